Source: an optimization exercise on an open RTL-to-GDS flow (aim: small area and a short achievable clock period). Production flows keep margins and buffers that such runs may drop. RTL that was checked went through simulation tests only; none was proved equivalent to the original. Order is by start time. A run may have started before the one above it ended, and the first run may already hold edits. Some runs may be left out. An edit can pass the tests and still lose a function that they never use. Function not checked in runs 2 to 11, 14, 17, 18, 21, 31, 42 and 43: the RTL went through the layout flow alone. The flow treats the clock pin as an ideal source, which a real chip does not have. Power figures rest on the tool's default switching activity, not on a simulated workload.

[flow/config.mk]
export PLATFORM = sky130hd
export DESIGN_NAME = alu_stage
export DESIGN_NICKNAME = alu_stage
export VERILOG_FILES = /design/flow/design.v
export SDC_FILE = /design/flow/constraint.sdc
export NUM_CORES = 4
export LEC_CHECK = 0
export CAP_MARGIN = 20
export CORE_MARGIN = 2
export CORE_UTILIZATION = 40
export SLEW_MARGIN = 20
[flow/constraint.sdc]
create_clock -name core_clock -period 5.0 [get_ports {clk}]
set_input_delay 1.0000 -clock core_clock [delete_from_list [all_inputs] [get_ports {clk}]]
set_output_delay 1.0000 -clock core_clock [all_outputs]
set_load 0.01 [all_outputs]
[flow/design.v]
package core_package;
typedef enum logic [3:0] {
    fetch, 
    decode,  
    execute,
    memory,
    WB,
    stall,
    flush
} state;
typedef enum logic [6:0] {
        OPCODE_LOAD     = 7'b00000_11,
        OPCODE_MISC_MEM = 7'b00011_11, 
        OPCODE_OP_IMM   = 7'b00100_11,  
        OPCODE_AUIPC    = 7'b00101_11, 
        OPCODE_STORE    = 7'b01000_11, 
        OPCODE_OP       = 7'b01100_11, 
        OPCODE_LUI      = 7'b01101_11, 
        OPCODE_BRANCH   = 7'b11000_11, 
        OPCODE_JALR     = 7'b11001_11, 
        OPCODE_JAL      = 7'b11011_11, 
        OPCODE_SYSTEM   = 7'b11100_11
    } opcode_e;
typedef enum {
        INSTR_TYPE_R,
        INSTR_TYPE_I,
        INSTR_TYPE_S,
        INSTR_TYPE_B,
        INSTR_TYPE_U,
        INSTR_TYPE_J,
        INSTR_TYPE_SYSTEM,
        INSTR_TYPE_UNKNOWN
} instr_type_e;
typedef enum {
        ALU_ADD,
        ALU_SUB,
        ALU_XOR,
        ALU_OR,
        ALU_AND,
        ALU_SLL,
        ALU_SLT,
        ALU_SLTU,
        ALU_SRA,
        ALU_SRL,
        ALU_JALR,
        ALU_EQ,
        ALU_NE,
        ALU_LT,
        ALU_LTU,
        ALU_GE,
        ALU_GEU
    } alu_op_e;
typedef enum logic[2:0] {
    LB  = 3'b000,
    LH  = 3'b001,
    LW  = 3'b010,
    LBU = 3'b100,
    LHU = 3'b101
} load_funct3_e;
typedef enum logic[2:0] {
    FENCE = 3'b000,
    FENCE_I = 3'b001
} misc_mem_funct3_e;
typedef enum logic[2:0] {
    ADDI = 3'b000,
    SLTI = 3'b010,
    SLTIU = 3'b011,
    XORI = 3'b100,
    ORI = 3'b110,
    ANDI = 3'b111,
    SLLI = 3'b001,
    SR_LA_I = 3'b101
} op_imm_funct3_e;
typedef enum logic[2:0] {
    SB = 3'b000,
    SH = 3'b001,
    SW = 3'b010
} store_funct3_e;
typedef enum logic[2:0] {
    ADD_SUB = 3'b000,
    SLL = 3'b001,
    SLT = 3'b010,
    SLTU = 3'b011,
    XOR = 3'b100,
    SR_LA = 3'b101,
    OR = 3'b110,
    AND = 3'b111
} op_funct3_e;
typedef enum logic[2:0] {
    BEQ = 3'b000,
    BNE = 3'b001,
    BLT = 3'b100,
    BGE = 3'b101,
    BLTU = 3'b110,
    BGEU = 3'b111
} branch_funct3_e;
typedef enum logic[2:0] {
    ECALL_EBREAK = 3'b000,
    CSRRW = 3'b001,
    CSRRS = 3'b010,
    CSRRC = 3'b011,
    CSRRWI = 3'b101,
    CSRRSI = 3'b110,
    CSRRCI = 3'b111
} system_funct3_e;
typedef enum logic [2:0] {
    MUL = 3'b000,
    MULH = 3'b001,
    MULHSU = 3'b010,
    MULHU = 3'b011,
    DIV = 3'b100,
    DIVU = 3'b101,
    REM = 3'b110,
    REMU = 3'b111
} md_funct3_e;
typedef enum logic [1:0]{
    u_mode = 2'b00,
    s_mode = 2'b01,
    h_mode = 2'b10,
    m_mode = 2'b11
} machine_mode_e;
typedef enum logic [11:0] {
    cycle = 12'hC00,
    utime = 12'hC01,
    instret = 12'hC02,
    cycleh = 12'hC80,
    timeh = 12'hC81,
    instreth = 12'hC82,
    sstatus = 12'h100,
    sie = 12'h104,
    stvec = 12'h105,
    scounteren = 12'h106,
    senvcfg = 12'h10A,
    sscratch = 12'h140,
    sepc = 12'h141,
    scause = 12'h142,
    stval = 12'h143,
    sip = 12'h144,
    satp = 12'h180,
    scontext = 12'h5A8,
    mvenderid = 12'hF11,
    marchid = 12'hF12,
    mimpid = 12'hF13,
    mhartid = 12'hF14,
    mconfigptr = 12'hF15,
    mstatus = 12'h300,
    misa = 12'h301,
    medeleg = 12'h302,
    mideleg = 12'h303,
    mie = 12'h304,
    mtvec = 12'h305,
    mcounteren = 12'h306,
    mstatush = 12'h310,
    mscratch = 12'h340,
    mepc = 12'h341,
    mcause = 12'h342,
    mtval = 12'h343,
    mip = 12'h344,
    mtinst = 12'h34A,
    mtval2 = 12'h34B,
    menvcfg = 12'h30A,
    menvcfgh = 12'h31A,
    mseccfg = 12'h747,
    mseccfgh = 12'h757,
    pmpcfg_start = 12'h3A0,
    pmpaddr_start = 12'h3B0,
    mcycle = 12'hB00,
    minstret = 12'hB02,
    mcycleh = 12'hB80,
    minstreth = 12'hB81,
    mcountinhibit = 12'h120,
    tselect = 12'h7A0,
    tdata1 = 12'h7A1,
    tdata2 = 12'h7A2,
    tdata3 = 12'h7A3,
    mcontext = 12'h7A8,
    dcsr = 12'h7B0,
    dpc = 12'h7B1,
    dscratch = 12'h7B2,
    dscratch1 = 12'h7B3,
    SM_RET = 12'b000_00010,
    WFI  = 12'b000_00101
} csr_e;
typedef enum logic [1:0] { 
    off = 2'b00,
    nondirty_claen_someOn = 2'b01,
    nonDirty_someClean = 2'b10,
    come_dirty = 2'b11
} csr_mstatus_XS_e;
typedef enum { 
    SD=31,
    TSR=22,
    TW=21,
    TVM=20,
    MXR=19,      
    SUM=18,
    MPRV=17,     
    MPP1=12,     
    MPP0=11,
    SPP=8,       
    MPIE=7,      
    UBE=6,
    SPIE=5,      
    MIE=3,       
    SIE=1        
} mstatus_field_e;
typedef enum { 
    MBE=5,       
    SBE=4        
 } mstatush_field_e;
typedef enum { 
    MEIP = 11,   
    SEIP = 9,    
    MTIP = 7,    
    STIP = 5,    
    MSIP = 3,    
    SSIP = 1     
} mip_field_e;
typedef enum { 
    MEIE = 11,   
    SEIE = 9,    
    MTIE = 7,    
    STIE = 5,    
    MSIE = 3,    
    SSIE = 1     
} mie_field_e;
typedef enum logic [7:0]{
    s_s_interrupt = 1,
    m_s_interrupt = 3,
    s_t_interrupt = 5,
    m_t_interrupt = 7,
    s_e_interrupt = 9,
    m_e_interrupt = 11
} mcause_interrupt_e;
typedef enum logic [7:0] {
    instruction_address_missaligmened = 0,
    instruction_access_fault = 1,
    illegal_instruction = 2,
    breakpoint = 3,
    load_address_misaligned = 4,
    load_access_fault = 5,
    store_address_misaligned = 6,
    store_access_fault = 7,
    environment_call_from_u_mode = 8,
    environment_call_from_s_mode = 9,
    environment_call_from_m_mode = 11,
    instruction_page_fault = 12,
    load_page_fault = 13,
    store_page_fault = 15
} mcause_nonInterrupt_e;
typedef enum logic [1:0] {
    Direct = 0,
    Vectored = 1
} mtvec_mode_e;
typedef enum {
    CY=0,
    TM=1,
    IR=2,
    HPM3=3
} mcounteren_field_e;
typedef enum {
    A=0,
    I=8,
    S=18,
    U=20
} misa_e;
endpackage
import core_package::*;
module ALU (
    input   core_package::alu_op_e      opcode_i,
    input   logic [31:0]                operand_A_i,
    input   logic [31:0]                operand_B_i,
    output  logic [31:0]                result_o
);
    always_comb begin : calculation
        case (opcode_i)
            ALU_ADD:    result_o = operand_A_i + operand_B_i;
            ALU_SUB:    result_o = operand_A_i - operand_B_i;
            ALU_AND:    result_o = operand_A_i & operand_B_i;
            ALU_OR:     result_o = operand_A_i | operand_B_i;
            ALU_XOR:    result_o = operand_A_i ^ operand_B_i;
            ALU_SLT:    result_o = {31'b0, $signed(operand_A_i) < $signed(operand_B_i)};
            ALU_SLTU:   result_o = {31'b0, operand_A_i < operand_B_i};
            ALU_SLL:    result_o = operand_A_i << operand_B_i;
            ALU_SRL:    result_o = operand_A_i >> operand_B_i;
            ALU_SRA:    result_o = $signed(operand_A_i) >>> operand_B_i;
            ALU_JALR:   begin
                            result_o = operand_A_i + operand_B_i;
                            result_o = {{result_o[31:1]}, 1'b0};
                        end
            ALU_EQ:     result_o = {31'b0, operand_A_i == operand_B_i};
            ALU_NE:     result_o = {31'b0, operand_A_i != operand_B_i};
            ALU_LT:     result_o = {31'b0, $signed(operand_A_i) < $signed(operand_B_i)};
            ALU_GE:     result_o = {31'b0, $signed(operand_A_i) >= $signed(operand_B_i)};
            ALU_LTU:    result_o = {31'b0, operand_A_i < operand_B_i};
            ALU_GEU:    result_o = {31'b0, operand_A_i >= operand_B_i};
            default: result_o = 32'h0;
        endcase
    end
endmodule
module alu_stage (
    input   logic           clk,
    input   logic [4:0]     op,
    input   logic [31:0]    a,
    input   logic [31:0]    b,
    output  logic [31:0]    y
);
    logic [4:0]  op_q;
    logic [31:0] a_q, b_q;
    logic [31:0] result;
    always_ff @(posedge clk) begin
        op_q <= op;
        a_q  <= a;
        b_q  <= b;
        y    <= result;
    end
    ALU u_alu (
        .opcode_i    ({27'b0, op_q}),
        .operand_A_i (a_q),
        .operand_B_i (b_q),
        .result_o    (result)
    );
endmodule
[flow/run.sh]
#!/bin/bash
# synth_recipe.tcl (not shown) runs the flow's synth.tcl, then flattens the netlist and writes it again
# the make line also repeats each setting of config.mk as NAME=value (left out here)
make -C /OpenROAD-flow-scripts/flow DESIGN_CONFIG=/design/flow/config.mk WORK_HOME=/design/flow/orfs CLKGATE_MAP_FILE= SYNTH_SCRIPT=/design/flow/synth_recipe.tcl finish
==> key figures, run 1 <==
Routing
  – Antenna-violating nets left: 0
  – Drt first pass iters: 6
  – Final WL: 57,300 µm
  – Detail-routed via count per cell: between 6 and 7
  – DRC errors left: 0
  – Detailed Route Iter0 Violations: 2,007
  – Average routed wire per standard cell: 28.5 µm
  – Via count: between 10,000 and 15,000

Critical path
  – Worst Path Class, Setup: flop to flop
  – Logic depth of the worst register-to-register path: 10
  – Arrival time of data at the critical path endpoint: slightly below 5000 ps
  – Register-to-register setup slack: 420 ps
  – Crit end category: flop
  – Largest fanout of any net on the critical path: 17
  – Reg-to-Reg End: y[0]
  – Critical Path Start Type: flop
  – Worst EP required: 5240 ps
  – R2R Path Start: a_q[31]

Placed design
  – Placement-stage worst setup slack: 586 ps
  – IO Port Bufs: 101
  – DPL Wire Length: roughly 44,000 µm
  – Routability congestion estimate: 1.06

Synthesis
  – Area share of the largest cell type after synthesis: 0.169
  – Most frequent cell after synthesis: nor2_1
  – Ys Warns: 2
  – Netlist cell types: 98
  – Mapped Area: 0.0120 mm²
  – Biggest area contributors in the synthesized netlist: dfxtp_1 (17%), ha_1 (10%), mux4_2 (7.9%)
  – Post-Syn Instances: ~1,600
  – Top cell types by occurrence after synthesis: nor2_1 (165), nand2_1 (139), a21oi_1 (128)
  – Async set or reset register ratio after synthesis: 0
  – Synthesized area per cell: 7.63 µm²
  – Cell taking the most area after synthesis: dfxtp_1
  – Post-synthesis sequential area ratio: 0.169
  – #FFs+latches synth: 101
  – Number of enable-type register cells in the synthesized netlist: 0
  – Net count after synthesis: around 1,700
  – Dominant register cell in the synthesized netlist: dfxtp_1

Layout
  – Fraction of layout instances using a drive strength above 1: 0.100
  – Total Nets Final: 1,783
  – Layout-stage area growth over the synthesis result: 13.9%
  – Number of antenna repair diodes: 0

Status
  – Run status: complete, no violations

Timing
  – Final number of max-transition violations: 0
  – Min setup slack post-route: 423 ps
  – Transition time of the tightest slew-check pin: 1140 ps
  – Fin crit period: ~4600 ps
  – Achievable clock frequency: 219 MHz
  – Fin. Hold Viols: 0
  – Hold_ws: 713 ps
  – Setup Skew: 13.6 ps
  – Setup repair after global routing missed its margin: false
  – Final Setup Violations: 0
  – Setup TNS: 0 ps
  – Fraction of the cycle the final worst path needs: 0.915
  – Worst slew slack as a fraction of its limit: 0.238

Clock network
  – Gates resized, CTS repair: 0
  – Clock sink total: 101
  – Post-CTS setup buffer count: 0
  – Inserted Clock Buffers: 9
  – Clock Latency Late Sink: 390 ps
  – CTS max path bufs: 2
  – H-tree depth: 3
  – Clock Tree Root: clkbuf_16
  – CTS tree: done
  – Count of hold-fix buffers inserted at cts: 0
  – Clock transition at the registers of the reported paths: roughly 70 ps

Worst hold path
  – Min-delay worst type: flop to flop
  – Min-delay src: b_q[3]
  – Hold Path End: y[3]
  – Worst Hold Depth: 3

Global routing
  – Vias in the first global route: 12,500
  – Antenna violations before repair: 1
  – First-pass GRT wire length: 84,200 µm
  – Total overflow reported by the global router: 0
  – All-Layer GR Usage: 0.367
  – Pin count of the biggest net entering global routing: between 70 and 80

Power
  – PwrDens: 207 mW/mm²
  – Power consumption: 2.82 mW
  – Leakage power figure: 5.46 nW
  – Worst voltage drop across the vdd grid: 179 µV

Floorplanning
  – Site Rows: 63
  – Top-Level Pins: 102
  – Starting density of the core: 0.405
  – Die Area: 0.0313 mm²
  – Die Width: about 180 µm
  – Die Ht: 177 µm
  – Area of the placeable core: 0.0296 mm²

Job
  – Max capacitance violation total: 0
through the flow:
stage / instances / instance area (µm²) / util
2_1_floorplan: 1568 / 12000 / -
3_3_place_gp: 1994 / 13300 / 0.451
3_5_place_dp: 1994 / 13300 / 0.451
4_1_cts: 2010 / 13600 / 0.461
5_1_grt: 2010 / 13600 / 0.461
6_report: 2010 / 13600 / 0.461
layout by cell type (no fill, tap or decap), types with 5 or more instances in the layout:
cell type / count
a21oi_1: 128
or3_1: 5
ha_1: 96
o31ai_1: 13
nor4_1: 16
a211oi_1: 33
o21ai_1: 27
nor2_1: 165
o21ai_0: 83
a221o_1: 13
o21a_1: 8
o21bai_1: 18
a211o_1: 7
dfxtp_1: 96
o221ai_1: 10
buf_4: 61
xnor2_1: 5
clkbuf_16: 10
a311oi_1: 5
nor3_1: 43
clkdlybuf4s50_1: 101
o2111ai_1: 9
a221oi_1: 39
o22ai_1: 21
o31a_1: 7
a31oi_1: 23
nand3_1: 37
or4_1: 8
nand2_1: 139
inv_1: 93
nand4_1: 12
mux2i_1: 64
o211ai_1: 14
mux4_2: 42
a21o_1: 14
and3_1: 11
a22oi_1: 6
nand2b_1: 16
nor2b_1: 8
report_power, final:
part	internal, mW	total, mW	switching, mW
sequential	0.868	0.941	0.0730
clock	0.419	0.769	0.350
combinational	0.448	1.12	0.667
final cells by class:
class                   count  area [µm²]
multi-input cells        1244        8950
well taps                 390         488
inverters                  96         360
flip-flops and latches    101        2040
clock buffers              13         262
repair buffers            163        1490
fillers                  2995       15900
clock inverters             3        41.3
logic make-up after synthesis:
kind of cell,synth area share
xor+xnor,0.00586
mux,0.138
compound gates,0.317
fa+ha+maj,0.104
flops,0.169
simple gates,0.183
buf+inv,0.0837
worst max-delay path by stage:
stage	from	endpoint	slack, ps	cells past startpoint
after CTS	a_q[31]	y[0]	560	10
final	a_q[31]	y[0]	420	10
after global routing	a_q[31]	y[0]	330	10
after floorplan	b_q[2]	y[21]	1210	16
after global placement	a_q[31]	y[0]	260	10
after detailed placement	a_q[31]	y[0]	590	10
worst max-delay path, cell delays in order, from the launching register on:
cell       delay (ps)
dfxtp_1           790
inv_1             440
ha_1              530
or4_1             610
or4_1             520
nor4_1            380
nand2_1           320
nand3_1           170
o31ai_1            80
a311oi_1          400
o2111ai_1         180
registers in the layout, indices dropped and copies added (netlist names):
signal  count
op_q        5
y          32
b_q        32
a_q        32
per-layer routing:
layer,GRT usage,part of all wire
met3,0.0722,0.090
met2,0.560,0.43
met5,0,0.00019
met4,0.212,0.069
met1,0.481,0.41
==> inputs of run 2 (changes only) <==
--- a/flow/design.v
+++ b/flow/design.v
@@ -267,35 +267,99 @@
 endpackage
 import core_package::*;
+module ALU_pre (
+    input   logic [4:0]     op_i,
+    input   logic [31:0]    a_i,
+    input   logic [31:0]    b_i,
+    output  logic [31:0]    p_o,
+    output  logic [31:0]    g_o,
+    output  logic           cmp_o
+);
+    logic is_add, is_jalr, is_sub, is_cmp, is_scmp, is_lt;
+    logic is_xor, is_or, is_and, is_sll, is_srl, is_sra, is_eq, is_ne;
+    logic arith, inv;
+    logic [31:0] x, yv, pp, gg;
+    logic s0, c1;
+    always_comb begin
+        is_add  = op_i == 5'd0;
+        is_sub  = op_i == 5'd1;
+        is_xor  = op_i == 5'd2;
+        is_or   = op_i == 5'd3;
+        is_and  = op_i == 5'd4;
+        is_sll  = op_i == 5'd5;
+        is_sra  = op_i == 5'd8;
+        is_srl  = op_i == 5'd9;
+        is_jalr = op_i == 5'd10;
+        is_eq   = op_i == 5'd11;
+        is_ne   = op_i == 5'd12;
+        is_cmp  = (op_i == 5'd6) | (op_i == 5'd7) | (op_i == 5'd13) |
+                  (op_i == 5'd14) | (op_i == 5'd15) | (op_i == 5'd16);
+        is_scmp = (op_i == 5'd6) | (op_i == 5'd13) | (op_i == 5'd15);
+        is_lt   = (op_i == 5'd6) | (op_i == 5'd7) | (op_i == 5'd13) | (op_i == 5'd14);
+        inv     = is_sub | is_cmp;
+        arith   = is_add | is_jalr | inv;
+    end
+    assign x  = a_i ^ {is_scmp, 31'b0};
+    assign yv = b_i ^ {32{inv}} ^ {is_scmp, 31'b0};
+    assign pp = x ^ yv;
+    assign gg = x & yv;
+    assign s0 = pp[0] ^ inv;
+    assign c1 = gg[0] | (pp[0] & inv);
+    logic [31:0] sh_in, sh_t, sh_r, rev_r;
+    logic        fill, big;
+    always_comb begin
+        for (int i = 0; i < 32; i++) sh_in[i] = is_sll ? a_i[31-i] : a_i[i];
+        fill = is_sra & a_i[31];
+        big  = |b_i[31:5];
+        sh_t = 32'($signed({fill, sh_in}) >>> b_i[4:0]);
+        sh_r = big ? {32{fill}} : sh_t;
+        for (int i = 0; i < 32; i++) rev_r[i] = sh_r[31-i];
+    end
+    logic eq;
+    assign eq = a_i == b_i;
+    always_comb begin
+        if (arith) begin
+            p_o = {pp[31:1], (is_cmp ? is_lt : (s0 & ~is_jalr))};
+            g_o = {gg[31:1], c1};
+        end else begin
+            g_o = 32'b0;
+            p_o = ({32{is_xor}} & (a_i ^ b_i)) |
+                  ({32{is_or}}  & (a_i | b_i)) |
+                  ({32{is_and}} & (a_i & b_i)) |
+                  ({32{is_srl | is_sra}} & sh_r) |
+                  ({32{is_sll}} & rev_r) |
+                  {31'b0, (is_eq & eq) | (is_ne & ~eq)};
+        end
+        cmp_o = is_cmp;
+    end
+endmodule
 module ALU (
-    input   core_package::alu_op_e      opcode_i,
-    input   logic [31:0]                operand_A_i,
-    input   logic [31:0]                operand_B_i,
-    output  logic [31:0]                result_o
+    input   logic [31:0]    p_i,
+    input   logic [31:0]    g_i,
+    input   logic           cmp_i,
+    output  logic [31:0]    result_o
 );
-    always_comb begin : calculation
-        case (opcode_i)
-            ALU_ADD:    result_o = operand_A_i + operand_B_i;
-            ALU_SUB:    result_o = operand_A_i - operand_B_i;
-            ALU_AND:    result_o = operand_A_i & operand_B_i;
-            ALU_OR:     result_o = operand_A_i | operand_B_i;
-            ALU_XOR:    result_o = operand_A_i ^ operand_B_i;
-            ALU_SLT:    result_o = {31'b0, $signed(operand_A_i) < $signed(operand_B_i)};
-            ALU_SLTU:   result_o = {31'b0, operand_A_i < operand_B_i};
-            ALU_SLL:    result_o = operand_A_i << operand_B_i;
-            ALU_SRL:    result_o = operand_A_i >> operand_B_i;
-            ALU_SRA:    result_o = $signed(operand_A_i) >>> operand_B_i;
-            ALU_JALR:   begin
-                            result_o = operand_A_i + operand_B_i;
-                            result_o = {{result_o[31:1]}, 1'b0};
-                        end
-            ALU_EQ:     result_o = {31'b0, operand_A_i == operand_B_i};
-            ALU_NE:     result_o = {31'b0, operand_A_i != operand_B_i};
-            ALU_LT:     result_o = {31'b0, $signed(operand_A_i) < $signed(operand_B_i)};
-            ALU_GE:     result_o = {31'b0, $signed(operand_A_i) >= $signed(operand_B_i)};
-            ALU_LTU:    result_o = {31'b0, operand_A_i < operand_B_i};
-            ALU_GEU:    result_o = {31'b0, operand_A_i >= operand_B_i};
-            default: result_o = 32'h0;
-        endcase
+    logic [31:0] gl [0:5];
+    logic [31:0] pl [0:5];
+    always_comb begin
+        gl[0] = g_i;
+        pl[0] = {p_i[31:1], 1'b0};
+        for (int l = 0; l < 5; l++) begin
+            for (int i = 0; i < 32; i++) begin
+                if (i >= (1 << l)) begin
+                    gl[l+1][i] = gl[l][i] | (pl[l][i] & gl[l][i - (1 << l)]);
+                    pl[l+1][i] = pl[l][i] & pl[l][i - (1 << l)];
+                end else begin
+                    gl[l+1][i] = gl[l][i];
+                    pl[l+1][i] = pl[l][i];
+                end
+            end
+        end
     end
+    logic [31:0] c;   
+    logic        cout;
+    assign c    = {gl[5][30:0], 1'b0};
+    assign cout = gl[5][31];
+    assign result_o[31:1] = (p_i[31:1] ^ c[31:1]) & {31{~cmp_i}};
+    assign result_o[0]    = p_i[0] ^ (cmp_i & cout);
 endmodule
 module alu_stage (
@@ -306,18 +370,26 @@
     output  logic [31:0]    y
 );
-    logic [4:0]  op_q;
-    logic [31:0] a_q, b_q;
+    logic [31:0] p_d, g_d, p_q, g_q;
+    logic        cmp_d, cmp_q;
     logic [31:0] result;
+    ALU_pre u_pre (
+        .op_i  (op),
+        .a_i   (a),
+        .b_i   (b),
+        .p_o   (p_d),
+        .g_o   (g_d),
+        .cmp_o (cmp_d)
+    );
     always_ff @(posedge clk) begin
-        op_q <= op;
-        a_q  <= a;
-        b_q  <= b;
-        y    <= result;
+        p_q   <= p_d;
+        g_q   <= g_d;
+        cmp_q <= cmp_d;
+        y     <= result;
     end
     ALU u_alu (
-        .opcode_i    ({27'b0, op_q}),
-        .operand_A_i (a_q),
-        .operand_B_i (b_q),
-        .result_o    (result)
+        .p_i      (p_q),
+        .g_i      (g_q),
+        .cmp_i    (cmp_q),
+        .result_o (result)
     );
 endmodule
--- a/flow/config.mk
+++ b/flow/config.mk
@@ -9,3 +9,5 @@
 export CORE_MARGIN = 2
 export CORE_UTILIZATION = 40
+export SETUP_SLACK_MARGIN = 2.5
 export SLEW_MARGIN = 20
+export TNS_END_PERCENT = 100
==> run 2 against run 1 <==
Design area is 12% lower. Utilization is 8.4 points higher. Still clean. Fmax increased by 36%. Combinational power shrank 13%. Largest power group unchanged. Non-clock buffer count is 45 higher. Area after synthesis is 25% lower. Sequential share of layout area is 1.3 points higher. Die area decreased by 24%. Register-to-register slack better by 2100 ps. Setup slack gained 1200 ps. Cell count decreased by 26%.
==> key figures, run 2 <==
Power
  – Leakage power figure: 5.15 nW
  – PwrDens: 215 mW/mm²
  – Power consumption: 2.58 mW
  – Worst voltage drop across the vdd grid: 155 µV

Critical path
  – Crit end category: flop
  – Crit path cell chain: buf_6 > or3b_4 > nor2_4 > buf_6 > mux4_2 > buf_6 > mux2i_4 > mux2_4 > o32ai_1 > or3_1 > a221o_1
  – Worst EP required: 5230 ps
  – Arrival time of data at the critical path endpoint: 3590 ps
  – Register-to-register setup slack: 2530 ps
  – Critical Path Start Type: input port
  – Reg-to-Reg End: y[26]
  – Delay of the slowest cell on the worst path: 520 ps
  – Worst path most repeated cell: buf_6
  – Worst Path Class, Setup: input port to flop
  – Cell at the slowest stage of the critical path: mux4_2
  – R2R Path Start: p_q[1]
  – Logic depth of the worst register-to-register path: 9
  – Largest fanout of any net on the critical path: 4

Synthesis
  – Ys Warns: 5
  – Biggest area contributors in the synthesized netlist: dfxtp_1 (22%), ha_1 (13%), mux4_2 (9.5%)
  – Dominant register cell in the synthesized netlist: dfxtp_1
  – Post-synthesis sequential area ratio: 0.215
  – Top cell types by occurrence after synthesis: dfxtp_1 (97), ha_1 (96), nor2_1 (89)
  – Cell taking the most area after synthesis: dfxtp_1
  – Area share of the largest cell type after synthesis: 0.215
  – Netlist cell types: 67
  – Most frequent cell after synthesis: dfxtp_1
  – Async set or reset register ratio after synthesis: 0
  – Mapped Area: 0.00901 mm²
  – Number of enable-type register cells in the synthesized netlist: 0
  – Synthesized area per cell: 8.56 µm²
  – Post-Syn Instances: 1,053
  – #FFs+latches synth: 97
  – Net count after synthesis: 1,219

Timing
  – Fraction of the cycle the final worst path needs: 0.673
  – Setup TNS: 0 ps
  – Fin crit period: 3360 ps
  – Min setup slack post-route: between 1500 and 2000 ps
  – Worst slew slack as a fraction of its limit: 0.527
  – Fin. Hold Viols: 0
  – Setup repair after global routing missed its margin: true
  – Achievable clock frequency: 297 MHz
  – Final number of max-transition violations: 0
  – Setup Skew: 8.28 ps
  – Final Setup Violations: 0
  – Transition time of the tightest slew-check pin: about 700 ps

Clock network
  – Clock Tree Root: clkbuf_16
  – Clock sink total: 97
  – Inserted Clock Buffers: 9
  – CTS max path bufs: 2
  – CTS tree: done
  – Clock transition at the registers of the reported paths: 70 ps
  – H-tree depth: 3
  – Clock Latency Late Sink: between 300 and 400 ps

Routing
  – Via count: between 8,000 and 9,000
  – Final WL: 32,300 µm
  – Average routed wire per standard cell: roughly 22 µm
  – Antenna-violating nets left: 0
  – Detailed Route Iter0 Violations: 831
  – Drt first pass iters: 7
  – Detail-routed via count per cell: 5.98
  – DRC errors left: 0

Layout
  – Multi-input gate area: 0.00706 mm²
  – Layout-stage area growth over the synthesis result: 32.9%
  – Cell area after layout: approximately 0.012 mm²
  – Most common library cell in the layout ignoring fill and taps: dfxtp_1
  – Fraction of layout instances using a drive strength above 1: 0.222
  – Total Nets Final: 1,376
  – Commonest non-fill, non-tap cells in the layout: dfxtp_1 (95), ha_1 (93), clkdlybuf4s50_1 (87)
  – Number of inserted filler cells in the final layout: 2,020
  – Fraction of the core area covered by cells at the end of the flow: 0.545
  – Sequential cell area in the final layout: 0.00194 mm²
  – Number of antenna repair diodes: 0
  – Biggest regs: g_q: 32 flops, p_q: 32 flops, y: 32 flops

Global routing
  – First-pass GRT wire length: 48,800 µm
  – GRT Max-Usage Layer: met2
  – Pin count of the biggest net entering global routing: 39
  – Vias in the first global route: 8,362
  – Antenna violations before repair: 0
  – GR Layer Usage met2: 0.424
  – Total overflow reported by the global router: 0
  – All-Layer GR Usage: 0.264
  – Met3 Usage GRT: 0.0409
  – Global routing usage on met1: 0.367

Placed design
  – DPL Wire Length: about 25,000 µm
  – Routability congestion estimate: 1.03
  – Placement Cell Area: 0.0104 mm²
  – Placement-stage worst setup slack: 798 ps
  – IO Port Bufs: ~100

Floorplanning
  – Starting density of the core: 0.410
  – Site Rows: 54
  – Die Width: 154 µm
  – Area of the placeable core: 0.0220 mm²
  – Top-Level Pins: roughly 100
  – Die Area: 0.0238 mm²
  – Die Ht: 154 µm

Worst hold path
  – Hold Path End: y[0]
  – Min-delay src: p_q[0]
  – Min-delay worst type: flop to flop
  – Worst Hold Depth: 1

Job
  – Max capacitance violation total: 0

Status
  – Run status: complete, no violations
==> run 2: cell count changes after synthesis, moves of 21 or more <==
cell / before / now
xnor2_1: 5 / 47
a221oi_1: 39 / 3
nor3_1: 43 / 11
mux2i_1: 64 / 43
and2_1: 1 / 37
o21ai_1: 26 / 3
o21ai_0: 84 / 43
nand2_1: 139 / 61
buf_2: 34 / 6
nor2_1: 165 / 89
a21oi_1: 128 / 56
==> run 2: cell families (layout without fill, tap and decap cells) <==
| kind of cell | count (synthesis) | in the layout | share of synthesized area |
|---|---|---|---|
| AND/OR/NAND/NOR | 291 | 292 | 0.160 |
| AO/OA/AOI/OAI | 277 | 277 | 0.221 |
| buffers and inverters | 146 | 307 | 0.0616 |
| flip-flops | 97 | 97 | 0.215 |
| adder cells (fa/ha/maj) | 96 | 96 | 0.133 |
| multiplexers | 89 | 89 | 0.153 |
| XOR/XNOR | 57 | 57 | 0.0554 |
==> run 2: how the worst max path moves through the flow <==
| stage | endpoint | startpoint | slack, ps |
|---|---|---|---|
| after global placement | p_q[13] | op[2] | 830 |
| after floorplan | p_q[25] | op[1] | 1470 |
| after global routing | p_q[8] | op[1] | 1600 |
| final | p_q[13] | op[1] | 1640 |
| after detailed placement | p_q[25] | op[2] | 800 |
| after CTS | p_q[25] | op[4] | 1630 |
==> run 2: metrics by stage <==
step | hold WS [ps] | cells
after global routing | 457 | 1495
after global placement | 445 | 1407
final | 447 | 1495
after floorplan | 409 | 1053
after detailed placement | 443 | 1407
after CTS | 453 | 1458
==> run 2: layout make-up <==
type | count | area share
clock inverters | 6 | 0.00460
repair buffers | 208 | 0.168
multi-input cells | 811 | 0.589
inverters | 83 | 0.0264
well taps | 280 | 0.0292
flip-flops and latches | 97 | 0.162
clock buffers | 10 | 0.0200
==> run 2: report_power, final <==
part           internal, mW  switching (mW)  total, mW
registers             0.859          0.0728      0.932
logic                 0.484           0.492      0.976
clock network         0.362           0.310      0.671
==> run 2: timing repair <==
| action | CTS | global route |
|---|---|---|
| pin swaps | 34 | 37 |
| hold buffers | 0 | 0 |
| gates cloned | 1 | 2 |
| buffers inserted | 34 | 35 |
| endpoints found under the setup margin | 65 | 62 |
| resized for setup | 102 | 74 |
==> run 2: worst max-delay path: cells and delay by family <==
family | cells | cell delay [ps]
buf+inv | 3 | 370
compound gates | 2 | 380
simple gates | 3 | 990
mux | 3 | 850
==> run 2: per-layer routing <==
| metal | up-vias | routed length, µm |
|---|---|---|
| li1 | 4231 | - |
| met1 | 4218 | 13900 |
| met4 | 0 | 992 |
| met2 | 431 | 14700 |
| met5 | - | 0 |
| met3 | 62 | 2740 |
==> inputs of run 3 (changes only) <==
--- a/flow/config.mk
+++ b/flow/config.mk
@@ -9,5 +9,3 @@
 export CORE_MARGIN = 2
 export CORE_UTILIZATION = 40
-export SETUP_SLACK_MARGIN = 2.5
 export SLEW_MARGIN = 20
-export TNS_END_PERCENT = 100
==> run 3 against run 2 <==
Routed wire length fell by 3.5%. First-iteration DRC count is 3.2% higher. Non-clock buffer count down 75. Critical endpoint is now p_q[25]. Highest routed layer unchanged.
==> key figures, run 3 <==
Synthesis
  – Area share of the largest cell type after synthesis: 0.215
  – Number of enable-type register cells in the synthesized netlist: 0
  – Post-synthesis sequential area ratio: 0.215
  – Ys Warns: 5
  – Cell taking the most area after synthesis: dfxtp_1
  – Async set or reset register ratio after synthesis: 0
  – Biggest area contributors in the synthesized netlist: dfxtp_1 (22%), ha_1 (13%), mux4_2 (9.5%)
  – Most frequent cell after synthesis: dfxtp_1
  – Post-Syn Instances: between 1,000 and 1,500
  – Netlist cell types: 67
  – Dominant register cell in the synthesized netlist: dfxtp_1
  – #FFs+latches synth: 97
  – Net count after synthesis: 1,219
  – Synthesized area per cell: between 8 and 9 µm²
  – Mapped Area: 0.00901 mm²
  – Top cell types by occurrence after synthesis: dfxtp_1 (97), ha_1 (96), nor2_1 (89)

Critical path
  – Logic depth of the worst setup path including buffers: 9
  – Crit path cell chain: clkdlybuf4s50_1 > or3b_4 > or2_1 > mux4_2 > mux4_2 > and2_1 > a311oi_1 > o21ai_1 > a221o_1
  – Crit end category: flop
  – Crit path to: p_q[25]
  – Critical path origin: op[2]
  – Worst Path Class, Setup: input port to flop
  – R2R Path Start: p_q[2]
  – Worst path most repeated cell: mux4_2
  – Arrival time of data at the critical path endpoint: 4340 ps
  – Reg-to-Reg End: y[31]
  – Worst path top cell family by delay: multiplexers
  – Register-to-register setup slack: 2320 ps
  – Critical Path Start Type: input port
  – Delay of the slowest cell on the worst path: just under 600 ps
  – Logic depth of the worst register-to-register path: 8
  – Cell at the slowest stage of the critical path: mux4_2
  – Worst path buffer plus inverter count: 1
  – Worst EP required: ~5200 ps
  – Largest fanout of any net on the critical path: 12

Layout
  – Fraction of layout instances using a drive strength above 1: 0.101
  – Commonest non-fill, non-tap cells in the layout: clkdlybuf4s50_1 (100), dfxtp_1 (97), ha_1 (96)
  – Post-route non-filler standard cell count: 1,419
  – Total Nets Final: approximately 1,300
  – Most common library cell in the layout ignoring fill and taps: clkdlybuf4s50_1
  – Number of antenna repair diodes: 0
  – Layout-stage area growth over the synthesis result: 18.5%
  – Number of inserted filler cells in the final layout: between 2,000 and 2,500
  – Biggest regs: g_q: 32 flops, p_q: 32 flops, y: 32 flops

Clock network
  – Clock transition at the registers of the reported paths: 70 ps
  – CTS tree: done
  – Clock Tree Root: clkbuf_16
  – Clock Latency Late Sink: approximately 350 ps
  – Clock sink total: 97
  – Gates resized, CTS repair: 0
  – Post-CTS setup buffer count: 0
  – Inserted Clock Buffers: 9
  – Count of hold-fix buffers inserted at cts: 0
  – H-tree depth: 3
  – CTS max path bufs: 2

Routing
  – Final WL: 31,200 µm
  – Antenna-violating nets left: 0
  – DRC errors left: 0
  – Average routed wire per standard cell: 22.0 µm
  – Detail-routed via count per cell: 6.05
  – Detailed Route Iter0 Violations: 858
  – Via count: 8,582
  – Drt first pass iters: 8

Global routing
  – Antenna violations before repair: 0
  – Pin count of the biggest net entering global routing: 57
  – All-Layer GR Usage: 0.263
  – First-pass GRT wire length: about 49,000 µm
  – Total overflow reported by the global router: 0
  – Vias in the first global route: around 8,000

Power
  – Leakage power figure: 4.59 nW
  – Worst voltage drop across the vdd grid: 125 µV
  – PwrDens: 229 mW/mm²
  – Power consumption: 2.44 mW

Timing
  – Transition time of the tightest slew-check pin: 973 ps
  – Setup TNS: 0 ps
  – Fraction of the cycle the final worst path needs: 0.821
  – Final number of max-transition violations: 0
  – Setup repair after global routing missed its margin: false
  – Setup Skew: roughly 8.4 ps
  – Fin. Hold Viols: 0
  – Fin crit period: 4110 ps
  – Final Setup Violations: 0
  – Achievable clock frequency: 244 MHz
  – Worst slew slack as a fraction of its limit: 0.343

Placed design
  – DPL Wire Length: 24,900 µm
  – Placed Cells incl. Taps: 1,403
  – IO Port Bufs: 101
  – Routability congestion estimate: 1.04

Job
  – Max capacitance violation total: 0

Worst hold path
  – Min-delay worst type: flop to flop
  – Worst Hold Depth: 1

Floorplanning
  – Die Width: 154 µm
  – Die Area: 0.0238 mm²
  – Area of the placeable core: 0.0220 mm²
  – Site Rows: 54
  – Die Ht: ~150 µm
  – Starting density of the core: 0.410
  – Top-Level Pins: 102

Status
  – Run status: complete, no violations
-- run 3: logic make-up after synthesis --
kind of cell    share of synthesized area
compound gates                      0.221
xor+xnor                           0.0554
fa+ha+maj                           0.133
buf+inv                            0.0616
flops                               0.215
mux                                 0.153
simple gates                        0.160
-- run 3: how the worst min path moves through the flow --
stage	start	endpoint	slack (ps)
floorplan	p_q[0]	y[0]	410
finish	p_q[0]	y[0]	450
global placement	p_q[0]	y[0]	440
detailed placement	p_q[0]	y[0]	440
CTS	p_q[0]	y[0]	450
global route	p_q[0]	y[0]	470
-- run 3: stage by stage --
| step | area, µm² | util | hold WS, ps | worst slack (ps) |
|---|---|---|---|---|
| after floorplan | 9010 | - | 409 | 1290 |
| after global placement | 10400 | 0.473 | 445 | 587 |
| after detailed placement | 10400 | 0.473 | 443 | 540 |
| after CTS | 10700 | 0.487 | 454 | 907 |
| after global routing | 10700 | 0.487 | 466 | 681 |
| final | 10700 | 0.487 | 448 | 894 |
-- run 3: layer usage --
layer  track usage  vias to the layer above  share of wire
met5             0                        -              0
met4        0.0837                        0          0.028
met3        0.0383                       52          0.075
met2         0.413                      384           0.45
met1         0.373                     4076           0.45
li1              -                     4070              -
-- run 3: layout make-up --
cell class / instances / area [µm²] / area share
Tap cell: 280 / 350 / 0.0328
Timing Repair Buffer: 133 / 1250 / 0.117
Clock inverter: 6 / 55.1 / 0.00515
Inverter: 83 / 312 / 0.0292
Multi-Input combinational cell: 810 / 6540 / 0.612
Clock buffer: 10 / 239 / 0.0224
Sequential cell: 97 / 1940 / 0.182
-- run 3: report_power, final --
group / internal [mW] / total [mW] / leakage (nW) / switching, mW
Combinational: 0.395 / 0.834 / 3.65 / 0.439
Sequential: 0.859 / 0.932 / 0.800 / 0.0729
Clock: 0.362 / 0.678 / 0.146 / 0.317
Total: 1.62 / 2.44 / 4.59 / 0.829
==> inputs of run 4 (changes only) <==
--- a/flow/design.v
+++ b/flow/design.v
@@ -273,11 +273,8 @@
     output  logic [31:0]    p_o,
     output  logic [31:0]    g_o,
-    output  logic           cmp_o
+    output  logic [3:0]     sel_o
 );
-    logic is_add, is_jalr, is_sub, is_cmp, is_scmp, is_lt;
-    logic is_xor, is_or, is_and, is_sll, is_srl, is_sra, is_eq, is_ne;
-    logic arith, inv;
-    logic [31:0] x, yv, pp, gg;
-    logic s0, c1;
+    logic is_add, is_sub, is_xor, is_or, is_and, is_sll, is_sra, is_srl;
+    logic is_jalr, is_eq, is_ne, is_cmp, is_scmp, is_lt, is_shr;
     always_comb begin
         is_add  = op_i == 5'd0;
@@ -296,39 +293,41 @@
         is_scmp = (op_i == 5'd6) | (op_i == 5'd13) | (op_i == 5'd15);
         is_lt   = (op_i == 5'd6) | (op_i == 5'd7) | (op_i == 5'd13) | (op_i == 5'd14);
-        inv     = is_sub | is_cmp;
-        arith   = is_add | is_jalr | inv;
+        is_shr  = is_sra | is_srl;
     end
-    assign x  = a_i ^ {is_scmp, 31'b0};
-    assign yv = b_i ^ {32{inv}} ^ {is_scmp, 31'b0};
-    assign pp = x ^ yv;
-    assign gg = x & yv;
-    assign s0 = pp[0] ^ inv;
-    assign c1 = gg[0] | (pp[0] & inv);
-    logic [31:0] sh_in, sh_t, sh_r, rev_r;
-    logic        fill, big;
-    always_comb begin
-        for (int i = 0; i < 32; i++) sh_in[i] = is_sll ? a_i[31-i] : a_i[i];
-        fill = is_sra & a_i[31];
-        big  = |b_i[31:5];
-        sh_t = 32'($signed({fill, sh_in}) >>> b_i[4:0]);
-        sh_r = big ? {32{fill}} : sh_t;
-        for (int i = 0; i < 32; i++) rev_r[i] = sh_r[31-i];
+    logic pos, neg;             
+    assign pos = is_add | is_jalr;
+    assign neg = is_sub | is_cmp;
+    logic [31:0] axb, anb, aob, anbn;
+    assign axb  = a_i ^ b_i;
+    assign anb  = a_i & b_i;
+    assign aob  = a_i | b_i;
+    assign anbn = a_i & ~b_i;
+    logic        big, fill;
+    logic [31:0] a_rev, sh_op;
+    always_comb begin
+        for (int i = 0; i < 32; i++) a_rev[i] = a_i[31-i];
+        big   = |b_i[31:5];
+        fill  = is_sra & a_i[31];
+        sh_op = big ? {32{fill}} : (is_sll ? a_rev : a_i);
     end
     logic eq;
     assign eq = a_i == b_i;
     always_comb begin
-        if (arith) begin
-            p_o = {pp[31:1], (is_cmp ? is_lt : (s0 & ~is_jalr))};
-            g_o = {gg[31:1], c1};
-        end else begin
-            g_o = 32'b0;
-            p_o = ({32{is_xor}} & (a_i ^ b_i)) |
-                  ({32{is_or}}  & (a_i | b_i)) |
-                  ({32{is_and}} & (a_i & b_i)) |
-                  ({32{is_srl | is_sra}} & sh_r) |
-                  ({32{is_sll}} & rev_r) |
-                  {31'b0, (is_eq & eq) | (is_ne & ~eq)};
-        end
-        cmp_o = is_cmp;
+        p_o = ({32{pos | is_xor}} & axb) |
+              ({32{neg}}          & ~axb) |
+              ({32{is_or}}        & aob) |
+              ({32{is_and}}       & anb) |
+              ({32{is_sll | is_shr}} & sh_op);
+        g_o = ({32{pos}} & anb) |
+              ({32{neg}} & anbn);
+        if (is_scmp) g_o[31] = ~a_i[31] & b_i[31];
+        if (is_jalr) p_o[0] = 1'b0;
+        if (is_sub)  p_o[0] = axb[0];
+        if (is_cmp)  p_o[0] = is_lt;
+        if (is_eq)   p_o[0] = eq;
+        if (is_ne)   p_o[0] = ~eq;
+        if (neg)     g_o[0] = a_i[0] | ~b_i[0];
+        if (is_sll | is_shr) g_o = {26'b0, is_sra, big ? 5'b0 : b_i[4:0]};
+        sel_o = {is_sll, is_shr, is_cmp, ~(is_sll | is_shr | is_cmp)};
     end
 endmodule
@@ -336,5 +335,5 @@
     input   logic [31:0]    p_i,
     input   logic [31:0]    g_i,
-    input   logic           cmp_i,
+    input   logic [3:0]     sel_i,
     output  logic [31:0]    result_o
 );
@@ -356,10 +355,23 @@
         end
     end
-    logic [31:0] c;   
+    logic [31:0] sum;
     logic        cout;
-    assign c    = {gl[5][30:0], 1'b0};
+    assign sum  = p_i ^ {gl[5][30:0], 1'b0};
     assign cout = gl[5][31];
-    assign result_o[31:1] = (p_i[31:1] ^ c[31:1]) & {31{~cmp_i}};
-    assign result_o[0]    = p_i[0] ^ (cmp_i & cout);
+    logic [31:0] sr, sr_rev;
+    logic        fill;
+    always_comb begin
+        fill = g_i[5] & p_i[31];
+        sr   = 32'($signed({fill, p_i}) >>> g_i[4:0]);
+        for (int i = 0; i < 32; i++) sr_rev[i] = sr[31-i];
+    end
+    logic sel_sll, sel_shr, sel_cmp, sel_add;
+    assign {sel_sll, sel_shr, sel_cmp, sel_add} = sel_i;
+    always_comb begin
+        result_o = ({32{sel_add}} & sum) |
+                   ({32{sel_shr}} & sr) |
+                   ({32{sel_sll}} & sr_rev);
+        result_o[0] = result_o[0] | (sel_cmp & (p_i[0] ^ cout));
+    end
 endmodule
 module alu_stage (
@@ -371,5 +383,5 @@
 );
     logic [31:0] p_d, g_d, p_q, g_q;
-    logic        cmp_d, cmp_q;
+    logic [3:0]  sel_d, sel_q;
     logic [31:0] result;
     ALU_pre u_pre (
@@ -379,10 +391,10 @@
         .p_o   (p_d),
         .g_o   (g_d),
-        .cmp_o (cmp_d)
+        .sel_o (sel_d)
     );
     always_ff @(posedge clk) begin
         p_q   <= p_d;
         g_q   <= g_d;
-        cmp_q <= cmp_d;
+        sel_q <= sel_d;
         y     <= result;
     end
@@ -390,5 +402,5 @@
         .p_i      (p_q),
         .g_i      (g_q),
-        .cmp_i    (cmp_q),
+        .sel_i    (sel_q),
         .result_o (result)
     );
--- a/flow/config.mk
+++ b/flow/config.mk
@@ -9,3 +9,5 @@
 export CORE_MARGIN = 2
 export CORE_UTILIZATION = 40
+export SETUP_SLACK_MARGIN = 2.5
 export SLEW_MARGIN = 20
+export TNS_END_PERCENT = 100
==> run 4 against run 3 <==
Still clean on timing, DRC and antenna. Worst hold slack improved by 96 ps. Sequential share of layout area shrank 0.55 points. First-iteration DRC count is 2.4% higher.
==> key figures, run 4 <==
Clock network
  – CTS max path bufs: 2
  – H-tree depth: 3
  – CTS tree: done
  – Clock transition at the registers of the reported paths: 80 ps
  – Inserted Clock Buffers: 9
  – Clock sink total: 100
  – Clock Tree Root: clkbuf_16
  – Clock Latency Late Sink: ~360 ps

Routing
  – Detailed Route Iter0 Violations: 879
  – Final WL: 30,700 µm
  – Antenna-violating nets left: 0
  – Via count: 9,143
  – Detail-routed via count per cell: 5.87
  – Average routed wire per standard cell: approximately 20 µm
  – DRC errors left: 0
  – Drt first pass iters: 7

Synthesis
  – Post-Syn Instances: 1,197
  – Most frequent cell after synthesis: nand2_1
  – #FFs+latches synth: 100
  – Number of enable-type register cells in the synthesized netlist: 0
  – Net count after synthesis: 1,365
  – Synthesized area per cell: 7.64 µm²
  – Netlist cell types: 62
  – Mapped Area: 0.00914 mm²
  – Cell taking the most area after synthesis: dfxtp_1
  – Top cell types by occurrence after synthesis: nand2_1 (186), dfxtp_1 (100), ha_1 (98)
  – Dominant register cell in the synthesized netlist: dfxtp_1
  – Area share of the largest cell type after synthesis: 0.219
  – Ys Warns: 5
  – Post-synthesis sequential area ratio: 0.219
  – Async set or reset register ratio after synthesis: 0
  – Biggest area contributors in the synthesized netlist: dfxtp_1 (22%), ha_1 (13%), nand2_1 (7.6%)

Critical path
  – Worst EP required: 5300 ps
  – Worst Path Class, Setup: input port to flop
  – R2R Path Start: g_q[0]
  – Register-to-register setup slack: about 2500 ps
  – Crit path cell chain: buf_2 > nor4_4 > nand4_1 > nor2_4 > o21a_1 > o21ai_4 > buf_12 > buf_16 > a31oi_2 > o32ai_2 > a21oi_1
  – Reg-to-Reg End: y[29]
  – Critical Path Start Type: input port
  – Logic depth of the worst register-to-register path: 10
  – Arrival time of data at the critical path endpoint: 2830 ps
  – Delay of the slowest cell on the worst path: 340 ps
  – Cell at the slowest stage of the critical path: nor4_4
  – Critical path origin: b[11]
  – Crit end category: flop
  – Largest fanout of any net on the critical path: 4

Timing
  – Fin crit period: approximately 2500 ps
  – Setup repair after global routing missed its margin: true
  – Setup TNS: 0 ps
  – Setup Skew: 6.20 ps
  – Fraction of the cycle the final worst path needs: 0.507
  – Final number of max-transition violations: 0
  – Final Setup Violations: 0
  – Worst slew slack as a fraction of its limit: 0.391
  – Achievable clock frequency: around 400 MHz
  – Fin. Hold Viols: 0
  – Transition time of the tightest slew-check pin: 912 ps

Floorplanning
  – Die Width: 155 µm
  – Area of the placeable core: 0.0226 mm²
  – Die Area: between 0.02 and 0.025 mm²
  – Site Rows: 55
  – Die Ht: 155 µm
  – Starting density of the core: 0.405
  – Top-Level Pins: between 100 and 150

Power
  – Switching share of power: 0.380
  – PwrDens: 248 mW/mm²
  – Sw Pwr: 1.08 mW
  – Share of total power in sequential cells: 0.373
  – Worst voltage drop across the vdd grid: 138 µV
  – Cell internal power dissipation: 1.76 mW
  – Clock network fraction of total power: 0.249
  – Leakage power figure: 5.12 nW
  – Combinational power share: 0.378

Global routing
  – All-Layer GR Usage: 0.247
  – Antenna violations before repair: 0
  – Met3 Usage GRT: 0.0334
  – Total overflow reported by the global router: 0
  – Pin count of the biggest net entering global routing: 36
  – GR Layer Usage met2: 0.376
  – Vias in the first global route: 8,310
  – Global routing usage on met1: 0.356
  – GRT Max-Usage Layer: met2
  – First-pass GRT wire length: roughly 47,000 µm

Placed design
  – Routability congestion estimate: 0.894
  – DPL Wire Length: 21,700 µm
  – IO Port Bufs: between 100 and 150
  – Placed Cells incl. Taps: 1,506

Layout
  – Biggest regs: g_q: 32 flops, p_q: 32 flops, y: 32 flops
  – Total Nets Final: ~1,400
  – Most common library cell in the layout ignoring fill and taps: nand2_1
  – Layout-stage area growth over the synthesis result: 25.6%
  – Commonest non-fill, non-tap cells in the layout: nand2_1 (182), dfxtp_1 (89), inv_1 (88)
  – Number of antenna repair diodes: 0
  – Fraction of layout instances using a drive strength above 1: 0.174
  – Post-route non-filler standard cell count: around 1,600
  – Number of inserted filler cells in the final layout: approximately 2,200

Status
  – Run status: complete, no violations

Worst hold path
  – Worst Hold Depth: 1
  – Hold Path End: y[0]
  – Min-delay worst type: flop to flop
  – Min-delay src: sel_q[1]

Job
  – Max capacitance violation total: 0
run 4: cell types whose count changed after synthesis, moves of 23 or more:
cell / change
xnor2_1: -34
or3_1: +28
a31oi_1: +30
o21ai_0: +45
and2_1: -34
nand2_1: +125
a22o_1: +23
a21oi_1: +27
run 4: kinds of logic (layout without fill, tap and decap cells):
group / after synthesis / in the layout / synth area share
and+or+nand+nor: 374 / 375 / 0.184
adders and majority gates: 98 / 98 / 0.134
buffers and inverters: 185 / 260 / 0.0835
muxes: 66 / 66 / 0.109
xor gates and xnor gates: 27 / 27 / 0.0259
DFF: 100 / 100 / 0.219
AOI/OAI and AO/OA: 347 / 347 / 0.245
run 4: power groups by stage:
stage	Sequential (mW)	Clock [mW]	Combinational (mW)
2_1_floorplan	0.996	0	0.632
3_3_place_gp	1.07	0	0.954
3_5_place_dp	1.07	0	0.959
4_1_cts	1.05	0.719	1.00
5_1_grt	1.08	0.745	1.16
6_report	1.06	0.707	1.08
run 4: timing repair:
item	CTS	global route
hold buffers	0	0
resized for setup	181	105
pin swaps	28	33
setup endpoints to repair	92	64
cloned	5	5
buffers inserted	5	21
run 4: metrics by stage:
stage	power [mW]	hold WS, ps	utilization	instance area [µm²]	setup WS (ps)
CTS	2.77	528	0.491	11100	2450
detailed placement	2.03	508	0.453	10200	1360
global placement	2.02	513	0.453	10200	1340
finish	2.85	544	0.509	11500	2470
floorplan	1.63	468	-	9150	2450
global route	2.98	549	0.509	11500	2400
run 4: layout make-up:
| type | count | area (µm²) | area share |
|---|---|---|---|
| clock buffers | 10 | 229 | 0.0199 |
| clock inverters | 6 | 53.8 | 0.00469 |
| inverters | 93 | 355 | 0.0310 |
| multi-input cells | 913 | 6970 | 0.608 |
| flip-flops and latches | 100 | 2020 | 0.176 |
| well taps | 285 | 357 | 0.0311 |
| repair buffers | 150 | 1480 | 0.129 |
| repair inverters | 1 | 5.00 | 0.000436 |
run 4: worst max-delay path: cells and delay by family:
| family | cells | cell delay, ps |
|---|---|---|
| AO/OA/AOI/OAI | 5 | 640 |
| buffers and inverters | 3 | 420 |
| AND/OR/NAND/NOR | 3 | 750 |
run 4: routing by layer:
metal	vias up	wire, µm
met5	-	0
li1	4403	-
met1	4322	14000
met3	62	2020
met2	356	13700
met4	0	1030
run 4: worst max-delay path by stage:
stage	to	depth (start not counted)
4_1_cts	p_q[10]	9
2_1_floorplan	p_q[10]	7
5_1_grt	p_q[0]	11
6_report	p_q[0]	11
3_3_place_gp	p_q[24]	8
3_5_place_dp	p_q[19]	8
==> inputs of run 5 (changes only) <==
--- a/flow/config.mk
+++ b/flow/config.mk
@@ -9,5 +9,5 @@
 export CORE_MARGIN = 2
 export CORE_UTILIZATION = 40
-export SETUP_SLACK_MARGIN = 2.5
+export SETUP_SLACK_MARGIN = 3.0
 export SLEW_MARGIN = 20
 export TNS_END_PERCENT = 100
==> run 5 against run 4 <==
Utilization increased by 5.3 points. Sequential share of layout area decreased by 1.6 points. Fmax decreased by 1.2%. Design area increased by 10%. Cell count increased by 3.3%. Count of clock-buffer cells in the layout unchanged. Highest routed layer unchanged. Sequential power about the same.
==> key figures, run 5 <==
Clock network
  – CTS tree: done
  – H-tree depth: 3
  – CTS max path bufs: 2
  – Clock transition at the registers of the reported paths: 80 ps
  – Clock Tree Root: clkbuf_16
  – Clock Latency Late Sink: 370 ps
  – Inserted Clock Buffers: 9
  – Clock sink total: 100

Power
  – Leakage power figure: roughly 5.6 nW
  – Sw Pwr: approximately 1.2 mW
  – Power consumption: 3.04 mW
  – Cell internal power dissipation: around 1.9 mW
  – PwrDens: 240 mW/mm²
  – Clock network fraction of total power: 0.252
  – Share of total power in sequential cells: 0.350
  – Switching share of power: 0.382
  – Worst voltage drop across the vdd grid: 166 µV
  – Combinational power share: 0.399

Floorplanning
  – Site Rows: 55
  – Die Ht: 155 µm
  – Starting density of the core: 0.405
  – Die Area: 0.0241 mm²
  – Die Width: 155 µm
  – Area of the placeable core: between 0.02 and 0.025 mm²
  – Top-Level Pins: 102

Layout
  – Post-route non-filler standard cell count: 1,609
  – Fraction of the core area covered by cells at the end of the flow: 0.562
  – Number of antenna repair diodes: 0
  – Layout-stage area growth over the synthesis result: 38.7%
  – Multi-input gate area: roughly 0.0076 mm²
  – Most common library cell in the layout ignoring fill and taps: nand2_1
  – Fraction of layout instances using a drive strength above 1: 0.274
  – Number of inserted filler cells in the final layout: slightly above 2,000
  – Biggest regs: g_q: 32 flops, p_q: 32 flops, y: 32 flops
  – Total Nets Final: 1,487
  – Sequential cell area in the final layout: 0.00204 mm²
  – Commonest non-fill, non-tap cells in the layout: nand2_1 (177), inv_1 (85), ha_1 (84)

Placed design
  – DPL Wire Length: 21,800 µm
  – Routability congestion estimate: 0.895
  – Placement-stage worst setup slack: 1340 ps
  – IO Port Bufs: 101
  – Placed Cells incl. Taps: 1,510

Timing
  – Final Setup Violations: 0
  – Fin crit period: around 2600 ps
  – Achievable clock frequency: 390 MHz
  – Setup repair after global routing missed its margin: true
  – Final number of max-transition violations: 0
  – Fin. Hold Viols: 0
  – Fraction of the cycle the final worst path needs: 0.513
  – Setup TNS: 0 ps
  – Setup Skew: between 10 and 15 ps
  – Worst slew slack as a fraction of its limit: 0.358
  – Min setup slack post-route: 2440 ps
  – Transition time of the tightest slew-check pin: 962 ps

Synthesis
  – Mapped Area: between 0.009 and 0.01 mm²
  – Biggest area contributors in the synthesized netlist: dfxtp_1 (22%), ha_1 (13%), nand2_1 (7.6%)
  – Number of enable-type register cells in the synthesized netlist: 0
  – Ys Warns: 5
  – Most frequent cell after synthesis: nand2_1
  – Cell taking the most area after synthesis: dfxtp_1
  – Top cell types by occurrence after synthesis: nand2_1 (186), dfxtp_1 (100), ha_1 (98)
  – Post-synthesis sequential area ratio: 0.219
  – Synthesized area per cell: 7.64 µm²
  – Dominant register cell in the synthesized netlist: dfxtp_1
  – Netlist cell types: 62
  – #FFs+latches synth: 100
  – Async set or reset register ratio after synthesis: 0
  – Post-Syn Instances: ~1,200
  – Net count after synthesis: 1,365
  – Area share of the largest cell type after synthesis: 0.219

Global routing
  – Antenna violations before repair: 0
  – Total overflow reported by the global router: 0
  – First-pass GRT wire length: 48,800 µm
  – All-Layer GR Usage: 0.258
  – Vias in the first global route: just under 9,000
  – Pin count of the biggest net entering global routing: 33

Critical path
  – Arrival time of data at the critical path endpoint: between 2000 and 3000 ps
  – Worst Path Class, Setup: flop to flop
  – Critical Path Start Type: flop
  – Largest fanout of any net on the critical path: 8
  – Worst EP required: 5240 ps
  – Crit end category: flop

Worst hold path
  – Min-delay worst type: flop to flop

Routing
  – Via count: 9,532
  – Antenna-violating nets left: 0
  – Average routed wire per standard cell: 20.5 µm
  – Detailed Route Iter0 Violations: just over 1,000
  – Final WL: around 33,000 µm
  – DRC errors left: 0
  – Drt first pass iters: 6
  – Detail-routed via count per cell: between 5 and 6

Status
  – Run status: complete, no violations

Job
  – Max capacitance violation total: 0
## run 5: final timing paths
path / depth (start not counted) / to / slack [ps] / start
worst min register to register: 1 / y[0] / 540 / sel_q[1]
worst max register to register: 10 / y[29] / 2440 / g_q[0]
worst min-delay path: 1 / y[0] / 540 / sel_q[1]
worst max-delay path: 10 / y[29] / 2440 / g_q[0]
## run 5: cells by family (layout without fill, tap and decap cells)
kind of cell | Yosys count | count (layout) | synth area share
AOI/OAI and AO/OA | 347 | 347 | 0.245
xor gates and xnor gates | 27 | 27 | 0.0259
adders and majority gates | 98 | 98 | 0.134
buffers and inverters | 185 | 309 | 0.0835
DFF | 100 | 100 | 0.219
muxes | 66 | 66 | 0.109
and+or+nand+nor | 374 | 377 | 0.184
## run 5: cell type report
class | count | area share
clock inverter | 6 | 0.00621
clock buffer | 10 | 0.0181
multi-input combinational | 915 | 0.597
timing repair buffer | 200 | 0.162
tap | 285 | 0.0281
inverter | 93 | 0.0287
sequential | 100 | 0.161
## run 5: timing repair
action,CTS,global route
pin swaps,64,88
setup buffers,43,24
endpoints found under the setup margin,132,90
cloned,9,7
gates resized for setup,333,152
hold buffers,0,0
## run 5: per-stage QoR
step	hold slack (ps)	cell area, µm²
finish	540	12700
global route	557	12700
CTS	537	11900
detailed placement	520	10400
global placement	526	10400
floorplan	468	9450
## run 5: power by group through the flow
stage | sequential [mW] | clock (mW) | combinational [mW]
after floorplan | 0.996 | 0 | 0.656
after global placement | 1.07 | 0 | 0.971
after detailed placement | 1.07 | 0 | 0.974
after CTS | 1.05 | 0.768 | 1.09
after global routing | 1.08 | 0.796 | 1.30
final | 1.06 | 0.766 | 1.21
## run 5: worst max-delay path, cell delays in order (launching register included)
cell      delay, ps
dfxtp_4         440
buf_12          160
buf_12          140
mux4_2          540
mux2_4          300
nor2_2          100
a31oi_1          70
nor2_1          140
a21oi_1          90
a222oi_1        310
o21ai_1         120
## run 5: layer usage
| layer | up-vias | part of all wire | track usage | wire length, µm |
|---|---|---|---|---|
| li1 | 4508 | - | - | - |
| met2 | 421 | 0.47 | 0.412 | 15300 |
| met3 | 67 | 0.059 | 0.0306 | 1950 |
| met4 | 0 | 0.028 | 0.0874 | 937 |
| met5 | - | 0 | 0 | 0 |
| met1 | 4536 | 0.45 | 0.362 | 14700 |
==> inputs of run 6 (changes only) <==
--- a/flow/design.v
+++ b/flow/design.v
@@ -273,8 +273,8 @@
     output  logic [31:0]    p_o,
     output  logic [31:0]    g_o,
-    output  logic [3:0]     sel_o
+    output  logic [4:0]     sel_o
 );
     logic is_add, is_sub, is_xor, is_or, is_and, is_sll, is_sra, is_srl;
-    logic is_jalr, is_eq, is_ne, is_cmp, is_scmp, is_lt, is_shr;
+    logic is_jalr, is_eq, is_ne, is_cmp, is_scmp, is_lt, is_shr, is_sh;
     always_comb begin
         is_add  = op_i == 5'd0;
@@ -294,23 +294,18 @@
         is_lt   = (op_i == 5'd6) | (op_i == 5'd7) | (op_i == 5'd13) | (op_i == 5'd14);
         is_shr  = is_sra | is_srl;
+        is_sh   = is_shr | is_sll;
     end
     logic pos, neg;             
     assign pos = is_add | is_jalr;
     assign neg = is_sub | is_cmp;
-    logic [31:0] axb, anb, aob, anbn;
+    logic [31:0] axb, anb, aob, anbn, a_rev;
     assign axb  = a_i ^ b_i;
     assign anb  = a_i & b_i;
     assign aob  = a_i | b_i;
     assign anbn = a_i & ~b_i;
-    logic        big, fill;
-    logic [31:0] a_rev, sh_op;
-    always_comb begin
-        for (int i = 0; i < 32; i++) a_rev[i] = a_i[31-i];
-        big   = |b_i[31:5];
-        fill  = is_sra & a_i[31];
-        sh_op = big ? {32{fill}} : (is_sll ? a_rev : a_i);
-    end
-    logic eq;
-    assign eq = a_i == b_i;
+    always_comb for (int i = 0; i < 32; i++) a_rev[i] = a_i[31-i];
+    logic big, eq;
+    assign big = |b_i[31:5];
+    assign eq  = a_i == b_i;
     always_comb begin
         p_o = ({32{pos | is_xor}} & axb) |
@@ -318,5 +313,6 @@
               ({32{is_or}}        & aob) |
               ({32{is_and}}       & anb) |
-              ({32{is_sll | is_shr}} & sh_op);
+              ({32{is_shr}}       & a_i) |
+              ({32{is_sll}}       & a_rev);
         g_o = ({32{pos}} & anb) |
               ({32{neg}} & anbn);
@@ -328,6 +324,7 @@
         if (is_ne)   p_o[0] = ~eq;
         if (neg)     g_o[0] = a_i[0] | ~b_i[0];
-        if (is_sll | is_shr) g_o = {26'b0, is_sra, big ? 5'b0 : b_i[4:0]};
-        sel_o = {is_sll, is_shr, is_cmp, ~(is_sll | is_shr | is_cmp)};
+        if (is_sh)   g_o = {26'b0, is_sra, b_i[4:0]};
+        sel_o = {is_sra & big & a_i[31], is_sll & ~big, is_shr & ~big, is_cmp,
+                 ~(is_sh | is_cmp)};
     end
 endmodule
@@ -335,5 +332,5 @@
     input   logic [31:0]    p_i,
     input   logic [31:0]    g_i,
-    input   logic [3:0]     sel_i,
+    input   logic [4:0]     sel_i,
     output  logic [31:0]    result_o
 );
@@ -355,7 +352,7 @@
         end
     end
-    logic [31:0] sum;
+    logic [31:0] c;             
     logic        cout;
-    assign sum  = p_i ^ {gl[5][30:0], 1'b0};
+    assign c    = {gl[5][30:0], 1'b0};
     assign cout = gl[5][31];
     logic [31:0] sr, sr_rev;
@@ -366,11 +363,14 @@
         for (int i = 0; i < 32; i++) sr_rev[i] = sr[31-i];
     end
-    logic sel_sll, sel_shr, sel_cmp, sel_add;
-    assign {sel_sll, sel_shr, sel_cmp, sel_add} = sel_i;
-    always_comb begin
-        result_o = ({32{sel_add}} & sum) |
-                   ({32{sel_shr}} & sr) |
-                   ({32{sel_sll}} & sr_rev);
-        result_o[0] = result_o[0] | (sel_cmp & (p_i[0] ^ cout));
+    logic sel_ones, sel_sll, sel_shr, sel_cmp, sel_add;
+    assign {sel_ones, sel_sll, sel_shr, sel_cmp, sel_add} = sel_i;
+    logic [31:0] other, r0, r1;
+    always_comb begin
+        other = ({32{sel_shr}} & sr) | ({32{sel_sll}} & sr_rev) | {32{sel_ones}};
+        r0 = other | ({32{sel_add}} & p_i);
+        r1 = other | ({32{sel_add}} & ~p_i);
+        r0[0] = other[0] | ((sel_add | sel_cmp) & p_i[0]);
+        r1[0] = other[0] | (sel_add & p_i[0]) | (sel_cmp & ~p_i[0]);
+        for (int i = 0; i < 32; i++) result_o[i] = ((i == 0) ? cout : c[i]) ? r1[i] : r0[i];
     end
 endmodule
@@ -383,5 +383,5 @@
 );
     logic [31:0] p_d, g_d, p_q, g_q;
-    logic [3:0]  sel_d, sel_q;
+    logic [4:0]  sel_d, sel_q;
     logic [31:0] result;
     ALU_pre u_pre (
--- a/flow/config.mk
+++ b/flow/config.mk
@@ -9,5 +9,5 @@
 export CORE_MARGIN = 2
 export CORE_UTILIZATION = 40
-export SETUP_SLACK_MARGIN = 3.0
+export SETUP_SLACK_MARGIN = 2.5
 export SLEW_MARGIN = 20
 export TNS_END_PERCENT = 100
==> run 6 against run 5 <==
Worst hold slack better by 13 ps. Still clean. Flip-flop and latch count up 1. Combinational power down 3%. Design area is 13% lower. First-iteration DRC count shrank 14%. Critical endpoint is now y[0]. Synthesized cell count decreased by 9.9%. Count of clock-buffer cells in the layout decreased by 1. Highest routed layer unchanged.
==> key figures, run 6 <==
Power
  – Leakage power figure: 4.49 nW
  – PwrDens: 267 mW/mm²
  – Power consumption: 2.95 mW
  – Worst voltage drop across the vdd grid: about 190 µV

Routing
  – Average routed wire per standard cell: 20.8 µm
  – DRC errors left: 0
  – Antenna-violating nets left: 0
  – Detailed Route Iter0 Violations: roughly 870
  – Detail-routed via count per cell: 6.09
  – Final WL: 29,400 µm
  – Drt first pass iters: 17
  – Via count: 8,635

Layout
  – Total Nets Final: 1,299
  – Number of antenna repair diodes: 0
  – Most common library cell in the layout ignoring fill and taps: nand2_1
  – Commonest non-fill, non-tap cells in the layout: nand2_1 (125), dfxtp_1 (91), ha_1 (72)
  – Biggest regs: g_q: 32 flops, p_q: 32 flops, y: 32 flops
  – Cell area after layout: 0.0111 mm²
  – Fraction of layout instances using a drive strength above 1: 0.227
  – Layout-stage area growth over the synthesis result: 23.1%

Placed design
  – Placement-stage worst setup slack: 1310 ps
  – Placement Cell Area: 0.0102 mm²
  – DPL Wire Length: between 20,000 and 25,000 µm
  – Routability congestion estimate: approximately 0.9
  – IO Port Bufs: 101

Timing
  – Setup TNS: 0 ps
  – Transition time of the tightest slew-check pin: 839 ps
  – Achievable clock frequency: roughly 400 MHz
  – Fin. Hold Viols: 0
  – Final number of max-transition violations: 0
  – Setup repair after global routing missed its margin: true
  – Setup Skew: 10.5 ps
  – Fin crit period: about 2500 ps
  – Worst slew slack as a fraction of its limit: 0.438
  – Min setup slack post-route: around 2500 ps
  – Fraction of the cycle the final worst path needs: 0.504
  – Final Setup Violations: 0

Synthesis
  – Top cell types by occurrence after synthesis: nand2_1 (125), dfxtp_1 (101), ha_1 (97)
  – Synthesized area per cell: 8.33 µm²
  – Biggest area contributors in the synthesized netlist: dfxtp_1 (23%), ha_1 (14%), mux4_2 (7.3%)
  – Most frequent cell after synthesis: nand2_1
  – Mapped Area: 0.00898 mm²
  – Cell taking the most area after synthesis: dfxtp_1
  – Dominant register cell in the synthesized netlist: dfxtp_1
  – Async set or reset register ratio after synthesis: 0
  – Netlist cell types: 73
  – #FFs+latches synth: just over 100
  – Net count after synthesis: 1,245
  – Ys Warns: 5
  – Area share of the largest cell type after synthesis: 0.225
  – Number of enable-type register cells in the synthesized netlist: 0
  – Post-synthesis sequential area ratio: 0.225
  – Post-Syn Instances: ~1,100

Critical path
  – Worst Path Class, Setup: flop to flop
  – Arrival time of data at the critical path endpoint: 2780 ps
  – Crit end category: flop
  – Delay of the slowest cell on the worst path: 400 ps
  – Worst EP required: ~5300 ps
  – Cell at the slowest stage of the critical path: dfxtp_4
  – Largest fanout of any net on the critical path: 6
  – Critical Path Start Type: flop
  – Crit path cell chain: buf_6 > a21o_4 > a22o_4 > a221o_1 > a211o_4 > a31oi_4 > buf_4 > or4_1 > nand3_1

Clock network
  – Clock Tree Root: clkbuf_16
  – Clock transition at the registers of the reported paths: 80 ps
  – Count of hold-fix buffers inserted at cts: 0
  – Clock Latency Late Sink: approximately 360 ps
  – H-tree depth: 3
  – CTS tree: done
  – Clock sink total: 101
  – CTS max path bufs: 2
  – Inserted Clock Buffers: 9

Global routing
  – Pin count of the biggest net entering global routing: 45
  – First-pass GRT wire length: 45,200 µm
  – All-Layer GR Usage: 0.241
  – Total overflow reported by the global router: 0
  – Vias in the first global route: 8,023
  – Antenna violations before repair: 0

Floorplanning
  – Die Ht: 154 µm
  – Site Rows: 54
  – Starting density of the core: 0.409
  – Area of the placeable core: roughly 0.022 mm²
  – Die Area: 0.0237 mm²
  – Top-Level Pins: slightly above 100
  – Die Width: between 150 and 200 µm

Job
  – Max capacitance violation total: 0

Worst hold path
  – Min-delay worst type: flop to flop

Status
  – Run status: complete, no violations
[run 6: changes by cell type after synthesis, sizes merged, moves of 9 or more]
| cell | change |
|---|---|
| nor2 | -41 |
| a21oi | -27 |
| a222oi | -9 |
| o221ai | -9 |
| a221oi | +19 |
| a21o | -9 |
| o2111ai | +33 |
| a31oi | -33 |
| a22oi | +24 |
| or3 | -30 |
| nand2 | -61 |
| o21ai | -11 |
[run 6: stage by stage]
stage | instances | utilization | hold slack, ps
floorplan | 1078 | - | 484
global placement | 1379 | 0.464 | 552
detailed placement | 1379 | 0.464 | 551
CTS | 1407 | 0.497 | 557
global route | 1417 | 0.503 | 595
finish | 1417 | 0.503 | 553
[run 6: metal layers]
layer / GRT usage / part of all wire / vias up
met4: 0.0863 / 0.029 / 0
li1: - / - / 4087
met2: 0.363 / 0.44 / 379
met1: 0.350 / 0.47 / 4112
met5: 0 / 0 / -
met3: 0.0327 / 0.066 / 57
[run 6: critical path: cells and delay by family (launching register included)]
| family | cells | cell delay [ps] |
|---|---|---|
| AOI/OAI and AO/OA | 5 | 1530 |
| and+or+nand+nor | 2 | 160 |
| buffers and inverters | 2 | 330 |
| DFF | 1 | 400 |
[run 6: repair_timing]
action	4_1_cts	5_1_grt
gates resized for setup	163	146
setup endpoints to repair	99	47
hold endpoints to repair	0	0
setup buffers	11	9
cloned	1	1
pin swaps	12	24
[run 6: worst paths after layout]
kind,depth (start not counted),endpoint,slack (ps),from
max,9,y[0],2480,g_q[0]
min reg2reg,3,y[0],550,sel_q[1]
max reg2reg,9,y[0],2480,g_q[0]
min,3,y[0],550,sel_q[1]
[run 6: cell type report]
cell class,instances,area [µm²]
clock inverters,7,68.8
clock buffers,9,225
fillers,2059,10900
inverters,83,312
flip-flops and latches,101,2040
multi-input cells,799,6880
repair buffers,138,1170
well taps,280,350
[run 6: power by group]
group | switching (mW) | leakage (nW) | internal, mW
registers | 0.152 | 0.843 | 0.916
logic | 0.618 | 3.51 | 0.556
clock network | 0.359 | 0.143 | 0.351
[run 6: cell families (layout without fill, tap and decap cells)]
| kind of cell | Yosys count | count (layout) | synth area share |
|---|---|---|---|
| AOI/OAI and AO/OA | 355 | 356 | 0.284 |
| xor gates and xnor gates | 22 | 22 | 0.0215 |
| adders and majority gates | 97 | 97 | 0.135 |
| buffers and inverters | 179 | 237 | 0.0805 |
| DFF | 101 | 101 | 0.225 |
| muxes | 69 | 69 | 0.119 |
| and+or+nand+nor | 255 | 255 | 0.135 |
==> inputs of run 7 (changes only) <==
--- a/flow/config.mk
+++ b/flow/config.mk
@@ -9,5 +9,5 @@
 export CORE_MARGIN = 2
 export CORE_UTILIZATION = 40
-export SETUP_SLACK_MARGIN = 2.5
+export SETUP_SLACK_MARGIN = 3.0
 export SLEW_MARGIN = 20
 export TNS_END_PERCENT = 100
==> run 7 against run 6 <==
Still clean. Via count is 8.7% higher. Cell count is 6.8% higher. Utilization is 9.0 points higher. Design area is 18% higher. Critical path type is now input port to flop.
==> key figures, run 7 <==
Status
  – Run status: complete, no violations

Timing
  – Final number of max-transition violations: 0
  – Achievable clock frequency: 405 MHz
  – Hold_ws: 582 ps
  – Transition time of the tightest slew-check pin: 826 ps
  – Fraction of the cycle the final worst path needs: 0.494
  – Setup Skew: 10.3 ps
  – Fin. Hold Viols: 0
  – Setup repair after global routing missed its margin: true
  – Final Setup Violations: 0
  – Min setup slack post-route: 2530 ps
  – Setup TNS: 0 ps
  – Fin crit period: 2470 ps
  – Worst slew slack as a fraction of its limit: 0.449

Synthesis
  – Net count after synthesis: approximately 1,200
  – Synthesized area per cell: 8.33 µm²
  – Area share of the largest cell type after synthesis: 0.225
  – Dominant register cell in the synthesized netlist: dfxtp_1
  – #FFs+latches synth: about 100
  – Area share of and/or/nand/nor cells after synthesis: 0.135
  – Number of enable-type register cells in the synthesized netlist: 0
  – Mapped Area: about 0.009 mm²
  – Cell taking the most area after synthesis: dfxtp_1
  – Async set or reset register ratio after synthesis: 0
  – Biggest area contributors in the synthesized netlist: dfxtp_1 (23%), ha_1 (14%), mux4_2 (7.3%)
  – Post-synthesis sequential area ratio: 0.225
  – Top cell types by occurrence after synthesis: nand2_1 (125), dfxtp_1 (101), ha_1 (97)
  – Largest family of logic cells by synthesized area: compound AO/OA/AOI/OAI gates
  – Share of the synthesized netlist area taken by xor and xnor gates: 0.0215
  – Synth Area in Compound Gates: 0.284
  – Multiplexer share of the synthesized area: 0.119
  – Post-Syn Instances: about 1,100
  – Ys Warns: 5
  – Adder-cell share of the synthesized area: 0.135
  – Most frequent cell after synthesis: nand2_1
  – Netlist cell types: 73

Floorplanning
  – Die Area: 0.0237 mm²
  – Starting density of the core: 0.409
  – Area of the placeable core: 0.0220 mm²
  – Die Ht: 154 µm
  – Site Rows: 54
  – Die Width: 154 µm
  – Top-Level Pins: roughly 100

Placed design
  – Placed Cells incl. Taps: 1,379
  – Routability congestion estimate: 0.894
  – Placement-stage worst setup slack: 1290 ps
  – IO Port Bufs: 101
  – DPL Wire Length: between 20,000 and 25,000 µm
  – Placement Cell Area: ~0.010 mm²

Power
  – Worst voltage drop across the vdd grid: 167 µV
  – Combinational power share: 0.455
  – Clock network fraction of total power: 0.218
  – Sw Pwr: roughly 1.3 mW
  – PwrDens: 253 mW/mm²
  – Cell internal power dissipation: 2.03 mW
  – Leakage power figure: 5.44 nW
  – Switching share of power: 0.383
  – Power consumption: 3.30 mW
  – Share of total power in sequential cells: 0.327

Layout
  – Cell area after layout: 0.0130 mm²
  – Multi-input gate area: 0.00768 mm²
  – Post-route non-filler standard cell count: 1,513
  – Number of antenna repair diodes: 0
  – Most common library cell in the layout ignoring fill and taps: nand2_1
  – Biggest regs: g_q: 32 flops, p_q: 32 flops, y: 32 flops
  – Total Nets Final: between 1,000 and 1,500
  – Sequential cell area in the final layout: 0.00207 mm²
  – Layout-stage area growth over the synthesis result: 45.1%
  – Fraction of layout instances using a drive strength above 1: 0.430
  – Commonest non-fill, non-tap cells in the layout: nand2_1 (121), buf_4 (86), dfxtp_1 (77)
  – Fraction of the core area covered by cells at the end of the flow: 0.594
  – Number of inserted filler cells in the final layout: 1,835

Critical path
  – Worst Path Class, Setup: input port to flop
  – Delay of the slowest cell on the worst path: 350 ps
  – Arrival time of data at the critical path endpoint: 2770 ps
  – Critical Path Start Type: input port
  – Crit path cell chain: buf_2 > inv_1 > ha_4 > nor4_4 > nand4_1 > o41ai_2 > a32oi_1 > or2_4 > a21oi_2
  – Largest fanout of any net on the critical path: 5
  – Cell at the slowest stage of the critical path: o41ai_2
  – Crit end category: flop
  – Worst EP required: 5300 ps

Routing
  – Met2 WL post-DR: 15,600 µm
  – Average routed wire per standard cell: 22.3 µm
  – Via count: 9,388
  – Antenna-violating nets left: 0
  – Max Used Layer: met4
  – Final WL: roughly 34,000 µm
  – Drt first pass iters: 14
  – Routed length on met1: 14,700 µm
  – DRC errors left: 0
  – Detailed Route Iter0 Violations: 925
  – Detailed-routed wire length on met3: 2310 µm
  – Detail-routed via count per cell: 6.20

Global routing
  – All-Layer GR Usage: 0.269
  – Pin count of the biggest net entering global routing: 47
  – Total overflow reported by the global router: 0
  – Vias in the first global route: 8,558
  – First-pass GRT wire length: 50,000 µm
  – Antenna violations before repair: 0

Clock network
  – Count of hold-fix buffers inserted at cts: 0
  – Clock sink total: 101
  – Clock Latency Late Sink: 360 ps
  – Inserted Clock Buffers: 9
  – H-tree depth: 3
  – Clock transition at the registers of the reported paths: 70 ps
  – CTS tree: done
  – Clock Tree Root: clkbuf_16
  – CTS max path bufs: 2

Job
  – Max capacitance violation total: 0

Worst hold path
  – Min-delay worst type: flop to flop
==> run 7: cell counts after synthesis <==
Identical to the previous run, type by type.
==> run 7: kinds of logic (layout without fill, tap and decap cells) <==
kind of cell    Yosys count  count (layout)
flops                   101             101
fa+ha+maj                97              97
mux                      69              69
simple gates            255             256
compound gates          355             356
xor+xnor                 22              22
buf+inv                 179             332
==> run 7: layer usage <==
metal | up-vias | track usage
met5 | - | 0
met4 | 0 | 0.109
met3 | 76 | 0.0324
met2 | 468 | 0.424
met1 | 4536 | 0.374
li1 | 4308 | -
==> run 7: final timing paths <==
path | end | slack, ps | from | cells after the start
setup / recovery | p_q[0] | 2530 | a[2] | 9
hold / removal | y[0] | 580 | sel_q[1] | 3
hold reg to reg | y[0] | 580 | sel_q[1] | 3
setup reg to reg | y[23] | 2540 | g_q[0] | 9
==> run 7: repair_timing <==
action / in CTS / in global routing
pin swaps: 83 / 80
endpoints found under the setup margin: 133 / 90
gates cloned: 8 / 3
buffers inserted: 71 / 36
gates resized for setup: 461 / 228
==> run 7: final cells by class <==
type	instances	share of cell area
multi-input combinational	800	0.590
clock inverter	5	0.00317
timing repair buffer	233	0.174
inverter	83	0.0278
tap	280	0.0269
sequential	101	0.159
clock buffer	11	0.0194
==> run 7: worst max-delay path, delay by kind of cell <==
family	cells	cell delay, ps
buffers and inverters	2	200
and+or+nand+nor	3	760
adders and majority gates	1	240
AOI/OAI and AO/OA	3	560
==> run 7: power groups by stage <==
stage / sequential [mW] / clock [mW] / combinational [mW]
after floorplan: 1.00 / 0 / 0.753
after global placement: 1.10 / 0 / 1.06
after detailed placement: 1.10 / 0 / 1.07
after CTS: 1.07 / 0.723 / 1.32
after global routing: 1.09 / 0.756 / 1.59
final: 1.08 / 0.717 / 1.50
==> inputs of run 8 (changes only) <==
--- a/flow/config.mk
+++ b/flow/config.mk
@@ -6,8 +6,9 @@
 export NUM_CORES = 4
 export LEC_CHECK = 0
+export ABC_AREA = 1
 export CAP_MARGIN = 20
 export CORE_MARGIN = 2
 export CORE_UTILIZATION = 40
-export SETUP_SLACK_MARGIN = 3.0
+export SETUP_SLACK_MARGIN = 3.3
 export SLEW_MARGIN = 20
 export TNS_END_PERCENT = 100
==> run 8 against run 7 <==
Non-clock buffer count increased by 5. Count of clock-buffer cells in the layout decreased by 1. First-iteration DRC count up 50%. Clock power barely moved. Die area rose by 11%. Sequential share of layout area shrank 2.3 points. Synthesized cell count increased by 54%. Cell count is 44% higher. Global-route usage up 8.4 points. Setup slack improved by 530 ps. Combinational power is essentially flat. Clock skew grew 5.4 ps. Critical endpoint is now p_q[15]. Largest cell class unchanged. Largest power group unchanged.
==> key figures, run 8 <==
Status
  – Run status: complete, no violations

Synthesis
  – #FFs+latches synth: 101
  – Area share of the largest cell type after synthesis: 0.202
  – Async set or reset register ratio after synthesis: 0
  – Most frequent cell after synthesis: nand2_1
  – Cell taking the most area after synthesis: dfxtp_1
  – Post-Syn Instances: 1,664
  – Netlist cell types: 41
  – Dominant register cell in the synthesized netlist: dfxtp_1
  – Net count after synthesis: 1,831
  – Top cell types by occurrence after synthesis: nand2_1 (510), nand3_1 (308), inv_1 (223)
  – Biggest area contributors in the synthesized netlist: dfxtp_1 (20%), nand2_1 (19%), nand3_1 (15%)
  – Number of enable-type register cells in the synthesized netlist: 0
  – Mapped Area: between 0.01 and 0.015 mm²
  – Ys Warns: 5
  – Post-synthesis sequential area ratio: 0.202
  – Synthesized area per cell: roughly 6.0 µm²

Layout
  – Total Nets Final: 2,019
  – Most common library cell in the layout ignoring fill and taps: nand2_1
  – Fraction of layout instances using a drive strength above 1: 0.458
  – Number of antenna repair diodes: 0
  – Number of inserted filler cells in the final layout: 2,087
  – Biggest regs: g_q: 32 flops, p_q: 32 flops, y: 32 flops
  – Fraction of the core area covered by cells at the end of the flow: 0.647
  – Cell area after layout: approximately 0.016 mm²
  – Multi-input gate area: 0.00939 mm²
  – Layout-stage area growth over the synthesis result: 58.3%
  – Post-route non-filler standard cell count: 2,181
  – Commonest non-fill, non-tap cells in the layout: nand2_1 (376), nand3_1 (162), inv_1 (147)
  – Sequential cell area in the final layout: ~0.0021 mm²

Timing
  – Hold_ws: 645 ps
  – Setup TNS: 0 ps
  – Final Setup Violations: 0
  – Fin. Hold Viols: 0
  – Setup repair after global routing missed its margin: true
  – Fin crit period: 1940 ps
  – Final number of max-transition violations: 0
  – Fraction of the cycle the final worst path needs: 0.388
  – Achievable clock frequency: 515 MHz
  – Setup Skew: 15.6 ps
  – Transition time of the tightest slew-check pin: 808 ps
  – Min setup slack post-route: 3060 ps
  – Worst slew slack as a fraction of its limit: 0.461

Clock network
  – Clock transition at the registers of the reported paths: 80 ps
  – Clock Tree Root: clkbuf_16
  – Clock sink total: 101
  – H-tree depth: 3
  – CTS max path bufs: 2
  – Inserted Clock Buffers: 9
  – CTS tree: done
  – Clock Latency Late Sink: 370 ps

Placed design
  – DPL Wire Length: 29,900 µm
  – Placed Cells incl. Taps: 2,032
  – Placement-stage worst setup slack: 1670 ps
  – Placement Cell Area: 0.0116 mm²
  – Routability congestion estimate: 0.931
  – IO Port Bufs: 101

Routing
  – Average routed wire per standard cell: roughly 22 µm
  – Detail-routed via count per cell: 5.95
  – Final WL: 49,000 µm
  – DRC errors left: 0
  – Via count: ~13,000
  – Detailed Route Iter0 Violations: 1,384
  – Drt first pass iters: 7
  – Antenna-violating nets left: 0

Global routing
  – Pin count of the biggest net entering global routing: 36
  – All-Layer GR Usage: 0.353
  – Vias in the first global route: 12,100
  – Total overflow reported by the global router: 0
  – First-pass GRT wire length: 70,500 µm
  – Antenna violations before repair: 2

Floorplanning
  – Die Area: 0.0263 mm²
  – Top-Level Pins: 102
  – Die Ht: 162 µm
  – Die Width: 162 µm
  – Starting density of the core: 0.409
  – Site Rows: 57
  – Area of the placeable core: 0.0245 mm²

Worst hold path
  – Min-delay worst type: flop to flop

Critical path
  – Largest fanout of any net on the critical path: 7
  – Crit end category: flop
  – Worst EP required: 5280 ps
  – Worst Path Class, Setup: input port to flop
  – Arrival time of data at the critical path endpoint: 2220 ps
  – Critical Path Start Type: input port
  – Register-to-register setup slack: 3210 ps

Power
  – Worst voltage drop across the vdd grid: 155 µV
  – Leakage power figure: 7.59 nW
  – PwrDens: 204 mW/mm²
  – Power consumption: 3.23 mW

Job
  – Max capacitance violation total: 0
run 8: changes by cell type in the layout (fill, tap and decap cells not counted), sizes merged, moves of 43 or more:
cell   before  now
nand2     125  515
nor2       32  102
o21ai      83   35
inv        85  237
nand3       9  311
buf       174  225
o22ai       5   48
run 8: repair_timing:
item                       CTS  global route
resized for setup          827           378
buffers inserted            84            27
pin swaps                   76            71
setup endpoints to repair  133           132
gates cloned                21             1
hold buffers                 0             0
run 8: layout make-up:
class,instances,area share
inverters,235,0.0676
clock inverters,6,0.00292
repair buffers,238,0.156
repair inverters,6,0.00419
flip-flops and latches,101,0.136
well taps,324,0.0256
clock buffers,10,0.0151
multi-input cells,1261,0.593
run 8: worst paths after layout:
kind	from	to	depth (start not counted)
setup / recovery	op[2]	p_q[15]	9
hold reg to reg	sel_q[1]	y[0]	4
hold / removal	sel_q[1]	y[0]	4
setup reg to reg	g_q[0]	y[30]	13
run 8: cell families after synthesis:
group,synth area share
and+or+nand+nor,0.425
buffers and inverters,0.127
AOI/OAI and AO/OA,0.125
DFF,0.202
adders and majority gates,0.121
run 8: where the power goes:
group	switching (mW)	internal, mW
sequential	0.148	0.897
clock	0.362	0.357
combinational	0.877	0.590
total	1.39	1.84
run 8: worst max-delay path, cell delays in order:
cell,delay [ps]
buf_12,120
nor2_4,200
nand3_2,140
nand3_4,100
nor2_4,60
buf_12,160
buf_12,150
buf_12,120
o211ai_1,160
run 8: layer usage:
layer  part of all wire  routed length [µm]  track usage
met5                  0                   0            0
met1               0.38               18600        0.438
met3              0.097                4760       0.0613
met2               0.45               21800        0.571
met4              0.077                3770        0.218
==> inputs of run 9 (changes only) <==
--- a/flow/config.mk
+++ b/flow/config.mk
@@ -10,5 +10,5 @@
 export CORE_MARGIN = 2
 export CORE_UTILIZATION = 40
-export SETUP_SLACK_MARGIN = 3.3
+export SETUP_SLACK_MARGIN = 3.0
 export SLEW_MARGIN = 20
 export TNS_END_PERCENT = 100
==> run 9 against run 8 <==
Still clean on timing, DRC and antenna. Synthesized cell count stayed put. Register-to-register slack lost 150 ps. First-iteration DRC count is 2.5% lower. Critical path type unchanged.
==> key figures, run 9 <==
Critical path
  – Delay of the slowest cell on the worst path: 190 ps
  – Worst path most repeated cell: buf_4
  – Crit end category: flop
  – Cell at the slowest stage of the critical path: buf_12
  – Largest fanout of any net on the critical path: 7
  – Critical Path Start Type: input port
  – Crit path cell chain: buf_4 > nor2_4 > buf_4 > nand3_4 > buf_12 > buf_4 > o22ai_2 > nor2_1 > o211ai_1
  – Worst Path Class, Setup: input port to flop
  – Arrival time of data at the critical path endpoint: 2260 ps
  – Worst EP required: 5280 ps

Global routing
  – Vias in the first global route: 11,400
  – Antenna violations before repair: 0
  – Global routing usage on met1: 0.426
  – GR Layer Usage met2: 0.526
  – Pin count of the biggest net entering global routing: 35
  – First-pass GRT wire length: between 60,000 and 70,000 µm
  – Met3 Usage GRT: 0.0511
  – All-Layer GR Usage: 0.329
  – GRT Max-Usage Layer: met2
  – Total overflow reported by the global router: 0

Floorplanning
  – Area of the placeable core: 0.0245 mm²
  – Top-Level Pins: 102
  – Die Ht: 162 µm
  – Site Rows: 57
  – Starting density of the core: 0.409
  – Die Area: approximately 0.026 mm²
  – Die Width: ~160 µm

Routing
  – Detailed Route Iter0 Violations: ~1,400
  – Detail-routed via count per cell: slightly below 6
  – Drt first pass iters: 5
  – Average routed wire per standard cell: 20.6 µm
  – DRC errors left: 0
  – Via count: roughly 12,000
  – Antenna-violating nets left: 0
  – Final WL: around 43,000 µm

Synthesis
  – Post-synthesis sequential area ratio: 0.202
  – Cell taking the most area after synthesis: dfxtp_1
  – Area share of the largest cell type after synthesis: 0.202
  – Ys Warns: 5
  – Dominant register cell in the synthesized netlist: dfxtp_1
  – Netlist cell types: just over 40
  – Most frequent cell after synthesis: nand2_1
  – Biggest area contributors in the synthesized netlist: dfxtp_1 (20%), nand2_1 (19%), nand3_1 (15%)
  – #FFs+latches synth: roughly 100
  – Mapped Area: 0.0100 mm²
  – Post-Syn Instances: 1,664
  – Synthesized area per cell: 6.01 µm²
  – Async set or reset register ratio after synthesis: 0
  – Net count after synthesis: between 1,500 and 2,000
  – Top cell types by occurrence after synthesis: nand2_1 (510), nand3_1 (308), inv_1 (223)
  – Number of enable-type register cells in the synthesized netlist: 0

Power
  – Worst voltage drop across the vdd grid: 157 µV
  – Leakage power figure: 6.37 nW
  – Sw Pwr: about 1.2 mW
  – PwrDens: 218 mW/mm²
  – Switching share of power: 0.411
  – Share of total power in sequential cells: 0.365
  – Power consumption: roughly 2.8 mW
  – Clock network fraction of total power: 0.249
  – Cell internal power dissipation: 1.66 mW
  – Combinational power share: 0.386

Layout
  – Biggest regs: g_q: 32 flops, p_q: 32 flops, y: 32 flops
  – Layout-stage area growth over the synthesis result: 29.5%
  – Number of antenna repair diodes: 0
  – Most common library cell in the layout ignoring fill and taps: nand2_1
  – Total Nets Final: 1,951
  – Fraction of layout instances using a drive strength above 1: 0.201
  – Commonest non-fill, non-tap cells in the layout: nand2_1 (501), nand3_1 (293), inv_1 (163)

Placed design
  – DPL Wire Length: 30,000 µm
  – IO Port Bufs: 101
  – Routability congestion estimate: 0.995

Timing
  – Fin crit period: 1980 ps
  – Fraction of the cycle the final worst path needs: 0.396
  – Setup repair after global routing missed its margin: true
  – Transition time of the tightest slew-check pin: 960 ps
  – Final Setup Violations: 0
  – Setup Skew: 9.27 ps
  – Worst slew slack as a fraction of its limit: 0.359
  – Fin. Hold Viols: 0
  – Achievable clock frequency: 505 MHz
  – Setup TNS: 0 ps
  – Final number of max-transition violations: 0

Clock network
  – Clock Latency Late Sink: 370 ps
  – Clock sink total: between 100 and 150
  – CTS max path bufs: 2
  – Clock Tree Root: clkbuf_16
  – Inserted Clock Buffers: 9
  – Count of hold-fix buffers inserted at cts: 0
  – Clock transition at the registers of the reported paths: 80 ps
  – CTS tree: done
  – H-tree depth: 3

Worst hold path
  – Min-delay worst type: flop to flop

Status
  – Run status: complete, no violations

Job
  – Max capacitance violation total: 0
==> run 9: final timing paths <==
check             startpoint  endpoint  slack [ps]  cells past startpoint
hold reg to reg      p_q[25]     y[25]         660                      3
setup / recovery       op[2]    p_q[5]        3020                      9
setup reg to reg      g_q[4]     y[13]        3060                     10
hold / removal       p_q[25]     y[25]         660                      3
==> run 9: layout make-up <==
type,count,area [µm²]
well taps,324,405
flip-flops and latches,101,2070
clock buffers,9,225
multi-input cells,1262,7480
clock inverters,6,52.6
fillers,2421,11500
inverters,235,930
repair inverters,3,23.8
repair buffers,172,1770
==> run 9: power by group through the flow <==
| stage | logic (mW) | clock network [mW] | registers (mW) |
|---|---|---|---|
| 2_1_floorplan | 0.563 | 0 | 0.981 |
| 3_3_place_gp | 0.916 | 0 | 1.03 |
| 3_5_place_dp | 0.920 | 0 | 1.03 |
| 4_1_cts | 1.03 | 0.706 | 1.02 |
| 5_1_grt | 1.18 | 0.744 | 1.04 |
| 6_report | 1.09 | 0.703 | 1.03 |
==> run 9: cells by family after synthesis <==
group	synth area share
and+or+nand+nor	0.425
AOI/OAI and AO/OA	0.125
buffers and inverters	0.127
DFF	0.202
adders and majority gates	0.121
==> run 9: metrics by stage <==
stage | worst slack [ps] | area (µm²) | hold slack [ps] | utilization | instances
2_1_floorplan | 2970 | 10100 | 525 | - | 1664
3_3_place_gp | 1620 | 11200 | 663 | 0.457 | 2031
3_5_place_dp | 1540 | 11200 | 672 | 0.457 | 2031
4_1_cts | 2880 | 12700 | 679 | 0.520 | 2093
5_1_grt | 2960 | 13000 | 686 | 0.530 | 2112
6_report | 3020 | 13000 | 661 | 0.530 | 2112
==> run 9: layer usage <==
layer  share of wire  wire, µm
met1            0.41     17800
met5               0         0
met3           0.089      3860
met4           0.063      2730
met2            0.44     19100
==> run 9: critical path, delay by kind of cell <==
| family | cells | cell delay (ps) |
|---|---|---|
| buffers and inverters | 4 | 630 |
| and+or+nand+nor | 3 | 380 |
| AOI/OAI and AO/OA | 2 | 240 |
==> run 9: repair_timing <==
item	CTS	global route
setup endpoints to repair	132	98
setup buffers	33	15
pin swaps	30	27
resized for setup	349	140
gates cloned	14	4
==> inputs of run 10 (changes only) <==
--- a/flow/design.v
+++ b/flow/design.v
@@ -273,8 +273,9 @@
     output  logic [31:0]    p_o,
     output  logic [31:0]    g_o,
-    output  logic [4:0]     sel_o
+    output  logic [3:0]     sel_o
 );
     logic is_add, is_sub, is_xor, is_or, is_and, is_sll, is_sra, is_srl;
     logic is_jalr, is_eq, is_ne, is_cmp, is_scmp, is_lt, is_shr, is_sh;
+    logic neg, arith, kx, kn;
     always_comb begin
         is_add  = op_i == 5'd0;
@@ -295,35 +296,32 @@
         is_shr  = is_sra | is_srl;
         is_sh   = is_shr | is_sll;
+        neg     = is_sub | is_cmp | is_eq | is_ne;
+        arith   = is_add | is_jalr | is_sub | is_cmp;
+        kx      = arith | is_xor | is_or;
+        kn      = is_or | is_and;
     end
-    logic pos, neg;             
-    assign pos = is_add | is_jalr;
-    assign neg = is_sub | is_cmp;
-    logic [31:0] axb, anb, aob, anbn, a_rev;
-    assign axb  = a_i ^ b_i;
-    assign anb  = a_i & b_i;
-    assign aob  = a_i | b_i;
-    assign anbn = a_i & ~b_i;
+    logic [31:0] bb, x, n, a_rev;
+    assign bb = b_i ^ {32{neg}};
+    assign x  = a_i ^ bb;
+    assign n  = a_i & bb;
     always_comb for (int i = 0; i < 32; i++) a_rev[i] = a_i[31-i];
     logic big, eq;
     assign big = |b_i[31:5];
-    assign eq  = a_i == b_i;
+    assign eq  = &x;            
     always_comb begin
-        p_o = ({32{pos | is_xor}} & axb) |
-              ({32{neg}}          & ~axb) |
-              ({32{is_or}}        & aob) |
-              ({32{is_and}}       & anb) |
-              ({32{is_shr}}       & a_i) |
-              ({32{is_sll}}       & a_rev);
-        g_o = ({32{pos}} & anb) |
-              ({32{neg}} & anbn);
-        if (is_scmp) g_o[31] = ~a_i[31] & b_i[31];
+        p_o = ({32{kx}}     & x) |
+              ({32{kn}}     & n) |
+              ({32{is_shr}} & a_i) |
+              ({32{is_sll}} & a_rev);
+        g_o = {32{arith}} & n;
+        if (is_scmp) g_o[31] = ~(a_i[31] | bb[31]);
         if (is_jalr) p_o[0] = 1'b0;
-        if (is_sub)  p_o[0] = axb[0];
+        if (is_sub)  p_o[0] = ~x[0];
         if (is_cmp)  p_o[0] = is_lt;
         if (is_eq)   p_o[0] = eq;
         if (is_ne)   p_o[0] = ~eq;
-        if (neg)     g_o[0] = a_i[0] | ~b_i[0];
-        if (is_sh)   g_o = {26'b0, is_sra, b_i[4:0]};
-        sel_o = {is_sra & big & a_i[31], is_sll & ~big, is_shr & ~big, is_cmp,
+        if (is_sub | is_cmp) g_o[0] = n[0] | x[0];
+        if (is_sh)   g_o = {26'b0, is_sra, b_i[4:0] | {5{big}}};
+        sel_o = {is_sll & ~big, is_sra | (is_srl & ~big), is_cmp,
                  ~(is_sh | is_cmp)};
     end
@@ -332,7 +330,53 @@
     input   logic [31:0]    p_i,
     input   logic [31:0]    g_i,
-    input   logic [4:0]     sel_i,
+    input   logic [3:0]     sel_i,
     output  logic [31:0]    result_o
 );
+    logic [31:0] c;             
+    ALU_carry u_carry (
+        .p_i (p_i),
+        .g_i (g_i),
+        .c_o (c)
+    );
+    logic [31:0] sr;
+    ALU_shift u_shift (
+        .a_i    (p_i),
+        .amt_i  (g_i[4:0]),
+        .fill_i (g_i[5] & p_i[31]),
+        .r_o    (sr)
+    );
+    ALU_select u_select (
+        .p_i      (p_i),
+        .c_i      (c),
+        .sr_i     (sr),
+        .sel_i    (sel_i),
+        .result_o (result_o)
+    );
+endmodule
+module ALU_select (
+    input   logic [31:0]    p_i,
+    input   logic [31:0]    c_i,
+    input   logic [31:0]    sr_i,
+    input   logic [3:0]     sel_i,
+    output  logic [31:0]    result_o
+);
+    logic sel_sll, sel_shr, sel_cmp, sel_add;
+    assign {sel_sll, sel_shr, sel_cmp, sel_add} = sel_i;
+    logic [31:0] other, r0, r1;
+    always_comb begin
+        for (int i = 0; i < 32; i++)
+            other[i] = (sel_shr & sr_i[i]) | (sel_sll & sr_i[31-i]);
+        r0 = other | ({32{sel_add}} & p_i);
+        r1 = other | ({32{sel_add}} & ~p_i);
+        r0[0] = other[0] | ((sel_add | sel_cmp) & p_i[0]);
+        r1[0] = other[0] | (sel_add & p_i[0]) | (sel_cmp & ~p_i[0]);
+        for (int i = 0; i < 32; i++) result_o[i] = c_i[i] ? r1[i] : r0[i];
+    end
+endmodule
+module ALU_carry (
+    input   logic [31:0]    p_i,
+    input   logic [31:0]    g_i,
+    output  logic [31:0]    c_o
+);
     logic [31:0] gl [0:5];
     logic [31:0] pl [0:5];
@@ -351,27 +395,14 @@
             end
         end
+        c_o = {gl[5][30:0], gl[5][31]};
     end
-    logic [31:0] c;             
-    logic        cout;
-    assign c    = {gl[5][30:0], 1'b0};
-    assign cout = gl[5][31];
-    logic [31:0] sr, sr_rev;
-    logic        fill;
-    always_comb begin
-        fill = g_i[5] & p_i[31];
-        sr   = 32'($signed({fill, p_i}) >>> g_i[4:0]);
-        for (int i = 0; i < 32; i++) sr_rev[i] = sr[31-i];
-    end
-    logic sel_ones, sel_sll, sel_shr, sel_cmp, sel_add;
-    assign {sel_ones, sel_sll, sel_shr, sel_cmp, sel_add} = sel_i;
-    logic [31:0] other, r0, r1;
-    always_comb begin
-        other = ({32{sel_shr}} & sr) | ({32{sel_sll}} & sr_rev) | {32{sel_ones}};
-        r0 = other | ({32{sel_add}} & p_i);
-        r1 = other | ({32{sel_add}} & ~p_i);
-        r0[0] = other[0] | ((sel_add | sel_cmp) & p_i[0]);
-        r1[0] = other[0] | (sel_add & p_i[0]) | (sel_cmp & ~p_i[0]);
-        for (int i = 0; i < 32; i++) result_o[i] = ((i == 0) ? cout : c[i]) ? r1[i] : r0[i];
-    end
+endmodule
+module ALU_shift (
+    input   logic [31:0]    a_i,
+    input   logic [4:0]     amt_i,
+    input   logic           fill_i,
+    output  logic [31:0]    r_o
+);
+    assign r_o = 32'($signed({fill_i, a_i}) >>> amt_i);
 endmodule
 module alu_stage (
@@ -383,5 +414,5 @@
 );
     logic [31:0] p_d, g_d, p_q, g_q;
-    logic [4:0]  sel_d, sel_q;
+    logic [3:0]  sel_d, sel_q;
     logic [31:0] result;
     ALU_pre u_pre (
==> flow/flow/run.sh (new file) <==
#!/bin/bash
# Standard layout, with plain buffers (instead of the delay cells that
# buffer_ports picks by default) on the input and output ports.
set -euo pipefail
bash standard.sh BUFFER_PORTS_ARGS="-buffer_cell sky130_fd_sc_hd__buf_2" finish > standard_make.log 2>&1
==> flow/standard.sh (new file) <==
#!/bin/bash
# synth_recipe.tcl (not shown) runs the flow's synth.tcl, then flattens the netlist and writes it again
# the make line also repeats each setting of config.mk as NAME=value (left out here)
make -C /OpenROAD-flow-scripts/flow DESIGN_CONFIG=/design/flow/config.mk WORK_HOME=/design/flow/orfs CLKGATE_MAP_FILE= SYNTH_SCRIPT=/design/flow/synth_recipe.tcl "${@:-finish}"
--- a/flow/config.mk
+++ b/flow/config.mk
@@ -12,3 +12,4 @@
 export SETUP_SLACK_MARGIN = 3.0
 export SLEW_MARGIN = 20
+export SYNTH_HIERARCHICAL = 1
 export TNS_END_PERCENT = 100
removed: flow/run.sh
==> run 10 against run 9 <==
Still clean. Register-to-register slack improved by 40 ps. Combinational power rose by 17%. Critical path depth rose by 9. Design area shrank 10%. Setup slack lost 1300 ps. Die area shrank 10%. Worst hold slack got worse by 120 ps. Fmax is 40% lower. Sequential power is essentially flat. Critical path type unchanged. Highest routed layer unchanged.
==> key figures, run 10 <==
Timing
  – Hold_ws: 546 ps
  – Achievable clock frequency: 301 MHz
  – Fin crit period: 3320 ps
  – Setup repair after global routing missed its margin: true
  – Setup Skew: 13.6 ps
  – Fin. Hold Viols: 0
  – Transition time of the tightest slew-check pin: 604 ps
  – Setup TNS: 0 ps
  – Fraction of the cycle the final worst path needs: 0.664
  – Final number of max-transition violations: 0
  – Worst slew slack as a fraction of its limit: 0.597
  – Final Setup Violations: 0

Synthesis
  – Biggest area contributors in the synthesized netlist: nand2_1 (26%), dfxtp_1 (22%), nand3_1 (14%)
  – Synthesized area per cell: 5.78 µm²
  – Ys Warns: 12
  – Post-synthesis sequential area ratio: 0.224
  – Dominant register cell in the synthesized netlist: dfxtp_1
  – Area share of the largest cell type after synthesis: 0.255
  – Number of enable-type register cells in the synthesized netlist: 0
  – Post-Syn Instances: 1,547
  – Async set or reset register ratio after synthesis: 0
  – Most frequent cell after synthesis: nand2_1
  – Net count after synthesis: ~1,700
  – Mapped Area: 0.00894 mm²
  – Netlist cell types: 43
  – Top cell types by occurrence after synthesis: nand2_1 (608), nand3_1 (251), inv_1 (187)
  – #FFs+latches synth: 100
  – Cell taking the most area after synthesis: nand2_1

Layout
  – Fraction of the core area covered by cells at the end of the flow: 0.532
  – Biggest regs: g_q: 32 flops, p_q: 32 flops, y: 32 flops
  – Post-route non-filler standard cell count: 1,964
  – Number of inserted filler cells in the final layout: 2,190
  – Total Nets Final: 1,784
  – Layout-stage area growth over the synthesis result: 30.2%
  – Most common library cell in the layout ignoring fill and taps: nand2_1
  – Number of antenna repair diodes: 0
  – Commonest non-fill, non-tap cells in the layout: nand2_1 (583), nand3_1 (240), inv_1 (160)
  – Fraction of layout instances using a drive strength above 1: 0.271

Critical path
  – R2R Path Start: g_q[1]
  – Logic depth of the worst register-to-register path: 13
  – Crit end category: flop
  – Arrival time of data at the critical path endpoint: between 3000 and 4000 ps
  – Worst EP required: 5230 ps
  – Critical Path Start Type: input port
  – Worst Path Class, Setup: input port to flop
  – Largest fanout of any net on the critical path: 6
  – Reg-to-Reg End: y[0]
  – Register-to-register setup slack: 3100 ps

Floorplanning
  – Area of the placeable core: around 0.022 mm²
  – Starting density of the core: 0.409
  – Die Ht: 154 µm
  – Top-Level Pins: 102
  – Site Rows: 54
  – Die Area: ~0.024 mm²
  – Die Width: 154 µm

Routing
  – Via count: ~10,000
  – Average routed wire per standard cell: between 15 and 20 µm
  – Drt first pass iters: 6
  – Detailed Route Iter0 Violations: between 900 and 1,000
  – Detail-routed via count per cell: about 5.3
  – DRC errors left: 0
  – Final WL: 33,600 µm
  – Antenna-violating nets left: 0

Clock network
  – Clock transition at the registers of the reported paths: 80 ps
  – CTS max path bufs: 2
  – CTS tree: done
  – Count of hold-fix buffers inserted at cts: 0
  – Clock sink total: 100
  – Inserted Clock Buffers: 9
  – Clock Tree Root: clkbuf_16
  – H-tree depth: 3
  – Clock Latency Late Sink: 360 ps

Status
  – Run status: complete, no violations

Placed design
  – Routability congestion estimate: ~0.93
  – IO Port Bufs: 101
  – DPL Wire Length: 23,600 µm
  – Placed Cells incl. Taps: 1,878

Worst hold path
  – Min-delay src: p_q[0]
  – Hold Path End: y[0]
  – Worst Hold Depth: 2
  – Min-delay worst type: flop to flop

Job
  – Max capacitance violation total: 0

Global routing
  – First-pass GRT wire length: 51,300 µm
  – GR Layer Usage met2: 0.434
  – Antenna violations before repair: 0
  – Pin count of the biggest net entering global routing: 40
  – Global routing usage on met1: 0.362
  – Vias in the first global route: 9,526
  – Total overflow reported by the global router: 0
  – GRT Max-Usage Layer: met2
  – Met3 Usage GRT: 0.0327
  – All-Layer GR Usage: 0.273

Power
  – PwrDens: around 270 mW/mm²
  – Leakage power figure: ~6 nW
  – Power consumption: 3.14 mW
  – Worst voltage drop across the vdd grid: between 150 and 200 µV
[run 10: changes by cell type after synthesis, moves of 19 or more]
cell / before / now
ha_1: 97 / 34
o22ai_1: 46 / 2
nand2_2: 3 / 30
a21oi_1: 45 / 20
nand3_1: 308 / 251
inv_1: 223 / 187
xor2_1: 0 / 31
nand2_1: 510 / 608
or2_2: 2 / 33
a22oi_1: 1 / 20
[run 10: repair_timing]
action	CTS	global route
buffers inserted	51	11
gates resized for setup	118	138
setup endpoints to repair	99	99
hold endpoints to repair	0	0
cloned	8	1
pin swaps	46	46
[run 10: worst max-delay path by stage]
stage,startpoint,end,cells past startpoint
detailed placement,op[3],p_q[0],15
global route,op[4],p_q[0],18
finish,op[4],p_q[0],18
CTS,op[1],p_q[0],19
floorplan,op[1],p_q[0],17
global placement,op[3],p_q[0],15
[run 10: worst max-delay path, cell delays in order]
cell	delay, ps
buf_12	110
inv_8	40
nand4_1	150
nand2_2	90
nor2_4	100
inv_2	60
a21oi_4	140
nand2_4	100
buf_12	150
buf_4	130
xor2_1	140
ha_2	330
nand2_1	90
nor4_4	350
nor3b_2	280
nand2_1	110
nand2_1	80
nand4_1	100
[run 10: layout make-up]
class	instances	area, µm²	area share
clock buffer	10	229	0.0197
clock inverter	5	108	0.00924
inverter	193	793	0.0681
multi-input combinational	1195	6730	0.578
sequential	100	2020	0.173
tap	280	350	0.0301
timing repair buffer	176	1380	0.119
timing repair inverter	5	37.5	0.00322
[run 10: stage by stage]
stage / setup WS, ps / area, µm²
global route: 1630 / 11600
CTS: 1930 / 10900
finish: 1680 / 11600
detailed placement: 964 / 9570
global placement: 951 / 9570
floorplan: 1960 / 9050
[run 10: power by group]
| group | total [mW] | internal [mW] | switching, mW |
|---|---|---|---|
| Clock | 0.823 | 0.491 | 0.332 |
| Combinational | 1.28 | 0.503 | 0.780 |
| Sequential | 1.03 | 0.902 | 0.133 |
| Total | 3.14 | 1.90 | 1.24 |
[run 10: kinds of logic after synthesis]
| group | count (synthesis) | share of synthesized area |
|---|---|---|
| XOR/XNOR | 32 | 0.0313 |
| adder cells (fa/ha/maj) | 34 | 0.0476 |
| AO/OA/AOI/OAI | 71 | 0.0529 |
| buffers and inverters | 252 | 0.126 |
| flip-flops | 100 | 0.224 |
| AND/OR/NAND/NOR | 1058 | 0.518 |
[run 10: routing by layer]
| metal | share of wire | vias up |
|---|---|---|
| met4 | 0.053 | 0 |
| met5 | 0 | - |
| met3 | 0.077 | 95 |
| met2 | 0.45 | 521 |
| li1 | - | 5141 |
| met1 | 0.42 | 4617 |
[run 10: Yosys stat by module, one instance, submodules excluded]
module / cells / flops+latches / copies in the design
ALU_select: 270 / 0 / 1
ALU: 2 / 0 / 1
ALU_carry: 399 / 0 / 1
ALU_shift: 396 / 0 / 1
alu_stage: 100 / 100 / 1
ALU_pre: 380 / 0 / 1
==> inputs of run 11 (changes only) <==
==> flow/run.sh (new file) <==
#!/bin/bash
# synth_recipe.tcl (not shown) runs the flow's synth.tcl, then flattens the netlist and writes it again
# the make line also repeats each setting of config.mk as NAME=value (left out here)
make -C /OpenROAD-flow-scripts/flow DESIGN_CONFIG=/design/flow/config.mk WORK_HOME=/design/flow/orfs CLKGATE_MAP_FILE= SYNTH_SCRIPT=/design/flow/synth_recipe.tcl finish
removed: flow/flow/run.sh
removed: flow/standard.sh
==> run 11 against run 10 <==
Sequential power is essentially flat. Area after synthesis is the same. Critical path depth shrank 1. Register-to-register slack is essentially flat. Combinational power grew 5%. Routed wire length grew 2.9%. Setup slack gained 65 ps. Count of clock-buffer cells in the layout shrank 1. Largest power group unchanged.
==> key figures, run 11 <==
Status
  – Run status: complete, no violations

Power
  – PwrDens: 252 mW/mm²
  – Worst voltage drop across the vdd grid: ~140 µV
  – Sw Pwr: 1.29 mW
  – Combinational power share: 0.437
  – Cell internal power dissipation: approximately 1.8 mW
  – Switching share of power: 0.418
  – Share of total power in sequential cells: 0.334
  – Leakage power figure: 6.21 nW
  – Clock network fraction of total power: 0.229

Critical path
  – R2R Path Start: p_q[2]
  – Critical Path Start Type: input port
  – Crit path to: p_q[0]
  – Arrival time of data at the critical path endpoint: 3480 ps
  – Largest fanout of any net on the critical path: 6
  – Register-to-register setup slack: around 3100 ps
  – Worst Path Class, Setup: input port to flop
  – Critical path origin: op[4]
  – Worst EP required: 5230 ps
  – Crit end category: flop
  – Reg-to-Reg End: y[23]
  – Logic depth of the worst register-to-register path: 10

Placed design
  – IO Port Bufs: 101
  – Routability congestion estimate: 0.936
  – DPL Wire Length: between 20,000 and 25,000 µm
  – Placement Cell Area: 0.0101 mm²

Layout
  – Cell area after layout: 0.0123 mm²
  – Layout-stage area growth over the synthesis result: 37.1%
  – Commonest non-fill, non-tap cells in the layout: nand2_1 (582), nand3_1 (236), inv_1 (164)
  – Number of inserted filler cells in the final layout: 2,105
  – Fraction of the core area covered by cells at the end of the flow: 0.560
  – Number of antenna repair diodes: 0
  – Biggest regs: g_q: 32 flops, p_q: 32 flops, y: 32 flops
  – Total Nets Final: 1,781
  – Most common library cell in the layout ignoring fill and taps: nand2_1
  – Fraction of layout instances using a drive strength above 1: 0.211

Synthesis
  – Dominant register cell in the synthesized netlist: dfxtp_1
  – Post-Syn Instances: 1,547
  – Area share of the largest cell type after synthesis: 0.255
  – Cell taking the most area after synthesis: nand2_1
  – Async set or reset register ratio after synthesis: 0
  – #FFs+latches synth: 100
  – Net count after synthesis: 1,651
  – Most frequent cell after synthesis: nand2_1
  – Biggest area contributors in the synthesized netlist: nand2_1 (26%), dfxtp_1 (22%), nand3_1 (14%)
  – Ys Warns: 12
  – Number of enable-type register cells in the synthesized netlist: 0
  – Mapped Area: 0.00894 mm²
  – Synthesized area per cell: 5.78 µm²
  – Netlist cell types: 43
  – Post-synthesis sequential area ratio: 0.224
  – Top cell types by occurrence after synthesis: nand2_1 (608), nand3_1 (251), inv_1 (187)

Timing
  – Worst slew slack as a fraction of its limit: 0.308
  – Setup repair after global routing missed its margin: true
  – Final Setup Violations: 0
  – Fin. Hold Viols: 0
  – Final number of max-transition violations: 0
  – Achievable clock frequency: 307 MHz
  – Setup Skew: ~16 ps
  – Fraction of the cycle the final worst path needs: 0.650
  – Transition time of the tightest slew-check pin: 1040 ps
  – Fin crit period: ~3300 ps
  – Setup TNS: 0 ps

Routing
  – Final WL: between 30,000 and 40,000 µm
  – Antenna-violating nets left: 0
  – Detail-routed via count per cell: 5.36
  – Via count: between 10,000 and 15,000
  – DRC errors left: 0
  – Drt first pass iters: 6
  – Detailed Route Iter0 Violations: 900
  – Average routed wire per standard cell: about 18 µm

Job
  – Max capacitance violation total: 0

Clock network
  – Inserted Clock Buffers: 9
  – CTS max path bufs: 2
  – Clock sink total: 100
  – Clock transition at the registers of the reported paths: 80 ps
  – CTS tree: done
  – H-tree depth: 3
  – Clock Latency Late Sink: roughly 370 ps
  – Clock Tree Root: clkbuf_16

Floorplanning
  – Die Area: between 0.02 and 0.025 mm²
  – Site Rows: 54
  – Area of the placeable core: between 0.02 and 0.025 mm²
  – Die Width: 154 µm
  – Starting density of the core: 0.409
  – Top-Level Pins: a little over 100
  – Die Ht: 154 µm

Global routing
  – Antenna violations before repair: 0
  – First-pass GRT wire length: between 50,000 and 60,000 µm
  – Pin count of the biggest net entering global routing: 40
  – Vias in the first global route: 9,477
  – Total overflow reported by the global router: 0
  – All-Layer GR Usage: 0.267

Worst hold path
  – Min-delay worst type: flop to flop
==> run 11: cell counts after synthesis <==
Identical to the previous run, type by type.
==> run 11: how the worst min path moves through the flow <==
stage	endpoint	cells after the start	from	slack, ps
finish	y[0]	2	p_q[0]	550
global route	y[0]	2	p_q[0]	570
CTS	y[0]	2	p_q[0]	560
detailed placement	y[0]	2	p_q[0]	540
global placement	y[0]	2	p_q[0]	530
floorplan	y[0]	2	p_q[0]	440
==> run 11: final cells by class <==
class,count,area (µm²),share of cell area
Multi-Input combinational cell,1198,6940,0.566
Sequential cell,100,2020,0.164
Timing Repair Buffer,171,1830,0.149
Inverter,193,807,0.0658
Tap cell,280,350,0.0286
Clock buffer,9,225,0.0184
Clock inverter,7,72.6,0.00592
Timing Repair inverter,4,30.0,0.00245
==> run 11: metal layers <==
layer | GRT usage | wire length [µm] | share of wire | vias up
met3 | 0.0318 | 2450 | 0.071 | 105
li1 | - | - | - | 5154
met5 | 0 | 0 | 0 | -
met2 | 0.434 | 15600 | 0.45 | 517
met4 | 0.127 | 2160 | 0.062 | 0
met1 | 0.351 | 14300 | 0.41 | 4734
==> run 11: kinds of logic (layout without fill, tap and decap cells) <==
group | count (synthesis) | count (layout) | share of synthesized area
simple gates | 1058 | 1061 | 0.518
buf+inv | 252 | 384 | 0.126
flops | 100 | 100 | 0.224
compound gates | 71 | 71 | 0.0529
fa+ha+maj | 34 | 34 | 0.0476
xor+xnor | 32 | 32 | 0.0313
==> run 11: critical path, cell delays in order <==
cell and delay [ps]:
buf_12 100, inv_6 40, nand4_1 130, nand2_2 90, nor2_4 100, inv_2 70, a21oi_4 140, buf_12 160
nand2_8 90, buf_4 160, xor2_1 150, ha_1 340, nand4_1 170, nor4_2 420, nand2_1 120, nand2_1 90
nand4_1 100
==> run 11: per-stage QoR <==
stage	hold WS [ps]	worst slack [ps]	total power [mW]	instances
after floorplan	442	1960	1.73	1547
after global placement	527	588	2.13	1879
after detailed placement	544	550	2.14	1879
after CTS	556	2020	2.91	1936
after global routing	570	1740	3.27	1962
final	547	1750	3.10	1962
==> run 11: what timing repair did <==
item / in CTS / in global routing
setup endpoints to repair: 132 / 100
resized for setup: 164 / 188
cloned: 6 / 3
buffers inserted: 35 / 23
pin swaps: 55 / 52
hold buffers: 0 / 0
==> run 11: power groups by stage <==
stage | combinational [mW] | clock (mW) | sequential [mW]
after floorplan | 0.712 | 0 | 1.02
after global placement | 1.08 | 0 | 1.04
after detailed placement | 1.09 | 0 | 1.05
after CTS | 1.16 | 0.729 | 1.02
after global routing | 1.47 | 0.753 | 1.05
final | 1.35 | 0.710 | 1.03
==> run 11: modules after synthesis (local to each module, per instance) <==
module      area [µm²]  times used  cells inside
ALU               7.51           1             2
ALU_shift         1890           1           396
ALU_select        1180           1           270
ALU_carry         1680           1           399
ALU_pre           2180           1           380
alu_stage         2000           1           100
==> inputs of run 12 (changes only) <==
--- a/flow/design.v
+++ b/flow/design.v
@@ -298,31 +298,32 @@
         neg     = is_sub | is_cmp | is_eq | is_ne;
         arith   = is_add | is_jalr | is_sub | is_cmp;
-        kx      = arith | is_xor | is_or;
+        kx      = arith | is_xor | is_or | is_eq | is_ne;
         kn      = is_or | is_and;
     end
-    logic [31:0] bb, x, n, a_rev;
-    assign bb = b_i ^ {32{neg}};
-    assign x  = a_i ^ bb;
-    assign n  = a_i & bb;
+    logic [31:0] x, n, m, a_rev;
+    assign x = a_i ^ b_i;
+    assign n = a_i & b_i;
+    assign m = a_i & ~b_i;
     always_comb for (int i = 0; i < 32; i++) a_rev[i] = a_i[31-i];
-    logic big, eq;
+    logic big;
     assign big = |b_i[31:5];
-    assign eq  = &x;            
     always_comb begin
-        p_o = ({32{kx}}     & x) |
+        p_o = ({32{kx}}     & (x ^ {32{neg}})) |
               ({32{kn}}     & n) |
               ({32{is_shr}} & a_i) |
               ({32{is_sll}} & a_rev);
-        g_o = {32{arith}} & n;
-        if (is_scmp) g_o[31] = ~(a_i[31] | bb[31]);
+        g_o = ({32{is_add | is_jalr}} & n) |
+              ({32{is_sub | is_cmp}}  & m);
+        if (is_scmp) g_o[31] = ~a_i[31] & b_i[31];
         if (is_jalr) p_o[0] = 1'b0;
-        if (is_sub)  p_o[0] = ~x[0];
+        if (is_sub)  p_o[0] = x[0];
         if (is_cmp)  p_o[0] = is_lt;
-        if (is_eq)   p_o[0] = eq;
-        if (is_ne)   p_o[0] = ~eq;
-        if (is_sub | is_cmp) g_o[0] = n[0] | x[0];
+        if (is_eq)   p_o[0] = 1'b0;
+        if (is_ne)   p_o[0] = 1'b1;
+        if (is_sub | is_cmp) g_o[0] = a_i[0] | ~b_i[0];
+        if (is_eq | is_ne)   g_o[0] = ~x[0];
         if (is_sh)   g_o = {26'b0, is_sra, b_i[4:0] | {5{big}}};
-        sel_o = {is_sll & ~big, is_sra | (is_srl & ~big), is_cmp,
-                 ~(is_sh | is_cmp)};
+        sel_o = {is_sll & ~big, is_sra | (is_srl & ~big), is_cmp | is_eq | is_ne,
+                 ~(is_sh | is_cmp | is_eq | is_ne)};
     end
 endmodule
==> flow/flow/run.sh (new file) <==
#!/bin/bash
# Standard layout, with plain buffers (instead of the delay cells that
# buffer_ports picks by default) on the input and output ports.
set -euo pipefail
bash standard.sh BUFFER_PORTS_ARGS="-buffer_cell sky130_fd_sc_hd__buf_2" finish > standard_make.log 2>&1
==> flow/standard.sh (new file) <==
#!/bin/bash
# synth_recipe.tcl (not shown) runs the flow's synth.tcl, then flattens the netlist and writes it again
# the make line also repeats each setting of config.mk as NAME=value (left out here)
make -C /OpenROAD-flow-scripts/flow DESIGN_CONFIG=/design/flow/config.mk WORK_HOME=/design/flow/orfs CLKGATE_MAP_FILE= SYNTH_SCRIPT=/design/flow/synth_recipe.tcl "${@:-finish}"
--- a/flow/config.mk
+++ b/flow/config.mk
@@ -6,5 +6,5 @@
 export NUM_CORES = 4
 export LEC_CHECK = 0
-export ABC_AREA = 1
+export ABC_AREA = 0
 export CAP_MARGIN = 20
 export CORE_MARGIN = 2
removed: flow/run.sh
==> run 12 against run 11 <==
Still clean. Count of clock-buffer cells in the layout up 1. Register-to-register slack worse by 520 ps. Setup slack better by 840 ps. Clock power is 0.8% lower. Die area fell by 4.6%. Synthesized cell count down 40%. Sequential power hardly changed. Critical path depth is 10 lower. First-iteration DRC count decreased by 31%. Global-route usage fell by 1.9 points. Via count decreased by 22%. Critical endpoint is now y[26]. Highest routed layer unchanged.
==> key figures, run 12 <==
Floorplanning
  – Die Ht: 150 µm
  – Site Rows: between 50 and 60
  – Die Width: between 100 and 150 µm
  – Top-Level Pins: between 100 and 150
  – Area of the placeable core: roughly 0.021 mm²
  – Starting density of the core: 0.406
  – Die Area: 0.0225 mm²

Layout
  – Number of antenna repair diodes: 0
  – Fraction of layout instances using a drive strength above 1: 0.337
  – Biggest regs: g_q: 32 flops, p_q: 32 flops, y: 32 flops
  – Total Nets Final: between 1,000 and 1,500
  – Layout-stage area growth over the synthesis result: 24.3%
  – Commonest non-fill, non-tap cells in the layout: buf_2 (90), dfxtp_1 (72), ha_1 (65)
  – Most common library cell in the layout ignoring fill and taps: buf_2

Timing
  – Achievable clock frequency: around 410 MHz
  – Setup Skew: 10.5 ps
  – Final number of max-transition violations: 0
  – Hold_ws: between 400 and 500 ps
  – Worst slew slack as a fraction of its limit: 0.427
  – Fin. Hold Viols: 0
  – Fin crit period: about 2400 ps
  – Fraction of the cycle the final worst path needs: 0.482
  – Setup repair after global routing missed its margin: true
  – Final Setup Violations: 0
  – Setup TNS: 0 ps
  – Transition time of the tightest slew-check pin: between 800 and 900 ps

Synthesis
  – Biggest area contributors in the synthesized netlist: dfxtp_1 (24%), ha_1 (9.5%), mux4_2 (8.2%)
  – Async set or reset register ratio after synthesis: 0
  – Cell taking the most area after synthesis: dfxtp_1
  – Net count after synthesis: ~1,100
  – Post-Syn Instances: 924
  – Ys Warns: 12
  – Netlist cell types: 85
  – Most frequent cell after synthesis: dfxtp_1
  – Mapped Area: 0.00852 mm²
  – Number of enable-type register cells in the synthesized netlist: 0
  – Top cell types by occurrence after synthesis: dfxtp_1 (100), ha_1 (65), a22oi_1 (62)
  – Post-synthesis sequential area ratio: 0.235
  – #FFs+latches synth: 100
  – Dominant register cell in the synthesized netlist: dfxtp_1
  – Synthesized area per cell: 9.22 µm²
  – Area share of the largest cell type after synthesis: 0.235

Critical path
  – Crit end category: flop
  – Largest fanout of any net on the critical path: 5
  – Arrival time of data at the critical path endpoint: 2620 ps
  – Worst Path Class, Setup: flop to flop
  – Worst EP required: roughly 5200 ps
  – Critical Path Start Type: flop

Routing
  – Final WL: 28,500 µm
  – Drt first pass iters: 5
  – Detailed Route Iter0 Violations: ~620
  – Antenna-violating nets left: 0
  – DRC errors left: 0
  – Detail-routed via count per cell: around 6.2
  – Average routed wire per standard cell: 21.8 µm
  – Via count: 8,169

Global routing
  – Pin count of the biggest net entering global routing: 33
  – Antenna violations before repair: 0
  – Vias in the first global route: between 7,000 and 8,000
  – Total overflow reported by the global router: 0
  – All-Layer GR Usage: 0.248
  – First-pass GRT wire length: 43,000 µm

Clock network
  – Clock Tree Root: clkbuf_16
  – Clock transition at the registers of the reported paths: 70 ps
  – CTS tree: done
  – Inserted Clock Buffers: 9
  – Clock Latency Late Sink: 360 ps
  – CTS max path bufs: 2
  – Clock sink total: 100
  – Count of hold-fix buffers inserted at cts: 0
  – H-tree depth: 3

Job
  – Max capacitance violation total: 0

Worst hold path
  – Min-delay worst type: flop to flop

Power
  – Leakage power figure: 4.27 nW
  – PwrDens: 267 mW/mm²
  – Worst voltage drop across the vdd grid: 138 µV

Status
  – Run status: complete, no violations

Placed design
  – DPL Wire Length: approximately 20,000 µm
  – IO Port Bufs: approximately 100
  – Routability congestion estimate: 0.958
run 12: metal layers:
metal	part of all wire	track usage	vias to the layer above	wire length, µm
met2	0.45	0.376	354	12700
met1	0.44	0.340	3939	12700
met3	0.080	0.0637	53	2300
met4	0.029	0.0901	0	822
li1	-	-	3823	-
met5	0	0	-	0
run 12: kinds of logic after synthesis:
group | share of synthesized area
flip-flops | 0.235
buffers and inverters | 0.0729
XOR/XNOR | 0.0350
multiplexers | 0.141
adder cells (fa/ha/maj) | 0.0955
AO/OA/AOI/OAI | 0.324
AND/OR/NAND/NOR | 0.0965
run 12: worst paths after layout:
kind | from | to | slack, ps | depth (start not counted)
worst max-delay path | g_q[1] | y[26] | 2590 | 7
worst min-delay path | sel_q[1] | y[0] | 440 | 2
worst max register to register | g_q[1] | y[26] | 2590 | 7
worst min register to register | sel_q[1] | y[0] | 440 | 2
run 12: cell type report:
| class | instances | area (µm²) |
|---|---|---|
| clock inverter | 5 | 60.1 |
| multi-input combinational | 707 | 6470 |
| sequential | 100 | 2050 |
| inverter | 52 | 201 |
| timing repair buffer | 160 | 1230 |
| tap | 275 | 344 |
| clock buffer | 10 | 229 |
| fill | 1991 | 10400 |
run 12: through the flow:
stage          utilization  cell area [µm²]  worst slack (ps)  std cells  total power [mW]
2_1_floorplan            -             8600              2880        924              1.61
3_3_place_gp         0.432             9060              1950       1242              1.92
3_5_place_dp         0.433             9060              1940       1242              1.91
4_1_cts              0.487            10200              2650       1290              2.76
5_1_grt              0.505            10600              2560       1309              2.96
6_report             0.505            10600              2590       1309              2.83
run 12: power by group:
part	internal (mW)	switching [mW]	total (mW)
logic	0.508	0.585	1.09
clock network	0.388	0.315	0.704
registers	0.893	0.140	1.03
run 12: critical path: stages, from the launching register on:
cell and delay, ps:
dfxtp_4 370, buf_12 120, mux4_2 500, mux2_4 290, a222oi_1 370, o211ai_1 270
a22oi_1 250, o21ai_1 100
run 12: what timing repair did:
action                                  CTS  global route
cloned                                    3             2
gates resized for setup                 139            53
setup buffers                            30            17
pin swaps                                22            30
endpoints found under the setup margin   98            70
run 12: Yosys stat by module (local to each module, per instance):
| module | area, µm² | flip-flops and latches | cells inside | times used |
|---|---|---|---|---|
| alu_stage | 2000 | 100 | 100 | 1 |
| ALU_pre | 2730 | 0 | 341 | 1 |
| ALU_shift | 2110 | 0 | 227 | 1 |
| ALU | 6.26 | 0 | 1 | 1 |
| ALU_select | 732 | 0 | 107 | 1 |
| ALU_carry | 936 | 0 | 148 | 1 |
==> inputs of run 13 (changes only) <==
--- a/flow/config.mk
+++ b/flow/config.mk
@@ -6,5 +6,5 @@
 export NUM_CORES = 4
 export LEC_CHECK = 0
-export ABC_AREA = 0
+export ABC_AREA = 1
 export CAP_MARGIN = 20
 export CORE_MARGIN = 2
==> run 13 against run 12 <==
Still clean. Via count increased by 34%. Fmax increased by 22%. Global-route usage increased by 2.1 points. Die area increased by 14%. Register-to-register slack improved by 510 ps. Combinational power decreased by 11%. Synthesized cell count increased by 87%. Cell count increased by 65%. Count of clock-buffer cells in the layout decreased by 1. Critical path type is now input port to flop.
==> key figures, run 13 <==
Critical path
  – Worst path top cell family by delay: buffers and inverters
  – Logic depth of the worst setup path including buffers: 9
  – Crit end category: flop
  – Delay of the slowest cell on the worst path: 220 ps
  – Worst EP required: 5310 ps
  – Worst path buffer plus inverter count: 4
  – Critical Path Start Type: input port
  – Crit path cell chain: buf_4 > nor2_2 > inv_2 > o21ai_4 > bufinv_16 > nand2_8 > clkbuf_16 > nand2_1 > nand3_1
  – Worst Path Class, Setup: input port to flop
  – Cell at the slowest stage of the critical path: bufinv_16
  – Largest fanout of any net on the critical path: 8
  – Logic depth of the worst register-to-register path: 9
  – Arrival time of data at the critical path endpoint: 2280 ps

Clock network
  – CTS max path bufs: 2
  – Clock Latency Late Sink: 360 ps
  – Clock Tree Root: clkbuf_16
  – Inserted Clock Buffers: 9
  – Clock sink total: 100
  – Count of hold-fix buffers inserted at cts: 0
  – Clock transition at the registers of the reported paths: 80 ps
  – CTS tree: done
  – H-tree depth: 3

Routing
  – Detail-routed via count per cell: 5.08
  – Final WL: 35,000 µm
  – Antenna-violating nets left: 0
  – Drt first pass iters: 5
  – DRC errors left: 0
  – Detailed Route Iter0 Violations: around 960
  – Average routed wire per standard cell: 16.2 µm
  – Via count: 11,000

Power
  – Worst voltage drop across the vdd grid: 138 µV
  – Switching share of power: 0.414
  – Cell internal power dissipation: 1.60 mW
  – Leakage power figure: 6.40 nW
  – Clock network fraction of total power: 0.268
  – Combinational power share: 0.357
  – PwrDens: between 200 and 250 mW/mm²
  – Power consumption: 2.72 mW
  – Sw Pwr: 1.13 mW
  – Share of total power in sequential cells: 0.376

Layout
  – Most common library cell in the layout ignoring fill and taps: nand2_1
  – Layout-stage area growth over the synthesis result: 16.9%
  – Multi-input gate area: approximately 0.0065 mm²
  – Number of inserted filler cells in the final layout: 2,655
  – Total Nets Final: 1,965
  – Fraction of layout instances using a drive strength above 1: 0.165
  – Sequential cell area in the final layout: 0.00202 mm²
  – Cell area after layout: around 0.011 mm²
  – Commonest non-fill, non-tap cells in the layout: nand2_1 (614), inv_1 (271), nand3_1 (264)
  – Number of antenna repair diodes: 0
  – Biggest regs: g_q: 32 flops, p_q: 32 flops, y: 32 flops

Synthesis
  – Cell taking the most area after synthesis: nand2_1
  – #FFs+latches synth: 100
  – Net count after synthesis: 1,863
  – Biggest area contributors in the synthesized netlist: nand2_1 (24%), dfxtp_1 (21%), nand3_1 (14%)
  – Area share of the largest cell type after synthesis: 0.242
  – Number of enable-type register cells in the synthesized netlist: 0
  – Top cell types by occurrence after synthesis: nand2_1 (627), inv_1 (279), nand3_1 (269)
  – Ys Warns: 12
  – Synthesized area per cell: 5.63 µm²
  – Netlist cell types: 37
  – Async set or reset register ratio after synthesis: 0
  – Mapped Area: 0.00973 mm²
  – Dominant register cell in the synthesized netlist: dfxtp_1
  – Most frequent cell after synthesis: nand2_1
  – Post-Syn Instances: 1,728
  – Post-synthesis sequential area ratio: 0.206

Timing
  – Worst slew slack as a fraction of its limit: 0.626
  – Setup repair after global routing missed its margin: true
  – Setup TNS: 0 ps
  – Setup Skew: a little over 8 ps
  – Fin. Hold Viols: 0
  – Achievable clock frequency: 507 MHz
  – Fin crit period: 1970 ps
  – Final Setup Violations: 0
  – Final number of max-transition violations: 0
  – Transition time of the tightest slew-check pin: 560 ps
  – Fraction of the cycle the final worst path needs: 0.394
  – Min setup slack post-route: 3030 ps

Worst hold path
  – Min-delay worst type: flop to flop
  – Worst Hold Depth: 4

Placed design
  – Placement-stage worst setup slack: about 1800 ps
  – IO Port Bufs: 101
  – DPL Wire Length: 26,200 µm
  – Placement Cell Area: 0.0103 mm²
  – Routability congestion estimate: 0.963

Global routing
  – Total overflow reported by the global router: 0
  – All-Layer GR Usage: 0.269
  – Pin count of the biggest net entering global routing: 35
  – First-pass GRT wire length: about 54,000 µm
  – Antenna violations before repair: 2
  – Vias in the first global route: roughly 10,000

Floorplanning
  – Starting density of the core: 0.404
  – Area of the placeable core: 0.0241 mm²
  – Site Rows: 57
  – Top-Level Pins: 102
  – Die Ht: roughly 160 µm
  – Die Area: 0.0256 mm²
  – Die Width: ~160 µm

Status
  – Run status: complete, no violations

Job
  – Max capacitance violation total: 0
## run 13: final cells by class
type | count | area share
multi-input cells | 1286 | 0.568
flip-flops and latches | 100 | 0.177
inverters | 284 | 0.0989
repair buffers | 144 | 0.0915
well taps | 324 | 0.0356
clock buffers | 9 | 0.0198
clock inverters | 7 | 0.00572
repair inverters | 5 | 0.00341
## run 13: cell families (layout without fill, tap and decap cells)
logic type,after synthesis,after routing,synth area share
fa+ha+maj,65,65,0.0836
buf+inv,346,449,0.154
compound gates,96,96,0.0553
flops,100,100,0.206
simple gates,1121,1125,0.501
## run 13: worst paths after layout
kind	start	to	slack [ps]
worst max-delay path	op[2]	p_q[2]	3030
worst min-delay path	sel_q[1]	y[0]	560
worst min register to register	sel_q[1]	y[0]	560
worst max register to register	p_q[16]	y[26]	3100
## run 13: modules after synthesis, one instance, submodules excluded
module / cells / flops+latches / area (µm²) / copies in the design
alu_stage: 100 / 100 / 2000 / 1
ALU_select: 270 / 0 / 1180 / 1
ALU_pre: 561 / 0 / 2970 / 1
ALU_carry: 399 / 0 / 1680 / 1
ALU_shift: 396 / 0 / 1890 / 1
ALU: 2 / 0 / 7.51 / 1
## run 13: per-layer routing
layer	track usage	wire length, µm	up-vias	part of all wire
li1	-	-	5564	-
met1	0.347	14700	4850	0.42
met2	0.454	16100	464	0.46
met3	0.0340	2600	78	0.074
met4	0.108	1580	4	0.045
met5	0	31	-	0.00089
## run 13: power groups by stage
stage	Combinational, mW	Clock, mW	Sequential [mW]
finish	0.971	0.729	1.02
global route	1.08	0.768	1.03
CTS	0.921	0.736	1.02
detailed placement	0.876	0	1.04
global placement	0.869	0	1.04
floorplan	0.614	0	0.997
## run 13: per-stage QoR
stage	utilization	instances	hold WS, ps
after floorplan	-	1728	442
after global placement	0.426	2100	531
after detailed placement	0.428	2101	559
after CTS	0.455	2141	571
after global routing	0.472	2159	618
final	0.472	2159	559
## run 13: what timing repair did
action	in CTS	in global routing
cloned	7	6
setup endpoints to repair	97	85
pin swaps	2	10
resized for setup	41	55
setup buffers	17	12
## run 13: worst min-delay path, delay by kind of cell (launching register included)
family	cells	cell delay (ps)
flops	1	320
simple gates	4	200
==> inputs of run 14 (changes only) <==
--- a/flow/design.v
+++ b/flow/design.v
@@ -301,26 +301,31 @@
         kn      = is_or | is_and;
     end
-    logic [31:0] x, n, m, a_rev;
-    assign x = a_i ^ b_i;
-    assign n = a_i & b_i;
-    assign m = a_i & ~b_i;
+    logic t00, t01, t10, t11, g0s, g1s;
+    always_comb begin
+        t00 = neg;                                    
+        t01 = (kx & ~neg);                            
+        t10 = (kx & ~neg) | is_shr;                   
+        t11 = neg | kn | is_shr;                      
+        g1s = is_add | is_jalr;                       
+        g0s = is_sub | is_cmp;                        
+    end
+    logic [31:0] a_rev;
     always_comb for (int i = 0; i < 32; i++) a_rev[i] = a_i[31-i];
     logic big;
     assign big = |b_i[31:5];
     always_comb begin
-        p_o = ({32{kx}}     & (x ^ {32{neg}})) |
-              ({32{kn}}     & n) |
-              ({32{is_shr}} & a_i) |
-              ({32{is_sll}} & a_rev);
-        g_o = ({32{is_add | is_jalr}} & n) |
-              ({32{is_sub | is_cmp}}  & m);
+        for (int i = 0; i < 32; i++) begin
+            p_o[i] = (b_i[i] ? (a_i[i] ? t11 : t01) : (a_i[i] ? t10 : t00)) |
+                     (is_sll & a_rev[i]);
+            g_o[i] = a_i[i] & (b_i[i] ? g1s : g0s);
+        end
         if (is_scmp) g_o[31] = ~a_i[31] & b_i[31];
         if (is_jalr) p_o[0] = 1'b0;
-        if (is_sub)  p_o[0] = x[0];
+        if (is_sub)  p_o[0] = a_i[0] ^ b_i[0];
         if (is_cmp)  p_o[0] = is_lt;
         if (is_eq)   p_o[0] = 1'b0;
         if (is_ne)   p_o[0] = 1'b1;
         if (is_sub | is_cmp) g_o[0] = a_i[0] | ~b_i[0];
-        if (is_eq | is_ne)   g_o[0] = ~x[0];
+        if (is_eq | is_ne)   g_o[0] = a_i[0] ~^ b_i[0];
         if (is_sh)   g_o = {26'b0, is_sra, b_i[4:0] | {5{big}}};
         sel_o = {is_sll & ~big, is_sra | (is_srl & ~big), is_cmp | is_eq | is_ne,
@@ -380,12 +385,21 @@
     output  logic [31:0]    c_o
 );
-    logic [31:0] gl [0:5];
-    logic [31:0] pl [0:5];
+    logic [31:0] gl [0:6];
+    logic [31:0] pl [0:6];
     always_comb begin
         gl[0] = g_i;
         pl[0] = {p_i[31:1], 1'b0};
-        for (int l = 0; l < 5; l++) begin
+        for (int i = 0; i < 32; i++) begin
+            if (i & 1) begin
+                gl[1][i] = gl[0][i] | (pl[0][i] & gl[0][i-1]);
+                pl[1][i] = pl[0][i] & pl[0][i-1];
+            end else begin
+                gl[1][i] = gl[0][i];
+                pl[1][i] = pl[0][i];
+            end
+        end
+        for (int l = 1; l < 5; l++) begin
             for (int i = 0; i < 32; i++) begin
-                if (i >= (1 << l)) begin
+                if ((i & 1) && i >= (1 << l) + 1) begin
                     gl[l+1][i] = gl[l][i] | (pl[l][i] & gl[l][i - (1 << l)]);
                     pl[l+1][i] = pl[l][i] & pl[l][i - (1 << l)];
@@ -396,5 +410,14 @@
             end
         end
-        c_o = {gl[5][30:0], gl[5][31]};
+        for (int i = 0; i < 32; i++) begin
+            if (!(i & 1) && i > 0) begin
+                gl[6][i] = gl[5][i] | (pl[5][i] & gl[5][i-1]);
+                pl[6][i] = pl[5][i] & pl[5][i-1];
+            end else begin
+                gl[6][i] = gl[5][i];
+                pl[6][i] = pl[5][i];
+            end
+        end
+        c_o = {gl[6][30:0], gl[6][31]};
     end
 endmodule
==> run 14 against run 13 <==
Still clean. Die area is 14% lower. Design area is 8.0% lower. Register-to-register slack hardly changed. Worst hold slack worse by 52 ps. Clock skew is 6.8 ps higher. Count of clock-buffer cells in the layout stayed put. Flip-flop and latch count stayed put. Sequential power hardly changed. Combinational power is 18% higher. Routed wire length is 12% lower. Largest power group is now combinational cells.
==> key figures, run 14 <==
Routing
  – Detail-routed via count per cell: 5.36
  – Average routed wire per standard cell: approximately 17 µm
  – Detailed Route Iter0 Violations: between 900 and 1,000
  – Antenna-violating nets left: 0
  – Drt first pass iters: 6
  – Via count: 9,897
  – DRC errors left: 0
  – Final WL: 30,800 µm

Timing
  – Final number of max-transition violations: 0
  – Transition time of the tightest slew-check pin: 602 ps
  – Achievable clock frequency: 461 MHz
  – Final Setup Violations: 0
  – Fraction of the cycle the final worst path needs: 0.434
  – Fin crit period: 2170 ps
  – Worst slew slack as a fraction of its limit: 0.598
  – Setup Skew: 15.0 ps
  – Fin. Hold Viols: 0
  – Setup repair after global routing missed its margin: true
  – Setup TNS: 0 ps

Critical path
  – Worst path top cell family by delay: simple AND/OR/NAND/NOR gates
  – Worst Path Class, Setup: input port to flop
  – Critical Path Start Type: input port
  – Largest fanout of any net on the critical path: 7
  – Worst path most repeated cell: nor2_4
  – Crit end category: flop
  – Worst path buffer plus inverter count: 2
  – Cell at the slowest stage of the critical path: nor3_4
  – Worst EP required: roughly 5200 ps
  – Delay of the slowest cell on the worst path: 290 ps
  – Crit path cell chain: buf_6 > nor2_4 > nand2_4 > nor2_4 > nor3_4 > nand3_4 > inv_4 > a21oi_2 > o21ai_1 > o221ai_1
  – Arrival time of data at the critical path endpoint: 2380 ps

Synthesis
  – Post-synthesis sequential area ratio: 0.240
  – Cell taking the most area after synthesis: dfxtp_1
  – Net count after synthesis: 1,516
  – Area share of the largest cell type after synthesis: 0.240
  – Async set or reset register ratio after synthesis: 0
  – Netlist cell types: 44
  – Top cell types by occurrence after synthesis: nand2_1 (498), nand3_1 (225), inv_1 (188)
  – Most frequent cell after synthesis: nand2_1
  – Ys Warns: 12
  – Synthesized area per cell: 5.76 µm²
  – Dominant register cell in the synthesized netlist: dfxtp_1
  – Post-Syn Instances: 1,445
  – Mapped Area: approximately 0.0083 mm²
  – Biggest area contributors in the synthesized netlist: dfxtp_1 (24%), nand2_1 (22%), nand3_1 (14%)
  – #FFs+latches synth: 100
  – Number of enable-type register cells in the synthesized netlist: 0

Layout
  – Total Nets Final: 1,644
  – Biggest regs: g_q: 32 flops, p_q: 32 flops, y: 32 flops
  – Multi-input gate area: 0.00567 mm²
  – Most common library cell in the layout ignoring fill and taps: nand2_1
  – Layout-stage area growth over the synthesis result: 25.6%
  – Number of inserted filler cells in the final layout: 2,085
  – Commonest non-fill, non-tap cells in the layout: nand2_1 (481), nand3_1 (218), inv_1 (174)
  – Fraction of layout instances using a drive strength above 1: 0.245
  – Number of antenna repair diodes: 0
  – Sequential cell area in the final layout: 0.00202 mm²

Job
  – Max capacitance violation total: 0

Clock network
  – H-tree depth: 3
  – CTS max path bufs: 2
  – Clock sink total: 100
  – Clock Tree Root: clkbuf_16
  – CTS tree: done
  – Count of hold-fix buffers inserted at cts: 0
  – Clock transition at the registers of the reported paths: approximately 60 ps
  – Clock Latency Late Sink: between 300 and 400 ps
  – Inserted Clock Buffers: 9

Global routing
  – Pin count of the biggest net entering global routing: 35
  – Total overflow reported by the global router: 0
  – Antenna violations before repair: 0
  – All-Layer GR Usage: 0.268
  – Vias in the first global route: 8,534
  – First-pass GRT wire length: around 46,000 µm

Floorplanning
  – Die Area: 0.0220 mm²
  – Site Rows: 52
  – Starting density of the core: 0.409
  – Area of the placeable core: 0.0204 mm²
  – Die Ht: approximately 150 µm
  – Top-Level Pins: between 100 and 150
  – Die Width: 148 µm

Worst hold path
  – Min-delay worst type: flop to flop

Placed design
  – DPL Wire Length: 20,800 µm
  – Routability congestion estimate: between 0.9 and 1
  – IO Port Bufs: 101

Status
  – Run status: complete, no violations

Power
  – PwrDens: 279 mW/mm²
  – Worst voltage drop across the vdd grid: 140 µV
  – Leakage power figure: roughly 5.5 nW
  – Power consumption: 2.92 mW
## run 14: cell types whose count changed after synthesis, sizes merged, moves of 7 or more
cell / before / now
ha: 65 / 1
nand2: 658 / 529
a21o: 1 / 8
inv: 284 / 202
o21ai: 32 / 74
o211ai: 0 / 31
o22ai: 31 / 5
nand3: 284 / 243
a21oi: 27 / 72
nor2: 133 / 53
## run 14: routing by layer
layer	track usage	vias up	routed length, µm
met5	0	-	0
met4	0.120	0	1490
met3	0.0337	97	2580
met2	0.422	534	13900
met1	0.368	4338	12800
li1	-	4928	-
## run 14: what timing repair did
action / 4_1_cts / 5_1_grt
gates resized for setup: 84 / 102
pin swaps: 23 / 33
setup endpoints to repair: 92 / 99
cloned: 9 / 7
buffers inserted: 34 / 20
## run 14: cell families after synthesis
family,count (synthesis),synth area share
AND/OR/NAND/NOR,876,0.471
buffers and inverters,263,0.142
AO/OA/AOI/OAI,205,0.145
flip-flops,100,0.240
adder cells (fa/ha/maj),1,0.00150
## run 14: per-stage QoR
stage | cell area, µm² | hold WS, ps | cells | utilization | setup slack (ps)
3_3_place_gp | 8850 | 496 | 1762 | 0.435 | 1310
3_5_place_dp | 8850 | 500 | 1762 | 0.435 | 1240
5_1_grt | 10500 | 515 | 1847 | 0.514 | 2800
4_1_cts | 9820 | 509 | 1820 | 0.482 | 2890
6_report | 10500 | 507 | 1847 | 0.514 | 2830
2_1_floorplan | 8410 | 442 | 1445 | - | 2760
## run 14: layout make-up
type | count | share of cell area
Clock inverter | 6 | 0.00933
Multi-Input combinational cell | 1087 | 0.542
Inverter | 203 | 0.0794
Timing Repair inverter | 8 | 0.00538
Sequential cell | 100 | 0.193
Clock buffer | 9 | 0.0215
Tap cell | 270 | 0.0323
Timing Repair Buffer | 164 | 0.117
## run 14: modules after synthesis (local to each module, per instance)
| module | copies in the design | area (µm²) | flops+latches |
|---|---|---|---|
| ALU_pre | 1 | 2210 | 0 |
| alu_stage | 1 | 2000 | 100 |
| ALU_shift | 1 | 1890 | 0 |
| ALU_select | 1 | 1180 | 0 |
| ALU_carry | 1 | 1040 | 0 |
| ALU | 1 | 7.51 | 0 |
## run 14: path summary, 6_finish.rpt
check	start	to	slack [ps]	depth (start not counted)
setup reg to reg	g_q[1]	y[29]	3110	14
hold / removal	p_q[0]	y[0]	510	2
hold reg to reg	p_q[0]	y[0]	510	2
setup / recovery	op[4]	p_q[23]	2830	10
## run 14: report_power, final
group | total (mW) | internal [mW] | switching [mW]
Clock | 0.775 | 0.443 | 0.332
Combinational | 1.15 | 0.418 | 0.729
Sequential | 0.996 | 0.901 | 0.0951
Total | 2.92 | 1.76 | 1.16
## run 14: worst min-delay path: stages (launching register included)
cell	delay, ps
dfxtp_1	350
nand2_1	70
nand2_1	40
==> inputs of run 15 (changes only) <==
--- a/flow/design.v
+++ b/flow/design.v
@@ -301,31 +301,26 @@
         kn      = is_or | is_and;
     end
-    logic t00, t01, t10, t11, g0s, g1s;
-    always_comb begin
-        t00 = neg;                                    
-        t01 = (kx & ~neg);                            
-        t10 = (kx & ~neg) | is_shr;                   
-        t11 = neg | kn | is_shr;                      
-        g1s = is_add | is_jalr;                       
-        g0s = is_sub | is_cmp;                        
-    end
-    logic [31:0] a_rev;
+    logic [31:0] x, n, m, a_rev;
+    assign x = a_i ^ b_i;
+    assign n = a_i & b_i;
+    assign m = a_i & ~b_i;
     always_comb for (int i = 0; i < 32; i++) a_rev[i] = a_i[31-i];
     logic big;
     assign big = |b_i[31:5];
     always_comb begin
-        for (int i = 0; i < 32; i++) begin
-            p_o[i] = (b_i[i] ? (a_i[i] ? t11 : t01) : (a_i[i] ? t10 : t00)) |
-                     (is_sll & a_rev[i]);
-            g_o[i] = a_i[i] & (b_i[i] ? g1s : g0s);
-        end
+        p_o = ({32{kx}}     & (x ^ {32{neg}})) |
+              ({32{kn}}     & n) |
+              ({32{is_shr}} & a_i) |
+              ({32{is_sll}} & a_rev);
+        g_o = ({32{is_add | is_jalr}} & n) |
+              ({32{is_sub | is_cmp}}  & m);
         if (is_scmp) g_o[31] = ~a_i[31] & b_i[31];
         if (is_jalr) p_o[0] = 1'b0;
-        if (is_sub)  p_o[0] = a_i[0] ^ b_i[0];
+        if (is_sub)  p_o[0] = x[0];
         if (is_cmp)  p_o[0] = is_lt;
         if (is_eq)   p_o[0] = 1'b0;
         if (is_ne)   p_o[0] = 1'b1;
         if (is_sub | is_cmp) g_o[0] = a_i[0] | ~b_i[0];
-        if (is_eq | is_ne)   g_o[0] = a_i[0] ~^ b_i[0];
+        if (is_eq | is_ne)   g_o[0] = ~x[0];
         if (is_sh)   g_o = {26'b0, is_sra, b_i[4:0] | {5{big}}};
         sel_o = {is_sll & ~big, is_sra | (is_srl & ~big), is_cmp | is_eq | is_ne,
--- a/flow/config.mk
+++ b/flow/config.mk
@@ -9,5 +9,5 @@
 export CAP_MARGIN = 20
 export CORE_MARGIN = 2
-export CORE_UTILIZATION = 40
+export CORE_UTILIZATION = 65
 export SETUP_SLACK_MARGIN = 3.0
 export SLEW_MARGIN = 20
==> run 15 against run 14 <==
Cell count is the same. Clock skew shrank 1.9 ps. Critical path depth shrank 1. First-iteration DRC count grew 54%. Utilization grew 26 points. Register-to-register slack lost 30 ps. Highest routed layer unchanged.
==> key figures, run 15 <==
Layout
  – Commonest non-fill, non-tap cells in the layout: nand2_1 (516), nand3_1 (254), inv_1 (226)
  – Post-route non-filler standard cell count: 1,847
  – Number of antenna repair diodes: 0
  – Fraction of the core area covered by cells at the end of the flow: 0.769
  – Most common library cell in the layout ignoring fill and taps: nand2_1
  – Biggest regs: g_q: 32 flops, p_q: 32 flops, y: 32 flops
  – Fraction of layout instances using a drive strength above 1: 0.193
  – Layout-stage area growth over the synthesis result: 16.6%
  – Total Nets Final: 1,797
  – Cell area after layout: 0.0106 mm²

Power
  – PwrDens: 260 mW/mm²
  – Leakage power figure: ~5.9 nW
  – Worst voltage drop across the vdd grid: 178 µV

Synthesis
  – Ys Warns: 12
  – Area share of the largest cell type after synthesis: 0.223
  – #FFs+latches synth: 100
  – Top cell types by occurrence after synthesis: nand2_1 (539), nand3_1 (262), inv_1 (234)
  – Dominant register cell in the synthesized netlist: dfxtp_1
  – Netlist cell types: 33
  – Post-synthesis sequential area ratio: 0.220
  – Net count after synthesis: ~1,700
  – Async set or reset register ratio after synthesis: 0
  – Mapped Area: just over 0.009 mm²
  – Most frequent cell after synthesis: nand2_1
  – Synthesized area per cell: 5.82 µm²
  – Number of enable-type register cells in the synthesized netlist: 0
  – Biggest area contributors in the synthesized netlist: nand2_1 (22%), dfxtp_1 (22%), nand3_1 (14%)
  – Post-Syn Instances: approximately 1,600
  – Cell taking the most area after synthesis: nand2_1

Routing
  – Antenna-violating nets left: 0
  – Final WL: roughly 32,000 µm
  – Detail-routed via count per cell: 5.86
  – Detailed Route Iter0 Violations: 1,390
  – Via count: between 10,000 and 15,000
  – Drt first pass iters: 6
  – DRC errors left: 0
  – Average routed wire per standard cell: 17.4 µm

Critical path
  – Largest fanout of any net on the critical path: 8
  – Delay of the slowest cell on the worst path: 200 ps
  – Worst path most repeated cell: nand3_4
  – Arrival time of data at the critical path endpoint: 2270 ps
  – Worst EP required: 5240 ps
  – Cell at the slowest stage of the critical path: nor2_4
  – Worst Path Class, Setup: input port to flop
  – Crit end category: flop
  – Crit path cell chain: buf_4 > inv_4 > nand4_1 > nand3_4 > nor2_4 > buf_12 > nand3_4 > nand2_1 > nand3_1
  – Worst path buffer plus inverter count: 3
  – Worst path top cell family by delay: simple AND/OR/NAND/NOR gates
  – Critical Path Start Type: input port

Global routing
  – Antenna violations before repair: 0
  – Pin count of the biggest net entering global routing: 35
  – Vias in the first global route: ~9,500
  – All-Layer GR Usage: 0.400
  – Total overflow reported by the global router: 0
  – First-pass GRT wire length: 46,300 µm

Clock network
  – Clock Tree Root: clkbuf_16
  – H-tree depth: 3
  – Clock sink total: 100
  – Clock Latency Late Sink: 370 ps
  – Clock transition at the registers of the reported paths: 80 ps
  – Inserted Clock Buffers: 9
  – CTS max path bufs: 2
  – CTS tree: done

Floorplanning
  – Area of the placeable core: 0.0138 mm²
  – Die Area: roughly 0.015 mm²
  – Die Width: approximately 120 µm
  – Top-Level Pins: 102
  – Site Rows: between 40 and 50
  – Starting density of the core: 0.660
  – Die Ht: 122 µm

Timing
  – Achievable clock frequency: 492 MHz
  – Final number of max-transition violations: 0
  – Transition time of the tightest slew-check pin: 1130 ps
  – Worst slew slack as a fraction of its limit: 0.247
  – Fin. Hold Viols: 0
  – Setup TNS: 0 ps
  – Final Setup Violations: 0
  – Fin crit period: 2030 ps
  – Setup Skew: about 13 ps
  – Setup repair after global routing missed its margin: true
  – Fraction of the cycle the final worst path needs: 0.406

Placed design
  – Routability congestion estimate: around 0.93
  – DPL Wire Length: 21,000 µm
  – Placed Cells incl. Taps: 1,786
  – Placement Cell Area: 0.00943 mm²
  – IO Port Bufs: between 100 and 150

Worst hold path
  – Min-delay worst type: flop to flop

Job
  – Max capacitance violation total: 0

Status
  – Run status: complete, no violations
[run 15: stage by stage]
stage	setup slack, ps	hold WS (ps)	power (mW)
after floorplan	3060	442	1.58
after global placement	1840	481	1.82
after detailed placement	1770	482	1.84
after CTS	2980	489	2.62
after global routing	2920	520	2.87
final	2970	487	2.75
[run 15: cells by family after synthesis]
kind of cell,Yosys count,synth area share
flops,100,0.220
simple gates,1000,0.482
buf+inv,305,0.148
compound gates,91,0.0602
fa+ha+maj,65,0.0895
[run 15: layout make-up]
type	instances	area [µm²]
repair buffers	140	925
flip-flops and latches	100	2020
clock inverters	6	78.8
well taps	180	225
inverters	243	977
repair inverters	5	38.8
clock buffers	10	239
multi-input cells	1163	6080
fillers	1140	3180
[run 15: repair_timing]
item / in CTS / in global routing
endpoints found under the setup margin: 97 / 97
gates resized for setup: 34 / 88
pin swaps: 1 / 18
setup buffers: 10 / 21
endpoints found under the hold margin: 0 / 0
hold buffers: 0 / 0
gates cloned: 6 / 8
[run 15: per-module statistics from Yosys, one instance, submodules excluded]
module	cells inside	flops+latches	area [µm²]	times used
ALU_carry	232	0	1040	1
alu_stage	100	100	2000	1
ALU	2	0	7.51	1
ALU_select	270	0	1180	1
ALU_pre	561	0	2970	1
ALU_shift	396	0	1890	1
[run 15: final timing paths]
check	from	end	slack, ps	depth (start not counted)
min reg2reg	p_q[0]	y[0]	490	2
min	p_q[0]	y[0]	490	2
max reg2reg	g_q[4]	y[31]	3080	14
max	op[4]	p_q[31]	2970	9
[run 15: power breakdown]
part           total [mW]  internal, mW  switching, mW
combinational       0.973         0.344          0.629
sequential           1.00         0.893          0.109
clock               0.775         0.413          0.362
total                2.75          1.65           1.10
[run 15: worst reg2reg max path, cell delays in order (launching register included)]
cell	delay [ps]
dfxtp_1	310
buf_6	170
nand2_1	90
nand2_1	90
inv_1	90
nand3_2	110
nand2_1	110
nand2_2	80
nand2_2	70
nand2_2	90
nand2_1	70
nand2_1	80
or2_2	280
nand3_1	80
nand2_1	80
[run 15: routing by layer]
| layer | vias to the layer above | global-route usage | wire [µm] |
|---|---|---|---|
| li1 | 5087 | - | - |
| met1 | 4784 | 0.498 | 11400 |
| met2 | 764 | 0.652 | 14600 |
| met3 | 195 | 0.0609 | 3660 |
| met4 | 0 | 0.239 | 2460 |
| met5 | - | 0 | 0 |
==> inputs of run 16 (changes only) <==
--- a/flow/config.mk
+++ b/flow/config.mk
@@ -9,5 +9,5 @@
 export CAP_MARGIN = 20
 export CORE_MARGIN = 2
-export CORE_UTILIZATION = 65
+export CORE_UTILIZATION = 40
 export SETUP_SLACK_MARGIN = 3.0
 export SLEW_MARGIN = 20
==> run 16 against run 15 <==
Still clean on timing, DRC and antenna. Clock skew about the same. Area after synthesis unchanged. Die area increased by 60%. Setup slack improved by 78 ps. Clock power decreased by 8.3%. Critical path type is now flop to flop.
==> key figures, run 16 <==
Critical path
  – Crit end category: flop
  – Reg-to-Reg End: y[29]
  – Arrival time of data at the critical path endpoint: roughly 2300 ps
  – Critical path origin: p_q[27]
  – R2R Path Start: p_q[27]
  – Largest fanout of any net on the critical path: 6
  – Critical Path Start Type: flop
  – Worst Path Class, Setup: flop to flop
  – Register-to-register setup slack: 3050 ps
  – Worst EP required: 5290 ps
  – Logic depth of the worst register-to-register path: 11

Synthesis
  – Post-Syn Instances: 1,561
  – Dominant register cell in the synthesized netlist: dfxtp_1
  – Async set or reset register ratio after synthesis: 0
  – Share of the synthesized netlist area taken by xor and xnor gates: 0
  – Area share of the largest cell type after synthesis: 0.223
  – Cell taking the most area after synthesis: nand2_1
  – Netlist cell types: 33
  – Biggest area contributors in the synthesized netlist: nand2_1 (22%), dfxtp_1 (22%), nand3_1 (14%)
  – Synth Area in Compound Gates: 0.0602
  – Synthesized area per cell: 5.82 µm²
  – Most frequent cell after synthesis: nand2_1
  – Adder-cell share of the synthesized area: 0.0895
  – Ys Warns: 12
  – #FFs+latches synth: 100
  – Net count after synthesis: ~1,700
  – Top cell types by occurrence after synthesis: nand2_1 (539), nand3_1 (262), inv_1 (234)
  – Number of enable-type register cells in the synthesized netlist: 0
  – Area share of and/or/nand/nor cells after synthesis: 0.482
  – Multiplexer share of the synthesized area: 0
  – Largest family of logic cells by synthesized area: simple AND/OR/NAND/NOR gates
  – Post-synthesis sequential area ratio: 0.220
  – Mapped Area: slightly above 0.009 mm²

Power
  – Leakage power figure: between 5 and 6 nW
  – Worst voltage drop across the vdd grid: 147 µV
  – PwrDens: 250 mW/mm²
  – Power consumption: 2.66 mW

Job
  – Max capacitance violation total: 0

Placed design
  – Placement Cell Area: roughly 0.0096 mm²
  – IO Port Bufs: slightly above 100
  – DPL Wire Length: 21,900 µm
  – Placement-stage worst setup slack: 2040 ps
  – Routability congestion estimate: 0.919

Floorplanning
  – Starting density of the core: 0.405
  – Die Area: approximately 0.024 mm²
  – Site Rows: 55
  – Die Width: 155 µm
  – Area of the placeable core: 0.0224 mm²
  – Top-Level Pins: slightly above 100
  – Die Ht: 155 µm

Routing
  – Detailed Route Iter0 Violations: 981
  – Final WL: 31,000 µm
  – Detail-routed via count per cell: a little over 5
  – DRC errors left: 0
  – Antenna-violating nets left: 0
  – Average routed wire per standard cell: 15.9 µm
  – Via count: between 9,000 and 10,000
  – Drt first pass iters: 6

Global routing
  – GRT Max-Usage Layer: met2
  – Vias in the first global route: around 9,100
  – All-Layer GR Usage: 0.253
  – Pin count of the biggest net entering global routing: 35
  – GR Layer Usage met2: 0.396
  – Met3 Usage GRT: 0.0235
  – Antenna violations before repair: 0
  – Total overflow reported by the global router: 0
  – First-pass GRT wire length: 47,800 µm
  – Global routing usage on met1: 0.348

Worst hold path
  – Hold Path End: y[0]
  – Min-delay worst type: flop to flop
  – Min-delay src: p_q[0]
  – Worst Hold Depth: 2

Timing
  – Fraction of the cycle the final worst path needs: 0.391
  – Min setup slack post-route: between 3000 and 4000 ps
  – Setup TNS: 0 ps
  – Transition time of the tightest slew-check pin: 1130 ps
  – Final Setup Violations: 0
  – Setup Skew: ~13 ps
  – Setup repair after global routing missed its margin: true
  – Fin crit period: ~2000 ps
  – Achievable clock frequency: 512 MHz
  – Fin. Hold Viols: 0
  – Worst slew slack as a fraction of its limit: 0.244
  – Final number of max-transition violations: 0

Clock network
  – H-tree depth: 3
  – Clock Latency Late Sink: approximately 360 ps
  – CTS tree: done
  – Inserted Clock Buffers: 9
  – Count of hold-fix buffers inserted at cts: 0
  – Clock transition at the registers of the reported paths: 70 ps
  – Clock Tree Root: clkbuf_16
  – CTS max path bufs: 2
  – Clock sink total: 100

Layout
  – Cell area after layout: 0.0106 mm²
  – Number of inserted filler cells in the final layout: 2,436
  – Multi-input gate area: 0.00604 mm²
  – Total Nets Final: 1,787
  – Sequential cell area in the final layout: approximately 0.0020 mm²
  – Most common library cell in the layout ignoring fill and taps: nand2_1
  – Commonest non-fill, non-tap cells in the layout: nand2_1 (522), nand3_1 (254), inv_1 (223)
  – Fraction of layout instances using a drive strength above 1: 0.189
  – Biggest regs: g_q: 32 flops, p_q: 32 flops, y: 32 flops
  – Number of antenna repair diodes: 0
  – Layout-stage area growth over the synthesis result: 17.1%

Status
  – Run status: complete, no violations
[run 16: routing by layer]
layer,up-vias,part of all wire
met5,-,0
met4,0,0.040
met3,66,0.068
met2,428,0.45
met1,4394,0.44
li1,5060,-
[run 16: kinds of logic after synthesis]
family          after synthesis
compound gates               91
fa+ha+maj                    65
buf+inv                     305
flops                       100
simple gates               1000
[run 16: power by group]
part	switching, mW	internal (mW)
Sequential	0.112	0.892
Clock	0.359	0.351
Combinational	0.599	0.342
[run 16: worst max path at each step]
stage,endpoint,slack [ps],cells after the start
4_1_cts,p_q[16],3000,10
5_1_grt,g_q[31],2950,9
3_3_place_gp,g_q[31],2020,8
6_report,y[29],3050,11
3_5_place_dp,g_q[0],2040,8
2_1_floorplan,g_q[1],3060,9
[run 16: worst max-delay path, cell delays in order, from the launching register on]
cell and delay, ps:
dfxtp_1 540, nand2_1 170, nor2_1 180, inv_1 100, nor3_1 210, nand2_1 100, nand2_2 120, nand2_1 70
nand2_1 80, or2_2 100, nand3_1 70, nand2_1 140
[run 16: stage by stage]
step / util / hold slack [ps] / std cells
after floorplan: - / 442 / 1561
after global placement: 0.426 / 504 / 1890
after detailed placement: 0.426 / 500 / 1890
after CTS: 0.454 / 512 / 1924
after global routing: 0.474 / 524 / 1942
final: 0.474 / 497 / 1942
[run 16: repair_timing]
action                                  CTS  global route
pin swaps                                 3            15
endpoints found under the setup margin   98            97
setup buffers                            11            15
gates cloned                              7             3
resized for setup                        41            84
[run 16: cell type report]
type	instances	area share
Clock inverter	7	0.00670
Sequential cell	100	0.191
Timing Repair Buffer	134	0.0865
Inverter	243	0.0908
Tap cell	285	0.0335
Timing Repair inverter	4	0.00271
Clock buffer	9	0.0212
Multi-Input combinational cell	1160	0.568
[run 16: Yosys stat by module (local to each module, per instance)]
module,cells inside,area (µm²),copies in the design
ALU,2,7.51,1
ALU_select,270,1180,1
ALU_shift,396,1890,1
ALU_carry,232,1040,1
ALU_pre,561,2970,1
alu_stage,100,2000,1
==> inputs of run 17 (changes only) <==
--- a/flow/design.v
+++ b/flow/design.v
@@ -301,26 +301,33 @@
         kn      = is_or | is_and;
     end
-    logic [31:0] x, n, m, a_rev;
-    assign x = a_i ^ b_i;
-    assign n = a_i & b_i;
-    assign m = a_i & ~b_i;
+    logic [31:0] a_rev, pb, gb;
     always_comb for (int i = 0; i < 32; i++) a_rev[i] = a_i[31-i];
     logic big;
     assign big = |b_i[31:5];
+    ALU_pre_bit u_bit [31:0] (
+        .a_i   (a_i),
+        .b_i   (b_i),
+        .ar_i  (a_rev),
+        .kxp_i (kx & ~neg),
+        .kxn_i (kx & neg),
+        .kn_i  (kn),
+        .ka_i  (is_shr),
+        .kr_i  (is_sll),
+        .kg1_i (is_add | is_jalr),
+        .kg0_i (is_sub | is_cmp),
+        .p_o   (pb),
+        .g_o   (gb)
+    );
     always_comb begin
-        p_o = ({32{kx}}     & (x ^ {32{neg}})) |
-              ({32{kn}}     & n) |
-              ({32{is_shr}} & a_i) |
-              ({32{is_sll}} & a_rev);
-        g_o = ({32{is_add | is_jalr}} & n) |
-              ({32{is_sub | is_cmp}}  & m);
+        p_o = pb;
+        g_o = gb;
         if (is_scmp) g_o[31] = ~a_i[31] & b_i[31];
         if (is_jalr) p_o[0] = 1'b0;
-        if (is_sub)  p_o[0] = x[0];
+        if (is_sub)  p_o[0] = a_i[0] ^ b_i[0];
         if (is_cmp)  p_o[0] = is_lt;
         if (is_eq)   p_o[0] = 1'b0;
         if (is_ne)   p_o[0] = 1'b1;
         if (is_sub | is_cmp) g_o[0] = a_i[0] | ~b_i[0];
-        if (is_eq | is_ne)   g_o[0] = ~x[0];
+        if (is_eq | is_ne)   g_o[0] = a_i[0] ~^ b_i[0];
         if (is_sh)   g_o = {26'b0, is_sra, b_i[4:0] | {5{big}}};
         sel_o = {is_sll & ~big, is_sra | (is_srl & ~big), is_cmp | is_eq | is_ne,
@@ -328,4 +335,24 @@
     end
 endmodule
+module ALU_pre_bit (
+    input   logic   a_i,
+    input   logic   b_i,
+    input   logic   ar_i,
+    input   logic   kxp_i,
+    input   logic   kxn_i,
+    input   logic   kn_i,
+    input   logic   ka_i,
+    input   logic   kr_i,
+    input   logic   kg1_i,
+    input   logic   kg0_i,
+    output  logic   p_o,
+    output  logic   g_o
+);
+    logic x, n;
+    assign x   = a_i ^ b_i;
+    assign n   = a_i & b_i;
+    assign p_o = (x ? kxp_i : kxn_i) | (kn_i & n) | (ka_i & a_i) | (kr_i & ar_i);
+    assign g_o = a_i & (b_i ? kg1_i : kg0_i);
+endmodule
 module ALU (
     input   logic [31:0]    p_i,
@@ -364,15 +391,37 @@
     logic sel_sll, sel_shr, sel_cmp, sel_add;
     assign {sel_sll, sel_shr, sel_cmp, sel_add} = sel_i;
-    logic [31:0] other, r0, r1;
+    logic [31:0] sr_rev;
+    always_comb for (int i = 0; i < 32; i++) sr_rev[i] = sr_i[31-i];
+    ALU_select_bit u_bit [31:1] (
+        .p_i     (p_i[31:1]),
+        .c_i     (c_i[31:1]),
+        .sr_i    (sr_i[31:1]),
+        .srr_i   (sr_rev[31:1]),
+        .shr_i   (sel_shr),
+        .sll_i   (sel_sll),
+        .add_i   (sel_add),
+        .y_o     (result_o[31:1])
+    );
     always_comb begin
-        for (int i = 0; i < 32; i++)
-            other[i] = (sel_shr & sr_i[i]) | (sel_sll & sr_i[31-i]);
-        r0 = other | ({32{sel_add}} & p_i);
-        r1 = other | ({32{sel_add}} & ~p_i);
-        r0[0] = other[0] | ((sel_add | sel_cmp) & p_i[0]);
-        r1[0] = other[0] | (sel_add & p_i[0]) | (sel_cmp & ~p_i[0]);
-        for (int i = 0; i < 32; i++) result_o[i] = c_i[i] ? r1[i] : r0[i];
+        logic o0;
+        o0 = (sel_shr & sr_i[0]) | (sel_sll & sr_i[31]);
+        result_o[0] = c_i[0] ? (o0 | (sel_add & p_i[0]) | (sel_cmp & ~p_i[0]))
+                             : (o0 | ((sel_add | sel_cmp) & p_i[0]));
     end
 endmodule
+module ALU_select_bit (
+    input   logic   p_i,
+    input   logic   c_i,
+    input   logic   sr_i,
+    input   logic   srr_i,
+    input   logic   shr_i,
+    input   logic   sll_i,
+    input   logic   add_i,
+    output  logic   y_o
+);
+    logic o;
+    assign o   = (shr_i & sr_i) | (sll_i & srr_i);
+    assign y_o = c_i ? (o | (add_i & ~p_i)) : (o | (add_i & p_i));
+endmodule
 module ALU_carry (
     input   logic [31:0]    p_i,
--- a/flow/config.mk
+++ b/flow/config.mk
@@ -6,5 +6,5 @@
 export NUM_CORES = 4
 export LEC_CHECK = 0
-export ABC_AREA = 1
+export ABC_AREA = 0
 export CAP_MARGIN = 20
 export CORE_MARGIN = 2
==> run 17 against run 16 <==
Still clean. Utilization is 7.2 points higher. Non-clock buffer count rose by 66. Worst hold slack worse by 61 ps. Critical path type unchanged. Critical endpoint is now y[23].
==> key figures, run 17 <==
Critical path
  – Critical path origin: g_q[1]
  – Reg-to-Reg End: y[23]
  – Logic depth of the worst register-to-register path: 9
  – Register-to-register setup slack: around 2600 ps
  – Largest fanout of any net on the critical path: 6
  – R2R Path Start: g_q[1]
  – Critical Path Start Type: flop
  – Worst EP required: approximately 5200 ps
  – Crit path to: y[23]
  – Worst Path Class, Setup: flop to flop
  – Crit end category: flop
  – Arrival time of data at the critical path endpoint: 2650 ps

Layout
  – Biggest regs: g_q: 32 flops, p_q: 32 flops, y: 32 flops
  – Layout-stage area growth over the synthesis result: 33.1%
  – Total Nets Final: 1,174
  – Most common library cell in the layout ignoring fill and taps: buf_2
  – Commonest non-fill, non-tap cells in the layout: buf_2 (96), mux2i_1 (91), dfxtp_1 (76)
  – Fraction of the core area covered by cells at the end of the flow: 0.546
  – Sequential cell area in the final layout: 0.00204 mm²
  – Fraction of layout instances using a drive strength above 1: 0.362
  – Number of antenna repair diodes: 0
  – Number of inserted filler cells in the final layout: between 1,500 and 2,000
  – Multi-input gate area: around 0.0064 mm²

Synthesis
  – #FFs+latches synth: 100
  – Post-synthesis sequential area ratio: 0.240
  – Dominant register cell in the synthesized netlist: dfxtp_1
  – Top cell types by occurrence after synthesis: mux2i_1 (103), dfxtp_1 (100), nand2_1 (68)
  – Synthesized area per cell: about 9 µm²
  – Area share of the largest cell type after synthesis: 0.240
  – Ys Warns: 12
  – Most frequent cell after synthesis: mux2i_1
  – Cell taking the most area after synthesis: dfxtp_1
  – Netlist cell types: 78
  – Mapped Area: 0.00833 mm²
  – Post-Syn Instances: ~920
  – Number of enable-type register cells in the synthesized netlist: 0
  – Async set or reset register ratio after synthesis: 0
  – Net count after synthesis: just over 1,000
  – Biggest area contributors in the synthesized netlist: dfxtp_1 (24%), mux2i_1 (12%), mux4_2 (8.4%)

Timing
  – Fin crit period: 2410 ps
  – Final number of max-transition violations: 0
  – Final Setup Violations: 0
  – Fraction of the cycle the final worst path needs: 0.483
  – Setup repair after global routing missed its margin: true
  – Setup TNS: 0 ps
  – Achievable clock frequency: 414 MHz
  – Worst slew slack as a fraction of its limit: 0.521
  – Setup Skew: about 13 ps
  – Transition time of the tightest slew-check pin: between 700 and 800 ps
  – Fin. Hold Viols: 0

Global routing
  – First-pass GRT wire length: 45,200 µm
  – Antenna violations before repair: 0
  – All-Layer GR Usage: 0.267
  – Total overflow reported by the global router: 0
  – Pin count of the biggest net entering global routing: 35
  – Vias in the first global route: 7,465

Clock network
  – Clock sink total: 100
  – CTS tree: done
  – Clock transition at the registers of the reported paths: 60 ps
  – CTS max path bufs: 2
  – Count of hold-fix buffers inserted at cts: 0
  – Clock Latency Late Sink: 370 ps
  – H-tree depth: 3
  – Clock Tree Root: clkbuf_16
  – Inserted Clock Buffers: 9

Floorplanning
  – Starting density of the core: 0.410
  – Area of the placeable core: 0.0203 mm²
  – Die Ht: 148 µm
  – Die Width: 148 µm
  – Die Area: 0.0220 mm²
  – Site Rows: 52
  – Top-Level Pins: about 100

Placed design
  – Routability congestion estimate: 0.959
  – DPL Wire Length: around 20,000 µm
  – IO Port Bufs: 101

Worst hold path
  – Min-delay worst type: flop to flop

Power
  – PwrDens: about 260 mW/mm²
  – Sw Pwr: 1.06 mW
  – Share of total power in sequential cells: 0.358
  – Cell internal power dissipation: 1.78 mW
  – Switching share of power: 0.373
  – Leakage power figure: 4.75 nW
  – Clock network fraction of total power: 0.231
  – Worst voltage drop across the vdd grid: 151 µV
  – Combinational power share: 0.410

Job
  – Max capacitance violation total: 0

Routing
  – Detailed Route Iter0 Violations: between 800 and 900
  – Final WL: 32,000 µm
  – Average routed wire per standard cell: 23.7 µm
  – Via count: 8,358
  – Drt first pass iters: 9
  – DRC errors left: 0
  – Detail-routed via count per cell: roughly 6.2
  – Antenna-violating nets left: 0

Status
  – Run status: complete, no violations
## run 17: cell count changes in the layout (fill, tap and decap cells not counted), moves of 31 or more
cell	delta
nand2_1	-455
nand3_1	-250
inv_1	-174
mux2i_1	+91
nor2_1	-61
nor2b_1	+38
a222oi_1	+35
nand2_2	-35
a22oi_1	+32
ha_1	-32
mux4_2	+31
o21ai_1	+31
## run 17: per-module statistics from Yosys (local to each module, per instance)
module	flip-flops and latches	copies in the design
ALU_pre	0	1
ALU	0	1
ALU_pre_bit	0	32
ALU_shift	0	1
ALU_carry	0	1
alu_stage	100	1
ALU_select	0	1
ALU_select_bit	0	31
## run 17: worst min path at each step
stage | startpoint | to | slack (ps) | cells past startpoint
after floorplan | sel_q[1] | y[0] | 420 | 2
after global placement | sel_q[1] | y[0] | 430 | 2
after detailed placement | sel_q[1] | y[0] | 420 | 2
after CTS | sel_q[1] | y[0] | 430 | 2
after global routing | sel_q[1] | y[0] | 460 | 2
final | sel_q[1] | y[0] | 440 | 2
## run 17: cell families after synthesis
logic type / after synthesis / share of synthesized area
mux: 147 / 0.225
simple gates: 233 / 0.143
fa+ha+maj: 34 / 0.0508
xor+xnor: 35 / 0.0368
buf+inv: 119 / 0.0775
compound gates: 255 / 0.226
flops: 100 / 0.240
## run 17: through the flow
stage	hold slack (ps)	setup slack (ps)	area [µm²]	total power, mW	std cells
2_1_floorplan	416	2120	8470	1.64	923
3_3_place_gp	434	1440	8870	1.91	1236
3_5_place_dp	424	1870	8900	1.91	1238
4_1_cts	433	2590	10400	2.76	1316
5_1_grt	464	2500	11100	2.96	1346
6_report	436	2590	11100	2.85	1346
## run 17: power by group through the flow
stage,logic [mW],clock network (mW),registers (mW)
after global placement,0.860,0,1.05
after detailed placement,0.858,0,1.05
final,1.17,0.658,1.02
after CTS,1.07,0.677,1.01
after floorplan,0.642,0,0.999
after global routing,1.23,0.702,1.03
## run 17: worst max-delay path: stages, from the launching register on
cell and delay (ps):
dfxtp_4 390, buf_6 160, a21o_1 200, o2bb2ai_4 160, a21o_1 210, a31o_4 260, a21o_4 240, a311o_1 350
xnor2_2 210, o21ai_1 110
## run 17: final cells by class
| cell class | instances | share of cell area |
|---|---|---|
| Clock buffer | 9 | 0.0203 |
| Multi-Input combinational cell | 708 | 0.576 |
| Tap cell | 270 | 0.0305 |
| Inverter | 52 | 0.0186 |
| Sequential cell | 100 | 0.184 |
| Timing Repair Buffer | 200 | 0.166 |
| Clock inverter | 7 | 0.00485 |
## run 17: what timing repair did
action / in CTS / in global routing
buffers inserted: 54 / 20
pin swaps: 52 / 61
gates cloned: 8 / 10
endpoints found under the setup margin: 98 / 95
gates resized for setup: 148 / 68
## run 17: per-layer routing
layer	track usage	share of wire	vias up	wire length, µm
li1	-	-	3788	-
met1	0.364	0.42	4030	13400
met2	0.421	0.46	452	14800
met3	0.0423	0.070	88	2240
met4	0.113	0.046	0	1470
met5	0	0	-	0
==> inputs of run 18 (changes only) <==
--- a/flow/design.v
+++ b/flow/design.v
@@ -330,5 +330,5 @@
         if (is_sub | is_cmp) g_o[0] = a_i[0] | ~b_i[0];
         if (is_eq | is_ne)   g_o[0] = a_i[0] ~^ b_i[0];
-        if (is_sh)   g_o = {26'b0, is_sra, b_i[4:0] | {5{big}}};
+        if (is_sh)   g_o[5:0] = {is_sra, b_i[4:0] | {5{big}}};   
         sel_o = {is_sll & ~big, is_sra | (is_srl & ~big), is_cmp | is_eq | is_ne,
                  ~(is_sh | is_cmp | is_eq | is_ne)};
==> run 18 against run 17 <==
Utilization shrank 1.0 points. Cell count shrank 1.6%. Combinational power grew 5%. Count of clock-buffer cells in the layout grew 2. Fmax shrank 0.53%. Sequential power is essentially flat. Clock skew is essentially flat. Total power grew 3.8%. Critical endpoint is now y[4].
==> key figures, run 18 <==
Synthesis
  – Top cell types by occurrence after synthesis: mux2i_1 (102), dfxtp_1 (100), nand2_1 (67)
  – Cell taking the most area after synthesis: dfxtp_1
  – Area share of the largest cell type after synthesis: 0.242
  – Post-synthesis sequential area ratio: 0.242
  – Net count after synthesis: 1,021
  – Synthesized area per cell: 9.02 µm²
  – Most frequent cell after synthesis: mux2i_1
  – Async set or reset register ratio after synthesis: 0
  – Biggest area contributors in the synthesized netlist: dfxtp_1 (24%), mux2i_1 (12%), mux4_2 (8.4%)
  – Dominant register cell in the synthesized netlist: dfxtp_1
  – Ys Warns: 12
  – Number of enable-type register cells in the synthesized netlist: 0
  – #FFs+latches synth: 100
  – Netlist cell types: 76
  – Mapped Area: 0.00828 mm²
  – Post-Syn Instances: ~900

Power
  – Worst voltage drop across the vdd grid: 154 µV
  – Clock network fraction of total power: 0.238
  – Combinational power share: 0.417
  – Switching share of power: 0.372
  – Cell internal power dissipation: between 1.5 and 2 mW
  – Leakage power figure: 4.67 nW
  – Share of total power in sequential cells: 0.345
  – Sw Pwr: 1.10 mW
  – PwrDens: around 270 mW/mm²

Layout
  – Biggest regs: g_q: 32 flops, p_q: 32 flops, y: 32 flops
  – Fraction of layout instances using a drive strength above 1: 0.371
  – Total Nets Final: 1,151
  – Layout-stage area growth over the synthesis result: 31.4%
  – Most common library cell in the layout ignoring fill and taps: buf_2
  – Post-route non-filler standard cell count: roughly 1,300
  – Commonest non-fill, non-tap cells in the layout: buf_2 (96), mux2i_1 (84), dfxtp_1 (84)

Job
  – Max capacitance violation total: 0

Routing
  – Drt first pass iters: 10
  – Via count: 8,160
  – Antenna-violating nets left: 0
  – Average routed wire per standard cell: 22.9 µm
  – Final WL: 30,300 µm
  – DRC errors left: 0
  – Detailed Route Iter0 Violations: approximately 920
  – Detail-routed via count per cell: 6.16

Critical path
  – Crit path cell chain: mux4_2 > mux2_4 > a222oi_1 > o221ai_2 > a22oi_1 > o21ai_1
  – Largest fanout of any net on the critical path: 6
  – Cell at the slowest stage of the critical path: mux4_2
  – Arrival time of data at the critical path endpoint: ~2700 ps
  – Delay of the slowest cell on the worst path: ~550 ps
  – Worst Path Class, Setup: flop to flop
  – Worst EP required: 5240 ps
  – Crit end category: flop
  – Critical Path Start Type: flop

Floorplanning
  – Starting density of the core: 0.408
  – Top-Level Pins: 102
  – Die Width: 148 µm
  – Site Rows: 52
  – Die Area: 0.0219 mm²
  – Die Ht: 148 µm
  – Area of the placeable core: about 0.020 mm²

Clock network
  – Count of hold-fix buffers inserted at cts: 0
  – CTS tree: done
  – Inserted Clock Buffers: 9
  – CTS max path bufs: 2
  – Clock transition at the registers of the reported paths: roughly 70 ps
  – H-tree depth: 3
  – Clock sink total: 100
  – Clock Latency Late Sink: 370 ps
  – Clock Tree Root: clkbuf_16

Timing
  – Setup Skew: around 12 ps
  – Final Setup Violations: 0
  – Setup TNS: 0 ps
  – Final number of max-transition violations: 0
  – Setup repair after global routing missed its margin: true
  – Fraction of the cycle the final worst path needs: 0.485
  – Achievable clock frequency: 412 MHz
  – Fin crit period: ~2400 ps
  – Worst slew slack as a fraction of its limit: 0.256
  – Fin. Hold Viols: 0
  – Transition time of the tightest slew-check pin: 1110 ps

Global routing
  – Pin count of the biggest net entering global routing: 35
  – First-pass GRT wire length: 43,800 µm
  – All-Layer GR Usage: 0.259
  – Vias in the first global route: 7,481
  – Antenna violations before repair: 1
  – Total overflow reported by the global router: 0

Worst hold path
  – Min-delay worst type: flop to flop

Placed design
  – Placed Cells incl. Taps: between 1,000 and 1,500
  – Routability congestion estimate: 0.971
  – IO Port Bufs: 101
  – DPL Wire Length: 19,300 µm

Status
  – Run status: complete, no violations
## run 18: cell count changes in the layout (fill, tap and decap cells not counted), sizes merged, moves of 3 or more
| cell | change |
|---|---|
| and2 | -26 |
| buf | +10 |
| clkinv | -4 |
| inv | +4 |
| clkbuf | -3 |
## run 18: power groups by stage
stage          clock network, mW  registers (mW)  logic, mW
2_1_floorplan                  0            1.00      0.653
5_1_grt                    0.745            1.03       1.29
4_1_cts                    0.714            1.01       1.10
6_report                   0.704            1.02       1.23
3_5_place_dp                   0            1.04      0.865
3_3_place_gp                   0            1.04      0.869
## run 18: per-layer routing
| metal | track usage | vias up | wire length, µm |
|---|---|---|---|
| met4 | 0.107 | 0 | 1080 |
| met1 | 0.344 | 3946 | 12600 |
| met5 | 0 | - | 0 |
| met2 | 0.420 | 432 | 14500 |
| li1 | - | 3711 | - |
| met3 | 0.0435 | 71 | 2030 |
## run 18: kinds of logic after synthesis
kind of cell    Yosys count  synth area share
compound gates          259             0.231
simple gates            205             0.122
mux                     145             0.224
buf+inv                 141            0.0949
flops                   100             0.242
xor+xnor                 35            0.0370
fa+ha+maj                33            0.0499
## run 18: path summary, 6_finish.rpt
check        startpoint   end  slack [ps]  cells after the start
min            sel_q[1]  y[0]         440                      2
max              g_q[1]  y[4]        2570                      6
min reg2reg    sel_q[1]  y[0]         440                      2
max reg2reg      g_q[1]  y[4]        2570                      6
## run 18: modules after synthesis, one instance, submodules excluded
| module | cell area, µm² | flip-flops and latches | copies in the design |
|---|---|---|---|
| ALU | 6.26 | 0 | 1 |
| ALU_pre_bit | 52.6 | 0 | 32 |
| ALU_pre | 968 | 0 | 1 |
| ALU_select_bit | 25.0 | 0 | 31 |
| ALU_select | 27.5 | 0 | 1 |
| alu_stage | 2000 | 100 | 1 |
| ALU_carry | 709 | 0 | 1 |
| ALU_shift | 2110 | 0 | 1 |
## run 18: cell type report
type,instances,area [µm²]
timing repair buffer,204,1710
antenna,1,2.50
tap,270,338
clock inverter,5,41.3
sequential,100,2030
clock buffer,11,253
multi-input combinational,680,6300
inverter,53,208
fill,1803,9420
## run 18: timing repair
item,in CTS,in global routing
pin swaps,56,33
endpoints found under the setup margin,99,82
setup buffers,63,24
resized for setup,159,65
gates cloned,6,4
## run 18: metrics by stage
step / total power [mW] / util / instance area, µm² / setup WS (ps) / hold slack, ps
6_report: 2.95 / 0.536 / 10900 / 2570 / 438
5_1_grt: 3.07 / 0.536 / 10900 / 2490 / 463
4_1_cts: 2.83 / 0.508 / 10300 / 2580 / 438
3_5_place_dp: 1.91 / 0.429 / 8720 / 1740 / 429
3_3_place_gp: 1.91 / 0.429 / 8720 / 1770 / 435
2_1_floorplan: 1.65 / - / 8460 / 2140 / 416
## run 18: critical path, delay by kind of cell (launching register included)
kind	cells	cell delay [ps]
DFF	1	420
AOI/OAI and AO/OA	4	1040
muxes	2	840
==> inputs of run 19 (changes only) <==
==> flow/design.v: back to that of run 15 <==
--- a/flow/config.mk
+++ b/flow/config.mk
@@ -6,9 +6,9 @@
 export NUM_CORES = 4
 export LEC_CHECK = 0
-export ABC_AREA = 0
+export ABC_AREA = 1
 export CAP_MARGIN = 20
 export CORE_MARGIN = 2
 export CORE_UTILIZATION = 40
-export SETUP_SLACK_MARGIN = 3.0
+export SETUP_SLACK_MARGIN = 3.1
 export SLEW_MARGIN = 20
 export SYNTH_HIERARCHICAL = 1
==> run 19 against run 18 <==
Still clean. Utilization fell by 3.2 points. Cell count grew 49%. Area after synthesis increased by 9.7%. Combinational power fell by 17%. Non-clock buffer count fell by 51. Design area grew 3.9%. Setup slack better by 440 ps. Total power is 5.0% lower. Count of clock-buffer cells in the layout shrank 2. Clock power is about 10% higher. Clock skew rose by 5.2 ps. Routed wire length increased by 9.3%. Critical path type is now input port to flop. Largest cell class unchanged.
==> key figures, run 19 <==
Floorplanning
  – Site Rows: between 50 and 60
  – Area of the placeable core: 0.0224 mm²
  – Starting density of the core: 0.405
  – Die Area: ~0.024 mm²
  – Die Width: 155 µm
  – Die Ht: 155 µm
  – Top-Level Pins: 102

Global routing
  – Total overflow reported by the global router: 0
  – All-Layer GR Usage: 0.246
  – Antenna violations before repair: 0
  – Pin count of the biggest net entering global routing: 35
  – Vias in the first global route: 9,006
  – First-pass GRT wire length: 46,600 µm

Clock network
  – H-tree depth: 3
  – Clock sink total: 100
  – Inserted Clock Buffers: 9
  – Clock Latency Late Sink: between 300 and 400 ps
  – Clock transition at the registers of the reported paths: about 80 ps
  – Clock Tree Root: clkbuf_16
  – Count of hold-fix buffers inserted at cts: 0
  – CTS max path bufs: 2
  – CTS tree: done

Layout
  – Layout-stage area growth over the synthesis result: 24.4%
  – Cell area after layout: 0.0113 mm²
  – Commonest non-fill, non-tap cells in the layout: nand2_1 (501), nand3_1 (237), inv_1 (220)
  – Fraction of layout instances using a drive strength above 1: 0.238
  – Number of antenna repair diodes: 0
  – Post-route non-filler standard cell count: 1,967
  – Total Nets Final: 1,812
  – Most common library cell in the layout ignoring fill and taps: nand2_1
  – Number of inserted filler cells in the final layout: 2,330
  – Fraction of the core area covered by cells at the end of the flow: 0.504
  – Biggest regs: g_q: 32 flops, p_q: 32 flops, y: 32 flops

Synthesis
  – Dominant register cell in the synthesized netlist: dfxtp_1
  – Number of enable-type register cells in the synthesized netlist: 0
  – Most frequent cell after synthesis: nand2_1
  – Top cell types by occurrence after synthesis: nand2_1 (539), nand3_1 (262), inv_1 (234)
  – Area share of the largest cell type after synthesis: 0.223
  – Net count after synthesis: between 1,500 and 2,000
  – Post-Syn Instances: 1,561
  – Post-synthesis sequential area ratio: 0.220
  – Ys Warns: 12
  – #FFs+latches synth: 100
  – Mapped Area: 0.00908 mm²
  – Cell taking the most area after synthesis: nand2_1
  – Netlist cell types: 33
  – Synthesized area per cell: 5.82 µm²
  – Async set or reset register ratio after synthesis: 0
  – Biggest area contributors in the synthesized netlist: nand2_1 (22%), dfxtp_1 (22%), nand3_1 (14%)

Routing
  – Average routed wire per standard cell: 16.8 µm
  – Detail-routed via count per cell: 5.22
  – Final WL: around 33,000 µm
  – Via count: approximately 10,000
  – Drt first pass iters: 5
  – Antenna-violating nets left: 0
  – DRC errors left: 0
  – Detailed Route Iter0 Violations: 1,042

Critical path
  – Worst EP required: 5260 ps
  – Critical Path Start Type: input port
  – Crit end category: flop
  – Worst Path Class, Setup: input port to flop
  – Arrival time of data at the critical path endpoint: 2240 ps
  – Logic depth of the worst register-to-register path: 14
  – Largest fanout of any net on the critical path: 9

Timing
  – Setup repair after global routing missed its margin: true
  – Final number of max-transition violations: 0
  – Fraction of the cycle the final worst path needs: 0.397
  – Fin. Hold Viols: 0
  – Fin crit period: 1990 ps
  – Worst slew slack as a fraction of its limit: 0.533
  – Achievable clock frequency: just over 500 MHz
  – Setup Skew: 17.6 ps
  – Final Setup Violations: 0
  – Min setup slack post-route: between 3000 and 4000 ps
  – Transition time of the tightest slew-check pin: 700 ps
  – Setup TNS: 0 ps
  – Hold_ws: between 500 and 600 ps

Placed design
  – Routability congestion estimate: around 0.9
  – Placement Cell Area: 0.00959 mm²
  – IO Port Bufs: 101
  – Placement-stage worst setup slack: 2040 ps
  – Placed Cells incl. Taps: 1,891
  – DPL Wire Length: 22,100 µm

Job
  – Max capacitance violation total: 0

Power
  – PwrDens: 248 mW/mm²
  – Worst voltage drop across the vdd grid: about 130 µV
  – Leakage power figure: 6.17 nW
  – Power consumption: 2.81 mW

Worst hold path
  – Min-delay worst type: flop to flop
  – Worst Hold Depth: 2

Status
  – Run status: complete, no violations
==> run 19: final timing paths <==
path                              from  endpoint  slack, ps
worst min-delay path            p_q[0]      y[0]        510
worst min register to register  p_q[0]      y[0]        510
worst max-delay path             op[2]   g_q[11]       3010
worst max register to register  g_q[2]     y[27]       3120
==> run 19: timing repair <==
| action | 4_1_cts | 5_1_grt |
|---|---|---|
| setup endpoints to repair | 98 | 97 |
| pin swaps | 5 | 34 |
| gates cloned | 4 | 14 |
| gates resized for setup | 43 | 178 |
| buffers inserted | 14 | 28 |
==> run 19: area by class of cell <==
class	instances	area, µm²	share of cell area
clock buffer	9	225	0.0199
inverter	243	1010	0.0890
tap	285	357	0.0316
timing repair inverter	6	48.8	0.00432
timing repair buffer	153	1160	0.103
clock inverter	7	92.6	0.00819
multi-input combinational	1164	6350	0.562
sequential	100	2050	0.182
==> run 19: logic make-up (layout without fill, tap and decap cells) <==
group | count (synthesis) | after routing | share of synthesized area
AND/OR/NAND/NOR | 1000 | 1008 | 0.482
AO/OA/AOI/OAI | 91 | 91 | 0.0602
adder cells (fa/ha/maj) | 65 | 65 | 0.0895
buffers and inverters | 305 | 418 | 0.148
flip-flops | 100 | 100 | 0.220
==> run 19: power breakdown <==
group | switching (mW) | leakage [nW] | internal, mW
Sequential | 0.114 | 0.837 | 0.895
Combinational | 0.639 | 5.17 | 0.382
Clock | 0.372 | 0.156 | 0.403
==> run 19: modules after synthesis (local to each module, per instance) <==
module | cells inside | copies in the design | flops+latches | area (µm²)
ALU | 2 | 1 | 0 | 7.51
ALU_carry | 232 | 1 | 0 | 1040
ALU_pre | 561 | 1 | 0 | 2970
ALU_select | 270 | 1 | 0 | 1180
ALU_shift | 396 | 1 | 0 | 1890
alu_stage | 100 | 1 | 100 | 2000
==> run 19: critical path, cell delays in order <==
cell,delay (ps)
buf_6,110
inv_4,70
nand2_4,60
nor2_4,210
nand2_2,100
o21ai_4,100
buf_4,210
inv_6,80
o21ai_0,280
==> run 19: routing by layer <==
layer | wire length [µm] | up-vias | global-route usage
met3 | 2290 | 95 | 0.0272
met1 | 14300 | 4575 | 0.340
met4 | 1400 | 0 | 0.113
met5 | 0 | - | 0
met2 | 15200 | 470 | 0.385
li1 | - | 5137 | -
==> inputs of run 20 (changes only) <==
--- a/flow/config.mk
+++ b/flow/config.mk
@@ -10,5 +10,5 @@
 export CORE_MARGIN = 2
 export CORE_UTILIZATION = 40
-export SETUP_SLACK_MARGIN = 3.1
+export SETUP_SLACK_MARGIN = 3.2
 export SLEW_MARGIN = 20
 export SYNTH_HIERARCHICAL = 1
==> run 20 against run 19 <==
Fmax rose by 2.8%. Clock power shrank about 10%. Area after synthesis unchanged. Global-route usage up 2.3 points. Cell count is 1.2% higher. Total power grew 1.2%.
==> key figures, run 20 <==
Layout
  – Layout-stage area growth over the synthesis result: 32.7%
  – Total Nets Final: 1,836
  – Biggest regs: g_q: 32 flops, p_q: 32 flops, y: 32 flops
  – Most common library cell in the layout ignoring fill and taps: nand2_1
  – Fraction of layout instances using a drive strength above 1: 0.319
  – Commonest non-fill, non-tap cells in the layout: nand2_1 (453), inv_1 (220), nand3_1 (200)
  – Number of antenna repair diodes: 0

Clock network
  – Clock Latency Late Sink: 360 ps
  – CTS max path bufs: 2
  – Inserted Clock Buffers: 9
  – Clock sink total: 100
  – H-tree depth: 3
  – Clock Tree Root: clkbuf_16
  – CTS tree: done
  – Clock transition at the registers of the reported paths: ~70 ps
  – Count of hold-fix buffers inserted at cts: 0

Timing
  – Final Setup Violations: 0
  – Setup repair after global routing missed its margin: true
  – Fraction of the cycle the final worst path needs: 0.386
  – Setup TNS: 0 ps
  – Worst slew slack as a fraction of its limit: 0.520
  – Setup Skew: 9.49 ps
  – Transition time of the tightest slew-check pin: 719 ps
  – Fin. Hold Viols: 0
  – Final number of max-transition violations: 0
  – Achievable clock frequency: 518 MHz
  – Fin crit period: a little under 2000 ps

Synthesis
  – Dominant register cell in the synthesized netlist: dfxtp_1
  – #FFs+latches synth: 100
  – Synthesized area per cell: 5.82 µm²
  – Netlist cell types: 33
  – Ys Warns: 12
  – Area share of the largest cell type after synthesis: 0.223
  – Top cell types by occurrence after synthesis: nand2_1 (539), nand3_1 (262), inv_1 (234)
  – Async set or reset register ratio after synthesis: 0
  – Post-Syn Instances: 1,561
  – Mapped Area: roughly 0.009 mm²
  – Post-synthesis sequential area ratio: 0.220
  – Most frequent cell after synthesis: nand2_1
  – Net count after synthesis: 1,696
  – Cell taking the most area after synthesis: nand2_1
  – Biggest area contributors in the synthesized netlist: nand2_1 (22%), dfxtp_1 (22%), nand3_1 (14%)
  – Number of enable-type register cells in the synthesized netlist: 0

Critical path
  – Arrival time of data at the critical path endpoint: 2160 ps
  – Crit end category: flop
  – Worst Path Class, Setup: input port to flop
  – Largest fanout of any net on the critical path: 8
  – Critical Path Start Type: input port
  – Worst EP required: 5230 ps

Global routing
  – Total overflow reported by the global router: 0
  – First-pass GRT wire length: 50,300 µm
  – Antenna violations before repair: 0
  – Vias in the first global route: 9,490
  – Pin count of the biggest net entering global routing: 34
  – All-Layer GR Usage: 0.269

Routing
  – DRC errors left: 0
  – Via count: roughly 10,000
  – Detailed Route Iter0 Violations: between 800 and 900
  – Antenna-violating nets left: 0
  – Drt first pass iters: 5
  – Detail-routed via count per cell: 5.23
  – Average routed wire per standard cell: 16.6 µm
  – Final WL: 33,100 µm

Status
  – Run status: complete, no violations

Floorplanning
  – Starting density of the core: 0.405
  – Top-Level Pins: 102
  – Die Width: 155 µm
  – Die Area: 0.0239 mm²
  – Area of the placeable core: 0.0224 mm²
  – Die Ht: 155 µm
  – Site Rows: 55

Power
  – Worst voltage drop across the vdd grid: 143 µV
  – Leakage power figure: 6.56 nW
  – Power consumption: between 2 and 3 mW
  – PwrDens: ~240 mW/mm²

Placed design
  – IO Port Bufs: 101
  – Routability congestion estimate: 0.924
  – DPL Wire Length: 21,700 µm

Job
  – Max capacitance violation total: 0

Worst hold path
  – Min-delay worst type: flop to flop
-- run 20: cell counts after synthesis --
No cell type changed its count.
-- run 20: through the flow --
stage                     hold WS (ps)  cell area [µm²]  setup slack [ps]  instances   util
after global placement             481             9610              1690       1891  0.429
after floorplan                    442             9150              3120       1561      -
after CTS                          503            11100              3120       1969  0.494
final                              498            12100              3070       1991  0.537
after detailed placement           493             9610              1590       1891  0.429
after global routing               539            12100              3020       1991  0.537
-- run 20: worst max-delay path, cell delays in order --
cell,delay (ps)
buf_12,90
clkinv_8,50
nand4_1,180
nand3_4,120
nor2_4,230
buf_6,140
nand3_4,170
nand2_2,100
nand3_1,80
-- run 20: report_power, final --
group | total [mW] | switching (mW) | internal [mW]
registers | 1.01 | 0.109 | 0.898
clock network | 0.697 | 0.337 | 0.360
logic | 1.13 | 0.693 | 0.441
-- run 20: cell type report --
cell class	instances	area, µm²
fill	2253	10400
multi-input combinational	1164	6820
sequential	100	2070
timing repair buffer	175	1440
inverter	243	1010
tap	285	357
clock buffer	10	239
timing repair inverter	8	70.1
clock inverter	6	53.8
-- run 20: path summary, 6_finish.rpt --
| check | endpoint | cells after the start | startpoint | slack [ps] |
|---|---|---|---|---|
| setup reg to reg | y[29] | 13 | p_q[8] | 3210 |
| setup / recovery | p_q[26] | 9 | op[4] | 3070 |
| hold reg to reg | y[0] | 2 | p_q[0] | 500 |
| hold / removal | y[0] | 2 | p_q[0] | 500 |
-- run 20: repair_timing --
action	CTS	global route
pin swaps	29	35
resized for setup	151	215
setup buffers	45	18
cloned	17	4
endpoints found under the setup margin	111	126
-- run 20: modules after synthesis (local to each module, per instance) --
module | cells inside | flip-flops and latches | area [µm²] | times used
ALU_pre | 561 | 0 | 2970 | 1
alu_stage | 100 | 100 | 2000 | 1
ALU_shift | 396 | 0 | 1890 | 1
ALU_select | 270 | 0 | 1180 | 1
ALU_carry | 232 | 0 | 1040 | 1
ALU | 2 | 0 | 7.51 | 1
-- run 20: routing by layer --
| metal | GRT usage | share of wire |
|---|---|---|
| met2 | 0.444 | 0.46 |
| met5 | 0 | 0 |
| met4 | 0.145 | 0.051 |
| met1 | 0.346 | 0.42 |
| met3 | 0.0269 | 0.069 |
-- run 20: logic make-up after synthesis --
group                    count (synthesis)  synth area share
AO/OA/AOI/OAI                           91            0.0602
adder cells (fa/ha/maj)                 65            0.0895
flip-flops                             100             0.220
AND/OR/NAND/NOR                       1000             0.482
buffers and inverters                  305             0.148
==> inputs of run 21 (changes only) <==
--- a/flow/design.v
+++ b/flow/design.v
@@ -301,27 +301,32 @@
         kn      = is_or | is_and;
     end
-    logic [31:0] x, n, m, a_rev;
-    assign x = a_i ^ b_i;
-    assign n = a_i & b_i;
-    assign m = a_i & ~b_i;
+    logic t00, t01, t10, t11, g0s, g1s;
+    always_comb begin
+        t00 = neg;                                    
+        t01 = (kx & ~neg);                            
+        t10 = (kx & ~neg) | is_shr;                   
+        t11 = neg | kn | is_shr;                      
+        g1s = is_add | is_jalr;                       
+        g0s = is_sub | is_cmp;                        
+    end
+    logic [31:0] a_rev;
     always_comb for (int i = 0; i < 32; i++) a_rev[i] = a_i[31-i];
     logic big;
     assign big = |b_i[31:5];
     always_comb begin
-        p_o = ({32{kx}}     & (x ^ {32{neg}})) |
-              ({32{kn}}     & n) |
-              ({32{is_shr}} & a_i) |
-              ({32{is_sll}} & a_rev);
-        g_o = ({32{is_add | is_jalr}} & n) |
-              ({32{is_sub | is_cmp}}  & m);
+        for (int i = 0; i < 32; i++) begin
+            p_o[i] = (b_i[i] ? (a_i[i] ? t11 : t01) : (a_i[i] ? t10 : t00)) |
+                     (is_sll & a_rev[i]);
+            g_o[i] = a_i[i] & (b_i[i] ? g1s : g0s);
+        end
         if (is_scmp) g_o[31] = ~a_i[31] & b_i[31];
         if (is_jalr) p_o[0] = 1'b0;
-        if (is_sub)  p_o[0] = x[0];
+        if (is_sub)  p_o[0] = a_i[0] ^ b_i[0];
         if (is_cmp)  p_o[0] = is_lt;
         if (is_eq)   p_o[0] = 1'b0;
         if (is_ne)   p_o[0] = 1'b1;
         if (is_sub | is_cmp) g_o[0] = a_i[0] | ~b_i[0];
-        if (is_eq | is_ne)   g_o[0] = ~x[0];
-        if (is_sh)   g_o = {26'b0, is_sra, b_i[4:0] | {5{big}}};
+        if (is_eq | is_ne)   g_o[0] = a_i[0] ~^ b_i[0];
+        if (is_sh)   g_o[5:0] = {is_sra, b_i[4:0] | {5{big}}};   
         sel_o = {is_sll & ~big, is_sra | (is_srl & ~big), is_cmp | is_eq | is_ne,
                  ~(is_sh | is_cmp | is_eq | is_ne)};
--- a/flow/config.mk
+++ b/flow/config.mk
@@ -10,5 +10,5 @@
 export CORE_MARGIN = 2
 export CORE_UTILIZATION = 40
-export SETUP_SLACK_MARGIN = 3.2
+export SETUP_SLACK_MARGIN = 3.0
 export SLEW_MARGIN = 20
 export SYNTH_HIERARCHICAL = 1
==> run 21 against run 20 <==
Flip-flop and latch count stayed put. Highest routed layer unchanged. Fmax decreased by 15%. Design area is 10% lower. Register-to-register slack worse by 150 ps. Count of clock-buffer cells in the layout is 1 lower. Largest power group unchanged. Area after synthesis shrank 9.3%. Clock skew grew 1.6 ps. Critical path depth rose by 4. Critical endpoint is now p_q[29]. Sequential share of layout area is 1.6 points higher.
==> key figures, run 21 <==
Status
  – Run status: complete, no violations

Global routing
  – Vias in the first global route: about 8,900
  – Antenna violations before repair: 0
  – All-Layer GR Usage: 0.275
  – First-pass GRT wire length: roughly 47,000 µm
  – Total overflow reported by the global router: 0
  – Pin count of the biggest net entering global routing: 35

Timing
  – Achievable clock frequency: 440 MHz
  – Setup TNS: 0 ps
  – Setup repair after global routing missed its margin: true
  – Worst slew slack as a fraction of its limit: 0.570
  – Hold_ws: roughly 500 ps
  – Fin crit period: approximately 2300 ps
  – Fraction of the cycle the final worst path needs: 0.454
  – Final number of max-transition violations: 0
  – Final Setup Violations: 0
  – Transition time of the tightest slew-check pin: approximately 640 ps
  – Setup Skew: 11.1 ps
  – Fin. Hold Viols: 0

Critical path
  – Critical Path Start Type: input port
  – Worst path most repeated cell: buf_12
  – Logic depth of the worst setup path including buffers: 13
  – Worst EP required: 5240 ps
  – Cell at the slowest stage of the critical path: nor2_4
  – Worst Path Class, Setup: input port to flop
  – Crit path cell chain: buf_12 > nor2_4 > nand4_1 > nand2_2 > buf_12 > nor2_4 > buf_12 > nand2_8 > clkbuf_16 > nand2_2 > o21ai_1 > o21ai_1 > nand2_1
  – Delay of the slowest cell on the worst path: 200 ps
  – Crit end category: flop
  – Arrival time of data at the critical path endpoint: 2510 ps
  – Logic depth of the worst register-to-register path: 13
  – Worst path buffer plus inverter count: 4
  – Worst path top cell family by delay: simple AND/OR/NAND/NOR gates
  – Largest fanout of any net on the critical path: 7

Clock network
  – Clock Latency Late Sink: 350 ps
  – Clock sink total: 100
  – Clock Tree Root: clkbuf_16
  – Inserted Clock Buffers: 9
  – CTS max path bufs: 2
  – Clock transition at the registers of the reported paths: about 70 ps
  – H-tree depth: 3
  – Count of hold-fix buffers inserted at cts: 0
  – CTS tree: done

Synthesis
  – Number of enable-type register cells in the synthesized netlist: 0
  – Post-Syn Instances: 1,456
  – #FFs+latches synth: 100
  – Synthesized area per cell: roughly 5.7 µm²
  – Most frequent cell after synthesis: nand2_1
  – Net count after synthesis: approximately 1,500
  – Mapped Area: 0.00824 mm²
  – Async set or reset register ratio after synthesis: 0
  – Biggest area contributors in the synthesized netlist: dfxtp_1 (24%), nand2_1 (24%), nand3_1 (14%)
  – Ys Warns: 12
  – Area share of the largest cell type after synthesis: 0.243
  – Post-synthesis sequential area ratio: 0.243
  – Netlist cell types: 37
  – Cell taking the most area after synthesis: dfxtp_1
  – Top cell types by occurrence after synthesis: nand2_1 (524), nand3_1 (226), inv_1 (179)
  – Dominant register cell in the synthesized netlist: dfxtp_1

Power
  – Switching share of power: 0.407
  – Clock network fraction of total power: 0.250
  – Sw Pwr: 1.19 mW
  – Combinational power share: 0.403
  – PwrDens: about 270 mW/mm²
  – Leakage power figure: 5.61 nW
  – Cell internal power dissipation: 1.73 mW
  – Worst voltage drop across the vdd grid: 164 µV
  – Share of total power in sequential cells: 0.347

Placed design
  – IO Port Bufs: 101
  – Routability congestion estimate: 0.948
  – DPL Wire Length: 20,600 µm

Layout
  – Biggest regs: g_q: 32 flops, p_q: 32 flops, y: 32 flops
  – Commonest non-fill, non-tap cells in the layout: nand2_1 (464), nand3_1 (219), inv_1 (165)
  – Total Nets Final: 1,662
  – Layout-stage area growth over the synthesis result: 31.5%
  – Multi-input gate area: 0.00579 mm²
  – Most common library cell in the layout ignoring fill and taps: nand2_1
  – Sequential cell area in the final layout: 0.00203 mm²
  – Fraction of layout instances using a drive strength above 1: 0.284
  – Number of antenna repair diodes: 0
  – Number of inserted filler cells in the final layout: 2,007

Floorplanning
  – Die Ht: 147 µm
  – Starting density of the core: 0.407
  – Site Rows: 52
  – Area of the placeable core: 0.0202 mm²
  – Die Area: 0.0218 mm²
  – Top-Level Pins: around 100
  – Die Width: 147 µm

Routing
  – Final WL: 32,900 µm
  – Detailed Route Iter0 Violations: 1,008
  – Average routed wire per standard cell: 17.6 µm
  – Drt first pass iters: 6
  – Detail-routed via count per cell: around 5.5
  – Antenna-violating nets left: 0
  – Via count: slightly above 10,000
  – DRC errors left: 0

Worst hold path
  – Worst Hold Depth: 2
  – Min-delay worst type: flop to flop

Job
  – Max capacitance violation total: 0
run 21: changes by cell type in the layout (fill, tap and decap cells not counted), sizes merged, moves of 25 or more:
cell    change
inv        -53
nand3      -40
a21oi      +49
o22ai      -28
o211ai     +25
ha         -64
nor2       -52
o21ai      +61
run 21: logic make-up after synthesis:
logic type | after synthesis | share of synthesized area
AOI/OAI and AO/OA | 201 | 0.138
and+or+nand+nor | 903 | 0.483
adders and majority gates | 1 | 0.00152
DFF | 100 | 0.243
buffers and inverters | 251 | 0.134
run 21: per-module statistics from Yosys (local to each module, per instance):
module      times used  cells inside  flops+latches  cell area [µm²]
ALU_pre              1           456              0             2120
alu_stage            1           100            100             2000
ALU                  1             2              0             7.51
ALU_shift            1           396              0             1890
ALU_select           1           270              0             1180
ALU_carry            1           232              0             1040
run 21: repair_timing:
action,CTS,global route
endpoints found under the setup margin,99,97
pin swaps,27,60
cloned,12,5
resized for setup,116,165
buffers inserted,38,22
run 21: area by class of cell:
cell class / instances / area share
Tap cell: 270 / 0.0312
Timing Repair Buffer: 177 / 0.144
Sequential cell: 100 / 0.188
Timing Repair inverter: 5 / 0.00381
Multi-Input combinational cell: 1108 / 0.534
Clock buffer: 9 / 0.0208
Inverter: 190 / 0.0717
Clock inverter: 6 / 0.00658
run 21: per-stage QoR:
step	utilization	total power, mW	std cells	setup WS [ps]	cell area, µm²
after global placement	0.437	1.96	1773	1680	8840
after CTS	0.496	2.79	1838	2920	10000
after global routing	0.535	3.07	1865	2690	10800
after floorplan	-	1.66	1456	2900	8350
after detailed placement	0.437	1.97	1773	1620	8840
final	0.535	2.92	1865	2730	10800
run 21: tightest hold or removal path: cells and delay by family (launching register included):
kind	cells	cell delay, ps
simple gates	2	110
flops	1	350
run 21: final timing paths:
| kind | startpoint | endpoint | slack (ps) |
|---|---|---|---|
| min | p_q[0] | y[0] | 500 |
| max | op[2] | p_q[29] | 2730 |
| max reg2reg | g_q[1] | y[24] | 3060 |
| min reg2reg | p_q[0] | y[0] | 500 |
run 21: power groups by stage:
stage	clock network (mW)	registers, mW	logic [mW]
after floorplan	0	1.00	0.659
after global placement	0	1.03	0.935
after detailed placement	0	1.03	0.939
after CTS	0.745	1.01	1.03
after global routing	0.769	1.02	1.28
final	0.729	1.01	1.18
run 21: metal layers:
| layer | global-route usage | share of wire |
|---|---|---|
| met5 | 0 | 0 |
| met4 | 0.120 | 0.055 |
| met3 | 0.0321 | 0.079 |
| met2 | 0.464 | 0.47 |
| met1 | 0.355 | 0.40 |
==> inputs of run 22 (changes only) <==
--- a/flow/design.v
+++ b/flow/design.v
@@ -301,32 +301,27 @@
         kn      = is_or | is_and;
     end
-    logic t00, t01, t10, t11, g0s, g1s;
-    always_comb begin
-        t00 = neg;                                    
-        t01 = (kx & ~neg);                            
-        t10 = (kx & ~neg) | is_shr;                   
-        t11 = neg | kn | is_shr;                      
-        g1s = is_add | is_jalr;                       
-        g0s = is_sub | is_cmp;                        
-    end
-    logic [31:0] a_rev;
+    logic [31:0] x, n, m, a_rev;
+    assign x = a_i ^ b_i;
+    assign n = a_i & b_i;
+    assign m = a_i & ~b_i;
     always_comb for (int i = 0; i < 32; i++) a_rev[i] = a_i[31-i];
     logic big;
     assign big = |b_i[31:5];
     always_comb begin
-        for (int i = 0; i < 32; i++) begin
-            p_o[i] = (b_i[i] ? (a_i[i] ? t11 : t01) : (a_i[i] ? t10 : t00)) |
-                     (is_sll & a_rev[i]);
-            g_o[i] = a_i[i] & (b_i[i] ? g1s : g0s);
-        end
+        p_o = ({32{kx}}     & (x ^ {32{neg}})) |
+              ({32{kn}}     & n) |
+              ({32{is_shr}} & a_i) |
+              ({32{is_sll}} & a_rev);
+        g_o = ({32{is_add | is_jalr}} & n) |
+              ({32{is_sub | is_cmp}}  & m);
         if (is_scmp) g_o[31] = ~a_i[31] & b_i[31];
         if (is_jalr) p_o[0] = 1'b0;
-        if (is_sub)  p_o[0] = a_i[0] ^ b_i[0];
+        if (is_sub)  p_o[0] = x[0];
         if (is_cmp)  p_o[0] = is_lt;
         if (is_eq)   p_o[0] = 1'b0;
         if (is_ne)   p_o[0] = 1'b1;
         if (is_sub | is_cmp) g_o[0] = a_i[0] | ~b_i[0];
-        if (is_eq | is_ne)   g_o[0] = a_i[0] ~^ b_i[0];
-        if (is_sh)   g_o[5:0] = {is_sra, b_i[4:0] | {5{big}}};   
+        if (is_eq | is_ne)   g_o[0] = ~x[0];
+        if (is_sh)   g_o = {26'b0, is_sra, b_i[4:0] | {5{big}}};
         sel_o = {is_sll & ~big, is_sra | (is_srl & ~big), is_cmp | is_eq | is_ne,
                  ~(is_sh | is_cmp | is_eq | is_ne)};
--- a/flow/config.mk
+++ b/flow/config.mk
@@ -10,5 +10,5 @@
 export CORE_MARGIN = 2
 export CORE_UTILIZATION = 40
-export SETUP_SLACK_MARGIN = 3.0
+export SETUP_SLACK_MARGIN = 2.8
 export SLEW_MARGIN = 20
 export SYNTH_HIERARCHICAL = 1
==> run 22 against run 21 <==
Still clean on timing, DRC and antenna. Sequential share of layout area up 1.2 points. Via count down 6.5%. Combinational power down 27%. Clock power down 2.7%. Sequential power about the same. Die area up 10%. Clock skew up 1.3 ps.
==> key figures, run 22 <==
Status
  – Run status: complete, no violations

Floorplanning
  – Site Rows: 55
  – Die Width: 155 µm
  – Starting density of the core: 0.405
  – Area of the placeable core: ~0.022 mm²
  – Die Ht: 155 µm
  – Die Area: 0.0239 mm²
  – Top-Level Pins: 102

Power
  – Leakage power figure: 5.65 nW
  – Worst voltage drop across the vdd grid: 134 µV
  – PwrDens: 257 mW/mm²

Clock network
  – Clock Tree Root: clkbuf_16
  – Clock Latency Late Sink: 360 ps
  – H-tree depth: 3
  – CTS max path bufs: 2
  – Inserted Clock Buffers: 9
  – CTS tree: done
  – Clock transition at the registers of the reported paths: 80 ps
  – Count of hold-fix buffers inserted at cts: 0
  – Clock sink total: 100

Synthesis
  – Multiplexer share of the synthesized area: 0
  – Mapped Area: approximately 0.009 mm²
  – Dominant register cell in the synthesized netlist: dfxtp_1
  – Cell taking the most area after synthesis: nand2_1
  – Async set or reset register ratio after synthesis: 0
  – Synth Area in Compound Gates: 0.0602
  – Netlist cell types: 33
  – Area share of and/or/nand/nor cells after synthesis: 0.482
  – Ys Warns: 12
  – Biggest area contributors in the synthesized netlist: nand2_1 (22%), dfxtp_1 (22%), nand3_1 (14%)
  – Most frequent cell after synthesis: nand2_1
  – Post-synthesis sequential area ratio: 0.220
  – Post-Syn Instances: roughly 1,600
  – Share of the synthesized netlist area taken by xor and xnor gates: 0
  – Area share of the largest cell type after synthesis: 0.223
  – Net count after synthesis: roughly 1,700
  – Adder-cell share of the synthesized area: 0.0895
  – #FFs+latches synth: 100
  – Number of enable-type register cells in the synthesized netlist: 0
  – Synthesized area per cell: 5.82 µm²
  – Top cell types by occurrence after synthesis: nand2_1 (539), nand3_1 (262), inv_1 (234)
  – Largest family of logic cells by synthesized area: simple AND/OR/NAND/NOR gates

Timing
  – Setup TNS: 0 ps
  – Achievable clock frequency: 474 MHz
  – Worst slew slack as a fraction of its limit: 0.298
  – Transition time of the tightest slew-check pin: 1050 ps
  – Fraction of the cycle the final worst path needs: 0.422
  – Fin. Hold Viols: 0
  – Fin crit period: 2110 ps
  – Setup repair after global routing missed its margin: true
  – Setup Skew: between 10 and 15 ps
  – Final number of max-transition violations: 0
  – Final Setup Violations: 0

Placed design
  – Placed Cells incl. Taps: roughly 1,900
  – DPL Wire Length: 21,900 µm
  – Routability congestion estimate: 0.919
  – IO Port Bufs: 101

Layout
  – Biggest regs: g_q: 32 flops, p_q: 32 flops, y: 32 flops
  – Most common library cell in the layout ignoring fill and taps: nand2_1
  – Total Nets Final: 1,758
  – Fraction of layout instances using a drive strength above 1: 0.147
  – Commonest non-fill, non-tap cells in the layout: nand2_1 (535), nand3_1 (262), inv_1 (230)
  – Post-route non-filler standard cell count: approximately 1,900
  – Layout-stage area growth over the synthesis result: 10.6%
  – Number of antenna repair diodes: 0

Critical path
  – Worst Path Class, Setup: input port to flop
  – Reg-to-Reg End: y[29]
  – Register-to-register setup slack: 2970 ps
  – Logic depth of the worst register-to-register path: 14
  – Critical Path Start Type: input port
  – Crit end category: flop
  – Largest fanout of any net on the critical path: 15
  – R2R Path Start: g_q[1]
  – Arrival time of data at the critical path endpoint: 2350 ps
  – Worst EP required: 5240 ps

Routing
  – Detailed Route Iter0 Violations: 883
  – Average routed wire per standard cell: 15.3 µm
  – Antenna-violating nets left: 0
  – Via count: 9,624
  – Final WL: between 20,000 and 30,000 µm
  – DRC errors left: 0
  – Detail-routed via count per cell: 5.03
  – Drt first pass iters: 5

Global routing
  – Antenna violations before repair: 0
  – All-Layer GR Usage: 0.243
  – Total overflow reported by the global router: 0
  – First-pass GRT wire length: 46,300 µm
  – Pin count of the biggest net entering global routing: 35
  – Vias in the first global route: just under 9,000

Worst hold path
  – Min-delay src: p_q[0]
  – Min-delay worst type: flop to flop
  – Hold Path End: y[0]
  – Worst Hold Depth: 2

Job
  – Max capacitance violation total: 0
-- run 22: cell types whose count changed after synthesis, sizes merged, moves of 5 or more --
cell	previous run	this run
nor3	9	4
a21oi	68	19
o211ai	26	1
o22ai	3	31
clkbuf	12	6
nand3	241	279
o21ai	92	31
inv	189	242
nor2	62	115
nand2	549	563
ha	1	65
nor4	6	0
buf	49	56
-- run 22: cell families (layout without fill, tap and decap cells) --
logic type	after synthesis	count (layout)
AOI/OAI and AO/OA	91	91
DFF	100	100
adders and majority gates	65	65
buffers and inverters	305	371
and+or+nand+nor	1000	1001
-- run 22: repair_timing --
item | CTS | global route
gates resized for setup | 13 | 24
pin swaps | 0 | 2
cloned | 2 | 2
setup buffers | 0 | 3
setup endpoints to repair | 72 | 84
-- run 22: how the worst max path moves through the flow --
stage	from	to	slack (ps)	cells after the start
6_report	op[3]	p_q[30]	2890	9
5_1_grt	g_q[1]	y[0]	2760	16
4_1_cts	g_q[1]	y[0]	2730	14
3_5_place_dp	op[1]	g_q[0]	2040	8
3_3_place_gp	op[2]	g_q[31]	2020	8
2_1_floorplan	op[3]	g_q[1]	3060	9
-- run 22: power breakdown --
group / internal (mW) / switching [mW]
sequential: 0.890 / 0.112
combinational: 0.300 / 0.566
clock: 0.351 / 0.358
total: 1.54 / 1.04
-- run 22: area by class of cell --
class | instances | area [µm²]
tap | 285 | 357
clock buffer | 9 | 225
sequential | 100 | 2010
inverter | 243 | 943
clock inverter | 7 | 71.3
fill | 2503 | 12400
timing repair buffer | 109 | 598
timing repair inverter | 3 | 22.5
multi-input combinational | 1157 | 5820
-- run 22: per-layer routing --
layer | routed length (µm) | global-route usage | share of wire
met5 | 0 | 0 | 0
met3 | 1750 | 0.0213 | 0.060
met2 | 12800 | 0.381 | 0.44
met4 | 1180 | 0.106 | 0.040
met1 | 13600 | 0.341 | 0.46
-- run 22: Yosys stat by module (local to each module, per instance) --
module,cells,area (µm²),copies in the design,flops+latches
ALU_pre,561,2970,1,0
alu_stage,100,2000,1,100
ALU_shift,396,1890,1,0
ALU_select,270,1180,1,0
ALU_carry,232,1040,1,0
ALU,2,7.51,1,0
-- run 22: per-stage QoR --
| stage | hold WS [ps] | power, mW | setup WS (ps) | utilization | cell area (µm²) |
|---|---|---|---|---|---|
| floorplan | 442 | 1.58 | 3060 | - | 9080 |
| global placement | 504 | 1.85 | 2020 | 0.426 | 9560 |
| detailed placement | 500 | 1.85 | 2040 | 0.426 | 9560 |
| CTS | 512 | 2.56 | 2730 | 0.442 | 9910 |
| global route | 524 | 2.74 | 2760 | 0.448 | 10000 |
| finish | 500 | 2.58 | 2890 | 0.448 | 10000 |
-- run 22: worst max-delay path, cell delays in order --
cell and delay, ps:
buf_2 130, nand2_1 90, inv_1 60, nand3_1 170, nand3_2 150, nor2_4 230, nand3_4 280, nand2_1 140
nand3_1 90
==> inputs of run 23 (changes only) <==
--- a/flow/design.v
+++ b/flow/design.v
@@ -313,6 +313,6 @@
               ({32{is_shr}} & a_i) |
               ({32{is_sll}} & a_rev);
-        g_o = ({32{is_add | is_jalr}} & n) |
-              ({32{is_sub | is_cmp}}  & m);
+        for (int i = 0; i < 32; i++)
+            g_o[i] = a_i[i] & (b_i[i] ? (is_add | is_jalr) : (is_sub | is_cmp));
         if (is_scmp) g_o[31] = ~a_i[31] & b_i[31];
         if (is_jalr) p_o[0] = 1'b0;
@@ -323,5 +323,5 @@
         if (is_sub | is_cmp) g_o[0] = a_i[0] | ~b_i[0];
         if (is_eq | is_ne)   g_o[0] = ~x[0];
-        if (is_sh)   g_o = {26'b0, is_sra, b_i[4:0] | {5{big}}};
+        if (is_sh)   g_o[5:0] = {is_sra, b_i[4:0] | {5{big}}};   
         sel_o = {is_sll & ~big, is_sra | (is_srl & ~big), is_cmp | is_eq | is_ne,
                  ~(is_sh | is_cmp | is_eq | is_ne)};
==> run 23 against run 22 <==
Still clean on timing, DRC and antenna. Critical path depth is the same. Non-clock buffer count increased by 5. Die area is 3.6% lower. Routed wire length fell by 3.4%. Critical endpoint is now g_q[0]. Largest cell class unchanged. Largest power group unchanged.
==> key figures, run 23 <==
Synthesis
  – Post-Syn Instances: ~1,500
  – #FFs+latches synth: 100
  – Post-synthesis sequential area ratio: 0.229
  – Mapped Area: slightly below 0.009 mm²
  – Synthesized area per cell: approximately 5.8 µm²
  – Area share of the largest cell type after synthesis: 0.243
  – Cell taking the most area after synthesis: nand2_1
  – Net count after synthesis: around 1,600
  – Number of enable-type register cells in the synthesized netlist: 0
  – Netlist cell types: 36
  – Biggest area contributors in the synthesized netlist: nand2_1 (24%), dfxtp_1 (23%), nand3_1 (16%)
  – Ys Warns: 12
  – Top cell types by occurrence after synthesis: nand2_1 (566), nand3_1 (284), inv_1 (216)
  – Dominant register cell in the synthesized netlist: dfxtp_1
  – Async set or reset register ratio after synthesis: 0
  – Most frequent cell after synthesis: nand2_1

Timing
  – Fin. Hold Viols: 0
  – Fin crit period: 2120 ps
  – Setup TNS: 0 ps
  – Hold_ws: about 550 ps
  – Transition time of the tightest slew-check pin: about 1000 ps
  – Setup Skew: 10.8 ps
  – Achievable clock frequency: 472 MHz
  – Final number of max-transition violations: 0
  – Fraction of the cycle the final worst path needs: 0.424
  – Min setup slack post-route: 2880 ps
  – Worst slew slack as a fraction of its limit: 0.322
  – Final Setup Violations: 0
  – Setup repair after global routing missed its margin: true

Placed design
  – Placement-stage worst setup slack: 2370 ps
  – DPL Wire Length: 21,500 µm
  – Placement Cell Area: a little over 0.009 mm²
  – Routability congestion estimate: 0.916
  – IO Port Bufs: 101

Layout
  – Cell area after layout: 0.00969 mm²
  – Commonest non-fill, non-tap cells in the layout: nand2_1 (566), nand3_1 (283), inv_1 (214)
  – Number of antenna repair diodes: 0
  – Most common library cell in the layout ignoring fill and taps: nand2_1
  – Biggest regs: g_q: 32 flops, p_q: 32 flops, y: 32 flops
  – Fraction of layout instances using a drive strength above 1: 0.157
  – Layout-stage area growth over the synthesis result: 10.8%
  – Fraction of the core area covered by cells at the end of the flow: 0.448
  – Number of inserted filler cells in the final layout: 2,403
  – Total Nets Final: 1,687

Clock network
  – Clock transition at the registers of the reported paths: around 80 ps
  – CTS tree: done
  – Clock sink total: 100
  – Inserted Clock Buffers: 9
  – Clock Latency Late Sink: around 360 ps
  – Clock Tree Root: clkbuf_16
  – Count of hold-fix buffers inserted at cts: 0
  – H-tree depth: 3
  – CTS max path bufs: 2

Routing
  – Average routed wire per standard cell: 15.2 µm
  – Drt first pass iters: 5
  – Detail-routed via count per cell: between 5 and 6
  – Via count: 9,525
  – Final WL: around 28,000 µm
  – Antenna-violating nets left: 0
  – DRC errors left: 0
  – Detailed Route Iter0 Violations: 820

Critical path
  – Register-to-register setup slack: 2910 ps
  – Worst Path Class, Setup: input port to flop
  – Arrival time of data at the critical path endpoint: 2350 ps
  – Largest fanout of any net on the critical path: 7
  – Crit end category: flop
  – Critical Path Start Type: input port
  – Worst EP required: 5230 ps

Job
  – Max capacitance violation total: 0

Global routing
  – Total overflow reported by the global router: 0
  – First-pass GRT wire length: 45,300 µm
  – Antenna violations before repair: 0
  – Pin count of the biggest net entering global routing: 35
  – Vias in the first global route: roughly 8,600
  – All-Layer GR Usage: 0.242

Power
  – Leakage power figure: 5.65 nW
  – Worst voltage drop across the vdd grid: ~140 µV
  – PwrDens: roughly 280 mW/mm²

Floorplanning
  – Area of the placeable core: 0.0216 mm²
  – Site Rows: 54
  – Die Width: 152 µm
  – Starting density of the core: 0.405
  – Die Area: 0.0231 mm²
  – Top-Level Pins: 102
  – Die Ht: 152 µm

Worst hold path
  – Min-delay worst type: flop to flop

Status
  – Run status: complete, no violations
[run 23: Yosys stat by module (local to each module, per instance)]
module / flip-flops and latches / cells / cell area, µm²
ALU_shift: 0 / 396 / 1890
ALU_carry: 0 / 232 / 1040
ALU_pre: 0 / 516 / 2630
ALU_select: 0 / 270 / 1180
ALU: 0 / 2 / 7.51
alu_stage: 100 / 100 / 2000
[run 23: report_power, final]
group	total, mW	internal, mW	leakage (nW)	switching [mW]
clock network	0.772	0.413	0.153	0.360
logic	0.935	0.325	4.67	0.610
registers	1.01	0.899	0.832	0.111
[run 23: timing repair]
action	4_1_cts	5_1_grt
cloned	1	2
resized for setup	4	18
setup buffers	0	3
setup endpoints to repair	55	69
[run 23: kinds of logic (layout without fill, tap and decap cells)]
family,after synthesis,count (layout),synth area share
compound gates,96,96,0.0666
buf+inv,289,360,0.149
fa+ha+maj,34,34,0.0486
flops,100,100,0.229
simple gates,997,998,0.507
[run 23: critical path, cell delays in order]
cell,delay (ps)
buf_2,140
nor2_1,180
nand2_2,170
nor2_4,210
inv_1,170
nand3_2,230
nand2_1,80
nand2_1,70
nand3_1,100
[run 23: layout make-up]
type,count,area (µm²),share of cell area
Inverter,228,876,0.0904
Timing Repair inverter,2,15.0,0.00155
Clock buffer,10,239,0.0247
Sequential cell,100,2010,0.207
Timing Repair Buffer,114,629,0.0649
Tap cell,280,350,0.0361
Clock inverter,6,77.6,0.00800
Multi-Input combinational cell,1128,5500,0.567
[run 23: per-stage QoR]
step                std cells  total power, mW
finish                   1868             2.72
CTS                      1862             2.70
detailed placement       1845             1.93
floorplan                1516             1.64
global placement         1845             1.93
global route             1868             2.90
[run 23: path summary, 6_finish.rpt]
| check | start | endpoint | cells after the start |
|---|---|---|---|
| worst min-delay path | sel_q[1] | y[0] | 4 |
| worst max-delay path | op[3] | g_q[0] | 9 |
| worst max register to register | g_q[4] | y[9] | 8 |
| worst min register to register | sel_q[1] | y[0] | 4 |
[run 23: per-layer routing]
| layer | global-route usage | share of wire |
|---|---|---|
| met2 | 0.390 | 0.45 |
| met4 | 0.0801 | 0.028 |
| met5 | 0 | 0 |
| met1 | 0.335 | 0.46 |
| met3 | 0.0311 | 0.059 |
==> inputs of run 24 (changes only) <==
--- a/flow/config.mk
+++ b/flow/config.mk
@@ -10,5 +10,5 @@
 export CORE_MARGIN = 2
 export CORE_UTILIZATION = 40
-export SETUP_SLACK_MARGIN = 2.8
+export SETUP_SLACK_MARGIN = 3.0
 export SLEW_MARGIN = 20
 export SYNTH_HIERARCHICAL = 1
==> run 24 against run 23 <==
Still clean on timing, DRC and antenna. Area after synthesis did not move. Synthesized cell count did not move. Non-clock buffer count rose by 28. Design area rose by 5.6%. First-iteration DRC count rose by 3.3%. Utilization rose by 2.5 points. Total power rose by 3.1%. Critical path depth did not move. Critical endpoint is now p_q[15]. Largest cell class unchanged.
==> key figures, run 24 <==
Placed design
  – Placed Cells incl. Taps: 1,845
  – IO Port Bufs: 101
  – Routability congestion estimate: 0.916
  – Placement-stage worst setup slack: 2370 ps
  – Placement Cell Area: 0.00924 mm²
  – DPL Wire Length: 21,500 µm

Power
  – Combinational power share: 0.363
  – Switching share of power: 0.398
  – Clock network fraction of total power: 0.275
  – Sw Pwr: 1.12 mW
  – Cell internal power dissipation: 1.69 mW
  – PwrDens: 274 mW/mm²
  – Share of total power in sequential cells: 0.362
  – Power consumption: approximately 2.8 mW
  – Leakage power figure: 5.89 nW
  – Worst voltage drop across the vdd grid: roughly 150 µV

Timing
  – Setup TNS: 0 ps
  – Min setup slack post-route: 3020 ps
  – Hold_ws: 558 ps
  – Setup Skew: ~10 ps
  – Fin crit period: 1980 ps
  – Transition time of the tightest slew-check pin: 600 ps
  – Fraction of the cycle the final worst path needs: 0.396
  – Worst slew slack as a fraction of its limit: 0.599
  – Achievable clock frequency: between 500 and 600 MHz
  – Final Setup Violations: 0
  – Final number of max-transition violations: 0
  – Setup repair after global routing missed its margin: true
  – Fin. Hold Viols: 0

Clock network
  – Clock sink total: 100
  – H-tree depth: 3
  – CTS tree: done
  – Clock Tree Root: clkbuf_16
  – CTS max path bufs: 2
  – Clock transition at the registers of the reported paths: 70 ps
  – Inserted Clock Buffers: 9
  – Clock Latency Late Sink: 360 ps
  – Count of hold-fix buffers inserted at cts: 0

Synthesis
  – Mapped Area: 0.00875 mm²
  – Top cell types by occurrence after synthesis: nand2_1 (566), nand3_1 (284), inv_1 (216)
  – Post-Syn Instances: 1,516
  – Synthesized area per cell: 5.77 µm²
  – Netlist cell types: 36
  – Post-synthesis sequential area ratio: 0.229
  – Ys Warns: 12
  – Biggest area contributors in the synthesized netlist: nand2_1 (24%), dfxtp_1 (23%), nand3_1 (16%)
  – Most frequent cell after synthesis: nand2_1
  – Number of enable-type register cells in the synthesized netlist: 0
  – Net count after synthesis: 1,620
  – #FFs+latches synth: 100
  – Dominant register cell in the synthesized netlist: dfxtp_1
  – Async set or reset register ratio after synthesis: 0
  – Area share of the largest cell type after synthesis: 0.243
  – Cell taking the most area after synthesis: nand2_1

Global routing
  – Antenna violations before repair: 0
  – GRT Max-Usage Layer: met2
  – Met3 Usage GRT: 0.0302
  – GR Layer Usage met2: 0.402
  – Total overflow reported by the global router: 0
  – All-Layer GR Usage: 0.247
  – Vias in the first global route: 8,691
  – First-pass GRT wire length: between 40,000 and 50,000 µm
  – Pin count of the biggest net entering global routing: 35
  – Global routing usage on met1: 0.340

Critical path
  – Critical Path Start Type: input port
  – Crit path cell chain: buf_2 > nor2_4 > nand2_4 > nor2_4 > clkinvlp_4 > buf_12 > nand2_8 > nand2_1 > nand3_1
  – R2R Path Start: g_q[1]
  – Worst path most repeated cell: nor2_4
  – Cell at the slowest stage of the critical path: clkinvlp_4
  – Critical path origin: op[2]
  – Delay of the slowest cell on the worst path: ~250 ps
  – Largest fanout of any net on the critical path: 8
  – Arrival time of data at the critical path endpoint: around 2300 ps
  – Worst EP required: 5300 ps
  – Crit end category: flop
  – Worst Path Class, Setup: input port to flop

Status
  – Run status: complete, no violations

Layout
  – Biggest regs: g_q: 32 flops, p_q: 32 flops, y: 32 flops
  – Cell area after layout: roughly 0.010 mm²
  – Most common library cell in the layout ignoring fill and taps: nand2_1
  – Fraction of layout instances using a drive strength above 1: 0.193
  – Layout-stage area growth over the synthesis result: 16.9%
  – Number of inserted filler cells in the final layout: 2,347
  – Total Nets Final: 1,719
  – Number of antenna repair diodes: 0
  – Fraction of the core area covered by cells at the end of the flow: 0.473
  – Commonest non-fill, non-tap cells in the layout: nand2_1 (556), nand3_1 (279), inv_1 (210)
  – Post-route non-filler standard cell count: 1,900

Floorplanning
  – Top-Level Pins: around 100
  – Die Ht: 152 µm
  – Site Rows: 54
  – Area of the placeable core: 0.0216 mm²
  – Die Area: between 0.02 and 0.025 mm²
  – Die Width: 152 µm
  – Starting density of the core: 0.405

Routing
  – Average routed wire per standard cell: 15.7 µm
  – Antenna-violating nets left: 0
  – Via count: 9,813
  – Drt first pass iters: 5
  – Detailed Route Iter0 Violations: 847
  – Final WL: 29,900 µm
  – DRC errors left: 0
  – Detail-routed via count per cell: 5.16

Worst hold path
  – Min-delay worst type: flop to flop
  – Min-delay src: sel_q[1]

Job
  – Max capacitance violation total: 0
==> run 24: Yosys stat by module (local to each module, per instance) <==
module	area, µm²	flip-flops and latches	cells inside	times used
ALU_carry	1040	0	232	1
ALU_pre	2630	0	516	1
ALU_select	1180	0	270	1
ALU	7.51	0	2	1
alu_stage	2000	100	100	1
ALU_shift	1890	0	396	1
==> run 24: power by group through the flow <==
stage               clock, mW  combinational, mW  sequential [mW]
floorplan                   0              0.637             1.00
global placement            0              0.889             1.04
detailed placement          0              0.896             1.04
CTS                     0.780              0.930             1.01
global route            0.814               1.13             1.03
finish                  0.770               1.02             1.01
==> run 24: final timing paths <==
check | end | slack [ps] | cells after the start
setup reg to reg | y[31] | 3110 | 14
setup / recovery | p_q[15] | 3020 | 9
hold / removal | y[0] | 560 | 4
hold reg to reg | y[0] | 560 | 4
==> run 24: layer usage <==
| metal | share of wire | vias up |
|---|---|---|
| li1 | - | 4983 |
| met4 | 0.029 | 0 |
| met2 | 0.46 | 366 |
| met5 | 0 | - |
| met3 | 0.064 | 51 |
| met1 | 0.44 | 4413 |
==> run 24: cell type report <==
type,count,area (µm²),area share
clock buffers,10,239,0.0234
repair buffers,142,970,0.0948
inverters,228,897,0.0877
clock inverters,6,77.6,0.00758
flip-flops and latches,100,2020,0.198
repair inverters,3,22.5,0.00220
multi-input cells,1131,5650,0.552
well taps,280,350,0.0342
==> run 24: cell families (layout without fill, tap and decap cells) <==
kind of cell / count (synthesis) / count (layout) / synth area share
adder cells (fa/ha/maj): 34 / 34 / 0.0486
flip-flops: 100 / 100 / 0.229
AO/OA/AOI/OAI: 96 / 96 / 0.0666
AND/OR/NAND/NOR: 997 / 1001 / 0.507
buffers and inverters: 289 / 389 / 0.149
==> run 24: timing repair <==
action                     4_1_cts  5_1_grt
setup endpoints to repair       92       93
pin swaps                        3       10
cloned                           4        5
setup buffers                   11       18
gates resized for setup         26       56
==> run 24: worst max-delay path: cells and delay by family <==
kind | cells | cell delay, ps
simple gates | 6 | 640
buf+inv | 3 | 630
==> inputs of run 25 (changes only) <==
--- a/flow/config.mk
+++ b/flow/config.mk
@@ -10,4 +10,5 @@
 export CORE_MARGIN = 2
 export CORE_UTILIZATION = 40
+export CTS_BUF_LIST = sky130_fd_sc_hd__clkbuf_8
 export SETUP_SLACK_MARGIN = 3.0
 export SLEW_MARGIN = 20
==> run 25 against run 24 <==
Fmax shrank 0.64%. First-iteration DRC count increased by 12%. Area after synthesis stayed put. Critical endpoint is now p_q[18]. Largest cell class unchanged.
==> key figures, run 25 <==
Timing
  – Achievable clock frequency: 502 MHz
  – Worst slew slack as a fraction of its limit: 0.583
  – Fin crit period: 1990 ps
  – Fin. Hold Viols: 0
  – Setup repair after global routing missed its margin: true
  – Final Setup Violations: 0
  – Fraction of the cycle the final worst path needs: 0.398
  – Min setup slack post-route: 3010 ps
  – Setup Skew: 13.8 ps
  – Transition time of the tightest slew-check pin: roughly 620 ps
  – Final number of max-transition violations: 0
  – Setup TNS: 0 ps

Power
  – Combinational power share: 0.387
  – Share of total power in sequential cells: 0.386
  – Worst voltage drop across the vdd grid: roughly 110 µV
  – Cell internal power dissipation: between 1.5 and 2 mW
  – Clock network fraction of total power: 0.227
  – PwrDens: 260 mW/mm²
  – Switching share of power: 0.417
  – Leakage power figure: 5.84 nW
  – Power consumption: 2.63 mW
  – Sw Pwr: 1.10 mW

Critical path
  – Cell at the slowest stage of the critical path: buf_4
  – Delay of the slowest cell on the worst path: 190 ps
  – Worst Path Class, Setup: input port to flop
  – Arrival time of data at the critical path endpoint: 2290 ps
  – Largest fanout of any net on the critical path: 7
  – Worst path top cell family by delay: simple AND/OR/NAND/NOR gates
  – Worst path most repeated cell: nand2_4
  – Worst path buffer plus inverter count: 3
  – Crit path cell chain: buf_2 > nand2_4 > inv_1 > nand3_1 > and2_4 > nand2_4 > nor2_4 > buf_4 > nand2_4 > nand2_1 > nand3_1
  – Critical Path Start Type: input port
  – Worst EP required: between 5000 and 6000 ps
  – Crit end category: flop

Placed design
  – Routability congestion estimate: approximately 0.92
  – Placement Cell Area: 0.00924 mm²
  – Placement-stage worst setup slack: 2370 ps
  – DPL Wire Length: 21,500 µm
  – IO Port Bufs: 101

Synthesis
  – Ys Warns: 12
  – Async set or reset register ratio after synthesis: 0
  – Most frequent cell after synthesis: nand2_1
  – Cell taking the most area after synthesis: nand2_1
  – Net count after synthesis: around 1,600
  – Synthesized area per cell: approximately 5.8 µm²
  – Mapped Area: approximately 0.009 mm²
  – Post-synthesis sequential area ratio: 0.229
  – #FFs+latches synth: 100
  – Biggest area contributors in the synthesized netlist: nand2_1 (24%), dfxtp_1 (23%), nand3_1 (16%)
  – Top cell types by occurrence after synthesis: nand2_1 (566), nand3_1 (284), inv_1 (216)
  – Number of enable-type register cells in the synthesized netlist: 0
  – Dominant register cell in the synthesized netlist: dfxtp_1
  – Netlist cell types: 36
  – Post-Syn Instances: 1,516
  – Area share of the largest cell type after synthesis: 0.243

Floorplanning
  – Site Rows: 54
  – Top-Level Pins: 102
  – Die Width: around 150 µm
  – Die Area: 0.0231 mm²
  – Starting density of the core: 0.405
  – Die Ht: approximately 150 µm
  – Area of the placeable core: 0.0216 mm²

Clock network
  – Inserted Clock Buffers: 9
  – Count of hold-fix buffers inserted at cts: 0
  – Clock sink total: 100
  – Clock Tree Root: clkbuf_8
  – H-tree depth: 3
  – CTS tree: done
  – Clock transition at the registers of the reported paths: 110 ps
  – Clock Latency Late Sink: 400 ps
  – CTS max path bufs: 2

Routing
  – Final WL: 29,800 µm
  – Via count: 9,868
  – Detail-routed via count per cell: approximately 5.2
  – Average routed wire per standard cell: 15.7 µm
  – Detailed Route Iter0 Violations: 945
  – DRC errors left: 0
  – Drt first pass iters: 7
  – Antenna-violating nets left: 0

Global routing
  – Pin count of the biggest net entering global routing: 35
  – Vias in the first global route: 8,697
  – All-Layer GR Usage: 0.247
  – First-pass GRT wire length: 46,200 µm
  – Antenna violations before repair: 0
  – Total overflow reported by the global router: 0

Layout
  – Cell area after layout: 0.0101 mm²
  – Most common library cell in the layout ignoring fill and taps: nand2_1
  – Fraction of layout instances using a drive strength above 1: 0.194
  – Total Nets Final: 1,719
  – Layout-stage area growth over the synthesis result: 15.5%
  – Commonest non-fill, non-tap cells in the layout: nand2_1 (559), nand3_1 (280), inv_1 (211)
  – Number of antenna repair diodes: 0
  – Biggest regs: g_q: 32 flops, p_q: 32 flops, y: 32 flops

Job
  – Max capacitance violation total: 0

Worst hold path
  – Min-delay worst type: flop to flop

Status
  – Run status: complete, no violations
==> run 25: repair_timing <==
action,4_1_cts,5_1_grt
gates cloned,4,5
endpoints found under the setup margin,77,94
resized for setup,25,55
setup buffers,8,21
pin swaps,3,10
==> run 25: cells by family after synthesis <==
| group | after synthesis | synth area share |
|---|---|---|
| compound gates | 96 | 0.0666 |
| fa+ha+maj | 34 | 0.0486 |
| buf+inv | 289 | 0.149 |
| flops | 100 | 0.229 |
| simple gates | 997 | 0.507 |
==> run 25: final timing paths <==
path | slack (ps) | from | depth (start not counted) | to
max | 3010 | op[1] | 11 | p_q[18]
min | 570 | sel_q[1] | 4 | y[0]
max reg2reg | 3130 | g_q[1] | 14 | y[31]
min reg2reg | 570 | sel_q[1] | 4 | y[0]
==> run 25: per-stage QoR <==
step	hold slack, ps	utilization	instances
6_report	567	0.468	1900
5_1_grt	585	0.468	1900
4_1_cts	550	0.446	1873
3_5_place_dp	535	0.427	1845
3_3_place_gp	530	0.427	1845
2_1_floorplan	442	-	1516
==> run 25: worst min-delay path: stages (launching register included) <==
cell     delay [ps]
dfxtp_1         330
nand2_1          60
nand2_1          40
nand2_1          50
nand2_1          40
==> run 25: layout make-up <==
type	count	area (µm²)
clock buffers	10	138
repair buffers	143	992
fillers	2369	11500
flip-flops and latches	100	2040
well taps	280	350
clock inverters	6	77.6
inverters	228	897
repair inverters	3	22.5
multi-input cells	1130	5600
==> run 25: per-layer routing <==
layer,part of all wire,track usage,up-vias
met5,0,0,-
met2,0.45,0.404,388
met4,0.033,0.0828,0
met1,0.44,0.338,4430
met3,0.068,0.0291,61
li1,-,-,4989
==> run 25: power by group through the flow <==
stage / clock network, mW / logic, mW / registers [mW]
floorplan: 0 / 0.637 / 1.00
global placement: 0 / 0.889 / 1.04
detailed placement: 0 / 0.896 / 1.04
CTS: 0.603 / 0.928 / 1.01
global route: 0.634 / 1.14 / 1.03
finish: 0.597 / 1.02 / 1.02
==> run 25: Yosys stat by module (local to each module, per instance) <==
| module | copies in the design | flip-flops and latches | cell area [µm²] |
|---|---|---|---|
| ALU_select | 1 | 0 | 1180 |
| ALU_pre | 1 | 0 | 2630 |
| ALU_carry | 1 | 0 | 1040 |
| ALU | 1 | 0 | 7.51 |
| ALU_shift | 1 | 0 | 1890 |
| alu_stage | 1 | 100 | 2000 |
==> inputs of run 26 (changes only) <==
--- a/flow/config.mk
+++ b/flow/config.mk
@@ -10,7 +10,6 @@
 export CORE_MARGIN = 2
 export CORE_UTILIZATION = 40
-export CTS_BUF_LIST = sky130_fd_sc_hd__clkbuf_8
 export SETUP_SLACK_MARGIN = 3.0
 export SLEW_MARGIN = 20
 export SYNTH_HIERARCHICAL = 1
-export TNS_END_PERCENT = 100
+export TNS_END_PERCENT = 0
==> run 26 against run 25 <==
Still clean on timing, DRC and antenna. Synthesized cell count unchanged. Via count down 1.5%. Combinational power about the same. Critical path type unchanged. Largest power group unchanged. Highest routed layer unchanged.
==> key figures, run 26 <==
Status
  – Run status: complete, no violations

Layout
  – Total Nets Final: 1,706
  – Number of antenna repair diodes: 0
  – Biggest regs: g_q: 32 flops, p_q: 32 flops, y: 32 flops
  – Most common library cell in the layout ignoring fill and taps: nand2_1
  – Cell area after layout: around 0.010 mm²
  – Fraction of layout instances using a drive strength above 1: 0.177
  – Number of inserted filler cells in the final layout: 2,376
  – Layout-stage area growth over the synthesis result: 14.8%
  – Commonest non-fill, non-tap cells in the layout: nand2_1 (561), nand3_1 (281), inv_1 (212)

Critical path
  – Critical Path Start Type: input port
  – Crit path cell chain: buf_2 > nor2_2 > nand2_4 > nor2_4 > clkinvlp_4 > buf_12 > nand2_8 > nand2_1 > nand3_1
  – Worst Path Class, Setup: input port to flop
  – Worst EP required: between 5000 and 6000 ps
  – Worst path top cell family by delay: simple AND/OR/NAND/NOR gates
  – Worst path buffer plus inverter count: 3
  – Largest fanout of any net on the critical path: 15
  – Cell at the slowest stage of the critical path: clkinvlp_4
  – Arrival time of data at the critical path endpoint: 2340 ps
  – Crit end category: flop
  – Delay of the slowest cell on the worst path: 240 ps

Synthesis
  – Cell taking the most area after synthesis: nand2_1
  – Top cell types by occurrence after synthesis: nand2_1 (566), nand3_1 (284), inv_1 (216)
  – Post-Syn Instances: 1,516
  – Most frequent cell after synthesis: nand2_1
  – Post-synthesis sequential area ratio: 0.229
  – Dominant register cell in the synthesized netlist: dfxtp_1
  – Ys Warns: 12
  – Biggest area contributors in the synthesized netlist: nand2_1 (24%), dfxtp_1 (23%), nand3_1 (16%)
  – Number of enable-type register cells in the synthesized netlist: 0
  – Mapped Area: 0.00875 mm²
  – #FFs+latches synth: 100
  – Area share of the largest cell type after synthesis: 0.243
  – Synthesized area per cell: approximately 5.8 µm²
  – Netlist cell types: 36
  – Async set or reset register ratio after synthesis: 0
  – Net count after synthesis: 1,620

Global routing
  – Pin count of the biggest net entering global routing: 35
  – First-pass GRT wire length: roughly 46,000 µm
  – Antenna violations before repair: 0
  – All-Layer GR Usage: 0.244
  – Total overflow reported by the global router: 0
  – Vias in the first global route: 8,599

Timing
  – Fin. Hold Viols: 0
  – Worst slew slack as a fraction of its limit: 0.589
  – Fraction of the cycle the final worst path needs: 0.407
  – Setup Skew: 10.6 ps
  – Transition time of the tightest slew-check pin: 615 ps
  – Final Setup Violations: 0
  – Achievable clock frequency: 491 MHz
  – Fin crit period: 2040 ps
  – Setup repair after global routing missed its margin: true
  – Setup TNS: 0 ps
  – Final number of max-transition violations: 0

Routing
  – Antenna-violating nets left: 0
  – Detailed Route Iter0 Violations: 850
  – Via count: between 9,000 and 10,000
  – Detail-routed via count per cell: just over 5
  – Drt first pass iters: 5
  – DRC errors left: 0
  – Average routed wire per standard cell: 15.5 µm
  – Final WL: 29,200 µm

Clock network
  – Clock transition at the registers of the reported paths: ~80 ps
  – CTS tree: done
  – Clock sink total: 100
  – Count of hold-fix buffers inserted at cts: 0
  – CTS max path bufs: 2
  – Clock Latency Late Sink: 360 ps
  – Inserted Clock Buffers: 9
  – H-tree depth: 3
  – Clock Tree Root: clkbuf_16

Floorplanning
  – Die Width: 152 µm
  – Starting density of the core: 0.405
  – Site Rows: 54
  – Top-Level Pins: 102
  – Die Area: ~0.023 mm²
  – Die Ht: around 150 µm
  – Area of the placeable core: roughly 0.022 mm²

Placed design
  – Routability congestion estimate: 0.916
  – DPL Wire Length: between 20,000 and 25,000 µm
  – Placement Cell Area: 0.00924 mm²
  – IO Port Bufs: roughly 100

Worst hold path
  – Min-delay worst type: flop to flop

Power
  – Worst voltage drop across the vdd grid: roughly 140 µV
  – PwrDens: 276 mW/mm²
  – Leakage power figure: 5.81 nW

Job
  – Max capacitance violation total: 0
==> run 26: cell count changes in the layout (fill, tap and decap cells not counted), moves of 2 or more <==
cell       delta
clkbuf_8      -9
dfxtp_2      -10
buf_4        -11
clkbuf_16     +7
dfxtp_4       -2
buf_6         +2
dfxtp_1      +12
nand2_1       +2
==> run 26: path summary, 6_finish.rpt <==
kind / from / end / slack (ps) / cells past startpoint
min reg2reg: sel_q[1] / y[0] / 560 / 4
max: op[2] / p_q[1] / 2960 / 9
max reg2reg: g_q[4] / y[25] / 3010 / 8
min: sel_q[1] / y[0] / 560 / 4
==> run 26: final cells by class <==
cell class,count,area [µm²],share of cell area
multi-input combinational,1130,5580,0.556
sequential,100,2020,0.201
inverter,228,895,0.0891
timing repair buffer,131,870,0.0866
tap,280,350,0.0349
clock buffer,10,239,0.0238
clock inverter,6,77.6,0.00772
timing repair inverter,2,15.0,0.00150
==> run 26: cells by family after synthesis <==
family | count (synthesis) | synth area share
buffers and inverters | 289 | 0.149
AO/OA/AOI/OAI | 96 | 0.0666
AND/OR/NAND/NOR | 997 | 0.507
flip-flops | 100 | 0.229
adder cells (fa/ha/maj) | 34 | 0.0486
==> run 26: per-stage QoR <==
step	total power [mW]	setup slack (ps)	util	hold WS, ps	cells
6_report	2.77	2960	0.464	556	1887
5_1_grt	2.95	2910	0.464	577	1887
4_1_cts	2.71	2880	0.446	548	1866
3_5_place_dp	1.93	2370	0.427	535	1845
3_3_place_gp	1.93	2370	0.427	530	1845
2_1_floorplan	1.64	3030	-	442	1516
==> run 26: worst min-delay path, delay by kind of cell, from the launching register on <==
family / cells / cell delay (ps)
flip-flops: 1 / 310
AND/OR/NAND/NOR: 4 / 190
==> run 26: timing repair <==
action | in CTS | in global routing
setup endpoints to repair | 92 | 96
gates cloned | 2 | 4
buffers inserted | 3 | 16
resized for setup | 13 | 43
pin swaps | 1 | 7
==> run 26: routing by layer <==
metal	share of wire	global-route usage
met1	0.44	0.335
met3	0.067	0.0305
met2	0.46	0.397
met5	0	0
met4	0.030	0.0801
==> run 26: Yosys stat by module (local to each module, per instance) <==
module      copies in the design  flip-flops and latches  cell area (µm²)  cells inside
ALU_carry                      1                       0             1040           232
ALU                            1                       0             7.51             2
ALU_select                     1                       0             1180           270
alu_stage                      1                     100             2000           100
ALU_pre                        1                       0             2630           516
ALU_shift                      1                       0             1890           396
==> run 26: power breakdown <==
group | total [mW] | leakage, nW | switching [mW] | internal [mW]
registers | 1.01 | 0.834 | 0.112 | 0.900
clock network | 0.768 | 0.153 | 0.356 | 0.412
logic | 0.988 | 4.83 | 0.631 | 0.357
total | 2.77 | 5.81 | 1.10 | 1.67
==> inputs of run 27 (changes only) <==
--- a/flow/design.v
+++ b/flow/design.v
@@ -380,23 +380,14 @@
     output  logic [31:0]    c_o
 );
-    logic [31:0] gl [0:6];
-    logic [31:0] pl [0:6];
+    logic [31:0] gl [0:5];
+    logic [31:0] pl [0:5];
     always_comb begin
         gl[0] = g_i;
         pl[0] = {p_i[31:1], 1'b0};
-        for (int i = 0; i < 32; i++) begin
-            if (i & 1) begin
-                gl[1][i] = gl[0][i] | (pl[0][i] & gl[0][i-1]);
-                pl[1][i] = pl[0][i] & pl[0][i-1];
-            end else begin
-                gl[1][i] = gl[0][i];
-                pl[1][i] = pl[0][i];
-            end
-        end
-        for (int l = 1; l < 5; l++) begin
+        for (int l = 0; l < 5; l++) begin
             for (int i = 0; i < 32; i++) begin
-                if ((i & 1) && i >= (1 << l) + 1) begin
-                    gl[l+1][i] = gl[l][i] | (pl[l][i] & gl[l][i - (1 << l)]);
-                    pl[l+1][i] = pl[l][i] & pl[l][i - (1 << l)];
+                if ((i >> l) & 1) begin
+                    gl[l+1][i] = gl[l][i] | (pl[l][i] & gl[l][((i >> l) << l) - 1]);
+                    pl[l+1][i] = pl[l][i] & pl[l][((i >> l) << l) - 1];
                 end else begin
                     gl[l+1][i] = gl[l][i];
@@ -405,14 +396,5 @@
             end
         end
-        for (int i = 0; i < 32; i++) begin
-            if (!(i & 1) && i > 0) begin
-                gl[6][i] = gl[5][i] | (pl[5][i] & gl[5][i-1]);
-                pl[6][i] = pl[5][i] & pl[5][i-1];
-            end else begin
-                gl[6][i] = gl[5][i];
-                pl[6][i] = pl[5][i];
-            end
-        end
-        c_o = {gl[6][30:0], gl[6][31]};
+        c_o = {gl[5][30:0], gl[5][31]};
     end
 endmodule
--- a/flow/config.mk
+++ b/flow/config.mk
@@ -13,3 +13,3 @@
 export SLEW_MARGIN = 20
 export SYNTH_HIERARCHICAL = 1
-export TNS_END_PERCENT = 0
+export TNS_END_PERCENT = 100
==> run 27 against run 26 <==
First-iteration DRC count grew 7.1%. Clock power is essentially flat. Clock skew shrank 2.5 ps. Largest cell class unchanged.
==> key figures, run 27 <==
Routing
  – Detail-routed via count per cell: 5.15
  – Antenna-violating nets left: 0
  – Average routed wire per standard cell: around 15 µm
  – Via count: about 9,600
  – Drt first pass iters: 6
  – Detailed Route Iter0 Violations: 910
  – DRC errors left: 0
  – Final WL: 28,700 µm

Power
  – Share of total power in sequential cells: 0.366
  – Cell internal power dissipation: 1.67 mW
  – Leakage power figure: roughly 5.8 nW
  – Combinational power share: 0.358
  – PwrDens: around 270 mW/mm²
  – Sw Pwr: 1.11 mW
  – Power consumption: around 2.8 mW
  – Switching share of power: 0.400
  – Clock network fraction of total power: 0.276
  – Worst voltage drop across the vdd grid: between 100 and 150 µV

Critical path
  – Worst path top cell family by delay: simple AND/OR/NAND/NOR gates
  – Worst EP required: 5230 ps
  – Worst Path Class, Setup: input port to flop
  – Critical path origin: op[1]
  – Crit path cell chain: clkbuf_4 > nand2_4 > inv_1 > nand3_1 > and2_4 > nand2_8 > nor2_4 > buf_4 > nand2_8 > nand2_1 > nand3_1
  – Logic depth of the worst register-to-register path: 13
  – Arrival time of data at the critical path endpoint: about 2300 ps
  – Crit path to: p_q[28]
  – Logic depth of the worst setup path including buffers: 11
  – Largest fanout of any net on the critical path: 8
  – R2R Path Start: g_q[0]
  – Register-to-register setup slack: ~3100 ps
  – Worst path buffer plus inverter count: 3
  – Delay of the slowest cell on the worst path: 200 ps
  – Crit end category: flop
  – Cell at the slowest stage of the critical path: nor2_4
  – Reg-to-Reg End: y[16]
  – Critical Path Start Type: input port

Layout
  – Total Nets Final: 1,692
  – Multi-input gate area: 0.00572 mm²
  – Most common library cell in the layout ignoring fill and taps: nand2_1
  – Number of inserted filler cells in the final layout: 2,299
  – Fraction of layout instances using a drive strength above 1: 0.180
  – Sequential cell area in the final layout: 0.00202 mm²
  – Commonest non-fill, non-tap cells in the layout: nand2_1 (551), nand3_1 (277), inv_1 (198)
  – Number of antenna repair diodes: 0
  – Biggest regs: g_q: 32 flops, p_q: 32 flops, y: 32 flops
  – Layout-stage area growth over the synthesis result: 16.9%

Timing
  – Fin crit period: 2030 ps
  – Final Setup Violations: 0
  – Setup TNS: 0 ps
  – Fin. Hold Viols: 0
  – Setup Skew: ~8.1 ps
  – Transition time of the tightest slew-check pin: 1010 ps
  – Achievable clock frequency: between 400 and 500 MHz
  – Setup repair after global routing missed its margin: true
  – Worst slew slack as a fraction of its limit: 0.328
  – Final number of max-transition violations: 0
  – Fraction of the cycle the final worst path needs: 0.407

Placed design
  – IO Port Bufs: 101
  – Routability congestion estimate: 0.895
  – DPL Wire Length: a little over 20,000 µm

Synthesis
  – Ys Warns: 12
  – Post-synthesis sequential area ratio: 0.232
  – Most frequent cell after synthesis: nand2_1
  – Net count after synthesis: 1,599
  – Number of enable-type register cells in the synthesized netlist: 0
  – Mapped Area: 0.00865 mm²
  – Post-Syn Instances: 1,495
  – Cell taking the most area after synthesis: nand2_1
  – Synthesized area per cell: 5.78 µm²
  – Top cell types by occurrence after synthesis: nand2_1 (558), nand3_1 (288), inv_1 (203)
  – Async set or reset register ratio after synthesis: 0
  – Biggest area contributors in the synthesized netlist: nand2_1 (24%), dfxtp_1 (23%), nand3_1 (17%)
  – Dominant register cell in the synthesized netlist: dfxtp_1
  – Area share of the largest cell type after synthesis: 0.242
  – Netlist cell types: 35
  – #FFs+latches synth: 100

Floorplanning
  – Site Rows: 53
  – Area of the placeable core: roughly 0.021 mm²
  – Starting density of the core: 0.410
  – Die Ht: roughly 150 µm
  – Die Width: 151 µm
  – Die Area: 0.0228 mm²
  – Top-Level Pins: 102

Global routing
  – Vias in the first global route: 8,345
  – First-pass GRT wire length: 43,600 µm
  – All-Layer GR Usage: 0.247
  – Pin count of the biggest net entering global routing: 39
  – Total overflow reported by the global router: 0
  – Antenna violations before repair: 0

Clock network
  – Clock transition at the registers of the reported paths: 70 ps
  – Clock sink total: 100
  – Clock Tree Root: clkbuf_16
  – Inserted Clock Buffers: 9
  – Count of hold-fix buffers inserted at cts: 0
  – Clock Latency Late Sink: 370 ps
  – CTS max path bufs: 2
  – H-tree depth: 3
  – CTS tree: done

Job
  – Max capacitance violation total: 0

Status
  – Run status: complete, no violations

Worst hold path
  – Min-delay worst type: flop to flop
## run 27: cell types whose count changed after synthesis, moves of 2 or more
| cell | change |
|---|---|
| nand2_1 | -8 |
| inv_1 | -13 |
| a21oi_1 | +16 |
| nand2_4 | +2 |
| nand3_2 | -5 |
| inv_2 | -2 |
| nand3_1 | +4 |
| a21boi_0 | +2 |
| nor2_2 | -2 |
| nand2_2 | -7 |
| nor2_1 | -3 |
| a21o_1 | -2 |
## run 27: power groups by stage
stage,registers (mW),clock network [mW],logic [mW]
after floorplan,1.00,0,0.635
after global placement,1.02,0,0.880
after detailed placement,1.02,0,0.888
after CTS,1.01,0.775,0.917
after global routing,1.03,0.803,1.11
final,1.01,0.766,0.995
## run 27: stage by stage
stage          hold slack (ps)  setup slack (ps)  cell area (µm²)   util  std cells
3_5_place_dp               509              2430             9110  0.432       1817
6_report                   526              2970            10100  0.479       1868
2_1_floorplan              442              3030             8650      -       1495
4_1_cts                    515              2970             9600  0.455       1842
3_3_place_gp               516              2490             9110  0.432       1817
5_1_grt                    558              2910            10100  0.479       1868
## run 27: Yosys stat by module, one instance, submodules excluded
module | cell area, µm² | flip-flops and latches | cells inside | times used
ALU_pre | 2630 | 0 | 516 | 1
ALU | 7.51 | 0 | 2 | 1
ALU_carry | 936 | 0 | 211 | 1
alu_stage | 2000 | 100 | 100 | 1
ALU_select | 1180 | 0 | 270 | 1
ALU_shift | 1890 | 0 | 396 | 1
## run 27: cells by family after synthesis
logic type	count (synthesis)	synth area share
buffers and inverters	274	0.145
adder cells (fa/ha/maj)	34	0.0492
AND/OR/NAND/NOR	976	0.499
flip-flops	100	0.232
AO/OA/AOI/OAI	111	0.0747
## run 27: worst min-delay path: cells and delay by family (launching register included)
kind             cells  cell delay [ps]
and+or+nand+nor      2              120
DFF                  1              360
## run 27: timing repair
item	4_1_cts	5_1_grt
gates resized for setup	28	62
endpoints found under the setup margin	90	90
cloned	4	5
buffers inserted	5	21
pin swaps	0	10
## run 27: final cells by class
type,count,area share
well taps,275,0.0341
clock inverters,6,0.00780
clock buffers,10,0.0227
inverters,212,0.0822
repair inverters,3,0.00223
multi-input cells,1126,0.566
flip-flops and latches,100,0.199
repair buffers,136,0.0859
## run 27: routing by layer
metal / GRT usage / vias to the layer above / share of wire
li1: - / 4936 / -
met1: 0.353 / 4314 / 0.46
met2: 0.383 / 321 / 0.45
met3: 0.0235 / 47 / 0.060
met4: 0.0935 / 0 / 0.030
met5: 0 / - / 0
## run 27: how the worst min path moves through the flow
stage               startpoint    to  slack, ps  depth (start not counted)
finish                  p_q[0]  y[0]        530                          2
global route            p_q[0]  y[0]        560                          2
CTS                     p_q[0]  y[0]        520                          2
detailed placement      p_q[0]  y[0]        510                          2
global placement        p_q[0]  y[0]        520                          2
floorplan               p_q[0]  y[0]        440                          2
==> inputs of run 28 (changes only) <==
--- a/flow/design.v
+++ b/flow/design.v
@@ -380,14 +380,23 @@
     output  logic [31:0]    c_o
 );
-    logic [31:0] gl [0:5];
-    logic [31:0] pl [0:5];
+    logic [31:0] gl [0:6];
+    logic [31:0] pl [0:6];
     always_comb begin
         gl[0] = g_i;
         pl[0] = {p_i[31:1], 1'b0};
-        for (int l = 0; l < 5; l++) begin
+        for (int i = 0; i < 32; i++) begin
+            if (i & 1) begin
+                gl[1][i] = gl[0][i] | (pl[0][i] & gl[0][i-1]);
+                pl[1][i] = pl[0][i] & pl[0][i-1];
+            end else begin
+                gl[1][i] = gl[0][i];
+                pl[1][i] = pl[0][i];
+            end
+        end
+        for (int l = 1; l < 5; l++) begin
             for (int i = 0; i < 32; i++) begin
-                if ((i >> l) & 1) begin
-                    gl[l+1][i] = gl[l][i] | (pl[l][i] & gl[l][((i >> l) << l) - 1]);
-                    pl[l+1][i] = pl[l][i] & pl[l][((i >> l) << l) - 1];
+                if ((i & 1) && i >= (1 << l) + 1) begin
+                    gl[l+1][i] = gl[l][i] | (pl[l][i] & gl[l][i - (1 << l)]);
+                    pl[l+1][i] = pl[l][i] & pl[l][i - (1 << l)];
                 end else begin
                     gl[l+1][i] = gl[l][i];
@@ -396,5 +405,14 @@
             end
         end
-        c_o = {gl[5][30:0], gl[5][31]};
+        for (int i = 0; i < 32; i++) begin
+            if (!(i & 1) && i > 0) begin
+                gl[6][i] = gl[5][i] | (pl[5][i] & gl[5][i-1]);
+                pl[6][i] = pl[5][i] & pl[5][i-1];
+            end else begin
+                gl[6][i] = gl[5][i];
+                pl[6][i] = pl[5][i];
+            end
+        end
+        c_o = {gl[6][30:0], gl[6][31]};
     end
 endmodule
==> flow/flow/run.sh (replaced) <==
#!/bin/bash
# Standard layout, with plain buffers (instead of the delay cells that
# buffer_ports picks by default) on the input and output ports, and an area
# recovery pass after clock tree synthesis: non-critical cells are downsized,
# then timing is repaired again to the same setup margin.
set -euo pipefail
bash standard.sh BUFFER_PORTS_ARGS="-buffer_cell sky130_fd_sc_hd__buf_2" \
  POST_CTS_TCL="$PWD/flow/post_cts.tcl" finish > standard_make.log 2>&1
==> flow/flow/post_cts.tcl (new file) <==
# Area recovery after clock tree synthesis: downsize cells off the critical
# paths, then repair setup timing to the flow's setup margin again.
repair_timing -recover_power 100
repair_timing -setup -setup_margin $::env(SETUP_SLACK_MARGIN) -repair_tns 100
detailed_placement
check_placement -verbose
==> run 28 against run 27 <==
Area after synthesis up 1.2%. Die area is 1.2% higher. Setup slack gained 35 ps. Total power rose by 1.6%. Sequential power about the same. Utilization is 0.29 points higher. Still clean. Routed wire length up 8.3%. Clock skew grew 3.6 ps. Via count rose by 3.4%. Global-route usage is 0.89 points higher. Largest power group is now combinational cells. Non-clock buffer count up 18.
==> key figures, run 28 <==
Routing
  – Antenna-violating nets left: 0
  – Drt first pass iters: 5
  – Detailed Route Iter0 Violations: 1,013
  – Final WL: 31,100 µm
  – Routed length on met1: 13,400 µm
  – Via count: roughly 9,900
  – Met2 WL post-DR: around 14,000 µm
  – Detail-routed via count per cell: around 5.2
  – Max Used Layer: met4
  – Average routed wire per standard cell: 16.2 µm
  – Detailed-routed wire length on met3: between 2000 and 2500 µm
  – DRC errors left: 0

Synthesis
  – Post-Syn Instances: 1,516
  – Netlist cell types: 36
  – Number of enable-type register cells in the synthesized netlist: 0
  – Synthesized area per cell: 5.77 µm²
  – Dominant register cell in the synthesized netlist: dfxtp_1
  – Mapped Area: 0.00875 mm²
  – Top cell types by occurrence after synthesis: nand2_1 (566), nand3_1 (284), inv_1 (216)
  – Cell taking the most area after synthesis: nand2_1
  – Biggest area contributors in the synthesized netlist: nand2_1 (24%), dfxtp_1 (23%), nand3_1 (16%)
  – Net count after synthesis: 1,620
  – #FFs+latches synth: 100
  – Area share of the largest cell type after synthesis: 0.243
  – Ys Warns: 12
  – Most frequent cell after synthesis: nand2_1
  – Async set or reset register ratio after synthesis: 0
  – Post-synthesis sequential area ratio: 0.229

Layout
  – Fraction of layout instances using a drive strength above 1: 0.192
  – Commonest non-fill, non-tap cells in the layout: nand2_1 (553), nand3_1 (268), inv_1 (210)
  – Total Nets Final: 1,733
  – Fraction of the core area covered by cells at the end of the flow: 0.482
  – Most common library cell in the layout ignoring fill and taps: nand2_1
  – Layout-stage area growth over the synthesis result: 19.1%
  – Number of antenna repair diodes: 0
  – Biggest regs: g_q: 32 flops, p_q: 32 flops, y: 32 flops

Global routing
  – Vias in the first global route: 8,946
  – Pin count of the biggest net entering global routing: 34
  – Antenna violations before repair: 0
  – All-Layer GR Usage: 0.256
  – First-pass GRT wire length: about 48,000 µm
  – Total overflow reported by the global router: 0

Status
  – Run status: complete, no violations

Critical path
  – Worst path buffer plus inverter count: 4
  – Worst Path Class, Setup: input port to flop
  – R2R Path Start: g_q[1]
  – Reg-to-Reg End: y[0]
  – Worst EP required: 5320 ps
  – Crit path cell chain: buf_12 > nor2_4 > nand4_1 > nand2_2 > clkinvlp_4 > buf_6 > nand2_2 > nand2_1 > o21bai_4 > inv_1
  – Cell at the slowest stage of the critical path: clkinvlp_4
  – Worst path top cell family by delay: simple AND/OR/NAND/NOR gates
  – Arrival time of data at the critical path endpoint: 2320 ps
  – Crit end category: flop
  – Worst path most repeated cell: nand2_2
  – Largest fanout of any net on the critical path: 5
  – Logic depth of the worst register-to-register path: 11
  – Delay of the slowest cell on the worst path: about 210 ps
  – Critical Path Start Type: input port
  – Logic depth of the worst setup path including buffers: 10
  – Register-to-register setup slack: 3060 ps

Clock network
  – Clock transition at the registers of the reported paths: 80 ps
  – CTS tree: done
  – Clock sink total: 100
  – Clock Latency Late Sink: 370 ps

Power
  – Power consumption: 2.82 mW
  – PwrDens: roughly 270 mW/mm²
  – Clock network fraction of total power: 0.275
  – Combinational power share: 0.365
  – Share of total power in sequential cells: 0.360
  – Worst voltage drop across the vdd grid: 147 µV
  – Sw Pwr: roughly 1.1 mW
  – Leakage power figure: 5.86 nW
  – Switching share of power: 0.402
  – Cell internal power dissipation: 1.68 mW

Floorplanning
  – Starting density of the core: 0.405
  – Top-Level Pins: 102
  – Area of the placeable core: 0.0216 mm²
  – Site Rows: 54
  – Die Area: 0.0231 mm²
  – Die Ht: 152 µm
  – Die Width: 152 µm

Worst hold path
  – Worst Hold Depth: 4
  – Hold Path End: y[0]
  – Min-delay worst type: flop to flop
  – Min-delay src: sel_q[1]

Timing
  – Fin. Hold Viols: 0
  – Setup Skew: 11.7 ps
  – Fin crit period: 2000 ps
  – Setup repair after global routing missed its margin: true
  – Setup TNS: 0 ps
  – Fraction of the cycle the final worst path needs: 0.400
  – Final number of max-transition violations: 0
  – Achievable clock frequency: 500 MHz
  – Worst slew slack as a fraction of its limit: 0.592
  – Final Setup Violations: 0
  – Transition time of the tightest slew-check pin: 611 ps

Placed design
  – IO Port Bufs: 101
  – Routability congestion estimate: between 0.9 and 1
  – DPL Wire Length: approximately 21,000 µm

Job
  – Max capacitance violation total: 0
-- run 28: cell types whose count changed in the layout (fill, tap and decap cells not counted), sizes merged, moves of 5 or more --
cell,previous run,this run
inv,211,224
nor2,45,50
buf,133,117
nand2,592,604
a21oi,56,41
clkinvlp,7,12
clkbuf,13,47
-- run 28: layout make-up --
cell class | count | area (µm²)
clock inverter | 6 | 77.6
tap | 280 | 350
sequential | 100 | 2030
inverter | 228 | 881
fill | 2349 | 11200
clock buffer | 10 | 239
timing repair inverter | 5 | 37.5
timing repair buffer | 154 | 1080
multi-input combinational | 1131 | 5720
-- run 28: power groups by stage --
stage	sequential, mW	clock, mW	combinational (mW)
detailed placement	1.04	0	0.896
floorplan	1.00	0	0.637
global route	1.03	0.816	1.15
finish	1.01	0.776	1.03
global placement	1.04	0	0.889
-- run 28: kinds of logic (layout without fill, tap and decap cells) --
logic type | after synthesis | in the layout | synth area share
buf+inv | 289 | 403 | 0.149
simple gates | 997 | 1001 | 0.507
flops | 100 | 100 | 0.229
fa+ha+maj | 34 | 34 | 0.0486
compound gates | 96 | 96 | 0.0666
-- run 28: tightest hold or removal path, stage by stage, from the launching register on --
cell and delay, ps:
dfxtp_1 310, nand2_1 60, nand2_1 40, nand2_1 50
nand2_1 40
-- run 28: metal layers --
metal / GRT usage / vias to the layer above
li1: - / 5010
met2: 0.422 / 389
met1: 0.344 / 4471
met5: 0 / -
met3: 0.0299 / 76
met4: 0.0943 / 0
-- run 28: through the flow --
step | area, µm² | instances | hold slack [ps] | setup slack, ps
finish | 10400 | 1914 | 553 | 3000
global placement | 9240 | 1845 | 530 | 2370
detailed placement | 9240 | 1845 | 535 | 2370
floorplan | 8750 | 1516 | 442 | 3030
global route | 10400 | 1914 | 583 | 2980
-- run 28: worst max path at each step --
| stage | startpoint | endpoint | slack, ps |
|---|---|---|---|
| finish | op[2] | g_q[27] | 3000 |
| global route | op[2] | g_q[26] | 2980 |
| detailed placement | op[3] | p_q[23] | 2370 |
| global placement | op[3] | p_q[23] | 2370 |
| floorplan | op[2] | g_q[0] | 3030 |
-- run 28: per-module statistics from Yosys (local to each module, per instance) --
module      times used  area, µm²  flip-flops and latches  cells
ALU_pre              1       2630                       0    516
alu_stage            1       2000                     100    100
ALU_shift            1       1890                       0    396
ALU_select           1       1180                       0    270
ALU_carry            1       1040                       0    232
ALU                  1       7.51                       0      2
==> inputs of run 29 (changes only) <==
==> flow/flow/run.sh (replaced) <==
#!/bin/bash
# Standard layout, with plain buffers (instead of the delay cells that
# buffer_ports picks by default) on the input and output ports.
set -euo pipefail
bash standard.sh BUFFER_PORTS_ARGS="-buffer_cell sky130_fd_sc_hd__buf_1" finish > standard_make.log 2>&1
removed: flow/flow/post_cts.tcl
==> run 29 against run 28 <==
Worst hold slack gained 7.8 ps. Non-clock buffer count down 15. Total power shrank 3.0%. Combinational power about the same. Largest cell class unchanged. Fmax rose by 0.76%. Count of clock-buffer cells in the layout is 1 lower. Highest routed layer unchanged. Still clean on timing, DRC and antenna.
==> key figures, run 29 <==
Power
  – Switching share of power: 0.410
  – Leakage power figure: 5.63 nW
  – Worst voltage drop across the vdd grid: 157 µV
  – Combinational power share: 0.367
  – Clock network fraction of total power: 0.263
  – PwrDens: 269 mW/mm²
  – Sw Pwr: 1.12 mW
  – Cell internal power dissipation: 1.61 mW
  – Share of total power in sequential cells: 0.370

Global routing
  – All-Layer GR Usage: 0.244
  – Antenna violations before repair: 0
  – Total overflow reported by the global router: 0
  – First-pass GRT wire length: roughly 45,000 µm
  – Vias in the first global route: 8,725
  – Pin count of the biggest net entering global routing: 35

Floorplanning
  – Area of the placeable core: 0.0216 mm²
  – Site Rows: 54
  – Die Area: roughly 0.023 mm²
  – Top-Level Pins: 102
  – Die Ht: 152 µm
  – Die Width: 152 µm
  – Starting density of the core: 0.405

Synthesis
  – Area share of and/or/nand/nor cells after synthesis: 0.507
  – Post-Syn Instances: approximately 1,500
  – Dominant register cell in the synthesized netlist: dfxtp_1
  – Async set or reset register ratio after synthesis: 0
  – Synthesized area per cell: ~5.8 µm²
  – Netlist cell types: 36
  – Share of the synthesized netlist area taken by xor and xnor gates: 0
  – Ys Warns: 12
  – Net count after synthesis: 1,620
  – Post-synthesis sequential area ratio: 0.229
  – Number of enable-type register cells in the synthesized netlist: 0
  – Largest family of logic cells by synthesized area: simple AND/OR/NAND/NOR gates
  – Cell taking the most area after synthesis: nand2_1
  – Most frequent cell after synthesis: nand2_1
  – Synth Area in Compound Gates: 0.0666
  – #FFs+latches synth: 100
  – Multiplexer share of the synthesized area: 0
  – Top cell types by occurrence after synthesis: nand2_1 (566), nand3_1 (284), inv_1 (216)
  – Biggest area contributors in the synthesized netlist: nand2_1 (24%), dfxtp_1 (23%), nand3_1 (16%)
  – Mapped Area: 0.00875 mm²
  – Adder-cell share of the synthesized area: 0.0486
  – Area share of the largest cell type after synthesis: 0.243

Routing
  – DRC errors left: 0
  – Detailed Route Iter0 Violations: just over 900
  – Via count: 9,851
  – Antenna-violating nets left: 0
  – Average routed wire per standard cell: around 16 µm
  – Final WL: ~30,000 µm
  – Detail-routed via count per cell: ~5.2
  – Drt first pass iters: 6

Timing
  – Worst slew slack as a fraction of its limit: 0.253
  – Setup TNS: 0 ps
  – Setup repair after global routing missed its margin: true
  – Fraction of the cycle the final worst path needs: 0.397
  – Final number of max-transition violations: 0
  – Fin crit period: 1980 ps
  – Hold_ws: 561 ps
  – Fin. Hold Viols: 0
  – Achievable clock frequency: 504 MHz
  – Setup Skew: 9.76 ps
  – Final Setup Violations: 0
  – Transition time of the tightest slew-check pin: ~1100 ps

Placed design
  – IO Port Bufs: 101
  – DPL Wire Length: approximately 21,000 µm
  – Routability congestion estimate: 0.953

Critical path
  – Critical path origin: op[3]
  – Arrival time of data at the critical path endpoint: 2220 ps
  – Worst EP required: around 5200 ps
  – Register-to-register setup slack: between 3000 and 4000 ps
  – Worst Path Class, Setup: input port to flop
  – Largest fanout of any net on the critical path: 8
  – Logic depth of the worst register-to-register path: 11
  – Crit end category: flop
  – Critical Path Start Type: input port
  – R2R Path Start: p_q[25]
  – Reg-to-Reg End: y[29]
  – Crit path to: p_q[27]

Layout
  – Fraction of layout instances using a drive strength above 1: 0.134
  – Total Nets Final: 1,716
  – Biggest regs: g_q: 32 flops, p_q: 32 flops, y: 32 flops
  – Multi-input gate area: between 0.005 and 0.006 mm²
  – Number of antenna repair diodes: 0
  – Commonest non-fill, non-tap cells in the layout: nand2_1 (557), nand3_1 (278), inv_1 (210)
  – Most common library cell in the layout ignoring fill and taps: nand2_1
  – Sequential cell area in the final layout: between 0.002 and 0.0025 mm²
  – Number of inserted filler cells in the final layout: 2,338
  – Layout-stage area growth over the synthesis result: 16.2%

Clock network
  – CTS tree: done
  – Clock sink total: 100
  – Clock transition at the registers of the reported paths: ~80 ps
  – Count of hold-fix buffers inserted at cts: 0
  – Clock Latency Late Sink: approximately 360 ps
  – H-tree depth: 3
  – Clock Tree Root: clkbuf_16
  – Inserted Clock Buffers: 9
  – CTS max path bufs: 2

Worst hold path
  – Worst Hold Depth: 2
  – Min-delay worst type: flop to flop
  – Min-delay src: p_q[0]

Status
  – Run status: complete, no violations

Job
  – Max capacitance violation total: 0
## run 29: cell counts after synthesis
Identical to the previous run, type by type.
## run 29: Yosys stat by module, one instance, submodules excluded
module / cell area (µm²) / times used / cells inside / flops+latches
ALU: 7.51 / 1 / 2 / 0
ALU_pre: 2630 / 1 / 516 / 0
ALU_carry: 1040 / 1 / 232 / 0
ALU_shift: 1890 / 1 / 396 / 0
alu_stage: 2000 / 1 / 100 / 100
ALU_select: 1180 / 1 / 270 / 0
## run 29: critical path, cell delays in order
cell and delay, ps:
clkbuf_4 160, nand2_2 100, inv_2 50, nand2_1 50, o21ai_1 70, nand2_2 110
nand2_4 100, nor2_4 180, buf_12 160, nand2_8 100, nand2_1 70, nand3_1 70
## run 29: repair_timing
action	4_1_cts	5_1_grt
endpoints found under the setup margin	96	94
setup buffers	8	16
pin swaps	4	11
cloned	3	8
endpoints found under the hold margin	0	0
gates resized for setup	27	69
## run 29: metal layers
layer  vias to the layer above  share of wire  track usage
met1                      4417           0.44        0.328
met3                        64          0.062       0.0299
li1                       4982              -            -
met4                         0          0.035       0.0908
met5                         -              0            0
met2                       388           0.46        0.400
## run 29: kinds of logic after synthesis
family          Yosys count
fa+ha+maj                34
buf+inv                 289
simple gates            997
compound gates           96
flops                   100
## run 29: stage by stage
step,setup slack (ps),instance area [µm²],instances,power [mW],utilization
final,3020,10200,1897,2.73,0.470
after global routing,2960,10200,1897,2.91,0.470
after CTS,2990,9620,1873,2.66,0.445
after detailed placement,2340,9120,1846,1.91,0.422
after global placement,2350,9120,1846,1.90,0.422
after floorplan,3030,8750,1516,1.64,-
## run 29: area by class of cell
class                      count  area share
multi-input combinational   1131       0.557
sequential                   100       0.199
inverter                     228      0.0900
timing repair buffer         139      0.0876
tap                          280      0.0345
clock buffer                   9      0.0222
clock inverter                 7     0.00763
timing repair inverter         3     0.00222
## run 29: worst min path at each step
| stage | to |
|---|---|
| after floorplan | y[0] |
| after global placement | y[0] |
| after detailed placement | y[0] |
| after CTS | y[0] |
| after global routing | y[0] |
| final | y[0] |
## run 29: power groups by stage
| stage | registers [mW] | logic (mW) | clock network [mW] |
|---|---|---|---|
| after floorplan | 1.00 | 0.637 | 0 |
| after global placement | 1.02 | 0.879 | 0 |
| after detailed placement | 1.02 | 0.889 | 0 |
| after CTS | 1.00 | 0.919 | 0.740 |
| after global routing | 1.03 | 1.11 | 0.770 |
| final | 1.01 | 1.00 | 0.720 |
==> inputs of run 30 (changes only) <==
==> flow/flow/run.sh (replaced) <==
#!/bin/bash
# Standard layout, with plain buffers (instead of the delay cells that
# buffer_ports picks by default) on the input and output ports.
set -euo pipefail
bash standard.sh BUFFER_PORTS_ARGS="-buffer_cell sky130_fd_sc_hd__buf_2" finish > standard_make.log 2>&1
--- a/flow/config.mk
+++ b/flow/config.mk
@@ -12,4 +12,3 @@
 export SETUP_SLACK_MARGIN = 3.0
 export SLEW_MARGIN = 20
-export SYNTH_HIERARCHICAL = 1
 export TNS_END_PERCENT = 100
==> run 30 against run 29 <==
Largest cell class unchanged. Still clean. Total power is 0.68% lower. Worst hold slack worse by 37 ps. Clock skew up 2.9 ps. Global-route usage rose by 3.8 points. Non-clock buffer count is 18 lower. Critical endpoint is now p_q[30]. First-iteration DRC count is 3.6% lower. Die area shrank 8.9%.
==> key figures, run 30 <==
Timing
  – Worst slew slack as a fraction of its limit: 0.579
  – Achievable clock frequency: 500 MHz
  – Fin crit period: 2000 ps
  – Transition time of the tightest slew-check pin: 632 ps
  – Setup repair after global routing missed its margin: true
  – Setup Skew: 12.7 ps
  – Min setup slack post-route: 3000 ps
  – Fin. Hold Viols: 0
  – Fraction of the cycle the final worst path needs: 0.400
  – Final number of max-transition violations: 0
  – Final Setup Violations: 0
  – Setup TNS: 0 ps

Floorplanning
  – Die Area: 0.0210 mm²
  – Die Ht: 145 µm
  – Top-Level Pins: 102
  – Site Rows: 51
  – Die Width: 145 µm
  – Area of the placeable core: 0.0195 mm²
  – Starting density of the core: 0.409

Placed design
  – Placement-stage worst setup slack: 2280 ps
  – Placement Cell Area: 0.00849 mm²
  – Placed Cells incl. Taps: 1,580
  – Routability congestion estimate: between 0.9 and 1
  – DPL Wire Length: approximately 22,000 µm
  – IO Port Bufs: between 100 and 150

Global routing
  – All-Layer GR Usage: 0.281
  – Antenna violations before repair: 0
  – First-pass GRT wire length: 46,300 µm
  – Pin count of the biggest net entering global routing: 35
  – Vias in the first global route: 8,292
  – Total overflow reported by the global router: 0

Power
  – Share of total power in sequential cells: 0.365
  – Combinational power share: 0.353
  – Switching share of power: 0.396
  – Leakage power figure: 4.57 nW
  – Clock network fraction of total power: 0.283
  – Cell internal power dissipation: 1.64 mW
  – Sw Pwr: 1.08 mW
  – Worst voltage drop across the vdd grid: 159 µV
  – PwrDens: 288 mW/mm²

Synthesis
  – #FFs+latches synth: 100
  – Biggest area contributors in the synthesized netlist: dfxtp_1 (25%), nand3_1 (17%), nand2_1 (16%)
  – Netlist cell types: 42
  – Cell taking the most area after synthesis: dfxtp_1
  – Multiplexer share of the synthesized area: 0.00142
  – Top cell types by occurrence after synthesis: nand2_1 (333), nand3_1 (265), inv_1 (132)
  – Post-synthesis sequential area ratio: 0.252
  – Share of the synthesized netlist area taken by xor and xnor gates: 0
  – Dominant register cell in the synthesized netlist: dfxtp_1
  – Async set or reset register ratio after synthesis: 0
  – Number of enable-type register cells in the synthesized netlist: 0
  – Mapped Area: between 0.007 and 0.008 mm²
  – Most frequent cell after synthesis: nand2_1
  – Net count after synthesis: 1,375
  – Post-Syn Instances: around 1,300
  – Synthesized area per cell: 6.26 µm²
  – Area share of and/or/nand/nor cells after synthesis: 0.380
  – Ys Warns: 6
  – Area share of the largest cell type after synthesis: 0.252
  – Largest family of logic cells by synthesized area: simple AND/OR/NAND/NOR gates
  – Synth Area in Compound Gates: 0.197
  – Adder-cell share of the synthesized area: 0.0535

Clock network
  – CTS max path bufs: 2
  – Inserted Clock Buffers: 9
  – Clock sink total: 100
  – H-tree depth: 3
  – Count of hold-fix buffers inserted at cts: 0
  – Clock Latency Late Sink: 370 ps
  – CTS tree: done
  – Clock Tree Root: clkbuf_16
  – Clock transition at the registers of the reported paths: 70 ps

Critical path
  – Crit end category: flop
  – Worst EP required: 5210 ps
  – Arrival time of data at the critical path endpoint: 2220 ps
  – Critical Path Start Type: input port
  – Worst Path Class, Setup: input port to flop
  – Largest fanout of any net on the critical path: 16

Routing
  – Detailed Route Iter0 Violations: 875
  – Average routed wire per standard cell: 18.7 µm
  – Via count: 9,116
  – Antenna-violating nets left: 0
  – Drt first pass iters: 5
  – Final WL: 30,300 µm
  – DRC errors left: 0
  – Detail-routed via count per cell: 5.63

Layout
  – Number of inserted filler cells in the final layout: roughly 2,000
  – Fraction of layout instances using a drive strength above 1: 0.174
  – Post-route non-filler standard cell count: around 1,600
  – Multi-input gate area: between 0.005 and 0.006 mm²
  – Fraction of the core area covered by cells at the end of the flow: 0.484
  – Total Nets Final: about 1,500
  – Sequential cell area in the final layout: 0.00203 mm²
  – Biggest regs: g_q: 32 flops, p_q: 32 flops, y: 32 flops
  – Layout-stage area growth over the synthesis result: 18.4%
  – Cell area after layout: about 0.0094 mm²
  – Most common library cell in the layout ignoring fill and taps: nand2_1
  – Commonest non-fill, non-tap cells in the layout: nand2_1 (320), nand3_1 (258), inv_1 (129)
  – Number of antenna repair diodes: 0

Worst hold path
  – Min-delay worst type: flop to flop

Job
  – Max capacitance violation total: 0

Status
  – Run status: complete, no violations
[run 30: changes by cell type in the layout (fill, tap and decap cells not counted), moves of 30 or more]
cell / delta
inv_1: -81
or2_2: -30
a21oi_1: +33
o21ai_1: +38
buf_2: +97
buf_1: -96
nand2_1: -237
o21ai_0: +62
[run 30: final cells by class]
type,instances,share of cell area
flip-flops and latches,100,0.215
clock inverters,6,0.00837
repair inverters,3,0.00319
repair buffers,121,0.0833
well taps,265,0.0352
inverters,142,0.0672
multi-input cells,972,0.562
clock buffers,10,0.0254
[run 30: final timing paths]
path / start / endpoint / slack [ps] / cells past startpoint
worst max-delay path: op[0] / p_q[30] / 3000 / 9
worst min-delay path: g_q[30] / y[31] / 520 / 3
worst max register to register: p_q[12] / y[30] / 3040 / 11
worst min register to register: g_q[30] / y[31] / 520 / 3
[run 30: kinds of logic (layout without fill, tap and decap cells)]
group / Yosys count / count (layout)
simple gates: 677 / 682
mux: 1 / 1
fa+ha+maj: 34 / 34
flops: 100 / 100
compound gates: 255 / 255
buf+inv: 204 / 282
[run 30: routing by layer]
| metal | up-vias | wire (µm) | track usage |
|---|---|---|---|
| met5 | - | 0 | 0 |
| met4 | 0 | 1170 | 0.133 |
| met3 | 54 | 2190 | 0.0299 |
| met2 | 409 | 13700 | 0.453 |
| met1 | 4146 | 13200 | 0.377 |
| li1 | 4507 | - | - |
[run 30: what timing repair did]
action | CTS | global route
gates cloned | 9 | 2
resized for setup | 50 | 54
pin swaps | 6 | 7
setup buffers | 6 | 6
endpoints found under the setup margin | 98 | 61
[run 30: worst max-delay path, cell delays in order]
cell	delay, ps
clkbuf_4	170
nand2_2	80
inv_1	60
o21ai_2	210
nand2_2	90
nor2_2	120
nand2_2	100
bufinv_16	240
o2111ai_1	140
[run 30: through the flow]
stage / power, mW / hold WS, ps
floorplan: 1.57 / 468
global placement: 1.86 / 509
detailed placement: 1.86 / 516
CTS: 2.68 / 520
global route: 2.86 / 573
finish: 2.72 / 524
[run 30: power by group through the flow]
stage	logic, mW	clock network (mW)	registers (mW)
final	0.958	0.768	0.990
after global routing	1.05	0.804	1.00
after CTS	0.914	0.776	0.988
after detailed placement	0.857	0	1.01
after global placement	0.857	0	1.00
after floorplan	0.578	0	0.991
==> inputs of run 31 (changes only) <==
--- a/flow/design.v
+++ b/flow/design.v
@@ -380,21 +380,12 @@
     output  logic [31:0]    c_o
 );
-    logic [31:0] gl [0:6];
-    logic [31:0] pl [0:6];
+    logic [31:0] gl [0:9];
+    logic [31:0] pl [0:9];
     always_comb begin
         gl[0] = g_i;
         pl[0] = {p_i[31:1], 1'b0};
-        for (int i = 0; i < 32; i++) begin
-            if (i & 1) begin
-                gl[1][i] = gl[0][i] | (pl[0][i] & gl[0][i-1]);
-                pl[1][i] = pl[0][i] & pl[0][i-1];
-            end else begin
-                gl[1][i] = gl[0][i];
-                pl[1][i] = pl[0][i];
-            end
-        end
-        for (int l = 1; l < 5; l++) begin
+        for (int l = 0; l < 5; l++) begin
             for (int i = 0; i < 32; i++) begin
-                if ((i & 1) && i >= (1 << l) + 1) begin
+                if ((i % (2 << l)) == (2 << l) - 1) begin
                     gl[l+1][i] = gl[l][i] | (pl[l][i] & gl[l][i - (1 << l)]);
                     pl[l+1][i] = pl[l][i] & pl[l][i - (1 << l)];
@@ -405,14 +396,16 @@
             end
         end
-        for (int i = 0; i < 32; i++) begin
-            if (!(i & 1) && i > 0) begin
-                gl[6][i] = gl[5][i] | (pl[5][i] & gl[5][i-1]);
-                pl[6][i] = pl[5][i] & pl[5][i-1];
-            end else begin
-                gl[6][i] = gl[5][i];
-                pl[6][i] = pl[5][i];
+        for (int l = 3; l >= 0; l--) begin
+            for (int i = 0; i < 32; i++) begin
+                if ((i % (2 << l)) == (1 << l) - 1 && i >= (2 << l)) begin
+                    gl[9-l][i] = gl[8-l][i] | (pl[8-l][i] & gl[8-l][i - (1 << l)]);
+                    pl[9-l][i] = pl[8-l][i] & pl[8-l][i - (1 << l)];
+                end else begin
+                    gl[9-l][i] = gl[8-l][i];
+                    pl[9-l][i] = pl[8-l][i];
+                end
             end
         end
-        c_o = {gl[6][30:0], gl[6][31]};
+        c_o = {gl[9][30:0], gl[9][31]};
     end
 endmodule
==> run 31 against run 30 <==
Register-to-register slack better by 30 ps. Global-route usage is 1.2 points lower. Via count decreased by 4.2%. Combinational power increased by 14%. Clock skew shrank 4.7 ps. Area after synthesis fell by 8.4%. Cell count fell by 7.2%. Clock power up 3.9%. Total power increased by 6.0%. Synthesized cell count down 11%. Utilization increased by 7.6 points. Die area decreased by 8.1%. Largest cell class unchanged. Largest power group is now combinational cells.
==> key figures, run 31 <==
Timing
  – Final number of max-transition violations: 0
  – Setup TNS: 0 ps
  – Final Setup Violations: 0
  – Setup repair after global routing missed its margin: true
  – Fraction of the cycle the final worst path needs: 0.423
  – Fin crit period: 2120 ps
  – Transition time of the tightest slew-check pin: 746 ps
  – Setup Skew: 7.96 ps
  – Achievable clock frequency: between 400 and 500 MHz
  – Hold_ws: 545 ps
  – Fin. Hold Viols: 0
  – Worst slew slack as a fraction of its limit: 0.502

Routing
  – Final WL: 28,300 µm
  – Antenna-violating nets left: 0
  – DRC errors left: 0
  – Drt first pass iters: 5
  – Detailed Route Iter0 Violations: around 780
  – Via count: a little under 9,000
  – Average routed wire per standard cell: 18.8 µm
  – Detail-routed via count per cell: slightly below 6

Synthesis
  – Post-synthesis sequential area ratio: 0.275
  – Synthesized area per cell: around 6.4 µm²
  – Number of enable-type register cells in the synthesized netlist: 0
  – Mapped Area: 0.00729 mm²
  – Top cell types by occurrence after synthesis: nand2_1 (255), nand3_1 (169), o21ai_0 (121)
  – #FFs+latches synth: 100
  – Async set or reset register ratio after synthesis: 0
  – Most frequent cell after synthesis: nand2_1
  – Post-Syn Instances: 1,137
  – Cell taking the most area after synthesis: dfxtp_1
  – Net count after synthesis: 1,241
  – Netlist cell types: 47
  – Dominant register cell in the synthesized netlist: dfxtp_1
  – Biggest area contributors in the synthesized netlist: dfxtp_1 (27%), nand2_1 (13%), nand3_1 (12%)
  – Ys Warns: 6
  – Area share of the largest cell type after synthesis: 0.275

Clock network
  – Clock Tree Root: clkbuf_16
  – H-tree depth: 3
  – CTS tree: done
  – Clock sink total: 100
  – Inserted Clock Buffers: 9
  – Clock Latency Late Sink: 360 ps
  – CTS max path bufs: 2
  – Clock transition at the registers of the reported paths: 80 ps

Job
  – Max capacitance violation total: 0

Global routing
  – Total overflow reported by the global router: 0
  – GR Layer Usage met2: 0.414
  – Antenna violations before repair: 0
  – Vias in the first global route: approximately 7,600
  – Met3 Usage GRT: 0.0418
  – GRT Max-Usage Layer: met2
  – All-Layer GR Usage: 0.269
  – First-pass GRT wire length: 41,400 µm
  – Pin count of the biggest net entering global routing: 37
  – Global routing usage on met1: 0.376

Power
  – PwrDens: around 290 mW/mm²
  – Worst voltage drop across the vdd grid: 180 µV
  – Leakage power figure: roughly 4.6 nW

Placed design
  – IO Port Bufs: 101
  – Routability congestion estimate: 0.933
  – DPL Wire Length: 18,400 µm

Layout
  – Number of antenna repair diodes: 0
  – Layout-stage area growth over the synthesis result: 37.6%
  – Total Nets Final: 1,373
  – Biggest regs: g_q: 32 flops, p_q: 32 flops, y: 32 flops
  – Multi-input gate area: 0.00548 mm²
  – Sequential cell area in the final layout: between 0.002 and 0.0025 mm²
  – Number of inserted filler cells in the final layout: 1,718
  – Fraction of layout instances using a drive strength above 1: 0.297
  – Fraction of the core area covered by cells at the end of the flow: 0.560
  – Most common library cell in the layout ignoring fill and taps: nand2_1
  – Commonest non-fill, non-tap cells in the layout: nand2_1 (231), nand3_1 (138), inv_1 (101)

Floorplanning
  – Die Ht: 139 µm
  – Die Area: 0.0193 mm²
  – Starting density of the core: 0.407
  – Die Width: 139 µm
  – Area of the placeable core: 0.0179 mm²
  – Site Rows: between 40 and 50
  – Top-Level Pins: approximately 100

Critical path
  – R2R Path Start: g_q[0]
  – Arrival time of data at the critical path endpoint: 2340 ps
  – Critical Path Start Type: input port
  – Crit end category: flop
  – Worst Path Class, Setup: input port to flop
  – Largest fanout of any net on the critical path: 7
  – Register-to-register setup slack: 3070 ps
  – Logic depth of the worst register-to-register path: 19
  – Reg-to-Reg End: y[31]
  – Worst EP required: 5220 ps

Worst hold path
  – Worst Hold Depth: 2
  – Hold Path End: y[15]
  – Min-delay worst type: flop to flop
  – Min-delay src: g_q[14]

Status
  – Run status: complete, no violations
-- run 31: metal layers --
layer,part of all wire,vias to the layer above,routed length [µm]
met5,0,-,0
met4,0.042,0,1190
met3,0.078,75,2190
met2,0.45,423,12800
met1,0.43,4011,12100
li1,-,4224,-
-- run 31: what timing repair did --
| item | 4_1_cts | 5_1_grt |
|---|---|---|
| gates cloned | 10 | 5 |
| buffers inserted | 24 | 34 |
| resized for setup | 91 | 187 |
| hold buffers | 0 | 0 |
| pin swaps | 16 | 45 |
| setup endpoints to repair | 93 | 74 |
-- run 31: power by group --
part / switching [mW] / leakage [nW] / total (mW) / internal (mW)
logic: 0.673 / 3.57 / 1.09 / 0.421
registers: 0.0911 / 0.832 / 0.988 / 0.897
clock network: 0.340 / 0.165 / 0.798 / 0.458
total: 1.10 / 4.57 / 2.88 / 1.78
-- run 31: cell type report --
cell class | instances | share of cell area
inverters | 120 | 0.0534
flip-flops and latches | 100 | 0.201
repair inverters | 3 | 0.00212
repair buffers | 174 | 0.135
well taps | 229 | 0.0286
clock inverters | 6 | 0.00936
multi-input cells | 861 | 0.547
clock buffers | 10 | 0.0238
-- run 31: worst max-delay path: stages --
cell        delay [ps]
buf_12             100
inv_8               40
nand2_8             70
clkinvlp_4         170
nand3_4            160
nand2_4             70
nor2_4             290
clkinv_4           180
nor2_2             130
o41ai_2            110
-- run 31: stage by stage --
stage,power [mW],worst slack (ps),instance area [µm²],instances
after detailed placement,1.81,1770,7910,1414
after CTS,2.71,2970,8940,1464
final,2.88,2880,10000,1503
after global placement,1.81,1840,7910,1414
after global routing,3.03,2840,10000,1503
after floorplan,1.54,2990,7410,1137
-- run 31: how the worst max path moves through the flow --
stage	start	end	slack, ps	cells after the start
finish	op[1]	g_q[31]	2880	10
global route	op[1]	p_q[0]	2840	14
CTS	op[1]	p_q[0]	2970	14
detailed placement	op[0]	p_q[0]	1770	14
global placement	op[3]	p_q[0]	1840	13
floorplan	op[3]	g_q[13]	2990	9
-- run 31: kinds of logic (layout without fill, tap and decap cells) --
logic type / Yosys count / in the layout / synth area share
adder cells (fa/ha/maj): 34 / 34 / 0.0583
flip-flops: 100 / 100 / 0.275
AND/OR/NAND/NOR: 511 / 517 / 0.310
buffers and inverters: 182 / 313 / 0.103
multiplexers: 6 / 6 / 0.00824
AO/OA/AOI/OAI: 304 / 304 / 0.246
==> inputs of run 32 (changes only) <==
--- a/flow/design.v
+++ b/flow/design.v
@@ -380,6 +380,6 @@
     output  logic [31:0]    c_o
 );
-    logic [31:0] gl [0:9];
-    logic [31:0] pl [0:9];
+    logic [31:0] gl [0:5];
+    logic [31:0] pl [0:5];
     always_comb begin
         gl[0] = g_i;
@@ -387,7 +387,7 @@
         for (int l = 0; l < 5; l++) begin
             for (int i = 0; i < 32; i++) begin
-                if ((i % (2 << l)) == (2 << l) - 1) begin
-                    gl[l+1][i] = gl[l][i] | (pl[l][i] & gl[l][i - (1 << l)]);
-                    pl[l+1][i] = pl[l][i] & pl[l][i - (1 << l)];
+                if ((i >> l) & 1) begin
+                    gl[l+1][i] = gl[l][i] | (pl[l][i] & gl[l][((i >> l) << l) - 1]);
+                    pl[l+1][i] = pl[l][i] & pl[l][((i >> l) << l) - 1];
                 end else begin
                     gl[l+1][i] = gl[l][i];
@@ -396,16 +396,5 @@
             end
         end
-        for (int l = 3; l >= 0; l--) begin
-            for (int i = 0; i < 32; i++) begin
-                if ((i % (2 << l)) == (1 << l) - 1 && i >= (2 << l)) begin
-                    gl[9-l][i] = gl[8-l][i] | (pl[8-l][i] & gl[8-l][i - (1 << l)]);
-                    pl[9-l][i] = pl[8-l][i] & pl[8-l][i - (1 << l)];
-                end else begin
-                    gl[9-l][i] = gl[8-l][i];
-                    pl[9-l][i] = pl[8-l][i];
-                end
-            end
-        end
-        c_o = {gl[9][30:0], gl[9][31]};
+        c_o = {gl[5][30:0], gl[5][31]};
     end
 endmodule
==> run 32 against run 31 <==
Still clean. Via count rose by 2.6%. Worst hold slack gained 69 ps. Total power decreased by 7.0%. Cell count up 3.1%. Non-clock buffer count decreased by 34.
==> key figures, run 32 <==
Routing
  – Final WL: 28,400 µm
  – Detailed-routed wire length on met3: 2320 µm
  – Detail-routed via count per cell: 5.79
  – Drt first pass iters: 5
  – Average routed wire per standard cell: 18.3 µm
  – Met2 WL post-DR: 12,800 µm
  – Antenna-violating nets left: 0
  – Max Used Layer: met4
  – Detailed Route Iter0 Violations: 843
  – Routed length on met1: 12,400 µm
  – DRC errors left: 0
  – Via count: 8,963

Timing
  – Final Setup Violations: 0
  – Fraction of the cycle the final worst path needs: 0.395
  – Setup TNS: 0 ps
  – Worst slew slack as a fraction of its limit: 0.579
  – Hold_ws: 614 ps
  – Final number of max-transition violations: 0
  – Achievable clock frequency: 506 MHz
  – Min setup slack post-route: 3020 ps
  – Setup repair after global routing missed its margin: true
  – Fin crit period: 1980 ps
  – Fin. Hold Viols: 0
  – Transition time of the tightest slew-check pin: 632 ps
  – Setup Skew: 12.5 ps

Layout
  – Total Nets Final: 1,414
  – Number of inserted filler cells in the final layout: between 1,500 and 2,000
  – Biggest regs: g_q: 32 flops, p_q: 32 flops, y: 32 flops
  – Fraction of the core area covered by cells at the end of the flow: 0.500
  – Number of antenna repair diodes: 0
  – Commonest non-fill, non-tap cells in the layout: nand2_1 (274), nand3_1 (266), inv_1 (105)
  – Fraction of layout instances using a drive strength above 1: 0.199
  – Layout-stage area growth over the synthesis result: 22.7%
  – Most common library cell in the layout ignoring fill and taps: nand2_1

Floorplanning
  – Area of the placeable core: roughly 0.019 mm²
  – Die Area: 0.0202 mm²
  – Top-Level Pins: 102
  – Starting density of the core: 0.407
  – Die Width: 142 µm
  – Die Ht: 142 µm
  – Site Rows: 50

Synthesis
  – Dominant register cell in the synthesized netlist: dfxtp_1
  – Post-synthesis sequential area ratio: 0.263
  – Biggest area contributors in the synthesized netlist: dfxtp_1 (26%), nand3_1 (18%), nand2_1 (14%)
  – Number of enable-type register cells in the synthesized netlist: 0
  – Net count after synthesis: 1,319
  – Cell taking the most area after synthesis: dfxtp_1
  – Mapped Area: 0.00762 mm²
  – Synthesized area per cell: 6.27 µm²
  – #FFs+latches synth: 100
  – Netlist cell types: 42
  – Top cell types by occurrence after synthesis: nand2_1 (289), nand3_1 (276), inv_1 (108)
  – Ys Warns: 6
  – Post-Syn Instances: 1,215
  – Area share of the largest cell type after synthesis: 0.263
  – Async set or reset register ratio after synthesis: 0
  – Most frequent cell after synthesis: nand2_1

Critical path
  – Critical path origin: op[4]
  – Arrival time of data at the critical path endpoint: 2260 ps
  – Reg-to-Reg End: y[27]
  – Logic depth of the worst register-to-register path: 9
  – Worst EP required: 5280 ps
  – Crit path to: p_q[28]
  – Largest fanout of any net on the critical path: 8
  – Register-to-register setup slack: 3140 ps
  – Crit end category: flop
  – R2R Path Start: g_q[2]
  – Critical Path Start Type: input port
  – Worst Path Class, Setup: input port to flop

Clock network
  – CTS tree: done
  – H-tree depth: 3
  – Clock sink total: 100
  – Inserted Clock Buffers: 9
  – Clock transition at the registers of the reported paths: 80 ps
  – CTS max path bufs: 2
  – Clock Latency Late Sink: between 300 and 400 ps
  – Clock Tree Root: clkbuf_16
  – Count of hold-fix buffers inserted at cts: 0

Global routing
  – Pin count of the biggest net entering global routing: 35
  – Vias in the first global route: 7,804
  – Total overflow reported by the global router: 0
  – All-Layer GR Usage: 0.265
  – Antenna violations before repair: 0
  – First-pass GRT wire length: 41,600 µm

Job
  – Max capacitance violation total: 0

Placed design
  – DPL Wire Length: between 20,000 and 25,000 µm
  – IO Port Bufs: 101
  – Placement-stage worst setup slack: 2130 ps
  – Routability congestion estimate: 0.955

Power
  – Leakage power figure: about 4.4 nW
  – PwrDens: 287 mW/mm²
  – Worst voltage drop across the vdd grid: 183 µV

Status
  – Run status: complete, no violations

Worst hold path
  – Worst Hold Depth: 3
  – Min-delay worst type: flop to flop
==> run 32: cell types whose count changed after synthesis, moves of 11 or more <==
cell      delta
o21ai_0     -65
a22oi_1     +11
buf_2       +13
o22ai_1     -14
nand3_1    +107
a221oi_1    -22
nand2_1     +34
a21oi_1     +11
o21ai_1     +21
==> run 32: kinds of logic after synthesis <==
logic type / synth area share
fa+ha+maj: 0.0558
compound gates: 0.207
buf+inv: 0.0992
flops: 0.263
simple gates: 0.375
==> run 32: report_power, final <==
part	internal (mW)	total (mW)	switching, mW
Sequential	0.897	0.996	0.0989
Clock	0.398	0.738	0.341
Combinational	0.335	0.946	0.611
Total	1.63	2.68	1.05
==> run 32: stage by stage <==
step / power [mW] / cells / cell area (µm²)
2_1_floorplan: 1.54 / 1215 / 7630
3_3_place_gp: 1.83 / 1495 / 8200
3_5_place_dp: 1.83 / 1495 / 8200
4_1_cts: 2.59 / 1523 / 8750
5_1_grt: 2.82 / 1549 / 9340
6_report: 2.68 / 1549 / 9340
==> run 32: area by class of cell <==
type | count | area [µm²] | area share
sequential | 100 | 2020 | 0.216
inverter | 122 | 546 | 0.0584
multi-input combinational | 931 | 5150 | 0.551
tap | 234 | 293 | 0.0313
timing repair inverter | 6 | 58.8 | 0.00629
clock buffer | 11 | 233 | 0.0249
timing repair buffer | 140 | 978 | 0.105
clock inverter | 5 | 68.8 | 0.00736
==> run 32: per-layer routing <==
metal / vias to the layer above / track usage
li1: 4398 / -
met1: 4051 / 0.382
met2: 457 / 0.410
met3: 57 / 0.0266
met4: 0 / 0.0942
met5: - / 0
==> run 32: worst min path at each step <==
stage | slack (ps) | endpoint | startpoint
floorplan | 490 | y[23] | p_q[23]
global placement | 600 | y[19] | p_q[19]
detailed placement | 600 | y[19] | p_q[19]
CTS | 620 | y[19] | p_q[19]
global route | 670 | y[19] | p_q[19]
finish | 610 | y[19] | p_q[19]
==> run 32: worst max-delay path: stages <==
cell	delay (ps)
buf_6	120
inv_8	70
nand3_4	80
nor3_4	270
nand3b_1	280
bufinv_16	240
o2111ai_4	190
==> run 32: what timing repair did <==
| action | CTS | global route |
|---|---|---|
| gates resized for setup | 37 | 95 |
| gates cloned | 4 | 7 |
| buffers inserted | 8 | 19 |
| pin swaps | 3 | 12 |
| endpoints found under the setup margin | 75 | 93 |
==> inputs of run 33 (changes only) <==
--- a/flow/config.mk
+++ b/flow/config.mk
@@ -10,5 +10,5 @@
 export CORE_MARGIN = 2
 export CORE_UTILIZATION = 40
-export SETUP_SLACK_MARGIN = 3.0
+export SETUP_SLACK_MARGIN = 2.9
 export SLEW_MARGIN = 20
 export TNS_END_PERCENT = 100
==> run 33 against run 32 <==
Setup slack got worse by 100 ps. Register-to-register slack got worse by 160 ps. Routed wire length fell by 4.0%. Fmax fell by 4.9%. Synthesized cell count did not move. Utilization fell by 1.9 points. Clock skew fell by 3.3 ps. Global-route usage barely moved. Sequential power barely moved. Critical path depth rose by 1. Largest cell class unchanged.
==> key figures, run 33 <==
Clock network
  – CTS tree: done
  – Count of hold-fix buffers inserted at cts: 0
  – Inserted Clock Buffers: 9
  – CTS max path bufs: 2
  – H-tree depth: 3
  – Clock Latency Late Sink: 360 ps
  – Clock sink total: 100
  – Clock Tree Root: clkbuf_16
  – Clock transition at the registers of the reported paths: about 70 ps

Synthesis
  – Area share of the largest cell type after synthesis: 0.263
  – Number of enable-type register cells in the synthesized netlist: 0
  – Top cell types by occurrence after synthesis: nand2_1 (289), nand3_1 (276), inv_1 (108)
  – Biggest area contributors in the synthesized netlist: dfxtp_1 (26%), nand3_1 (18%), nand2_1 (14%)
  – Ys Warns: 6
  – Most frequent cell after synthesis: nand2_1
  – Net count after synthesis: 1,319
  – Post-synthesis sequential area ratio: 0.263
  – #FFs+latches synth: 100
  – Async set or reset register ratio after synthesis: 0
  – Dominant register cell in the synthesized netlist: dfxtp_1
  – Synthesized area per cell: ~6.3 µm²
  – Netlist cell types: 42
  – Mapped Area: 0.00762 mm²
  – Post-Syn Instances: 1,215
  – Cell taking the most area after synthesis: dfxtp_1

Timing
  – Achievable clock frequency: 482 MHz
  – Worst slew slack as a fraction of its limit: 0.297
  – Hold_ws: 630 ps
  – Transition time of the tightest slew-check pin: 1050 ps
  – Fraction of the cycle the final worst path needs: 0.415
  – Final Setup Violations: 0
  – Fin crit period: about 2100 ps
  – Final number of max-transition violations: 0
  – Setup TNS: 0 ps
  – Setup Skew: 9.25 ps
  – Setup repair after global routing missed its margin: true
  – Fin. Hold Viols: 0

Critical path
  – Critical Path Start Type: input port
  – Worst path top cell family by delay: simple AND/OR/NAND/NOR gates
  – Worst Path Class, Setup: input port to flop
  – Register-to-register setup slack: 2980 ps
  – Crit path cell chain: buf_2 > inv_2 > nor2_1 > nand2_1 > nand2_2 > buf_6 > o21ai_0 > a21oi_1
  – Arrival time of data at the critical path endpoint: 2340 ps
  – Delay of the slowest cell on the worst path: 250 ps
  – Cell at the slowest stage of the critical path: nor2_1
  – Largest fanout of any net on the critical path: 20
  – Worst path buffer plus inverter count: 3
  – Worst EP required: 5260 ps
  – Crit end category: flop

Placed design
  – Routability congestion estimate: around 0.98
  – IO Port Bufs: 101
  – Placed Cells incl. Taps: 1,495
  – DPL Wire Length: 20,200 µm

Routing
  – Drt first pass iters: 5
  – Final WL: between 20,000 and 30,000 µm
  – Detail-routed via count per cell: 5.74
  – Detailed Route Iter0 Violations: 806
  – Average routed wire per standard cell: roughly 18 µm
  – Via count: 8,807
  – DRC errors left: 0
  – Antenna-violating nets left: 0

Layout
  – Number of inserted filler cells in the final layout: 1,984
  – Post-route non-filler standard cell count: 1,535
  – Most common library cell in the layout ignoring fill and taps: nand2_1
  – Total Nets Final: roughly 1,400
  – Commonest non-fill, non-tap cells in the layout: nand2_1 (284), nand3_1 (272), inv_1 (106)
  – Fraction of the core area covered by cells at the end of the flow: 0.480
  – Fraction of layout instances using a drive strength above 1: 0.166
  – Number of antenna repair diodes: 0
  – Layout-stage area growth over the synthesis result: 18.0%
  – Biggest regs: g_q: 32 flops, p_q: 32 flops, y: 32 flops

Global routing
  – Total overflow reported by the global router: 0
  – First-pass GRT wire length: 41,500 µm
  – Antenna violations before repair: 0
  – Pin count of the biggest net entering global routing: 35
  – All-Layer GR Usage: 0.264
  – Vias in the first global route: 7,734

Floorplanning
  – Starting density of the core: 0.407
  – Top-Level Pins: 102
  – Site Rows: 50
  – Die Area: between 0.02 and 0.025 mm²
  – Die Ht: 142 µm
  – Area of the placeable core: 0.0187 mm²
  – Die Width: 142 µm

Power
  – Power consumption: 2.70 mW
  – Leakage power figure: 4.30 nW
  – PwrDens: about 300 mW/mm²
  – Worst voltage drop across the vdd grid: around 180 µV

Job
  – Max capacitance violation total: 0

Worst hold path
  – Min-delay worst type: flop to flop

Status
  – Run status: complete, no violations
==> run 33: changes by cell type in the layout (fill, tap and decap cells not counted), sizes merged, moves of 2 or more <==
cell and change:
clkinvlp -2, bufinv +2, inv -3, buf -9
==> run 33: cell type report <==
cell class | count | area [µm²] | share of cell area
clock buffers | 10 | 229 | 0.0255
clock inverters | 5 | 108 | 0.0120
inverters | 122 | 509 | 0.0567
multi-input cells | 931 | 5000 | 0.557
flip-flops and latches | 100 | 2020 | 0.225
well taps | 234 | 293 | 0.0326
repair buffers | 131 | 810 | 0.0901
repair inverters | 2 | 15.0 | 0.00167
==> run 33: power breakdown <==
part | switching [mW] | leakage [nW] | internal, mW
Combinational | 0.574 | 3.30 | 0.305
Sequential | 0.106 | 0.834 | 0.897
Clock | 0.331 | 0.164 | 0.491
==> run 33: metal layers <==
metal,up-vias,share of wire,GRT usage
li1,4367,-,-
met1,3951,0.46,0.379
met2,410,0.42,0.392
met3,79,0.076,0.0387
met4,0,0.042,0.116
met5,-,0,0
==> run 33: logic make-up (layout without fill, tap and decap cells) <==
family,count (synthesis),after routing,synth area share
buffers and inverters,186,270,0.0992
AOI/OAI and AO/OA,256,257,0.207
and+or+nand+nor,639,640,0.375
adders and majority gates,34,34,0.0558
DFF,100,100,0.263
==> run 33: path summary, 6_finish.rpt <==
| kind | start | to | cells past startpoint |
|---|---|---|---|
| max | op[1] | g_q[24] | 8 |
| min | sel_q[1] | y[0] | 4 |
| max reg2reg | p_q[31] | y[31] | 8 |
| min reg2reg | sel_q[1] | y[0] | 4 |
==> run 33: what timing repair did <==
action | 4_1_cts | 5_1_grt
endpoints found under the setup margin | 92 | 77
gates resized for setup | 31 | 36
buffers inserted | 10 | 10
pin swaps | 2 | 3
gates cloned | 3 | 2
==> run 33: through the flow <==
stage          setup slack [ps]  cell area [µm²]
5_1_grt                    2860             8990
2_1_floorplan              2950             7620
4_1_cts                    2900             8740
3_5_place_dp               1890             8190
6_report                   2920             8990
3_3_place_gp               1920             8190
==> run 33: worst min-delay path, delay by kind of cell, from the launching register on <==
family	cells	cell delay, ps
and+or+nand+nor	3	170
AOI/OAI and AO/OA	1	90
DFF	1	350
==> inputs of run 34 (changes only) <==
--- a/flow/config.mk
+++ b/flow/config.mk
@@ -10,5 +10,5 @@
 export CORE_MARGIN = 2
 export CORE_UTILIZATION = 40
-export SETUP_SLACK_MARGIN = 2.9
+export SETUP_SLACK_MARGIN = 3.15
 export SLEW_MARGIN = 20
 export TNS_END_PERCENT = 100
==> run 34 against run 33 <==
Flip-flop and latch count did not move. Register-to-register slack improved by 220 ps. First-iteration DRC count fell by 4.7%. Non-clock buffer count rose by 52. Die area did not move. Count of clock-buffer cells in the layout did not move. Utilization rose by 7.5 points. Synthesized cell count did not move. Design area rose by 16%. Sequential power barely moved. Critical endpoint is now p_q[0]. Largest power group is now combinational cells.
==> key figures, run 34 <==
Status
  – Run status: complete, no violations

Synthesis
  – Mapped Area: 0.00762 mm²
  – Number of enable-type register cells in the synthesized netlist: 0
  – #FFs+latches synth: 100
  – Cell taking the most area after synthesis: dfxtp_1
  – Area share of the largest cell type after synthesis: 0.263
  – Dominant register cell in the synthesized netlist: dfxtp_1
  – Netlist cell types: between 40 and 50
  – Ys Warns: 6
  – Biggest area contributors in the synthesized netlist: dfxtp_1 (26%), nand3_1 (18%), nand2_1 (14%)
  – Async set or reset register ratio after synthesis: 0
  – Synthesized area per cell: ~6.3 µm²
  – Top cell types by occurrence after synthesis: nand2_1 (289), nand3_1 (276), inv_1 (108)
  – Post-synthesis sequential area ratio: 0.263
  – Post-Syn Instances: 1,215
  – Net count after synthesis: 1,319
  – Most frequent cell after synthesis: nand2_1

Floorplanning
  – Site Rows: 50
  – Top-Level Pins: approximately 100
  – Starting density of the core: 0.407
  – Die Ht: 142 µm
  – Area of the placeable core: between 0.015 and 0.02 mm²
  – Die Width: around 140 µm
  – Die Area: 0.0202 mm²

Critical path
  – Register-to-register setup slack: 3200 ps
  – Critical Path Start Type: input port
  – Largest fanout of any net on the critical path: 8
  – Crit end category: flop
  – Worst Path Class, Setup: input port to flop
  – Worst EP required: 5310 ps
  – Arrival time of data at the critical path endpoint: about 2300 ps

Power
  – Clock network fraction of total power: 0.272
  – Worst voltage drop across the vdd grid: 168 µV
  – PwrDens: 271 mW/mm²
  – Sw Pwr: 1.09 mW
  – Combinational power share: 0.374
  – Power consumption: roughly 2.8 mW
  – Share of total power in sequential cells: 0.354
  – Switching share of power: 0.386
  – Cell internal power dissipation: about 1.7 mW
  – Leakage power figure: 4.83 nW

Timing
  – Fin crit period: 2030 ps
  – Hold_ws: 603 ps
  – Achievable clock frequency: 493 MHz
  – Final Setup Violations: 0
  – Worst slew slack as a fraction of its limit: 0.606
  – Fraction of the cycle the final worst path needs: 0.406
  – Transition time of the tightest slew-check pin: 591 ps
  – Setup repair after global routing missed its margin: true
  – Setup TNS: 0 ps
  – Setup Skew: 17.8 ps
  – Final number of max-transition violations: 0
  – Fin. Hold Viols: 0

Global routing
  – Antenna violations before repair: 0
  – Total overflow reported by the global router: 0
  – All-Layer GR Usage: 0.291
  – Pin count of the biggest net entering global routing: 38
  – Vias in the first global route: 8,443
  – First-pass GRT wire length: 45,400 µm

Routing
  – Antenna-violating nets left: 0
  – Detailed Route Iter0 Violations: 768
  – Detail-routed via count per cell: about 6
  – Via count: 9,457
  – DRC errors left: 0
  – Met2 WL post-DR: between 10,000 and 15,000 µm
  – Routed length on met1: 12,900 µm
  – Average routed wire per standard cell: 19.4 µm
  – Detailed-routed wire length on met3: 2440 µm
  – Final WL: 31,000 µm
  – Max Used Layer: met4
  – Drt first pass iters: 5

Clock network
  – Count of hold-fix buffers inserted at cts: 0
  – Clock Tree Root: clkbuf_16
  – Clock transition at the registers of the reported paths: about 70 ps
  – H-tree depth: 3
  – Clock sink total: 100
  – CTS max path bufs: 2
  – CTS tree: done
  – Inserted Clock Buffers: 9
  – Clock Latency Late Sink: 370 ps

Placed design
  – IO Port Bufs: 101
  – DPL Wire Length: 20,000 µm
  – Routability congestion estimate: 0.965

Layout
  – Total Nets Final: around 1,500
  – Layout-stage area growth over the synthesis result: 36.3%
  – Number of inserted filler cells in the final layout: ~1,800
  – Multi-input gate area: 0.00563 mm²
  – Sequential cell area in the final layout: ~0.0020 mm²
  – Most common library cell in the layout ignoring fill and taps: nand2_1
  – Biggest regs: g_q: 32 flops, p_q: 32 flops, y: 32 flops
  – Number of antenna repair diodes: 0
  – Commonest non-fill, non-tap cells in the layout: nand2_1 (271), nand3_1 (260), inv_1 (99)
  – Fraction of layout instances using a drive strength above 1: 0.279

Job
  – Max capacitance violation total: 0

Worst hold path
  – Min-delay worst type: flop to flop
-- run 34: layer usage --
layer | track usage | vias to the layer above
li1 | - | 4497
met5 | 0 | -
met1 | 0.390 | 4342
met2 | 0.466 | 525
met4 | 0.143 | 0
met3 | 0.0310 | 93
-- run 34: final timing paths --
path,from,endpoint,cells after the start
worst max-delay path,op[1],p_q[0],13
worst min-delay path,p_q[31],y[31],3
worst max register to register,g_q[1],y[20],14
worst min register to register,p_q[31],y[31],3
-- run 34: through the flow --
stage	worst slack [ps]	util	instance area [µm²]	std cells
floorplan	3060	-	7850	1215
global placement	2030	0.446	8340	1493
detailed placement	2020	0.446	8340	1493
CTS	3050	0.517	9670	1569
global route	2830	0.555	10400	1594
finish	2970	0.555	10400	1594
-- run 34: area by class of cell --
type	count	area share
flip-flops and latches	100	0.196
repair inverters	7	0.00567
well taps	234	0.0282
clock buffers	10	0.0221
clock inverters	5	0.00796
repair buffers	183	0.141
multi-input cells	933	0.542
inverters	122	0.0577
-- run 34: logic make-up after synthesis --
logic type,count (synthesis),synth area share
and+or+nand+nor,639,0.375
AOI/OAI and AO/OA,256,0.207
buffers and inverters,186,0.0992
DFF,100,0.263
adders and majority gates,34,0.0558
-- run 34: critical path, cell delays in order --
cell and delay (ps):
buf_12 130, nor2_4 200, buf_6 130, nand3_4 110, nand2_8 160, inv_12 60, nand2_8 150, a21oi_2 70
nand2_1 70, nand2_1 70, nand2_1 70, nand2_1 50, nand2_1 60
-- run 34: power groups by stage --
stage | clock (mW) | combinational [mW] | sequential, mW
6_report | 0.765 | 1.05 | 0.998
5_1_grt | 0.801 | 1.14 | 1.01
4_1_cts | 0.771 | 0.946 | 0.991
3_5_place_dp | 0 | 0.832 | 1.01
3_3_place_gp | 0 | 0.829 | 1.01
2_1_floorplan | 0 | 0.570 | 0.991
-- run 34: timing repair --
item	CTS	global route
cloned	13	1
buffers inserted	48	24
pin swaps	20	27
resized for setup	124	129
endpoints found under the setup margin	94	93
==> inputs of run 35 (changes only) <==
--- a/flow/config.mk
+++ b/flow/config.mk
@@ -10,5 +10,6 @@
 export CORE_MARGIN = 2
 export CORE_UTILIZATION = 40
-export SETUP_SLACK_MARGIN = 3.15
+export PLACE_DENSITY = 0.9
+export SETUP_SLACK_MARGIN = 3.0
 export SLEW_MARGIN = 20
 export TNS_END_PERCENT = 100
==> run 35 against run 34 <==
Still clean on timing, DRC and antenna. Flip-flop and latch count unchanged. Fmax down 5.4%. Routed wire length down 5.0%. Sequential share of layout area up 2.1 points. Clock power down 7.2%. Non-clock buffer count down 37. Synthesized cell count unchanged. Global-route usage down 2.1 points. Setup slack worse by 120 ps.
==> key figures, run 35 <==
Status
  – Run status: complete, no violations

Layout
  – Post-route non-filler standard cell count: 1,555
  – Fraction of layout instances using a drive strength above 1: 0.204
  – Layout-stage area growth over the synthesis result: 22.5%
  – Commonest non-fill, non-tap cells in the layout: nand2_1 (281), nand3_1 (264), inv_1 (106)
  – Total Nets Final: 1,420
  – Number of antenna repair diodes: 0
  – Fraction of the core area covered by cells at the end of the flow: 0.499
  – Biggest regs: g_q: 32 flops, p_q: 32 flops, y: 32 flops
  – Most common library cell in the layout ignoring fill and taps: nand2_1

Clock network
  – Count of hold-fix buffers inserted at cts: 0
  – CTS tree: done
  – Clock Latency Late Sink: 380 ps
  – Clock Tree Root: clkbuf_16
  – H-tree depth: 3
  – Clock sink total: 100
  – Inserted Clock Buffers: 9
  – Clock transition at the registers of the reported paths: 80 ps
  – CTS max path bufs: 2

Timing
  – Setup Skew: 21.6 ps
  – Hold_ws: 612 ps
  – Setup repair after global routing missed its margin: true
  – Fraction of the cycle the final worst path needs: 0.429
  – Fin crit period: approximately 2100 ps
  – Final number of max-transition violations: 0
  – Final Setup Violations: 0
  – Worst slew slack as a fraction of its limit: 0.568
  – Setup TNS: 0 ps
  – Achievable clock frequency: 466 MHz
  – Transition time of the tightest slew-check pin: 644 ps
  – Min setup slack post-route: 2850 ps
  – Fin. Hold Viols: 0

Critical path
  – Cell at the slowest stage of the critical path: a21oi_1
  – Worst EP required: 5250 ps
  – Crit end category: flop
  – Critical Path Start Type: input port
  – Largest fanout of any net on the critical path: 7
  – Delay of the slowest cell on the worst path: 240 ps
  – Crit path cell chain: clkbuf_4 > inv_2 > nand3_2 > nor2_2 > buf_6 > buf_6 > a22oi_2 > o21ai_1 > a21oi_1 > o21ai_1
  – Arrival time of data at the critical path endpoint: 2400 ps
  – Register-to-register setup slack: 3030 ps
  – Worst Path Class, Setup: input port to flop

Power
  – Worst voltage drop across the vdd grid: 184 µV
  – Leakage power figure: around 4.5 nW
  – PwrDens: 285 mW/mm²

Routing
  – Via count: 9,587
  – DRC errors left: 0
  – Average routed wire per standard cell: 18.9 µm
  – Met2 WL post-DR: 12,400 µm
  – Max Used Layer: met4
  – Detailed Route Iter0 Violations: 1,258
  – Detailed-routed wire length on met3: between 4000 and 5000 µm
  – Final WL: 29,400 µm
  – Antenna-violating nets left: 0
  – Drt first pass iters: 9
  – Detail-routed via count per cell: 6.17
  – Routed length on met1: between 10,000 and 15,000 µm

Placed design
  – IO Port Bufs: slightly above 100
  – Routability congestion estimate: 0.950
  – Placed Cells incl. Taps: 1,492
  – DPL Wire Length: 19,300 µm
  – Placement-stage worst setup slack: 1660 ps

Job
  – Max capacitance violation total: 0

Synthesis
  – Net count after synthesis: 1,319
  – Synthesized area per cell: approximately 6.3 µm²
  – Top cell types by occurrence after synthesis: nand2_1 (289), nand3_1 (276), inv_1 (108)
  – Dominant register cell in the synthesized netlist: dfxtp_1
  – Number of enable-type register cells in the synthesized netlist: 0
  – Biggest area contributors in the synthesized netlist: dfxtp_1 (26%), nand3_1 (18%), nand2_1 (14%)
  – Cell taking the most area after synthesis: dfxtp_1
  – Mapped Area: 0.00762 mm²
  – Netlist cell types: between 40 and 50
  – Post-synthesis sequential area ratio: 0.263
  – Ys Warns: 6
  – Most frequent cell after synthesis: nand2_1
  – #FFs+latches synth: 100
  – Async set or reset register ratio after synthesis: 0
  – Post-Syn Instances: approximately 1,200
  – Area share of the largest cell type after synthesis: 0.263

Floorplanning
  – Die Ht: ~140 µm
  – Area of the placeable core: 0.0187 mm²
  – Site Rows: 50
  – Starting density of the core: 0.407
  – Die Width: 142 µm
  – Top-Level Pins: 102
  – Die Area: 0.0202 mm²

Global routing
  – Pin count of the biggest net entering global routing: 37
  – Vias in the first global route: 8,283
  – All-Layer GR Usage: 0.270
  – Total overflow reported by the global router: 0
  – Antenna violations before repair: 0
  – First-pass GRT wire length: 42,800 µm

Worst hold path
  – Min-delay worst type: flop to flop
[run 35: critical path: cells and delay by family]
family                 cells  cell delay [ps]
buffers and inverters      4              540
AND/OR/NAND/NOR            2              160
AO/OA/AOI/OAI              4              700
[run 35: cell families after synthesis]
group                    count (synthesis)  share of synthesized area
buffers and inverters                  186                     0.0992
flip-flops                             100                      0.263
adder cells (fa/ha/maj)                 34                     0.0558
AND/OR/NAND/NOR                        639                      0.375
AO/OA/AOI/OAI                          256                      0.207
[run 35: what timing repair did]
item	in CTS	in global routing
gates cloned	6	4
resized for setup	43	73
endpoints found under the setup margin	98	84
pin swaps	5	13
setup buffers	18	19
[run 35: area by class of cell]
type	instances	area (µm²)
multi-input cells	933	5200
repair inverters	4	25.0
clock buffers	10	239
repair buffers	146	968
well taps	234	293
flip-flops and latches	100	2020
inverters	122	533
clock inverters	6	53.8
fillers	1778	9380
[run 35: through the flow]
step                      total power [mW]  instance area (µm²)
final                                 2.66                 9330
after global placement                1.81                 8180
after detailed placement              1.82                 8180
after CTS                             2.55                 8830
after floorplan                       1.54                 7630
after global routing                  2.78                 9330
[run 35: power by group]
part	internal, mW	leakage [nW]	switching, mW	total [mW]
logic	0.331	3.47	0.623	0.953
clock network	0.361	0.147	0.349	0.710
registers	0.897	0.834	0.102	0.999
total	1.59	4.45	1.07	2.66
[run 35: per-layer routing]
| metal | global-route usage | vias to the layer above |
|---|---|---|
| li1 | - | 4397 |
| met1 | 0.372 | 4215 |
| met2 | 0.409 | 819 |
| met3 | 0.0575 | 156 |
| met4 | 0.114 | 0 |
| met5 | 0 | - |
[run 35: path summary, 6_finish.rpt]
| path | from | endpoint | cells after the start |
|---|---|---|---|
| setup / recovery | op[2] | p_q[23] | 10 |
| hold / removal | p_q[15] | y[15] | 3 |
| setup reg to reg | g_q[1] | y[25] | 15 |
| hold reg to reg | p_q[15] | y[15] | 3 |
==> inputs of run 36 (changes only) <==
--- a/flow/config.mk
+++ b/flow/config.mk
@@ -10,5 +10,5 @@
 export CORE_MARGIN = 2
 export CORE_UTILIZATION = 40
-export PLACE_DENSITY = 0.9
+export PLACE_DENSITY = 0.75
 export SETUP_SLACK_MARGIN = 3.0
 export SLEW_MARGIN = 20
==> run 36 against run 35 <==
Still clean. Worst hold slack better by 23 ps. Global-route usage is 1.5 points lower. Combinational power is 2.5% lower. Design area decreased by 1.0%.
==> key figures, run 36 <==
Layout
  – Layout-stage area growth over the synthesis result: 21.2%
  – Number of antenna repair diodes: 0
  – Fraction of layout instances using a drive strength above 1: 0.191
  – Total Nets Final: 1,412
  – Most common library cell in the layout ignoring fill and taps: nand2_1
  – Commonest non-fill, non-tap cells in the layout: nand2_1 (281), nand3_1 (265), inv_1 (106)
  – Biggest regs: g_q: 32 flops, p_q: 32 flops, y: 32 flops

Synthesis
  – Async set or reset register ratio after synthesis: 0
  – Cell taking the most area after synthesis: dfxtp_1
  – Net count after synthesis: 1,319
  – Area share of the largest cell type after synthesis: 0.263
  – Biggest area contributors in the synthesized netlist: dfxtp_1 (26%), nand3_1 (18%), nand2_1 (14%)
  – Mapped Area: 0.00762 mm²
  – Dominant register cell in the synthesized netlist: dfxtp_1
  – Number of enable-type register cells in the synthesized netlist: 0
  – Post-Syn Instances: approximately 1,200
  – Synthesized area per cell: 6.27 µm²
  – Ys Warns: 6
  – Post-synthesis sequential area ratio: 0.263
  – #FFs+latches synth: 100
  – Top cell types by occurrence after synthesis: nand2_1 (289), nand3_1 (276), inv_1 (108)
  – Netlist cell types: between 40 and 50
  – Most frequent cell after synthesis: nand2_1

Timing
  – Setup Skew: approximately 18 ps
  – Hold_ws: between 600 and 700 ps
  – Fin. Hold Viols: 0
  – Final number of max-transition violations: 0
  – Achievable clock frequency: 488 MHz
  – Min setup slack post-route: 2950 ps
  – Setup repair after global routing missed its margin: true
  – Fin crit period: a little over 2000 ps
  – Transition time of the tightest slew-check pin: approximately 1200 ps
  – Final Setup Violations: 0
  – Setup TNS: 0 ps
  – Worst slew slack as a fraction of its limit: 0.231
  – Fraction of the cycle the final worst path needs: 0.409

Global routing
  – All-Layer GR Usage: 0.255
  – Global routing usage on met1: 0.361
  – Met3 Usage GRT: 0.0548
  – Total overflow reported by the global router: 0
  – Vias in the first global route: 7,713
  – GR Layer Usage met2: 0.379
  – First-pass GRT wire length: 40,300 µm
  – GRT Max-Usage Layer: met2
  – Antenna violations before repair: 1
  – Pin count of the biggest net entering global routing: 36

Floorplanning
  – Die Ht: 142 µm
  – Top-Level Pins: 102
  – Area of the placeable core: 0.0187 mm²
  – Site Rows: 50
  – Starting density of the core: 0.407
  – Die Width: 142 µm
  – Die Area: 0.0202 mm²

Power
  – Sw Pwr: 1.07 mW
  – Combinational power share: 0.350
  – Clock network fraction of total power: 0.273
  – Share of total power in sequential cells: 0.376
  – Switching share of power: 0.404
  – PwrDens: 287 mW/mm²
  – Cell internal power dissipation: 1.58 mW
  – Worst voltage drop across the vdd grid: 190 µV
  – Leakage power figure: 4.42 nW

Critical path
  – Register-to-register setup slack: 3080 ps
  – Worst EP required: 5300 ps
  – Crit path cell chain: buf_2 > inv_4 > nand3_4 > nor3_4 > nand3b_1 > buf_4 > inv_8 > o21ai_1
  – Critical Path Start Type: input port
  – Crit end category: flop
  – Reg-to-Reg End: y[27]
  – Arrival time of data at the critical path endpoint: 2350 ps
  – Largest fanout of any net on the critical path: 15
  – Critical path origin: op[4]
  – Cell at the slowest stage of the critical path: nor3_4
  – Logic depth of the worst register-to-register path: 15
  – R2R Path Start: g_q[1]
  – Delay of the slowest cell on the worst path: between 300 and 400 ps
  – Worst Path Class, Setup: input port to flop

Routing
  – Final WL: 28,200 µm
  – Detail-routed via count per cell: 5.97
  – Average routed wire per standard cell: about 18 µm
  – Via count: between 9,000 and 10,000
  – Antenna-violating nets left: 0
  – DRC errors left: 0
  – Drt first pass iters: 5
  – Detailed Route Iter0 Violations: 1,155

Placed design
  – IO Port Bufs: 101
  – Placement-stage worst setup slack: 1620 ps
  – Routability congestion estimate: 0.972
  – DPL Wire Length: 19,300 µm

Worst hold path
  – Min-delay worst type: flop to flop
  – Hold Path End: y[15]
  – Worst Hold Depth: 3
  – Min-delay src: p_q[15]

Clock network
  – CTS max path bufs: 2
  – Inserted Clock Buffers: 9
  – Clock sink total: 100
  – H-tree depth: 3
  – Clock Latency Late Sink: around 370 ps
  – CTS tree: done
  – Clock Tree Root: clkbuf_16
  – Clock transition at the registers of the reported paths: 80 ps

Status
  – Run status: complete, no violations

Job
  – Max capacitance violation total: 0
[run 36: changes by cell type in the layout (fill, tap and decap cells not counted), sizes merged]
cell	previous run	this run
buf	141	135
clkbuf	14	11
clkinv	4	6
clkinvlp	4	6
inv	123	121
nor2	41	40
[run 36: worst max-delay path: cells and delay by family]
kind / cells / cell delay [ps]
AND/OR/NAND/NOR: 3 / 680
buffers and inverters: 4 / 500
AO/OA/AOI/OAI: 1 / 150
[run 36: final cells by class]
class                      instances  area, µm²
clock buffer                       9        225
clock inverter                     7       80.1
fill                            1889       9470
inverter                         122        546
multi-input combinational        932       5120
sequential                       100       2020
tap                              234        293
timing repair buffer             138        908
timing repair inverter             5       40.0
[run 36: logic make-up after synthesis]
| kind of cell | synth area share |
|---|---|
| compound gates | 0.207 |
| fa+ha+maj | 0.0558 |
| buf+inv | 0.0992 |
| flops | 0.263 |
| simple gates | 0.375 |
[run 36: repair_timing]
action | CTS | global route
setup endpoints to repair | 89 | 80
cloned | 4 | 6
pin swaps | 3 | 7
endpoints found under the hold margin | 0 | 0
hold buffers | 0 | 0
setup buffers | 9 | 18
resized for setup | 26 | 80
[run 36: worst max path at each step]
stage	to	slack (ps)	cells past startpoint
3_3_place_gp	p_q[0]	1660	12
2_1_floorplan	p_q[28]	3000	7
3_5_place_dp	p_q[0]	1620	12
4_1_cts	p_q[0]	2970	14
6_report	p_q[20]	2950	8
5_1_grt	p_q[0]	2850	13
[run 36: metrics by stage]
step | power (mW) | util | cells | area, µm²
after global routing | 2.77 | 0.494 | 1547 | 9230
after floorplan | 1.54 | - | 1215 | 7630
after global placement | 1.81 | 0.438 | 1494 | 8190
final | 2.65 | 0.494 | 1547 | 9230
after CTS | 2.56 | 0.465 | 1523 | 8700
after detailed placement | 1.82 | 0.438 | 1494 | 8190
[run 36: power by group through the flow]
| stage | Sequential (mW) | Clock, mW | Combinational [mW] |
|---|---|---|---|
| finish | 0.997 | 0.724 | 0.929 |
| detailed placement | 1.01 | 0 | 0.810 |
| floorplan | 0.991 | 0 | 0.553 |
| global route | 1.01 | 0.752 | 1.01 |
| global placement | 1.01 | 0 | 0.801 |
| CTS | 0.995 | 0.725 | 0.836 |
[run 36: routing by layer]
metal,up-vias,part of all wire,wire [µm]
li1,4384,-,-
met1,4159,0.41,11700
met2,594,0.43,12000
met3,92,0.12,3420
met4,0,0.039,1100
met5,-,0,0
==> inputs of run 37 (changes only) <==
--- a/flow/config.mk
+++ b/flow/config.mk
@@ -10,5 +10,6 @@
 export CORE_MARGIN = 2
 export CORE_UTILIZATION = 40
-export PLACE_DENSITY = 0.75
+export CTS_CLUSTER_DIAMETER = 100
+export CTS_CLUSTER_SIZE = 30
 export SETUP_SLACK_MARGIN = 3.0
 export SLEW_MARGIN = 20
==> run 37 against run 36 <==
Still clean. Die area is the same. Utilization up 0.60 points. Area after synthesis unchanged. Worst hold slack worse by 21 ps. Cell count increased by 0.13%. Total power grew 1.1%. Register-to-register slack gained 60 ps. Via count decreased by 2.9%. Sequential share of layout area down 0.25 points. Non-clock buffer count is 2 higher. Largest power group unchanged. Highest routed layer unchanged.
==> key figures, run 37 <==
Timing
  – Fin crit period: slightly below 2000 ps
  – Final Setup Violations: 0
  – Worst slew slack as a fraction of its limit: 0.579
  – Final number of max-transition violations: 0
  – Fraction of the cycle the final worst path needs: 0.395
  – Setup repair after global routing missed its margin: true
  – Achievable clock frequency: 506 MHz
  – Hold_ws: about 610 ps
  – Fin. Hold Viols: 0
  – Transition time of the tightest slew-check pin: 632 ps
  – Setup Skew: 12.5 ps
  – Setup TNS: 0 ps

Critical path
  – Critical Path Start Type: input port
  – Largest fanout of any net on the critical path: 8
  – Crit end category: flop
  – Logic depth of the worst register-to-register path: 9
  – Worst Path Class, Setup: input port to flop
  – Worst EP required: 5280 ps
  – Arrival time of data at the critical path endpoint: ~2300 ps

Synthesis
  – Mapped Area: 0.00762 mm²
  – Async set or reset register ratio after synthesis: 0
  – Cell taking the most area after synthesis: dfxtp_1
  – Top cell types by occurrence after synthesis: nand2_1 (289), nand3_1 (276), inv_1 (108)
  – Biggest area contributors in the synthesized netlist: dfxtp_1 (26%), nand3_1 (18%), nand2_1 (14%)
  – Synthesized area per cell: roughly 6.3 µm²
  – Netlist cell types: 42
  – Number of enable-type register cells in the synthesized netlist: 0
  – Area share of the largest cell type after synthesis: 0.263
  – Dominant register cell in the synthesized netlist: dfxtp_1
  – Post-Syn Instances: 1,215
  – #FFs+latches synth: 100
  – Net count after synthesis: 1,319
  – Post-synthesis sequential area ratio: 0.263
  – Most frequent cell after synthesis: nand2_1
  – Ys Warns: 6

Floorplanning
  – Starting density of the core: 0.407
  – Top-Level Pins: ~100
  – Die Area: ~0.020 mm²
  – Die Width: approximately 140 µm
  – Site Rows: 50
  – Area of the placeable core: 0.0187 mm²
  – Die Ht: 142 µm

Routing
  – DRC errors left: 0
  – Via count: between 8,000 and 9,000
  – Antenna-violating nets left: 0
  – Detailed Route Iter0 Violations: 843
  – Detail-routed via count per cell: 5.79
  – Final WL: 28,400 µm
  – Average routed wire per standard cell: approximately 18 µm
  – Drt first pass iters: 5

Global routing
  – Total overflow reported by the global router: 0
  – First-pass GRT wire length: roughly 42,000 µm
  – All-Layer GR Usage: 0.265
  – Vias in the first global route: slightly below 8,000
  – Pin count of the biggest net entering global routing: 35
  – Antenna violations before repair: 0

Layout
  – Number of inserted filler cells in the final layout: 1,938
  – Commonest non-fill, non-tap cells in the layout: nand2_1 (274), nand3_1 (266), inv_1 (105)
  – Number of antenna repair diodes: 0
  – Most common library cell in the layout ignoring fill and taps: nand2_1
  – Fraction of layout instances using a drive strength above 1: 0.199
  – Layout-stage area growth over the synthesis result: 22.7%
  – Total Nets Final: 1,414
  – Biggest regs: g_q: 32 flops, p_q: 32 flops, y: 32 flops

Placed design
  – DPL Wire Length: 20,100 µm
  – IO Port Bufs: 101
  – Routability congestion estimate: 0.955

Clock network
  – Clock Tree Root: clkbuf_16
  – Clock Latency Late Sink: 370 ps
  – CTS max path bufs: 2
  – Clock transition at the registers of the reported paths: 80 ps
  – Count of hold-fix buffers inserted at cts: 0
  – CTS tree: done
  – Inserted Clock Buffers: 9
  – H-tree depth: 3
  – Clock sink total: 100

Status
  – Run status: complete, no violations

Power
  – Leakage power figure: ~4.4 nW
  – PwrDens: 287 mW/mm²
  – Worst voltage drop across the vdd grid: 183 µV

Worst hold path
  – Worst Hold Depth: 3
  – Min-delay worst type: flop to flop

Job
  – Max capacitance violation total: 0
run 37: cell counts after synthesis:
No cell type changed its count.
run 37: kinds of logic after synthesis:
kind of cell | count (synthesis) | synth area share
AO/OA/AOI/OAI | 256 | 0.207
adder cells (fa/ha/maj) | 34 | 0.0558
buffers and inverters | 186 | 0.0992
flip-flops | 100 | 0.263
AND/OR/NAND/NOR | 639 | 0.375
run 37: worst max-delay path, stage by stage:
cell       delay, ps
buf_6            120
inv_8             70
nand3_4           80
nor3_4           270
nand3b_1         280
bufinv_16        240
o2111ai_4        190
run 37: path summary, 6_finish.rpt:
path | start | end | slack [ps]
setup reg to reg | g_q[2] | y[27] | 3140
hold reg to reg | p_q[19] | y[19] | 610
setup / recovery | op[4] | p_q[28] | 3020
hold / removal | p_q[19] | y[19] | 610
run 37: per-layer routing:
layer  GRT usage  routed length [µm]
met2       0.410               12800
met5           0                   0
met4      0.0942                 844
met3      0.0266                2320
met1       0.382               12400
run 37: repair_timing:
action | 4_1_cts | 5_1_grt
gates resized for setup | 37 | 95
pin swaps | 3 | 12
setup buffers | 8 | 19
setup endpoints to repair | 75 | 93
cloned | 4 | 7
run 37: power by group:
| group | switching, mW | total, mW | internal (mW) |
|---|---|---|---|
| clock network | 0.341 | 0.738 | 0.398 |
| logic | 0.611 | 0.946 | 0.335 |
| registers | 0.0989 | 0.996 | 0.897 |
run 37: stage by stage:
stage	utilization	setup WS, ps	cell area, µm²	std cells	power [mW]
3_5_place_dp	0.438	2130	8200	1495	1.83
3_3_place_gp	0.438	2120	8200	1495	1.83
4_1_cts	0.468	2890	8750	1523	2.59
2_1_floorplan	-	3000	7630	1215	1.54
6_report	0.500	3020	9340	1549	2.68
5_1_grt	0.500	2950	9340	1549	2.82
run 37: layout make-up:
cell class                      count  area [µm²]  share of cell area
Sequential cell                   100        2020               0.216
Timing Repair inverter              6        58.8             0.00629
Multi-Input combinational cell    931        5150               0.551
Timing Repair Buffer              140         978               0.105
Inverter                          122         546              0.0584
Clock inverter                      5        68.8             0.00736
Tap cell                          234         293              0.0313
Clock buffer                       11         233              0.0249
==> inputs of run 38 (changes only) <==
--- a/flow/config.mk
+++ b/flow/config.mk
@@ -10,6 +10,5 @@
 export CORE_MARGIN = 2
 export CORE_UTILIZATION = 40
-export CTS_CLUSTER_DIAMETER = 100
-export CTS_CLUSTER_SIZE = 30
+export GPL_ROUTABILITY_DRIVEN = 0
 export SETUP_SLACK_MARGIN = 3.0
 export SLEW_MARGIN = 20
==> run 38 against run 37 <==
Fmax shrank 5.8%. Sequential power is essentially flat. Clock skew shrank 3.7 ps. Via count shrank 1.2%. Count of clock-buffer cells in the layout shrank 2. Sequential share of layout area grew 0.41 points. Routed wire length shrank 3.0%. Design area shrank 2.0%. Setup slack lost 120 ps. Die area is the same. Critical endpoint is now p_q[2]. Largest power group unchanged.
==> key figures, run 38 <==
Layout
  – Commonest non-fill, non-tap cells in the layout: nand2_1 (280), nand3_1 (267), inv_1 (106)
  – Most common library cell in the layout ignoring fill and taps: nand2_1
  – Total Nets Final: 1,414
  – Layout-stage area growth over the synthesis result: 20.2%
  – Number of inserted filler cells in the final layout: around 2,000
  – Cell area after layout: 0.00916 mm²
  – Biggest regs: g_q: 32 flops, p_q: 32 flops, y: 32 flops
  – Fraction of layout instances using a drive strength above 1: 0.186
  – Post-route non-filler standard cell count: 1,550

Routing
  – Final WL: 27,500 µm
  – Detail-routed via count per cell: 5.71
  – Via count: 8,856
  – Antenna-violating nets left: 0
  – Detailed Route Iter0 Violations: ~770
  – Drt first pass iters: 5
  – Average routed wire per standard cell: 17.7 µm
  – DRC errors left: 0

Timing
  – Hold_ws: 637 ps
  – Fin. Hold Viols: 0
  – Final Setup Violations: 0
  – Fraction of the cycle the final worst path needs: 0.420
  – Transition time of the tightest slew-check pin: 1110 ps
  – Setup repair after global routing missed its margin: true
  – Setup TNS: 0 ps
  – Worst slew slack as a fraction of its limit: 0.257
  – Setup Skew: about 9 ps
  – Min setup slack post-route: a little under 3000 ps
  – Fin crit period: 2100 ps
  – Achievable clock frequency: ~480 MHz
  – Final number of max-transition violations: 0

Clock network
  – Clock Tree Root: clkbuf_16
  – Clock transition at the registers of the reported paths: 80 ps
  – H-tree depth: 3
  – Clock Latency Late Sink: 360 ps
  – CTS tree: done
  – Clock sink total: 100
  – CTS max path bufs: 2
  – Count of hold-fix buffers inserted at cts: 0
  – Inserted Clock Buffers: 9

Synthesis
  – Mapped Area: 0.00762 mm²
  – Share of the synthesized netlist area taken by xor and xnor gates: 0
  – Synth Area in Compound Gates: 0.207
  – Async set or reset register ratio after synthesis: 0
  – Top cell types by occurrence after synthesis: nand2_1 (289), nand3_1 (276), inv_1 (108)
  – Cell taking the most area after synthesis: dfxtp_1
  – Post-synthesis sequential area ratio: 0.263
  – Most frequent cell after synthesis: nand2_1
  – Net count after synthesis: 1,319
  – Synthesized area per cell: 6.27 µm²
  – Post-Syn Instances: around 1,200
  – #FFs+latches synth: 100
  – Largest family of logic cells by synthesized area: simple AND/OR/NAND/NOR gates
  – Biggest area contributors in the synthesized netlist: dfxtp_1 (26%), nand3_1 (18%), nand2_1 (14%)
  – Netlist cell types: 42
  – Area share of the largest cell type after synthesis: 0.263
  – Area share of and/or/nand/nor cells after synthesis: 0.375
  – Multiplexer share of the synthesized area: 0
  – Adder-cell share of the synthesized area: 0.0558
  – Ys Warns: 6
  – Number of enable-type register cells in the synthesized netlist: 0
  – Dominant register cell in the synthesized netlist: dfxtp_1

Power
  – PwrDens: roughly 290 mW/mm²
  – Combinational power share: 0.350
  – Cell internal power dissipation: 1.57 mW
  – Switching share of power: 0.400
  – Leakage power figure: between 4 and 5 nW
  – Share of total power in sequential cells: 0.382
  – Sw Pwr: ~1.0 mW
  – Clock network fraction of total power: 0.268
  – Worst voltage drop across the vdd grid: about 200 µV

Floorplanning
  – Starting density of the core: 0.407
  – Site Rows: 50
  – Top-Level Pins: 102
  – Area of the placeable core: 0.0187 mm²
  – Die Ht: 142 µm
  – Die Width: 142 µm
  – Die Area: slightly above 0.02 mm²

Critical path
  – Worst EP required: roughly 5300 ps
  – Reg-to-Reg End: y[31]
  – Worst Path Class, Setup: input port to flop
  – Crit path cell chain: buf_2 > inv_2 > nand3_2 > nor3_4 > nand3b_1 > bufinv_8 > o2111ai_1
  – Worst path buffer plus inverter count: 3
  – Delay of the slowest cell on the worst path: 330 ps
  – Largest fanout of any net on the critical path: 31
  – Worst path top cell family by delay: simple AND/OR/NAND/NOR gates
  – Crit end category: flop
  – Critical path origin: op[1]
  – Cell at the slowest stage of the critical path: nor3_4
  – Arrival time of data at the critical path endpoint: 2380 ps
  – R2R Path Start: p_q[31]
  – Critical Path Start Type: input port
  – Register-to-register setup slack: between 3000 and 4000 ps
  – Logic depth of the worst register-to-register path: 9
  – Logic depth of the worst setup path including buffers: 7
  – Crit path to: p_q[2]

Worst hold path
  – Min-delay src: p_q[19]
  – Min-delay worst type: flop to flop

Global routing
  – Antenna violations before repair: 1
  – First-pass GRT wire length: 42,400 µm
  – Pin count of the biggest net entering global routing: 35
  – All-Layer GR Usage: 0.268
  – Vias in the first global route: a little under 8,000
  – Total overflow reported by the global router: 0

Placed design
  – IO Port Bufs: 101
  – Placement Cell Area: 0.00819 mm²
  – Placement-stage worst setup slack: 1570 ps
  – DPL Wire Length: 19,700 µm
  – Placed Cells incl. Taps: 1,494

Job
  – Max capacitance violation total: 0

Status
  – Run status: complete, no violations
==> run 38: changes by cell type in the layout (fill, tap and decap cells not counted), sizes merged <==
cell / previous run / this run
buf: 137 / 140
bufinv: 2 / 1
clkinv: 3 / 7
clkbuf: 13 / 11
inv: 122 / 118
diode: 0 / 1
==> run 38: cell type report <==
| class | instances | area, µm² | area share |
|---|---|---|---|
| well taps | 234 | 293 | 0.0320 |
| clock buffers | 9 | 225 | 0.0246 |
| repair buffers | 143 | 951 | 0.104 |
| diodes | 1 | 2.50 | 0.000273 |
| inverters | 122 | 534 | 0.0583 |
| flip-flops and latches | 100 | 2020 | 0.220 |
| repair inverters | 3 | 23.8 | 0.00260 |
| multi-input cells | 931 | 5050 | 0.552 |
| clock inverters | 7 | 60.1 | 0.00656 |
==> run 38: cells by family (layout without fill, tap and decap cells) <==
family | after synthesis | in the layout
buffers and inverters | 186 | 284
DFF | 100 | 100
other | 0 | 1
and+or+nand+nor | 639 | 641
AOI/OAI and AO/OA | 256 | 256
adders and majority gates | 34 | 34
==> run 38: what timing repair did <==
| item | 4_1_cts | 5_1_grt |
|---|---|---|
| setup endpoints to repair | 99 | 81 |
| pin swaps | 5 | 2 |
| buffers inserted | 16 | 16 |
| gates resized for setup | 43 | 41 |
| gates cloned | 5 | 2 |
==> run 38: power groups by stage <==
stage / combinational [mW] / clock, mW / sequential (mW)
global placement: 0.808 / 0 / 1.02
finish: 0.913 / 0.701 / 0.999
CTS: 0.847 / 0.705 / 1.00
floorplan: 0.553 / 0 / 0.991
detailed placement: 0.812 / 0 / 1.02
global route: 1.01 / 0.744 / 1.01
==> run 38: how the worst min path moves through the flow <==
stage | endpoint | cells past startpoint
final | y[19] | 3
after global routing | y[15] | 3
after CTS | y[19] | 3
after detailed placement | y[19] | 3
after global placement | y[0] | 4
after floorplan | y[23] | 3
==> run 38: layer usage <==
metal / vias up / GRT usage / part of all wire
met3: 75 / 0.0488 / 0.078
li1: 4386 / - / -
met1: 3954 / 0.380 / 0.45
met5: - / 0 / 0
met2: 441 / 0.404 / 0.43
met4: 0 / 0.104 / 0.038
==> run 38: metrics by stage <==
| stage | power, mW | util |
|---|---|---|
| after floorplan | 1.54 | - |
| after global placement | 1.83 | 0.438 |
| after detailed placement | 1.83 | 0.438 |
| after CTS | 2.55 | 0.472 |
| after global routing | 2.77 | 0.489 |
| final | 2.61 | 0.490 |
==> run 38: worst reg2reg max path, delay by kind of cell, from the launching register on <==
kind,cells,cell delay [ps]
simple gates,5,600
compound gates,3,500
buf+inv,1,150
flops,1,560
==> inputs of run 39 (changes only) <==
--- a/flow/config.mk
+++ b/flow/config.mk
@@ -10,6 +10,5 @@
 export CORE_MARGIN = 2
 export CORE_UTILIZATION = 40
-export GPL_ROUTABILITY_DRIVEN = 0
-export SETUP_SLACK_MARGIN = 3.0
+export SETUP_SLACK_MARGIN = 3.05
 export SLEW_MARGIN = 20
 export TNS_END_PERCENT = 100
==> run 39 against run 38 <==
Worst hold slack got worse by 20 ps. Setup slack improved by 110 ps. Register-to-register slack improved by 40 ps. Sequential share of layout area decreased by 0.94 points. Area after synthesis unchanged. First-iteration DRC count increased by 3.9%. Critical path depth increased by 1. Fmax increased by 5.7%.
==> key figures, run 39 <==
Synthesis
  – Async set or reset register ratio after synthesis: 0
  – Area share of the largest cell type after synthesis: 0.263
  – Top cell types by occurrence after synthesis: nand2_1 (289), nand3_1 (276), inv_1 (108)
  – Cell taking the most area after synthesis: dfxtp_1
  – Mapped Area: 0.00762 mm²
  – Number of enable-type register cells in the synthesized netlist: 0
  – Synthesized area per cell: 6.27 µm²
  – Dominant register cell in the synthesized netlist: dfxtp_1
  – Netlist cell types: 42
  – #FFs+latches synth: 100
  – Post-synthesis sequential area ratio: 0.263
  – Net count after synthesis: 1,319
  – Post-Syn Instances: 1,215
  – Most frequent cell after synthesis: nand2_1
  – Biggest area contributors in the synthesized netlist: dfxtp_1 (26%), nand3_1 (18%), nand2_1 (14%)
  – Ys Warns: 6

Worst hold path
  – Min-delay worst type: flop to flop

Clock network
  – Count of hold-fix buffers inserted at cts: 0
  – Clock transition at the registers of the reported paths: 70 ps
  – Clock Tree Root: clkbuf_16
  – CTS tree: done
  – H-tree depth: 3
  – Clock Latency Late Sink: 360 ps
  – CTS max path bufs: 2
  – Clock sink total: 100
  – Inserted Clock Buffers: 9

Routing
  – DRC errors left: 0
  – Average routed wire per standard cell: 18.5 µm
  – Antenna-violating nets left: 0
  – Detail-routed via count per cell: 5.75
  – Final WL: 29,000 µm
  – Via count: 8,990
  – Detailed Route Iter0 Violations: 804
  – Drt first pass iters: 6

Timing
  – Final Setup Violations: 0
  – Transition time of the tightest slew-check pin: around 1100 ps
  – Min setup slack post-route: between 3000 and 4000 ps
  – Fraction of the cycle the final worst path needs: 0.397
  – Achievable clock frequency: between 500 and 600 MHz
  – Setup repair after global routing missed its margin: true
  – Worst slew slack as a fraction of its limit: 0.263
  – Final number of max-transition violations: 0
  – Setup Skew: 12.7 ps
  – Fin. Hold Viols: 0
  – Fin crit period: 1980 ps
  – Setup TNS: 0 ps

Floorplanning
  – Area of the placeable core: 0.0187 mm²
  – Die Width: 142 µm
  – Die Ht: 142 µm
  – Die Area: 0.0202 mm²
  – Top-Level Pins: 102
  – Site Rows: 50
  – Starting density of the core: 0.407

Layout
  – Number of inserted filler cells in the final layout: 1,984
  – Commonest non-fill, non-tap cells in the layout: nand2_1 (276), nand3_1 (265), inv_1 (103)
  – Fraction of layout instances using a drive strength above 1: 0.218
  – Layout-stage area growth over the synthesis result: 25.5%
  – Post-route non-filler standard cell count: about 1,600
  – Biggest regs: g_q: 32 flops, p_q: 32 flops, y: 32 flops
  – Number of antenna repair diodes: 0
  – Most common library cell in the layout ignoring fill and taps: nand2_1
  – Total Nets Final: 1,431
  – Fraction of the core area covered by cells at the end of the flow: 0.511

Critical path
  – Delay of the slowest cell on the worst path: 310 ps
  – Cell at the slowest stage of the critical path: nor3_2
  – Worst EP required: ~5300 ps
  – Arrival time of data at the critical path endpoint: 2230 ps
  – Worst path most repeated cell: nand4_1
  – Worst Path Class, Setup: input port to flop
  – Crit path cell chain: buf_2 > inv_1 > nand4_1 > nor3_2 > nand4_1 > buf_6 > o21ai_0 > nand2_1
  – Largest fanout of any net on the critical path: 7
  – Crit end category: flop
  – Critical Path Start Type: input port
  – Register-to-register setup slack: around 3200 ps

Placed design
  – Placed Cells incl. Taps: about 1,500
  – DPL Wire Length: 20,500 µm
  – Placement-stage worst setup slack: roughly 1800 ps
  – Routability congestion estimate: just over 0.9
  – IO Port Bufs: just over 100

Global routing
  – All-Layer GR Usage: 0.283
  – Vias in the first global route: approximately 8,200
  – Antenna violations before repair: 0
  – First-pass GRT wire length: 44,200 µm
  – Pin count of the biggest net entering global routing: 35
  – Total overflow reported by the global router: 0

Power
  – PwrDens: 279 mW/mm²
  – Worst voltage drop across the vdd grid: 169 µV
  – Leakage power figure: 4.56 nW

Status
  – Run status: complete, no violations

Job
  – Max capacitance violation total: 0
## run 39: per-layer routing
| metal | track usage | share of wire | vias up |
|---|---|---|---|
| li1 | - | - | 4431 |
| met1 | 0.383 | 0.43 | 4105 |
| met2 | 0.439 | 0.45 | 382 |
| met3 | 0.0451 | 0.074 | 72 |
| met4 | 0.137 | 0.044 | 0 |
| met5 | 0 | 0 | - |
## run 39: critical path, delay by kind of cell
family	cells	cell delay, ps
buffers and inverters	3	370
AOI/OAI and AO/OA	1	140
and+or+nand+nor	4	730
## run 39: cell families after synthesis
kind of cell,Yosys count,synth area share
adders and majority gates,34,0.0558
AOI/OAI and AO/OA,256,0.207
DFF,100,0.263
and+or+nand+nor,639,0.375
buffers and inverters,186,0.0992
## run 39: cell type report
class                   instances  area (µm²)  share of cell area
multi-input cells             933        5250               0.549
flip-flops and latches        100        2020               0.211
repair buffers                155        1100               0.116
inverters                     122         562              0.0588
well taps                     234         293              0.0306
clock buffers                   9         225              0.0236
clock inverters                 5        60.1             0.00628
repair inverters                6        46.3             0.00484
## run 39: power breakdown
group	internal, mW	leakage (nW)	total (mW)	switching [mW]
Sequential	0.897	0.833	0.994	0.0967
Combinational	0.348	3.59	0.963	0.616
Clock	0.386	0.138	0.714	0.329
## run 39: through the flow
| stage | total power [mW] | instance area (µm²) | hold slack [ps] |
|---|---|---|---|
| 3_5_place_dp | 1.84 | 8260 | 608 |
| 3_3_place_gp | 1.84 | 8260 | 605 |
| 4_1_cts | 2.61 | 9090 | 624 |
| 6_report | 2.67 | 9560 | 617 |
| 2_1_floorplan | 1.55 | 7730 | 494 |
| 5_1_grt | 2.83 | 9560 | 660 |
## run 39: repair_timing
item                                    in CTS  in global routing
pin swaps                                   11                 18
gates cloned                                 9                  2
endpoints found under the setup margin      99                 87
setup buffers                               25                 20
resized for setup                           66                 83
## run 39: final timing paths
check	startpoint	end	cells past startpoint
setup reg to reg	g_q[1]	y[22]	15
setup / recovery	b[22]	g_q[0]	8
hold reg to reg	p_q[31]	y[31]	3
hold / removal	p_q[31]	y[31]	3
==> inputs of run 40 (changes only) <==
--- a/flow/config.mk
+++ b/flow/config.mk
@@ -7,8 +7,8 @@
 export LEC_CHECK = 0
 export ABC_AREA = 1
-export CAP_MARGIN = 20
+export CAP_MARGIN = 0
 export CORE_MARGIN = 2
 export CORE_UTILIZATION = 40
-export SETUP_SLACK_MARGIN = 3.05
-export SLEW_MARGIN = 20
+export SETUP_SLACK_MARGIN = 3.0
+export SLEW_MARGIN = 0
 export TNS_END_PERCENT = 100
==> run 40 against run 39 <==
Still clean. Global-route usage is 1.8 points lower. Via count fell by 0.58%. Register-to-register slack worse by 20 ps. Design area decreased by 2.3%. Sequential share of layout area grew 0.51 points. Flip-flop and latch count did not move. Total power increased by 0.24%. Synthesized cell count stayed put. Die area unchanged. Critical path type unchanged. Largest power group unchanged. Highest routed layer unchanged.
==> key figures, run 40 <==
Timing
  – Worst slew slack as a fraction of its limit: 0.219
  – Fin. Hold Viols: 0
  – Min setup slack post-route: 3030 ps
  – Final Setup Violations: 0
  – Final number of max-transition violations: 0
  – Setup Skew: ~13 ps
  – Setup repair after global routing missed its margin: true
  – Achievable clock frequency: 507 MHz
  – Transition time of the tightest slew-check pin: about 1200 ps
  – Setup TNS: 0 ps
  – Fraction of the cycle the final worst path needs: 0.395
  – Fin crit period: 1970 ps

Routing
  – Detail-routed via count per cell: 5.77
  – Detailed Route Iter0 Violations: between 800 and 900
  – Via count: between 8,000 and 9,000
  – Final WL: 28,400 µm
  – Antenna-violating nets left: 0
  – Drt first pass iters: 5
  – Average routed wire per standard cell: roughly 18 µm
  – DRC errors left: 0

Power
  – Combinational power share: 0.353
  – Switching share of power: 0.391
  – Power consumption: 2.68 mW
  – Clock network fraction of total power: 0.275
  – PwrDens: 287 mW/mm²
  – Sw Pwr: 1.05 mW
  – Share of total power in sequential cells: 0.372
  – Leakage power figure: between 4 and 5 nW
  – Cell internal power dissipation: 1.63 mW
  – Worst voltage drop across the vdd grid: 183 µV

Clock network
  – Inserted Clock Buffers: 9
  – Count of hold-fix buffers inserted at cts: 0
  – CTS max path bufs: 2
  – Clock sink total: 100
  – Clock Tree Root: clkbuf_16
  – H-tree depth: 3
  – CTS tree: done
  – Clock transition at the registers of the reported paths: approximately 80 ps
  – Clock Latency Late Sink: approximately 370 ps

Synthesis
  – Cell taking the most area after synthesis: dfxtp_1
  – #FFs+latches synth: 100
  – Post-Syn Instances: 1,215
  – Post-synthesis sequential area ratio: 0.263
  – Mapped Area: approximately 0.0076 mm²
  – Ys Warns: 6
  – Most frequent cell after synthesis: nand2_1
  – Area share of the largest cell type after synthesis: 0.263
  – Biggest area contributors in the synthesized netlist: dfxtp_1 (26%), nand3_1 (18%), nand2_1 (14%)
  – Number of enable-type register cells in the synthesized netlist: 0
  – Async set or reset register ratio after synthesis: 0
  – Synthesized area per cell: 6.27 µm²
  – Dominant register cell in the synthesized netlist: dfxtp_1
  – Top cell types by occurrence after synthesis: nand2_1 (289), nand3_1 (276), inv_1 (108)
  – Netlist cell types: 42
  – Net count after synthesis: 1,319

Worst hold path
  – Worst Hold Depth: 3
  – Min-delay worst type: flop to flop

Layout
  – Number of inserted filler cells in the final layout: 1,947
  – Fraction of the core area covered by cells at the end of the flow: 0.499
  – Number of antenna repair diodes: 0
  – Layout-stage area growth over the synthesis result: 22.6%
  – Commonest non-fill, non-tap cells in the layout: nand2_1 (275), nand3_1 (266), inv_1 (105)
  – Total Nets Final: approximately 1,400
  – Fraction of layout instances using a drive strength above 1: 0.197
  – Cell area after layout: approximately 0.0093 mm²
  – Most common library cell in the layout ignoring fill and taps: nand2_1
  – Biggest regs: g_q: 32 flops, p_q: 32 flops, y: 32 flops

Status
  – Run status: complete, no violations

Global routing
  – Vias in the first global route: 7,804
  – Pin count of the biggest net entering global routing: 35
  – All-Layer GR Usage: 0.265
  – Antenna violations before repair: 0
  – Total overflow reported by the global router: 0
  – First-pass GRT wire length: 41,600 µm

Floorplanning
  – Top-Level Pins: 102
  – Site Rows: 50
  – Die Area: just over 0.02 mm²
  – Starting density of the core: 0.407
  – Area of the placeable core: around 0.019 mm²
  – Die Ht: about 140 µm
  – Die Width: about 140 µm

Placed design
  – Placement Cell Area: 0.00820 mm²
  – Routability congestion estimate: 0.955
  – Placement-stage worst setup slack: 2130 ps
  – DPL Wire Length: 20,100 µm
  – IO Port Bufs: 101

Critical path
  – Worst EP required: 5260 ps
  – Worst Path Class, Setup: input port to flop
  – Logic depth of the worst register-to-register path: 16
  – Crit path cell chain: buf_6 > inv_8 > nand3_4 > nor3_4 > buf_4 > nor2_4 > buf_8 > nand2_1 > o2111ai_1 > o21ai_1
  – Delay of the slowest cell on the worst path: 270 ps
  – Cell at the slowest stage of the critical path: nor3_4
  – Largest fanout of any net on the critical path: 10
  – Critical Path Start Type: input port
  – Arrival time of data at the critical path endpoint: 2230 ps
  – Crit end category: flop

Job
  – Max capacitance violation total: 0
## run 40: changes by cell type in the layout (fill, tap and decap cells not counted), sizes merged
cell    change
buf        -17
clkbuf      +4
clkinv      -2
inv         +2
nand2       -1
nor2        -1
## run 40: worst paths after layout
check	end	slack, ps	start
max	g_q[31]	3030	op[4]
min	y[19]	630	p_q[19]
max reg2reg	y[19]	3140	g_q[1]
min reg2reg	y[19]	630	p_q[19]
## run 40: power by group through the flow
stage	logic [mW]	clock network [mW]	registers [mW]
2_1_floorplan	0.553	0	0.991
3_3_place_gp	0.815	0	1.02
3_5_place_dp	0.818	0	1.02
4_1_cts	0.847	0.745	1.00
5_1_grt	1.04	0.771	1.01
6_report	0.946	0.737	0.995
## run 40: kinds of logic after synthesis
logic type | count (synthesis) | synth area share
flops | 100 | 0.263
buf+inv | 186 | 0.0992
compound gates | 256 | 0.207
simple gates | 639 | 0.375
fa+ha+maj | 34 | 0.0558
## run 40: per-layer routing
layer	vias to the layer above	wire [µm]	part of all wire	GRT usage
met5	-	0	0	0
met4	0	824	0.029	0.0942
met3	58	2220	0.078	0.0266
met2	429	12800	0.45	0.410
met1	4051	12600	0.44	0.382
li1	4400	-	-	-
## run 40: critical path, delay by kind of cell
kind | cells | cell delay (ps)
simple gates | 4 | 450
buf+inv | 4 | 510
compound gates | 2 | 270
## run 40: layout make-up
type	count	area [µm²]	area share
timing repair buffer	140	978	0.105
sequential	100	2020	0.216
timing repair inverter	6	58.8	0.00630
inverter	122	548	0.0587
multi-input combinational	931	5140	0.551
tap	234	293	0.0313
clock inverter	5	68.8	0.00737
clock buffer	11	233	0.0249
## run 40: through the flow
stage | hold WS (ps) | cells
after floorplan | 494 | 1215
after global placement | 597 | 1495
after detailed placement | 600 | 1495
after CTS | 620 | 1523
after global routing | 670 | 1549
final | 626 | 1549
## run 40: what timing repair did
| action | in CTS | in global routing |
|---|---|---|
| setup buffers | 8 | 19 |
| gates cloned | 4 | 7 |
| pin swaps | 3 | 12 |
| gates resized for setup | 37 | 96 |
| setup endpoints to repair | 75 | 95 |
==> inputs of run 41 (changes only) <==
--- a/flow/config.mk
+++ b/flow/config.mk
@@ -7,8 +7,8 @@
 export LEC_CHECK = 0
 export ABC_AREA = 1
-export CAP_MARGIN = 0
+export CAP_MARGIN = 20
 export CORE_MARGIN = 2
-export CORE_UTILIZATION = 40
+export CORE_UTILIZATION = 30
 export SETUP_SLACK_MARGIN = 3.0
-export SLEW_MARGIN = 0
+export SLEW_MARGIN = 20
 export TNS_END_PERCENT = 100
==> run 41 against run 40 <==
Synthesized cell count stayed put. Register-to-register slack got worse by 50 ps. Clock skew rose by 4.0 ps. Sequential share of layout area shrank 0.38 points. Global-route usage shrank 5.4 points. Total power is 2.1% lower. Via count is 1.4% higher. Flip-flop and latch count unchanged. Design area is 1.6% higher. Critical path type unchanged. Critical endpoint is now p_q[28]. Largest cell class unchanged. Highest routed layer is now met5.
==> key figures, run 41 <==
Synthesis
  – Ys Warns: 6
  – Post-Syn Instances: approximately 1,200
  – Synthesized area per cell: 6.27 µm²
  – Number of enable-type register cells in the synthesized netlist: 0
  – Mapped Area: 0.00762 mm²
  – Area share of the largest cell type after synthesis: 0.263
  – Post-synthesis sequential area ratio: 0.263
  – Cell taking the most area after synthesis: dfxtp_1
  – Most frequent cell after synthesis: nand2_1
  – Net count after synthesis: about 1,300
  – Biggest area contributors in the synthesized netlist: dfxtp_1 (26%), nand3_1 (18%), nand2_1 (14%)
  – Async set or reset register ratio after synthesis: 0
  – Top cell types by occurrence after synthesis: nand2_1 (289), nand3_1 (276), inv_1 (108)
  – Dominant register cell in the synthesized netlist: dfxtp_1
  – Netlist cell types: 42
  – #FFs+latches synth: 100

Timing
  – Setup Skew: 17.3 ps
  – Final number of max-transition violations: 0
  – Setup repair after global routing missed its margin: true
  – Achievable clock frequency: just under 500 MHz
  – Setup TNS: 0 ps
  – Worst slew slack as a fraction of its limit: 0.599
  – Transition time of the tightest slew-check pin: between 600 and 700 ps
  – Fin crit period: roughly 2000 ps
  – Fraction of the cycle the final worst path needs: 0.404
  – Final Setup Violations: 0
  – Fin. Hold Viols: 0

Global routing
  – Total overflow reported by the global router: 0
  – Antenna violations before repair: 2
  – Pin count of the biggest net entering global routing: 55
  – Vias in the first global route: 7,909
  – First-pass GRT wire length: 43,600 µm
  – All-Layer GR Usage: 0.211

Critical path
  – Worst path buffer plus inverter count: 3
  – Critical Path Start Type: input port
  – Critical path origin: op[1]
  – Worst path top cell family by delay: simple AND/OR/NAND/NOR gates
  – Worst EP required: roughly 5300 ps
  – Register-to-register setup slack: slightly above 3000 ps
  – Delay of the slowest cell on the worst path: 270 ps
  – Reg-to-Reg End: y[25]
  – Logic depth of the worst register-to-register path: 15
  – Worst Path Class, Setup: input port to flop
  – R2R Path Start: g_q[1]
  – Largest fanout of any net on the critical path: 8
  – Cell at the slowest stage of the critical path: nand3b_1
  – Arrival time of data at the critical path endpoint: 2290 ps
  – Crit path cell chain: buf_4 > inv_4 > nand3_4 > nor3_4 > nand3b_1 > bufinv_16 > o2111ai_1
  – Crit end category: flop

Routing
  – Detail-routed via count per cell: 5.46
  – Final WL: 29,400 µm
  – Average routed wire per standard cell: 17.7 µm
  – DRC errors left: 0
  – Antenna-violating nets left: 0
  – Detailed-routed wire length on met3: 2430 µm
  – Max Used Layer: met5
  – Detailed Route Iter0 Violations: 958
  – Met2 WL post-DR: 12,300 µm
  – Drt first pass iters: 6
  – Via count: roughly 9,000
  – Routed length on met1: 13,800 µm

Floorplanning
  – Die Ht: 163 µm
  – Die Width: approximately 160 µm
  – Area of the placeable core: 0.0250 mm²
  – Site Rows: 58
  – Top-Level Pins: 102
  – Starting density of the core: 0.304
  – Die Area: 0.0267 mm²

Layout
  – Fraction of layout instances using a drive strength above 1: 0.203
  – Multi-input gate area: 0.00517 mm²
  – Most common library cell in the layout ignoring fill and taps: nand2_1
  – Sequential cell area in the final layout: about 0.002 mm²
  – Total Nets Final: 1,426
  – Number of inserted filler cells in the final layout: 2,733
  – Commonest non-fill, non-tap cells in the layout: nand2_1 (278), nand3_1 (265), inv_1 (106)
  – Biggest regs: g_q: 32 flops, p_q: 32 flops, y: 32 flops
  – Layout-stage area growth over the synthesis result: 24.7%

Placed design
  – Routability congestion estimate: 0.880
  – DPL Wire Length: around 21,000 µm
  – IO Port Bufs: 101

Clock network
  – Inserted Clock Buffers: 9
  – Clock Latency Late Sink: 360 ps
  – CTS tree: done
  – Clock Tree Root: clkbuf_16
  – Clock sink total: 100
  – H-tree depth: 3
  – CTS max path bufs: 2
  – Clock transition at the registers of the reported paths: around 80 ps
  – Count of hold-fix buffers inserted at cts: 0

Worst hold path
  – Hold Path End: y[15]
  – Min-delay worst type: flop to flop
  – Min-delay src: p_q[15]
  – Worst Hold Depth: 3

Power
  – Power consumption: 2.62 mW
  – PwrDens: 276 mW/mm²
  – Worst voltage drop across the vdd grid: between 150 and 200 µV
  – Leakage power figure: 4.49 nW

Status
  – Run status: complete, no violations

Job
  – Max capacitance violation total: 0
[run 41: layout make-up]
type / count / area share
sequential: 100 / 0.212
antenna: 1 / 0.000264
timing repair inverter: 5 / 0.00435
clock inverter: 5 / 0.00474
timing repair buffer: 152 / 0.108
multi-input combinational: 932 / 0.545
clock buffer: 11 / 0.0245
inverter: 122 / 0.0572
tap: 330 / 0.0435
[run 41: how the worst max path moves through the flow]
stage / cells after the start / to
after floorplan: 7 / p_q[28]
after global placement: 13 / p_q[0]
after detailed placement: 12 / p_q[0]
after CTS: 10 / g_q[31]
after global routing: 7 / p_q[28]
final: 7 / p_q[28]
[run 41: per-layer routing]
| metal | global-route usage | vias up |
|---|---|---|
| met2 | 0.309 | 437 |
| met4 | 0.0676 | 2 |
| li1 | - | 4422 |
| met1 | 0.313 | 4131 |
| met3 | 0.0328 | 67 |
| met5 | 0 | - |
[run 41: what timing repair did]
action,CTS,global route
setup endpoints to repair,99,75
pin swaps,5,11
buffers inserted,14,26
gates resized for setup,45,78
gates cloned,5,6
[run 41: logic make-up after synthesis]
| logic type | after synthesis | synth area share |
|---|---|---|
| DFF | 100 | 0.263 |
| adders and majority gates | 34 | 0.0558 |
| AOI/OAI and AO/OA | 256 | 0.207 |
| and+or+nand+nor | 639 | 0.375 |
| buffers and inverters | 186 | 0.0992 |
[run 41: report_power, final]
part | switching, mW | total [mW] | internal (mW)
Clock | 0.330 | 0.676 | 0.346
Sequential | 0.102 | 0.999 | 0.897
Combinational | 0.612 | 0.948 | 0.336
[run 41: worst min-delay path, cell delays in order, from the launching register on]
cell and delay (ps):
dfxtp_1 370, nand2_1 100, nand3_1 70, nand3_1 80
[run 41: through the flow]
step | util | hold slack [ps] | instance area, µm² | worst slack (ps) | instances
2_1_floorplan | - | 494 | 7630 | 3000 | 1215
3_3_place_gp | 0.332 | 611 | 8310 | 1560 | 1590
3_5_place_dp | 0.332 | 618 | 8310 | 1530 | 1590
4_1_cts | 0.356 | 626 | 8920 | 2940 | 1625
5_1_grt | 0.379 | 676 | 9500 | 2920 | 1658
6_report | 0.379 | 640 | 9500 | 2980 | 1658
==> inputs of run 42 (changes only) <==
--- a/flow/design.v
+++ b/flow/design.v
@@ -277,5 +277,5 @@
     logic is_add, is_sub, is_xor, is_or, is_and, is_sll, is_sra, is_srl;
     logic is_jalr, is_eq, is_ne, is_cmp, is_scmp, is_lt, is_shr, is_sh;
-    logic neg, arith, kx, kn;
+    logic neg, kx, kn;
     always_comb begin
         is_add  = op_i == 5'd0;
@@ -296,8 +296,17 @@
         is_shr  = is_sra | is_srl;
         is_sh   = is_shr | is_sll;
-        neg     = is_sub | is_cmp | is_eq | is_ne;
-        arith   = is_add | is_jalr | is_sub | is_cmp;
-        kx      = arith | is_xor | is_or | is_eq | is_ne;
-        kn      = is_or | is_and;
+    end
+    logic [3:0] l;
+    logic       h;
+    logic       ksr, ksl, kg1, kg0;
+    assign {h, l} = op_i;
+    always_comb begin
+        neg = h | l[2] | (l[0] & ~l[1]) | (l[3] & l[0]);
+        kx  = h | ~(~l[1] & (l[3] ^ l[2]));
+        kn  = ~h & ~l[3] & ((~l[2] & l[1] & l[0]) | (l[2] & ~l[1] & ~l[0]));
+        ksr = l[3] & ~l[2] & ~l[1];
+        ksl = ~l[3] & l[2] & ~l[1] & l[0];
+        kg1 = ~h & ~l[0] & ~l[2] & (~l[1] | l[3]);
+        kg0 = h | (l[2] & l[1]) | (~l[1] & l[0]);
     end
     logic [31:0] x, n, m, a_rev;
@@ -309,10 +318,10 @@
     assign big = |b_i[31:5];
     always_comb begin
-        p_o = ({32{kx}}     & (x ^ {32{neg}})) |
-              ({32{kn}}     & n) |
-              ({32{is_shr}} & a_i) |
-              ({32{is_sll}} & a_rev);
+        p_o = ({32{kx}}  & (x ^ {32{neg}})) |
+              ({32{kn}}  & n) |
+              ({32{ksr}} & a_i) |
+              ({32{ksl}} & a_rev);
         for (int i = 0; i < 32; i++)
-            g_o[i] = a_i[i] & (b_i[i] ? (is_add | is_jalr) : (is_sub | is_cmp));
+            g_o[i] = a_i[i] & (b_i[i] ? kg1 : kg0);
         if (is_scmp) g_o[31] = ~a_i[31] & b_i[31];
         if (is_jalr) p_o[0] = 1'b0;
@@ -325,5 +334,5 @@
         if (is_sh)   g_o[5:0] = {is_sra, b_i[4:0] | {5{big}}};   
         sel_o = {is_sll & ~big, is_sra | (is_srl & ~big), is_cmp | is_eq | is_ne,
-                 ~(is_sh | is_cmp | is_eq | is_ne)};
+                 is_add | is_sub | is_xor | is_or | is_and | is_jalr};
     end
 endmodule
--- a/flow/config.mk
+++ b/flow/config.mk
@@ -9,5 +9,5 @@
 export CAP_MARGIN = 20
 export CORE_MARGIN = 2
-export CORE_UTILIZATION = 30
+export CORE_UTILIZATION = 40
 export SETUP_SLACK_MARGIN = 3.0
 export SLEW_MARGIN = 20
==> run 42 against run 41 <==
Design area increased by 5.9%. Non-clock buffer count down 7. Count of clock-buffer cells in the layout is 2 lower. Setup slack gained 41 ps. Utilization is 12 points higher. Via count up 8.8%. Clock power up 17%. Clock skew decreased by 3.7 ps. Largest cell class unchanged. Largest power group is now combinational cells.
==> key figures, run 42 <==
Synthesis
  – Post-synthesis sequential area ratio: 0.243
  – Net count after synthesis: 1,470
  – Most frequent cell after synthesis: nand2_1
  – Top cell types by occurrence after synthesis: nand2_1 (404), nand3_1 (348), dfxtp_1 (100)
  – Mapped Area: 0.00825 mm²
  – Biggest area contributors in the synthesized netlist: dfxtp_1 (24%), nand3_1 (21%), nand2_1 (18%)
  – #FFs+latches synth: 100
  – Number of enable-type register cells in the synthesized netlist: 0
  – Post-Syn Instances: 1,362
  – Async set or reset register ratio after synthesis: 0
  – Area share of the largest cell type after synthesis: 0.243
  – Netlist cell types: 39
  – Ys Warns: 6
  – Dominant register cell in the synthesized netlist: dfxtp_1
  – Cell taking the most area after synthesis: dfxtp_1
  – Synthesized area per cell: slightly above 6 µm²

Layout
  – Commonest non-fill, non-tap cells in the layout: nand2_1 (398), nand3_1 (322), buf_2 (98)
  – Cell area after layout: 0.0101 mm²
  – Number of inserted filler cells in the final layout: 2,134
  – Layout-stage area growth over the synthesis result: 21.8%
  – Fraction of the core area covered by cells at the end of the flow: 0.497
  – Number of antenna repair diodes: 0
  – Biggest regs: g_q: 32 flops, p_q: 32 flops, y: 32 flops
  – Post-route non-filler standard cell count: 1,723
  – Most common library cell in the layout ignoring fill and taps: nand2_1
  – Total Nets Final: 1,556
  – Fraction of layout instances using a drive strength above 1: 0.224

Global routing
  – GR Layer Usage met2: 0.442
  – All-Layer GR Usage: 0.280
  – Pin count of the biggest net entering global routing: 63
  – Vias in the first global route: 8,809
  – Total overflow reported by the global router: 0
  – GRT Max-Usage Layer: met2
  – Global routing usage on met1: 0.384
  – First-pass GRT wire length: about 48,000 µm
  – Met3 Usage GRT: 0.0333
  – Antenna violations before repair: 0

Placed design
  – Placed Cells incl. Taps: 1,671
  – IO Port Bufs: roughly 100
  – Placement Cell Area: approximately 0.0089 mm²
  – Placement-stage worst setup slack: between 1500 and 2000 ps
  – DPL Wire Length: 22,100 µm
  – Routability congestion estimate: 0.958

Timing
  – Fin crit period: 1980 ps
  – Final number of max-transition violations: 0
  – Min setup slack post-route: 3020 ps
  – Transition time of the tightest slew-check pin: 757 ps
  – Setup Skew: 13.7 ps
  – Final Setup Violations: 0
  – Worst slew slack as a fraction of its limit: 0.495
  – Achievable clock frequency: 505 MHz
  – Fin. Hold Viols: 0
  – Fraction of the cycle the final worst path needs: 0.396
  – Setup TNS: 0 ps
  – Setup repair after global routing missed its margin: true

Worst hold path
  – Min-delay src: g_q[16]
  – Worst Hold Depth: 4
  – Min-delay worst type: flop to flop
  – Hold Path End: y[17]

Critical path
  – Critical path origin: op[1]
  – Arrival time of data at the critical path endpoint: 2270 ps
  – Critical Path Start Type: input port
  – Crit end category: flop
  – Register-to-register setup slack: just over 3000 ps
  – Largest fanout of any net on the critical path: 16
  – Reg-to-Reg End: y[17]
  – R2R Path Start: g_q[3]
  – Logic depth of the worst register-to-register path: 12
  – Worst EP required: about 5300 ps
  – Worst Path Class, Setup: input port to flop

Power
  – Cell internal power dissipation: 1.70 mW
  – Worst voltage drop across the vdd grid: between 100 and 150 µV
  – Share of total power in sequential cells: 0.341
  – Clock network fraction of total power: 0.268
  – Sw Pwr: 1.26 mW
  – Switching share of power: 0.425
  – Combinational power share: 0.391
  – PwrDens: 294 mW/mm²
  – Leakage power figure: a little under 5 nW

Routing
  – DRC errors left: 0
  – Detailed Route Iter0 Violations: 1,148
  – Average routed wire per standard cell: approximately 19 µm
  – Via count: roughly 9,900
  – Drt first pass iters: 5
  – Detail-routed via count per cell: around 5.7
  – Final WL: 32,000 µm
  – Antenna-violating nets left: 0

Floorplanning
  – Area of the placeable core: 0.0202 mm²
  – Die Width: 148 µm
  – Die Ht: approximately 150 µm
  – Die Area: about 0.022 mm²
  – Starting density of the core: 0.408
  – Top-Level Pins: about 100
  – Site Rows: 52

Job
  – Max capacitance violation total: 0

Clock network
  – CTS max path bufs: 2
  – Clock sink total: 100
  – H-tree depth: 3
  – Clock Tree Root: clkbuf_16
  – Inserted Clock Buffers: 9
  – CTS tree: done
  – Clock transition at the registers of the reported paths: 80 ps
  – Count of hold-fix buffers inserted at cts: 0
  – Clock Latency Late Sink: between 300 and 400 ps

Status
  – Run status: complete, no violations
==> run 42: cell types whose count changed after synthesis, moves of 13 or more <==
cell	previous run	this run
nand2_1	289	404
nand2_2	9	24
inv_1	108	82
clkbuf_1	21	34
o2111ai_1	5	36
a22oi_1	15	0
o21ai_1	41	2
o211ai_1	25	4
a21oi_1	73	57
nand3_1	276	348
or2_2	1	39
==> run 42: final cells by class <==
class / count / area, µm² / area share
well taps: 270 / 338 / 0.0336
multi-input cells: 1095 / 5940 / 0.591
clock inverters: 7 / 97.6 / 0.00971
repair buffers: 145 / 1020 / 0.101
clock buffers: 9 / 225 / 0.0224
inverters: 95 / 400 / 0.0398
repair inverters: 2 / 15.0 / 0.00149
flip-flops and latches: 100 / 2020 / 0.201
==> run 42: cell families (layout without fill, tap and decap cells) <==
| group | Yosys count | in the layout | share of synthesized area |
|---|---|---|---|
| AO/OA/AOI/OAI | 161 | 161 | 0.121 |
| adder cells (fa/ha/maj) | 38 | 38 | 0.0576 |
| buffers and inverters | 171 | 258 | 0.0845 |
| flip-flops | 100 | 100 | 0.243 |
| AND/OR/NAND/NOR | 892 | 896 | 0.495 |
==> run 42: stage by stage <==
step | total power, mW | hold WS, ps
after floorplan | 1.70 | 521
after global placement | 2.01 | 558
after detailed placement | 2.01 | 557
after CTS | 2.86 | 568
after global routing | 3.12 | 608
final | 2.96 | 563
==> run 42: power by group through the flow <==
stage	clock network (mW)	registers, mW	logic (mW)
2_1_floorplan	0	0.972	0.733
3_3_place_gp	0	1.01	0.995
3_5_place_dp	0	1.01	1.00
4_1_cts	0.797	0.997	1.07
5_1_grt	0.827	1.02	1.27
6_report	0.791	1.01	1.16
==> run 42: timing repair <==
| action | in CTS | in global routing |
|---|---|---|
| pin swaps | 6 | 10 |
| setup endpoints to repair | 72 | 73 |
| resized for setup | 31 | 77 |
| cloned | 6 | 4 |
| buffers inserted | 19 | 7 |
==> run 42: worst max-delay path by stage <==
stage,to,cells after the start
global placement,p_q[25],7
floorplan,g_q[0],11
finish,g_q[14],8
global route,y[17],11
CTS,g_q[18],6
detailed placement,p_q[3],7
==> run 42: worst max-delay path, cell delays in order <==
cell and delay (ps):
clkbuf_4 180, inv_2 160, nand2_2 110, o211ai_1 150, buf_4 180, buf_4 240, o21ai_0 100, a21oi_1 150
==> run 42: per-layer routing <==
metal,wire length [µm],part of all wire
met1,13900,0.43
met2,14300,0.45
met3,2350,0.073
met4,1480,0.046
met5,0,0
==> inputs of run 43 (changes only) <==
--- a/flow/design.v
+++ b/flow/design.v
@@ -277,5 +277,5 @@
     logic is_add, is_sub, is_xor, is_or, is_and, is_sll, is_sra, is_srl;
     logic is_jalr, is_eq, is_ne, is_cmp, is_scmp, is_lt, is_shr, is_sh;
-    logic neg, kx, kn;
+    logic neg, arith, kx, kn;
     always_comb begin
         is_add  = op_i == 5'd0;
@@ -296,17 +296,8 @@
         is_shr  = is_sra | is_srl;
         is_sh   = is_shr | is_sll;
-    end
-    logic [3:0] l;
-    logic       h;
-    logic       ksr, ksl, kg1, kg0;
-    assign {h, l} = op_i;
-    always_comb begin
-        neg = h | l[2] | (l[0] & ~l[1]) | (l[3] & l[0]);
-        kx  = h | ~(~l[1] & (l[3] ^ l[2]));
-        kn  = ~h & ~l[3] & ((~l[2] & l[1] & l[0]) | (l[2] & ~l[1] & ~l[0]));
-        ksr = l[3] & ~l[2] & ~l[1];
-        ksl = ~l[3] & l[2] & ~l[1] & l[0];
-        kg1 = ~h & ~l[0] & ~l[2] & (~l[1] | l[3]);
-        kg0 = h | (l[2] & l[1]) | (~l[1] & l[0]);
+        neg     = is_sub | is_cmp | is_eq | is_ne;
+        arith   = is_add | is_jalr | is_sub | is_cmp;
+        kx      = arith | is_xor | is_or | is_eq | is_ne;
+        kn      = is_or | is_and;
     end
     logic [31:0] x, n, m, a_rev;
@@ -318,10 +309,10 @@
     assign big = |b_i[31:5];
     always_comb begin
-        p_o = ({32{kx}}  & (x ^ {32{neg}})) |
-              ({32{kn}}  & n) |
-              ({32{ksr}} & a_i) |
-              ({32{ksl}} & a_rev);
+        p_o = ({32{kx}}     & (x ^ {32{neg}})) |
+              ({32{kn}}     & n) |
+              ({32{is_shr}} & a_i) |
+              ({32{is_sll}} & a_rev);
         for (int i = 0; i < 32; i++)
-            g_o[i] = a_i[i] & (b_i[i] ? kg1 : kg0);
+            g_o[i] = a_i[i] & (b_i[i] ? (is_add | is_jalr) : (is_sub | is_cmp));
         if (is_scmp) g_o[31] = ~a_i[31] & b_i[31];
         if (is_jalr) p_o[0] = 1'b0;
@@ -332,7 +323,7 @@
         if (is_sub | is_cmp) g_o[0] = a_i[0] | ~b_i[0];
         if (is_eq | is_ne)   g_o[0] = ~x[0];
-        if (is_sh)   g_o[5:0] = {is_sra, b_i[4:0] | {5{big}}};   
+        if (is_sh)   g_o[5:0] = {is_sra & a_i[31], b_i[4:0] | {5{big}}};   
         sel_o = {is_sll & ~big, is_sra | (is_srl & ~big), is_cmp | is_eq | is_ne,
-                 is_add | is_sub | is_xor | is_or | is_and | is_jalr};
+                 ~(is_sh | is_cmp | is_eq | is_ne)};
     end
 endmodule
@@ -353,5 +344,5 @@
         .a_i    (p_i),
         .amt_i  (g_i[4:0]),
-        .fill_i (g_i[5] & p_i[31]),
+        .fill_i (g_i[5]),
         .r_o    (sr)
     );
==> run 43 against run 42 <==
Register-to-register slack better by 30 ps. Sequential power about the same. Fmax down 4.9%. Utilization increased by 2.0 points. Global-route usage increased by 0.14 points. Clock skew barely moved. Count of clock-buffer cells in the layout grew 2. Non-clock buffer count rose by 10. Area after synthesis down 8.6%. Critical path depth grew 2. Worst hold slack better by 35 ps. Critical path type unchanged. Highest routed layer unchanged.
==> key figures, run 43 <==
Status
  – Run status: complete, no violations

Routing
  – Final WL: between 20,000 and 30,000 µm
  – Drt first pass iters: 5
  – Via count: ~9,200
  – Antenna-violating nets left: 0
  – Average routed wire per standard cell: 18.6 µm
  – DRC errors left: 0
  – Detailed Route Iter0 Violations: 885
  – Detail-routed via count per cell: between 5 and 6

Clock network
  – CTS max path bufs: 2
  – Clock transition at the registers of the reported paths: approximately 80 ps
  – Inserted Clock Buffers: 9
  – Clock Tree Root: clkbuf_16
  – Clock sink total: 100
  – H-tree depth: 3
  – CTS tree: done
  – Clock Latency Late Sink: approximately 360 ps

Synthesis
  – Area share of the largest cell type after synthesis: 0.265
  – Top cell types by occurrence after synthesis: nand2_1 (352), nand3_1 (232), inv_1 (126)
  – Number of enable-type register cells in the synthesized netlist: 0
  – #FFs+latches synth: 100
  – Cell taking the most area after synthesis: dfxtp_1
  – Post-Syn Instances: 1,241
  – Dominant register cell in the synthesized netlist: dfxtp_1
  – Mapped Area: 0.00754 mm²
  – Net count after synthesis: 1,345
  – Post-synthesis sequential area ratio: 0.265
  – Most frequent cell after synthesis: nand2_1
  – Async set or reset register ratio after synthesis: 0
  – Biggest area contributors in the synthesized netlist: dfxtp_1 (27%), nand2_1 (18%), nand3_1 (15%)
  – Ys Warns: 6
  – Netlist cell types: 35
  – Synthesized area per cell: between 6 and 7 µm²

Global routing
  – Antenna violations before repair: 0
  – Pin count of the biggest net entering global routing: 35
  – Vias in the first global route: 8,223
  – Total overflow reported by the global router: 0
  – All-Layer GR Usage: 0.281
  – First-pass GRT wire length: around 44,000 µm

Critical path
  – Worst path buffer plus inverter count: 4
  – Worst path top cell family by delay: buffers and inverters
  – Worst path most repeated cell: buf_12
  – Crit end category: flop
  – Worst EP required: 5280 ps
  – Cell at the slowest stage of the critical path: nor2_4
  – Delay of the slowest cell on the worst path: 200 ps
  – Largest fanout of any net on the critical path: 8
  – Critical Path Start Type: input port
  – Worst Path Class, Setup: input port to flop
  – Arrival time of data at the critical path endpoint: around 2400 ps
  – Crit path cell chain: buf_12 > nor2_4 > nand3_2 > nand2_2 > nor2_4 > buf_12 > nand3_4 > clkinvlp_4 > buf_12 > o21ai_0

Layout
  – Fraction of layout instances using a drive strength above 1: 0.203
  – Cell area after layout: 0.00959 mm²
  – Most common library cell in the layout ignoring fill and taps: nand2_1
  – Total Nets Final: 1,452
  – Number of antenna repair diodes: 0
  – Fraction of the core area covered by cells at the end of the flow: 0.516
  – Commonest non-fill, non-tap cells in the layout: nand2_1 (342), nand3_1 (223), inv_1 (115)
  – Biggest regs: g_q: 32 flops, p_q: 32 flops, y: 32 flops
  – Layout-stage area growth over the synthesis result: 27.2%

Timing
  – Achievable clock frequency: ~480 MHz
  – Setup Skew: 13.5 ps
  – Setup repair after global routing missed its margin: true
  – Worst slew slack as a fraction of its limit: 0.571
  – Final Setup Violations: 0
  – Fin. Hold Viols: 0
  – Setup TNS: 0 ps
  – Fin crit period: ~2100 ps
  – Final number of max-transition violations: 0
  – Transition time of the tightest slew-check pin: between 600 and 700 ps
  – Fraction of the cycle the final worst path needs: 0.416

Floorplanning
  – Site Rows: 50
  – Die Ht: 141 µm
  – Die Width: 141 µm
  – Top-Level Pins: 102
  – Starting density of the core: 0.406
  – Area of the placeable core: 0.0186 mm²
  – Die Area: 0.0200 mm²

Placed design
  – Placement Cell Area: 0.00817 mm²
  – DPL Wire Length: around 20,000 µm
  – Routability congestion estimate: just over 0.9
  – IO Port Bufs: 101

Job
  – Max capacitance violation total: 0

Worst hold path
  – Min-delay worst type: flop to flop

Power
  – Leakage power figure: around 4.7 nW
  – Power consumption: 2.69 mW
  – PwrDens: 281 mW/mm²
  – Worst voltage drop across the vdd grid: around 160 µV
==> run 43: changes by cell type in the layout (fill, tap and decap cells not counted), moves of 21 or more <==
cell / change
or2_2: -38
nand2_1: -56
o21ai_2: +30
a221oi_1: +28
inv_1: +45
o22ai_1: +31
o2111ai_1: -35
nand3_2: -21
nand3_1: -99
o21ai_1: +31
==> run 43: cells by family after synthesis <==
logic type	count (synthesis)	synth area share
AND/OR/NAND/NOR	647	0.369
AO/OA/AOI/OAI	266	0.206
buffers and inverters	194	0.103
flip-flops	100	0.265
adder cells (fa/ha/maj)	34	0.0564
==> run 43: cell type report <==
cell class              count  area (µm²)
repair buffers            155        1260
inverters                 130         524
fillers                  1890        8990
well taps                 234         293
multi-input cells         949        5200
clock inverters             4        32.5
flip-flops and latches    100        2010
clock buffers              11         243
repair inverters            3        22.5
==> run 43: path summary, 6_finish.rpt <==
path / start / endpoint / slack [ps] / cells past startpoint
min: p_q[31] / y[31] / 600 / 3
max reg2reg: g_q[1] / y[21] / 3080 / 15
min reg2reg: p_q[31] / y[31] / 600 / 3
max: op[3] / p_q[10] / 2920 / 10
==> run 43: per-stage QoR <==
stage	cells	hold slack, ps	setup slack, ps
final	1586	599	2920
after global routing	1586	652	2890
after CTS	1565	606	3010
after detailed placement	1522	599	1760
after global placement	1522	601	1840
after floorplan	1241	494	2930
==> run 43: metal layers <==
layer / vias to the layer above / global-route usage / wire [µm]
met5: - / 0 / 0
met4: 0 / 0.0937 / 972
met3: 57 / 0.0395 / 2180
met2: 416 / 0.450 / 13400
met1: 4264 / 0.390 / 13000
li1: 4456 / - / -
==> run 43: report_power, final <==
group          switching [mW]  leakage, nW  total [mW]  internal, mW
sequential             0.0895        0.834       0.986         0.897
clock                   0.339        0.129       0.692         0.353
combinational           0.644         3.70        1.02         0.371
==> run 43: tightest hold or removal path: stages (launching register included) <==
cell and delay (ps):
dfxtp_1 360, nand2_1 80, nand3_1 60, nand2_1 70
==> run 43: timing repair <==
action,4_1_cts,5_1_grt
pin swaps,9,20
resized for setup,65,138
gates cloned,7,3
hold buffers,0,0
buffers inserted,21,18
setup endpoints to repair,97,77

static timing again, ports no longer ideal:
No port has a modelled driver above. Below, the same layouts with a new extraction and two added sets of constraints. Step 1 (the two cells are an assumption about what drives the block):
set clk [get_ports {clk}]
set_driving_cell -lib_cell sky130_fd_sc_hd__clkbuf_16 $clk
set_driving_cell -lib_cell sky130_fd_sc_hd__buf_2 [delete_from_list [all_inputs] $clk]
Step 2 adds t to the input delays and takes it off the output delays; t is the mean of the earliest and latest rising clock arrival at the registers after step 1. Input paths then give back, and output paths get back, about the clock's delay inside the block. Slacks: no drivers / after step 1 / after step 2; pairs: no drivers / after step 1.
run | shift t [ns] | setup WS [ns] | worst setup path at the end
run 1 | 0.438 | 0.423 / 0.423 / 0.423 | register to register
run 2 | 0.380 | 1.637 / 1.647 / 1.267 | input to register
run 3 | 0.385 | 0.894 / 0.912 / 0.527 | input to register
run 4 | 0.408 | 2.466 / 2.476 / 2.086 | input to register
run 5 | 0.411 | 2.436 / 2.436 / 2.091 | input to register
run 6 | 0.404 | 2.479 / 2.479 / 2.102 | input to register
run 7 | 0.403 | 2.530 / 2.542 / 2.142 | input to register
run 8 | 0.417 | 3.059 / 3.063 / 2.646 | input to register
run 9 | 0.410 | 3.019 / 2.998 / 2.631 | input to register
run 10 | 0.400 | 1.682 / 1.662 / 1.262 | input to register
run 11 | 0.405 | 1.748 / 1.731 / 1.326 | input to register
run 12 | 0.404 | 2.590 / 2.590 / 2.564 | input to register
run 13 | 0.405 | 3.029 / 3.055 / 2.649 | input to register
run 14 | 0.399 | 2.832 / 2.834 / 2.435 | input to register
run 15 | 0.408 | 2.968 / 2.977 / 2.569 | input to register
run 16 | 0.408 | 3.047 / 3.047 / 2.676 | input to register
run 17 | 0.403 | 2.586 / 2.586 / 2.270 | input to register
run 18 | 0.404 | 2.573 / 2.573 / 2.269 | input to register
run 19 | 0.412 | 3.014 / 3.023 / 2.611 | input to register
run 20 | 0.401 | 3.069 / 3.051 / 2.651 | input to register
run 21 | 0.400 | 2.729 / 2.715 / 2.315 | input to register
run 22 | 0.407 | 2.889 / 2.919 / 2.512 | input to register
run 23 | 0.404 | 2.881 / 2.908 / 2.503 | input to register
run 24 | 0.404 | 3.021 / 3.046 / 2.642 | input to register
run 25 | 0.438 | 3.008 / 3.024 / 2.591 | input to register
run 26 | 0.402 | 2.963 / 2.990 / 2.588 | input to register
run 27 | 0.408 | 2.967 / 2.993 / 2.584 | input to register
run 28 | 0.405 | 3.001 / 2.997 / 2.592 | input to register
run 29 | 0.398 | 3.017 / 3.037 / 2.639 | input to register
run 30 | 0.411 | 2.999 / 3.031 / 2.619 | input to register
run 31 | 0.398 | 2.884 / 2.860 / 2.462 | input to register
run 32 | 0.403 | 3.025 / 3.036 / 2.633 | input to register
run 33 | 0.397 | 2.924 / 2.941 / 2.545 | input to register
run 34 | 0.399 | 2.970 / 2.964 / 2.565 | input to register
run 35 | 0.417 | 2.854 / 2.876 / 2.459 | input to register
run 36 | 0.412 | 2.953 / 2.980 / 2.568 | input to register
run 37 | 0.403 | 3.025 / 3.036 / 2.633 | input to register
run 38 | 0.401 | 2.902 / 2.927 / 2.526 | input to register
run 39 | 0.395 | 3.016 / 3.037 / 2.643 | input to register
run 40 | 0.404 | 3.026 / 3.039 / 2.634 | input to register
run 41 | 0.404 | 2.981 / 3.010 / 2.605 | input to register
run 42 | 0.408 | 3.022 / 3.044 / 2.636 | input to register
run 43 | 0.393 | 2.919 / 2.911 / 2.518 | input to register
After both steps setup and hold are still met in every run listed.
